Context: an optimization exercise on an open-source flow, tuned for small area and a short achievable clock period. The choices shown serve that exercise and are no tape-out recipe. Where RTL was checked, it was by simulation tests only, not by an equivalence proof against the original. Runs are listed by start time; runs that overlapped did not see each other's results, and the first one shown may already differ from the original design. Not every run is shown, and edits may drop behaviour that the tests do not exercise. For runs 2 to 20, 23, 25, 29, 30, 33, 35, 38, 39, 42 and 43, only the layout was checked, not whether the RTL still works. No activity file was given, so power comes from the tool's default toggle rates.

==> flow/design.v <==
module alu_reg (
  input clk,
  input [7:0] a,
  input [7:0] b,
  input [3:0] mode,
  output reg [7:0] s,
  output reg cout
);
  reg [7:0] a_q, b_q;
  reg [3:0] mode_q;
  wire [7:0] s_w;
  wire cout_w;
  alu_8_bits alu (.s(s_w), .cout(cout_w), .mode(mode_q), .a(a_q), .b(b_q));
  always @(posedge clk) begin
    a_q <= a;
    b_q <= b;
    mode_q <= mode;
    s <= s_w;
    cout <= cout_w;
  end
endmodule

`timescale 1ns / 1ps
module alu_8_bits(s, cout, mode, a, b);
  input [7:0] a, b;
  input [3:0] mode;
  output [7:0] s;
  output cout;
  reg [8:0] alu_result;  
  assign s = alu_result[7:0];
  assign cout = alu_result[8];
  always @(*) begin
    case(mode)
      4'b0000: alu_result = a + b;
      4'b0001: alu_result = a - b;
      4'b0010: alu_result = a * b;
      4'b0011: alu_result = (b != 0) ? a / b : 9'd0;
      4'b0100: alu_result = a << 1;
      4'b0101: alu_result = a >> 1;
      4'b0110: alu_result = {a[6:0], a[7]};        
      4'b0111: alu_result = {a[0], a[7:1]};        
      4'b1000: alu_result = a & b;
      4'b1001: alu_result = a | b;
      4'b1010: alu_result = a ^ b;
      4'b1011: alu_result = ~(a | b);
      4'b1100: alu_result = ~(a & b);
      4'b1101: alu_result = ~(a ^ b);
      4'b1110: alu_result = (a > b) ? 9'd1 : 9'd0;   
      4'b1111: alu_result = (a == b) ? 9'd1 : 9'd0;  
      default: alu_result = a + b;
    endcase
  end
endmodule
==> flow/run.sh <==
#!/bin/bash
# synth_recipe.tcl (not shown) runs the flow's synth.tcl, then flattens the netlist and writes it again
# the make line also repeats each setting of config.mk as NAME=value (left out here)
make -C /OpenROAD-flow-scripts/flow DESIGN_CONFIG=/design/flow/config.mk WORK_HOME=/design/flow/orfs CLKGATE_MAP_FILE= SYNTH_SCRIPT=/design/flow/synth_recipe.tcl finish
==> flow/config.mk <==
export PLATFORM = sky130hd
export DESIGN_NAME = alu_reg
export DESIGN_NICKNAME = alu_reg
export VERILOG_FILES = /design/flow/design.v
export SDC_FILE = /design/flow/constraint.sdc
export NUM_CORES = 4
export LEC_CHECK = 0
export CAP_MARGIN = 20
export CORE_MARGIN = 2
export CORE_UTILIZATION = 40
export SLEW_MARGIN = 20
==> flow/constraint.sdc <==
create_clock -name core_clock -period 11.0 [get_ports {clk}]
set_input_delay 2.2000 -clock core_clock [delete_from_list [all_inputs] [get_ports {clk}]]
set_output_delay 2.2000 -clock core_clock [all_outputs]
set_load 0.01 [all_outputs]
==> reports/summary.txt, run 1 <==
Clock slew at reported path FFs = 0.05 ns
Reg-to-reg startpoint = b_q[6]
Hold Startpoint = a_q[7]
Worst setup SP type = flip-flop
Die H = 119 um
Int Pwr = 0.406 mW
Worst slew margin = 0.298
Finished Cell Area = 0.00639 mm^2
Commonest non-fill, non-tap cell in the layout = ha_1
Clock net sink count = 29
Syn_area_per_cell = 7.74 um^2
Worst slew pin tran = 1.04 ns
Total global-route track usage = 0.240
CTS max path bufs = 2
Crit-path slowest cell = or4b_2
Initial antenna violation count = 0
FF+latch count, synth = 29
Power per cell area = 107 mW/mm^2
Port Buffers = 29
Cells after Synth = 687
Highest Clock Rate = 93.9 MHz
Sequential-to-total area share from yosys stat = 0.109
GR Overflow Total = 0
Placed cell count = 882
DRC Markers = 0
Die area = 0.0142 mm^2
I/O Pins = 30
First-pass GRT wire length = 27.1 mm
Combinational power share = 0.573
Reg-to-Reg End = s[0]
Fin crit period = 10.64 ns
Crit end category = flip-flop
Number of CTS-inserted buffers = 5
CP max FO = 7
CTS tree = yes
Layout Skew = 0.00662 ns
Peak VDD IR = 0.0000724 V
Clock Latency Late Sink = 0.28 ns
Area after DPL = 0.00586 mm^2
1st-iter DRT viols = 472
Flop2flop setup slack = 0.36 ns
Setup ws final = 0.356 ns
Post-Place Setup Slack = -0.228 ns
FILL cells = 1,275
# diodes = 0
Vias/cell = 5.98
Arr. time, crit path = 10.79 ns
H-tree depth = 2
First-pass iteration count of the detailed router = 8
Most frequent CP cell = ha_1
GPL Wtd Cong = 0.897
Sw Pwr = 0.276 mW
Worst hold path cell count = 3
Number of global-route vias before repair = 5,246
Final slew viol count = 0
Switch share = 0.405
Antenna viol nets, final = 0
Starting Density = 0.406
Sequential fraction of design power = 0.184
Tot Pwr = 0.683 mW
CTS Root Cell = clkbuf_16
Row count = 42
Top_reg_cell synth = dfxtp_1
Final hold violation count = 0
Area Growth Syn to Fin = 20.2%
Synth Cell Area = 0.00532 mm^2
Final Core Density = 0.489
Commonest cells after routing, fill and taps aside = ha_1, nor2_1, inv_1
Worst EP required = 11.15 ns
Ratio of cells with drive above 1 in the final layout = 0.133
# nets final = 857
WL/cell = 19.3 um
LEAKAGE = 2.85 nW
Worst Hold End = cout
R2R cell count = 45
Fin crit share = 0.968
Final Setup Violations = 0
Worst Hold Class = reg2reg
EDFF count, synth = 0
Yosys cell types = 74
Max-cap viol count = 0
Dpl hpwl = 12.9 mm
Critical path class = reg2reg
Via Count = 5,421
DRT Wirelength = 17.5 mm
Clock power frac = 0.243
Largest net degree at the start of global routing = 44
Synth warnings = 2
Die width = 119 um
Placeable core area = 0.0131 mm^2
Status = finished clean
Slowest stage delay, CP = 0.66 ns
Non-Filler Instances = 907
Ys async rst share = 0
[power by group through the flow]
stage,Sequential [mW],Combinational (mW),Clock (mW)
finish,0.126,0.391,0.166
global route,0.126,0.430,0.176
CTS,0.125,0.362,0.169
floorplan,0.126,0.258,0
detailed placement,0.127,0.357,0
global placement,0.127,0.352,0
[state kept, by name, summed over array words and instances, names as in the netlist]
signal and flops:
a_q 8, b_q 8, cout 1, mode_q 4
s 8
[through the flow]
step | TNS, ns | hold slack (ns)
after floorplan | 0 | 0.612
after global placement | 0 | 0.794
after detailed placement | -0.228 | 0.785
after CTS | 0 | 0.790
after global routing | -0.0711 | 0.803
final | 0 | 0.790
[final cells by class]
| type | instances | area (um^2) | share of cell area |
|---|---|---|---|
| clock inverters | 2 | 37.5 | 0.00587 |
| well taps | 176 | 220 | 0.0344 |
| flip-flops and latches | 29 | 581 | 0.0908 |
| inverters | 60 | 225 | 0.0352 |
| multi-input cells | 569 | 4620 | 0.723 |
| clock buffers | 6 | 139 | 0.0217 |
| repair buffers | 65 | 568 | 0.0889 |
[synth_stat cells, types with 5 or more instances]
| master | n | area, um^2 |
|---|---|---|
| ha_1 | 86 | 1080 |
| nor2_1 | 78 | 293 |
| inv_1 | 59 | 221 |
| nand2_1 | 48 | 180 |
| a21oi_1 | 43 | 215 |
| o21ai_0 | 37 | 185 |
| dfxtp_1 | 29 | 581 |
| clkbuf_1 | 23 | 86.3 |
| fa_1 | 20 | 400 |
| nor3_1 | 17 | 85.1 |
| xnor2_1 | 17 | 149 |
| xor2_1 | 17 | 149 |
| a21o_1 | 15 | 113 |
| nand2b_1 | 14 | 87.6 |
| mux2_2 | 12 | 135 |
| mux2i_1 | 12 | 120 |
| o21a_1 | 10 | 75.1 |
| or3_1 | 10 | 62.6 |
| o211ai_1 | 9 | 67.6 |
| nand3_1 | 8 | 40.0 |
| o22ai_1 | 8 | 50.1 |
| a211oi_1 | 6 | 45.0 |
| a31oi_1 | 6 | 37.5 |
| o31ai_1 | 6 | 45.0 |
| a22o_1 | 5 | 43.8 |
[layer usage]
metal / share of wire / up-vias / global-route usage
met4: 0.036 / 0 / 0.0744
li1: - / 2548 / -
met1: 0.41 / 2568 / 0.314
met5: 0 / - / 0
met3: 0.086 / 62 / 0.0484
met2: 0.46 / 243 / 0.397
[worst max-delay path by stage]
| stage | start | to | slack (ns) | depth (start not counted) |
|---|---|---|---|---|
| 6_report | b_q[6] | s[0] | 0.36 | 45 |
| 5_1_grt | b_q[6] | s[0] | -0.07 | 49 |
| 4_1_cts | b_q[6] | s[0] | 0.01 | 45 |
| 3_5_place_dp | b_q[6] | s[0] | -0.23 | 45 |
| 3_3_place_gp | b_q[6] | s[0] | 0.22 | 45 |
| 2_1_floorplan | b_q[0] | s[0] | 0.02 | 46 |
[cell families after synthesis]
group           share of synthesized area
flops                               0.109
xor+xnor                           0.0645
mux                                0.0508
buf+inv                            0.0657
compound gates                      0.252
simple gates                        0.180
other cells                      0.000705
fa+ha+maj                           0.278
[critical path: cells and delay by family (launching register included)]
kind                       cells  cell delay, ns
AOI/OAI and AO/OA             21            3.64
adders and majority gates      7            1.97
buffers and inverters          3            0.47
DFF                            1            0.31
muxes                          3            0.99
and+or+nand+nor               11            3.10
[repair_timing]
item,4_1_cts,5_1_grt
setup buffers,1,16
hold buffers,0,0
setup endpoints to repair,1,1
resized for setup,4,40
pin swaps,1,19
==> inputs of run 2 (changes only) <==
==> flow/design.v (replaced) <==
module alu_reg (
  input clk,
  input [7:0] a,
  input [7:0] b,
  input [3:0] mode,
  output reg [7:0] s,
  output reg cout
);
  reg [7:0] a_q, b_q;
  reg [3:0] mode_q;
  wire [7:0] s_w;
  wire cout_w;
  alu_8_bits alu (.s(s_w), .cout(cout_w), .mode(mode_q), .a(a_q), .b(b_q));
  always @(posedge clk) begin
    a_q <= a;
    b_q <= b;
    mode_q <= mode;
    s <= s_w;
    cout <= cout_w;
  end
endmodule

`timescale 1ns / 1ps
module alu_div_step #(parameter W = 1) (t, d, hz, q, r);
  input  [W-1:0] t, d;
  input          hz;
  output         q;
  output [W-1:0] r;
  wire [W:0] diff = {1'b0, t} - {1'b0, d};
  assign q = hz & ~diff[W];
  assign r = q ? diff[W-1:0] : t;
endmodule
module alu_8_bits(s, cout, mode, a, b);
  input [7:0] a, b;
  input [3:0] mode;
  output [7:0] s;
  output cout;
  wire       sub = (mode == 4'd1) | (mode == 4'd14);
  wire [8:0] sum = {1'b0, a} + {sub, b ^ {8{sub}}} + {8'd0, sub};
  wire       eq  = (a == b);
  wire       gt  = ~sum[8] & ~eq;
  wire [8:0] prod = a * b;
  wire [6:0] r7; wire [6:0] r6w;
  wire q7, q6, q5, q4, q3, q2, q1, q0;
  wire [0:0] d7r; wire [1:0] d6r; wire [2:0] d5r; wire [3:0] d4r;
  wire [4:0] d3r; wire [5:0] d2r; wire [6:0] d1r; wire [7:0] d0r;
  alu_div_step #(1) s7 (.t(a[7]),              .d(b[0]),   .hz(b[7:1] == 0), .q(q7), .r(d7r));
  alu_div_step #(2) s6 (.t({d7r, a[6]}),       .d(b[1:0]), .hz(b[7:2] == 0), .q(q6), .r(d6r));
  alu_div_step #(3) s5 (.t({d6r, a[5]}),       .d(b[2:0]), .hz(b[7:3] == 0), .q(q5), .r(d5r));
  alu_div_step #(4) s4 (.t({d5r, a[4]}),       .d(b[3:0]), .hz(b[7:4] == 0), .q(q4), .r(d4r));
  alu_div_step #(5) s3 (.t({d4r, a[3]}),       .d(b[4:0]), .hz(b[7:5] == 0), .q(q3), .r(d3r));
  alu_div_step #(6) s2 (.t({d3r, a[2]}),       .d(b[5:0]), .hz(b[7:6] == 0), .q(q2), .r(d2r));
  alu_div_step #(7) s1 (.t({d2r, a[1]}),       .d(b[6:0]), .hz(b[7] == 0),   .q(q1), .r(d1r));
  alu_div_step #(8) s0 (.t({d1r, a[0]}),       .d(b[7:0]), .hz(1'b1),        .q(q0), .r(d0r));
  wire [7:0] quo = (b != 0) ? {q7, q6, q5, q4, q3, q2, q1, q0} : 8'd0;
  reg [8:0] r;
  assign s = r[7:0];
  assign cout = r[8];
  always @(*) begin
    case (mode)
      4'd0:  r = sum;
      4'd1:  r = sum;
      4'd2:  r = prod;
      4'd3:  r = {1'b0, quo};
      4'd4:  r = {a, 1'b0};
      4'd5:  r = {2'b0, a[7:1]};
      4'd6:  r = {1'b0, a[6:0], a[7]};
      4'd7:  r = {1'b0, a[0], a[7:1]};
      4'd8:  r = {1'b0, a & b};
      4'd9:  r = {1'b0, a | b};
      4'd10: r = {1'b0, a ^ b};
      4'd11: r = {1'b1, ~(a | b)};
      4'd12: r = {1'b1, ~(a & b)};
      4'd13: r = {1'b1, ~(a ^ b)};
      4'd14: r = {8'd0, gt};
      default: r = {8'd0, eq};
    endcase
  end
endmodule
--- a/flow/config.mk
+++ b/flow/config.mk
@@ -5,6 +5,7 @@
 export SDC_FILE = /design/flow/constraint.sdc
 export NUM_CORES = 4
 export LEC_CHECK = 0
+export ABC_AREA = 1
 export CAP_MARGIN = 20
 export CORE_MARGIN = 2
 export CORE_UTILIZATION = 40
==> reports/summary.txt, run 2 <==
Power per cell area = 111 mW/mm^2
Fin crit period = 9.37 ns
R2R cell count = 56
Final setup TNS = 0 ns
Setup ws final = 1.63 ns
Ratio of cells with drive above 1 in the final layout = 0.0695
CTS max path bufs = 2
Area Growth Syn to Fin = 13.1%
# diodes = 0
Crit-path slowest cell = dfxtp_1
Synth top area share = 0.219
RSZ-0062 raised after global routing = no
Critical path class = reg2reg
Finished Cell Area = 0.00529 mm^2
Via Count = 4,332
Crit end category = flip-flop
DRT Wirelength = 13.3 mm
Max-cap viol count = 0
Number of global-route vias before repair = 4,350
Reg-to-Reg End = s[0]
Fin crit share = 0.851
Layout Skew = 0.00254 ns
Port Buffers = 29
Die H = 112 um
Final slew viol count = 0
Commonest cells after routing, fill and taps aside = inv_1, nand2_1, ha_1
Post-cts sizing count = 0
H-tree depth = 2
Worst slew pin tran = 0.767 ns
Worst Setup SP = b_q[0]
Highest Clock Rate = 107 MHz
Clock net sink count = 29
Die width = 112 um
Initial antenna violation count = 0
Synth warnings = 2
Top_reg_cell synth = dfxtp_1
Antenna viol nets, final = 0
WL/cell = 16.2 um
Final hold violation count = 0
LEAKAGE = 2.82 nW
Clock Latency Late Sink = 0.29 ns
Hold-fix buffers, CTS = 0
I/O Pins = 30
Worst Hold End = s[0]
Area after DPL = 0.00511 mm^2
Flop2flop setup slack = 1.63 ns
Cells after Synth = 644
Die area = 0.0126 mm^2
Crit path max-delay family = adder cells
Post-CTS setup buffer count = 0
Synth Cell Area = 0.00468 mm^2
1st-iter DRT viols = 362
Peak VDD IR = 0.0000607 V
First-pass GRT wire length = 22.4 mm
Dpl hpwl = 10.4 mm
Worst hold path cell count = 4
GPL Wtd Cong = 0.963
Vias/cell = 5.29
Largest net degree at the start of global routing = 18
First-pass iteration count of the detailed router = 5
DRC Markers = 0
Worst slew margin = 0.488
Clock slew at reported path FFs = 0.06 ns
Count leader, synth = inv_1
FF+latch count, synth = 29
Row count = 39
Commonest non-fill, non-tap cell in the layout = inv_1
Hold Startpoint = mode_q[3]
Starting Density = 0.410
EDFF count, synth = 0
CTS Root Cell = clkbuf_16
Number of CTS-inserted buffers = 5
Yosys cell types = 53
CTS tree = yes
Sequential-to-total area share from yosys stat = 0.124
# nets final = 803
Ys async rst share = 0
Top post-synthesis cells by count = inv_1, nand2_1, ha_1, a21oi_1, nor2_1
Worst EP required = 11.14 ns
Worst Hold Class = reg2reg
Status = finished clean
Most frequent CP cell = nand2_1
Worst setup SP type = flip-flop
Top cells by area, synth = ha_1, dfxtp_1, fa_1, inv_1, nand2_1
GR Overflow Total = 0
Total global-route track usage = 0.222
Final Setup Violations = 0
Registers with the most flip-flops = a_q (8), b_q (8), s (8)
CP max FO = 17
Post-Place Setup Slack = 1.76 ns
Arr. time, crit path = 9.51 ns
Post-synth top area cell = ha_1
Placeable core area = 0.0114 mm^2
Buf/Inv on CP = 8
FILL cells = 1,187
Reg-to-reg startpoint = b_q[0]
Syn_area_per_cell = 7.26 um^2
Slowest stage delay, CP = 0.56 ns
run 2: worst max-delay path by stage:
stage / to / slack [ns] / cells after the start
after detailed placement: s[0] / 1.76 / 55
after global routing: s[0] / 0.71 / 56
after CTS: s[0] / 1.73 / 56
after global placement: s[0] / 2.18 / 55
after floorplan: s[0] / 3.01 / 57
final: s[0] / 1.63 / 56
run 2: report_power, final:
part	switching (mW)	leakage, nW	internal (mW)
Combinational	0.166	2.50	0.124
Sequential	0.0136	0.244	0.115
Clock	0.0567	0.0831	0.113
run 2: area by class of cell:
type,count,area [um^2],area share
repair buffers,30,298,0.0563
clock inverters,2,37.5,0.00709
well taps,143,179,0.0338
multi-input cells,479,3570,0.675
clock buffers,6,139,0.0262
inverters,130,488,0.0922
flip-flops and latches,29,581,0.110
run 2: per-stage QoR:
stage          instances  total power [mW]  utilization  hold WS (ns)
2_1_floorplan        644             0.343            -         0.633
3_3_place_gp         811             0.416        0.448         0.721
3_5_place_dp         811             0.419        0.448         0.729
4_1_cts              819             0.591        0.463         0.747
5_1_grt              819             0.644        0.463         0.801
6_report             819             0.588        0.463         0.740
run 2: cells by family after synthesis:
family,after synthesis,synth area share
AND/OR/NAND/NOR,216,0.207
buffers and inverters,136,0.113
AO/OA/AOI/OAI,121,0.164
adder cells (fa/ha/maj),107,0.326
XOR/XNOR,34,0.0637
flip-flops,29,0.124
multiplexers,1,0.00214
run 2: worst register-to-register path, delay by kind of cell (launching register included):
| kind | cells | cell delay [ns] |
|---|---|---|
| adder cells (fa/ha/maj) | 8 | 2.77 |
| AND/OR/NAND/NOR | 22 | 2.69 |
| AO/OA/AOI/OAI | 18 | 2.38 |
| buffers and inverters | 8 | 0.81 |
| flip-flops | 1 | 0.56 |
run 2: metal layers:
metal	vias up	share of wire	global-route usage
met5	-	0	0
met4	0	0.018	0.0577
met3	23	0.075	0.0313
met2	153	0.46	0.365
met1	2001	0.45	0.308
li1	2155	-	-
==> inputs of run 3 (changes only) <==
--- a/flow/config.mk
+++ b/flow/config.mk
@@ -9,4 +9,5 @@
 export CAP_MARGIN = 20
 export CORE_MARGIN = 2
 export CORE_UTILIZATION = 40
+export SETUP_SLACK_MARGIN = 4
 export SLEW_MARGIN = 20
==> reports/summary.txt, run 3 <==
Status = finished clean
Port Buffers = 29
Buf/Inv on CP = 3
Via Count = 4,580
Number of CTS-inserted buffers = 5
Peak VDD IR = 0.0000782 V
Final hold violation count = 0
Die area = 0.0126 mm^2
# nets final = 851
Final Setup Violations = 0
Top cells by area, synth = ha_1, dfxtp_1, fa_1, inv_1, nand2_1
DRT Wirelength = 14.7 mm
Worst Hold Class = reg2reg
Ys async rst share = 0
Hold Startpoint = mode_q[3]
Placeable core area = 0.0114 mm^2
CTS Root Cell = clkbuf_16
Commonest non-fill, non-tap cell in the layout = inv_1
Top post-synthesis cells by count = inv_1, nand2_1, ha_1, a21oi_1, nor2_1
Starting Density = 0.410
Crit end category = flip-flop
Final setup TNS = 0 ns
FF+latch count, synth = 29
Synth Cell Area = 0.00468 mm^2
Final Core Density = 0.533
Switch share = 0.407
RSZ-0062 raised after global routing = yes
Critical path class = reg2reg
H-tree depth = 2
Int Pwr = 0.387 mW
Dpl hpwl = 10.5 mm
Layout Skew = 0.0114 ns
I/O Pins = 30
Antenna viol nets, final = 0
LEAKAGE = 3.09 nW
Registers with the most flip-flops = a_q (8), b_q (8), s (8)
Post-synth top area cell = ha_1
Vias/cell = 5.28
Syn_area_per_cell = 7.26 um^2
CTS tree = yes
Reg-to-reg startpoint = a_q[7]
Row count = 39
Synth warnings = 2
Worst EP required = 11.15 ns
Worst slew pin tran = 0.677 ns
Final slew viol count = 0
1st-iter DRT viols = 320
Highest Clock Rate = 125 MHz
Clock net sink count = 29
First-pass GRT wire length = 23.0 mm
Clock Latency Late Sink = 0.29 ns
Arr. time, crit path = 8.15 ns
Sequential-to-total area share from yosys stat = 0.124
GR Overflow Total = 0
Largest net degree at the start of global routing = 17
Worst setup SP type = flip-flop
WL/cell = 16.9 um
Combinational power share = 0.540
Initial antenna violation count = 0
Cells after Synth = 644
First-pass iteration count of the detailed router = 5
Sequential fraction of design power = 0.197
Die width = 112 um
Count leader, synth = inv_1
Most frequent CP cell = nand2_2
Clock power frac = 0.263
Hold-fix buffers, CTS = 0
CTS max path bufs = 2
Fin crit share = 0.727
Max-cap viol count = 0
CP max FO = 8
DRC Markers = 0
GPL Wtd Cong = 0.918
Power per cell area = 107 mW/mm^2
EDFF count, synth = 0
Synth top area share = 0.219
Die H = 112 um
Area Growth Syn to Fin = 30.1%
Crit path max-delay family = simple AND/OR/NAND/NOR gates
Worst Setup SP = a_q[7]
Commonest cells after routing, fill and taps aside = inv_1, nand2_1, ha_1
Yosys cell types = 53
# diodes = 0
Number of global-route vias before repair = 4,603
Top_reg_cell synth = dfxtp_1
Clock slew at reported path FFs = 0.06 ns
Ratio of cells with drive above 1 in the final layout = 0.240
Slowest stage delay, CP = 0.52 ns
Total global-route track usage = 0.230
Crit-path slowest cell = fa_2
Fin crit period = 7.99 ns
Sw Pwr = 0.266 mW
Worst slew margin = 0.548
## run 3: cell type report
| class | instances | area (um^2) |
|---|---|---|
| multi-input combinational | 481 | 3990 |
| tap | 143 | 179 |
| inverter | 130 | 490 |
| sequential | 29 | 601 |
| clock inverter | 2 | 37.5 |
| clock buffer | 6 | 139 |
| fill | 1070 | 5330 |
| timing repair buffer | 76 | 654 |
## run 3: kinds of logic after synthesis
logic type / share of synthesized area
simple gates: 0.207
buf+inv: 0.113
compound gates: 0.164
fa+ha+maj: 0.326
xor+xnor: 0.0637
flops: 0.124
mux: 0.00214
## run 3: through the flow
stage | worst slack, ns | hold WS (ns) | instance area [um^2] | total power [mW] | instances
finish | 3.01 | 0.742 | 6090 | 0.653 | 867
global route | 2.47 | 0.794 | 6090 | 0.703 | 867
detailed placement | 2.44 | 0.657 | 5210 | 0.431 | 810
global placement | 2.82 | 0.649 | 5210 | 0.424 | 810
floorplan | 3.47 | 0.579 | 4790 | 0.350 | 644
CTS | 3.09 | 0.744 | 5810 | 0.626 | 858
## run 3: routing by layer
metal | vias to the layer above | GRT usage | routed length (um)
met5 | - | 0 | 0
met4 | 0 | 0.0829 | 496
met3 | 32 | 0.0297 | 675
met2 | 129 | 0.392 | 6960
met1 | 2166 | 0.298 | 6540
li1 | 2253 | - | -
## run 3: path summary, 6_finish.rpt
path	slack, ns	cells past startpoint	end
min	0.74	4	s[0]
max	3.01	54	s[0]
max reg2reg	3.01	54	s[0]
min reg2reg	0.74	4	s[0]
## run 3: power by group through the flow
stage	logic, mW	registers [mW]	clock network (mW)
floorplan	0.223	0.128	0
global placement	0.291	0.133	0
detailed placement	0.298	0.133	0
CTS	0.326	0.128	0.172
global route	0.396	0.129	0.177
finish	0.353	0.128	0.172
## run 3: worst reg2reg max path: cells and delay by family, from the launching register on
| family | cells | cell delay (ns) |
|---|---|---|
| xor+xnor | 1 | 0.14 |
| buf+inv | 3 | 0.23 |
| simple gates | 24 | 2.51 |
| compound gates | 18 | 2.32 |
| flops | 1 | 0.37 |
| fa+ha+maj | 8 | 2.32 |
## run 3: repair_timing
action,CTS,global route
endpoints found under the setup margin,2,2
pin swaps,43,43
cloned,2,0
endpoints found under the hold margin,0,0
setup buffers,38,9
resized for setup,40,48
==> inputs of run 4 (changes only) <==
==> flow/design.v (replaced) <==
module alu_reg (
  input clk,
  input [7:0] a,
  input [7:0] b,
  input [3:0] mode,
  output reg [7:0] s,
  output reg cout
);
  reg [7:0] a_q, b_q;
  reg [3:0] mode_q;
  wire [7:0] s_w;
  wire cout_w;
  alu_8_bits alu (.s(s_w), .cout(cout_w), .mode(mode_q), .a(a_q), .b(b_q));
  always @(posedge clk) begin
    a_q <= a;
    b_q <= b;
    mode_q <= mode;
    s <= s_w;
    cout <= cout_w;
  end
endmodule

`timescale 1ns / 1ps
module alu_md_step #(parameter W = 1) (dv, x, m, d, hz, q, r);
  input          dv;
  input  [W-1:0] x, m, d;
  input          hz;
  output         q;
  output [W-1:0] r;
  wire [W-1:0] op = dv ? ~d : m;
  wire [W:0]   y  = {1'b0, x} + {1'b0, op} + {{W{1'b0}}, dv};
  assign q = hz & y[W];
  assign r = (dv & ~q) ? x : y[W-1:0];
endmodule
module alu_8_bits(s, cout, mode, a, b);
  input [7:0] a, b;
  input [3:0] mode;
  output [7:0] s;
  output cout;
  wire       sub = (mode == 4'd1) | (mode == 4'd14);
  wire [8:0] sum = {1'b0, a} + {sub, b ^ {8{sub}}} + {8'd0, sub};
  wire       eq  = (a == b);
  wire       gt  = ~sum[8] & ~eq;
  wire dv = mode[0];
  wire q7, q6, q5, q4, q3, q2, q1, q0;
  wire [0:0] r7; wire [1:0] r6; wire [2:0] r5; wire [3:0] r4;
  wire [4:0] r3; wire [5:0] r2; wire [6:0] r1; wire [7:0] r0;
  assign q7 = (b[7:1] == 7'd0) & (a[7] | ~b[0]);
  assign r7 = dv ? (a[7] & ~(q7 & b[0])) : (a[1] & b[7]);
  alu_md_step #(2) s6 (.dv(dv), .x({r7, dv ? a[6] : a[0] & b[7]}), .m(a[2:1] & {2{b[6]}}),
                       .d(b[1:0]), .hz(b[7:2] == 6'd0), .q(q6), .r(r6));
  alu_md_step #(3) s5 (.dv(dv), .x({r6, dv ? a[5] : a[0] & b[6]}), .m(a[3:1] & {3{b[5]}}),
                       .d(b[2:0]), .hz(b[7:3] == 5'd0), .q(q5), .r(r5));
  alu_md_step #(4) s4 (.dv(dv), .x({r5, dv ? a[4] : a[0] & b[5]}), .m(a[4:1] & {4{b[4]}}),
                       .d(b[3:0]), .hz(b[7:4] == 4'd0), .q(q4), .r(r4));
  alu_md_step #(5) s3 (.dv(dv), .x({r4, dv ? a[3] : a[0] & b[4]}), .m(a[5:1] & {5{b[3]}}),
                       .d(b[4:0]), .hz(b[7:5] == 3'd0), .q(q3), .r(r3));
  alu_md_step #(6) s2 (.dv(dv), .x({r3, dv ? a[2] : a[0] & b[3]}), .m(a[6:1] & {6{b[2]}}),
                       .d(b[5:0]), .hz(b[7:6] == 2'd0), .q(q2), .r(r2));
  alu_md_step #(7) s1 (.dv(dv), .x({r2, dv ? a[1] : a[0] & b[2]}), .m(a[7:1] & {7{b[1]}}),
                       .d(b[6:0]), .hz(~b[7]), .q(q1), .r(r1));
  alu_md_step #(8) s0 (.dv(dv), .x({r1, dv ? a[0] : a[0] & b[1]}), .m({1'b0, a[7:1]} & {8{b[0]}}),
                       .d(b[7:0]), .hz(1'b1), .q(q0), .r(r0));
  wire [8:0] prod = {r0, a[0] & b[0]};
  wire [7:0] quo  = (b != 8'd0) ? {q7, q6, q5, q4, q3, q2, q1, q0} : 8'd0;
  reg [8:0] r;
  assign s = r[7:0];
  assign cout = r[8];
  always @(*) begin
    case (mode)
      4'd0:  r = sum;
      4'd1:  r = sum;
      4'd2:  r = prod;
      4'd3:  r = {1'b0, quo};
      4'd4:  r = {a, 1'b0};
      4'd5:  r = {2'b0, a[7:1]};
      4'd6:  r = {1'b0, a[6:0], a[7]};
      4'd7:  r = {1'b0, a[0], a[7:1]};
      4'd8:  r = {1'b0, a & b};
      4'd9:  r = {1'b0, a | b};
      4'd10: r = {1'b0, a ^ b};
      4'd11: r = {1'b1, ~(a | b)};
      4'd12: r = {1'b1, ~(a & b)};
      4'd13: r = {1'b1, ~(a ^ b)};
      4'd14: r = {8'd0, gt};
      default: r = {8'd0, eq};
    endcase
  end
endmodule
--- a/flow/config.mk
+++ b/flow/config.mk
@@ -9,5 +9,4 @@
 export CAP_MARGIN = 20
 export CORE_MARGIN = 2
 export CORE_UTILIZATION = 40
-export SETUP_SLACK_MARGIN = 4
 export SLEW_MARGIN = 20
==> reports/summary.txt, run 4 <==
Worst setup SP type = flip-flop
Placeable core area = 0.0104 mm^2
Status = finished clean
First-pass GRT wire length = 22.0 mm
CTS tree = yes
Top_reg_cell synth = dfxtp_1
Layout Skew = 0.0137 ns
Clock net sink count = 29
Area Growth Syn to Fin = 18.8%
Worst EP required = 11.22 ns
Slowest stage delay, CP = 0.46 ns
CTS Root Cell = clkbuf_8
I/O Pins = 30
FF+latch count, synth = 29
Arr. time, crit path = 10.46 ns
Syn_area_per_cell = 6.63 um^2
Cells after Synth = 645
Critical path class = reg2reg
Row count = 37
CP max FO = 21
Total global-route track usage = 0.245
Synth Cell Area = 0.00428 mm^2
Fin crit period = 10.24 ns
Clock Latency Late Sink = 0.29 ns
# nets final = 774
Synth top area share = 0.143
Top post-synthesis cells by count = nand2_1, inv_1, nor2_1, ha_1, o21ai_0
Crit end category = flip-flop
Final Core Density = 0.490
Die area = 0.0115 mm^2
Die H = 107 um
Worst slew pin tran = 0.883 ns
Final slew viol count = 0
Via Count = 4,492
First-pass iteration count of the detailed router = 5
Number of CTS-inserted buffers = 5
Worst slew margin = 0.405
DRC Markers = 0
Top cells by area, synth = ha_1, dfxtp_1, nand2_1, inv_1, fa_1
Sequential-to-total area share from yosys stat = 0.136
Worst Hold Class = reg2reg
1st-iter DRT viols = 394
LEAKAGE = 2.55 nW
Number of global-route vias before repair = 4,367
Buf/Inv on CP = 9
Yosys cell types = 53
Ys async rst share = 0
Initial antenna violation count = 0
Highest Clock Rate = 97.7 MHz
Crit path max-delay family = simple AND/OR/NAND/NOR gates
Final Setup Violations = 0
Commonest cells after routing, fill and taps aside = nand2_1, inv_1, nor2_1
Hold-fix buffers, CTS = 0
Fin crit share = 0.931
Final setup TNS = 0 ns
Registers with the most flip-flops = a_q (8), b_q (8), s (8)
GPL Wtd Cong = 0.973
Antenna viol nets, final = 0
EDFF count, synth = 0
DRT Wirelength = 13.9 mm
Post-synth top area cell = ha_1
Dpl hpwl = 11.0 mm
WL/cell = 16.8 um
Largest net degree at the start of global routing = 43
Power per cell area = 138 mW/mm^2
GR Overflow Total = 0
Clock slew at reported path FFs = 0.08 ns
CTS max path bufs = 2
Synth warnings = 2
H-tree depth = 2
Final hold violation count = 0
Starting Density = 0.413
Commonest non-fill, non-tap cell in the layout = nand2_1
Die width = 107 um
Max-cap viol count = 0
Peak VDD IR = 0.0000725 V
# diodes = 0
Crit-path slowest cell = fa_1
Port Buffers = 29
Vias/cell = 5.43
Most frequent CP cell = nand2_1
Count leader, synth = nand2_1
Ratio of cells with drive above 1 in the final layout = 0.145
## run 4: cell count changes in the layout (fill, tap and decap cells not counted), moves of 8 or more
cell	change
nor2_1	+19
inv_1	-17
ha_4	-8
nand2_2	-8
buf_4	-31
ha_1	-24
nand3_1	+18
o21ai_0	+11
nand2_1	+39
## run 4: worst register-to-register path: cells and delay by family (launching register included)
| kind | cells | cell delay, ns |
|---|---|---|
| AO/OA/AOI/OAI | 20 | 2.65 |
| multiplexers | 1 | 0.27 |
| adder cells (fa/ha/maj) | 8 | 2.74 |
| AND/OR/NAND/NOR | 32 | 3.29 |
| flip-flops | 1 | 0.40 |
| buffers and inverters | 9 | 0.81 |
## run 4: per-layer routing
metal,wire (um),vias to the layer above,GRT usage
met5,0,-,0
met4,197,0,0.0531
met3,858,21,0.0339
met2,6660,166,0.421
met1,6190,2093,0.328
li1,-,2212,-
## run 4: final cells by class
class / count / area, um^2
fill: 1060 / 5290
sequential: 29 / 587
multi-input combinational: 501 / 3370
timing repair buffer: 44 / 433
inverter: 109 / 417
clock inverter: 1 / 5.00
tap: 136 / 170
clock buffer: 7 / 96.3
## run 4: per-stage QoR
stage / setup WS [ns] / instances / power [mW] / cell area (um^2) / hold WS (ns)
floorplan: 0.555 / 645 / 0.452 / 4280 / 0.625
global placement: 0.241 / 815 / 0.561 / 4800 / 0.694
detailed placement: -0.0463 / 815 / 0.562 / 4800 / 0.692
CTS: 0.0143 / 823 / 0.668 / 4900 / 0.701
global route: -0.0580 / 827 / 0.772 / 5080 / 0.751
finish: 0.762 / 827 / 0.702 / 5080 / 0.699
## run 4: final timing paths
check / startpoint / end / slack [ns] / depth (start not counted)
max: mode_q[0] / s[2] / 0.76 / 70
min: b_q[7] / s[2] / 0.70 / 3
max reg2reg: mode_q[0] / s[2] / 0.76 / 70
min reg2reg: b_q[7] / s[2] / 0.70 / 3
## run 4: logic make-up after synthesis
| kind of cell | after synthesis | synth area share |
|---|---|---|
| compound gates | 119 | 0.179 |
| xor+xnor | 20 | 0.0409 |
| fa+ha+maj | 63 | 0.209 |
| buf+inv | 115 | 0.103 |
| flops | 29 | 0.136 |
| mux | 1 | 0.00234 |
| simple gates | 298 | 0.330 |
## run 4: repair_timing
action	CTS	global route
buffers inserted	0	3
pin swaps	0	4
endpoints found under the hold margin	0	0
endpoints found under the setup margin	3	9
cloned	0	1
resized for setup	2	43
## run 4: where the power goes
part	internal (mW)	switching (mW)
combinational	0.194	0.280
clock	0.0566	0.0469
sequential	0.115	0.00963
total	0.366	0.336
==> inputs of run 5 (changes only) <==
==> flow/design.v (replaced) <==
module alu_reg (
  input clk,
  input [7:0] a,
  input [7:0] b,
  input [3:0] mode,
  output reg [7:0] s,
  output reg cout
);
  reg [7:0] a_q, b_q;
  reg [3:0] mode_q;
  wire [7:0] s_w;
  wire cout_w;
  alu_8_bits alu (.s(s_w), .cout(cout_w), .mode(mode_q), .a(a_q), .b(b_q));
  always @(posedge clk) begin
    a_q <= a;
    b_q <= b;
    mode_q <= mode;
    s <= s_w;
    cout <= cout_w;
  end
endmodule

`timescale 1ns / 1ps
module alu_div4_step #(parameter W = 2) (t, d1, d2, d3, hz1, hz2, hz3, q, r);
  input  [W-1:0] t, d1, d2, d3;
  input          hz1, hz2, hz3;
  output [1:0]   q;
  output [W-1:0] r;
  wire [W:0] y1 = {1'b0, t} - {1'b0, d1};
  wire [W:0] y2 = {1'b0, t} - {1'b0, d2};
  wire [W:0] y3 = {1'b0, t} - {1'b0, d3};
  wire ge1 = hz1 & ~y1[W];
  wire ge2 = hz2 & ~y2[W];
  wire ge3 = hz3 & ~y3[W];
  assign q = {ge2, ge3 | (ge1 & ~ge2)};
  assign r = ge3 ? y3[W-1:0] : ge2 ? y2[W-1:0] : ge1 ? y1[W-1:0] : t;
endmodule
module alu_8_bits(s, cout, mode, a, b);
  input [7:0] a, b;
  input [3:0] mode;
  output [7:0] s;
  output cout;
  wire [15:0] m = 16'd1 << mode;
  wire sub = m[1] | m[14];
  wire [7:0] bb = b ^ {8{sub}};
  wire [7:0] p = a ^ bb;
  wire [8:0] sum0 = {1'b0, a} + {1'b0, bb} + {8'd0, sub};
  wire [8:0] sum = {sum0[8] ^ sub, sum0[7:0]};
  wire eq = ~|p;
  wire gt = sum0[8] & ~&p;
  wire [7:0] g = a & b;
  wire G = m[8] | m[9] | m[11] | m[12];
  wire P = m[9] | m[10] | m[11] | m[13];
  wire inv = m[11] | m[12] | m[13];
  wire lg = m[8] | m[9] | m[10] | inv;
  wire [7:0] f = ((g & {8{G}}) | (p & {8{P}})) ^ {8{inv}};
  wire [8:0] prod = a * b;
  wire [9:0] b3 = {2'b0, b} + {1'b0, b, 1'b0};
  wire [1:0] qa, qb, qc, qd;
  wire [1:0] ra; wire [3:0] rb; wire [5:0] rc; wire [7:0] rd;
  alu_div4_step #(2) d3s (.t(a[7:6]), .d1(b[1:0]), .d2({b[0], 1'b0}), .d3(b3[1:0]),
    .hz1(b[7:2] == 0), .hz2(b[7:1] == 0), .hz3(b3[9:2] == 0), .q(qa), .r(ra));
  alu_div4_step #(4) d2s (.t({ra, a[5:4]}), .d1(b[3:0]), .d2({b[2:0], 1'b0}), .d3(b3[3:0]),
    .hz1(b[7:4] == 0), .hz2(b[7:3] == 0), .hz3(b3[9:4] == 0), .q(qb), .r(rb));
  alu_div4_step #(6) d1s (.t({rb, a[3:2]}), .d1(b[5:0]), .d2({b[4:0], 1'b0}), .d3(b3[5:0]),
    .hz1(b[7:6] == 0), .hz2(b[7:5] == 0), .hz3(b3[9:6] == 0), .q(qc), .r(rc));
  alu_div4_step #(8) d0s (.t({rc, a[1:0]}), .d1(b[7:0]), .d2({b[6:0], 1'b0}), .d3(b3[7:0]),
    .hz1(1'b1), .hz2(~b[7]), .hz3(b3[9:8] == 0), .q(qd), .r(rd));
  wire [7:0] quo = {qa, qb, qc, qd} & {8{|b}};
  wire ar  = m[0] | m[1];
  wire shl = m[4] | m[6];
  wire shr = m[5] | m[7];
  assign s = (sum[7:0] & {8{ar}}) | (prod[7:0] & {8{m[2]}}) | (quo & {8{m[3]}})
           | (f & {8{lg}}) | ({a[6:0], 1'b0} & {8{shl}}) | ({1'b0, a[7:1]} & {8{shr}})
           | {7'd0, (m[6] & a[7]) | (m[14] & gt) | (m[15] & eq)} | {m[7] & a[0], 7'd0};
  assign cout = (ar & sum[8]) | (m[2] & prod[8]) | (m[4] & a[7]) | inv;
endmodule
==> reports/summary.txt, run 5 <==
Fin crit period = 7.37 ns
Largest net degree at the start of global routing = 16
Synth Cell Area = 0.00529 mm^2
Arr. time, crit path = 7.55 ns
Die area = 0.0142 mm^2
Antenna viol nets, final = 0
CTS Root Cell = clkbuf_16
Die width = 119 um
Most frequent CP cell = nand2_1
Highest Clock Rate = 136 MHz
Placeable core area = 0.0131 mm^2
CP max FO = 13
H-tree depth = 2
Crit end category = flip-flop
Slowest stage delay, CP = 0.66 ns
Area Growth Syn to Fin = 12.2%
Crit path max-delay family = simple AND/OR/NAND/NOR gates
Syn_area_per_cell = 7.19 um^2
Power per cell area = 110 mW/mm^2
LEAKAGE = 3.22 nW
Hold-fix buffers, CTS = 0
DRT Wirelength = 15.3 mm
Starting Density = 0.404
Final setup TNS = 0 ns
CTS tree = yes
Commonest cells after routing, fill and taps aside = nand2_1, inv_1, ha_1
Registers with the most flip-flops = a_q (8), b_q (8), s (8)
Worst EP required = 11.18 ns
# diodes = 0
Post-synthesis simple-gate area fraction = 0.224
# nets final = 916
Layout Skew = 0.0136 ns
Fin crit share = 0.670
Final slew viol count = 0
Final hold violation count = 0
Die H = 119 um
GR Overflow Total = 0
Final Setup Violations = 0
Total global-route track usage = 0.220
Synth top area share = 0.237
Row count = 42
Worst slew pin tran = 0.786 ns
Sequential-to-total area share from yosys stat = 0.110
DRC Markers = 0
Max-cap viol count = 0
WL/cell = 16.2 um
Setup ws final = 3.63 ns
Clock slew at reported path FFs = 0.06 ns
Ratio of cells with drive above 1 in the final layout = 0.0638
Buf/Inv on CP = 4
Top post-synthesis cells by count = nand2_1, inv_1, ha_1, a21oi_1, nor2_1
Commonest non-fill, non-tap cell in the layout = nand2_1
Crit-path slowest cell = dfxtp_1
Number of CTS-inserted buffers = 5
RSZ-0062 raised after global routing = no
Via Count = 4,906
Synth warnings = 1
First-pass iteration count of the detailed router = 7
Yosys cell types = 47
FF+latch count, synth = 29
Vias/cell = 5.20
Peak VDD IR = 0.0000733 V
Cells after Synth = 736
Post-cts sizing count = 0
GPL Wtd Cong = 0.930
Mux contribution to synthesized area = 0
Dpl hpwl = 12.3 mm
Top_reg_cell synth = dfxtp_1
1st-iter DRT viols = 317
Post-synth top area cell = ha_1
Clock net sink count = 29
Post-Place Setup Slack = 3.78 ns
I/O Pins = 30
Critical path class = reg2reg
Number of global-route vias before repair = 4,805
Post-Synth Adder-Cell Area = 0.343
EDFF count, synth = 0
Initial antenna violation count = 0
Post-CTS setup buffer count = 0
Compound-gate portion of the synthesized area = 0.134
Worst setup SP type = flip-flop
CTS max path bufs = 2
Flop2flop setup slack = 3.63 ns
Top cells by area, synth = ha_1, dfxtp_1, fa_1, nand2_1, inv_1
First-pass GRT wire length = 24.6 mm
Worst slew margin = 0.475
Ys async rst share = 0
Status = finished clean
Port Buffers = 29
Worst Hold Class = reg2reg
Largest family of logic cells by synthesized area = adder cells
Post-Synth XOR/XNOR Area = 0.0743
Clock Latency Late Sink = 0.29 ns
Count leader, synth = nand2_1
run 5: cell count changes after synthesis, moves of 14 or more:
cell,delta
a21oi_1,+16
fa_1,+14
ha_1,+51
inv_1,+41
nor2_1,-20
o21ai_0,-19
run 5: logic make-up (layout without fill, tap and decap cells):
| family | Yosys count | count (layout) |
|---|---|---|
| AO/OA/AOI/OAI | 119 | 119 |
| XOR/XNOR | 44 | 44 |
| adder cells (fa/ha/maj) | 128 | 128 |
| buffers and inverters | 159 | 191 |
| flip-flops | 29 | 29 |
| AND/OR/NAND/NOR | 257 | 257 |
run 5: worst reg2reg max path, delay by kind of cell (launching register included):
family | cells | cell delay (ns)
and+or+nand+nor | 21 | 2.38
AOI/OAI and AO/OA | 12 | 1.72
adders and majority gates | 4 | 1.51
buffers and inverters | 4 | 0.81
DFF | 1 | 0.66
xor gates and xnor gates | 1 | 0.20
run 5: final timing paths:
check	startpoint	to	cells after the start
max	b_q[1]	s[0]	42
min	mode_q[0]	cout	3
max reg2reg	b_q[1]	s[0]	42
min reg2reg	mode_q[0]	cout	3
run 5: area by class of cell:
cell class                 instances  area [um^2]
clock buffer                       7          153
clock inverter                     1         5.00
fill                            1344         7150
inverter                         152          573
multi-input combinational        548         4100
sequential                        29          581
tap                              176          220
timing repair buffer              31          305
run 5: power breakdown:
| part | total [mW] | switching (mW) | leakage, nW | internal [mW] |
|---|---|---|---|---|
| clock network | 0.151 | 0.0550 | 0.0799 | 0.0958 |
| logic | 0.367 | 0.217 | 2.89 | 0.150 |
| registers | 0.132 | 0.0157 | 0.245 | 0.117 |
| total | 0.650 | 0.288 | 3.22 | 0.363 |
run 5: routing by layer:
layer | global-route usage | share of wire | vias up
li1 | - | - | 2451
met1 | 0.289 | 0.46 | 2246
met2 | 0.365 | 0.46 | 162
met3 | 0.0254 | 0.046 | 47
met4 | 0.0923 | 0.040 | 0
met5 | 0 | 0 | -
run 5: per-stage QoR:
step                      cells  total power [mW]   util  instance area (um^2)  hold slack (ns)
after global placement      936             0.490  0.441                  5780            0.763
after floorplan             736             0.392      -                  5290            0.631
after CTS                   944             0.651  0.454                  5930            0.779
final                       944             0.650  0.454                  5930            0.785
after global routing        944             0.705  0.454                  5930            0.838
after detailed placement    936             0.497  0.441                  5780            0.745
==> inputs of run 6 (changes only) <==
==> flow/design.v (replaced) <==
module alu_reg (
  input clk,
  input [7:0] a,
  input [7:0] b,
  input [3:0] mode,
  output reg [7:0] s,
  output reg cout
);
  reg [7:0] a_q, b_q;
  reg [3:0] mode_q;
  wire [7:0] s_w;
  wire cout_w;
  alu_8_bits alu (.s(s_w), .cout(cout_w), .mode(mode_q), .a(a_q), .b(b_q));
  always @(posedge clk) begin
    a_q <= a;
    b_q <= b;
    mode_q <= mode;
    s <= s_w;
    cout <= cout_w;
  end
endmodule

`timescale 1ns / 1ps
module alu_rca #(parameter W = 2) (x, y, sum, co);
  input  [W-1:0] x, y;
  output [W-1:0] sum;
  output         co;
  wire [W:0] c;
  assign c[0] = 1'b0;
  genvar i;
  generate for (i = 0; i < W; i = i + 1) begin : bit_
    assign c[i+1] = (x[i] & y[i]) | ((x[i] | y[i]) & c[i]);
  end endgenerate
  assign sum = x ^ y ^ c[W-1:0];
  assign co = c[W];
endmodule
module alu_div4_step #(parameter W = 2) (t, n1, n2, n3, hz1, hz2, hz3, q, r);
  input  [W-1:0] t, n1, n2, n3;
  input          hz1, hz2, hz3;
  output [1:0]   q;
  output [W-1:0] r;
  wire [W-1:0] y1, y2, y3;
  wire c1, c2, c3;
  alu_rca #(W) u1 (.x(t), .y(n1), .sum(y1), .co(c1));
  alu_rca #(W) u2 (.x(t), .y(n2), .sum(y2), .co(c2));
  alu_rca #(W) u3 (.x(t), .y(n3), .sum(y3), .co(c3));
  wire ge1 = hz1 & c1;
  wire ge2 = hz2 & c2;
  wire ge3 = hz3 & c3;
  assign q = {ge2, ge3 | (ge1 & ~ge2)};
  assign r = ge3 ? y3 : ge2 ? y2 : ge1 ? y1 : t;
endmodule
module alu_8_bits(s, cout, mode, a, b);
  input [7:0] a, b;
  input [3:0] mode;
  output [7:0] s;
  output cout;
  wire [15:0] m = 16'd1 << mode;
  wire sub = m[1] | m[14];
  wire [7:0] bb = b ^ {8{sub}};
  wire [7:0] p = a ^ bb;
  wire [8:0] c;
  assign c[0] = sub;
  genvar j;
  generate for (j = 0; j < 8; j = j + 1) begin : add_
    assign c[j+1] = (a[j] & bb[j]) | (p[j] & c[j]);
  end endgenerate
  wire [8:0] sum = {c[8] ^ sub, p ^ c[7:0]};
  wire eq = ~|p;
  wire gt = c[8] & ~&p;
  wire [7:0] g = a & b;
  wire G = m[8] | m[9] | m[11] | m[12];
  wire P = m[9] | m[10] | m[11] | m[13];
  wire inv = m[11] | m[12] | m[13];
  wire lg = m[8] | m[9] | m[10] | inv;
  wire [7:0] f = ((g & {8{G}}) | (p & {8{P}})) ^ {8{inv}};
  wire [8:0] prod = a * b;
  wire [9:0] b3 = {2'b0, b} + {1'b0, b, 1'b0};
  wire [7:0] n1 = ~b + 8'd1;
  wire [7:0] n2 = {n1[6:0], 1'b0};
  wire [7:0] n3 = ~b3[7:0] + 8'd1;
  wire [1:0] qa, qb, qc, qd;
  wire [1:0] ra; wire [3:0] rb; wire [5:0] rc; wire [7:0] rd;
  alu_div4_step #(2) d3s (.t(a[7:6]), .n1(n1[1:0]), .n2(n2[1:0]), .n3(n3[1:0]),
    .hz1(b[7:2] == 0), .hz2(b[7:1] == 0), .hz3(b3[9:2] == 0), .q(qa), .r(ra));
  alu_div4_step #(4) d2s (.t({ra, a[5:4]}), .n1(n1[3:0]), .n2(n2[3:0]), .n3(n3[3:0]),
    .hz1(b[7:4] == 0), .hz2(b[7:3] == 0), .hz3(b3[9:4] == 0), .q(qb), .r(rb));
  alu_div4_step #(6) d1s (.t({rb, a[3:2]}), .n1(n1[5:0]), .n2(n2[5:0]), .n3(n3[5:0]),
    .hz1(b[7:6] == 0), .hz2(b[7:5] == 0), .hz3(b3[9:6] == 0), .q(qc), .r(rc));
  alu_div4_step #(8) d0s (.t({rc, a[1:0]}), .n1(n1[7:0]), .n2(n2[7:0]), .n3(n3[7:0]),
    .hz1(1'b1), .hz2(~b[7]), .hz3(b3[9:8] == 0), .q(qd), .r(rd));
  wire [7:0] quo = {qa, qb, qc, qd} & {8{|b}};
  wire ar  = m[0] | m[1];
  wire shl = m[4] | m[6];
  wire shr = m[5] | m[7];
  assign s = (sum[7:0] & {8{ar}}) | (prod[7:0] & {8{m[2]}}) | (quo & {8{m[3]}})
           | (f & {8{lg}}) | ({a[6:0], 1'b0} & {8{shl}}) | ({1'b0, a[7:1]} & {8{shr}})
           | {7'd0, (m[6] & a[7]) | (m[14] & gt) | (m[15] & eq)} | {m[7] & a[0], 7'd0};
  assign cout = (ar & sum[8]) | (m[2] & prod[8]) | (m[4] & a[7]) | inv;
endmodule
==> reports/summary.txt, run 6 <==
Clock net sink count = 29
# nets final = 871
Synth top area share = 0.172
Post-Place Setup Slack = 3.72 ns
Die width = 117 um
Final hold violation count = 0
Port Buffers = 29
Worst setup SP type = flip-flop
Via Count = 4,651
Fin crit share = 0.669
Most frequent CP cell = nand2_1
# diodes = 0
CTS max path bufs = 2
EDFF count, synth = 0
Syn_area_per_cell = 7.05 um^2
Initial antenna violation count = 0
Worst slew pin tran = 1.07 ns
CP max FO = 13
Worst Hold Class = reg2reg
1st-iter DRT viols = 401
I/O Pins = 30
Final slew viol count = 0
Area Growth Syn to Fin = 12.6%
Yosys cell types = 48
Count leader, synth = nand2_1
GPL Wtd Cong = 0.922
Final Setup Violations = 0
Dpl hpwl = 12.2 mm
Number of CTS-inserted buffers = 5
Synth Cell Area = 0.00512 mm^2
DRC Markers = 0
Post-CTS setup buffer count = 0
GR Overflow Total = 0
Final setup TNS = 0 ns
Hold Slack = 0.738 ns
Critical path class = reg2reg
CTS tree = yes
Top cells by area, synth = fa_1, ha_1, nand2_1, dfxtp_1, inv_1
Row count = 41
Die H = 117 um
Die area = 0.0137 mm^2
Crit-path slowest cell = dfxtp_1
Hold-fix buffers, CTS = 0
Total global-route track usage = 0.227
Top_reg_cell synth = dfxtp_1
Setup ws final = 3.64 ns
Number of global-route vias before repair = 4,539
Ys async rst share = 0
Layout Skew = 0.0161 ns
Crit end category = flip-flop
Top post-synthesis cells by count = nand2_1, inv_1, ha_1, nand3_1, fa_1
First-pass iteration count of the detailed router = 5
Peak VDD IR = 0.0000713 V
LEAKAGE = 3.07 nW
CTS Root Cell = clkbuf_16
Fin crit period = 7.36 ns
Starting Density = 0.407
Synth warnings = 1
Antenna viol nets, final = 0
Power per cell area = 114 mW/mm^2
Sequential-to-total area share from yosys stat = 0.113
Post-cts sizing count = 0
Commonest non-fill, non-tap cell in the layout = nand2_1
DRT Wirelength = 14.8 mm
Worst EP required = 11.17 ns
First-pass GRT wire length = 23.5 mm
WL/cell = 16.0 um
Tot Pwr = 0.660 mW
Registers with the most flip-flops = a_q (8), b_q (8), s (8)
Arr. time, crit path = 7.53 ns
Max-cap viol count = 0
Placeable core area = 0.0126 mm^2
Cells after Synth = 726
Largest net degree at the start of global routing = 15
Vias/cell = 5.02
FF+latch count, synth = 29
Commonest cells after routing, fill and taps aside = nand2_1, inv_1, ha_1
H-tree depth = 2
Post-synth top area cell = fa_1
Ratio of cells with drive above 1 in the final layout = 0.0836
Slowest stage delay, CP = 0.73 ns
Highest Clock Rate = 136 MHz
Clock slew at reported path FFs = 0.07 ns
Worst slew margin = 0.283
Clock Latency Late Sink = 0.30 ns
Status = finished clean
RSZ-0062 raised after global routing = no
-- run 6: critical path, delay by kind of cell, from the launching register on --
kind                       cells  cell delay [ns]
buffers and inverters         10             1.15
AOI/OAI and AO/OA              5             0.67
xor gates and xnor gates       1             0.26
adders and majority gates      6             2.10
and+or+nand+nor               26             2.32
DFF                            1             0.73
-- run 6: routing by layer --
layer  part of all wire  global-route usage  vias up
li1                   -                   -     2313
met1               0.48               0.321     2179
met2               0.44               0.367      139
met3              0.052              0.0350       20
met4              0.021              0.0471        0
met5                  0                   0        -
-- run 6: worst paths after layout --
path	cells after the start	end	slack, ns	from
hold reg to reg	2	s[3]	0.74	a_q[4]
hold / removal	2	s[3]	0.74	a_q[4]
setup reg to reg	48	s[0]	3.64	b_q[0]
setup / recovery	48	s[0]	3.64	b_q[0]
-- run 6: kinds of logic after synthesis --
family / Yosys count / synth area share
AOI/OAI and AO/OA: 73 / 0.0919
xor gates and xnor gates: 48 / 0.0821
adders and majority gates: 97 / 0.301
buffers and inverters: 166 / 0.124
DFF: 29 / 0.113
muxes: 1 / 0.00195
and+or+nand+nor: 312 / 0.286
-- run 6: power by group --
part / internal (mW) / switching [mW]
Clock: 0.113 / 0.0610
Combinational: 0.143 / 0.210
Sequential: 0.116 / 0.0169
Total: 0.372 / 0.288
-- run 6: area by class of cell --
type	count	area, um^2
clock buffer	6	139
clock inverter	2	37.5
fill	1277	6800
inverter	155	582
multi-input combinational	531	3910
sequential	29	581
tap	172	215
timing repair buffer	31	305
-- run 6: stage by stage --
step	utilization	cell area, um^2	std cells
finish	0.459	5770	926
global route	0.459	5770	926
CTS	0.459	5770	926
detailed placement	0.445	5590	918
global placement	0.445	5590	918
floorplan	-	5120	726
==> inputs of run 7 (changes only) <==
==> flow/design.v (replaced) <==
module alu_reg (
  input clk,
  input [7:0] a,
  input [7:0] b,
  input [3:0] mode,
  output reg [7:0] s,
  output reg cout
);
  reg [7:0] a_q, b_q;
  reg [3:0] mode_q;
  wire [7:0] s_w;
  wire cout_w;
  alu_8_bits alu (.s(s_w), .cout(cout_w), .mode(mode_q), .a(a_q), .b(b_q));
  always @(posedge clk) begin
    a_q <= a;
    b_q <= b;
    mode_q <= mode;
    s <= s_w;
    cout <= cout_w;
  end
endmodule

`timescale 1ns / 1ps
module alu_rcs #(parameter W = 2) (x, y, dif, nb);
  input  [W-1:0] x, y;
  output [W-1:0] dif;
  output         nb;
  wire [W:0] c;
  wire [W-1:0] yn = ~y;
  assign c[0] = 1'b1;
  genvar i;
  generate for (i = 0; i < W; i = i + 1) begin : bit_
    assign c[i+1] = (x[i] & yn[i]) | ((x[i] | yn[i]) & c[i]);
  end endgenerate
  assign dif = x ^ yn ^ c[W-1:0];
  assign nb = c[W];
endmodule
module alu_div4_step #(parameter W = 2) (t, d1, d2, d3, hz1, hz2, hz3, q, r);
  input  [W-1:0] t, d1, d2, d3;
  input          hz1, hz2, hz3;
  output [1:0]   q;
  output [W-1:0] r;
  wire [W-1:0] y1, y2, y3;
  wire c1, c2, c3;
  alu_rcs #(W) u1 (.x(t), .y(d1), .dif(y1), .nb(c1));
  alu_rcs #(W) u2 (.x(t), .y(d2), .dif(y2), .nb(c2));
  alu_rcs #(W) u3 (.x(t), .y(d3), .dif(y3), .nb(c3));
  wire ge1 = hz1 & c1;
  wire ge2 = hz2 & c2;
  wire ge3 = hz3 & c3;
  assign q = {ge2, ge3 | (ge1 & ~ge2)};
  assign r = ge3 ? y3 : ge2 ? y2 : ge1 ? y1 : t;
endmodule
module alu_mul9(a, b, p);
  input [7:0] a, b;
  output [8:0] p;
  wire mw1 = (a[0] & b[6]) ^ (a[1] & b[5]);
  wire mw2 = (a[0] & b[6]) & (a[1] & b[5]);
  wire mw3 = (a[0] & b[7]) ^ (a[1] & b[6]) ^ (a[2] & b[5]);
  wire mw4 = ((a[0] & b[7]) & (a[1] & b[6])) | ((a[0] & b[7]) & (a[2] & b[5])) | ((a[1] & b[6]) & (a[2] & b[5]));
  wire mw5 = (a[3] & b[4]) ^ (a[4] & b[3]);
  wire mw6 = (a[3] & b[4]) & (a[4] & b[3]);
  wire mw7 = (a[0] & b[4]) ^ (a[1] & b[3]);
  wire mw8 = (a[0] & b[4]) & (a[1] & b[3]);
  wire mw9 = (a[0] & b[5]) ^ (a[1] & b[4]) ^ (a[2] & b[3]);
  wire mw10 = ((a[0] & b[5]) & (a[1] & b[4])) | ((a[0] & b[5]) & (a[2] & b[3])) | ((a[1] & b[4]) & (a[2] & b[3]));
  wire mw11 = (a[3] & b[2]) ^ (a[4] & b[1]);
  wire mw12 = (a[3] & b[2]) & (a[4] & b[1]);
  wire mw13 = (a[2] & b[4]) ^ (a[3] & b[3]) ^ (a[4] & b[2]);
  wire mw14 = ((a[2] & b[4]) & (a[3] & b[3])) | ((a[2] & b[4]) & (a[4] & b[2])) | ((a[3] & b[3]) & (a[4] & b[2]));
  wire mw15 = (a[5] & b[1]) ^ (a[6] & b[0]) ^ mw1;
  wire mw16 = ((a[5] & b[1]) & (a[6] & b[0])) | ((a[5] & b[1]) & mw1) | ((a[6] & b[0]) & mw1);
  wire mw17 = (a[5] & b[2]) ^ (a[6] & b[1]) ^ (a[7] & b[0]);
  wire mw18 = ((a[5] & b[2]) & (a[6] & b[1])) | ((a[5] & b[2]) & (a[7] & b[0])) | ((a[6] & b[1]) & (a[7] & b[0]));
  wire mw19 = mw3 ^ mw5 ^ mw2;
  wire mw20 = (mw3 & mw5) | (mw3 & mw2) | (mw5 & mw2);
  wire mw21 = (a[0] & b[3]) ^ (a[1] & b[2]);
  wire mw22 = (a[0] & b[3]) & (a[1] & b[2]);
  wire mw23 = (a[2] & b[2]) ^ (a[3] & b[1]) ^ (a[4] & b[0]);
  wire mw24 = ((a[2] & b[2]) & (a[3] & b[1])) | ((a[2] & b[2]) & (a[4] & b[0])) | ((a[3] & b[1]) & (a[4] & b[0]));
  wire mw25 = (a[5] & b[0]) ^ mw9 ^ mw11;
  wire mw26 = ((a[5] & b[0]) & mw9) | ((a[5] & b[0]) & mw11) | (mw9 & mw11);
  wire mw27 = mw13 ^ mw15 ^ mw10;
  wire mw28 = (mw13 & mw15) | (mw13 & mw10) | (mw15 & mw10);
  wire mw29 = mw17 ^ mw19 ^ mw14;
  wire mw30 = (mw17 & mw19) | (mw17 & mw14) | (mw19 & mw14);
  wire mw31 = (a[0] & b[2]) ^ (a[1] & b[1]);
  wire mw32 = (a[0] & b[2]) & (a[1] & b[1]);
  wire mw33 = (a[2] & b[1]) ^ (a[3] & b[0]) ^ mw21;
  wire mw34 = ((a[2] & b[1]) & (a[3] & b[0])) | ((a[2] & b[1]) & mw21) | ((a[3] & b[0]) & mw21);
  wire mw35 = mw7 ^ mw23 ^ mw22;
  wire mw36 = (mw7 & mw23) | (mw7 & mw22) | (mw23 & mw22);
  wire mw37 = mw8 ^ mw25 ^ mw24;
  wire mw38 = (mw8 & mw25) | (mw8 & mw24) | (mw25 & mw24);
  wire mw39 = mw12 ^ mw27 ^ mw26;
  wire mw40 = (mw12 & mw27) | (mw12 & mw26) | (mw27 & mw26);
  wire mw41 = mw16 ^ mw29 ^ mw28;
  wire mw42 = (mw16 & mw29) | (mw16 & mw28) | (mw29 & mw28);
  wire mw43 = (a[0] & b[1]) ^ (a[1] & b[0]);
  wire mw44 = (a[0] & b[1]) & (a[1] & b[0]);
  wire mw45 = (a[2] & b[0]) ^ mw31 ^ mw44;
  wire mw46 = ((a[2] & b[0]) & mw31) | ((a[2] & b[0]) & mw44) | (mw31 & mw44);
  wire mw47 = mw33 ^ mw32 ^ mw46;
  wire mw48 = (mw33 & mw32) | (mw33 & mw46) | (mw32 & mw46);
  wire mw49 = mw35 ^ mw34 ^ mw48;
  wire mw50 = (mw35 & mw34) | (mw35 & mw48) | (mw34 & mw48);
  wire mw51 = mw37 ^ mw36 ^ mw50;
  wire mw52 = (mw37 & mw36) | (mw37 & mw50) | (mw36 & mw50);
  wire mw53 = mw39 ^ mw38 ^ mw52;
  wire mw54 = (mw39 & mw38) | (mw39 & mw52) | (mw38 & mw52);
  wire mw55 = mw41 ^ mw40 ^ mw54;
  wire mw56 = (mw41 & mw40) | (mw41 & mw54) | (mw40 & mw54);
  wire mw57 = (a[1] & b[7]) ^ (a[2] & b[6]) ^ (a[3] & b[5]) ^ (a[4] & b[4]) ^ (a[5] & b[3]) ^ (a[6] & b[2]) ^ (a[7] & b[1]) ^ mw4 ^ mw6 ^ mw18 ^ mw20 ^ mw30 ^ mw42 ^ mw56;
  assign p = {mw57, mw55, mw53, mw51, mw49, mw47, mw45, mw43, (a[0] & b[0])};
endmodule
module alu_8_bits(s, cout, mode, a, b);
  input [7:0] a, b;
  input [3:0] mode;
  output [7:0] s;
  output cout;
  wire [15:0] m = 16'd1 << mode;
  wire sub = m[1] | m[14];
  wire [7:0] bb = b ^ {8{sub}};
  wire [7:0] p = a ^ bb;
  wire [8:0] c;
  assign c[0] = sub;
  genvar j;
  generate for (j = 0; j < 8; j = j + 1) begin : add_
    assign c[j+1] = (a[j] & bb[j]) | (p[j] & c[j]);
  end endgenerate
  wire [8:0] sum = {c[8] ^ sub, p ^ c[7:0]};
  wire eq = ~|p;
  wire gt = c[8] & ~&p;
  wire [7:0] g = a & b;
  wire G = m[8] | m[9] | m[11] | m[12];
  wire P = m[9] | m[10] | m[11] | m[13];
  wire inv = m[11] | m[12] | m[13];
  wire lg = m[8] | m[9] | m[10] | inv;
  wire [7:0] f = ((g & {8{G}}) | (p & {8{P}})) ^ {8{inv}};
  wire [8:0] prod;
  alu_mul9 mul (.a(a), .b(b), .p(prod));
  wire [9:0] b3 = {2'b0, b} + {1'b0, b, 1'b0};
  wire [1:0] qa, qb, qc, qd;
  wire [1:0] ra; wire [3:0] rb; wire [5:0] rc; wire [7:0] rd;
  alu_div4_step #(2) d3s (.t(a[7:6]), .d1(b[1:0]), .d2({b[0], 1'b0}), .d3(b3[1:0]),
    .hz1(b[7:2] == 0), .hz2(b[7:1] == 0), .hz3(b <= 8'd1), .q(qa), .r(ra));
  alu_div4_step #(4) d2s (.t({ra, a[5:4]}), .d1(b[3:0]), .d2({b[2:0], 1'b0}), .d3(b3[3:0]),
    .hz1(b[7:4] == 0), .hz2(b[7:3] == 0), .hz3(b <= 8'd5), .q(qb), .r(rb));
  alu_div4_step #(6) d1s (.t({rb, a[3:2]}), .d1(b[5:0]), .d2({b[4:0], 1'b0}), .d3(b3[5:0]),
    .hz1(b[7:6] == 0), .hz2(b[7:5] == 0), .hz3(b <= 8'd21), .q(qc), .r(rc));
  alu_div4_step #(8) d0s (.t({rc, a[1:0]}), .d1(b[7:0]), .d2({b[6:0], 1'b0}), .d3(b3[7:0]),
    .hz1(1'b1), .hz2(~b[7]), .hz3(b <= 8'd85), .q(qd), .r(rd));
  wire [7:0] quo = {qa, qb, qc, qd} & {8{|b}};
  wire ar  = m[0] | m[1];
  wire shl = m[4] | m[6];
  wire shr = m[5] | m[7];
  assign s = (sum[7:0] & {8{ar}}) | (prod[7:0] & {8{m[2]}}) | (quo & {8{m[3]}})
           | (f & {8{lg}}) | ({a[6:0], 1'b0} & {8{shl}}) | ({1'b0, a[7:1]} & {8{shr}})
           | {7'd0, (m[6] & a[7]) | (m[14] & gt) | (m[15] & eq)} | {m[7] & a[0], 7'd0};
  assign cout = (ar & sum[8]) | (m[2] & prod[8]) | (m[4] & a[7]) | inv;
endmodule
==> reports/summary.txt, run 7 <==
Multi-input gate area = 0.00358 mm^2
Hold-fix buffers, CTS = 0
Fin crit share = 0.619
GR Overflow Total = 0
# nets final = 795
Fin crit period = 6.81 ns
Worst slew margin = 0.467
Synth Cell Area = 0.00474 mm^2
Hold Slack = 0.785 ns
Largest family of logic cells by synthesized area = adder cells
Count leader, synth = nand2_1
Die width = 113 um
Critical path class = reg2reg
Antenna viol nets, final = 0
Tot Pwr = 0.597 mW
LEAKAGE = 2.84 nW
Final Setup Violations = 0
Top post-synthesis cells by count = nand2_1, inv_1, fa_1, ha_1, nand3_1
Slowest stage delay, CP = 0.72 ns
Initial antenna violation count = 0
DRT Wirelength = 14.0 mm
Placeable core area = 0.0115 mm^2
Most frequent CP cell = nand2_1
CP max FO = 15
Number of CTS-inserted buffers = 5
Crit-path slowest cell = dfxtp_1
CTS Root Cell = clkbuf_16
Dpl hpwl = 11.2 mm
EDFF count, synth = 0
Post-synth top area cell = fa_1
Sequential cell area = 581 um^2
DRC Markers = 0
Final slew viol count = 0
Max-cap viol count = 0
Clock net sink count = 29
Largest net degree at the start of global routing = 22
Setup ws final = 4.19 ns
Finished Cell Area = 0.00535 mm^2
Post-Place Setup Slack = 4.22 ns
# diodes = 0
Top_reg_cell synth = dfxtp_1
Commonest cells after routing, fill and taps aside = nand2_1, inv_1, fa_1
Via Count = 4,241
Port Buffers = 29
CTS max path bufs = 2
Post-synthesis simple-gate area fraction = 0.241
Die area = 0.0127 mm^2
Yosys cell types = 44
Ratio of cells with drive above 1 in the final layout = 0.0627
CTS tree = yes
Arr. time, crit path = 7.00 ns
Synth warnings = 1
Area Growth Syn to Fin = 12.7%
Compound-gate portion of the synthesized area = 0.0912
Vias/cell = 5.22
Row count = 39
Post-Synth Adder-Cell Area = 0.361
Non-Filler Instances = 813
First-pass GRT wire length = 22.8 mm
Ys async rst share = 0
Placed cell count = 805
WL/cell = 17.2 um
Crit end category = flip-flop
Post-cts sizing count = 0
First-pass iteration count of the detailed router = 26
Worst EP required = 11.19 ns
Synth top area share = 0.224
Final hold violation count = 0
Die H = 113 um
GPL Wtd Cong = 0.988
Area after DPL = 0.00519 mm^2
Post-CTS setup buffer count = 0
RSZ-0062 raised after global routing = no
Final Core Density = 0.464
Number of global-route vias before repair = 4,356
Power per cell area = 112 mW/mm^2
Clock Latency Late Sink = 0.29 ns
Cells after Synth = 640
Mux contribution to synthesized area = 0
Status = finished clean
1st-iter DRT viols = 405
Syn_area_per_cell = 7.41 um^2
Peak VDD IR = 0.0000556 V
Commonest non-fill, non-tap cell in the layout = nand2_1
Registers with the most flip-flops = a_q (8), b_q (8), s (8)
Sequential-to-total area share from yosys stat = 0.122
Highest Clock Rate = 147 MHz
Worst setup SP type = flip-flop
Worst Hold Class = reg2reg
Starting Density = 0.412
Final setup TNS = 0 ns
H-tree depth = 2
Post-Synth XOR/XNOR Area = 0.0628
Total global-route track usage = 0.232
FILL cells = 1,161
I/O Pins = 30
Layout Skew = 0.00775 ns
FF+latch count, synth = 29
Clock slew at reported path FFs = 0.05 ns
Top cells by area, synth = fa_1, ha_1, dfxtp_1, nand2_1, inv_1
Worst slew pin tran = 0.798 ns
run 7: worst paths after layout:
path                                start    to  slack (ns)  cells after the start
worst max-delay path               b_q[1]  s[1]        4.19                     37
worst min-delay path            mode_q[0]  cout        0.79                      3
worst max register to register     b_q[1]  s[1]        4.19                     37
worst min register to register  mode_q[0]  cout        0.79                      3
run 7: logic make-up after synthesis:
group,Yosys count
and+or+nand+nor,252
buffers and inverters,153
adders and majority gates,105
AOI/OAI and AO/OA,67
xor gates and xnor gates,34
DFF,29
run 7: per-layer routing:
metal / part of all wire / GRT usage / routed length (um) / up-vias
met5: 0 / 0 / 0 / -
met4: 0.029 / 0.0764 / 403 / 0
met3: 0.074 / 0.0375 / 1040 / 24
met2: 0.46 / 0.382 / 6440 / 170
met1: 0.44 / 0.314 / 6120 / 2021
li1: - / - / - / 2026
run 7: layout make-up:
type | instances | area share
Inverter | 144 | 0.101
Clock buffer | 7 | 0.0285
Clock inverter | 1 | 0.000936
Sequential cell | 29 | 0.109
Timing Repair Buffer | 31 | 0.0571
Multi-Input combinational cell | 458 | 0.670
Tap cell | 143 | 0.0335
run 7: critical path, delay by kind of cell, from the launching register on:
kind	cells	cell delay, ns
buffers and inverters	7	0.81
AOI/OAI and AO/OA	3	0.49
DFF	1	0.72
adders and majority gates	8	2.65
and+or+nand+nor	19	2.04
run 7: power breakdown:
group | total (mW) | switching (mW) | internal, mW
clock | 0.147 | 0.0516 | 0.0957
combinational | 0.316 | 0.188 | 0.129
sequential | 0.133 | 0.0166 | 0.116
==> inputs of run 8 (changes only) <==
--- a/flow/design.v
+++ b/flow/design.v
@@ -25,15 +25,27 @@
   input  [W-1:0] x, y;
   output [W-1:0] dif;
   output         nb;
-  wire [W:0] c;
+  localparam L = (W <= 1) ? 1 : $clog2(W);
   wire [W-1:0] yn = ~y;
-  assign c[0] = 1'b1;
-  genvar i;
-  generate for (i = 0; i < W; i = i + 1) begin : bit_
-    assign c[i+1] = (x[i] & yn[i]) | ((x[i] | yn[i]) & c[i]);
+  wire [W-1:0] g [0:L];
+  wire [W-1:0] p [0:L];
+  assign g[0] = (x & yn) | {{(W-1){1'b0}}, x[0] | yn[0]};
+  assign p[0] = x | yn;
+  genvar l, i;
+  generate for (l = 0; l < L; l = l + 1) begin : lvl
+    for (i = 0; i < W; i = i + 1) begin : bit_
+      if ((i >> l) & 1) begin : join_
+        localparam integer J = ((i >> l) << l) - 1;
+        assign g[l+1][i] = g[l][i] | (p[l][i] & g[l][J]);
+        assign p[l+1][i] = p[l][i] & p[l][J];
+      end else begin : pass_
+        assign g[l+1][i] = g[l][i];
+        assign p[l+1][i] = p[l][i];
+      end
+    end
   end endgenerate
-  assign dif = x ^ yn ^ c[W-1:0];
-  assign nb = c[W];
+  assign dif = x ^ yn ^ {g[L][W-2:0], 1'b1};
+  assign nb = g[L][W-1];
 endmodule
 module alu_div4_step #(parameter W = 2) (t, d1, d2, d3, hz1, hz2, hz3, q, r);
   input  [W-1:0] t, d1, d2, d3;
==> reports/summary.txt, run 8 <==
Cells after Synth = 703
Grt met1 use = 0.280
Crit path max-delay family = adder cells
Fin crit period = 6.27 ns
FILL cells = 1,305
Die area = 0.0139 mm^2
Power per cell area = 116 mW/mm^2
Top_reg_cell synth = dfxtp_1
Port Buffers = 29
Die width = 118 um
LEAKAGE = 3.06 nW
EDFF count, synth = 0
Worst EP required = 11.19 ns
Antenna viol nets, final = 0
Worst setup SP type = flip-flop
# nets final = 874
Number of CTS-inserted buffers = 5
DRC Markers = 0
Arr. time, crit path = 6.46 ns
WL/cell = 16.8 um
Synth warnings = 5
Synth top area share = 0.190
Total global-route track usage = 0.226
Final hold violation count = 0
DRT Wirelength = 15.3 mm
1st-iter DRT viols = 392
Largest net degree at the start of global routing = 22
Peak VDD IR = 0.0000608 V
CP max FO = 16
Count leader, synth = nand2_1
Most frequent CP cell = nand2_1
Ratio of cells with drive above 1 in the final layout = 0.0870
First-pass iteration count of the detailed router = 5
Status = finished clean
Starting Density = 0.410
Hold-fix buffers, CTS = 0
RSZ-0062 raised after global routing = no
FF+latch count, synth = 29
Commonest non-fill, non-tap cell in the layout = nand2_1
Post-synth top area cell = ha_1
Top cells by area, synth = ha_1, fa_1, dfxtp_1, nand2_1, inv_1
Critical path class = reg2reg
Sequential-to-total area share from yosys stat = 0.112
GR Overflow Total = 0
Vias/cell = 5.18
Via Count = 4,705
Sequential cell area = 581 um^2
H-tree depth = 2
GPL Wtd Cong = 0.975
Row count = 41
Clock Latency Late Sink = 0.30 ns
Final slew viol count = 0
Synth Cell Area = 0.00519 mm^2
Number of global-route vias before repair = 4,814
Clock net sink count = 29
Final Setup Violations = 0
GR Util met2 = 0.375
Placeable core area = 0.0127 mm^2
Post-cts sizing count = 0
Ys async rst share = 0
Fin crit share = 0.570
CTS max path bufs = 2
CTS tree = yes
CTS Root Cell = clkbuf_16
Worst Hold Class = reg2reg
Post-CTS setup buffer count = 0
Crit-path slowest cell = o21ai_0
Registers with the most flip-flops = a_q (8), b_q (8), s (8)
Max-cap viol count = 0
Multi-input gate area = 0.00405 mm^2
Dpl hpwl = 12.2 mm
Post-Place Setup Slack = 4.74 ns
Final setup TNS = 0 ns
First-pass GRT wire length = 24.7 mm
Highest Clock Rate = 159 MHz
Syn_area_per_cell = 7.38 um^2
Die H = 118 um
Top Usage Layer GRT = met2
Area Growth Syn to Fin = 13.0%
# diodes = 0
Crit end category = flip-flop
Initial antenna violation count = 0
Clock slew at reported path FFs = 0.06 ns
Worst slew margin = 0.317
Worst slew pin tran = 1.01 ns
Commonest cells after routing, fill and taps aside = nand2_1, inv_1, ha_1
Setup ws final = 4.73 ns
I/O Pins = 30
Layout Skew = 0.00958 ns
Slowest stage delay, CP = 0.84 ns
GR Util met3 = 0.0441
Buf/Inv on CP = 4
Yosys cell types = 40
Top post-synthesis cells by count = nand2_1, inv_1, ha_1, nand3_1, fa_1
## run 8: kinds of logic after synthesis
family / Yosys count / share of synthesized area
AO/OA/AOI/OAI: 87 / 0.106
adder cells (fa/ha/maj): 118 / 0.341
buffers and inverters: 147 / 0.108
AND/OR/NAND/NOR: 277 / 0.258
flip-flops: 29 / 0.112
XOR/XNOR: 45 / 0.0759
## run 8: power breakdown
part / internal, mW / leakage, nW / switching, mW
clock: 0.113 / 0.0831 / 0.0602
sequential: 0.116 / 0.245 / 0.0134
combinational: 0.152 / 2.73 / 0.227
total: 0.381 / 3.06 / 0.301
## run 8: worst register-to-register path: cells and delay by family (launching register included)
kind	cells	cell delay [ns]
adder cells (fa/ha/maj)	4	1.62
AND/OR/NAND/NOR	18	1.60
buffers and inverters	4	1.01
AO/OA/AOI/OAI	2	0.93
flip-flops	1	0.81
XOR/XNOR	1	0.18
## run 8: final cells by class
| cell class | count | area share |
|---|---|---|
| Clock buffer | 6 | 0.0237 |
| Sequential cell | 29 | 0.0989 |
| Tap cell | 172 | 0.0367 |
| Inverter | 138 | 0.0883 |
| Multi-Input combinational cell | 527 | 0.690 |
| Clock inverter | 2 | 0.00640 |
| Timing Repair Buffer | 34 | 0.0559 |
## run 8: layer usage
layer	vias up	wire length, um
met5	-	0
met4	0	645
met3	40	997
met2	186	7090
met1	2196	6520
li1	2283	-
## run 8: final timing paths
check | startpoint | to | slack, ns | depth (start not counted)
hold / removal | mode_q[2] | cout | 0.62 | 2
setup reg to reg | b_q[1] | s[0] | 4.73 | 29
setup / recovery | b_q[1] | s[0] | 4.73 | 29
hold reg to reg | mode_q[2] | cout | 0.62 | 2
## run 8: stage by stage
stage	utilization	instance area, um^2	hold slack, ns	instances	total power [mW]
finish	0.463	5870	0.618	908	0.682
global route	0.463	5870	0.660	908	0.741
CTS	0.463	5870	0.636	908	0.688
detailed placement	0.449	5690	0.628	900	0.509
global placement	0.449	5690	0.611	900	0.504
floorplan	-	5190	0.559	703	0.395
==> inputs of run 9 (changes only) <==
--- a/flow/config.mk
+++ b/flow/config.mk
@@ -5,7 +5,6 @@
 export SDC_FILE = /design/flow/constraint.sdc
 export NUM_CORES = 4
 export LEC_CHECK = 0
-export ABC_AREA = 1
 export CAP_MARGIN = 20
 export CORE_MARGIN = 2
 export CORE_UTILIZATION = 40
==> reports/summary.txt, run 9 <==
1st-iter DRT viols = 445
Ratio of cells with drive above 1 in the final layout = 0.0728
Largest net degree at the start of global routing = 37
Starting Density = 0.407
Arr. time, crit path = 7.62 ns
Ys async rst share = 0
Fin crit period = 7.44 ns
Die H = 123 um
DRT Wirelength = 17.8 mm
Setup ws final = 3.56 ns
Final Setup Violations = 0
Commonest cells after routing, fill and taps aside = ha_1, nor2_1, inv_1
Final Core Density = 0.454
Final slew viol count = 0
Worst EP required = 11.18 ns
CTS tree = yes
Power per cell area = 117 mW/mm^2
First-pass iteration count of the detailed router = 5
Number of CTS-inserted buffers = 5
Clock net sink count = 29
Hold-fix buffers, CTS = 0
Worst setup SP type = flip-flop
Worst Hold Class = reg2reg
Synth warnings = 5
Max-cap viol count = 0
Worst slew pin tran = 0.887 ns
Largest family of logic cells by synthesized area = adder cells
EDFF count, synth = 0
Placeable core area = 0.0138 mm^2
Critical path class = reg2reg
Post-Synth Adder-Cell Area = 0.316
Port Buffers = 29
Clock slew at reported path FFs = 0.06 ns
Peak VDD IR = 0.0000808 V
LEAKAGE = 2.72 nW
Post-CTS setup buffer count = 0
Post-synth top area cell = ha_1
Dpl hpwl = 13.6 mm
FILL cells = 1,365
Top cells by area, synth = ha_1, fa_1, dfxtp_1, nor2_1, inv_1
Clock Latency Late Sink = 0.29 ns
Vias/cell = 5.92
Fin crit share = 0.677
# nets final = 852
Synth Cell Area = 0.00563 mm^2
Sequential-to-total area share from yosys stat = 0.103
Final setup TNS = 0 ns
Row count = 43
Registers with the most flip-flops = a_q (8), b_q (8), s (8)
Top post-synthesis cells by count = ha_1, nor2_1, inv_1, a21oi_1, nand2_1
GR Overflow Total = 0
Cells after Synth = 693
CTS max path bufs = 2
Compound-gate portion of the synthesized area = 0.256
I/O Pins = 30
Sequential cell area = 581 um^2
Via Count = 5,301
Initial antenna violation count = 1
CP max FO = 20
Highest Clock Rate = 134 MHz
Worst slew margin = 0.408
Number of global-route vias before repair = 5,315
GPL Wtd Cong = 0.953
Buf/Inv on CP = 5
Crit end category = flip-flop
Post-cts sizing count = 0
Layout Skew = 0.0150 ns
Crit path max-delay family = compound AO/OA/AOI/OAI gates
Post-Place Setup Slack = 3.65 ns
Mux contribution to synthesized area = 0.0325
Die area = 0.0150 mm^2
Yosys cell types = 83
Tot Pwr = 0.735 mW
Final hold violation count = 0
H-tree depth = 2
CTS Root Cell = clkbuf_16
Most frequent CP cell = o21ai_0
Count leader, synth = ha_1
Top_reg_cell synth = dfxtp_1
Area Growth Syn to Fin = 11.5%
Die width = 123 um
Post-synthesis simple-gate area fraction = 0.157
FF+latch count, synth = 29
Status = finished clean
WL/cell = 19.9 um
Slowest stage delay, CP = 0.52 ns
Commonest non-fill, non-tap cell in the layout = ha_1
Hold Slack = 0.800 ns
Synth top area share = 0.176
Antenna viol nets, final = 0
Syn_area_per_cell = 8.12 um^2
First-pass GRT wire length = 28.5 mm
Multi-input gate area = 0.00463 mm^2
Crit-path slowest cell = or4_1
Post-Synth XOR/XNOR Area = 0.0620
RSZ-0062 raised after global routing = no
Total global-route track usage = 0.248
DRC Markers = 0
==> run 9: cell families after synthesis <==
group,Yosys count
flops,29
simple gates,189
mux,17
compound gates,197
buf+inv,103
xor+xnor,39
fa+ha+maj,119
==> run 9: per-stage QoR <==
| stage | area, um^2 | std cells |
|---|---|---|
| floorplan | 5630 | 693 |
| global placement | 6090 | 886 |
| detailed placement | 6090 | 886 |
| CTS | 6270 | 894 |
| global route | 6270 | 894 |
| finish | 6270 | 895 |
==> run 9: worst paths after layout <==
| kind | endpoint | start | cells past startpoint | slack (ns) |
|---|---|---|---|---|
| setup / recovery | s[1] | b_q[1] | 28 | 3.56 |
| hold / removal | cout | mode_q[2] | 2 | 0.80 |
| setup reg to reg | s[1] | b_q[1] | 28 | 3.56 |
| hold reg to reg | cout | mode_q[2] | 2 | 0.80 |
==> run 9: layout make-up <==
type                            count  share of cell area
Antenna cell                        1            0.000399
Clock buffer                        6              0.0221
Clock inverter                      2             0.00599
Inverter                           78              0.0471
Multi-Input combinational cell    561               0.739
Sequential cell                    29              0.0926
Tap cell                          180              0.0359
Timing Repair Buffer               38              0.0571
==> run 9: worst min-delay path, cell delays in order (launching register included) <==
cell	delay, ns
dfxtp_1	0.30
buf_4	0.23
o22ai_1	0.21
==> run 9: where the power goes <==
group	leakage, nW	switching [mW]	internal (mW)	total (mW)
sequential	0.244	0.0135	0.115	0.129
combinational	2.39	0.254	0.182	0.436
clock	0.0831	0.0573	0.113	0.170
==> run 9: per-layer routing <==
metal,track usage,share of wire,up-vias
met4,0.0761,0.029,0
met5,0,0,-
met1,0.331,0.44,2544
met2,0.404,0.46,233
li1,-,-,2477
met3,0.0511,0.073,47
==> inputs of run 10 (changes only) <==
--- a/flow/config.mk
+++ b/flow/config.mk
@@ -5,7 +5,10 @@
 export SDC_FILE = /design/flow/constraint.sdc
 export NUM_CORES = 4
 export LEC_CHECK = 0
+export ABC_AREA = 1
 export CAP_MARGIN = 20
 export CORE_MARGIN = 2
 export CORE_UTILIZATION = 40
+export SETUP_SLACK_MARGIN = 5
 export SLEW_MARGIN = 20
+export TNS_END_PERCENT = 0
==> reports/summary.txt, run 10 <==
Layout Skew = 0.00875 ns
FILL cells = 1,299
I/O Pins = 30
Final Setup Violations = 0
Critical path class = reg2reg
EDFF count, synth = 0
Number of CTS-inserted buffers = 5
Die area = 0.0139 mm^2
# diodes = 0
Synth warnings = 5
Final hold violation count = 0
Clock Latency Late Sink = 0.30 ns
Fin crit period = 5.39 ns
Peak VDD IR = 0.0000605 V
Combinational power share = 0.557
Sequential-to-total area share from yosys stat = 0.112
Commonest cells after routing, fill and taps aside = nand2_1, inv_1, ha_1
Area Growth Syn to Fin = 14.3%
Placeable core area = 0.0127 mm^2
Mux contribution to synthesized area = 0
Die H = 118 um
First-pass iteration count of the detailed router = 5
WL/cell = 16.8 um
GR Overflow Total = 0
Switch share = 0.440
Area after DPL = 0.00569 mm^2
Synth top area share = 0.190
Hold-fix buffers, CTS = 0
CTS Root Cell = clkbuf_16
Finished Cell Area = 0.00593 mm^2
FF+latch count, synth = 29
DRT Wirelength = 15.4 mm
Largest net degree at the start of global routing = 22
Clock net sink count = 29
LEAKAGE = 3.07 nW
Syn_area_per_cell = 7.38 um^2
Count leader, synth = nand2_1
Registers with the most flip-flops = a_q (8), b_q (8), s (8)
Starting Density = 0.410
Arr. time, crit path = 5.58 ns
Max-cap viol count = 0
Int Pwr = 0.383 mW
Multi-input gate area = 0.00406 mm^2
Status = finished clean
# nets final = 879
Ys async rst share = 0
Total global-route track usage = 0.226
Post-synth top area cell = ha_1
Top_reg_cell synth = dfxtp_1
DRC Markers = 0
CP max FO = 16
Worst setup SP type = flip-flop
Final setup TNS = 0 ns
1st-iter DRT viols = 370
Worst EP required = 11.19 ns
First-pass GRT wire length = 24.7 mm
Antenna viol nets, final = 0
Port Buffers = 29
Final slew viol count = 0
Sequential cell area = 587 um^2
Synth Cell Area = 0.00519 mm^2
CTS tree = yes
Row count = 41
Power per cell area = 115 mW/mm^2
Most frequent CP cell = nand2_1
Post-Synth Adder-Cell Area = 0.341
Number of global-route vias before repair = 4,814
Die width = 118 um
Via Count = 4,768
Highest Clock Rate = 186 MHz
Ratio of cells with drive above 1 in the final layout = 0.101
Sequential fraction of design power = 0.190
Worst Hold Class = reg2reg
Initial antenna violation count = 0
Crit end category = flip-flop
Cells after Synth = 703
RSZ-0062 raised after global routing = no
Clock slew at reported path FFs = 0.06 ns
Sw Pwr = 0.301 mW
Dpl hpwl = 12.2 mm
Post-synthesis simple-gate area fraction = 0.258
Crit-path slowest cell = fa_1
Yosys cell types = 40
Worst slew pin tran = 0.865 ns
Slowest stage delay, CP = 0.41 ns
Fin crit share = 0.490
Vias/cell = 5.22
Largest family of logic cells by synthesized area = adder cells
Compound-gate portion of the synthesized area = 0.106
H-tree depth = 2
Commonest non-fill, non-tap cell in the layout = nand2_1
Post-Synth XOR/XNOR Area = 0.0759
GPL Wtd Cong = 0.975
Worst slew margin = 0.419
CTS max path bufs = 2
Top post-synthesis cells by count = nand2_1, inv_1, ha_1, nand3_1, fa_1
Top cells by area, synth = ha_1, fa_1, dfxtp_1, nand2_1, inv_1
Clock power frac = 0.253
-- run 10: changes by cell type in the layout (fill, tap and decap cells not counted), sizes merged, moves of 10 or more --
cell,before,now
a21oi,48,24
xnor2,30,12
nor2,78,30
mux2i,10,0
nand3,15,60
inv,76,136
xor2,9,33
o21ai,42,28
nand2,44,171
-- run 10: power by group through the flow --
stage                     logic [mW]  registers (mW)  clock network [mW]
after floorplan                0.264           0.131                   0
after global placement         0.373           0.132                   0
after detailed placement       0.377           0.132                   0
after CTS                      0.380           0.130               0.179
after global routing           0.429           0.131               0.184
final                          0.381           0.130               0.173
-- run 10: stage by stage --
step	instances	worst slack (ns)	power, mW	util	hold WS, ns
2_1_floorplan	703	5.92	0.395	-	0.559
3_3_place_gp	900	5.04	0.504	0.449	0.611
3_5_place_dp	900	4.74	0.509	0.449	0.628
4_1_cts	908	5.34	0.688	0.463	0.636
5_1_grt	913	5.02	0.744	0.468	0.660
6_report	913	5.61	0.684	0.468	0.616
-- run 10: final timing paths --
kind	start	endpoint	slack (ns)	cells past startpoint
max	b_q[3]	s[0]	5.61	39
min	mode_q[2]	cout	0.62	2
max reg2reg	b_q[3]	s[0]	5.61	39
min reg2reg	mode_q[2]	cout	0.62	2
-- run 10: per-layer routing --
metal / vias up / track usage / share of wire
met5: - / 0 / 0
met4: 0 / 0.110 / 0.040
met3: 44 / 0.0441 / 0.069
met2: 197 / 0.375 / 0.46
met1: 2230 / 0.280 / 0.43
li1: 2297 / - / -
-- run 10: layout make-up --
type	instances	area share
tap	172	0.0363
clock buffer	6	0.0234
multi-input combinational	527	0.685
sequential	29	0.0989
timing repair buffer	39	0.0616
inverter	138	0.0886
clock inverter	2	0.00633
-- run 10: worst max-delay path, delay by kind of cell, from the launching register on --
| family | cells | cell delay [ns] |
|---|---|---|
| DFF | 1 | 0.31 |
| AOI/OAI and AO/OA | 5 | 0.73 |
| buffers and inverters | 6 | 0.97 |
| and+or+nand+nor | 23 | 1.92 |
| xor gates and xnor gates | 1 | 0.18 |
| adders and majority gates | 4 | 1.16 |
-- run 10: cell families after synthesis --
kind of cell    after synthesis
flops                        29
compound gates               87
xor+xnor                     45
buf+inv                     147
fa+ha+maj                   118
simple gates                277
-- run 10: timing repair --
item / 4_1_cts / 5_1_grt
hold endpoints to repair: 0 / 0
resized for setup: 2 / 7
cloned: 0 / 0
setup buffers: 0 / 5
endpoints found under the setup margin: 2 / 2
==> inputs of run 11 (changes only) <==
--- a/flow/config.mk
+++ b/flow/config.mk
@@ -9,6 +9,6 @@
 export CAP_MARGIN = 20
 export CORE_MARGIN = 2
 export CORE_UTILIZATION = 40
-export SETUP_SLACK_MARGIN = 5
+export SETUP_SLACK_MARGIN = 3
 export SLEW_MARGIN = 20
 export TNS_END_PERCENT = 0
==> reports/summary.txt, run 11 <==
Commonest cells after routing, fill and taps aside = nand2_1, inv_1, ha_1
CTS Root Cell = clkbuf_16
Hold-fix buffers, CTS = 0
1st-iter DRT viols = 392
CTS max path bufs = 2
Die H = 118 um
Top_reg_cell synth = dfxtp_1
Initial antenna violation count = 0
Fin crit period = 6.27 ns
DRC Markers = 0
Peak VDD IR = 0.0000608 V
CTS tree = yes
Final setup TNS = 0 ns
Sequential-to-total area share from yosys stat = 0.112
Final Setup Violations = 0
Switch share = 0.441
Synth Cell Area = 0.00519 mm^2
Row count = 41
Clock net sink count = 29
Count leader, synth = nand2_1
Sequential fraction of design power = 0.190
Placeable core area = 0.0127 mm^2
Clock slew at reported path FFs = 0.06 ns
Critical path class = reg2reg
Ys async rst share = 0
GPL Wtd Cong = 0.975
Cells after Synth = 703
Ratio of cells with drive above 1 in the final layout = 0.0870
Combinational power share = 0.556
Worst EP required = 11.19 ns
Via Count = 4,705
Clock power frac = 0.254
Crit end category = flip-flop
Status = finished clean
Worst slew pin tran = 1.01 ns
RSZ-0062 raised after global routing = no
First-pass GRT wire length = 24.7 mm
Area Growth Syn to Fin = 13.0%
Largest net degree at the start of global routing = 22
Slowest stage delay, CP = 0.84 ns
Yosys cell types = 40
Arr. time, crit path = 6.46 ns
Antenna viol nets, final = 0
Most frequent CP cell = nand2_1
Post-CTS setup buffer count = 0
Synth top area share = 0.190
# diodes = 0
Commonest non-fill, non-tap cell in the layout = nand2_1
FF+latch count, synth = 29
Die width = 118 um
Int Pwr = 0.381 mW
Setup ws final = 4.73 ns
First-pass iteration count of the detailed router = 5
WL/cell = 16.8 um
Worst setup SP type = flip-flop
Layout Skew = 0.00958 ns
Post-Place Setup Slack = 4.74 ns
DRT Wirelength = 15.3 mm
GR Overflow Total = 0
Crit-path slowest cell = o21ai_0
Highest Clock Rate = 159 MHz
Final hold violation count = 0
Worst Hold Class = reg2reg
Fin crit share = 0.570
Final slew viol count = 0
I/O Pins = 30
Sw Pwr = 0.301 mW
Port Buffers = 29
Die area = 0.0139 mm^2
LEAKAGE = 3.06 nW
Dpl hpwl = 12.2 mm
CP max FO = 16
Total global-route track usage = 0.226
Registers with the most flip-flops = a_q (8), b_q (8), s (8)
Clock Latency Late Sink = 0.30 ns
Syn_area_per_cell = 7.38 um^2
Max-cap viol count = 0
Post-cts sizing count = 0
Post-synth top area cell = ha_1
Top cells by area, synth = ha_1, fa_1, dfxtp_1, nand2_1, inv_1
Synth warnings = 5
Number of CTS-inserted buffers = 5
Starting Density = 0.410
Vias/cell = 5.18
Top Usage Layer GRT = met2
Power per cell area = 116 mW/mm^2
Number of global-route vias before repair = 4,814
Top post-synthesis cells by count = nand2_1, inv_1, ha_1, nand3_1, fa_1
GR Util met3 = 0.0441
EDFF count, synth = 0
Worst slew margin = 0.317
# nets final = 874
H-tree depth = 2
GR Util met2 = 0.375
Grt met1 use = 0.280
run 11: stage by stage:
step	cell area, um^2	util	total power [mW]	cells	hold slack, ns
2_1_floorplan	5190	-	0.395	703	0.559
3_3_place_gp	5690	0.449	0.504	900	0.611
3_5_place_dp	5690	0.449	0.509	900	0.628
4_1_cts	5870	0.463	0.688	908	0.636
5_1_grt	5870	0.463	0.741	908	0.660
6_report	5870	0.463	0.682	908	0.618
run 11: routing by layer:
layer / wire length, um / vias up / part of all wire
met1: 6520 / 2196 / 0.43
met3: 997 / 40 / 0.065
met4: 645 / 0 / 0.042
li1: - / 2283 / -
met2: 7090 / 186 / 0.46
met5: 0 / - / 0
run 11: cell type report:
| cell class | instances | area (um^2) |
|---|---|---|
| timing repair buffer | 34 | 328 |
| tap | 172 | 215 |
| multi-input combinational | 527 | 4050 |
| sequential | 29 | 581 |
| inverter | 138 | 518 |
| fill | 1305 | 6800 |
| clock inverter | 2 | 37.5 |
| clock buffer | 6 | 139 |
run 11: cells by family (layout without fill, tap and decap cells):
logic type               after synthesis  after routing  synth area share
adder cells (fa/ha/maj)              118            118             0.341
XOR/XNOR                              45             45            0.0759
buffers and inverters                147            180             0.108
AO/OA/AOI/OAI                         87             87             0.106
AND/OR/NAND/NOR                      277            277             0.258
flip-flops                            29             29             0.112
run 11: worst paths after layout:
path / to / start / cells after the start / slack (ns)
max: s[0] / b_q[1] / 29 / 4.73
max reg2reg: s[0] / b_q[1] / 29 / 4.73
min: cout / mode_q[2] / 2 / 0.62
min reg2reg: cout / mode_q[2] / 2 / 0.62
run 11: power groups by stage:
stage | clock network [mW] | logic [mW] | registers (mW)
final | 0.173 | 0.379 | 0.130
after global routing | 0.184 | 0.426 | 0.131
after CTS | 0.179 | 0.379 | 0.130
after detailed placement | 0 | 0.377 | 0.132
after global placement | 0 | 0.373 | 0.132
after floorplan | 0 | 0.264 | 0.131
run 11: worst max-delay path, delay by kind of cell (launching register included):
kind,cells,cell delay (ns)
DFF,1,0.81
adders and majority gates,4,1.62
xor gates and xnor gates,1,0.18
and+or+nand+nor,18,1.60
AOI/OAI and AO/OA,2,0.93
buffers and inverters,4,1.01
==> inputs of run 12 (changes only) <==
--- a/flow/design.v
+++ b/flow/design.v
@@ -46,6 +46,31 @@
   end endgenerate
   assign dif = x ^ yn ^ {g[L][W-2:0], 1'b1};
   assign nb = g[L][W-1];
+endmodule
+module alu_pfa #(parameter W = 2) (x, y, sum, co);
+  input  [W-1:0] x, y;
+  output [W-1:0] sum;
+  output         co;
+  localparam L = (W <= 1) ? 1 : $clog2(W);
+  wire [W-1:0] g [0:L];
+  wire [W-1:0] p [0:L];
+  assign g[0] = x & y;
+  assign p[0] = x | y;
+  genvar l, i;
+  generate for (l = 0; l < L; l = l + 1) begin : lvl
+    for (i = 0; i < W; i = i + 1) begin : bit_
+      if ((i >> l) & 1) begin : join_
+        localparam integer J = ((i >> l) << l) - 1;
+        assign g[l+1][i] = g[l][i] | (p[l][i] & g[l][J]);
+        assign p[l+1][i] = p[l][i] & p[l][J];
+      end else begin : pass_
+        assign g[l+1][i] = g[l][i];
+        assign p[l+1][i] = p[l][i];
+      end
+    end
+  end endgenerate
+  assign sum = x ^ y ^ {g[L][W-2:0], 1'b0};
+  assign co = g[L][W-1];
 endmodule
 module alu_div4_step #(parameter W = 2) (t, d1, d2, d3, hz1, hz2, hz3, q, r);
   input  [W-1:0] t, d1, d2, d3;
@@ -151,7 +176,9 @@
   wire [7:0] f = ((g & {8{G}}) | (p & {8{P}})) ^ {8{inv}};
   wire [8:0] prod;
   alu_mul9 mul (.a(a), .b(b), .p(prod));
-  wire [9:0] b3 = {2'b0, b} + {1'b0, b, 1'b0};
+  wire [7:0] b3s; wire b3c;
+  alu_pfa #(8) b3a (.x({1'b0, b[7:1]}), .y(b), .sum(b3s), .co(b3c));
+  wire [9:0] b3 = {b3c, b3s, b[0]};
   wire [1:0] qa, qb, qc, qd;
   wire [1:0] ra; wire [3:0] rb; wire [5:0] rc; wire [7:0] rd;
   alu_div4_step #(2) d3s (.t(a[7:6]), .d1(b[1:0]), .d2({b[0], 1'b0}), .d3(b3[1:0]),
--- a/flow/config.mk
+++ b/flow/config.mk
@@ -9,6 +9,4 @@
 export CAP_MARGIN = 20
 export CORE_MARGIN = 2
 export CORE_UTILIZATION = 40
-export SETUP_SLACK_MARGIN = 3
 export SLEW_MARGIN = 20
-export TNS_END_PERCENT = 0
==> reports/summary.txt, run 12 <==
WL/cell = 17.0 um
Int Pwr = 0.347 mW
Arr. time, crit path = 6.20 ns
LEAKAGE = 3.01 nW
Die width = 117 um
# nets final = 872
Total global-route track usage = 0.242
Status = finished clean
Peak VDD IR = 0.0000615 V
Area after DPL = 0.00563 mm^2
GR Overflow Total = 0
Clock Latency Late Sink = 0.30 ns
Clock power frac = 0.219
Largest net degree at the start of global routing = 21
EDFF count, synth = 0
CTS Root Cell = clkbuf_16
1st-iter DRT viols = 481
Crit-path slowest cell = dfxtp_1
Highest Clock Rate = 165 MHz
Row count = 41
Number of global-route vias before repair = 4,849
Sequential-to-total area share from yosys stat = 0.113
Max-cap viol count = 0
Most frequent CP cell = nand2_1
Worst Hold Class = reg2reg
Slowest stage delay, CP = 0.78 ns
Antenna viol nets, final = 0
Starting Density = 0.408
Combinational power share = 0.577
Final slew viol count = 0
Post-cts sizing count = 0
Vias/cell = 5.20
Critical path class = reg2reg
Top post-synthesis cells by count = inv_1, nand2_1, ha_1, nand3_1, fa_1
Sequential fraction of design power = 0.204
Top_reg_cell synth = dfxtp_1
Fin crit period = 6.07 ns
Commonest non-fill, non-tap cell in the layout = inv_1
Ys async rst share = 0
Initial antenna violation count = 0
Worst slew pin tran = 0.718 ns
Registers with the most flip-flops = a_q (8), b_q (8), s (8)
Placeable core area = 0.0126 mm^2
Final setup TNS = 0 ns
Sw Pwr = 0.289 mW
Hold Slack = 0.670 ns
Setup ws final = 4.93 ns
H-tree depth = 2
Post-synth top area cell = ha_1
DRT Wirelength = 15.4 mm
FF+latch count, synth = 29
I/O Pins = 30
Die area = 0.0137 mm^2
FILL cells = 1,248
Cells after Synth = 700
Syn_area_per_cell = 7.32 um^2
Clock slew at reported path FFs = 0.06 ns
Via Count = 4,704
Final hold violation count = 0
GPL Wtd Cong = 0.974
Synth Cell Area = 0.00513 mm^2
First-pass iteration count of the detailed router = 5
Top cells by area, synth = ha_1, fa_1, dfxtp_1, inv_1, nand2_1
RSZ-0062 raised after global routing = no
Worst setup SP type = flip-flop
First-pass GRT wire length = 25.0 mm
Synth warnings = 6
Port Buffers = 29
Commonest cells after routing, fill and taps aside = inv_1, nand2_1, ha_1
Count leader, synth = inv_1
Synth top area share = 0.190
CTS tree = yes
# diodes = 0
Post-CTS setup buffer count = 0
Layout Skew = 0.0114 ns
Ratio of cells with drive above 1 in the final layout = 0.0655
Clock net sink count = 29
Worst slew margin = 0.521
CTS max path bufs = 2
CP max FO = 15
Crit end category = flip-flop
Hold-fix buffers, CTS = 0
Worst EP required = 11.13 ns
Area Growth Syn to Fin = 12.5%
Power per cell area = 110 mW/mm^2
Yosys cell types = 37
Dpl hpwl = 12.2 mm
Number of CTS-inserted buffers = 5
Fin crit share = 0.552
Finished Cell Area = 0.00577 mm^2
Final Setup Violations = 0
DRC Markers = 0
Post-Place Setup Slack = 5.00 ns
Die H = 117 um
Switch share = 0.454
==> run 12: final cells by class <==
| type | instances | area (um^2) | share of cell area |
|---|---|---|---|
| multi-input combinational | 517 | 3960 | 0.687 |
| tap | 172 | 215 | 0.0373 |
| sequential | 29 | 581 | 0.101 |
| timing repair buffer | 34 | 328 | 0.0568 |
| clock buffer | 6 | 129 | 0.0223 |
| inverter | 145 | 544 | 0.0944 |
| clock inverter | 2 | 10.0 | 0.00174 |
==> run 12: routing by layer <==
layer / track usage / wire length (um) / share of wire / vias up
met4: 0.115 / 665 / 0.043 / 0
met2: 0.401 / 7200 / 0.47 / 203
met1: 0.304 / 6430 / 0.42 / 2179
met5: 0 / 0 / 0 / -
met3: 0.0469 / 1090 / 0.071 / 49
li1: - / - / - / 2273
==> run 12: worst paths after layout <==
kind,start,end,slack [ns],cells after the start
setup / recovery,b_q[1],s[1],4.93,30
hold / removal,mode_q[1],cout,0.67,3
setup reg to reg,b_q[1],s[1],4.93,30
hold reg to reg,mode_q[1],cout,0.67,3
==> run 12: power by group through the flow <==
| stage | logic, mW | clock network [mW] | registers, mW |
|---|---|---|---|
| finish | 0.367 | 0.139 | 0.130 |
| detailed placement | 0.365 | 0 | 0.132 |
| floorplan | 0.258 | 0 | 0.131 |
| global placement | 0.361 | 0 | 0.131 |
| CTS | 0.367 | 0.144 | 0.130 |
| global route | 0.417 | 0.147 | 0.131 |
==> run 12: worst max-delay path: cells and delay by family, from the launching register on <==
kind            cells  cell delay, ns
flops               1            0.78
compound gates      7            1.20
fa+ha+maj           5            1.89
buf+inv             6            0.91
simple gates       12            1.12
==> run 12: kinds of logic (layout without fill, tap and decap cells) <==
kind of cell             Yosys count  after routing  share of synthesized area
AND/OR/NAND/NOR                  273            273                      0.247
buffers and inverters            154            187                      0.114
adder cells (fa/ha/maj)          119            119                      0.350
AO/OA/AOI/OAI                     82             82                      0.102
XOR/XNOR                          43             43                     0.0735
flip-flops                        29             29                      0.113
==> run 12: metrics by stage <==
stage	power (mW)	utilization	instances
3_5_place_dp	0.496	0.448	897
2_1_floorplan	0.388	-	700
5_1_grt	0.696	0.459	905
3_3_place_gp	0.492	0.448	897
4_1_cts	0.641	0.459	905
6_report	0.636	0.459	905
==> inputs of run 13 (changes only) <==
--- a/flow/design.v
+++ b/flow/design.v
@@ -46,31 +46,6 @@
   end endgenerate
   assign dif = x ^ yn ^ {g[L][W-2:0], 1'b1};
   assign nb = g[L][W-1];
-endmodule
-module alu_pfa #(parameter W = 2) (x, y, sum, co);
-  input  [W-1:0] x, y;
-  output [W-1:0] sum;
-  output         co;
-  localparam L = (W <= 1) ? 1 : $clog2(W);
-  wire [W-1:0] g [0:L];
-  wire [W-1:0] p [0:L];
-  assign g[0] = x & y;
-  assign p[0] = x | y;
-  genvar l, i;
-  generate for (l = 0; l < L; l = l + 1) begin : lvl
-    for (i = 0; i < W; i = i + 1) begin : bit_
-      if ((i >> l) & 1) begin : join_
-        localparam integer J = ((i >> l) << l) - 1;
-        assign g[l+1][i] = g[l][i] | (p[l][i] & g[l][J]);
-        assign p[l+1][i] = p[l][i] & p[l][J];
-      end else begin : pass_
-        assign g[l+1][i] = g[l][i];
-        assign p[l+1][i] = p[l][i];
-      end
-    end
-  end endgenerate
-  assign sum = x ^ y ^ {g[L][W-2:0], 1'b0};
-  assign co = g[L][W-1];
 endmodule
 module alu_div4_step #(parameter W = 2) (t, d1, d2, d3, hz1, hz2, hz3, q, r);
   input  [W-1:0] t, d1, d2, d3;
@@ -176,9 +151,7 @@
   wire [7:0] f = ((g & {8{G}}) | (p & {8{P}})) ^ {8{inv}};
   wire [8:0] prod;
   alu_mul9 mul (.a(a), .b(b), .p(prod));
-  wire [7:0] b3s; wire b3c;
-  alu_pfa #(8) b3a (.x({1'b0, b[7:1]}), .y(b), .sum(b3s), .co(b3c));
-  wire [9:0] b3 = {b3c, b3s, b[0]};
+  wire [9:0] b3 = {2'b0, b} + {1'b0, b, 1'b0};
   wire [1:0] qa, qb, qc, qd;
   wire [1:0] ra; wire [3:0] rb; wire [5:0] rc; wire [7:0] rd;
   alu_div4_step #(2) d3s (.t(a[7:6]), .d1(b[1:0]), .d2({b[0], 1'b0}), .d3(b3[1:0]),
--- a/flow/config.mk
+++ b/flow/config.mk
@@ -8,5 +8,5 @@
 export ABC_AREA = 1
 export CAP_MARGIN = 20
 export CORE_MARGIN = 2
-export CORE_UTILIZATION = 40
+export CORE_UTILIZATION = 65
 export SLEW_MARGIN = 20
==> reports/summary.txt, run 13 <==
Sequential fraction of design power = 0.211
Top cells by area, synth = ha_1, fa_1, dfxtp_1, nand2_1, inv_1
Status = finished clean
Max-cap viol count = 0
First-pass GRT wire length = 24.0 mm
Syn_area_per_cell = 7.38 um^2
Layout Skew = 0.00421 ns
Fin crit period = 6.28 ns
Die H = 93.4 um
Number of global-route vias before repair = 4,892
# nets final = 873
Sequential cell area = 581 um^2
Non-Filler Instances = 837
DRT Wirelength = 15.0 mm
Largest net degree at the start of global routing = 22
CTS Root Cell = clkbuf_8
Registers with the most flip-flops = a_q (8), b_q (8), s (8)
WL/cell = 17.9 um
Via Count = 4,886
Final Setup Violations = 0
Slowest stage delay, CP = 0.83 ns
Crit-path slowest cell = o21ai_0
Crit end category = flip-flop
Most frequent CP cell = nand2_1
Count leader, synth = nand2_1
Power per cell area = 108 mW/mm^2
RSZ-0062 raised after global routing = no
Top_reg_cell synth = dfxtp_1
GPL Wtd Cong = 0.974
Top post-synthesis cells by count = nand2_1, inv_1, ha_1, nand3_1, fa_1
I/O Pins = 30
Ys async rst share = 0
Combinational power share = 0.598
Synth Cell Area = 0.00519 mm^2
Placeable core area = 0.00773 mm^2
Die area = 0.00872 mm^2
Vias/cell = 5.84
Hold-fix buffers, CTS = 0
Cells after Synth = 703
Worst Hold Class = reg2reg
Dpl hpwl = 12.0 mm
Post-synth top area cell = ha_1
Sw Pwr = 0.281 mW
Clock power frac = 0.190
H-tree depth = 2
Peak VDD IR = 0.0000827 V
Row count = 32
Clock Latency Late Sink = 0.29 ns
Synth warnings = 5
CTS max path bufs = 2
CP max FO = 16
GR Overflow Total = 0
Worst EP required = 11.18 ns
Critical path class = reg2reg
Starting Density = 0.672
Worst slew pin tran = 1.01 ns
EDFF count, synth = 0
Post-CTS setup buffer count = 0
1st-iter DRT viols = 350
Hold Startpoint = mode_q[2]
Fin crit share = 0.571
Worst setup SP type = flip-flop
# diodes = 0
Initial antenna violation count = 0
FF+latch count, synth = 29
Ratio of cells with drive above 1 in the final layout = 0.0844
FILL cells = 628
Clock slew at reported path FFs = 0.07 ns
Clock net sink count = 29
Commonest non-fill, non-tap cell in the layout = nand2_1
Final Core Density = 0.739
Final setup TNS = 0 ns
Yosys cell types = 40
Int Pwr = 0.339 mW
Worst slew margin = 0.322
Multi-input gate area = 0.00405 mm^2
Hold Slack = 0.656 ns
Total global-route track usage = 0.361
First-pass iteration count of the detailed router = 10
Arr. time, crit path = 6.47 ns
Synth top area share = 0.190
Die width = 93.4 um
Post-cts sizing count = 0
Worst Setup SP = b_q[1]
Area Growth Syn to Fin = 10.1%
Reg-to-reg startpoint = b_q[1]
Port Buffers = 29
Antenna viol nets, final = 0
Final hold violation count = 0
Final slew viol count = 0
CTS tree = yes
Highest Clock Rate = 159 MHz
LEAKAGE = 3.03 nW
Sequential-to-total area share from yosys stat = 0.112
Placed cell count = 829
Switch share = 0.453
Commonest cells after routing, fill and taps aside = nand2_1, inv_1, ha_1
Number of CTS-inserted buffers = 5
DRC Markers = 0
==> run 13: area by class of cell <==
| class | instances | area share |
|---|---|---|
| inverters | 138 | 0.0907 |
| well taps | 102 | 0.0223 |
| clock buffers | 7 | 0.0151 |
| flip-flops and latches | 29 | 0.102 |
| clock inverters | 1 | 0.00526 |
| multi-input cells | 527 | 0.709 |
| repair buffers | 33 | 0.0561 |
==> run 13: critical path, delay by kind of cell (launching register included) <==
family	cells	cell delay (ns)
AO/OA/AOI/OAI	1	0.83
adder cells (fa/ha/maj)	4	1.37
buffers and inverters	4	1.00
flip-flops	1	0.80
AND/OR/NAND/NOR	24	2.15
==> run 13: cells by family (layout without fill, tap and decap cells) <==
family,Yosys count,in the layout,synth area share
adders and majority gates,118,118,0.341
AOI/OAI and AO/OA,87,87,0.106
and+or+nand+nor,277,277,0.258
buffers and inverters,147,179,0.108
DFF,29,29,0.112
xor gates and xnor gates,45,45,0.0759
==> run 13: worst paths after layout <==
check              end  slack (ns)  cells after the start
hold reg to reg   cout        0.66                      2
hold / removal    cout        0.66                      2
setup reg to reg  s[0]        4.72                     33
setup / recovery  s[0]        4.72                     33
==> run 13: power by group through the flow <==
stage | Sequential (mW) | Clock, mW | Combinational, mW
2_1_floorplan | 0.131 | 0 | 0.264
6_report | 0.131 | 0.118 | 0.371
5_1_grt | 0.132 | 0.123 | 0.411
4_1_cts | 0.131 | 0.118 | 0.368
3_3_place_gp | 0.133 | 0 | 0.356
3_5_place_dp | 0.133 | 0 | 0.365
==> run 13: metal layers <==
metal | global-route usage | part of all wire | up-vias | routed length (um)
li1 | - | - | 2288 | -
met1 | 0.427 | 0.38 | 2283 | 5720
met2 | 0.632 | 0.50 | 252 | 7460
met3 | 0.0379 | 0.069 | 63 | 1040
met4 | 0.208 | 0.053 | 0 | 802
met5 | 0 | 0 | - | 0
==> run 13: per-stage QoR <==
step	total power [mW]	setup slack [ns]	instance area [um^2]
after floorplan	0.395	5.92	5190
after global placement	0.489	5.16	5600
after detailed placement	0.498	4.83	5600
after CTS	0.617	4.79	5710
after global routing	0.667	4.10	5710
final	0.620	4.72	5710
==> inputs of run 14 (changes only) <==
--- a/flow/config.mk
+++ b/flow/config.mk
@@ -8,5 +8,6 @@
 export ABC_AREA = 1
 export CAP_MARGIN = 20
 export CORE_MARGIN = 2
-export CORE_UTILIZATION = 65
+export CORE_UTILIZATION = 40
+export SETUP_SLACK_MARGIN = 3
 export SLEW_MARGIN = 20
==> reports/summary.txt, run 14 <==
Status = finished clean
Number of global-route vias before repair = 4,814
# nets final = 874
Clock Latency Late Sink = 0.30 ns
Top post-synthesis cells by count = nand2_1, inv_1, ha_1, nand3_1, fa_1
Arr. time, crit path = 6.46 ns
Synth warnings = 5
GPL Wtd Cong = 0.975
CTS Root Cell = clkbuf_16
Ratio of cells with drive above 1 in the final layout = 0.0870
Registers with the most flip-flops = a_q (8), b_q (8), s (8)
Total global-route track usage = 0.226
Most frequent CP cell = nand2_1
Crit end category = flip-flop
Post-synth top area cell = ha_1
Worst EP required = 11.19 ns
Dpl hpwl = 12.2 mm
H-tree depth = 2
Worst setup SP type = flip-flop
Fin crit period = 6.27 ns
Multi-input gate area = 0.00405 mm^2
Sequential cell area = 581 um^2
LEAKAGE = 3.06 nW
Buf/Inv on CP = 4
Non-Filler Instances = 908
Syn_area_per_cell = 7.38 um^2
Initial antenna violation count = 0
First-pass iteration count of the detailed router = 5
Post-cts sizing count = 0
Largest net degree at the start of global routing = 22
Crit-path slowest cell = o21ai_0
Worst slew margin = 0.317
Highest Clock Rate = 159 MHz
Final setup TNS = 0 ns
Sequential-to-total area share from yosys stat = 0.112
Yosys cell types = 40
Peak VDD IR = 0.0000608 V
Slowest stage delay, CP = 0.84 ns
Synth Cell Area = 0.00519 mm^2
DRC Markers = 0
Placeable core area = 0.0127 mm^2
Critical path class = reg2reg
Die H = 118 um
GR Overflow Total = 0
Area Growth Syn to Fin = 13.0%
FILL cells = 1,305
CP max FO = 16
Max-cap viol count = 0
CTS tree = yes
Post-CTS setup buffer count = 0
Die area = 0.0139 mm^2
Crit path max-delay family = adder cells
FF+latch count, synth = 29
Synth top area share = 0.190
DRT Wirelength = 15.3 mm
Die width = 118 um
Top_reg_cell synth = dfxtp_1
Final hold violation count = 0
Commonest cells after routing, fill and taps aside = nand2_1, inv_1, ha_1
Vias/cell = 5.18
First-pass GRT wire length = 24.7 mm
Starting Density = 0.410
WL/cell = 16.8 um
CTS max path bufs = 2
RSZ-0062 raised after global routing = no
Final Setup Violations = 0
Port Buffers = 29
Row count = 41
Commonest non-fill, non-tap cell in the layout = nand2_1
Hold-fix buffers, CTS = 0
Via Count = 4,705
Worst slew pin tran = 1.01 ns
Clock net sink count = 29
Count leader, synth = nand2_1
Clock slew at reported path FFs = 0.06 ns
EDFF count, synth = 0
Ys async rst share = 0
Fin crit share = 0.570
Final slew viol count = 0
Number of CTS-inserted buffers = 5
Worst Hold Class = reg2reg
Placed cell count = 900
I/O Pins = 30
# diodes = 0
Cells after Synth = 703
1st-iter DRT viols = 392
Layout Skew = 0.00958 ns
Power per cell area = 116 mW/mm^2
Top cells by area, synth = ha_1, fa_1, dfxtp_1, nand2_1, inv_1
Antenna viol nets, final = 0
==> run 14: cell count changes in the layout (fill, tap and decap cells not counted), sizes merged <==
| cell | delta |
|---|---|
| clkinvlp | +1 |
| buf | +1 |
| clkbuf | -1 |
==> run 14: metal layers <==
| metal | vias to the layer above | track usage | routed length [um] |
|---|---|---|---|
| met5 | - | 0 | 0 |
| met1 | 2196 | 0.280 | 6520 |
| li1 | 2283 | - | - |
| met3 | 40 | 0.0441 | 997 |
| met2 | 186 | 0.375 | 7090 |
| met4 | 0 | 0.110 | 645 |
==> run 14: area by class of cell <==
class                           instances  share of cell area
Clock buffer                            6              0.0237
Clock inverter                          2             0.00640
Inverter                              138              0.0883
Multi-Input combinational cell        527               0.690
Sequential cell                        29              0.0989
Tap cell                              172              0.0367
Timing Repair Buffer                   34              0.0559
==> run 14: cell families after synthesis <==
| group | after synthesis | share of synthesized area |
|---|---|---|
| AND/OR/NAND/NOR | 277 | 0.258 |
| buffers and inverters | 147 | 0.108 |
| adder cells (fa/ha/maj) | 118 | 0.341 |
| AO/OA/AOI/OAI | 87 | 0.106 |
| XOR/XNOR | 45 | 0.0759 |
| flip-flops | 29 | 0.112 |
==> run 14: metrics by stage <==
| stage | setup slack [ns] | utilization | power, mW | cell area (um^2) | hold WS, ns |
|---|---|---|---|---|---|
| 2_1_floorplan | 5.92 | - | 0.395 | 5190 | 0.559 |
| 3_3_place_gp | 5.04 | 0.449 | 0.504 | 5690 | 0.611 |
| 3_5_place_dp | 4.74 | 0.449 | 0.509 | 5690 | 0.628 |
| 4_1_cts | 4.72 | 0.463 | 0.688 | 5870 | 0.636 |
| 5_1_grt | 4.12 | 0.463 | 0.741 | 5870 | 0.660 |
| 6_report | 4.73 | 0.463 | 0.682 | 5870 | 0.618 |
==> run 14: worst paths after layout <==
check	from	endpoint	slack [ns]	depth (start not counted)
setup reg to reg	b_q[1]	s[0]	4.73	29
hold / removal	mode_q[2]	cout	0.62	2
setup / recovery	b_q[1]	s[0]	4.73	29
hold reg to reg	mode_q[2]	cout	0.62	2
==> run 14: power breakdown <==
part	switching, mW	total (mW)	internal, mW
sequential	0.0134	0.130	0.116
clock	0.0602	0.173	0.113
combinational	0.227	0.379	0.152
total	0.301	0.682	0.381
==> run 14: worst register-to-register path, delay by kind of cell (launching register included) <==
kind,cells,cell delay (ns)
adders and majority gates,4,1.62
and+or+nand+nor,18,1.60
buffers and inverters,4,1.01
AOI/OAI and AO/OA,2,0.93
DFF,1,0.81
xor gates and xnor gates,1,0.18
==> inputs of run 15 (changes only) <==
--- a/flow/design.v
+++ b/flow/design.v
@@ -46,6 +46,31 @@
   end endgenerate
   assign dif = x ^ yn ^ {g[L][W-2:0], 1'b1};
   assign nb = g[L][W-1];
+endmodule
+module alu_pfa #(parameter W = 2) (x, y, sum, co);
+  input  [W-1:0] x, y;
+  output [W-1:0] sum;
+  output         co;
+  localparam L = (W <= 1) ? 1 : $clog2(W);
+  wire [W-1:0] g [0:L];
+  wire [W-1:0] p [0:L];
+  assign g[0] = x & y;
+  assign p[0] = x | y;
+  genvar l, i;
+  generate for (l = 0; l < L; l = l + 1) begin : lvl
+    for (i = 0; i < W; i = i + 1) begin : bit_
+      if ((i >> l) & 1) begin : join_
+        localparam integer J = ((i >> l) << l) - 1;
+        assign g[l+1][i] = g[l][i] | (p[l][i] & g[l][J]);
+        assign p[l+1][i] = p[l][i] & p[l][J];
+      end else begin : pass_
+        assign g[l+1][i] = g[l][i];
+        assign p[l+1][i] = p[l][i];
+      end
+    end
+  end endgenerate
+  assign sum = x ^ y ^ {g[L][W-2:0], 1'b0};
+  assign co = g[L][W-1];
 endmodule
 module alu_div4_step #(parameter W = 2) (t, d1, d2, d3, hz1, hz2, hz3, q, r);
   input  [W-1:0] t, d1, d2, d3;
@@ -151,7 +176,9 @@
   wire [7:0] f = ((g & {8{G}}) | (p & {8{P}})) ^ {8{inv}};
   wire [8:0] prod;
   alu_mul9 mul (.a(a), .b(b), .p(prod));
-  wire [9:0] b3 = {2'b0, b} + {1'b0, b, 1'b0};
+  wire [7:0] b3s; wire b3c;
+  alu_pfa #(8) b3a (.x({1'b0, b[7:1]}), .y(b), .sum(b3s), .co(b3c));
+  wire [9:0] b3 = {b3c, b3s, b[0]};
   wire [1:0] qa, qb, qc, qd;
   wire [1:0] ra; wire [3:0] rb; wire [5:0] rc; wire [7:0] rd;
   alu_div4_step #(2) d3s (.t(a[7:6]), .d1(b[1:0]), .d2({b[0], 1'b0}), .d3(b3[1:0]),
--- a/flow/config.mk
+++ b/flow/config.mk
@@ -9,5 +9,6 @@
 export CAP_MARGIN = 20
 export CORE_MARGIN = 2
 export CORE_UTILIZATION = 40
-export SETUP_SLACK_MARGIN = 3
+export SETUP_SLACK_MARGIN = 5
 export SLEW_MARGIN = 20
+export TNS_END_PERCENT = 0
==> reports/summary.txt, run 15 <==
Hold Startpoint = mode_q[1]
Hold-fix buffers, CTS = 0
Row count = 41
Final slew viol count = 0
Most frequent CP cell = nand2_1
Max-cap viol count = 0
Critical path class = reg2reg
Slowest stage delay, CP = 0.50 ns
Count leader, synth = inv_1
Clock net sink count = 29
Final Setup Violations = 0
Commonest non-fill, non-tap cell in the layout = inv_1
Antenna viol nets, final = 0
Placeable core area = 0.0126 mm^2
Die area = 0.0137 mm^2
Peak VDD IR = 0.0000613 V
Top post-synthesis cells by count = inv_1, nand2_1, ha_1, nand3_1, fa_1
Synth top area share = 0.190
Area Growth Syn to Fin = 13.2%
I/O Pins = 30
Crit end category = flip-flop
1st-iter DRT viols = 374
Worst hold path cell count = 3
R2R cell count = 34
Registers with the most flip-flops = a_q (8), b_q (8), s (8)
RSZ-0062 raised after global routing = no
Worst EP required = 11.13 ns
Status = finished clean
Port Buffers = 29
Fin crit share = 0.501
Number of global-route vias before repair = 4,849
Reg-to-Reg End = s[1]
Via Count = 4,730
Top cells by area, synth = ha_1, fa_1, dfxtp_1, inv_1, nand2_1
Commonest cells after routing, fill and taps aside = inv_1, nand2_1, ha_1
First-pass GRT wire length = 25.0 mm
Sequential-to-total area share from yosys stat = 0.113
Synth warnings = 6
GR Overflow Total = 0
Crit-path slowest cell = fa_1
Area after DPL = 0.00563 mm^2
Dpl hpwl = 12.2 mm
Die H = 117 um
Largest net degree at the start of global routing = 21
DRT Wirelength = 15.4 mm
Arr. time, crit path = 5.64 ns
# nets final = 875
Layout Skew = 0.0115 ns
Starting Density = 0.408
Flop2flop setup slack = 5.49 ns
Worst slew margin = 0.544
First-pass iteration count of the detailed router = 5
Highest Clock Rate = 182 MHz
Total global-route track usage = 0.242
Clock slew at reported path FFs = 0.06 ns
Finished Cell Area = 0.00581 mm^2
Yosys cell types = 37
FF+latch count, synth = 29
Reg-to-reg startpoint = b_q[3]
Final hold violation count = 0
Worst Hold Class = reg2reg
Ratio of cells with drive above 1 in the final layout = 0.0788
CTS Root Cell = clkbuf_16
CTS tree = yes
Placed cell count = 897
EDFF count, synth = 0
Die width = 117 um
# diodes = 0
CTS max path bufs = 2
GPL Wtd Cong = 0.974
Top_reg_cell synth = dfxtp_1
CP max FO = 16
DRC Markers = 0
Ys async rst share = 0
Worst Hold End = cout
Number of CTS-inserted buffers = 5
Syn_area_per_cell = 7.32 um^2
LEAKAGE = 3.02 nW
Vias/cell = 5.21
WL/cell = 17.0 um
Initial antenna violation count = 0
Final setup TNS = 0 ns
Fin crit period = 5.51 ns
Post-synth top area cell = ha_1
Power per cell area = 110 mW/mm^2
Worst setup SP type = flip-flop
Cells after Synth = 700
H-tree depth = 2
Worst slew pin tran = 0.681 ns
Non-Filler Instances = 908
Clock Latency Late Sink = 0.30 ns
Synth Cell Area = 0.00513 mm^2
[run 15: changes by cell type after synthesis, moves of 4 or more]
cell     previous run  this run
o21ai_0            23        19
xnor2_1            12        19
inv_1             134       141
nand4_1             3         7
nor2_1             28        33
xor2_1             33        24
nand2_2            25        14
[run 15: how the worst max path moves through the flow]
stage                 from  endpoint  slack, ns
CTS                 b_q[5]      s[1]       5.19
finish              b_q[3]      s[1]       5.49
global placement    b_q[1]      s[0]       5.21
global route        b_q[7]      s[0]       5.00
floorplan           b_q[1]      s[0]       5.85
detailed placement  b_q[1]      s[1]       5.00
[run 15: routing by layer]
layer,GRT usage,routed length [um],up-vias,share of wire
li1,-,-,2278,-
met1,0.304,6500,2198,0.42
met2,0.401,7190,205,0.47
met3,0.0469,1040,49,0.067
met4,0.115,667,0,0.043
met5,0,0,-,0
[run 15: layout make-up]
type	count	area, um^2
Fill cell	1248	6760
Multi-Input combinational cell	517	3970
Sequential cell	29	586
Inverter	145	548
Timing Repair Buffer	37	350
Tap cell	172	215
Clock buffer	6	129
Clock inverter	2	10.0
[run 15: worst max-delay path, delay by kind of cell (launching register included)]
family                   cells  cell delay, ns
AO/OA/AOI/OAI                7            1.12
adder cells (fa/ha/maj)      4            1.17
buffers and inverters        7            1.09
flip-flops                   1            0.30
AND/OR/NAND/NOR             16            1.63
[run 15: cells by family after synthesis]
group	count (synthesis)	synth area share
simple gates	273	0.247
buf+inv	154	0.114
fa+ha+maj	119	0.350
compound gates	82	0.102
xor+xnor	43	0.0735
flops	29	0.113
[run 15: per-stage QoR]
stage,util,hold WS [ns],total power [mW],setup slack (ns)
after global routing,0.462,0.723,0.698,5.00
after global placement,0.448,0.670,0.492,5.21
final,0.462,0.670,0.639,5.49
after detailed placement,0.448,0.657,0.496,5.00
after floorplan,-,0.545,0.388,5.85
after CTS,0.459,0.674,0.641,5.19
[run 15: what timing repair did]
item / CTS / global route
endpoints found under the setup margin: 1 / 2
resized for setup: 1 / 6
buffers inserted: 0 / 3
[run 15: where the power goes]
group | internal [mW] | switching [mW] | total [mW]
Combinational | 0.149 | 0.220 | 0.369
Clock | 0.0831 | 0.0563 | 0.139
Sequential | 0.117 | 0.0135 | 0.130
==> inputs of run 16 (changes only) <==
--- a/flow/design.v
+++ b/flow/design.v
@@ -46,31 +46,6 @@
   end endgenerate
   assign dif = x ^ yn ^ {g[L][W-2:0], 1'b1};
   assign nb = g[L][W-1];
-endmodule
-module alu_pfa #(parameter W = 2) (x, y, sum, co);
-  input  [W-1:0] x, y;
-  output [W-1:0] sum;
-  output         co;
-  localparam L = (W <= 1) ? 1 : $clog2(W);
-  wire [W-1:0] g [0:L];
-  wire [W-1:0] p [0:L];
-  assign g[0] = x & y;
-  assign p[0] = x | y;
-  genvar l, i;
-  generate for (l = 0; l < L; l = l + 1) begin : lvl
-    for (i = 0; i < W; i = i + 1) begin : bit_
-      if ((i >> l) & 1) begin : join_
-        localparam integer J = ((i >> l) << l) - 1;
-        assign g[l+1][i] = g[l][i] | (p[l][i] & g[l][J]);
-        assign p[l+1][i] = p[l][i] & p[l][J];
-      end else begin : pass_
-        assign g[l+1][i] = g[l][i];
-        assign p[l+1][i] = p[l][i];
-      end
-    end
-  end endgenerate
-  assign sum = x ^ y ^ {g[L][W-2:0], 1'b0};
-  assign co = g[L][W-1];
 endmodule
 module alu_div4_step #(parameter W = 2) (t, d1, d2, d3, hz1, hz2, hz3, q, r);
   input  [W-1:0] t, d1, d2, d3;
@@ -176,9 +151,7 @@
   wire [7:0] f = ((g & {8{G}}) | (p & {8{P}})) ^ {8{inv}};
   wire [8:0] prod;
   alu_mul9 mul (.a(a), .b(b), .p(prod));
-  wire [7:0] b3s; wire b3c;
-  alu_pfa #(8) b3a (.x({1'b0, b[7:1]}), .y(b), .sum(b3s), .co(b3c));
-  wire [9:0] b3 = {b3c, b3s, b[0]};
+  wire [9:0] b3 = {2'b0, b} + {1'b0, b, 1'b0};
   wire [1:0] qa, qb, qc, qd;
   wire [1:0] ra; wire [3:0] rb; wire [5:0] rc; wire [7:0] rd;
   alu_div4_step #(2) d3s (.t(a[7:6]), .d1(b[1:0]), .d2({b[0], 1'b0}), .d3(b3[1:0]),
==> flow/flow/run.sh (new file) <==
#!/bin/bash
set -euo pipefail
sed -e 's/SETUP_SLACK_MARGIN=[-0-9.]*/SETUP_SLACK_MARGIN=$MARGIN/' standard.sh > margin.sh
bash standard.sh synth > make_synth.log 2>&1
MARGIN=8 bash margin.sh > make_finish.log 2>&1
==> flow/standard.sh (new file) <==
#!/bin/bash
# synth_recipe.tcl (not shown) runs the flow's synth.tcl, then flattens the netlist and writes it again
# the make line also repeats each setting of config.mk as NAME=value (left out here)
make -C /OpenROAD-flow-scripts/flow DESIGN_CONFIG=/design/flow/config.mk WORK_HOME=/design/flow/orfs CLKGATE_MAP_FILE= SYNTH_SCRIPT=/design/flow/synth_recipe.tcl "${@:-finish}"
removed: flow/run.sh
==> reports/summary.txt, run 16 <==
Status = finished clean
Dpl hpwl = 12.5 mm
Max-cap viol count = 0
Combinational power share = 0.593
Arr. time, crit path = 4.86 ns
Number of global-route vias before repair = 5,211
Critical path class = reg2reg
Non-Filler Instances = 957
DRC Markers = 0
# diodes = 0
Int Pwr = 0.410 mW
Post-synth top area cell = ha_1
Total global-route track usage = 0.247
EDFF count, synth = 0
Top post-synthesis cells by count = nand2_1, inv_1, ha_1, nand3_1, fa_1
H-tree depth = 2
FILL cells = 1,220
R2R cell count = 23
Multi-input gate area = 0.00432 mm^2
Flop2flop setup slack = 6.32 ns
I/O Pins = 30
RSZ-0062 raised after global routing = yes
Fin crit period = 4.68 ns
Die area = 0.0139 mm^2
Commonest non-fill, non-tap cell in the layout = nand2_1
1st-iter DRT viols = 347
Highest Clock Rate = 214 MHz
Ys async rst share = 0
Cells after Synth = 703
Yosys cell types = 40
Ratio of cells with drive above 1 in the final layout = 0.231
Largest net degree at the start of global routing = 19
Die H = 118 um
Syn_area_per_cell = 7.38 um^2
FF+latch count, synth = 29
GPL Wtd Cong = 0.961
Sequential fraction of design power = 0.174
Final slew viol count = 0
Sequential cell area = 616 um^2
CTS tree = yes
Final Setup Violations = 0
Reg-to-reg startpoint = mode_q[1]
Power per cell area = 111 mW/mm^2
Port Buffers = 29
CTS max path bufs = 2
Clock net sink count = 29
DRT Wirelength = 16.9 mm
GR Overflow Total = 0
Clock Latency Late Sink = 0.29 ns
Worst hold path cell count = 2
Worst slew margin = 0.404
Crit-path slowest cell = fa_1
Worst setup SP type = flip-flop
Reg-to-Reg End = s[0]
Synth top area share = 0.190
Synth warnings = 5
Vias/cell = 5.23
Top_reg_cell synth = dfxtp_1
Synth Cell Area = 0.00519 mm^2
Initial antenna violation count = 0
Worst slew pin tran = 0.887 ns
LEAKAGE = 3.31 nW
Sequential-to-total area share from yosys stat = 0.112
Registers with the most flip-flops = a_q (8), b_q (8), s (8)
Worst Hold End = cout
Via Count = 5,006
CP max FO = 9
Clock power frac = 0.233
Worst Hold Class = reg2reg
WL/cell = 17.7 um
Fin crit share = 0.426
Slowest stage delay, CP = 0.42 ns
Sw Pwr = 0.325 mW
First-pass GRT wire length = 26.9 mm
Top cells by area, synth = ha_1, fa_1, dfxtp_1, nand2_1, inv_1
Antenna viol nets, final = 0
Hold Startpoint = mode_q[2]
Area Growth Syn to Fin = 27.1%
Commonest cells after routing, fill and taps aside = nand2_1, inv_1, ha_1
Switch share = 0.442
Area after DPL = 0.00575 mm^2
Placed cell count = 897
Finished Cell Area = 0.00660 mm^2
# nets final = 923
Worst EP required = 11.18 ns
Peak VDD IR = 0.0000601 V
Starting Density = 0.410
Hold-fix buffers, CTS = 0
CP Cell Sequence = inv_1 -> nor2_1 -> inv_1 -> nor3_2 -> nor2_1 -> buf_6 -> inv_1 -> o21ai_0 -> inv_1 -> fa_1 -> fa_1 -> fa_1 -> fa_1 -> inv_1 -> fa_1 -> inv_1 -> fa_1 -> fa_1 -> nand2_1 -> o41ai_1 -> nand2_1 -> o2111a_1 -> nand2_1
Most frequent CP cell = fa_1
CTS Root Cell = clkbuf_16
First-pass iteration count of the detailed router = 5
Placeable core area = 0.0127 mm^2
Row count = 41
Final setup TNS = 0 ns
Final hold violation count = 0
Layout Skew = 0.00500 ns
Clock slew at reported path FFs = 0.06 ns
Number of CTS-inserted buffers = 5
Die width = 118 um
Crit end category = flip-flop
Count leader, synth = nand2_1
==> run 16: changes by cell type in the layout (fill, tap and decap cells not counted), moves of 8 or more <==
cell     previous run  this run
buf_4               8        51
inv_1             140       116
nand2_2            14        26
nand2_1           139       129
nand2_4             6        16
nand3_1            54        45
dfxtp_1            25        17
dfxtp_4             0         8
inv_2               4        12
nand3_2             6        14
==> run 16: stage by stage <==
stage | hold WS, ns | setup slack [ns] | util | power (mW)
floorplan | 0.559 | 6.47 | - | 0.402
global placement | 0.619 | 5.15 | 0.454 | 0.513
detailed placement | 0.614 | 5.17 | 0.454 | 0.517
CTS | 0.624 | 6.39 | 0.508 | 0.714
global route | 0.678 | 6.09 | 0.521 | 0.791
finish | 0.613 | 6.32 | 0.521 | 0.735
==> run 16: metal layers <==
metal	up-vias	track usage	part of all wire
met2	190	0.419	0.48
met1	2370	0.304	0.41
met4	0	0.123	0.042
met3	58	0.0363	0.061
met5	-	0	0
li1	2388	-	-
==> run 16: worst max-delay path by stage <==
stage	startpoint	to	slack (ns)	cells after the start
floorplan	b_q[1]	s[0]	6.47	33
global placement	b_q[3]	s[0]	5.15	38
detailed placement	b_q[3]	s[0]	5.17	32
CTS	a_q[6]	s[0]	6.39	38
global route	a_q[6]	s[0]	6.09	39
finish	mode_q[1]	s[0]	6.32	23
==> run 16: area by class of cell <==
class / count / share of cell area
clock buffers: 6 / 0.0211
repair buffers: 83 / 0.108
flip-flops and latches: 29 / 0.0933
inverters: 138 / 0.0836
clock inverters: 2 / 0.00569
multi-input cells: 527 / 0.655
well taps: 172 / 0.0326
==> run 16: repair_timing <==
item,4_1_cts,5_1_grt
setup endpoints to repair,18,18
pin swaps,26,18
gates resized for setup,53,25
setup buffers,43,9
==> run 16: cells by family after synthesis <==
family | Yosys count | synth area share
xor+xnor | 45 | 0.0759
fa+ha+maj | 118 | 0.341
simple gates | 277 | 0.258
flops | 29 | 0.112
buf+inv | 147 | 0.108
compound gates | 87 | 0.106
==> run 16: power groups by stage <==
stage | clock network (mW) | registers [mW] | logic, mW
floorplan | 0 | 0.131 | 0.271
global placement | 0 | 0.137 | 0.376
detailed placement | 0 | 0.136 | 0.380
CTS | 0.173 | 0.128 | 0.413
global route | 0.179 | 0.129 | 0.483
finish | 0.171 | 0.128 | 0.436
==> run 16: worst max-delay path, delay by kind of cell, from the launching register on <==
family | cells | cell delay, ns
AO/OA/AOI/OAI | 3 | 0.50
adder cells (fa/ha/maj) | 7 | 2.56
buffers and inverters | 7 | 0.69
flip-flops | 1 | 0.33
AND/OR/NAND/NOR | 6 | 0.48
==> inputs of run 17 (changes only) <==
--- a/flow/design.v
+++ b/flow/design.v
@@ -25,27 +25,15 @@
   input  [W-1:0] x, y;
   output [W-1:0] dif;
   output         nb;
-  localparam L = (W <= 1) ? 1 : $clog2(W);
+  wire [W:0] c;
   wire [W-1:0] yn = ~y;
-  wire [W-1:0] g [0:L];
-  wire [W-1:0] p [0:L];
-  assign g[0] = (x & yn) | {{(W-1){1'b0}}, x[0] | yn[0]};
-  assign p[0] = x | yn;
-  genvar l, i;
-  generate for (l = 0; l < L; l = l + 1) begin : lvl
-    for (i = 0; i < W; i = i + 1) begin : bit_
-      if ((i >> l) & 1) begin : join_
-        localparam integer J = ((i >> l) << l) - 1;
-        assign g[l+1][i] = g[l][i] | (p[l][i] & g[l][J]);
-        assign p[l+1][i] = p[l][i] & p[l][J];
-      end else begin : pass_
-        assign g[l+1][i] = g[l][i];
-        assign p[l+1][i] = p[l][i];
-      end
-    end
+  assign c[0] = 1'b1;
+  genvar i;
+  generate for (i = 0; i < W; i = i + 1) begin : bit_
+    assign c[i+1] = (x[i] & yn[i]) | ((x[i] | yn[i]) & c[i]);
   end endgenerate
-  assign dif = x ^ yn ^ {g[L][W-2:0], 1'b1};
-  assign nb = g[L][W-1];
+  assign dif = x ^ yn ^ c[W-1:0];
+  assign nb = c[W];
 endmodule
 module alu_div4_step #(parameter W = 2) (t, d1, d2, d3, hz1, hz2, hz3, q, r);
   input  [W-1:0] t, d1, d2, d3;
==> flow/run.sh (new file) <==
#!/bin/bash
# synth_recipe.tcl (not shown) runs the flow's synth.tcl, then flattens the netlist and writes it again
# the make line also repeats each setting of config.mk as NAME=value (left out here)
make -C /OpenROAD-flow-scripts/flow DESIGN_CONFIG=/design/flow/config.mk WORK_HOME=/design/flow/orfs CLKGATE_MAP_FILE= SYNTH_SCRIPT=/design/flow/synth_recipe.tcl finish
removed: flow/flow/run.sh
removed: flow/standard.sh
==> reports/summary.txt, run 17 <==
Clock slew at reported path FFs = 0.05 ns
Highest Clock Rate = 176 MHz
# nets final = 829
Top_reg_cell synth = dfxtp_1
Commonest non-fill, non-tap cell in the layout = nand2_1
RSZ-0062 raised after global routing = no
Hold Startpoint = a_q[6]
Layout Skew = 0.00979 ns
Top post-synthesis cells by count = nand2_1, inv_1, fa_1, ha_1, nand3_1
Die area = 0.0127 mm^2
Post-Synth XOR/XNOR Area = 0.0628
Crit-path slowest cell = fa_2
Registers with the most flip-flops = a_q (8), b_q (8), s (8)
First-pass GRT wire length = 22.6 mm
Clock net sink count = 29
Final Core Density = 0.509
Fin crit period = 5.68 ns
LEAKAGE = 2.99 nW
H-tree depth = 2
Arr. time, crit path = 5.86 ns
Synth warnings = 1
Reg-to-Reg End = s[0]
Vias/cell = 5.20
Largest net degree at the start of global routing = 22
Initial antenna violation count = 0
Mux contribution to synthesized area = 0
DRC Markers = 0
Clock Latency Late Sink = 0.30 ns
Non-Filler Instances = 847
Port Buffers = 29
Area after DPL = 0.00520 mm^2
First-pass iteration count of the detailed router = 16
WL/cell = 17.0 um
Flop2flop setup slack = 5.32 ns
Worst setup SP type = flip-flop
Post-Synth Adder-Cell Area = 0.361
Hold-fix buffers, CTS = 0
FILL cells = 1,148
Post-Place Setup Slack = 4.25 ns
Slowest stage delay, CP = 0.41 ns
CTS max path bufs = 2
Compound-gate portion of the synthesized area = 0.0912
1st-iter DRT viols = 260
Commonest cells after routing, fill and taps aside = nand2_1, inv_1, ha_1
Placed cell count = 806
Hold Slack = 0.675 ns
Critical path class = reg2reg
Final Setup Violations = 0
Synth Cell Area = 0.00474 mm^2
Largest family of logic cells by synthesized area = adder cells
Antenna viol nets, final = 0
Via Count = 4,408
Worst Hold Class = reg2reg
Number of global-route vias before repair = 4,320
Worst slew pin tran = 0.816 ns
Dpl hpwl = 11.0 mm
Most frequent CP cell = nand2_1
Placeable core area = 0.0115 mm^2
Yosys cell types = 44
Cells after Synth = 640
CTS Root Cell = clkbuf_16
FF+latch count, synth = 29
Max-cap viol count = 0
Fin crit share = 0.516
R2R cell count = 48
I/O Pins = 30
CP max FO = 9
Number of CTS-inserted buffers = 5
# diodes = 0
Synth top area share = 0.224
Worst hold path cell count = 2
Ratio of cells with drive above 1 in the final layout = 0.180
Post-synth top area cell = fa_1
Finished Cell Area = 0.00586 mm^2
Final slew viol count = 0
Final setup TNS = 0 ns
Crit end category = flip-flop
Final hold violation count = 0
Top cells by area, synth = fa_1, ha_1, dfxtp_1, nand2_1, inv_1
Row count = 39
Area Growth Syn to Fin = 23.5%
Total global-route track usage = 0.233
Peak VDD IR = 0.0000705 V
DRT Wirelength = 14.4 mm
Worst Hold End = s[5]
Sequential-to-total area share from yosys stat = 0.122
Syn_area_per_cell = 7.41 um^2
CTS tree = yes
GR Overflow Total = 0
EDFF count, synth = 0
Ys async rst share = 0
Worst EP required = 11.18 ns
Post-synthesis simple-gate area fraction = 0.241
Setup ws final = 5.32 ns
Power per cell area = 110 mW/mm^2
Starting Density = 0.412
Count leader, synth = nand2_1
Tot Pwr = 0.644 mW
Status = finished clean
GPL Wtd Cong = 1.01
Die width = 113 um
Reg-to-reg startpoint = b_q[1]
Die H = 113 um
Worst slew margin = 0.453
run 17: timing repair:
item | in CTS | in global routing
buffers inserted | 6 | 26
resized for setup | 20 | 58
gates cloned | 0 | 1
endpoints found under the setup margin | 3 | 3
pin swaps | 0 | 21
run 17: worst max-delay path by stage:
stage | startpoint | endpoint | depth (start not counted) | slack (ns)
3_5_place_dp | b_q[1] | s[0] | 40 | 4.25
2_1_floorplan | b_q[1] | s[0] | 41 | 5.10
6_report | b_q[1] | s[0] | 48 | 5.32
5_1_grt | b_q[1] | s[0] | 48 | 4.88
4_1_cts | a_q[6] | s[0] | 46 | 5.01
3_3_place_gp | b_q[1] | s[0] | 40 | 4.57
run 17: logic make-up (layout without fill, tap and decap cells):
family,count (synthesis),in the layout
AOI/OAI and AO/OA,67,67
xor gates and xnor gates,34,34
adders and majority gates,105,105
buffers and inverters,153,217
DFF,29,29
and+or+nand+nor,252,252
run 17: critical path, delay by kind of cell (launching register included):
family,cells,cell delay [ns]
flip-flops,1,0.36
AND/OR/NAND/NOR,28,2.26
AO/OA/AOI/OAI,3,0.21
adder cells (fa/ha/maj),7,1.93
buffers and inverters,10,0.81
run 17: where the power goes:
| part | switching (mW) | internal [mW] |
|---|---|---|
| clock network | 0.0539 | 0.113 |
| logic | 0.201 | 0.147 |
| registers | 0.0140 | 0.116 |
| total | 0.269 | 0.376 |
run 17: layout make-up:
type	count	area [um^2]	area share
Multi-Input combinational cell	458	3720	0.635
Sequential cell	29	608	0.104
Timing Repair Buffer	65	598	0.102
Inverter	144	579	0.0988
Tap cell	143	179	0.0305
Clock buffer	7	143	0.0243
Clock inverter	1	30.0	0.00512
run 17: layer usage:
metal / global-route usage / vias to the layer above / part of all wire / wire [um]
met2: 0.366 / 204 / 0.45 / 6490
met1: 0.308 / 2062 / 0.43 / 6180
li1: - / 2103 / - / -
met5: 0 / - / 0 / 0
met4: 0.100 / 0 / 0.043 / 622
met3: 0.0562 / 39 / 0.079 / 1130
==> inputs of run 18 (changes only) <==
==> flow/flow/run.sh (new file) <==
#!/bin/bash
set -euo pipefail
sed -e 's/SETUP_SLACK_MARGIN=[-0-9.]*/SETUP_SLACK_MARGIN=$MARGIN/' standard.sh > margin.sh
bash standard.sh synth > make_synth.log 2>&1
MARGIN=8 bash margin.sh > make_finish.log 2>&1
==> flow/standard.sh (new file) <==
#!/bin/bash
# synth_recipe.tcl (not shown) runs the flow's synth.tcl, then flattens the netlist and writes it again
# the make line also repeats each setting of config.mk as NAME=value (left out here)
make -C /OpenROAD-flow-scripts/flow DESIGN_CONFIG=/design/flow/config.mk WORK_HOME=/design/flow/orfs CLKGATE_MAP_FILE= SYNTH_SCRIPT=/design/flow/synth_recipe.tcl "${@:-finish}"
removed: flow/run.sh
==> reports/summary.txt, run 18 <==
Crit path max-delay family = simple AND/OR/NAND/NOR gates
Worst slew margin = 0.397
Setup ws final = 5.44 ns
CTS Root Cell = clkbuf_16
Crit-path slowest cell = fa_2
1st-iter DRT viols = 451
Antenna viol nets, final = 0
Sequential-to-total area share from yosys stat = 0.122
# diodes = 0
Row count = 39
Top_reg_cell synth = dfxtp_1
Layout Skew = 0.00398 ns
CTS tree = yes
Fin crit share = 0.505
Synth warnings = 1
# nets final = 846
Hold Slack = 0.728 ns
Die width = 113 um
Worst setup SP type = flip-flop
FILL cells = 1,080
Top cells by area, synth = fa_1, ha_1, dfxtp_1, nand2_1, inv_1
Initial antenna violation count = 0
Registers with the most flip-flops = a_q (8), b_q (8), s (8)
Largest net degree at the start of global routing = 18
Worst hold path cell count = 3
Sequential fraction of design power = 0.194
Buf/Inv on CP = 7
Ys async rst share = 0
Max-cap viol count = 0
Clock net sink count = 29
Most frequent CP cell = nand2_1
EDFF count, synth = 0
Synth Cell Area = 0.00474 mm^2
Arr. time, crit path = 5.73 ns
Top post-synthesis cells by count = nand2_1, inv_1, fa_1, ha_1, nand3_1
Switch share = 0.420
RSZ-0062 raised after global routing = yes
Slowest stage delay, CP = 0.40 ns
Clock Latency Late Sink = 0.28 ns
Count leader, synth = nand2_1
LEAKAGE = 3.06 nW
Sw Pwr = 0.277 mW
Worst Hold Class = reg2reg
Port Buffers = 29
Worst slew pin tran = 0.901 ns
Yosys cell types = 44
Dpl hpwl = 11.2 mm
Ratio of cells with drive above 1 in the final layout = 0.223
First-pass iteration count of the detailed router = 18
Crit end category = flip-flop
Number of CTS-inserted buffers = 5
Die H = 113 um
Critical path class = reg2reg
Via Count = 4,563
Placeable core area = 0.0115 mm^2
GPL Wtd Cong = 1.00
Commonest cells after routing, fill and taps aside = nand2_1, inv_1, buf_4
Fin crit period = 5.56 ns
Synth top area share = 0.224
Final slew viol count = 0
First-pass GRT wire length = 24.1 mm
Clock slew at reported path FFs = 0.05 ns
Clock power frac = 0.252
Placed cell count = 806
Non-Filler Instances = 864
Worst EP required = 11.17 ns
Post-synth top area cell = fa_1
Final setup TNS = 0 ns
Post-Place Setup Slack = 4.82 ns
Vias/cell = 5.28
I/O Pins = 30
Syn_area_per_cell = 7.41 um^2
Commonest non-fill, non-tap cell in the layout = nand2_1
Area Growth Syn to Fin = 26.3%
Peak VDD IR = 0.0000512 V
WL/cell = 17.7 um
Number of global-route vias before repair = 4,597
Status = finished clean
Power per cell area = 110 mW/mm^2
Int Pwr = 0.382 mW
Total global-route track usage = 0.245
CTS max path bufs = 2
Combinational power share = 0.554
R2R cell count = 42
Crit path depth = 42
Starting Density = 0.412
Die area = 0.0127 mm^2
DRC Markers = 0
CP max FO = 7
H-tree depth = 2
GR Overflow Total = 0
FF+latch count, synth = 29
Final Setup Violations = 0
Final hold violation count = 0
DRT Wirelength = 15.3 mm
Tot Pwr = 0.659 mW
Highest Clock Rate = 180 MHz
Cells after Synth = 640
## run 18: cell counts after synthesis
No cell type changed its count.
## run 18: through the flow
step	cell area [um^2]	util
global route	5990	0.521
detailed placement	5270	0.458
global placement	5270	0.458
CTS	5960	0.517
finish	5990	0.521
floorplan	4830	-
## run 18: metal layers
metal	GRT usage	routed length [um]	vias to the layer above	part of all wire
met3	0.0487	1300	39	0.085
met1	0.326	6550	2154	0.43
li1	-	-	2138	-
met2	0.406	7040	232	0.46
met4	0.0756	397	0	0.026
met5	0	0	-	0
## run 18: final timing paths
path	start	to	slack, ns
worst max-delay path	a_q[7]	s[0]	5.44
worst min register to register	mode_q[0]	cout	0.73
worst max register to register	a_q[7]	s[0]	5.44
worst min-delay path	mode_q[0]	cout	0.73
## run 18: logic make-up after synthesis
family / count (synthesis) / share of synthesized area
compound gates: 67 / 0.0913
xor+xnor: 34 / 0.0628
fa+ha+maj: 105 / 0.361
buf+inv: 153 / 0.122
flops: 29 / 0.122
simple gates: 252 / 0.241
## run 18: final cells by class
| cell class | count | area [um^2] | area share |
|---|---|---|---|
| Multi-Input combinational cell | 458 | 3740 | 0.625 |
| Tap cell | 143 | 179 | 0.0298 |
| Clock inverter | 2 | 37.5 | 0.00626 |
| Timing Repair Buffer | 82 | 704 | 0.118 |
| Inverter | 144 | 578 | 0.0964 |
| Sequential cell | 29 | 612 | 0.102 |
| Clock buffer | 6 | 139 | 0.0232 |
## run 18: worst min-delay path, stage by stage (launching register included)
cell and delay [ns]:
dfxtp_1 0.37, nor2_1 0.15, a21oi_1 0.09, o211ai_1 0.08
## run 18: power by group through the flow
stage	registers, mW	clock network (mW)	logic [mW]
floorplan	0.131	0	0.223
global placement	0.135	0	0.317
detailed placement	0.135	0	0.321
CTS	0.128	0.170	0.359
global route	0.130	0.176	0.406
finish	0.128	0.166	0.365
## run 18: repair_timing
item	in CTS	in global routing
gates resized for setup	61	7
setup endpoints to repair	18	18
hold buffers	0	0
pin swaps	30	3
setup buffers	46	4
==> inputs of run 19 (changes only) <==
==> flow/design.v: back to that of run 12 <==
==> flow/flow/run.sh (replaced) <==
#!/bin/bash
set -euo pipefail
MARGIN=6
BUFCELL=sky130_fd_sc_hd__buf_1
sed -e "s/SETUP_SLACK_MARGIN=[-0-9.]*/SETUP_SLACK_MARGIN=${MARGIN}/" \
    -e "s/\"\\\${@:-finish}\"/BUFFER_PORTS_ARGS=\"-buffer_cell ${BUFCELL}\" \"\${@:-finish}\"/" \
    standard.sh > layout.sh
bash standard.sh synth > make_synth.log 2>&1
bash layout.sh > make_layout.log 2>&1
==> reports/summary.txt, run 19 <==
Ratio of cells with drive above 1 in the final layout = 0.217
Cells after Synth = 700
Antenna viol nets, final = 0
Fin crit period = 4.87 ns
Worst slew margin = 0.523
Power per cell area = 104 mW/mm^2
Commonest non-fill, non-tap cell in the layout = nand2_1
Vias/cell = 5.29
Final Setup Violations = 0
Status = finished clean
H-tree depth = 2
GPL Wtd Cong = 0.976
Die area = 0.0137 mm^2
Fin crit share = 0.443
Registers with the most flip-flops = a_q (8), b_q (8), s (8)
First-pass iteration count of the detailed router = 5
Worst EP required = 11.18 ns
Top post-synthesis cells by count = inv_1, nand2_1, ha_1, nand3_1, fa_1
First-pass GRT wire length = 25.4 mm
Initial antenna violation count = 0
Post-synth top area cell = ha_1
Clock net sink count = 29
Synth warnings = 6
Sequential-to-total area share from yosys stat = 0.113
Worst Hold Class = reg2reg
Largest net degree at the start of global routing = 21
Final setup TNS = 0 ns
CTS max path bufs = 2
Placeable core area = 0.0126 mm^2
CP max FO = 9
Max-cap viol count = 0
Port Buffers = 29
Die H = 117 um
Commonest cells after routing, fill and taps aside = nand2_1, inv_1, ha_1
Area Growth Syn to Fin = 25.7%
FF+latch count, synth = 29
# diodes = 0
Final Core Density = 0.513
LEAKAGE = 3.22 nW
EDFF count, synth = 0
Crit-path slowest cell = fa_2
Starting Density = 0.408
Worst slew pin tran = 0.712 ns
Most frequent CP cell = nand2_1
GR Overflow Total = 0
WL/cell = 17.5 um
Top cells by area, synth = ha_1, fa_1, dfxtp_1, inv_1, nand2_1
I/O Pins = 30
Final hold violation count = 0
Dpl hpwl = 12.0 mm
DRT Wirelength = 17.0 mm
Critical path class = reg2reg
Clock Latency Late Sink = 0.29 ns
Clock slew at reported path FFs = 0.06 ns
Row count = 41
Count leader, synth = inv_1
Slowest stage delay, CP = 0.38 ns
Final slew viol count = 0
Ys async rst share = 0
Crit end category = flip-flop
DR top layer = met4
Hold Slack = 0.660 ns
Total global-route track usage = 0.245
Yosys cell types = 37
Worst setup SP type = flip-flop
Via Count = 5,124
Number of CTS-inserted buffers = 5
RSZ-0062 raised after global routing = yes
CTS Root Cell = clkbuf_16
DRC Markers = 0
Syn_area_per_cell = 7.32 um^2
Number of global-route vias before repair = 4,898
Layout Skew = 0.00713 ns
Met1 WL = 6.99 mm
Arr. time, crit path = 5.05 ns
Synth top area share = 0.190
Die width = 117 um
Highest Clock Rate = 205 MHz
Met2 Wirelength = 7.96 mm
1st-iter DRT viols = 622
Met3 routed WL = 1.17 mm
CTS tree = yes
Peak VDD IR = 0.0000639 V
# nets final = 936
Top_reg_cell synth = dfxtp_1
Synth Cell Area = 0.00513 mm^2
==> run 19: path summary, 6_finish.rpt <==
path                              from   end  slack, ns  depth (start not counted)
worst min register to register  a_q[7]  cout       0.66                          2
worst max register to register  a_q[6]  s[0]       6.13                         37
worst max-delay path            a_q[6]  s[0]       6.13                         37
worst min-delay path            a_q[7]  cout       0.66                          2
==> run 19: worst max-delay path: cells and delay by family, from the launching register on <==
family	cells	cell delay [ns]
adders and majority gates	4	0.95
DFF	1	0.37
and+or+nand+nor	22	2.04
AOI/OAI and AO/OA	4	0.54
buffers and inverters	7	0.86
==> run 19: routing by layer <==
layer	vias to the layer above	global-route usage
li1	2410	-
met1	2416	0.308
met2	237	0.402
met3	61	0.0448
met4	0	0.122
met5	-	0
==> run 19: metrics by stage <==
step           setup slack (ns)  cell area, um^2  total power [mW]  cells
2_1_floorplan              6.07             5130             0.389    700
3_3_place_gp               5.34             5450             0.479    897
3_5_place_dp               5.10             5450             0.482    897
4_1_cts                    6.02             5810             0.635    921
5_1_grt                    5.79             6440             0.731    969
6_report                   6.13             6440             0.672    969
==> run 19: report_power, final <==
group	switching [mW]	leakage [nW]	total [mW]	internal (mW)
clock	0.0563	0.0706	0.140	0.0832
sequential	0.0123	0.247	0.128	0.116
combinational	0.239	2.90	0.405	0.166
==> run 19: cell type report <==
type	count	area (um^2)
Clock inverter	2	10.0
Inverter	145	593
Timing Repair Buffer	98	719
Tap cell	172	215
Multi-Input combinational cell	517	4170
Sequential cell	29	607
Fill cell	1227	6120
Clock buffer	6	129
==> run 19: logic make-up (layout without fill, tap and decap cells) <==
logic type,count (synthesis),after routing,synth area share
AO/OA/AOI/OAI,82,82,0.102
flip-flops,29,29,0.113
AND/OR/NAND/NOR,273,273,0.247
buffers and inverters,154,251,0.114
adder cells (fa/ha/maj),119,119,0.350
XOR/XNOR,43,43,0.0735
==> run 19: timing repair <==
action                                  in CTS  in global routing
gates cloned                                 0                  2
endpoints found under the setup margin       3                  2
hold buffers                                 0                  0
pin swaps                                    2                 33
setup buffers                               16                 46
gates resized for setup                     32                 67
==> inputs of run 20 (changes only) <==
--- a/flow/flow/run.sh
+++ b/flow/flow/run.sh
@@ -1,6 +1,6 @@
 #!/bin/bash
 set -euo pipefail
-MARGIN=6
+MARGIN=7
 BUFCELL=sky130_fd_sc_hd__buf_1
 sed -e "s/SETUP_SLACK_MARGIN=[-0-9.]*/SETUP_SLACK_MARGIN=${MARGIN}/" \
     -e "s/\"\\\${@:-finish}\"/BUFFER_PORTS_ARGS=\"-buffer_cell ${BUFCELL}\" \"\${@:-finish}\"/" \
--- a/flow/config.mk
+++ b/flow/config.mk
@@ -9,6 +9,7 @@
 export CAP_MARGIN = 20
 export CORE_MARGIN = 2
 export CORE_UTILIZATION = 40
+export CTS_BUF_LIST = sky130_fd_sc_hd__clkbuf_4
 export SETUP_SLACK_MARGIN = 5
 export SLEW_MARGIN = 20
 export TNS_END_PERCENT = 0
==> reports/summary.txt, run 20 <==
Area after DPL = 0.00546 mm^2
CP max FO = 5
Final hold violation count = 0
First-pass iteration count of the detailed router = 8
Die width = 117 um
WL/cell = 17.9 um
Non-Filler Instances = 950
Crit path depth = 31
Int Pwr = 0.302 mW
Hold Slack = 0.690 ns
Top cells by area, synth = ha_1, fa_1, dfxtp_1, inv_1, nand2_1
Worst setup SP type = flip-flop
Commonest cells after routing, fill and taps aside = nand2_1, inv_1, ha_1
GR Util met3 = 0.0412
DRT Wirelength = 17.0 mm
Number of CTS-inserted buffers = 5
Ratio of cells with drive above 1 in the final layout = 0.201
Largest net degree at the start of global routing = 18
I/O Pins = 30
Grt met1 use = 0.336
Antenna viol nets, final = 0
Arr. time, crit path = 5.02 ns
CTS tree = yes
Power per cell area = 97.8 mW/mm^2
Syn_area_per_cell = 7.32 um^2
Highest Clock Rate = 210 MHz
Row count = 41
Mux contribution to synthesized area = 0
Reg-to-Reg End = s[0]
Die H = 117 um
Yosys cell types = 37
Worst slew pin tran = 0.739 ns
Clock net sink count = 29
Fin crit period = 4.75 ns
EDFF count, synth = 0
DRC Markers = 0
Synth top area share = 0.190
Cells after Synth = 700
RSZ-0062 raised after global routing = yes
Tot Pwr = 0.596 mW
Hold Startpoint = mode_q[1]
Worst Setup SP = b_q[1]
Top Usage Layer GRT = met2
Post-Synth Adder-Cell Area = 0.350
Crit end category = flip-flop
Initial antenna violation count = 0
FF+latch count, synth = 29
Placed cell count = 894
Vias/cell = 5.25
Largest family of logic cells by synthesized area = adder cells
Sequential-to-total area share from yosys stat = 0.113
Switch share = 0.493
Total global-route track usage = 0.260
Post-Synth XOR/XNOR Area = 0.0735
Sequential fraction of design power = 0.214
Final setup TNS = 0 ns
Port Buffers = 29
Max-cap viol count = 0
Worst Hold Class = reg2reg
Top post-synthesis cells by count = inv_1, nand2_1, ha_1, nand3_1, fa_1
Clock slew at reported path FFs = 0.11 ns
Synth warnings = 6
1st-iter DRT viols = 532
Number of global-route vias before repair = 4,996
H-tree depth = 2
Slowest stage delay, CP = 0.53 ns
Die area = 0.0137 mm^2
Area Growth Syn to Fin = 18.9%
Flop2flop setup slack = 6.25 ns
Worst EP required = 11.27 ns
Starting Density = 0.408
Crit-path slowest cell = fa_2
Compound-gate portion of the synthesized area = 0.102
Clock Latency Late Sink = 0.36 ns
Reg-to-reg startpoint = b_q[1]
Combinational power share = 0.669
Status = finished clean
Buf/Inv on CP = 5
CTS max path bufs = 2
Top_reg_cell synth = dfxtp_1
GPL Wtd Cong = 0.945
Crit path max-delay family = adder cells
Fin crit share = 0.432
Critical path class = reg2reg
Dpl hpwl = 12.3 mm
R2R cell count = 31
Worst slew margin = 0.505
Ys async rst share = 0
Placeable core area = 0.0126 mm^2
Crit path capture = s[0]
Final slew viol count = 0
Final Setup Violations = 0
Layout Skew = 0.0177 ns
Peak VDD IR = 0.0000733 V
# nets final = 918
Clock power frac = 0.117
Commonest non-fill, non-tap cell in the layout = nand2_1
Finished Cell Area = 0.00609 mm^2
Post-synth top area cell = ha_1
Synth Cell Area = 0.00513 mm^2
Registers with the most flip-flops = a_q (8), b_q (8), s (8)
GR Overflow Total = 0
Post-synthesis simple-gate area fraction = 0.247
Sw Pwr = 0.294 mW
First-pass GRT wire length = 26.4 mm
GR Util met2 = 0.423
# diodes = 0
LEAKAGE = 3.08 nW
Via Count = 4,988
CTS Root Cell = clkbuf_4
Count leader, synth = inv_1
run 20: kinds of logic (layout without fill, tap and decap cells):
group,Yosys count,after routing
and+or+nand+nor,273,273
adders and majority gates,119,119
DFF,29,29
xor gates and xnor gates,43,43
buffers and inverters,154,232
AOI/OAI and AO/OA,82,82
run 20: how the worst min path moves through the flow:
stage	cells past startpoint	slack (ns)	to
floorplan	2	0.55	s[1]
global placement	3	0.66	cout
detailed placement	3	0.65	cout
CTS	3	0.68	cout
global route	3	0.71	cout
finish	3	0.69	cout
run 20: metrics by stage:
step	worst slack (ns)	utilization
final	6.25	0.485
after floorplan	6.36	-
after global placement	5.19	0.435
after global routing	5.95	0.485
after CTS	6.31	0.475
after detailed placement	5.06	0.435
run 20: power groups by stage:
stage / Combinational, mW / Clock [mW] / Sequential [mW]
finish: 0.399 / 0.0699 / 0.128
global route: 0.447 / 0.0745 / 0.129
CTS: 0.381 / 0.0721 / 0.128
detailed placement: 0.349 / 0 / 0.136
global placement: 0.347 / 0 / 0.135
floorplan: 0.261 / 0 / 0.131
run 20: final cells by class:
type                    instances  area [um^2]
clock buffers                   6         45.0
clock inverters                 1         3.75
fillers                      1277         6470
inverters                     145          576
multi-input cells             517         4140
flip-flops and latches         29          612
well taps                     172          215
repair buffers                 80          507
run 20: per-layer routing:
metal,routed length (um),part of all wire
met3,1170,0.069
met5,0,0
met2,7750,0.46
met4,1010,0.059
met1,7090,0.42
run 20: worst register-to-register path, delay by kind of cell, from the launching register on:
family	cells	cell delay, ns
and+or+nand+nor	15	1.16
DFF	1	0.38
AOI/OAI and AO/OA	6	0.91
buffers and inverters	5	0.54
adders and majority gates	5	1.64
run 20: timing repair:
action | CTS | global route
setup endpoints to repair | 8 | 8
cloned | 0 | 0
pin swaps | 20 | 22
gates resized for setup | 53 | 18
endpoints found under the hold margin | 0 | 0
setup buffers | 41 | 8
hold buffers | 0 | 0
==> inputs of run 21 (changes only) <==
==> flow/design.v (replaced) <==
module alu_reg (
  input clk,
  input [7:0] a,
  input [7:0] b,
  input [3:0] mode,
  output reg [7:0] s,
  output reg cout
);
  reg [7:0] a_q, b_q;
  reg [3:0] mode_q;
  wire [7:0] s_w;
  wire cout_w;
  alu_8_bits alu (.s(s_w), .cout(cout_w), .mode(mode_q), .a(a_q), .b(b_q));
  always @(posedge clk) begin
    a_q <= a;
    b_q <= b;
    mode_q <= mode;
    s <= s_w;
    cout <= cout_w;
  end
endmodule

`timescale 1ns / 1ps
module alu_rcs #(parameter W = 2) (x, y, dif, nb);
  input  [W-1:0] x, y;
  output [W-1:0] dif;
  output         nb;
  localparam L = (W > 8) ? 4 : (W > 4) ? 3 : (W > 2) ? 2 : 1;
  wire [W-1:0] yn = ~y;
  wire [W-1:0] g [0:L];
  wire [W-1:0] p [0:L];
  assign g[0] = (x & yn) | {{(W-1){1'b0}}, x[0] | yn[0]};
  assign p[0] = x | yn;
  genvar l, i;
  generate for (l = 0; l < L; l = l + 1) begin : lvl
    for (i = 0; i < W; i = i + 1) begin : bit_
      if ((i >> l) & 1) begin : join_
        localparam integer J = ((i >> l) << l) - 1;
        assign g[l+1][i] = g[l][i] | (p[l][i] & g[l][J]);
        assign p[l+1][i] = p[l][i] & p[l][J];
      end else begin : pass_
        assign g[l+1][i] = g[l][i];
        assign p[l+1][i] = p[l][i];
      end
    end
  end endgenerate
  assign dif = x ^ yn ^ {g[L][W-2:0], 1'b1};
  assign nb = g[L][W-1];
endmodule
module alu_pfa #(parameter W = 2) (x, y, sum, co);
  input  [W-1:0] x, y;
  output [W-1:0] sum;
  output         co;
  localparam L = (W > 8) ? 4 : (W > 4) ? 3 : (W > 2) ? 2 : 1;
  wire [W-1:0] g [0:L];
  wire [W-1:0] p [0:L];
  assign g[0] = x & y;
  assign p[0] = x | y;
  genvar l, i;
  generate for (l = 0; l < L; l = l + 1) begin : lvl
    for (i = 0; i < W; i = i + 1) begin : bit_
      if ((i >> l) & 1) begin : join_
        localparam integer J = ((i >> l) << l) - 1;
        assign g[l+1][i] = g[l][i] | (p[l][i] & g[l][J]);
        assign p[l+1][i] = p[l][i] & p[l][J];
      end else begin : pass_
        assign g[l+1][i] = g[l][i];
        assign p[l+1][i] = p[l][i];
      end
    end
  end endgenerate
  assign sum = x ^ y ^ {g[L][W-2:0], 1'b0};
  assign co = g[L][W-1];
endmodule
module alu_div4_step #(parameter W = 2) (t, d1, d2, d3, hz1, hz2, hz3, q, r);
  input  [W-1:0] t, d1, d2, d3;
  input          hz1, hz2, hz3;
  output [1:0]   q;
  output [W-1:0] r;
  wire [W-1:0] y1, y2, y3;
  wire c1, c2, c3;
  alu_rcs #(W) u1 (.x(t), .y(d1), .dif(y1), .nb(c1));
  alu_rcs #(W) u2 (.x(t), .y(d2), .dif(y2), .nb(c2));
  alu_rcs #(W) u3 (.x(t), .y(d3), .dif(y3), .nb(c3));
  wire ge1 = hz1 & c1;
  wire ge2 = hz2 & c2;
  wire ge3 = hz3 & c3;
  assign q = {ge2, ge3 | (ge1 & ~ge2)};
  assign r = ge3 ? y3 : ge2 ? y2 : ge1 ? y1 : t;
endmodule
module alu_mul9(m0, m1, m2, m3, p);
  input [8:0] m0;
  input [6:0] m1;
  input [4:0] m2;
  input [2:0] m3;
  output [8:0] p;
  wire mw1 = m0[6] ^ m1[4];
  wire mw2 = m0[6] & m1[4];
  wire mw3 = m0[7] ^ m1[5] ^ m2[3];
  wire mw4 = (m0[7] & m1[5]) | (m0[7] & m2[3]) | (m1[5] & m2[3]);
  wire mw5 = m0[4] ^ m1[2];
  wire mw6 = m0[4] & m1[2];
  wire mw7 = m0[5] ^ m1[3] ^ m2[1];
  wire mw8 = (m0[5] & m1[3]) | (m0[5] & m2[1]) | (m1[3] & m2[1]);
  wire mw9 = m2[2] ^ m3[0] ^ mw1;
  wire mw10 = (m2[2] & m3[0]) | (m2[2] & mw1) | (m3[0] & mw1);
  wire mw11 = m3[1] ^ mw3 ^ mw2;
  wire mw12 = (m3[1] & mw3) | (m3[1] & mw2) | (mw3 & mw2);
  wire mw13 = m0[2] ^ m1[0];
  wire mw14 = m0[2] & m1[0];
  wire mw15 = m0[3] ^ m1[1] ^ mw14;
  wire mw16 = (m0[3] & m1[1]) | (m0[3] & mw14) | (m1[1] & mw14);
  wire mw17 = m2[0] ^ mw5 ^ mw16;
  wire mw18 = (m2[0] & mw5) | (m2[0] & mw16) | (mw5 & mw16);
  wire mw19 = mw7 ^ mw6 ^ mw18;
  wire mw20 = (mw7 & mw6) | (mw7 & mw18) | (mw6 & mw18);
  wire mw21 = mw9 ^ mw8 ^ mw20;
  wire mw22 = (mw9 & mw8) | (mw9 & mw20) | (mw8 & mw20);
  wire mw23 = mw11 ^ mw10 ^ mw22;
  wire mw24 = (mw11 & mw10) | (mw11 & mw22) | (mw10 & mw22);
  wire mw25 = m0[8] ^ m1[6] ^ m2[4] ^ m3[2] ^ mw4 ^ mw12 ^ mw24;
  assign p = {mw25, mw23, mw21, mw19, mw17, mw15, mw13, m0[1], m0[0]};
endmodule
module alu_8_bits(s, cout, mode, a, b);
  input [7:0] a, b;
  input [3:0] mode;
  output [7:0] s;
  output cout;
  wire [15:0] m = 16'd1 << mode;
  wire sub = m[1] | m[14];
  wire [7:0] bb = b ^ {8{sub}};
  wire [7:0] p = a ^ bb;
  wire [8:0] c;
  assign c[0] = sub;
  genvar j;
  generate for (j = 0; j < 8; j = j + 1) begin : add_
    assign c[j+1] = (a[j] & bb[j]) | (p[j] & c[j]);
  end endgenerate
  wire [8:0] sum = {c[8] ^ sub, p ^ c[7:0]};
  wire eq = ~|p;
  wire gt = c[8] & ~&p;
  wire [7:0] g = a & b;
  wire G = m[8] | m[9] | m[11] | m[12];
  wire P = m[9] | m[10] | m[11] | m[13];
  wire inv = m[11] | m[12] | m[13];
  wire lg = m[8] | m[9] | m[10] | inv;
  wire [7:0] f = ((g & {8{G}}) | (p & {8{P}})) ^ {8{inv}};
  wire [7:0] b3s; wire b3c;
  alu_pfa #(8) b3a (.x({1'b0, b[7:1]}), .y(b), .sum(b3s), .co(b3c));
  wire [9:0] b3 = {b3c, b3s, b[0]};
  function [8:0] pick(input [1:0] d, input [8:0] b1, input [8:0] b3x);
    case (d)
      2'd0: pick = 9'd0;
      2'd1: pick = b1;
      2'd2: pick = {b1[7:0], 1'b0};
      default: pick = b3x;
    endcase
  endfunction
  wire [8:0] m0 = pick(a[1:0], {1'b0, b}, b3[8:0]);
  wire [8:0] m1 = pick(a[3:2], {1'b0, b}, b3[8:0]);
  wire [8:0] m2 = pick(a[5:4], {1'b0, b}, b3[8:0]);
  wire [8:0] m3 = pick(a[7:6], {1'b0, b}, b3[8:0]);
  wire [8:0] prod;
  alu_mul9 mul (.m0(m0), .m1(m1[6:0]), .m2(m2[4:0]), .m3(m3[2:0]), .p(prod));
  wire [1:0] qa, qb, qc, qd;
  wire [1:0] ra; wire [3:0] rb; wire [5:0] rc; wire [7:0] rd;
  alu_div4_step #(2) d3s (.t(a[7:6]), .d1(b[1:0]), .d2({b[0], 1'b0}), .d3(b3[1:0]),
    .hz1(b[7:2] == 0), .hz2(b[7:1] == 0), .hz3(b <= 8'd1), .q(qa), .r(ra));
  alu_div4_step #(4) d2s (.t({ra, a[5:4]}), .d1(b[3:0]), .d2({b[2:0], 1'b0}), .d3(b3[3:0]),
    .hz1(b[7:4] == 0), .hz2(b[7:3] == 0), .hz3(b <= 8'd5), .q(qb), .r(rb));
  alu_div4_step #(6) d1s (.t({rb, a[3:2]}), .d1(b[5:0]), .d2({b[4:0], 1'b0}), .d3(b3[5:0]),
    .hz1(b[7:6] == 0), .hz2(b[7:5] == 0), .hz3(b <= 8'd21), .q(qc), .r(rc));
  alu_div4_step #(8) d0s (.t({rc, a[1:0]}), .d1(b[7:0]), .d2({b[6:0], 1'b0}), .d3(b3[7:0]),
    .hz1(1'b1), .hz2(~b[7]), .hz3(b <= 8'd85), .q(qd), .r(rd));
  wire [7:0] quo = {qa, qb, qc, qd} & {8{|b}};
  wire ar  = m[0] | m[1];
  wire shl = m[4] | m[6];
  wire shr = m[5] | m[7];
  assign s = (sum[7:0] & {8{ar}}) | (prod[7:0] & {8{m[2]}}) | (quo & {8{m[3]}})
           | (f & {8{lg}}) | ({a[6:0], 1'b0} & {8{shl}}) | ({1'b0, a[7:1]} & {8{shr}})
           | {7'd0, (m[6] & a[7]) | (m[14] & gt) | (m[15] & eq)} | {m[7] & a[0], 7'd0};
  assign cout = (ar & sum[8]) | (m[2] & prod[8]) | (m[4] & a[7]) | inv;
endmodule
--- a/flow/flow/run.sh
+++ b/flow/flow/run.sh
@@ -1,6 +1,6 @@
 #!/bin/bash
 set -euo pipefail
-MARGIN=7
+MARGIN=8
 BUFCELL=sky130_fd_sc_hd__buf_1
 sed -e "s/SETUP_SLACK_MARGIN=[-0-9.]*/SETUP_SLACK_MARGIN=${MARGIN}/" \
     -e "s/\"\\\${@:-finish}\"/BUFFER_PORTS_ARGS=\"-buffer_cell ${BUFCELL}\" \"\${@:-finish}\"/" \
--- a/flow/config.mk
+++ b/flow/config.mk
@@ -9,7 +9,7 @@
 export CAP_MARGIN = 20
 export CORE_MARGIN = 2
 export CORE_UTILIZATION = 40
-export CTS_BUF_LIST = sky130_fd_sc_hd__clkbuf_4
+export CTS_BUF_LIST = sky130_fd_sc_hd__clkbuf_8
 export SETUP_SLACK_MARGIN = 5
 export SLEW_MARGIN = 20
 export TNS_END_PERCENT = 0
==> reports/summary.txt, run 21 <==
Status = finished clean
Yosys cell types = 41
Flop2flop setup slack = 6.50 ns
H-tree depth = 2
Ratio of cells with drive above 1 in the final layout = 0.297
FILL cells = 1,075
Crit path depth = 35
First-pass GRT wire length = 26.6 mm
Number of CTS-inserted buffers = 5
Worst slew margin = 0.562
Sequential fraction of design power = 0.209
Registers with the most flip-flops = a_q (8), b_q (8), s (8)
Worst EP required = 11.18 ns
Fin crit period = 4.50 ns
Crit-path slowest cell = dfxtp_4
CP max FO = 10
Top post-synthesis cells by count = nand2_1, inv_1, ha_1, nand3_1, nor2_1
DRT Wirelength = 16.9 mm
Port Buffers = 29
# diodes = 0
Die width = 113 um
Largest net degree at the start of global routing = 15
Worst setup SP type = flip-flop
FF+latch count, synth = 29
Max-cap viol count = 0
Power per cell area = 96.7 mW/mm^2
Number of global-route vias before repair = 5,021
Synth warnings = 7
Antenna viol nets, final = 0
LEAKAGE = 2.99 nW
Commonest cells after routing, fill and taps aside = nand2_1, inv_1, buf_4
Syn_area_per_cell = 7.15 um^2
CTS Root Cell = clkbuf_8
Arr. time, crit path = 4.68 ns
Clock power frac = 0.182
Via Count = 5,095
Dpl hpwl = 11.9 mm
Final Core Density = 0.541
Final slew viol count = 0
Worst Hold Class = reg2reg
Cells after Synth = 671
Worst hold path cell count = 3
Worst slew pin tran = 0.655 ns
WL/cell = 18.5 um
Placeable core area = 0.0116 mm^2
Final setup TNS = 0 ns
Die area = 0.0129 mm^2
Combinational power share = 0.609
Top Usage Layer GRT = met2
Fin crit share = 0.410
Slowest stage delay, CP = 0.41 ns
Sw Pwr = 0.286 mW
Final Setup Violations = 0
Post-Place Setup Slack = 5.65 ns
Most frequent CP cell = nand2_1
Buf/Inv on CP = 4
Switch share = 0.473
Final hold violation count = 0
Clock net sink count = 29
Initial antenna violation count = 0
Grt met1 use = 0.349
Int Pwr = 0.319 mW
# nets final = 885
Starting Density = 0.415
Sequential-to-total area share from yosys stat = 0.121
Top_reg_cell synth = dfxtp_1
Post-synth top area cell = ha_1
Total global-route track usage = 0.265
R2R cell count = 35
Crit end category = flip-flop
Layout Skew = 0.0144 ns
I/O Pins = 30
GR Util met3 = 0.0574
RSZ-0062 raised after global routing = yes
Synth top area share = 0.172
CTS tree = yes
Synth Cell Area = 0.00479 mm^2
Clock Latency Late Sink = 0.30 ns
EDFF count, synth = 0
Area Growth Syn to Fin = 30.5%
GR Util met2 = 0.431
Count leader, synth = nand2_1
GPL Wtd Cong = 0.929
Setup ws final = 6.50 ns
Highest Clock Rate = 222 MHz
First-pass iteration count of the detailed router = 6
CTS max path bufs = 2
Top cells by area, synth = ha_1, dfxtp_1, fa_1, nand2_1, inv_1
Crit path max-delay family = simple AND/OR/NAND/NOR gates
Critical path class = reg2reg
Peak VDD IR = 0.0000525 V
Clock slew at reported path FFs = 0.07 ns
1st-iter DRT viols = 506
Commonest non-fill, non-tap cell in the layout = nand2_1
Vias/cell = 5.57
DRC Markers = 0
Ys async rst share = 0
GR Overflow Total = 0
Die H = 113 um
Row count = 39
==> run 21: cell types whose count changed in the layout (fill, tap and decap cells not counted), sizes merged, moves of 7 or more <==
| cell | previous run | this run |
|---|---|---|
| nand2 | 159 | 151 |
| buf | 80 | 102 |
| inv | 138 | 111 |
| o21ai | 21 | 38 |
| nor3 | 2 | 9 |
| o221ai | 0 | 8 |
| xnor2 | 19 | 7 |
| fa | 41 | 28 |
| ha | 78 | 66 |
==> run 21: worst min-delay path, stage by stage, from the launching register on <==
cell       delay [ns]
dfxtp_2          0.39
nor2_1           0.08
nand3_1          0.09
o2111ai_1        0.09
==> run 21: repair_timing <==
item                       CTS  global route
cloned                       0             0
setup buffers               48            25
pin swaps                   37            43
gates resized for setup     64            44
setup endpoints to repair    9            16
hold buffers                 0             0
==> run 21: per-stage QoR <==
stage          cells  cell area, um^2  power, mW  hold WS (ns)
6_report         914             6250      0.605         0.712
5_1_grt          914             6250      0.656         0.743
4_1_cts          889             5890      0.576         0.710
3_5_place_dp     833             5180      0.434         0.646
3_3_place_gp     833             5180      0.431         0.650
2_1_floorplan    671             4970      0.355         0.571
==> run 21: worst paths after layout <==
path,startpoint,end
setup / recovery,b_q[0],s[0]
hold / removal,mode_q[1],cout
setup reg to reg,b_q[0],s[0]
hold reg to reg,mode_q[1],cout
==> run 21: cell type report <==
class | count | area [um^2] | share of cell area
clock buffer | 7 | 96.3 | 0.0154
clock inverter | 1 | 5.00 | 0.000800
inverter | 119 | 498 | 0.0796
multi-input combinational | 513 | 4190 | 0.669
sequential | 29 | 621 | 0.0992
tap | 143 | 179 | 0.0286
timing repair buffer | 102 | 669 | 0.107
==> run 21: cells by family (layout without fill, tap and decap cells) <==
group                      Yosys count  count (layout)  share of synthesized area
and+or+nand+nor                    269             269                      0.269
adders and majority gates           94              94                      0.289
xor gates and xnor gates            35              35                     0.0639
buffers and inverters              129             229                      0.102
DFF                                 29              29                      0.121
AOI/OAI and AO/OA                  115             115                      0.154
==> run 21: power by group through the flow <==
stage	clock network (mW)	logic [mW]	registers, mW
2_1_floorplan	0	0.225	0.130
3_3_place_gp	0	0.296	0.135
3_5_place_dp	0	0.299	0.135
4_1_cts	0.114	0.337	0.126
5_1_grt	0.120	0.409	0.128
6_report	0.110	0.368	0.126
==> run 21: metal layers <==
layer / routed length (um) / up-vias
met1: 7210 / 2430
met3: 1340 / 39
met2: 7850 / 225
met5: 0 / -
li1: - / 2401
met4: 478 / 0
==> inputs of run 22 (changes only) <==
--- a/flow/flow/run.sh
+++ b/flow/flow/run.sh
@@ -1,6 +1,6 @@
 #!/bin/bash
 set -euo pipefail
-MARGIN=8
+MARGIN=7
 BUFCELL=sky130_fd_sc_hd__buf_1
 sed -e "s/SETUP_SLACK_MARGIN=[-0-9.]*/SETUP_SLACK_MARGIN=${MARGIN}/" \
     -e "s/\"\\\${@:-finish}\"/BUFFER_PORTS_ARGS=\"-buffer_cell ${BUFCELL}\" \"\${@:-finish}\"/" \
==> reports/summary.txt, run 22 <==
Status = finished clean
I/O Pins = 30
CTS max path bufs = 2
Non-Filler Instances = 914
H-tree depth = 2
1st-iter DRT viols = 506
Layout Skew = 0.0144 ns
Syn_area_per_cell = 7.15 um^2
Sequential fraction of design power = 0.209
Vias/cell = 5.57
Sw Pwr = 0.286 mW
Arr. time, crit path = 4.68 ns
Worst Hold Class = reg2reg
FF+latch count, synth = 29
DRC Markers = 0
CTS Root Cell = clkbuf_8
Worst hold path cell count = 3
Placeable core area = 0.0116 mm^2
Worst Setup SP = b_q[0]
Top cells by area, synth = ha_1, dfxtp_1, fa_1, nand2_1, inv_1
Largest net degree at the start of global routing = 15
Antenna viol nets, final = 0
Die H = 113 um
Synth Cell Area = 0.00479 mm^2
Count leader, synth = nand2_1
Slowest stage delay, CP = 0.41 ns
Hold-fix buffers, CTS = 0
FILL cells = 1,075
Die area = 0.0129 mm^2
Worst Hold End = cout
Top post-synthesis cells by count = nand2_1, inv_1, ha_1, nand3_1, nor2_1
Flop2flop setup slack = 6.50 ns
Final hold violation count = 0
Critical path class = reg2reg
Total global-route track usage = 0.265
Final setup TNS = 0 ns
Dpl hpwl = 11.9 mm
EDFF count, synth = 0
Combinational power share = 0.609
Final Setup Violations = 0
Clock net sink count = 29
Clock Latency Late Sink = 0.30 ns
LEAKAGE = 2.99 nW
GPL Wtd Cong = 0.929
First-pass GRT wire length = 26.6 mm
Int Pwr = 0.319 mW
Sequential-to-total area share from yosys stat = 0.121
Reg-to-Reg End = s[0]
Worst slew margin = 0.562
Number of global-route vias before repair = 5,021
RSZ-0062 raised after global routing = yes
# nets final = 885
Worst setup SP type = flip-flop
Commonest cells after routing, fill and taps aside = nand2_1, inv_1, buf_4
Top_reg_cell synth = dfxtp_1
Power per cell area = 96.7 mW/mm^2
Most frequent CP cell = nand2_1
GR Overflow Total = 0
Worst slew pin tran = 0.655 ns
Port Buffers = 29
Hold Startpoint = mode_q[1]
Registers with the most flip-flops = a_q (8), b_q (8), s (8)
Reg-to-reg startpoint = b_q[0]
Initial antenna violation count = 0
Highest Clock Rate = 222 MHz
First-pass iteration count of the detailed router = 6
Placed cell count = 833
Ratio of cells with drive above 1 in the final layout = 0.297
Clock slew at reported path FFs = 0.07 ns
Clock power frac = 0.182
Die width = 113 um
Sequential cell area = 621 um^2
Worst EP required = 11.18 ns
Fin crit period = 4.50 ns
Hold Slack = 0.712 ns
CP max FO = 10
Multi-input gate area = 0.00419 mm^2
Crit-path slowest cell = dfxtp_4
WL/cell = 18.5 um
Fin crit share = 0.410
DRT Wirelength = 16.9 mm
Final Core Density = 0.541
R2R cell count = 35
Peak VDD IR = 0.0000525 V
Yosys cell types = 41
Synth top area share = 0.172
Number of CTS-inserted buffers = 5
Cells after Synth = 671
Crit end category = flip-flop
CTS tree = yes
Post-synth top area cell = ha_1
Area Growth Syn to Fin = 30.5%
Max-cap viol count = 0
Row count = 39
Switch share = 0.473
Starting Density = 0.415
# diodes = 0
Tot Pwr = 0.605 mW
Final slew viol count = 0
Commonest non-fill, non-tap cell in the layout = nand2_1
Via Count = 5,095
Ys async rst share = 0
Synth warnings = 7
run 22: worst max-delay path by stage:
stage / end
floorplan: s[0]
detailed placement: s[0]
global placement: s[0]
finish: s[0]
CTS: s[0]
global route: s[0]
run 22: metrics by stage:
step	setup WS, ns	area (um^2)
floorplan	6.77	4970
global placement	5.67	5180
detailed placement	5.65	5180
CTS	6.54	5890
global route	6.15	6250
finish	6.50	6250
run 22: logic make-up after synthesis:
group,after synthesis,share of synthesized area
xor gates and xnor gates,35,0.0639
AOI/OAI and AO/OA,115,0.154
DFF,29,0.121
buffers and inverters,129,0.102
and+or+nand+nor,269,0.269
adders and majority gates,94,0.289
run 22: critical path: cells and delay by family, from the launching register on:
| kind | cells | cell delay [ns] |
|---|---|---|
| flops | 1 | 0.41 |
| compound gates | 4 | 0.69 |
| buf+inv | 4 | 0.48 |
| fa+ha+maj | 4 | 0.91 |
| simple gates | 23 | 1.90 |
run 22: cell type report:
| type | count | area share |
|---|---|---|
| Inverter | 119 | 0.0796 |
| Sequential cell | 29 | 0.0992 |
| Multi-Input combinational cell | 513 | 0.669 |
| Timing Repair Buffer | 102 | 0.107 |
| Tap cell | 143 | 0.0286 |
| Clock buffer | 7 | 0.0154 |
| Clock inverter | 1 | 0.000800 |
run 22: repair_timing:
action / in CTS / in global routing
endpoints found under the setup margin: 8 / 7
pin swaps: 37 / 43
buffers inserted: 48 / 25
resized for setup: 64 / 44
run 22: power by group through the flow:
stage	Combinational, mW	Clock (mW)	Sequential (mW)
2_1_floorplan	0.225	0	0.130
3_3_place_gp	0.296	0	0.135
4_1_cts	0.337	0.114	0.126
3_5_place_dp	0.299	0	0.135
6_report	0.368	0.110	0.126
5_1_grt	0.409	0.120	0.128
run 22: per-layer routing:
layer | global-route usage | routed length, um | part of all wire
met1 | 0.349 | 7210 | 0.43
met2 | 0.431 | 7850 | 0.47
met3 | 0.0574 | 1340 | 0.079
met4 | 0.0911 | 478 | 0.028
met5 | 0 | 0 | 0
==> inputs of run 23 (changes only) <==
--- a/flow/design.v
+++ b/flow/design.v
@@ -21,32 +21,6 @@
 endmodule
 
 `timescale 1ns / 1ps
-module alu_rcs #(parameter W = 2) (x, y, dif, nb);
-  input  [W-1:0] x, y;
-  output [W-1:0] dif;
-  output         nb;
-  localparam L = (W > 8) ? 4 : (W > 4) ? 3 : (W > 2) ? 2 : 1;
-  wire [W-1:0] yn = ~y;
-  wire [W-1:0] g [0:L];
-  wire [W-1:0] p [0:L];
-  assign g[0] = (x & yn) | {{(W-1){1'b0}}, x[0] | yn[0]};
-  assign p[0] = x | yn;
-  genvar l, i;
-  generate for (l = 0; l < L; l = l + 1) begin : lvl
-    for (i = 0; i < W; i = i + 1) begin : bit_
-      if ((i >> l) & 1) begin : join_
-        localparam integer J = ((i >> l) << l) - 1;
-        assign g[l+1][i] = g[l][i] | (p[l][i] & g[l][J]);
-        assign p[l+1][i] = p[l][i] & p[l][J];
-      end else begin : pass_
-        assign g[l+1][i] = g[l][i];
-        assign p[l+1][i] = p[l][i];
-      end
-    end
-  end endgenerate
-  assign dif = x ^ yn ^ {g[L][W-2:0], 1'b1};
-  assign nb = g[L][W-1];
-endmodule
 module alu_pfa #(parameter W = 2) (x, y, sum, co);
   input  [W-1:0] x, y;
   output [W-1:0] sum;
@@ -72,21 +46,21 @@
   assign sum = x ^ y ^ {g[L][W-2:0], 1'b0};
   assign co = g[L][W-1];
 endmodule
-module alu_div4_step #(parameter W = 2) (t, d1, d2, d3, hz1, hz2, hz3, q, r);
-  input  [W-1:0] t, d1, d2, d3;
+module alu_div4_step #(parameter W = 2) (tn, d1, d2, d3, hz1, hz2, hz3, q, rn);
+  input  [W-1:0] tn, d1, d2, d3;
   input          hz1, hz2, hz3;
   output [1:0]   q;
-  output [W-1:0] r;
+  output [W-1:0] rn;
   wire [W-1:0] y1, y2, y3;
   wire c1, c2, c3;
-  alu_rcs #(W) u1 (.x(t), .y(d1), .dif(y1), .nb(c1));
-  alu_rcs #(W) u2 (.x(t), .y(d2), .dif(y2), .nb(c2));
-  alu_rcs #(W) u3 (.x(t), .y(d3), .dif(y3), .nb(c3));
-  wire ge1 = hz1 & c1;
-  wire ge2 = hz2 & c2;
-  wire ge3 = hz3 & c3;
+  alu_pfa #(W) u1 (.x(tn), .y(d1), .sum(y1), .co(c1));
+  alu_pfa #(W) u2 (.x(tn), .y(d2), .sum(y2), .co(c2));
+  alu_pfa #(W) u3 (.x(tn), .y(d3), .sum(y3), .co(c3));
+  wire ge1 = hz1 & ~c1;
+  wire ge2 = hz2 & ~c2;
+  wire ge3 = hz3 & ~c3;
   assign q = {ge2, ge3 | (ge1 & ~ge2)};
-  assign r = ge3 ? y3 : ge2 ? y2 : ge1 ? y1 : t;
+  assign rn = ge3 ? y3 : ge2 ? y2 : ge1 ? y1 : tn;
 endmodule
 module alu_mul9(m0, m1, m2, m3, p);
   input [8:0] m0;
@@ -164,14 +138,14 @@
   alu_mul9 mul (.m0(m0), .m1(m1[6:0]), .m2(m2[4:0]), .m3(m3[2:0]), .p(prod));
   wire [1:0] qa, qb, qc, qd;
   wire [1:0] ra; wire [3:0] rb; wire [5:0] rc; wire [7:0] rd;
-  alu_div4_step #(2) d3s (.t(a[7:6]), .d1(b[1:0]), .d2({b[0], 1'b0}), .d3(b3[1:0]),
-    .hz1(b[7:2] == 0), .hz2(b[7:1] == 0), .hz3(b <= 8'd1), .q(qa), .r(ra));
-  alu_div4_step #(4) d2s (.t({ra, a[5:4]}), .d1(b[3:0]), .d2({b[2:0], 1'b0}), .d3(b3[3:0]),
-    .hz1(b[7:4] == 0), .hz2(b[7:3] == 0), .hz3(b <= 8'd5), .q(qb), .r(rb));
-  alu_div4_step #(6) d1s (.t({rb, a[3:2]}), .d1(b[5:0]), .d2({b[4:0], 1'b0}), .d3(b3[5:0]),
-    .hz1(b[7:6] == 0), .hz2(b[7:5] == 0), .hz3(b <= 8'd21), .q(qc), .r(rc));
-  alu_div4_step #(8) d0s (.t({rc, a[1:0]}), .d1(b[7:0]), .d2({b[6:0], 1'b0}), .d3(b3[7:0]),
-    .hz1(1'b1), .hz2(~b[7]), .hz3(b <= 8'd85), .q(qd), .r(rd));
+  alu_div4_step #(2) d3s (.tn(~a[7:6]), .d1(b[1:0]), .d2({b[0], 1'b0}), .d3(b3[1:0]),
+    .hz1(b[7:2] == 0), .hz2(b[7:1] == 0), .hz3(b <= 8'd1), .q(qa), .rn(ra));
+  alu_div4_step #(4) d2s (.tn({ra, ~a[5:4]}), .d1(b[3:0]), .d2({b[2:0], 1'b0}), .d3(b3[3:0]),
+    .hz1(b[7:4] == 0), .hz2(b[7:3] == 0), .hz3(b <= 8'd5), .q(qb), .rn(rb));
+  alu_div4_step #(6) d1s (.tn({rb, ~a[3:2]}), .d1(b[5:0]), .d2({b[4:0], 1'b0}), .d3(b3[5:0]),
+    .hz1(b[7:6] == 0), .hz2(b[7:5] == 0), .hz3(b <= 8'd21), .q(qc), .rn(rc));
+  alu_div4_step #(8) d0s (.tn({rc, ~a[1:0]}), .d1(b[7:0]), .d2({b[6:0], 1'b0}), .d3(b3[7:0]),
+    .hz1(1'b1), .hz2(~b[7]), .hz3(b <= 8'd85), .q(qd), .rn(rd));
   wire [7:0] quo = {qa, qb, qc, qd} & {8{|b}};
   wire ar  = m[0] | m[1];
   wire shl = m[4] | m[6];
==> reports/summary.txt, run 23 <==
Final slew viol count = 0
Commonest cells after routing, fill and taps aside = nand2_1, inv_1, ha_1, buf_4, nand3_1
CP max FO = 7
First-pass GRT wire length = 25.6 mm
Tot Pwr = 0.605 mW
Clock Latency Late Sink = 0.31 ns
Worst slew pin tran = 0.791 ns
Die area = 0.0126 mm^2
Clock power frac = 0.210
Post-synthesis simple-gate area fraction = 0.245
Top_reg_cell synth = dfxtp_1
Worst slew margin = 0.470
Layout Skew = 0.0243 ns
LEAKAGE = 2.80 nW
Total global-route track usage = 0.256
Initial antenna violation count = 0
Multi-input gate area = 0.00400 mm^2
Antenna viol nets, final = 0
I/O Pins = 30
Dpl hpwl = 11.8 mm
Worst setup SP type = flip-flop
Clock slew at reported path FFs = 0.07 ns
Post-synth top area cell = ha_1
Ratio of cells with drive above 1 in the final layout = 0.271
Most frequent CP cell = nand2_1
GR Overflow Total = 0
Count leader, synth = nand2_1
# diodes = 0
Registers with the most flip-flops = a_q (8), b_q (8), s (8)
Worst EP required = 11.24 ns
Ys async rst share = 0
Via Count = 4,956
Critical path class = reg2reg
Clock net sink count = 29
FILL cells = 1,098
# nets final = 856
Number of global-route vias before repair = 4,814
Starting Density = 0.410
Sequential-to-total area share from yosys stat = 0.123
Power per cell area = 102 mW/mm^2
Hold Slack = 0.651 ns
CTS tree = yes
RSZ-0062 raised after global routing = yes
Sequential cell area = 618 um^2
Final Setup Violations = 0
Yosys cell types = 41
Synth warnings = 6
Compound-gate portion of the synthesized area = 0.169
Fin crit period = 4.81 ns
Syn_area_per_cell = 7.18 um^2
Die H = 112 um
Number of CTS-inserted buffers = 5
Sw Pwr = 0.275 mW
Largest net degree at the start of global routing = 16
Placed cell count = 818
1st-iter DRT viols = 649
Post-Synth Adder-Cell Area = 0.297
Slowest stage delay, CP = 0.47 ns
Post-Synth XOR/XNOR Area = 0.0670
Synth Cell Area = 0.00470 mm^2
Synth top area share = 0.178
Setup ws final = 6.19 ns
Post-Place Setup Slack = 5.26 ns
Top cells by area, synth = ha_1, dfxtp_1, fa_1, nand2_1, inv_1
Int Pwr = 0.330 mW
WL/cell = 18.2 um
Die width = 112 um
Switch share = 0.454
CTS Root Cell = clkbuf_8
First-pass iteration count of the detailed router = 5
Mux contribution to synthesized area = 0
GPL Wtd Cong = 0.975
Top post-synthesis cells by count = nand2_1, inv_1, ha_1, nand3_1, o21ai_0
DRC Markers = 0
Hold-fix buffers, CTS = 0
Worst Hold Class = reg2reg
Row count = 39
CTS max path bufs = 2
Placeable core area = 0.0115 mm^2
Final setup TNS = 0 ns
Port Buffers = 29
Peak VDD IR = 0.0000700 V
Area Growth Syn to Fin = 26.5%
Status = finished clean
Commonest non-fill, non-tap cell in the layout = nand2_1
Largest family of logic cells by synthesized area = adder cells
H-tree depth = 2
Crit end category = flip-flop
DRT Wirelength = 16.1 mm
Combinational power share = 0.581
Non-Filler Instances = 884
Crit-path slowest cell = fa_2
Cells after Synth = 655
Area after DPL = 0.00505 mm^2
Final hold violation count = 0
Highest Clock Rate = 208 MHz
Final Core Density = 0.519
Sequential fraction of design power = 0.209
FF+latch count, synth = 29
Arr. time, crit path = 5.05 ns
Vias/cell = 5.61
Max-cap viol count = 0
Fin crit share = 0.438
EDFF count, synth = 0
Finished Cell Area = 0.00595 mm^2
[run 23: cell count changes after synthesis, moves of 3 or more]
cell,previous run,this run
a21oi_1,25,30
or2_2,0,5
nand4_1,3,6
nand2_1,121,111
clkinv_1,4,7
inv_2,1,4
o22ai_1,11,16
nor3_1,8,4
inv_1,113,102
nand3b_1,3,0
nor2_1,37,32
[run 23: routing by layer]
metal / track usage / routed length [um]
met1: 0.367 / 7250
met2: 0.406 / 7210
met3: 0.0346 / 1240
met4: 0.0707 / 418
met5: 0 / 0
[run 23: what timing repair did]
action                                  4_1_cts  5_1_grt
endpoints found under the setup margin        8        8
cloned                                        0        0
resized for setup                            90       13
endpoints found under the hold margin         0        0
setup buffers                                46       12
pin swaps                                    42       21
[run 23: final timing paths]
| path | startpoint | endpoint | slack (ns) | cells past startpoint |
|---|---|---|---|---|
| max | b_q[0] | s[0] | 6.19 | 30 |
| min | mode_q[0] | s[6] | 0.65 | 2 |
| max reg2reg | b_q[0] | s[0] | 6.19 | 30 |
| min reg2reg | mode_q[0] | s[6] | 0.65 | 2 |
[run 23: power by group through the flow]
| stage | Sequential (mW) | Combinational (mW) | Clock (mW) |
|---|---|---|---|
| after floorplan | 0.130 | 0.215 | 0 |
| after global routing | 0.127 | 0.391 | 0.133 |
| after detailed placement | 0.134 | 0.290 | 0 |
| after CTS | 0.126 | 0.334 | 0.129 |
| final | 0.126 | 0.352 | 0.127 |
| after global placement | 0.134 | 0.290 | 0 |
[run 23: cell type report]
type                       instances  share of cell area
inverter                         113              0.0795
multi-input combinational        504               0.673
tap                              143              0.0301
sequential                        29               0.104
clock buffer                       6              0.0139
clock inverter                     2             0.00631
timing repair buffer              87              0.0934
[run 23: worst max-delay path, delay by kind of cell (launching register included)]
family	cells	cell delay, ns
fa+ha+maj	5	1.59
buf+inv	8	1.00
xor+xnor	1	0.18
simple gates	13	0.96
flops	1	0.40
compound gates	3	0.63
[run 23: cells by family (layout without fill, tap and decap cells)]
group                      count (synthesis)  in the layout
AOI/OAI and AO/OA                        128            128
xor gates and xnor gates                  36             36
adders and majority gates                 95             95
buffers and inverters                    122            208
DFF                                       29             29
and+or+nand+nor                          245            245
==> inputs of run 24 (changes only) <==
==> flow/design.v: back to that of run 21 <==
==> flow/flow/run.sh (replaced) <==
#!/bin/bash
set -euo pipefail
MARGIN=7
BUFCELL=sky130_fd_sc_hd__buf_1
sed -e "s/SETUP_SLACK_MARGIN=[-0-9.]*/SETUP_SLACK_MARGIN=${MARGIN}/" \
    -e "s/\"\\\${@:-finish}\"/BUFFER_PORTS_ARGS=\"-buffer_cell ${BUFCELL}\" RECOVER_POWER=100 \"\${@:-finish}\"/" \
    standard.sh > layout.sh
bash standard.sh synth > make_synth.log 2>&1
bash layout.sh > make_layout.log 2>&1
==> reports/summary.txt, run 24 <==
Fin crit share = 0.482
Sequential cell area = 617 um^2
Ratio of cells with drive above 1 in the final layout = 0.285
Power per cell area = 96.9 mW/mm^2
Tot Pwr = 0.600 mW
DRC Markers = 0
Clock Latency Late Sink = 0.30 ns
Final setup TNS = 0 ns
Final Setup Violations = 0
Non-Filler Instances = 914
Final hold violation count = 0
1st-iter DRT viols = 467
Synth warnings = 7
Worst Hold Class = reg2reg
Count leader, synth = nand2_1
Commonest non-fill, non-tap cell in the layout = nand2_1
Total global-route track usage = 0.265
Die width = 113 um
Clock slew at reported path FFs = 0.07 ns
Worst EP required = 11.18 ns
GPL Wtd Cong = 0.929
Area Growth Syn to Fin = 29.2%
Peak VDD IR = 0.0000521 V
Yosys cell types = 41
Antenna viol nets, final = 0
Final slew viol count = 0
EDFF count, synth = 0
Dpl hpwl = 11.9 mm
Placeable core area = 0.0116 mm^2
Clock net sink count = 29
Highest Clock Rate = 189 MHz
Synth top area share = 0.172
Crit-path slowest cell = dfxtp_1
Max-cap viol count = 0
Buf/Inv on CP = 6
Placed cell count = 833
Commonest cells after routing, fill and taps aside = nand2_1, inv_1, buf_4
Cells after Synth = 671
Registers with the most flip-flops = a_q (8), b_q (8), s (8)
Critical path class = reg2reg
FILL cells = 1,086
Top cells by area, synth = ha_1, dfxtp_1, fa_1, nand2_1, inv_1
Sequential-to-total area share from yosys stat = 0.121
CTS tree = yes
Top_reg_cell synth = dfxtp_1
Multi-input gate area = 0.00413 mm^2
Worst slew margin = 0.421
# diodes = 0
Final Core Density = 0.536
Number of CTS-inserted buffers = 5
CTS Root Cell = clkbuf_8
Arr. time, crit path = 5.48 ns
WL/cell = 18.4 um
Die area = 0.0129 mm^2
GR Overflow Total = 0
Fin crit period = 5.30 ns
Post-synth top area cell = ha_1
Largest net degree at the start of global routing = 15
# nets final = 885
Row count = 39
First-pass GRT wire length = 26.6 mm
Die H = 113 um
Area after DPL = 0.00518 mm^2
Finished Cell Area = 0.00620 mm^2
Most frequent CP cell = nand2_1
Vias/cell = 5.58
H-tree depth = 2
Starting Density = 0.415
RSZ-0062 raised after global routing = yes
Syn_area_per_cell = 7.15 um^2
I/O Pins = 30
Slowest stage delay, CP = 0.66 ns
Worst setup SP type = flip-flop
Worst slew pin tran = 0.860 ns
FF+latch count, synth = 29
Layout Skew = 0.0134 ns
CTS max path bufs = 2
Ys async rst share = 0
Port Buffers = 29
Number of global-route vias before repair = 5,021
Crit path max-delay family = adder cells
Synth Cell Area = 0.00479 mm^2
Via Count = 5,099
Status = finished clean
First-pass iteration count of the detailed router = 5
Top post-synthesis cells by count = nand2_1, inv_1, ha_1, nand3_1, nor2_1
LEAKAGE = 2.99 nW
DRT Wirelength = 16.8 mm
Crit end category = flip-flop
Initial antenna violation count = 0
CP max FO = 7
Flop2flop setup slack = 5.70 ns
[run 24: power breakdown]
group | total [mW] | internal [mW] | switching (mW)
combinational | 0.364 | 0.145 | 0.219
clock | 0.110 | 0.0567 | 0.0532
sequential | 0.126 | 0.115 | 0.0111
[run 24: final cells by class]
cell class | count | area share
repair buffers | 102 | 0.108
clock inverters | 1 | 0.000808
multi-input cells | 513 | 0.667
inverters | 119 | 0.0804
well taps | 143 | 0.0289
flip-flops and latches | 29 | 0.0996
clock buffers | 7 | 0.0155
[run 24: logic make-up (layout without fill, tap and decap cells)]
group / count (synthesis) / count (layout) / synth area share
simple gates: 269 / 269 / 0.269
flops: 29 / 29 / 0.121
xor+xnor: 35 / 35 / 0.0639
buf+inv: 129 / 229 / 0.102
fa+ha+maj: 94 / 94 / 0.289
compound gates: 115 / 115 / 0.154
[run 24: final timing paths]
path | from | endpoint | cells after the start
max | b_q[0] | s[0] | 30
min | mode_q[0] | cout | 3
max reg2reg | b_q[0] | s[0] | 30
min reg2reg | mode_q[0] | cout | 3
[run 24: timing repair]
action	in CTS	in global routing
endpoints found under the setup margin	8	7
buffers inserted	48	25
hold endpoints to repair	0	0
gates resized for setup	64	44
hold buffers	0	0
pin swaps	37	43
[run 24: worst min-delay path, cell delays in order, from the launching register on]
cell	delay (ns)
dfxtp_1	0.35
nor2_1	0.15
nand3_1	0.10
o2111ai_1	0.08
[run 24: per-stage QoR]
stage	hold slack, ns	setup slack [ns]
2_1_floorplan	0.571	6.77
3_3_place_gp	0.650	5.67
3_5_place_dp	0.646	5.65
4_1_cts	0.710	6.54
5_1_grt	0.743	5.26
6_report	0.710	5.70
[run 24: metal layers]
layer	global-route usage	wire length, um	share of wire	up-vias
met5	0	0	0	-
met4	0.0911	493	0.029	0
met3	0.0574	1290	0.077	44
met2	0.431	7840	0.47	234
met1	0.349	7210	0.43	2417
li1	-	-	-	2404
==> inputs of run 25 (changes only) <==
--- a/flow/design.v
+++ b/flow/design.v
@@ -162,21 +162,29 @@
   wire [8:0] m3 = pick(a[7:6], {1'b0, b}, b3[8:0]);
   wire [8:0] prod;
   alu_mul9 mul (.m0(m0), .m1(m1[6:0]), .m2(m2[4:0]), .m3(m3[2:0]), .p(prod));
-  wire [1:0] qa, qb, qc, qd;
-  wire [1:0] ra; wire [3:0] rb; wire [5:0] rc; wire [7:0] rd;
+  wire [1:0] qa, qb, qc;
+  wire [1:0] ra; wire [3:0] rb; wire [5:0] rc;
   alu_div4_step #(2) d3s (.t(a[7:6]), .d1(b[1:0]), .d2({b[0], 1'b0}), .d3(b3[1:0]),
     .hz1(b[7:2] == 0), .hz2(b[7:1] == 0), .hz3(b <= 8'd1), .q(qa), .r(ra));
   alu_div4_step #(4) d2s (.t({ra, a[5:4]}), .d1(b[3:0]), .d2({b[2:0], 1'b0}), .d3(b3[3:0]),
     .hz1(b[7:4] == 0), .hz2(b[7:3] == 0), .hz3(b <= 8'd5), .q(qb), .r(rb));
   alu_div4_step #(6) d1s (.t({rb, a[3:2]}), .d1(b[5:0]), .d2({b[4:0], 1'b0}), .d3(b3[5:0]),
     .hz1(b[7:6] == 0), .hz2(b[7:5] == 0), .hz3(b <= 8'd21), .q(qc), .r(rc));
-  alu_div4_step #(8) d0s (.t({rc, a[1:0]}), .d1(b[7:0]), .d2({b[6:0], 1'b0}), .d3(b3[7:0]),
-    .hz1(1'b1), .hz2(~b[7]), .hz3(b <= 8'd85), .q(qd), .r(rd));
-  wire [7:0] quo = {qa, qb, qc, qd} & {8{|b}};
+  wire dq = m[3] & (|b);
+  wire n1, n2, n3;
+  wire [7:0] u1, u2, u3;
+  alu_rcs #(8) c1s (.x({rc, a[1:0]}), .y(b[7:0]), .dif(u1), .nb(n1));
+  alu_rcs #(8) c2s (.x({rc, a[1:0]}), .y({b[6:0], 1'b0}), .dif(u2), .nb(n2));
+  alu_rcs #(8) c3s (.x({rc, a[1:0]}), .y(b3[7:0]), .dif(u3), .nb(n3));
+  wire e1 = dq;
+  wire e2 = dq & ~b[7];
+  wire e3 = dq & (b <= 8'd85);
+  wire [1:0] qd = {e2 & n2, (e3 & n3) | (e1 & n1 & ~(e2 & n2))};
+  wire [7:0] quo = {{qa, qb, qc} & {6{dq}}, qd};
   wire ar  = m[0] | m[1];
   wire shl = m[4] | m[6];
   wire shr = m[5] | m[7];
-  assign s = (sum[7:0] & {8{ar}}) | (prod[7:0] & {8{m[2]}}) | (quo & {8{m[3]}})
+  assign s = (sum[7:0] & {8{ar}}) | (prod[7:0] & {8{m[2]}}) | quo
            | (f & {8{lg}}) | ({a[6:0], 1'b0} & {8{shl}}) | ({1'b0, a[7:1]} & {8{shr}})
            | {7'd0, (m[6] & a[7]) | (m[14] & gt) | (m[15] & eq)} | {m[7] & a[0], 7'd0};
   assign cout = (ar & sum[8]) | (m[2] & prod[8]) | (m[4] & a[7]) | inv;
==> flow/flow/run.sh (replaced) <==
#!/bin/bash
set -euo pipefail
MARGIN=7
BUFCELL=sky130_fd_sc_hd__buf_1
sed -e "s/SETUP_SLACK_MARGIN=[-0-9.]*/SETUP_SLACK_MARGIN=${MARGIN}/" \
    -e "s/\"\\\${@:-finish}\"/BUFFER_PORTS_ARGS=\"-buffer_cell ${BUFCELL}\" \"\${@:-finish}\"/" \
    standard.sh > layout.sh
bash standard.sh synth > make_synth.log 2>&1
bash layout.sh > make_layout.log 2>&1
==> reports/summary.txt, run 25 <==
DRC Markers = 0
Ratio of cells with drive above 1 in the final layout = 0.334
Yosys cell types = 41
I/O Pins = 30
Total global-route track usage = 0.275
Commonest cells after routing, fill and taps aside = nand2_1, inv_1, buf_4
First-pass iteration count of the detailed router = 6
CP max FO = 5
DR top layer = met4
1st-iter DRT viols = 578
RSZ-0062 raised after global routing = yes
FF+latch count, synth = 29
Layout Skew = 0.0210 ns
Placeable core area = 0.0119 mm^2
Largest net degree at the start of global routing = 15
Worst slew margin = 0.489
Final slew viol count = 0
# nets final = 884
Synth warnings = 7
Status = finished clean
Vias/cell = 5.72
Sequential cell area = 617 um^2
Synth top area share = 0.170
Via Count = 5,242
Synth Cell Area = 0.00485 mm^2
Critical path class = reg2reg
Ys async rst share = 0
Cells after Synth = 677
Multi-input gate area = 0.00435 mm^2
Hold-fix buffers, CTS = 0
Die H = 114 um
Fin crit period = 4.56 ns
DRT Wirelength = 17.8 mm
Clock slew at reported path FFs = 0.07 ns
Number of CTS-inserted buffers = 5
Registers with the most flip-flops = a_q (8), b_q (8), s (8)
Crit end category = flip-flop
Starting Density = 0.407
Most frequent CP cell = nand2_2
Met2 Wirelength = 8.38 mm
# diodes = 0
WL/cell = 19.4 um
Final setup TNS = 0 ns
CTS tree = yes
Power per cell area = 96.3 mW/mm^2
Dpl hpwl = 12.3 mm
Antenna viol nets, final = 0
Worst EP required = 11.24 ns
Worst slew pin tran = 0.763 ns
Worst Hold Class = reg2reg
Sequential-to-total area share from yosys stat = 0.120
FILL cells = 1,164
Count leader, synth = nand2_1
Final Setup Violations = 0
Die width = 114 um
Final hold violation count = 0
LEAKAGE = 2.97 nW
First-pass GRT wire length = 27.6 mm
EDFF count, synth = 0
Met1 WL = 7.23 mm
Row count = 40
Fin crit share = 0.415
Top cells by area, synth = ha_1, dfxtp_1, fa_1, nand2_1, inv_1
Arr. time, crit path = 4.80 ns
Peak VDD IR = 0.0000668 V
Clock net sink count = 29
Area Growth Syn to Fin = 31.6%
Flop2flop setup slack = 6.44 ns
Initial antenna violation count = 0
Worst setup SP type = flip-flop
Max-cap viol count = 0
Highest Clock Rate = 219 MHz
Top_reg_cell synth = dfxtp_1
H-tree depth = 2
GPL Wtd Cong = 0.984
Commonest non-fill, non-tap cell in the layout = nand2_1
Slowest stage delay, CP = 0.54 ns
Clock Latency Late Sink = 0.31 ns
Post-synth top area cell = ha_1
Met3 routed WL = 1.52 mm
Top post-synthesis cells by count = nand2_1, inv_1, ha_1, nand3_1
Number of global-route vias before repair = 5,144
Tot Pwr = 0.614 mW
Syn_area_per_cell = 7.16 um^2
Crit-path slowest cell = fa_2
GR Overflow Total = 0
Port Buffers = 29
CTS max path bufs = 2
Die area = 0.0130 mm^2
CTS Root Cell = clkbuf_8
run 25: worst max-delay path: cells and delay by family (launching register included):
kind	cells	cell delay [ns]
xor gates and xnor gates	1	0.16
and+or+nand+nor	19	1.82
adders and majority gates	5	1.41
AOI/OAI and AO/OA	3	0.41
buffers and inverters	5	0.31
DFF	1	0.38
run 25: cells by family (layout without fill, tap and decap cells):
logic type | after synthesis | after routing | synth area share
XOR/XNOR | 34 | 34 | 0.0615
buffers and inverters | 127 | 220 | 0.100
flip-flops | 29 | 29 | 0.120
AO/OA/AOI/OAI | 121 | 121 | 0.156
AND/OR/NAND/NOR | 272 | 272 | 0.276
adder cells (fa/ha/maj) | 94 | 94 | 0.286
run 25: per-layer routing:
metal,global-route usage,vias up
met5,0,-
met4,0.107,0
met3,0.0641,57
met2,0.450,279
met1,0.352,2496
li1,-,2410
run 25: repair_timing:
| action | 4_1_cts | 5_1_grt |
|---|---|---|
| endpoints found under the hold margin | 0 | 0 |
| resized for setup | 91 | 44 |
| pin swaps | 63 | 40 |
| buffers inserted | 56 | 10 |
| endpoints found under the setup margin | 8 | 8 |
run 25: path summary, 6_finish.rpt:
| path | end | startpoint | depth (start not counted) |
|---|---|---|---|
| setup / recovery | s[0] | a_q[6] | 33 |
| hold / removal | s[7] | mode_q[1] | 2 |
| setup reg to reg | s[0] | a_q[6] | 33 |
| hold reg to reg | s[7] | mode_q[1] | 2 |
run 25: cell type report:
type / instances / share of cell area
Clock buffer: 5 / 0.0108
Clock inverter: 3 / 0.00216
Sequential cell: 29 / 0.0968
Timing Repair Buffer: 95 / 0.100
Multi-Input combinational cell: 521 / 0.682
Inverter: 117 / 0.0787
Tap cell: 147 / 0.0289
run 25: report_power, final:
part / leakage, nW / internal [mW] / switching (mW) / total (mW)
combinational: 2.67 / 0.158 / 0.239 / 0.396
clock: 0.0491 / 0.0429 / 0.0480 / 0.0910
sequential: 0.248 / 0.115 / 0.0116 / 0.127
run 25: per-stage QoR:
step / std cells / instance area [um^2] / hold WS (ns) / worst slack, ns / util
after global placement: 843 / 5260 / 0.697 / 5.58 / 0.441
after CTS: 907 / 6140 / 0.626 / 6.50 / 0.515
final: 917 / 6370 / 0.692 / 6.44 / 0.535
after detailed placement: 843 / 5260 / 0.701 / 5.58 / 0.441
after global routing: 917 / 6370 / 0.708 / 6.20 / 0.535
after floorplan: 677 / 5040 / 0.587 / 6.74 / -
==> inputs of run 26 (changes only) <==
--- a/flow/design.v
+++ b/flow/design.v
@@ -162,29 +162,21 @@
   wire [8:0] m3 = pick(a[7:6], {1'b0, b}, b3[8:0]);
   wire [8:0] prod;
   alu_mul9 mul (.m0(m0), .m1(m1[6:0]), .m2(m2[4:0]), .m3(m3[2:0]), .p(prod));
-  wire [1:0] qa, qb, qc;
-  wire [1:0] ra; wire [3:0] rb; wire [5:0] rc;
+  wire [1:0] qa, qb, qc, qd;
+  wire [1:0] ra; wire [3:0] rb; wire [5:0] rc; wire [7:0] rd;
   alu_div4_step #(2) d3s (.t(a[7:6]), .d1(b[1:0]), .d2({b[0], 1'b0}), .d3(b3[1:0]),
     .hz1(b[7:2] == 0), .hz2(b[7:1] == 0), .hz3(b <= 8'd1), .q(qa), .r(ra));
   alu_div4_step #(4) d2s (.t({ra, a[5:4]}), .d1(b[3:0]), .d2({b[2:0], 1'b0}), .d3(b3[3:0]),
     .hz1(b[7:4] == 0), .hz2(b[7:3] == 0), .hz3(b <= 8'd5), .q(qb), .r(rb));
   alu_div4_step #(6) d1s (.t({rb, a[3:2]}), .d1(b[5:0]), .d2({b[4:0], 1'b0}), .d3(b3[5:0]),
     .hz1(b[7:6] == 0), .hz2(b[7:5] == 0), .hz3(b <= 8'd21), .q(qc), .r(rc));
-  wire dq = m[3] & (|b);
-  wire n1, n2, n3;
-  wire [7:0] u1, u2, u3;
-  alu_rcs #(8) c1s (.x({rc, a[1:0]}), .y(b[7:0]), .dif(u1), .nb(n1));
-  alu_rcs #(8) c2s (.x({rc, a[1:0]}), .y({b[6:0], 1'b0}), .dif(u2), .nb(n2));
-  alu_rcs #(8) c3s (.x({rc, a[1:0]}), .y(b3[7:0]), .dif(u3), .nb(n3));
-  wire e1 = dq;
-  wire e2 = dq & ~b[7];
-  wire e3 = dq & (b <= 8'd85);
-  wire [1:0] qd = {e2 & n2, (e3 & n3) | (e1 & n1 & ~(e2 & n2))};
-  wire [7:0] quo = {{qa, qb, qc} & {6{dq}}, qd};
+  alu_div4_step #(8) d0s (.t({rc, a[1:0]}), .d1(b[7:0]), .d2({b[6:0], 1'b0}), .d3(b3[7:0]),
+    .hz1(1'b1), .hz2(~b[7]), .hz3(b <= 8'd85), .q(qd), .r(rd));
+  wire [7:0] quo = {qa, qb, qc, qd} & {8{|b}};
   wire ar  = m[0] | m[1];
   wire shl = m[4] | m[6];
   wire shr = m[5] | m[7];
-  assign s = (sum[7:0] & {8{ar}}) | (prod[7:0] & {8{m[2]}}) | quo
+  assign s = (sum[7:0] & {8{ar}}) | (prod[7:0] & {8{m[2]}}) | (quo & {8{m[3]}})
            | (f & {8{lg}}) | ({a[6:0], 1'b0} & {8{shl}}) | ({1'b0, a[7:1]} & {8{shr}})
            | {7'd0, (m[6] & a[7]) | (m[14] & gt) | (m[15] & eq)} | {m[7] & a[0], 7'd0};
   assign cout = (ar & sum[8]) | (m[2] & prod[8]) | (m[4] & a[7]) | inv;
--- a/flow/config.mk
+++ b/flow/config.mk
@@ -8,7 +8,7 @@
 export ABC_AREA = 1
 export CAP_MARGIN = 20
 export CORE_MARGIN = 2
-export CORE_UTILIZATION = 40
+export CORE_UTILIZATION = 50
 export CTS_BUF_LIST = sky130_fd_sc_hd__clkbuf_8
 export SETUP_SLACK_MARGIN = 5
 export SLEW_MARGIN = 20
==> reports/summary.txt, run 26 <==
Status = finished clean
Crit-path slowest cell = fa_1
Worst Hold Class = reg2reg
DRC Markers = 0
Number of global-route vias before repair = 5,031
Peak VDD IR = 0.0000752 V
Synth warnings = 7
Dpl hpwl = 11.8 mm
Placeable core area = 0.00928 mm^2
Buf/Inv on CP = 4
Worst setup SP type = flip-flop
Post-synth top area cell = ha_1
Top post-synthesis cells by count = nand2_1, inv_1, ha_1, nand3_1, nor2_1
Clock Latency Late Sink = 0.29 ns
Post-Synth Adder-Cell Area = 0.289
Highest Clock Rate = 216 MHz
Die area = 0.0104 mm^2
CTS max path bufs = 2
DRT Wirelength = 17.2 mm
Area Growth Syn to Fin = 29.1%
Most frequent CP cell = nand2_2
GR Overflow Total = 0
Worst slew pin tran = 0.724 ns
Ratio of cells with drive above 1 in the final layout = 0.288
Compound-gate portion of the synthesized area = 0.154
Largest net degree at the start of global routing = 16
Crit path depth = 37
Worst slew margin = 0.515
Slowest stage delay, CP = 0.42 ns
Power per cell area = 98.9 mW/mm^2
Row count = 35
First-pass iteration count of the detailed router = 7
Clock slew at reported path FFs = 0.07 ns
Cells after Synth = 671
Initial antenna violation count = 0
Fin crit share = 0.422
Die width = 102 um
Crit path max-delay family = simple AND/OR/NAND/NOR gates
Max-cap viol count = 0
Commonest non-fill, non-tap cell in the layout = nand2_1
Worst EP required = 11.23 ns
CTS tree = yes
Final slew viol count = 0
Registers with the most flip-flops = a_q (8), b_q (8), s (8)
Final hold violation count = 0
Arr. time, crit path = 4.87 ns
EDFF count, synth = 0
Yosys cell types = 41
Largest family of logic cells by synthesized area = adder cells
Starting Density = 0.516
GPL Wtd Cong = 0.948
Count leader, synth = nand2_1
Top_reg_cell synth = dfxtp_1
Synth Cell Area = 0.00479 mm^2
1st-iter DRT viols = 386
Number of CTS-inserted buffers = 5
Post-synthesis simple-gate area fraction = 0.269
Synth top area share = 0.172
Sequential-to-total area share from yosys stat = 0.121
Post-Synth XOR/XNOR Area = 0.0639
RSZ-0062 raised after global routing = yes
Antenna viol nets, final = 0
Top cells by area, synth = ha_1, dfxtp_1, fa_1, nand2_1, inv_1
Critical path class = reg2reg
CTS Root Cell = clkbuf_8
Ys async rst share = 0
Syn_area_per_cell = 7.15 um^2
Layout Skew = 0.00998 ns
# nets final = 881
Via Count = 5,117
LEAKAGE = 2.95 nW
Vias/cell = 5.71
R2R cell count = 37
Crit end category = flip-flop
WL/cell = 19.1 um
Worst hold path cell count = 3
Commonest cells after routing, fill and taps aside = nand2_1, inv_1, buf_4
FF+latch count, synth = 29
Hold Slack = 0.698 ns
Fin crit period = 4.64 ns
Final Setup Violations = 0
Final Core Density = 0.667
Hold-fix buffers, CTS = 0
H-tree depth = 2
Mux contribution to synthesized area = 0
Die H = 102 um
Final setup TNS = 0 ns
I/O Pins = 30
First-pass GRT wire length = 26.4 mm
Total global-route track usage = 0.336
# diodes = 0
CP max FO = 10
Port Buffers = 29
Clock net sink count = 29
## run 26: cell types whose count changed in the layout (fill, tap and decap cells not counted), sizes merged, moves of 4 or more
cell	change
nand3	-12
a21oi	-8
nor3	+4
o2111ai	-4
o22ai	+4
## run 26: cell families (layout without fill, tap and decap cells)
logic type               count (synthesis)  in the layout
AND/OR/NAND/NOR                        269            269
AO/OA/AOI/OAI                          115            115
XOR/XNOR                                35             35
adder cells (fa/ha/maj)                 94             94
buffers and inverters                  129            225
flip-flops                              29             29
## run 26: metal layers
layer  vias up  share of wire  GRT usage
li1       2389              -          -
met4         0          0.040      0.129
met1      2427           0.42      0.449
met5         -              0          0
met3        60          0.077     0.0499
met2       241           0.46      0.549
## run 26: final cells by class
| class | instances | area (um^2) |
|---|---|---|
| Sequential cell | 29 | 617 |
| Clock inverter | 2 | 37.5 |
| Multi-Input combinational cell | 513 | 4150 |
| Fill cell | 822 | 3090 |
| Tap cell | 129 | 161 |
| Inverter | 119 | 502 |
| Clock buffer | 6 | 82.6 |
| Timing Repair Buffer | 98 | 638 |
## run 26: through the flow
stage	cells	setup WS, ns	power (mW)	instance area, um^2
detailed placement	819	5.60	0.432	5170
global route	896	6.10	0.658	6190
finish	896	6.36	0.612	6190
global placement	819	5.61	0.433	5170
floorplan	671	6.77	0.355	4970
CTS	878	6.53	0.587	5880
## run 26: repair_timing
item | in CTS | in global routing
resized for setup | 55 | 47
hold endpoints to repair | 0 | 0
setup buffers | 51 | 18
pin swaps | 27 | 41
endpoints found under the setup margin | 8 | 8
## run 26: power by group
group | total (mW) | internal [mW] | switching (mW)
logic | 0.361 | 0.142 | 0.219
clock network | 0.124 | 0.0737 | 0.0506
registers | 0.126 | 0.115 | 0.0113
total | 0.612 | 0.331 | 0.281
## run 26: worst paths after layout
kind	from	end	slack, ns
worst max-delay path	b_q[4]	s[0]	6.36
worst min-delay path	mode_q[1]	cout	0.70
worst max register to register	b_q[4]	s[0]	6.36
worst min register to register	mode_q[1]	cout	0.70
## run 26: worst reg2reg max path, delay by kind of cell, from the launching register on
| kind | cells | cell delay, ns |
|---|---|---|
| fa+ha+maj | 4 | 1.02 |
| flops | 1 | 0.38 |
| buf+inv | 4 | 0.49 |
| simple gates | 27 | 2.41 |
| compound gates | 2 | 0.28 |
==> inputs of run 27 (changes only) <==
==> flow/flow/run.sh (replaced) <==
#!/bin/bash
set -euo pipefail
MARGIN=7
BUFCELL=sky130_fd_sc_hd__buf_1
sed -e "s/SETUP_SLACK_MARGIN=[-0-9.]*/SETUP_SLACK_MARGIN=${MARGIN}/" \
    -e "s/\"\\\${@:-finish}\"/BUFFER_PORTS_ARGS=\"-buffer_cell ${BUFCELL}\" REMOVE_ABC_BUFFERS=1 \"\${@:-finish}\"/" \
    standard.sh > layout.sh
bash standard.sh synth > make_synth.log 2>&1
bash layout.sh > make_layout.log 2>&1
--- a/flow/config.mk
+++ b/flow/config.mk
@@ -8,7 +8,7 @@
 export ABC_AREA = 1
 export CAP_MARGIN = 20
 export CORE_MARGIN = 2
-export CORE_UTILIZATION = 50
+export CORE_UTILIZATION = 40
 export CTS_BUF_LIST = sky130_fd_sc_hd__clkbuf_8
 export SETUP_SLACK_MARGIN = 5
 export SLEW_MARGIN = 20
==> reports/summary.txt, run 27 <==
Final slew viol count = 0
Worst Hold Class = reg2reg
Yosys cell types = 41
Worst Hold End = cout
Row count = 39
Worst EP required = 11.18 ns
CP max FO = 5
CTS max path bufs = 2
H-tree depth = 2
Crit-path slowest cell = dfxtp_4
Port Buffers = 29
Clock Latency Late Sink = 0.31 ns
CTS tree = yes
Arr. time, crit path = 4.83 ns
Clock net sink count = 29
DRC Markers = 0
LEAKAGE = 2.92 nW
Post-synth top area cell = ha_1
Area after DPL = 0.00505 mm^2
EDFF count, synth = 0
Via Count = 5,150
Flop2flop setup slack = 6.35 ns
Total global-route track usage = 0.279
Worst setup SP type = flip-flop
Number of CTS-inserted buffers = 5
GR Overflow Total = 0
Ratio of cells with drive above 1 in the final layout = 0.278
RSZ-0062 raised after global routing = yes
Top cells by area, synth = ha_1, dfxtp_1, fa_1, nand2_1, inv_1
Placed cell count = 834
I/O Pins = 30
Placeable core area = 0.0116 mm^2
# nets final = 883
Top post-synthesis cells by count = nand2_1, inv_1, ha_1, nand3_1, nor2_1
Finished Cell Area = 0.00612 mm^2
Status = finished clean
Fin crit share = 0.423
Syn_area_per_cell = 7.15 um^2
Hold-fix buffers, CTS = 0
Critical path class = reg2reg
Peak VDD IR = 0.0000549 V
WL/cell = 19.2 um
Dpl hpwl = 12.5 mm
Commonest non-fill, non-tap cell in the layout = nand2_1
Largest net degree at the start of global routing = 15
Worst hold path cell count = 3
Initial antenna violation count = 0
Power per cell area = 96.7 mW/mm^2
Reg-to-reg startpoint = b_q[0]
Vias/cell = 5.65
DRT Wirelength = 17.5 mm
Antenna viol nets, final = 0
Synth warnings = 7
Synth Cell Area = 0.00479 mm^2
Setup ws final = 6.35 ns
Synth top area share = 0.172
Highest Clock Rate = 215 MHz
Post-Place Setup Slack = 4.82 ns
Reg-to-Reg End = s[0]
First-pass GRT wire length = 27.8 mm
Final hold violation count = 0
Cells after Synth = 671
Die area = 0.0129 mm^2
# diodes = 0
Worst slew pin tran = 0.710 ns
Layout Skew = 0.0151 ns
Final setup TNS = 0 ns
Tot Pwr = 0.592 mW
Number of global-route vias before repair = 5,205
Commonest cells after routing, fill and taps aside = nand2_1, inv_1, buf_4
Clock slew at reported path FFs = 0.08 ns
Sequential-to-total area share from yosys stat = 0.121
R2R cell count = 39
Ys async rst share = 0
Hold Startpoint = mode_q[1]
Final Setup Violations = 0
Non-Filler Instances = 912
1st-iter DRT viols = 435
Registers with the most flip-flops = a_q (8), b_q (8), s (8)
GPL Wtd Cong = 0.937
CTS Root Cell = clkbuf_8
Area Growth Syn to Fin = 27.6%
Count leader, synth = nand2_1
FF+latch count, synth = 29
Starting Density = 0.415
Max-cap viol count = 0
Die H = 113 um
First-pass iteration count of the detailed router = 5
Fin crit period = 4.65 ns
Die width = 113 um
Slowest stage delay, CP = 0.36 ns
Top_reg_cell synth = dfxtp_1
Crit end category = flip-flop
Worst slew margin = 0.525
==> run 27: final cells by class <==
cell class                 instances  area, um^2
tap                              143         179
multi-input combinational        513        4070
timing repair buffer             100         678
inverter                         119         487
clock inverter                     3        17.5
clock buffer                       5        68.8
fill                            1091        5450
sequential                        29         616
==> run 27: worst max path at each step <==
stage          slack [ns]  depth (start not counted)  startpoint  endpoint
6_report             6.35                         39      b_q[0]      s[0]
5_1_grt              6.08                         35      b_q[0]      s[0]
3_3_place_gp         4.92                         35      b_q[1]      s[0]
4_1_cts              6.45                         37      b_q[0]      s[0]
2_1_floorplan        6.19                         36      b_q[1]      s[0]
3_5_place_dp         4.82                         35      b_q[1]      s[0]
==> run 27: logic make-up (layout without fill, tap and decap cells) <==
family	after synthesis	in the layout	share of synthesized area
simple gates	269	269	0.269
buf+inv	129	227	0.102
compound gates	115	115	0.154
fa+ha+maj	94	94	0.289
xor+xnor	35	35	0.0639
flops	29	29	0.121
==> run 27: worst max-delay path, delay by kind of cell, from the launching register on <==
| family | cells | cell delay [ns] |
|---|---|---|
| AO/OA/AOI/OAI | 2 | 0.28 |
| XOR/XNOR | 1 | 0.14 |
| adder cells (fa/ha/maj) | 5 | 1.18 |
| buffers and inverters | 4 | 0.40 |
| flip-flops | 1 | 0.36 |
| AND/OR/NAND/NOR | 27 | 2.16 |
==> run 27: power breakdown <==
part	internal (mW)	switching, mW
Combinational	0.149	0.224
Sequential	0.115	0.0107
Clock	0.0436	0.0497
==> run 27: through the flow <==
| step | hold WS (ns) | utilization |
|---|---|---|
| after floorplan | 0.607 | - |
| final | 0.734 | 0.529 |
| after CTS | 0.723 | 0.521 |
| after global routing | 0.779 | 0.529 |
| after detailed placement | 0.712 | 0.437 |
| after global placement | 0.733 | 0.437 |
==> run 27: repair_timing <==
action	4_1_cts	5_1_grt
setup endpoints to repair	9	8
pin swaps	49	14
gates resized for setup	118	11
setup buffers	62	8
==> run 27: routing by layer <==
layer | global-route usage | vias to the layer above | share of wire
met1 | 0.363 | 2446 | 0.42
met3 | 0.0505 | 58 | 0.073
li1 | - | 2396 | -
met4 | 0.124 | 0 | 0.039
met5 | 0 | - | 0
met2 | 0.454 | 250 | 0.47
==> inputs of run 28 (changes only) <==
==> flow/flow/run.sh (replaced) <==
#!/bin/bash
set -euo pipefail
MARGIN=7
BUFCELL=sky130_fd_sc_hd__buf_1
sed -e "s/SETUP_SLACK_MARGIN=[-0-9.]*/SETUP_SLACK_MARGIN=${MARGIN}/" \
    -e "s/\"\\\${@:-finish}\"/BUFFER_PORTS_ARGS=\"-buffer_cell ${BUFCELL}\" SKIP_CTS_REPAIR_TIMING=1 \"\${@:-finish}\"/" \
    standard.sh > layout.sh
bash standard.sh synth > make_synth.log 2>&1
bash layout.sh > make_layout.log 2>&1
==> reports/summary.txt, run 28 <==
I/O Pins = 30
Sequential-to-total area share from yosys stat = 0.121
Port Buffers = 29
Commonest cells after routing, fill and taps aside = nand2_1, inv_1, buf_4
R2R cell count = 34
LEAKAGE = 2.95 nW
DRT Wirelength = 16.8 mm
FILL cells = 1,095
Most frequent CP cell = nand2_1
Vias/cell = 5.59
Highest Clock Rate = 219 MHz
# diodes = 0
Ys async rst share = 0
Reg-to-reg startpoint = b_q[0]
Worst EP required = 11.18 ns
Yosys cell types = 41
Crit-path slowest cell = fa_2
Placeable core area = 0.0116 mm^2
Count leader, synth = nand2_1
Top_reg_cell synth = dfxtp_1
Flop2flop setup slack = 6.43 ns
Non-Filler Instances = 908
Worst slew margin = 0.539
Row count = 39
DRC Markers = 0
Cells after Synth = 671
Max-cap viol count = 0
Largest net degree at the start of global routing = 19
Status = finished clean
CP max FO = 6
Syn_area_per_cell = 7.15 um^2
Synth Cell Area = 0.00479 mm^2
Final Setup Violations = 0
CTS Root Cell = clkbuf_8
Layout Skew = 0.0136 ns
GPL Wtd Cong = 0.929
Final setup TNS = 0 ns
Fin crit share = 0.416
EDFF count, synth = 0
WL/cell = 18.5 um
Worst slew pin tran = 0.688 ns
Critical path class = reg2reg
Final Core Density = 0.536
Arr. time, crit path = 4.75 ns
# nets final = 879
Worst hold path cell count = 2
Setup ws final = 6.43 ns
Die width = 113 um
Worst Hold End = s[6]
H-tree depth = 2
Clock slew at reported path FFs = 0.08 ns
Power per cell area = 96.3 mW/mm^2
Commonest non-fill, non-tap cell in the layout = nand2_1
Ratio of cells with drive above 1 in the final layout = 0.273
Worst Hold Class = reg2reg
1st-iter DRT viols = 502
GR Overflow Total = 0
First-pass iteration count of the detailed router = 5
Synth warnings = 7
Synth top area share = 0.172
Initial antenna violation count = 0
Clock Latency Late Sink = 0.30 ns
Placed cell count = 833
Final slew viol count = 0
Final hold violation count = 0
Area after DPL = 0.00518 mm^2
CTS tree = yes
Reg-to-Reg End = s[0]
Number of CTS-inserted buffers = 5
Starting Density = 0.415
Top cells by area, synth = ha_1, dfxtp_1, fa_1, nand2_1, inv_1
Fin crit period = 4.57 ns
Hold Startpoint = a_q[7]
Slowest stage delay, CP = 0.54 ns
Worst setup SP type = flip-flop
Clock net sink count = 29
Finished Cell Area = 0.00620 mm^2
Peak VDD IR = 0.0000519 V
CTS max path bufs = 2
Post-Place Setup Slack = 5.65 ns
Hold Slack = 0.613 ns
Number of global-route vias before repair = 4,742
FF+latch count, synth = 29
Total global-route track usage = 0.248
First-pass GRT wire length = 24.9 mm
Post-synth top area cell = ha_1
Tot Pwr = 0.597 mW
RSZ-0062 raised after global routing = yes
Die area = 0.0129 mm^2
Dpl hpwl = 11.9 mm
Crit end category = flip-flop
Registers with the most flip-flops = a_q (8), b_q (8), s (8)
Die H = 113 um
Antenna viol nets, final = 0
Top post-synthesis cells by count = nand2_1, inv_1, ha_1, nand3_1, nor2_1
Via Count = 5,072
Area Growth Syn to Fin = 29.3%
-- run 28: cell types whose count changed in the layout (fill, tap and decap cells not counted), sizes merged --
cell / delta
clkbuf: +3
inv: +2
clkinvlp: -4
buf: -5
-- run 28: worst max path at each step --
stage                       from    to  cells after the start
after global placement    b_q[6]  s[0]                     38
after CTS                 b_q[6]  s[0]                     38
final                     b_q[0]  s[0]                     34
after global routing      b_q[0]  s[0]                     29
after floorplan           b_q[1]  s[0]                     36
after detailed placement  b_q[6]  s[0]                     38
-- run 28: critical path: cells and delay by family, from the launching register on --
family                   cells  cell delay, ns
AND/OR/NAND/NOR             22            1.67
AO/OA/AOI/OAI                2            0.30
flip-flops                   1            0.45
buffers and inverters        4            0.29
adder cells (fa/ha/maj)      5            1.53
XOR/XNOR                     1            0.17
-- run 28: where the power goes --
part	switching, mW	leakage, nW	internal, mW
sequential	0.0119	0.248	0.115
combinational	0.218	2.64	0.142
clock	0.0531	0.0542	0.0567
-- run 28: cell type report --
cell class,instances,area [um^2],share of cell area
Multi-Input combinational cell,513,4170,0.673
Tap cell,143,179,0.0289
Clock inverter,1,5.00,0.000807
Timing Repair Buffer,96,623,0.101
Sequential cell,29,619,0.0999
Clock buffer,7,96.3,0.0155
Inverter,119,503,0.0811
-- run 28: layer usage --
layer	track usage	vias to the layer above	routed length, um	share of wire
li1	-	2390	-	-
met1	0.334	2399	7070	0.42
met2	0.402	249	7930	0.47
met3	0.0499	34	1420	0.085
met4	0.0740	0	362	0.022
met5	0	-	0	0
-- run 28: logic make-up after synthesis --
kind of cell    share of synthesized area
buf+inv                             0.102
xor+xnor                           0.0639
simple gates                        0.269
fa+ha+maj                           0.289
compound gates                      0.154
flops                               0.121
==> inputs of run 29 (changes only) <==
--- a/flow/design.v
+++ b/flow/design.v
@@ -164,11 +164,22 @@
   alu_mul9 mul (.m0(m0), .m1(m1[6:0]), .m2(m2[4:0]), .m3(m3[2:0]), .p(prod));
   wire [1:0] qa, qb, qc, qd;
   wire [1:0] ra; wire [3:0] rb; wire [5:0] rc; wire [7:0] rd;
+  reg [3:0] b3s4;
+  always @(*) begin
+    case (b[2:0])
+      3'd0: b3s4 = 4'd0;  3'd1: b3s4 = 4'd3;  3'd2: b3s4 = 4'd6;  3'd3: b3s4 = 4'd9;
+      3'd4: b3s4 = 4'd12; 3'd5: b3s4 = 4'd15; 3'd6: b3s4 = 4'd2;  default: b3s4 = 4'd5;
+    endcase
+  end
+  wire [5:0] b3s6;
+  wire b3s6c;
+  alu_pfa #(5) b3s6a (.x({1'b0, b[4:1]}), .y(b[4:0]), .sum(b3s6[5:1]), .co(b3s6c));
+  assign b3s6[0] = b[0];
   alu_div4_step #(2) d3s (.t(a[7:6]), .d1(b[1:0]), .d2({b[0], 1'b0}), .d3(b3[1:0]),
     .hz1(b[7:2] == 0), .hz2(b[7:1] == 0), .hz3(b <= 8'd1), .q(qa), .r(ra));
-  alu_div4_step #(4) d2s (.t({ra, a[5:4]}), .d1(b[3:0]), .d2({b[2:0], 1'b0}), .d3(b3[3:0]),
+  alu_div4_step #(4) d2s (.t({ra, a[5:4]}), .d1(b[3:0]), .d2({b[2:0], 1'b0}), .d3(b3s4),
     .hz1(b[7:4] == 0), .hz2(b[7:3] == 0), .hz3(b <= 8'd5), .q(qb), .r(rb));
-  alu_div4_step #(6) d1s (.t({rb, a[3:2]}), .d1(b[5:0]), .d2({b[4:0], 1'b0}), .d3(b3[5:0]),
+  alu_div4_step #(6) d1s (.t({rb, a[3:2]}), .d1(b[5:0]), .d2({b[4:0], 1'b0}), .d3(b3s6),
     .hz1(b[7:6] == 0), .hz2(b[7:5] == 0), .hz3(b <= 8'd21), .q(qc), .r(rc));
   alu_div4_step #(8) d0s (.t({rc, a[1:0]}), .d1(b[7:0]), .d2({b[6:0], 1'b0}), .d3(b3[7:0]),
     .hz1(1'b1), .hz2(~b[7]), .hz3(b <= 8'd85), .q(qd), .r(rd));
==> flow/flow/run.sh (replaced) <==
#!/bin/bash
set -euo pipefail
MARGIN=7
BUFCELL=sky130_fd_sc_hd__buf_1
sed -e "s/SETUP_SLACK_MARGIN=[-0-9.]*/SETUP_SLACK_MARGIN=${MARGIN}/" \
    -e "s/\"\\\${@:-finish}\"/BUFFER_PORTS_ARGS=\"-buffer_cell ${BUFCELL}\" \"\${@:-finish}\"/" \
    standard.sh > layout.sh
bash standard.sh synth > make_synth.log 2>&1
bash layout.sh > make_layout.log 2>&1
==> reports/summary.txt, run 29 <==
Status = finished clean
Sequential-to-total area share from yosys stat = 0.118
Final slew viol count = 0
Commonest non-fill, non-tap cell in the layout = nand2_1
Registers with the most flip-flops = a_q (8), b_q (8), s (8)
Ratio of cells with drive above 1 in the final layout = 0.251
Highest Clock Rate = 208 MHz
Clock Latency Late Sink = 0.32 ns
Cells after Synth = 685
Arr. time, crit path = 4.99 ns
CTS max path bufs = 2
Number of CTS-inserted buffers = 5
RSZ-0062 raised after global routing = yes
Ys async rst share = 0
Sequential fraction of design power = 0.215
I/O Pins = 30
Die H = 115 um
First-pass GRT wire length = 27.1 mm
Starting Density = 0.409
DRC Markers = 0
Buf/Inv on CP = 7
Die width = 115 um
Top_reg_cell synth = dfxtp_1
Largest family of logic cells by synthesized area = adder cells
Worst slew margin = 0.506
Number of global-route vias before repair = 4,976
Post-synthesis simple-gate area fraction = 0.239
Setup ws final = 6.20 ns
CTS Root Cell = clkbuf_8
Placeable core area = 0.0120 mm^2
Post-Synth Adder-Cell Area = 0.307
First-pass iteration count of the detailed router = 8
Multi-input gate area = 0.00420 mm^2
Final setup TNS = 0 ns
Post-Place Setup Slack = 5.22 ns
Combinational power share = 0.608
Post-synth top area cell = ha_1
Mux contribution to synthesized area = 0
Dpl hpwl = 12.5 mm
Synth top area share = 0.189
Worst slew pin tran = 0.734 ns
Slowest stage delay, CP = 0.51 ns
Top post-synthesis cells by count = nand2_1, inv_1, ha_1, nand3_1, o21ai_0
Final hold violation count = 0
Peak VDD IR = 0.0000712 V
Row count = 40
Synth Cell Area = 0.00491 mm^2
Fin crit share = 0.436
Fin crit period = 4.80 ns
FF+latch count, synth = 29
Critical path class = reg2reg
Commonest cells after routing, fill and taps aside = nand2_1, inv_1, ha_1
Largest net degree at the start of global routing = 18
Sw Pwr = 0.284 mW
H-tree depth = 2
Crit-path slowest cell = fa_2
Layout Skew = 0.0181 ns
Post-Synth XOR/XNOR Area = 0.0642
Final Setup Violations = 0
Hold-fix buffers, CTS = 0
Most frequent CP cell = nand2_2
CP max FO = 6
Area Growth Syn to Fin = 23.7%
Crit end category = flip-flop
Clock power frac = 0.177
Max-cap viol count = 0
Power per cell area = 97.6 mW/mm^2
Top cells by area, synth = ha_1, dfxtp_1, fa_1, nand2_1, inv_1
GPL Wtd Cong = 0.955
Total global-route track usage = 0.269
1st-iter DRT viols = 543
Yosys cell types = 41
Clock slew at reported path FFs = 0.06 ns
Count leader, synth = nand2_1
Synth warnings = 8
GR Overflow Total = 0
Int Pwr = 0.310 mW
WL/cell = 19.2 um
Sequential cell area = 616 um^2
Via Count = 5,067
Worst Hold Class = reg2reg
Crit path max-delay family = simple AND/OR/NAND/NOR gates
Antenna viol nets, final = 0
Die area = 0.0132 mm^2
Initial antenna violation count = 0
# diodes = 0
Syn_area_per_cell = 7.17 um^2
Port Buffers = 29
DRT Wirelength = 17.2 mm
# nets final = 872
FILL cells = 1,180
Switch share = 0.478
CTS tree = yes
Worst setup SP type = flip-flop
EDFF count, synth = 0
Clock net sink count = 29
Vias/cell = 5.66
LEAKAGE = 2.89 nW
Worst EP required = 11.19 ns
Compound-gate portion of the synthesized area = 0.164
run 29: cell count changes after synthesis, moves of 3 or more:
cell	previous run	this run
ha_1	66	74
nand2_2	22	14
a21oi_1	25	32
o21ai_0	33	40
inv_2	1	7
nor3_1	8	4
nand2_1	121	118
nor2_1	37	34
run 29: what timing repair did:
action,CTS,global route
pin swaps,42,21
resized for setup,89,12
setup buffers,35,5
endpoints found under the setup margin,9,9
run 29: logic make-up after synthesis:
family	Yosys count
xor gates and xnor gates	36
AOI/OAI and AO/OA	130
adders and majority gates	103
DFF	29
and+or+nand+nor	248
buffers and inverters	139
run 29: worst reg2reg max path: cells and delay by family, from the launching register on:
| family | cells | cell delay (ns) |
|---|---|---|
| flops | 1 | 0.44 |
| buf+inv | 7 | 0.60 |
| simple gates | 22 | 1.70 |
| fa+ha+maj | 5 | 1.45 |
| compound gates | 4 | 0.49 |
run 29: metrics by stage:
step                      std cells  instance area (um^2)  total power, mW  hold WS, ns  utilization
after floorplan                 685                  5110            0.355        0.585            -
after global placement          848                  5310            0.436        0.655        0.442
after detailed placement        848                  5310            0.439        0.682        0.442
after CTS                       891                  5980            0.583        0.709        0.498
after global routing            896                  6080            0.642        0.773        0.506
final                           896                  6080            0.593        0.717        0.506
run 29: layout make-up:
type                            instances  share of cell area
Sequential cell                        29               0.101
Clock buffer                            7              0.0159
Multi-Input combinational cell        517               0.691
Clock inverter                          1            0.000824
Inverter                              126              0.0883
Tap cell                              147              0.0303
Timing Repair Buffer                   69              0.0725
run 29: metal layers:
| metal | vias up | GRT usage | routed length (um) |
|---|---|---|---|
| met1 | 2404 | 0.369 | 7650 |
| met5 | - | 0 | 0 |
| met2 | 242 | 0.427 | 7740 |
| li1 | 2380 | - | - |
| met3 | 41 | 0.0527 | 1300 |
| met4 | 0 | 0.0900 | 481 |
run 29: power by group through the flow:
stage / Clock, mW / Combinational [mW] / Sequential [mW]
2_1_floorplan: 0 / 0.226 / 0.130
3_3_place_gp: 0 / 0.300 / 0.137
3_5_place_dp: 0 / 0.303 / 0.136
4_1_cts: 0.110 / 0.346 / 0.127
5_1_grt: 0.113 / 0.400 / 0.129
6_report: 0.105 / 0.360 / 0.128
run 29: path summary, 6_finish.rpt:
| check | start | end | slack (ns) | cells after the start |
|---|---|---|---|---|
| hold reg to reg | mode_q[1] | cout | 0.72 | 3 |
| hold / removal | mode_q[1] | cout | 0.72 | 3 |
| setup / recovery | b_q[0] | s[0] | 6.20 | 38 |
| setup reg to reg | b_q[0] | s[0] | 6.20 | 38 |
==> inputs of run 30 (changes only) <==
--- a/flow/design.v
+++ b/flow/design.v
@@ -71,6 +71,32 @@
   end endgenerate
   assign sum = x ^ y ^ {g[L][W-2:0], 1'b0};
   assign co = g[L][W-1];
+endmodule
+module alu_pfc #(parameter N = 8) (x, y, ci, sum, co);
+  input  [N-1:0] x, y;
+  input          ci;
+  output [N-1:0] sum;
+  output         co;
+  localparam L = (N > 8) ? 4 : (N > 4) ? 3 : (N > 2) ? 2 : 1;
+  wire [N-1:0] g [0:L];
+  wire [N-1:0] p [0:L];
+  assign g[0] = (x & y) | {{(N-1){1'b0}}, (x[0] | y[0]) & ci};
+  assign p[0] = x | y;
+  genvar l, i;
+  generate for (l = 0; l < L; l = l + 1) begin : lvl
+    for (i = 0; i < N; i = i + 1) begin : bit_
+      if ((i >> l) & 1) begin : join_
+        localparam integer J = ((i >> l) << l) - 1;
+        assign g[l+1][i] = g[l][i] | (p[l][i] & g[l][J]);
+        assign p[l+1][i] = p[l][i] & p[l][J];
+      end else begin : pass_
+        assign g[l+1][i] = g[l][i];
+        assign p[l+1][i] = p[l][i];
+      end
+    end
+  end endgenerate
+  assign sum = x ^ y ^ {g[L][N-2:0], ci};
+  assign co = g[L][N-1];
 endmodule
 module alu_div4_step #(parameter W = 2) (t, d1, d2, d3, hz1, hz2, hz3, q, r);
   input  [W-1:0] t, d1, d2, d3;
@@ -130,15 +156,11 @@
   wire sub = m[1] | m[14];
   wire [7:0] bb = b ^ {8{sub}};
   wire [7:0] p = a ^ bb;
-  wire [8:0] c;
-  assign c[0] = sub;
-  genvar j;
-  generate for (j = 0; j < 8; j = j + 1) begin : add_
-    assign c[j+1] = (a[j] & bb[j]) | (p[j] & c[j]);
-  end endgenerate
-  wire [8:0] sum = {c[8] ^ sub, p ^ c[7:0]};
+  wire [7:0] s8; wire c8;
+  alu_pfc #(8) addsub (.x(a), .y(bb), .ci(sub), .sum(s8), .co(c8));
+  wire [8:0] sum = {c8 ^ sub, s8};
   wire eq = ~|p;
-  wire gt = c[8] & ~&p;
+  wire gt = c8 & ~&p;
   wire [7:0] g = a & b;
   wire G = m[8] | m[9] | m[11] | m[12];
   wire P = m[9] | m[10] | m[11] | m[13];
@@ -164,22 +186,11 @@
   alu_mul9 mul (.m0(m0), .m1(m1[6:0]), .m2(m2[4:0]), .m3(m3[2:0]), .p(prod));
   wire [1:0] qa, qb, qc, qd;
   wire [1:0] ra; wire [3:0] rb; wire [5:0] rc; wire [7:0] rd;
-  reg [3:0] b3s4;
-  always @(*) begin
-    case (b[2:0])
-      3'd0: b3s4 = 4'd0;  3'd1: b3s4 = 4'd3;  3'd2: b3s4 = 4'd6;  3'd3: b3s4 = 4'd9;
-      3'd4: b3s4 = 4'd12; 3'd5: b3s4 = 4'd15; 3'd6: b3s4 = 4'd2;  default: b3s4 = 4'd5;
-    endcase
-  end
-  wire [5:0] b3s6;
-  wire b3s6c;
-  alu_pfa #(5) b3s6a (.x({1'b0, b[4:1]}), .y(b[4:0]), .sum(b3s6[5:1]), .co(b3s6c));
-  assign b3s6[0] = b[0];
   alu_div4_step #(2) d3s (.t(a[7:6]), .d1(b[1:0]), .d2({b[0], 1'b0}), .d3(b3[1:0]),
     .hz1(b[7:2] == 0), .hz2(b[7:1] == 0), .hz3(b <= 8'd1), .q(qa), .r(ra));
-  alu_div4_step #(4) d2s (.t({ra, a[5:4]}), .d1(b[3:0]), .d2({b[2:0], 1'b0}), .d3(b3s4),
+  alu_div4_step #(4) d2s (.t({ra, a[5:4]}), .d1(b[3:0]), .d2({b[2:0], 1'b0}), .d3(b3[3:0]),
     .hz1(b[7:4] == 0), .hz2(b[7:3] == 0), .hz3(b <= 8'd5), .q(qb), .r(rb));
-  alu_div4_step #(6) d1s (.t({rb, a[3:2]}), .d1(b[5:0]), .d2({b[4:0], 1'b0}), .d3(b3s6),
+  alu_div4_step #(6) d1s (.t({rb, a[3:2]}), .d1(b[5:0]), .d2({b[4:0], 1'b0}), .d3(b3[5:0]),
     .hz1(b[7:6] == 0), .hz2(b[7:5] == 0), .hz3(b <= 8'd21), .q(qc), .r(rc));
   alu_div4_step #(8) d0s (.t({rc, a[1:0]}), .d1(b[7:0]), .d2({b[6:0], 1'b0}), .d3(b3[7:0]),
     .hz1(1'b1), .hz2(~b[7]), .hz3(b <= 8'd85), .q(qd), .r(rd));
==> reports/summary.txt, run 30 <==
Synth top area share = 0.185
DRT Wirelength = 17.1 mm
Tot Pwr = 0.601 mW
GPL Wtd Cong = 0.947
Ratio of cells with drive above 1 in the final layout = 0.269
Final Setup Violations = 0
GR Overflow Total = 0
Number of global-route vias before repair = 4,864
Yosys cell types = 44
Final hold violation count = 0
DRC Markers = 0
Worst slew margin = 0.540
Arr. time, crit path = 4.88 ns
Worst Hold Class = reg2reg
FF+latch count, synth = 29
Area Growth Syn to Fin = 24.6%
Status = finished clean
Peak VDD IR = 0.0000706 V
Final slew viol count = 0
Fin crit share = 0.432
Vias/cell = 5.63
EDFF count, synth = 0
Clock slew at reported path FFs = 0.09 ns
1st-iter DRT viols = 474
Cells after Synth = 690
Worst setup SP type = flip-flop
H-tree depth = 2
Count leader, synth = nand2_1
Crit end category = flip-flop
First-pass iteration count of the detailed router = 5
Number of CTS-inserted buffers = 5
Crit path max-delay family = adder cells
Crit-path slowest cell = fa_1
FILL cells = 1,167
CTS max path bufs = 2
First-pass GRT wire length = 26.6 mm
Registers with the most flip-flops = a_q (8), b_q (8), s (8)
Die area = 0.0132 mm^2
Setup ws final = 6.25 ns
Critical path class = reg2reg
Sequential-to-total area share from yosys stat = 0.118
Multi-input gate area = 0.00417 mm^2
Initial antenna violation count = 1
Top_reg_cell synth = dfxtp_1
Starting Density = 0.411
Via Count = 5,188
Synth Cell Area = 0.00494 mm^2
Commonest non-fill, non-tap cell in the layout = nand2_1
CTS Root Cell = clkbuf_8
Total global-route track usage = 0.261
CP Cell Sequence = buf_12 -> ha_4 -> fa_2 -> a21oi_2 -> nor2_1 -> nor2_2 -> o31ai_1 -> xor2_1 -> o22ai_1 -> fa_1 -> inv_1 -> fa_1 -> inv_1 -> fa_2 -> xor2_1 -> xor2_1 -> xor2_1 -> or2_4 -> nand3_2 -> nand4_1
Largest net degree at the start of global routing = 16
Final Core Density = 0.512
Layout Skew = 0.0255 ns
Fin crit period = 4.75 ns
Clock Latency Late Sink = 0.31 ns
Max-cap viol count = 0
Commonest cells after routing, fill and taps aside = nand2_1, inv_1, ha_1
Top post-synthesis cells by count = nand2_1, inv_1, ha_1, nand3_1, nor2_1
Post-synth top area cell = ha_1
Worst slew pin tran = 0.691 ns
LEAKAGE = 2.93 nW
Slowest stage delay, CP = 0.55 ns
Worst EP required = 11.13 ns
Buf/Inv on CP = 3
Sequential cell area = 618 um^2
Antenna viol nets, final = 0
Dpl hpwl = 12.4 mm
Final setup TNS = 0 ns
Ys async rst share = 0
Post-Place Setup Slack = 5.42 ns
Port Buffers = 29
Row count = 40
CTS tree = yes
I/O Pins = 30
RSZ-0062 raised after global routing = yes
Die H = 115 um
CP max FO = 6
WL/cell = 18.6 um
Top cells by area, synth = ha_1, dfxtp_1, fa_1, nand2_1, inv_1
Die width = 115 um
Synth warnings = 8
Syn_area_per_cell = 7.15 um^2
Highest Clock Rate = 211 MHz
Placeable core area = 0.0120 mm^2
Most frequent CP cell = xor2_1
Clock net sink count = 29
# nets final = 892
Power per cell area = 97.7 mW/mm^2
run 30: cell types whose count changed in the layout (fill, tap and decap cells not counted), moves of 7 or more:
| cell | delta |
|---|---|
| buf_4 | +18 |
| nor2_1 | +13 |
| fa_1 | -13 |
| a21oi_1 | +7 |
| o21ai_0 | -15 |
| fa_2 | +8 |
run 30: worst register-to-register path, delay by kind of cell, from the launching register on:
family                     cells  cell delay [ns]
adders and majority gates      5             1.74
xor gates and xnor gates       4             0.88
AOI/OAI and AO/OA              3             0.65
and+or+nand+nor                5             0.59
DFF                            1             0.46
buffers and inverters          3             0.25
run 30: cells by family (layout without fill, tap and decap cells):
| kind of cell | Yosys count | after routing | synth area share |
|---|---|---|---|
| buf+inv | 130 | 214 | 0.101 |
| simple gates | 275 | 275 | 0.276 |
| compound gates | 121 | 121 | 0.156 |
| other cells | 0 | 1 | 0 |
| flops | 29 | 29 | 0.118 |
| xor+xnor | 38 | 38 | 0.0674 |
| fa+ha+maj | 97 | 97 | 0.282 |
run 30: worst paths after layout:
path,startpoint,to,slack (ns),cells past startpoint
setup / recovery,b_q[0],cout,6.25,20
setup reg to reg,b_q[0],cout,6.25,20
hold reg to reg,mode_q[1],cout,0.67,3
hold / removal,mode_q[1],cout,0.67,3
run 30: cell type report:
class / count / share of cell area
tap: 147 / 0.0299
clock buffer: 6 / 0.0134
timing repair buffer: 86 / 0.0926
clock inverter: 1 / 0.000610
multi-input combinational: 531 / 0.678
sequential: 29 / 0.101
inverter: 121 / 0.0850
antenna: 1 / 0.000407
run 30: metal layers:
metal	global-route usage	routed length, um
met5	0	0
met2	0.416	7800
met4	0.0819	472
met3	0.0438	1230
met1	0.360	7630
run 30: metrics by stage:
step | hold WS [ns] | area, um^2 | instances
finish | 0.669 | 6150 | 922
global route | 0.718 | 6150 | 921
CTS | 0.671 | 5780 | 897
detailed placement | 0.661 | 5330 | 857
global placement | 0.651 | 5330 | 857
floorplan | 0.572 | 5100 | 690
run 30: repair_timing:
item,4_1_cts,5_1_grt
pin swaps,16,27
buffers inserted,33,24
endpoints found under the setup margin,7,8
resized for setup,38,40
hold buffers,0,0
run 30: power by group:
group	total [mW]	internal (mW)	switching (mW)	leakage, nW
Combinational	0.378	0.152	0.226	2.63
Sequential	0.129	0.115	0.0135	0.248
Clock	0.0938	0.0487	0.0452	0.0485
==> inputs of run 31 (changes only) <==
--- a/flow/design.v
+++ b/flow/design.v
@@ -72,32 +72,6 @@
   assign sum = x ^ y ^ {g[L][W-2:0], 1'b0};
   assign co = g[L][W-1];
 endmodule
-module alu_pfc #(parameter N = 8) (x, y, ci, sum, co);
-  input  [N-1:0] x, y;
-  input          ci;
-  output [N-1:0] sum;
-  output         co;
-  localparam L = (N > 8) ? 4 : (N > 4) ? 3 : (N > 2) ? 2 : 1;
-  wire [N-1:0] g [0:L];
-  wire [N-1:0] p [0:L];
-  assign g[0] = (x & y) | {{(N-1){1'b0}}, (x[0] | y[0]) & ci};
-  assign p[0] = x | y;
-  genvar l, i;
-  generate for (l = 0; l < L; l = l + 1) begin : lvl
-    for (i = 0; i < N; i = i + 1) begin : bit_
-      if ((i >> l) & 1) begin : join_
-        localparam integer J = ((i >> l) << l) - 1;
-        assign g[l+1][i] = g[l][i] | (p[l][i] & g[l][J]);
-        assign p[l+1][i] = p[l][i] & p[l][J];
-      end else begin : pass_
-        assign g[l+1][i] = g[l][i];
-        assign p[l+1][i] = p[l][i];
-      end
-    end
-  end endgenerate
-  assign sum = x ^ y ^ {g[L][N-2:0], ci};
-  assign co = g[L][N-1];
-endmodule
 module alu_div4_step #(parameter W = 2) (t, d1, d2, d3, hz1, hz2, hz3, q, r);
   input  [W-1:0] t, d1, d2, d3;
   input          hz1, hz2, hz3;
@@ -156,11 +130,15 @@
   wire sub = m[1] | m[14];
   wire [7:0] bb = b ^ {8{sub}};
   wire [7:0] p = a ^ bb;
-  wire [7:0] s8; wire c8;
-  alu_pfc #(8) addsub (.x(a), .y(bb), .ci(sub), .sum(s8), .co(c8));
-  wire [8:0] sum = {c8 ^ sub, s8};
+  wire [8:0] c;
+  assign c[0] = sub;
+  genvar j;
+  generate for (j = 0; j < 8; j = j + 1) begin : add_
+    assign c[j+1] = (a[j] & bb[j]) | (p[j] & c[j]);
+  end endgenerate
+  wire [8:0] sum = {c[8] ^ sub, p ^ c[7:0]};
   wire eq = ~|p;
-  wire gt = c8 & ~&p;
+  wire gt = c[8] & ~&p;
   wire [7:0] g = a & b;
   wire G = m[8] | m[9] | m[11] | m[12];
   wire P = m[9] | m[10] | m[11] | m[13];
--- a/flow/config.mk
+++ b/flow/config.mk
@@ -10,6 +10,7 @@
 export CORE_MARGIN = 2
 export CORE_UTILIZATION = 40
 export CTS_BUF_LIST = sky130_fd_sc_hd__clkbuf_8
+export PLACE_DENSITY = 0.75
 export SETUP_SLACK_MARGIN = 5
 export SLEW_MARGIN = 20
 export TNS_END_PERCENT = 0
==> reports/summary.txt, run 31 <==
Peak VDD IR = 0.0000702 V
FF+latch count, synth = 29
Placeable core area = 0.0116 mm^2
Final hold violation count = 0
LEAKAGE = 2.99 nW
Die width = 113 um
Fin crit share = 0.421
DRT Wirelength = 16.9 mm
Starting Density = 0.415
Vias/cell = 5.76
Hold Startpoint = mode_q[0]
Count leader, synth = nand2_1
Fin crit period = 4.63 ns
Crit end category = flip-flop
Number of global-route vias before repair = 4,859
Cells after Synth = 671
Highest Clock Rate = 216 MHz
H-tree depth = 2
Clock slew at reported path FFs = 0.08 ns
# diodes = 0
Crit-path slowest cell = dfxtp_4
CP max FO = 10
Top post-synthesis cells by count = nand2_1, inv_1, ha_1, nand3_1, nor2_1
R2R cell count = 36
Antenna viol nets, final = 0
Worst hold path cell count = 3
Sequential-to-total area share from yosys stat = 0.121
Reg-to-reg startpoint = b_q[0]
Most frequent CP cell = nand2_1
Port Buffers = 29
Row count = 39
Largest net degree at the start of global routing = 16
Flop2flop setup slack = 6.37 ns
Die H = 113 um
Area after DPL = 0.00518 mm^2
Hold-fix buffers, CTS = 0
WL/cell = 18.5 um
Dpl hpwl = 11.0 mm
I/O Pins = 30
RSZ-0062 raised after global routing = yes
Post-synth top area cell = ha_1
Clock Latency Late Sink = 0.31 ns
Final Setup Violations = 0
Ratio of cells with drive above 1 in the final layout = 0.303
CTS max path bufs = 2
EDFF count, synth = 0
First-pass iteration count of the detailed router = 5
Die area = 0.0129 mm^2
DRC Markers = 0
Worst EP required = 11.17 ns
Clock net sink count = 29
Final setup TNS = 0 ns
CTS tree = yes
Worst slew margin = 0.581
Slowest stage delay, CP = 0.41 ns
Arr. time, crit path = 4.80 ns
Clock power frac = 0.165
Worst Hold End = cout
CTS Root Cell = clkbuf_8
Registers with the most flip-flops = a_q (8), b_q (8), s (8)
Synth Cell Area = 0.00479 mm^2
Synth warnings = 7
GPL Wtd Cong = 0.952
Layout Skew = 0.0254 ns
Critical path class = reg2reg
Commonest non-fill, non-tap cell in the layout = nand2_1
Worst slew pin tran = 0.626 ns
Max-cap viol count = 0
Top_reg_cell synth = dfxtp_1
Number of CTS-inserted buffers = 5
Via Count = 5,255
Area Growth Syn to Fin = 30.8%
1st-iter DRT viols = 602
Top cells by area, synth = ha_1, dfxtp_1, fa_1, nand2_1, inv_1
Synth top area share = 0.172
FILL cells = 1,025
Sequential fraction of design power = 0.211
Int Pwr = 0.307 mW
Tot Pwr = 0.599 mW
Sw Pwr = 0.292 mW
Worst Hold Class = reg2reg
Final slew viol count = 0
GR Overflow Total = 0
Final Core Density = 0.542
# nets final = 884
Ys async rst share = 0
Combinational power share = 0.624
Switch share = 0.488
Initial antenna violation count = 0
Syn_area_per_cell = 7.15 um^2
Worst setup SP type = flip-flop
Yosys cell types = 41
Total global-route track usage = 0.248
Reg-to-Reg End = s[0]
Status = finished clean
First-pass GRT wire length = 25.3 mm
Power per cell area = 95.4 mW/mm^2
Finished Cell Area = 0.00627 mm^2
Commonest cells after routing, fill and taps aside = nand2_1, inv_1, buf_4
## run 31: what timing repair did
action / in CTS / in global routing
setup endpoints to repair: 8 / 7
gates resized for setup: 70 / 44
pin swaps: 51 / 57
setup buffers: 54 / 18
## run 31: cell families after synthesis
logic type      share of synthesized area
xor+xnor                           0.0639
simple gates                        0.269
buf+inv                             0.102
flops                               0.121
compound gates                      0.154
fa+ha+maj                           0.289
## run 31: critical path: cells and delay by family, from the launching register on
kind,cells,cell delay [ns]
AND/OR/NAND/NOR,22,1.93
flip-flops,1,0.41
AO/OA/AOI/OAI,4,0.67
buffers and inverters,6,0.60
adder cells (fa/ha/maj),4,0.88
## run 31: per-stage QoR
step | cells | worst slack [ns] | hold WS, ns
floorplan | 671 | 6.77 | 0.571
global placement | 833 | 5.73 | 0.637
detailed placement | 833 | 5.69 | 0.630
CTS | 895 | 6.54 | 0.702
global route | 913 | 6.08 | 0.753
finish | 913 | 6.37 | 0.712
## run 31: how the worst max path moves through the flow
stage / slack [ns] / cells past startpoint / to / startpoint
after global routing: 6.08 / 36 / s[0] / b_q[0]
after detailed placement: 5.69 / 38 / s[0] / b_q[6]
after floorplan: 6.77 / 36 / s[0] / b_q[1]
after CTS: 6.54 / 39 / s[0] / b_q[0]
final: 6.37 / 36 / s[0] / b_q[0]
after global placement: 5.73 / 38 / s[0] / b_q[6]
## run 31: power by group through the flow
stage	registers, mW	clock network, mW	logic [mW]
floorplan	0.130	0	0.225
global placement	0.135	0	0.292
detailed placement	0.135	0	0.293
CTS	0.126	0.0987	0.336
global route	0.127	0.103	0.407
finish	0.126	0.0987	0.374
## run 31: area by class of cell
| class | count | area, um^2 | share of cell area |
|---|---|---|---|
| clock buffers | 5 | 68.8 | 0.0110 |
| clock inverters | 3 | 17.5 | 0.00279 |
| inverters | 119 | 489 | 0.0780 |
| multi-input cells | 513 | 4230 | 0.675 |
| flip-flops and latches | 29 | 619 | 0.0987 |
| well taps | 143 | 179 | 0.0285 |
| repair buffers | 101 | 666 | 0.106 |
## run 31: routing by layer
| layer | track usage | up-vias | wire length, um |
|---|---|---|---|
| li1 | - | 2394 | - |
| met1 | 0.326 | 2437 | 6660 |
| met2 | 0.402 | 333 | 7690 |
| met3 | 0.0489 | 91 | 1650 |
| met4 | 0.100 | 0 | 857 |
| met5 | 0 | - | 0 |
==> inputs of run 32 (changes only) <==
==> flow/flow/run.sh (replaced) <==
#!/bin/bash
set -euo pipefail
MARGIN=7
BUFCELL=sky130_fd_sc_hd__buf_1
sed -e "s/SETUP_SLACK_MARGIN=[-0-9.]*/SETUP_SLACK_MARGIN=${MARGIN}/" \
    -e "s/\"\\\${@:-finish}\"/BUFFER_PORTS_ARGS=\"-buffer_cell ${BUFCELL}\" SETUP_MOVE_SEQUENCE=unbuffer,sizeup,swap \"\${@:-finish}\"/" \
    standard.sh > layout.sh
bash standard.sh synth > make_synth.log 2>&1
bash layout.sh > make_layout.log 2>&1
--- a/flow/config.mk
+++ b/flow/config.mk
@@ -10,7 +10,6 @@
 export CORE_MARGIN = 2
 export CORE_UTILIZATION = 40
 export CTS_BUF_LIST = sky130_fd_sc_hd__clkbuf_8
-export PLACE_DENSITY = 0.75
 export SETUP_SLACK_MARGIN = 5
 export SLEW_MARGIN = 20
 export TNS_END_PERCENT = 0
==> reports/summary.txt, run 32 <==
Worst hold path cell count = 2
Synth Cell Area = 0.00479 mm^2
Sequential cell area = 611 um^2
Post-CTS setup buffer count = 0
First-pass iteration count of the detailed router = 5
Worst setup SP type = flip-flop
Switch share = 0.482
Hold Startpoint = a_q[7]
Clock power frac = 0.192
Clock slew at reported path FFs = 0.07 ns
Arr. time, crit path = 5.08 ns
Worst slew pin tran = 0.678 ns
Crit path max-delay family = adder cells
Sw Pwr = 0.276 mW
Worst Hold End = cout
Final slew viol count = 0
Most frequent CP cell = fa_1
Top cells by area, synth = ha_1, dfxtp_1, fa_1, nand2_1, inv_1
Initial antenna violation count = 0
Worst Hold Class = reg2reg
CTS max path bufs = 2
Ratio of cells with drive above 1 in the final layout = 0.203
FF+latch count, synth = 29
Largest net degree at the start of global routing = 19
Reg-to-Reg End = s[0]
Number of global-route vias before repair = 4,764
Commonest non-fill, non-tap cell in the layout = nand2_1
Top_reg_cell synth = dfxtp_1
Area Growth Syn to Fin = 16.3%
FILL cells = 1,156
Cells after Synth = 671
EDFF count, synth = 0
Status = finished clean
Slowest stage delay, CP = 0.58 ns
Synth top area share = 0.172
Combinational power share = 0.574
Sequential-to-total area share from yosys stat = 0.121
Starting Density = 0.415
Vias/cell = 5.64
Critical path class = reg2reg
First-pass GRT wire length = 25.2 mm
Final Core Density = 0.482
Peak VDD IR = 0.0000522 V
Reg-to-reg startpoint = mode_q[3]
Top post-synthesis cells by count = nand2_1, inv_1, ha_1, nand3_1, nor2_1
Layout Skew = 0.0142 ns
Hold-fix buffers, CTS = 0
GR Overflow Total = 0
RSZ-0062 raised after global routing = yes
Die width = 113 um
# diodes = 0
Row count = 39
CTS tree = yes
Sequential fraction of design power = 0.233
Non-Filler Instances = 841
Number of CTS-inserted buffers = 5
Crit-path slowest cell = a2111oi_1
Final Setup Violations = 0
Registers with the most flip-flops = a_q (8), b_q (8), s (8)
Antenna viol nets, final = 0
I/O Pins = 30
Clock Latency Late Sink = 0.30 ns
1st-iter DRT viols = 471
Int Pwr = 0.296 mW
Placed cell count = 833
DRT Wirelength = 15.6 mm
CP Cell Sequence = nor2_1 -> inv_1 -> nor2_4 -> nand2_1 -> nand2_4 -> xor2_1 -> fa_1 -> fa_1 -> fa_2 -> fa_1 -> inv_1 -> fa_1 -> inv_1 -> fa_1 -> fa_2 -> inv_1 -> o21ai_0 -> a2111oi_1 -> nand2_1
LEAKAGE = 2.61 nW
CTS Root Cell = clkbuf_8
Flop2flop setup slack = 6.09 ns
# nets final = 812
Fin crit period = 4.91 ns
Die H = 113 um
H-tree depth = 2
Hold Slack = 0.663 ns
Dpl hpwl = 11.9 mm
Highest Clock Rate = 204 MHz
R2R cell count = 19
CP max FO = 11
Commonest cells after routing, fill and taps aside = nand2_1, inv_1, nand3_1, ha_1, nor2_1
WL/cell = 18.5 um
Fin crit share = 0.447
Clock net sink count = 29
Via Count = 4,745
Total global-route track usage = 0.251
Synth warnings = 7
DRC Markers = 0
Placeable core area = 0.0116 mm^2
Power per cell area = 103 mW/mm^2
Final hold violation count = 0
Worst EP required = 11.17 ns
Max-cap viol count = 0
Ys async rst share = 0
Count leader, synth = nand2_1
Multi-input gate area = 0.00410 mm^2
Port Buffers = 29
Worst slew margin = 0.546
Buf/Inv on CP = 4
Crit end category = flip-flop
Yosys cell types = 41
Post-synth top area cell = ha_1
Final setup TNS = 0 ns
GPL Wtd Cong = 0.929
Syn_area_per_cell = 7.15 um^2
Die area = 0.0129 mm^2
## run 32: cell types whose count changed in the layout (fill, tap and decap cells not counted), sizes merged
cell,change
buf,-72
clkbuf,+2
clkinv,-1
clkinvlp,-1
## run 32: area by class of cell
type,count,area share
inverters,119,0.0860
multi-input cells,513,0.735
well taps,143,0.0321
clock inverters,1,0.000898
clock buffers,7,0.0173
repair buffers,29,0.0195
flip-flops and latches,29,0.110
## run 32: tightest hold or removal path, delay by kind of cell (launching register included)
kind	cells	cell delay, ns
flip-flops	1	0.39
AO/OA/AOI/OAI	1	0.09
AND/OR/NAND/NOR	1	0.12
## run 32: worst max-delay path by stage
stage,startpoint,end,slack [ns],cells past startpoint
after global placement,b_q[6],s[0],5.67,38
after CTS,b_q[3],s[0],6.10,39
final,mode_q[3],s[0],6.09,19
after detailed placement,b_q[6],s[0],5.65,38
after floorplan,b_q[1],s[0],6.77,36
after global routing,b_q[3],s[0],5.78,36
## run 32: cell families (layout without fill, tap and decap cells)
logic type                 count (synthesis)  in the layout  synth area share
adders and majority gates                 94             94             0.289
buffers and inverters                    129            156             0.102
DFF                                       29             29             0.121
xor gates and xnor gates                  35             35            0.0639
and+or+nand+nor                          269            269             0.269
AOI/OAI and AO/OA                        115            115             0.154
## run 32: routing by layer
layer  GRT usage  share of wire  up-vias  wire length, um
met5           0              0        -                0
met4      0.0724          0.024        0              367
met3      0.0515          0.076       34             1190
met2       0.410           0.46      214             7190
met1       0.337           0.44     2237             6850
li1            -              -     2260                -
## run 32: metrics by stage
step	instance area [um^2]	setup slack, ns	total power, mW
3_5_place_dp	5180	5.65	0.434
6_report	5570	6.09	0.572
2_1_floorplan	4970	6.77	0.355
3_3_place_gp	5180	5.67	0.431
5_1_grt	5570	5.78	0.622
4_1_cts	5420	6.10	0.556
## run 32: power by group through the flow
stage | sequential [mW] | clock [mW] | combinational (mW)
6_report | 0.134 | 0.110 | 0.328
5_1_grt | 0.135 | 0.120 | 0.367
4_1_cts | 0.133 | 0.114 | 0.310
3_5_place_dp | 0.135 | 0 | 0.299
3_3_place_gp | 0.135 | 0 | 0.296
2_1_floorplan | 0.130 | 0 | 0.225
## run 32: repair_timing
action / in CTS / in global routing
pin swaps: 22 / 34
gates resized for setup: 35 / 43
cloned: 0 / 0
setup endpoints to repair: 8 / 9
==> inputs of run 33 (changes only) <==
==> flow/design.v: back to that of run 23 <==
==> reports/summary.txt, run 33 <==
Status = finished clean
Fin crit period = 5.16 ns
Initial antenna violation count = 0
Die area = 0.0126 mm^2
Area Growth Syn to Fin = 12.4%
Sequential-to-total area share from yosys stat = 0.123
CTS Root Cell = clkbuf_8
Worst Hold Class = reg2reg
Most frequent CP cell = nand2_1
Final Setup Violations = 0
GPL Wtd Cong = 0.975
Synth top area share = 0.178
Synth Cell Area = 0.00470 mm^2
Clock power frac = 0.224
Commonest non-fill, non-tap cell in the layout = nand2_1
Worst slew margin = 0.488
Syn_area_per_cell = 7.18 um^2
Clock Latency Late Sink = 0.30 ns
Int Pwr = 0.302 mW
FILL cells = 1,157
Arr. time, crit path = 5.35 ns
Multi-input gate area = 0.00383 mm^2
Via Count = 4,624
Worst EP required = 11.19 ns
# nets final = 798
H-tree depth = 2
DR top layer = met4
Tot Pwr = 0.558 mW
WL/cell = 18.1 um
Placeable core area = 0.0115 mm^2
Cells after Synth = 655
First-pass GRT wire length = 24.4 mm
Top post-synthesis cells by count = nand2_1, inv_1, ha_1, nand3_1, o21ai_0
Met2 Wirelength = 6.65 mm
Dpl hpwl = 11.8 mm
DRT Wirelength = 15.0 mm
Peak VDD IR = 0.0000719 V
1st-iter DRT viols = 474
Worst slew pin tran = 0.764 ns
Ys async rst share = 0
EDFF count, synth = 0
Ratio of cells with drive above 1 in the final layout = 0.141
Worst setup SP type = flip-flop
Highest Clock Rate = 194 MHz
Number of CTS-inserted buffers = 5
Commonest cells after routing, fill and taps aside = nand2_1, inv_1, ha_1
Met3 routed WL = 1.02 mm
Sequential fraction of design power = 0.237
Hold-fix buffers, CTS = 0
Antenna viol nets, final = 0
# diodes = 0
CTS tree = yes
Sequential cell area = 603 um^2
Fin crit share = 0.469
Top_reg_cell synth = dfxtp_1
CP max FO = 15
Synth warnings = 6
Die width = 112 um
Post-CTS setup buffer count = 0
Setup ws final = 5.84 ns
Post-Place Setup Slack = 5.26 ns
Post-synth top area cell = ha_1
Port Buffers = 29
GR Overflow Total = 0
Worst hold path cell count = 2
Switch share = 0.458
Largest net degree at the start of global routing = 19
Die H = 112 um
Flop2flop setup slack = 5.84 ns
Top cells by area, synth = ha_1, dfxtp_1, fa_1, nand2_1, inv_1
Met1 WL = 7.01 mm
Combinational power share = 0.539
Total global-route track usage = 0.244
Slowest stage delay, CP = 0.52 ns
Hold Slack = 0.651 ns
Vias/cell = 5.60
First-pass iteration count of the detailed router = 5
Final setup TNS = 0 ns
Power per cell area = 105 mW/mm^2
Final hold violation count = 0
I/O Pins = 30
Final slew viol count = 0
DRC Markers = 0
Critical path class = reg2reg
FF+latch count, synth = 29
RSZ-0062 raised after global routing = yes
R2R cell count = 32
Max-cap viol count = 0
Crit-path slowest cell = dfxtp_4
Clock slew at reported path FFs = 0.07 ns
CTS max path bufs = 2
Count leader, synth = nand2_1
Sw Pwr = 0.255 mW
Crit end category = flip-flop
Registers with the most flip-flops = a_q (8), b_q (8), s (8)
LEAKAGE = 2.53 nW
Layout Skew = 0.0164 ns
Clock net sink count = 29
Row count = 39
Number of global-route vias before repair = 4,521
Starting Density = 0.410
Yosys cell types = 41
[run 33: power groups by stage]
stage | clock (mW) | combinational, mW | sequential [mW]
global route | 0.133 | 0.340 | 0.134
floorplan | 0 | 0.215 | 0.130
global placement | 0 | 0.290 | 0.134
detailed placement | 0 | 0.290 | 0.134
finish | 0.125 | 0.300 | 0.132
CTS | 0.129 | 0.296 | 0.132
[run 33: layout make-up]
| type | count | area share |
|---|---|---|
| well taps | 143 | 0.0339 |
| inverters | 113 | 0.0848 |
| repair buffers | 29 | 0.0206 |
| clock inverters | 2 | 0.00710 |
| flip-flops and latches | 29 | 0.114 |
| multi-input cells | 504 | 0.724 |
| clock buffers | 6 | 0.0156 |
[run 33: worst paths after layout]
check / from / to
worst max-delay path: b_q[1] / s[0]
worst min-delay path: mode_q[0] / s[6]
worst max register to register: b_q[1] / s[0]
worst min register to register: mode_q[0] / s[6]
[run 33: repair_timing]
action / 4_1_cts / 5_1_grt
gates resized for setup: 25 / 4
pin swaps: 12 / 8
endpoints found under the setup margin: 8 / 8
hold endpoints to repair: 0 / 0
[run 33: worst max-delay path, delay by kind of cell (launching register included)]
family / cells / cell delay, ns
xor gates and xnor gates: 1 / 0.15
buffers and inverters: 6 / 0.70
DFF: 1 / 0.52
and+or+nand+nor: 14 / 1.22
AOI/OAI and AO/OA: 6 / 0.89
adders and majority gates: 5 / 1.56
[run 33: routing by layer]
layer / up-vias / GRT usage
met3: 28 / 0.0367
li1: 2231 / -
met4: 0 / 0.0610
met2: 191 / 0.384
met1: 2174 / 0.353
met5: - / 0
[run 33: cells by family after synthesis]
family	after synthesis	synth area share
XOR/XNOR	36	0.0670
flip-flops	29	0.123
AO/OA/AOI/OAI	128	0.169
adder cells (fa/ha/maj)	95	0.297
buffers and inverters	122	0.0982
AND/OR/NAND/NOR	245	0.245
[run 33: per-stage QoR]
stage | util | area, um^2 | cells
after detailed placement | 0.440 | 5050 | 818
after CTS | 0.459 | 5260 | 826
after global routing | 0.461 | 5290 | 826
after floorplan | - | 4810 | 655
after global placement | 0.440 | 5050 | 818
final | 0.461 | 5290 | 826
==> inputs of run 34 (changes only) <==
==> flow/design.v: back to that of run 21 <==
==> flow/flow/run.sh (replaced) <==
#!/bin/bash
set -euo pipefail
MARGIN=7
BUFCELL=sky130_fd_sc_hd__buf_1
sed -e "s/SETUP_SLACK_MARGIN=[-0-9.]*/SETUP_SLACK_MARGIN=${MARGIN}/" \
    -e "s/\"\\\${@:-finish}\"/BUFFER_PORTS_ARGS=\"-buffer_cell ${BUFCELL}\" SETUP_MOVE_SEQUENCE=unbuffer,sizeup,swap,clone \"\${@:-finish}\"/" \
    standard.sh > layout.sh
bash standard.sh synth > make_synth.log 2>&1
bash layout.sh > make_layout.log 2>&1
==> reports/summary.txt, run 34 <==
Worst Hold Class = reg2reg
Highest Clock Rate = 208 MHz
Worst slew pin tran = 0.686 ns
Tot Pwr = 0.571 mW
Clock net sink count = 29
GR Overflow Total = 0
Slowest stage delay, CP = 0.53 ns
First-pass GRT wire length = 25.2 mm
Sequential-to-total area share from yosys stat = 0.121
Final setup TNS = 0 ns
Reg-to-reg startpoint = b_q[2]
I/O Pins = 30
FF+latch count, synth = 29
Worst setup SP type = flip-flop
Post-synth top area cell = ha_1
CTS Root Cell = clkbuf_8
Arr. time, crit path = 4.99 ns
Final Setup Violations = 0
DRC Markers = 0
Starting Density = 0.415
Reg-to-Reg End = s[0]
Die width = 113 um
WL/cell = 18.8 um
Ys async rst share = 0
LEAKAGE = 2.61 nW
Number of global-route vias before repair = 4,743
FILL cells = 1,153
Final slew viol count = 0
DRT Wirelength = 15.9 mm
Initial antenna violation count = 0
1st-iter DRT viols = 478
Commonest non-fill, non-tap cell in the layout = nand2_1
Crit-path slowest cell = dfxtp_4
Synth Cell Area = 0.00479 mm^2
Fin crit period = 4.82 ns
Area Growth Syn to Fin = 16.7%
Clock Latency Late Sink = 0.30 ns
Worst slew margin = 0.541
Dpl hpwl = 11.9 mm
Final hold violation count = 0
Total global-route track usage = 0.251
Port Buffers = 29
Status = finished clean
Yosys cell types = 41
# diodes = 0
Top post-synthesis cells by count = nand2_1, inv_1, ha_1, nand3_1, nor2_1
Antenna viol nets, final = 0
H-tree depth = 2
Critical path class = reg2reg
Fin crit share = 0.438
Hold-fix buffers, CTS = 0
Die H = 113 um
R2R cell count = 38
RSZ-0062 raised after global routing = yes
GPL Wtd Cong = 0.929
Top_reg_cell synth = dfxtp_1
Die area = 0.0129 mm^2
Placeable core area = 0.0116 mm^2
Worst Setup SP = b_q[2]
Registers with the most flip-flops = a_q (8), b_q (8), s (8)
Syn_area_per_cell = 7.15 um^2
Layout Skew = 0.0144 ns
Synth warnings = 7
Post-CTS setup buffer count = 0
Via Count = 4,838
Flop2flop setup slack = 6.18 ns
Commonest cells after routing, fill and taps aside = nand2_1, inv_1, ha_1
# nets final = 815
CP max FO = 16
Cells after Synth = 671
Row count = 39
Largest net degree at the start of global routing = 19
Ratio of cells with drive above 1 in the final layout = 0.198
Hold Startpoint = a_q[7]
Crit path capture = s[0]
Top cells by area, synth = ha_1, dfxtp_1, fa_1, nand2_1, inv_1
Worst EP required = 11.17 ns
Most frequent CP cell = nand2_1
CTS max path bufs = 2
Number of CTS-inserted buffers = 5
First-pass iteration count of the detailed router = 7
EDFF count, synth = 0
Max-cap viol count = 0
CTS tree = yes
Vias/cell = 5.73
Peak VDD IR = 0.0000512 V
Crit end category = flip-flop
Count leader, synth = nand2_1
Synth top area share = 0.172
Clock slew at reported path FFs = 0.08 ns
Power per cell area = 102 mW/mm^2
## run 34: what timing repair did
item | CTS | global route
pin swaps | 5 | 26
resized for setup | 39 | 35
endpoints found under the hold margin | 0 | 0
cloned | 3 | 0
endpoints found under the setup margin | 8 | 8
## run 34: through the flow
step                hold WS (ns)  instance area (um^2)  std cells  setup WS (ns)   util
global placement           0.650                  5180        833           5.67  0.448
finish                     0.655                  5590        844           6.18  0.484
global route               0.681                  5590        844           5.82  0.484
detailed placement         0.646                  5180        833           5.65  0.448
CTS                        0.666                  5460        844           6.27  0.472
floorplan                  0.571                  4970        671           6.77      -
## run 34: worst max-delay path, delay by kind of cell (launching register included)
kind | cells | cell delay, ns
xor+xnor | 1 | 0.16
compound gates | 3 | 0.43
flops | 1 | 0.53
simple gates | 27 | 2.14
buf+inv | 3 | 0.49
fa+ha+maj | 4 | 0.94
## run 34: where the power goes
group | internal, mW | switching (mW)
registers | 0.115 | 0.0184
logic | 0.124 | 0.204
clock network | 0.0567 | 0.0516
## run 34: worst min-delay path by stage
stage,cells past startpoint,endpoint
after floorplan,2,cout
after global placement,2,cout
after detailed placement,2,cout
after CTS,2,cout
after global routing,2,cout
final,2,cout
## run 34: cell type report
| cell class | instances | area (um^2) | area share |
|---|---|---|---|
| Tap cell | 143 | 179 | 0.0320 |
| Clock buffer | 7 | 96.3 | 0.0172 |
| Clock inverter | 1 | 5.00 | 0.000895 |
| Inverter | 119 | 487 | 0.0870 |
| Timing Repair inverter | 3 | 15.0 | 0.00268 |
| Sequential cell | 29 | 613 | 0.110 |
| Timing Repair Buffer | 29 | 109 | 0.0195 |
| Multi-Input combinational cell | 513 | 4090 | 0.731 |
## run 34: metal layers
metal  share of wire  up-vias  GRT usage
met5               0        -          0
met2            0.46      249      0.410
met1            0.43     2281      0.338
met3           0.087       45     0.0489
li1                -     2263          -
met4           0.027        0     0.0732
## run 34: kinds of logic (layout without fill, tap and decap cells)
group	Yosys count	count (layout)	share of synthesized area
AO/OA/AOI/OAI	115	115	0.154
XOR/XNOR	35	35	0.0639
adder cells (fa/ha/maj)	94	94	0.289
buffers and inverters	129	159	0.102
flip-flops	29	29	0.121
AND/OR/NAND/NOR	269	269	0.269
==> inputs of run 35 (changes only) <==
==> flow/design.v: back to that of run 23 <==
==> reports/summary.txt, run 35 <==
Cells after Synth = 655
Placed cell count = 818
CTS tree = yes
Layout Skew = 0.0191 ns
Post-CTS setup buffer count = 0
Setup ws final = 5.94 ns
Count leader, synth = nand2_1
Vias/cell = 5.67
Final setup TNS = 0 ns
Yosys cell types = 41
Final Core Density = 0.473
Hold-fix buffers, CTS = 0
Met3 routed WL = 1.28 mm
Power per cell area = 105 mW/mm^2
Reg-to-Reg End = cout
CP max FO = 18
DRC Markers = 0
Synth warnings = 6
Commonest non-fill, non-tap cell in the layout = nand2_1
Synth Cell Area = 0.00470 mm^2
# diodes = 0
EDFF count, synth = 0
Registers with the most flip-flops = a_q (8), b_q (8), s (8)
Final Setup Violations = 0
Worst slew pin tran = 0.770 ns
Met2 Wirelength = 6.86 mm
Final hold violation count = 0
Commonest cells after routing, fill and taps aside = nand2_1, inv_1, ha_1
Area Growth Syn to Fin = 15.3%
I/O Pins = 30
Placeable core area = 0.0115 mm^2
FF+latch count, synth = 29
Multi-input gate area = 0.00393 mm^2
CTS max path bufs = 2
CTS Root Cell = clkbuf_8
Most frequent CP cell = fa_1
Flop2flop setup slack = 5.94 ns
FILL cells = 1,145
Top cells by area, synth = ha_1, dfxtp_1, fa_1, nand2_1, inv_1
Sequential-to-total area share from yosys stat = 0.123
Clock slew at reported path FFs = 0.07 ns
Sequential cell area = 609 um^2
Highest Clock Rate = 198 MHz
Initial antenna violation count = 0
Crit-path slowest cell = fa_1
First-pass iteration count of the detailed router = 5
Port Buffers = 29
Max-cap viol count = 0
Top_reg_cell synth = dfxtp_1
Met1 WL = 6.84 mm
DR top layer = met4
Reg-to-reg startpoint = b_q[0]
Clock net sink count = 29
Worst slew margin = 0.484
GPL Wtd Cong = 0.975
H-tree depth = 2
Ys async rst share = 0
Number of global-route vias before repair = 4,568
Number of CTS-inserted buffers = 5
Worst Hold Class = reg2reg
Clock Latency Late Sink = 0.31 ns
Row count = 39
Antenna viol nets, final = 0
LEAKAGE = 2.54 nW
R2R cell count = 21
Crit end category = flip-flop
Hold Startpoint = mode_q[0]
1st-iter DRT viols = 494
Worst Hold End = s[6]
Starting Density = 0.410
Slowest stage delay, CP = 0.46 ns
Top post-synthesis cells by count = nand2_1, inv_1, ha_1, nand3_1, o21ai_0
Worst hold path cell count = 2
Status = finished clean
Worst setup SP type = flip-flop
Total global-route track usage = 0.248
Die width = 112 um
Largest net degree at the start of global routing = 19
Die H = 112 um
Via Count = 4,708
Fin crit period = 5.06 ns
DRT Wirelength = 15.3 mm
Synth top area share = 0.178
CP Cell Sequence = ha_1 -> fa_1 -> a21oi_1 -> nor2_1 -> nor2_2 -> fa_2 -> xor2_2 -> inv_1 -> o221ai_2 -> inv_1 -> ha_1 -> inv_1 -> fa_1 -> fa_1 -> fa_1 -> xor2_1 -> xnor2_1 -> xor2_1 -> a21oi_1 -> o21ai_0 -> nand3_1
# nets final = 802
WL/cell = 18.5 um
Peak VDD IR = 0.0000717 V
Worst EP required = 11.17 ns
Dpl hpwl = 11.8 mm
Syn_area_per_cell = 7.18 um^2
Fin crit share = 0.460
RSZ-0062 raised after global routing = yes
Die area = 0.0126 mm^2
Critical path class = reg2reg
Post-Place Setup Slack = 5.26 ns
Final slew viol count = 0
Tot Pwr = 0.568 mW
GR Overflow Total = 0
First-pass GRT wire length = 24.8 mm
Non-Filler Instances = 830
Arr. time, crit path = 5.23 ns
Post-synth top area cell = ha_1
Ratio of cells with drive above 1 in the final layout = 0.172
## run 35: worst max path at each step
stage,slack (ns),cells after the start,start,to
after detailed placement,5.26,32,b_q[4],s[0]
after global routing,5.59,35,b_q[1],s[0]
after CTS,6.02,28,b_q[1],s[0]
after global placement,5.32,32,b_q[4],s[0]
after floorplan,6.46,35,b_q[1],s[0]
final,5.94,21,b_q[0],cout
## run 35: kinds of logic after synthesis
kind of cell,count (synthesis),share of synthesized area
and+or+nand+nor,245,0.245
AOI/OAI and AO/OA,128,0.169
buffers and inverters,122,0.0982
DFF,29,0.123
adders and majority gates,95,0.297
xor gates and xnor gates,36,0.0670
## run 35: layer usage
layer	vias to the layer above	global-route usage
met5	-	0
met4	0	0.0642
met3	38	0.0405
met2	230	0.394
met1	2209	0.353
li1	2231	-
## run 35: cell type report
class,instances,share of cell area
multi-input cells,505,0.725
flip-flops and latches,29,0.112
inverters,113,0.0851
well taps,143,0.0330
repair buffers,29,0.0201
clock buffers,6,0.0152
clock inverters,2,0.00692
repair inverters,3,0.00277
## run 35: worst max-delay path, delay by kind of cell (launching register included)
family,cells,cell delay (ns)
flops,1,0.43
fa+ha+maj,7,2.53
simple gates,3,0.36
compound gates,4,0.57
xor+xnor,4,0.75
buf+inv,3,0.28
## run 35: power by group
| group | total [mW] | internal [mW] | switching, mW |
|---|---|---|---|
| combinational | 0.310 | 0.117 | 0.193 |
| sequential | 0.133 | 0.115 | 0.0173 |
| clock | 0.126 | 0.0737 | 0.0518 |
| total | 0.568 | 0.306 | 0.262 |
## run 35: what timing repair did
item,in CTS,in global routing
setup endpoints to repair,8,8
resized for setup,35,24
gates cloned,4,0
pin swaps,16,27
## run 35: through the flow
stage               area [um^2]  hold WS, ns
floorplan                  4810        0.578
global placement           5050        0.668
detailed placement         5050        0.627
CTS                        5330        0.648
global route               5420        0.693
finish                     5420        0.649
==> inputs of run 36 (changes only) <==
==> flow/design.v: back to that of run 21 <==
--- a/flow/flow/run.sh
+++ b/flow/flow/run.sh
@@ -1,6 +1,6 @@
 #!/bin/bash
 set -euo pipefail
-MARGIN=7
+MARGIN=6
 BUFCELL=sky130_fd_sc_hd__buf_1
 sed -e "s/SETUP_SLACK_MARGIN=[-0-9.]*/SETUP_SLACK_MARGIN=${MARGIN}/" \
     -e "s/\"\\\${@:-finish}\"/BUFFER_PORTS_ARGS=\"-buffer_cell ${BUFCELL}\" SETUP_MOVE_SEQUENCE=unbuffer,sizeup,swap,clone \"\${@:-finish}\"/" \
==> reports/summary.txt, run 36 <==
Status = finished clean
Final slew viol count = 0
Ratio of cells with drive above 1 in the final layout = 0.214
Post-synth top area cell = ha_1
Tot Pwr = 0.587 mW
Most frequent CP cell = fa_1
Largest net degree at the start of global routing = 19
Syn_area_per_cell = 7.15 um^2
Placeable core area = 0.0116 mm^2
Cells after Synth = 671
Worst slew pin tran = 0.682 ns
EDFF count, synth = 0
Initial antenna violation count = 0
Commonest non-fill, non-tap cell in the layout = nand2_1
Hold Startpoint = a_q[7]
Final Core Density = 0.492
Yosys cell types = 41
CTS max path bufs = 2
DRT Wirelength = 16.6 mm
Area Growth Syn to Fin = 18.7%
Arr. time, crit path = 5.17 ns
Top post-synthesis cells by count = nand2_1, inv_1, ha_1, nand3_1, nor2_1
Ys async rst share = 0
Final hold violation count = 0
Number of global-route vias before repair = 4,767
Finished Cell Area = 0.00569 mm^2
Crit end category = flip-flop
Fin crit share = 0.455
CTS tree = yes
Worst setup SP type = flip-flop
Synth Cell Area = 0.00479 mm^2
First-pass GRT wire length = 25.4 mm
RSZ-0062 raised after global routing = yes
Crit path max-delay family = adder cells
I/O Pins = 30
GPL Wtd Cong = 0.983
Buf/Inv on CP = 3
Synth top area share = 0.172
Commonest cells after routing, fill and taps aside = nand2_1, inv_1, ha_1
CTS Root Cell = clkbuf_8
Vias/cell = 5.76
Total global-route track usage = 0.255
Hold Slack = 0.646 ns
Fin crit period = 5.00 ns
Synth warnings = 7
Power per cell area = 103 mW/mm^2
Worst slew margin = 0.534
Slowest stage delay, CP = 0.73 ns
Antenna viol nets, final = 0
Clock Latency Late Sink = 0.30 ns
Dpl hpwl = 12.3 mm
LEAKAGE = 2.64 nW
Count leader, synth = nand2_1
Registers with the most flip-flops = a_q (8), b_q (8), s (8)
Reg-to-reg startpoint = b_q[3]
Die area = 0.0129 mm^2
Post-Place Setup Slack = 4.89 ns
Via Count = 4,896
Top_reg_cell synth = dfxtp_1
Sequential-to-total area share from yosys stat = 0.121
H-tree depth = 2
CP max FO = 16
CP Cell Sequence = clkinvlp_4 -> ha_1 -> inv_1 -> a31oi_1 -> fa_2 -> o221ai_1 -> fa_1 -> inv_1 -> fa_1 -> fa_1 -> fa_1 -> o22ai_1 -> a211oi_1 -> o211ai_1
Die H = 113 um
GR Overflow Total = 0
Peak VDD IR = 0.0000540 V
Final setup TNS = 0 ns
Highest Clock Rate = 200 MHz
Port Buffers = 29
# diodes = 0
Top cells by area, synth = ha_1, dfxtp_1, fa_1, nand2_1, inv_1
Setup ws final = 6.00 ns
Area after DPL = 0.00506 mm^2
Worst EP required = 11.17 ns
FF+latch count, synth = 29
Crit-path slowest cell = fa_2
Hold-fix buffers, CTS = 0
Final Setup Violations = 0
First-pass iteration count of the detailed router = 6
Die width = 113 um
Number of CTS-inserted buffers = 5
Critical path class = reg2reg
WL/cell = 19.5 um
1st-iter DRT viols = 581
# nets final = 821
Max-cap viol count = 0
Starting Density = 0.415
Clock net sink count = 29
Placed cell count = 835
Clock slew at reported path FFs = 0.08 ns
Row count = 39
Layout Skew = 0.00584 ns
Non-Filler Instances = 850
Worst Setup SP = b_q[3]
DRC Markers = 0
Worst Hold Class = reg2reg
==> run 36: repair_timing <==
item                                    4_1_cts  5_1_grt
setup buffers                                 0        0
cloned                                        5        2
endpoints found under the setup margin        7        4
pin swaps                                     9       59
resized for setup                            46       89
==> run 36: cell families after synthesis <==
kind of cell               Yosys count  synth area share
AOI/OAI and AO/OA                  115             0.154
adders and majority gates           94             0.289
xor gates and xnor gates            35            0.0639
DFF                                 29             0.121
and+or+nand+nor                    269             0.269
buffers and inverters              129             0.102
==> run 36: layout make-up <==
class	count	area, um^2
Tap cell	143	179
Timing Repair Buffer	32	165
Clock buffer	7	96.3
Multi-Input combinational cell	514	4130
Clock inverter	1	5.00
Timing Repair inverter	5	25.0
Sequential cell	29	606
Fill cell	1164	5870
Inverter	119	487
==> run 36: worst paths after layout <==
check                            end  slack [ns]  depth (start not counted)
worst max-delay path            s[7]        6.00                         14
worst min-delay path            cout        0.65                          2
worst max register to register  s[7]        6.00                         14
worst min register to register  cout        0.65                          2
==> run 36: metal layers <==
| metal | vias up | part of all wire | track usage |
|---|---|---|---|
| li1 | 2270 | - | - |
| met1 | 2336 | 0.43 | 0.338 |
| met2 | 226 | 0.45 | 0.399 |
| met3 | 64 | 0.072 | 0.0473 |
| met4 | 0 | 0.049 | 0.126 |
| met5 | - | 0 | 0 |
==> run 36: worst min-delay path, delay by kind of cell (launching register included) <==
family	cells	cell delay, ns
and+or+nand+nor	1	0.10
AOI/OAI and AO/OA	1	0.10
DFF	1	0.39
==> run 36: where the power goes <==
| group | leakage, nW | switching, mW | internal, mW |
|---|---|---|---|
| Clock | 0.0542 | 0.0508 | 0.0566 |
| Sequential | 0.247 | 0.0161 | 0.116 |
| Combinational | 2.34 | 0.219 | 0.129 |
==> inputs of run 37 (changes only) <==
==> flow/flow/run.sh (replaced) <==
#!/bin/bash
set -euo pipefail
MARGIN=7
BUFCELL=sky130_fd_sc_hd__buf_1
sed -e "s/SETUP_SLACK_MARGIN=[-0-9.]*/SETUP_SLACK_MARGIN=${MARGIN}/" \
    -e "s/\"\\\${@:-finish}\"/BUFFER_PORTS_ARGS=\"-buffer_cell ${BUFCELL}\" SETUP_MOVE_SEQUENCE=unbuffer,sizeup,swap,clone,split \"\${@:-finish}\"/" \
    standard.sh > layout.sh
bash standard.sh synth > make_synth.log 2>&1
bash layout.sh > make_layout.log 2>&1
==> reports/summary.txt, run 37 <==
Peak VDD IR = 0.0000522 V
Clock slew at reported path FFs = 0.07 ns
Max-cap viol count = 0
Cells after Synth = 671
Post-Place Setup Slack = 5.65 ns
Port Buffers = 29
Worst EP required = 11.18 ns
Arr. time, crit path = 4.85 ns
H-tree depth = 2
Commonest non-fill, non-tap cell in the layout = nand2_1
Most frequent CP cell = nand2_1
FILL cells = 1,148
Clock net sink count = 29
RSZ-0062 raised after global routing = yes
Ys async rst share = 0
DRT Wirelength = 16.7 mm
Top cells by area, synth = ha_1, dfxtp_1, fa_1, nand2_1, inv_1
Synth top area share = 0.172
Count leader, synth = nand2_1
Top post-synthesis cells by count = nand2_1, inv_1, ha_1, nand3_1, nor2_1
Number of global-route vias before repair = 4,906
Final Core Density = 0.491
Antenna viol nets, final = 0
First-pass iteration count of the detailed router = 5
Critical path class = reg2reg
Highest Clock Rate = 214 MHz
Finished Cell Area = 0.00568 mm^2
Die area = 0.0129 mm^2
Number of CTS-inserted buffers = 5
Commonest cells after routing, fill and taps aside = nand2_1, inv_1, ha_1
Worst slew pin tran = 0.676 ns
Slowest stage delay, CP = 0.40 ns
Sequential-to-total area share from yosys stat = 0.121
EDFF count, synth = 0
Fin crit share = 0.425
Worst slew margin = 0.547
Row count = 39
Registers with the most flip-flops = a_q (8), b_q (8), s (8)
Top_reg_cell synth = dfxtp_1
CTS Root Cell = clkbuf_8
Worst setup SP type = flip-flop
Starting Density = 0.415
Post-Synth Adder-Cell Area = 0.289
Largest family of logic cells by synthesized area = adder cells
Worst Hold Class = reg2reg
Die width = 113 um
# diodes = 0
Initial antenna violation count = 0
Yosys cell types = 41
Synth Cell Area = 0.00479 mm^2
Synth warnings = 7
Area after DPL = 0.00518 mm^2
Die H = 113 um
WL/cell = 19.6 um
Largest net degree at the start of global routing = 13
Vias/cell = 5.74
GPL Wtd Cong = 0.929
DRC Markers = 0
Power per cell area = 101 mW/mm^2
Total global-route track usage = 0.266
FF+latch count, synth = 29
Final slew viol count = 0
Fin crit period = 4.67 ns
Hold-fix buffers, CTS = 0
1st-iter DRT viols = 564
Status = finished clean
Via Count = 4,916
Placeable core area = 0.0116 mm^2
Ratio of cells with drive above 1 in the final layout = 0.222
Area Growth Syn to Fin = 18.4%
First-pass GRT wire length = 26.3 mm
Crit end category = flip-flop
Final Setup Violations = 0
Final hold violation count = 0
Setup ws final = 6.33 ns
# nets final = 827
Post-synth top area cell = ha_1
GR Overflow Total = 0
Dpl hpwl = 11.9 mm
Compound-gate portion of the synthesized area = 0.154
LEAKAGE = 2.66 nW
Layout Skew = 0.0135 ns
I/O Pins = 30
CP max FO = 7
Crit-path slowest cell = dfxtp_4
Post-Synth XOR/XNOR Area = 0.0639
Mux contribution to synthesized area = 0
CTS max path bufs = 2
Final setup TNS = 0 ns
Clock Latency Late Sink = 0.30 ns
Post-synthesis simple-gate area fraction = 0.269
Syn_area_per_cell = 7.15 um^2
CTS tree = yes
[run 37: cell counts after synthesis]
Identical to the previous run, type by type.
[run 37: kinds of logic (layout without fill, tap and decap cells)]
group	Yosys count	count (layout)
AND/OR/NAND/NOR	269	270
buffers and inverters	129	170
AO/OA/AOI/OAI	115	115
adder cells (fa/ha/maj)	94	94
XOR/XNOR	35	35
flip-flops	29	29
[run 37: worst paths after layout]
path / start / endpoint / slack (ns) / cells past startpoint
max: b_q[6] / s[0] / 6.33 / 37
min: a_q[7] / cout / 0.66 / 2
max reg2reg: b_q[6] / s[0] / 6.33 / 37
min reg2reg: a_q[7] / cout / 0.66 / 2
[run 37: area by class of cell]
type | count | area [um^2] | area share
repair inverters | 4 | 21.3 | 0.00375
flip-flops and latches | 29 | 613 | 0.108
repair buffers | 39 | 175 | 0.0309
clock buffers | 7 | 96.3 | 0.0170
multi-input cells | 514 | 4100 | 0.722
inverters | 119 | 487 | 0.0857
well taps | 143 | 179 | 0.0315
clock inverters | 1 | 5.00 | 0.000881
[run 37: where the power goes]
part | switching (mW) | internal [mW]
Combinational | 0.210 | 0.124
Clock | 0.0533 | 0.0567
Sequential | 0.0150 | 0.115
[run 37: worst max-delay path: cells and delay by family, from the launching register on]
family | cells | cell delay [ns]
buffers and inverters | 4 | 0.39
AOI/OAI and AO/OA | 3 | 0.48
adders and majority gates | 4 | 0.99
DFF | 1 | 0.40
and+or+nand+nor | 25 | 2.11
xor gates and xnor gates | 1 | 0.17
[run 37: layer usage]
metal | vias to the layer above | global-route usage | part of all wire
met1 | 2297 | 0.349 | 0.41
met5 | - | 0 | 0
met4 | 0 | 0.0943 | 0.038
met3 | 53 | 0.0590 | 0.098
met2 | 271 | 0.434 | 0.46
li1 | 2295 | - | -
[run 37: metrics by stage]
| step | instances | total power [mW] | hold WS [ns] |
|---|---|---|---|
| 6_report | 856 | 0.574 | 0.659 |
| 5_1_grt | 856 | 0.623 | 0.681 |
| 4_1_cts | 855 | 0.567 | 0.666 |
| 3_5_place_dp | 833 | 0.434 | 0.646 |
| 3_3_place_gp | 833 | 0.431 | 0.650 |
| 2_1_floorplan | 671 | 0.355 | 0.571 |
[run 37: repair_timing]
item	in CTS	in global routing
setup endpoints to repair	8	8
resized for setup	61	22
cloned	5	0
setup buffers	9	1
pin swaps	34	28
==> inputs of run 38 (changes only) <==
==> flow/design.v: back to that of run 23 <==
==> reports/summary.txt, run 38 <==
Yosys cell types = 41
Commonest non-fill, non-tap cell in the layout = nand2_1
FF+latch count, synth = 29
Synth Cell Area = 0.00470 mm^2
Final slew viol count = 0
I/O Pins = 30
DRT Wirelength = 16.3 mm
Starting Density = 0.410
H-tree depth = 2
GR Overflow Total = 0
Final hold violation count = 0
Post-Place Setup Slack = 5.26 ns
Die width = 112 um
Ys async rst share = 0
Worst slew margin = 0.484
Clock net sink count = 29
Ratio of cells with drive above 1 in the final layout = 0.204
Combinational power share = 0.558
GR Util met2 = 0.412
Tot Pwr = 0.578 mW
Sequential-to-total area share from yosys stat = 0.123
CP max FO = 6
Synth warnings = 6
Total global-route track usage = 0.263
Final Setup Violations = 0
Int Pwr = 0.310 mW
Worst slew pin tran = 0.770 ns
Critical path class = reg2reg
Number of CTS-inserted buffers = 5
Via Count = 4,849
Initial antenna violation count = 0
Crit end category = flip-flop
Power per cell area = 104 mW/mm^2
Most frequent CP cell = nand2_1
Number of global-route vias before repair = 4,696
Layout Skew = 0.0200 ns
Sw Pwr = 0.268 mW
Highest Clock Rate = 203 MHz
Worst setup SP type = flip-flop
Clock Latency Late Sink = 0.31 ns
Clock slew at reported path FFs = 0.07 ns
Die area = 0.0126 mm^2
DRC Markers = 0
Arr. time, crit path = 5.12 ns
Cells after Synth = 655
Area after DPL = 0.00505 mm^2
CTS max path bufs = 2
Finished Cell Area = 0.00553 mm^2
Post-synth top area cell = ha_1
WL/cell = 19.4 um
1st-iter DRT viols = 628
CTS tree = yes
EDFF count, synth = 0
Setup ws final = 6.07 ns
# diodes = 0
LEAKAGE = 2.57 nW
Count leader, synth = nand2_1
Dpl hpwl = 11.8 mm
Die H = 112 um
RSZ-0062 raised after global routing = yes
Max-cap viol count = 0
Commonest cells after routing, fill and taps aside = nand2_1, inv_1, ha_1
CTS Root Cell = clkbuf_8
Antenna viol nets, final = 0
Port Buffers = 29
Area Growth Syn to Fin = 17.6%
First-pass GRT wire length = 26.0 mm
First-pass iteration count of the detailed router = 5
Fin crit period = 4.93 ns
Worst EP required = 11.19 ns
Switch share = 0.464
Placeable core area = 0.0115 mm^2
Row count = 39
Top post-synthesis cells by count = nand2_1, inv_1, ha_1, nand3_1, o21ai_0
Slowest stage delay, CP = 0.45 ns
# nets final = 812
Clock power frac = 0.219
GR Util met3 = 0.0351
Grt met1 use = 0.376
Vias/cell = 5.77
Synth top area share = 0.178
Syn_area_per_cell = 7.18 um^2
Sequential fraction of design power = 0.224
Final setup TNS = 0 ns
Top cells by area, synth = ha_1, dfxtp_1, fa_1, nand2_1, inv_1
Largest net degree at the start of global routing = 16
Status = finished clean
Worst Hold Class = reg2reg
Top_reg_cell synth = dfxtp_1
Flop2flop setup slack = 6.07 ns
Registers with the most flip-flops = a_q (8), b_q (8), s (8)
GPL Wtd Cong = 0.975
Crit-path slowest cell = dfxtp_4
Peak VDD IR = 0.0000691 V
Top Usage Layer GRT = met2
Fin crit share = 0.448
==> run 38: cell types whose count changed after synthesis, moves of 4 or more <==
cell | before | now
inv_1 | 113 | 102
o22ai_1 | 11 | 16
a21oi_1 | 25 | 30
nor3_1 | 8 | 4
or2_2 | 0 | 5
nand2_1 | 121 | 111
nor2_1 | 37 | 32
==> run 38: area by class of cell <==
cell class                 instances  area (um^2)
fill                            1135         5940
multi-input combinational        505         3960
sequential                        29          616
inverter                         113          470
tap                              143          179
timing repair buffer              39          171
clock buffer                       6         82.6
clock inverter                     2         37.5
timing repair inverter             3         15.0
==> run 38: final timing paths <==
check,startpoint,to,cells past startpoint
max,b_q[1],s[0],32
min,mode_q[0],s[6],2
max reg2reg,b_q[1],s[0],32
min reg2reg,mode_q[0],s[6],2
==> run 38: per-layer routing <==
metal	part of all wire	wire length, um
met1	0.44	7210
met2	0.44	7200
met3	0.084	1370
met4	0.031	504
met5	0	0
==> run 38: cells by family (layout without fill, tap and decap cells) <==
family,Yosys count,after routing,share of synthesized area
AOI/OAI and AO/OA,128,128,0.169
xor gates and xnor gates,36,36,0.0670
buffers and inverters,122,163,0.0982
adders and majority gates,95,95,0.297
DFF,29,29,0.123
and+or+nand+nor,245,246,0.245
==> run 38: power by group through the flow <==
| stage | clock [mW] | sequential [mW] | combinational, mW |
|---|---|---|---|
| final | 0.126 | 0.129 | 0.322 |
| after floorplan | 0 | 0.130 | 0.215 |
| after detailed placement | 0 | 0.134 | 0.290 |
| after global placement | 0 | 0.134 | 0.290 |
| after global routing | 0.133 | 0.130 | 0.360 |
| after CTS | 0.129 | 0.129 | 0.314 |
==> run 38: critical path, delay by kind of cell, from the launching register on <==
family,cells,cell delay [ns]
xor+xnor,1,0.18
fa+ha+maj,5,1.51
simple gates,14,1.21
compound gates,6,0.90
flops,1,0.45
buf+inv,6,0.56
==> run 38: what timing repair did <==
action | 4_1_cts | 5_1_grt
endpoints found under the hold margin | 0 | 0
resized for setup | 67 | 11
hold buffers | 0 | 0
buffers inserted | 10 | 0
pin swaps | 36 | 20
setup endpoints to repair | 8 | 8
cloned | 4 | 0
==> run 38: per-stage QoR <==
| stage | hold slack, ns | std cells | util |
|---|---|---|---|
| CTS | 0.648 | 840 | 0.478 |
| global route | 0.694 | 840 | 0.482 |
| global placement | 0.668 | 818 | 0.440 |
| floorplan | 0.578 | 655 | - |
| detailed placement | 0.627 | 818 | 0.440 |
| finish | 0.650 | 840 | 0.482 |
==> inputs of run 39 (changes only) <==
==> flow/design.v: back to that of run 30 <==
==> reports/summary.txt, run 39 <==
Reg-to-reg startpoint = b_q[1]
Hold Slack = 0.667 ns
Number of CTS-inserted buffers = 5
Layout Skew = 0.0233 ns
Fin crit share = 0.440
Antenna viol nets, final = 0
Top cells by area, synth = ha_1, dfxtp_1, fa_1, nand2_1, inv_1
Ys async rst share = 0
Post-Place Setup Slack = 5.42 ns
Placeable core area = 0.0120 mm^2
Number of global-route vias before repair = 4,841
Power per cell area = 100 mW/mm^2
Via Count = 4,967
First-pass iteration count of the detailed router = 5
Vias/cell = 5.71
LEAKAGE = 2.66 nW
Slowest stage delay, CP = 0.49 ns
Initial antenna violation count = 1
Syn_area_per_cell = 7.15 um^2
Post-synth top area cell = ha_1
Tot Pwr = 0.580 mW
1st-iter DRT viols = 429
DRT Wirelength = 16.5 mm
R2R cell count = 34
RSZ-0062 raised after global routing = yes
Worst slew pin tran = 0.729 ns
Worst Hold End = cout
Critical path class = reg2reg
Peak VDD IR = 0.0000703 V
Row count = 40
Cells after Synth = 690
Synth top area share = 0.185
Crit-path slowest cell = dfxtp_4
Die H = 115 um
Clock net sink count = 29
Port Buffers = 29
CTS Root Cell = clkbuf_8
Clock slew at reported path FFs = 0.06 ns
Commonest cells after routing, fill and taps aside = nand2_1, inv_1, ha_1
Crit end category = flip-flop
Final Setup Violations = 0
Dpl hpwl = 12.4 mm
Ratio of cells with drive above 1 in the final layout = 0.235
CTS tree = yes
Clock Latency Late Sink = 0.31 ns
Sequential-to-total area share from yosys stat = 0.118
Hold-fix buffers, CTS = 0
Worst hold path cell count = 3
Hold Startpoint = mode_q[1]
# nets final = 841
Final slew viol count = 0
Max-cap viol count = 0
CTS max path bufs = 2
I/O Pins = 30
Final setup TNS = 0 ns
First-pass GRT wire length = 26.2 mm
Largest net degree at the start of global routing = 16
WL/cell = 19.0 um
Worst Hold Class = reg2reg
EDFF count, synth = 0
DRC Markers = 0
Die area = 0.0132 mm^2
Registers with the most flip-flops = a_q (8), b_q (8), s (8)
Total global-route track usage = 0.257
Count leader, synth = nand2_1
Arr. time, crit path = 5.00 ns
GPL Wtd Cong = 0.947
Worst setup SP type = flip-flop
Highest Clock Rate = 207 MHz
CP max FO = 8
Die width = 115 um
Area Growth Syn to Fin = 17.2%
Non-Filler Instances = 870
FF+latch count, synth = 29
Placed cell count = 857
Worst EP required = 11.16 ns
Commonest non-fill, non-tap cell in the layout = nand2_1
Yosys cell types = 44
Flop2flop setup slack = 6.16 ns
Final hold violation count = 0
Worst slew margin = 0.514
Status = finished clean
Reg-to-Reg End = s[0]
Top_reg_cell synth = dfxtp_1
# diodes = 0
Synth Cell Area = 0.00494 mm^2
Fin crit period = 4.84 ns
Setup ws final = 6.16 ns
GR Overflow Total = 0
Synth warnings = 8
H-tree depth = 2
Starting Density = 0.411
Top post-synthesis cells by count = nand2_1, inv_1, ha_1, nand3_1, nor2_1
[run 39: changes by cell type after synthesis, sizes merged, moves of 6 or more]
cell	delta
ha	+6
a21oi	+6
o21ai	-11
inv	+6
nand2	+9
nor2	+19
[run 39: worst max path at each step]
| stage | depth (start not counted) | endpoint | slack (ns) | from |
|---|---|---|---|---|
| floorplan | 17 | cout | 6.59 | b_q[1] |
| global placement | 40 | s[0] | 5.42 | b_q[7] |
| detailed placement | 40 | s[0] | 5.42 | b_q[7] |
| CTS | 35 | s[0] | 6.20 | b_q[1] |
| global route | 34 | s[0] | 5.84 | b_q[1] |
| finish | 34 | s[0] | 6.16 | b_q[1] |
[run 39: metal layers]
metal | up-vias | GRT usage | part of all wire
li1 | 2344 | - | -
met1 | 2348 | 0.352 | 0.45
met2 | 224 | 0.396 | 0.45
met3 | 49 | 0.0543 | 0.076
met4 | 2 | 0.102 | 0.031
met5 | - | 0 | 0.00067
[run 39: through the flow]
step,utilization,area [um^2]
6_report,0.482,5790
5_1_grt,0.482,5790
4_1_cts,0.465,5580
3_5_place_dp,0.443,5330
3_3_place_gp,0.443,5330
2_1_floorplan,-,5100
[run 39: repair_timing]
item                                    4_1_cts  5_1_grt
resized for setup                            45       47
pin swaps                                     9       29
buffers inserted                              3        0
endpoints found under the setup margin        7        8
cloned                                        2        1
[run 39: logic make-up after synthesis]
group | after synthesis | share of synthesized area
and+or+nand+nor | 275 | 0.276
buffers and inverters | 130 | 0.101
AOI/OAI and AO/OA | 121 | 0.156
adders and majority gates | 97 | 0.282
xor gates and xnor gates | 38 | 0.0674
DFF | 29 | 0.118
[run 39: cell type report]
class                   instances  area (um^2)
repair inverters                2         13.8
well taps                     147          184
flip-flops and latches         29          616
clock buffers                   6         82.6
repair buffers                 32          126
inverters                     121          517
fillers                      1178         6230
clock inverters                 1         3.75
multi-input cells             532         4240
[run 39: worst max-delay path: cells and delay by family (launching register included)]
| kind | cells | cell delay (ns) |
|---|---|---|
| and+or+nand+nor | 23 | 2.16 |
| AOI/OAI and AO/OA | 3 | 0.56 |
| buffers and inverters | 4 | 0.38 |
| DFF | 1 | 0.49 |
| adders and majority gates | 4 | 1.12 |
[run 39: power by group]
part	total [mW]	internal, mW	switching, mW	leakage [nW]
Combinational	0.354	0.134	0.219	2.37
Sequential	0.133	0.115	0.0172	0.248
Clock	0.0937	0.0487	0.0450	0.0485
==> inputs of run 40 (changes only) <==
--- a/flow/design.v
+++ b/flow/design.v
@@ -72,32 +72,6 @@
   assign sum = x ^ y ^ {g[L][W-2:0], 1'b0};
   assign co = g[L][W-1];
 endmodule
-module alu_pfc #(parameter N = 8) (x, y, ci, sum, co);
-  input  [N-1:0] x, y;
-  input          ci;
-  output [N-1:0] sum;
-  output         co;
-  localparam L = (N > 8) ? 4 : (N > 4) ? 3 : (N > 2) ? 2 : 1;
-  wire [N-1:0] g [0:L];
-  wire [N-1:0] p [0:L];
-  assign g[0] = (x & y) | {{(N-1){1'b0}}, (x[0] | y[0]) & ci};
-  assign p[0] = x | y;
-  genvar l, i;
-  generate for (l = 0; l < L; l = l + 1) begin : lvl
-    for (i = 0; i < N; i = i + 1) begin : bit_
-      if ((i >> l) & 1) begin : join_
-        localparam integer J = ((i >> l) << l) - 1;
-        assign g[l+1][i] = g[l][i] | (p[l][i] & g[l][J]);
-        assign p[l+1][i] = p[l][i] & p[l][J];
-      end else begin : pass_
-        assign g[l+1][i] = g[l][i];
-        assign p[l+1][i] = p[l][i];
-      end
-    end
-  end endgenerate
-  assign sum = x ^ y ^ {g[L][N-2:0], ci};
-  assign co = g[L][N-1];
-endmodule
 module alu_div4_step #(parameter W = 2) (t, d1, d2, d3, hz1, hz2, hz3, q, r);
   input  [W-1:0] t, d1, d2, d3;
   input          hz1, hz2, hz3;
@@ -156,11 +130,15 @@
   wire sub = m[1] | m[14];
   wire [7:0] bb = b ^ {8{sub}};
   wire [7:0] p = a ^ bb;
-  wire [7:0] s8; wire c8;
-  alu_pfc #(8) addsub (.x(a), .y(bb), .ci(sub), .sum(s8), .co(c8));
-  wire [8:0] sum = {c8 ^ sub, s8};
+  wire [8:0] c;
+  assign c[0] = sub;
+  genvar j;
+  generate for (j = 0; j < 8; j = j + 1) begin : add_
+    assign c[j+1] = (a[j] & bb[j]) | (p[j] & c[j]);
+  end endgenerate
+  wire [8:0] sum = {c[8] ^ sub, p ^ c[7:0]};
   wire eq = ~|p;
-  wire gt = c8 & ~&p;
+  wire gt = c[8] & ~&p;
   wire [7:0] g = a & b;
   wire G = m[8] | m[9] | m[11] | m[12];
   wire P = m[9] | m[10] | m[11] | m[13];
==> reports/summary.txt, run 40 <==
Commonest cells after routing, fill and taps aside = nand2_1, inv_1, ha_1
Clock slew at reported path FFs = 0.07 ns
Fin crit period = 4.67 ns
CTS tree = yes
Largest net degree at the start of global routing = 13
Syn_area_per_cell = 7.15 um^2
Worst EP required = 11.18 ns
First-pass GRT wire length = 26.3 mm
Critical path class = reg2reg
Ratio of cells with drive above 1 in the final layout = 0.222
Layout Skew = 0.0135 ns
# nets final = 827
Number of CTS-inserted buffers = 5
DRT Wirelength = 16.7 mm
Final Setup Violations = 0
Top post-synthesis cells by count = nand2_1, inv_1, ha_1, nand3_1, nor2_1
Multi-input gate area = 0.00410 mm^2
FF+latch count, synth = 29
Fin crit share = 0.425
Number of global-route vias before repair = 4,906
Die H = 113 um
Starting Density = 0.415
Synth warnings = 7
Highest Clock Rate = 214 MHz
Ys async rst share = 0
Peak VDD IR = 0.0000522 V
Final setup TNS = 0 ns
Registers with the most flip-flops = a_q (8), b_q (8), s (8)
I/O Pins = 30
FILL cells = 1,148
# diodes = 0
Die width = 113 um
Clock net sink count = 29
Antenna viol nets, final = 0
Clock Latency Late Sink = 0.30 ns
Final Core Density = 0.491
Via Count = 4,916
Count leader, synth = nand2_1
Initial antenna violation count = 0
Hold-fix buffers, CTS = 0
LEAKAGE = 2.66 nW
WL/cell = 19.6 um
Final slew viol count = 0
Crit end category = flip-flop
Yosys cell types = 41
CTS Root Cell = clkbuf_8
Placeable core area = 0.0116 mm^2
CTS max path bufs = 2
Status = finished clean
Commonest non-fill, non-tap cell in the layout = nand2_1
Max-cap viol count = 0
Total global-route track usage = 0.266
Cells after Synth = 671
Synth Cell Area = 0.00479 mm^2
DRC Markers = 0
Row count = 39
Post-synth top area cell = ha_1
Worst slew margin = 0.547
Tot Pwr = 0.574 mW
First-pass iteration count of the detailed router = 5
H-tree depth = 2
RSZ-0062 raised after global routing = yes
Top_reg_cell synth = dfxtp_1
1st-iter DRT viols = 564
Port Buffers = 29
Final hold violation count = 0
Hold Slack = 0.659 ns
Dpl hpwl = 11.9 mm
Vias/cell = 5.74
Post-Place Setup Slack = 5.65 ns
Top cells by area, synth = ha_1, dfxtp_1, fa_1, nand2_1, inv_1
Most frequent CP cell = nand2_1
GPL Wtd Cong = 0.929
Crit-path slowest cell = dfxtp_4
Sequential cell area = 613 um^2
Area Growth Syn to Fin = 18.4%
GR Overflow Total = 0
Die area = 0.0129 mm^2
Slowest stage delay, CP = 0.40 ns
Worst slew pin tran = 0.676 ns
Worst Hold Class = reg2reg
Arr. time, crit path = 4.85 ns
Sequential-to-total area share from yosys stat = 0.121
CP max FO = 7
EDFF count, synth = 0
Power per cell area = 101 mW/mm^2
Worst setup SP type = flip-flop
Synth top area share = 0.172
Setup ws final = 6.33 ns
## run 40: changes by cell type after synthesis, moves of 5 or more
cell,previous run,this run
nand3_2,11,6
clkinv_1,9,4
nand2_1,112,121
nand3_1,46,53
inv_1,106,113
inv_2,6,1
a21oi_1,37,25
o21ai_0,22,33
ha_1,73,66
nor2_1,46,37
## run 40: worst paths after layout
kind	cells past startpoint	slack (ns)	start	to
min	2	0.66	a_q[7]	cout
min reg2reg	2	0.66	a_q[7]	cout
max	37	6.33	b_q[6]	s[0]
max reg2reg	37	6.33	b_q[6]	s[0]
## run 40: metal layers
| metal | up-vias | global-route usage | part of all wire | wire length [um] |
|---|---|---|---|---|
| li1 | 2295 | - | - | - |
| met5 | - | 0 | 0 | 0 |
| met4 | 0 | 0.0943 | 0.038 | 640 |
| met2 | 271 | 0.434 | 0.46 | 7670 |
| met3 | 53 | 0.0590 | 0.098 | 1640 |
| met1 | 2297 | 0.349 | 0.41 | 6800 |
## run 40: cell type report
type	instances	area share
clock buffer	7	0.0170
timing repair buffer	39	0.0309
multi-input combinational	514	0.722
tap	143	0.0315
clock inverter	1	0.000881
timing repair inverter	4	0.00375
sequential	29	0.108
inverter	119	0.0857
## run 40: what timing repair did
item | in CTS | in global routing
resized for setup | 61 | 22
cloned | 5 | 0
endpoints found under the setup margin | 8 | 8
pin swaps | 34 | 28
setup buffers | 9 | 1
## run 40: cells by family (layout without fill, tap and decap cells)
group,Yosys count,in the layout,synth area share
adders and majority gates,94,94,0.289
buffers and inverters,129,170,0.102
AOI/OAI and AO/OA,115,115,0.154
DFF,29,29,0.121
and+or+nand+nor,269,270,0.269
xor gates and xnor gates,35,35,0.0639
## run 40: critical path: cells and delay by family, from the launching register on
family / cells / cell delay, ns
xor gates and xnor gates: 1 / 0.17
AOI/OAI and AO/OA: 3 / 0.48
DFF: 1 / 0.40
buffers and inverters: 4 / 0.39
and+or+nand+nor: 25 / 2.11
adders and majority gates: 4 / 0.99
## run 40: per-stage QoR
| stage | std cells | area, um^2 |
|---|---|---|
| after floorplan | 671 | 4970 |
| after global placement | 833 | 5180 |
| after detailed placement | 833 | 5180 |
| after CTS | 855 | 5610 |
| after global routing | 856 | 5680 |
| final | 856 | 5680 |
## run 40: report_power, final
part | internal (mW) | switching [mW] | total [mW]
Combinational | 0.124 | 0.210 | 0.334
Sequential | 0.115 | 0.0150 | 0.130
Clock | 0.0567 | 0.0533 | 0.110
==> inputs of run 41 (changes only) <==
--- a/flow/config.mk
+++ b/flow/config.mk
@@ -12,4 +12,4 @@
 export CTS_BUF_LIST = sky130_fd_sc_hd__clkbuf_8
 export SETUP_SLACK_MARGIN = 5
 export SLEW_MARGIN = 20
-export TNS_END_PERCENT = 0
+export TNS_END_PERCENT = 20
==> reports/summary.txt, run 41 <==
DRC Markers = 0
Sw Pwr = 0.278 mW
Synth warnings = 7
Row count = 39
R2R cell count = 37
Hold Slack = 0.659 ns
Cells after Synth = 671
Int Pwr = 0.296 mW
DRT Wirelength = 16.7 mm
Peak VDD IR = 0.0000522 V
Worst setup SP type = flip-flop
Arr. time, crit path = 4.85 ns
Die width = 113 um
Worst slew pin tran = 0.676 ns
Hold-fix buffers, CTS = 0
Registers with the most flip-flops = a_q (8), b_q (8), s (8)
Top_reg_cell synth = dfxtp_1
Clock power frac = 0.192
Top cells by area, synth = ha_1, dfxtp_1, fa_1, nand2_1, inv_1
Placed cell count = 833
I/O Pins = 30
Switch share = 0.484
Synth Cell Area = 0.00479 mm^2
Yosys cell types = 41
Ys async rst share = 0
Final Setup Violations = 0
Port Buffers = 29
Clock net sink count = 29
Synth top area share = 0.172
GPL Wtd Cong = 0.929
CP max FO = 7
Crit end category = flip-flop
Via Count = 4,916
Final Core Density = 0.491
LEAKAGE = 2.66 nW
Syn_area_per_cell = 7.15 um^2
Largest net degree at the start of global routing = 13
Sequential-to-total area share from yosys stat = 0.121
FF+latch count, synth = 29
Commonest cells after routing, fill and taps aside = nand2_1, inv_1, ha_1
Number of CTS-inserted buffers = 5
Flop2flop setup slack = 6.33 ns
RSZ-0062 raised after global routing = yes
Worst Setup SP = b_q[6]
Worst EP required = 11.18 ns
H-tree depth = 2
Die area = 0.0129 mm^2
Final hold violation count = 0
Worst slew margin = 0.547
Max-cap viol count = 0
Combinational power share = 0.581
1st-iter DRT viols = 564
Non-Filler Instances = 856
Antenna viol nets, final = 0
Die H = 113 um
Commonest non-fill, non-tap cell in the layout = nand2_1
Clock slew at reported path FFs = 0.07 ns
Reg-to-reg startpoint = b_q[6]
Dpl hpwl = 11.9 mm
Sequential fraction of design power = 0.227
GR Overflow Total = 0
Worst Hold Class = reg2reg
WL/cell = 19.6 um
First-pass GRT wire length = 26.3 mm
Status = finished clean
Vias/cell = 5.74
Most frequent CP cell = nand2_1
CTS tree = yes
Highest Clock Rate = 214 MHz
Total global-route track usage = 0.266
Post-synth top area cell = ha_1
Slowest stage delay, CP = 0.40 ns
Buf/Inv on CP = 4
Critical path class = reg2reg
Fin crit period = 4.67 ns
Final setup TNS = 0 ns
Top post-synthesis cells by count = nand2_1, inv_1, ha_1, nand3_1, nor2_1
Final slew viol count = 0
Power per cell area = 101 mW/mm^2
EDFF count, synth = 0
Crit path depth = 37
# nets final = 827
Layout Skew = 0.0135 ns
Clock Latency Late Sink = 0.30 ns
Area Growth Syn to Fin = 18.4%
Crit path max-delay family = simple AND/OR/NAND/NOR gates
Placeable core area = 0.0116 mm^2
Initial antenna violation count = 0
Ratio of cells with drive above 1 in the final layout = 0.222
Starting Density = 0.415
First-pass iteration count of the detailed router = 5
CTS Root Cell = clkbuf_8
CTS max path bufs = 2
Number of global-route vias before repair = 4,906
Count leader, synth = nand2_1
Crit path capture = s[0]
Fin crit share = 0.425
# diodes = 0
Crit-path slowest cell = dfxtp_4
Reg-to-Reg End = s[0]
## run 41: logic make-up (layout without fill, tap and decap cells)
family	count (synthesis)	after routing	synth area share
flops	29	29	0.121
xor+xnor	35	35	0.0639
simple gates	269	270	0.269
buf+inv	129	170	0.102
fa+ha+maj	94	94	0.289
compound gates	115	115	0.154
## run 41: per-layer routing
metal | vias up | routed length, um | global-route usage
met3 | 53 | 1640 | 0.0590
met5 | - | 0 | 0
met2 | 271 | 7670 | 0.434
met4 | 0 | 640 | 0.0943
li1 | 2295 | - | -
met1 | 2297 | 6800 | 0.349
## run 41: what timing repair did
action | 4_1_cts | 5_1_grt
endpoints found under the hold margin | 0 | 0
buffers inserted | 9 | 1
setup endpoints to repair | 8 | 8
pin swaps | 34 | 28
cloned | 5 | 0
resized for setup | 61 | 22
## run 41: worst min-delay path by stage
stage / startpoint / endpoint / slack (ns) / depth (start not counted)
6_report: a_q[7] / cout / 0.66 / 2
4_1_cts: a_q[7] / cout / 0.67 / 2
3_5_place_dp: a_q[7] / cout / 0.65 / 2
5_1_grt: a_q[7] / cout / 0.68 / 2
2_1_floorplan: a_q[7] / cout / 0.57 / 2
3_3_place_gp: a_q[7] / cout / 0.65 / 2
## run 41: power by group through the flow
| stage | clock network [mW] | logic [mW] | registers, mW |
|---|---|---|---|
| 3_5_place_dp | 0 | 0.299 | 0.135 |
| 4_1_cts | 0.114 | 0.323 | 0.130 |
| 5_1_grt | 0.120 | 0.371 | 0.132 |
| 6_report | 0.110 | 0.334 | 0.130 |
| 3_3_place_gp | 0 | 0.296 | 0.135 |
| 2_1_floorplan | 0 | 0.225 | 0.130 |
## run 41: cell type report
class,count,area (um^2)
clock buffers,7,96.3
repair buffers,39,175
inverters,119,487
repair inverters,4,21.3
flip-flops and latches,29,613
fillers,1148,5890
multi-input cells,514,4100
well taps,143,179
clock inverters,1,5.00
## run 41: metrics by stage
step	total power [mW]	area (um^2)	setup slack, ns
after CTS	0.567	5610	6.38
after global placement	0.431	5180	5.67
final	0.574	5680	6.33
after detailed placement	0.434	5180	5.65
after floorplan	0.355	4970	6.77
after global routing	0.623	5680	5.98
## run 41: worst register-to-register path, delay by kind of cell, from the launching register on
kind	cells	cell delay, ns
AOI/OAI and AO/OA	3	0.48
buffers and inverters	4	0.39
xor gates and xnor gates	1	0.17
and+or+nand+nor	25	2.12
adders and majority gates	4	1.00
DFF	1	0.40
==> inputs of run 42 (changes only) <==
--- a/flow/design.v
+++ b/flow/design.v
@@ -162,21 +162,29 @@
   wire [8:0] m3 = pick(a[7:6], {1'b0, b}, b3[8:0]);
   wire [8:0] prod;
   alu_mul9 mul (.m0(m0), .m1(m1[6:0]), .m2(m2[4:0]), .m3(m3[2:0]), .p(prod));
-  wire [1:0] qa, qb, qc, qd;
-  wire [1:0] ra; wire [3:0] rb; wire [5:0] rc; wire [7:0] rd;
+  wire [1:0] qa, qb, qc;
+  wire [1:0] ra; wire [3:0] rb; wire [5:0] rc;
   alu_div4_step #(2) d3s (.t(a[7:6]), .d1(b[1:0]), .d2({b[0], 1'b0}), .d3(b3[1:0]),
     .hz1(b[7:2] == 0), .hz2(b[7:1] == 0), .hz3(b <= 8'd1), .q(qa), .r(ra));
   alu_div4_step #(4) d2s (.t({ra, a[5:4]}), .d1(b[3:0]), .d2({b[2:0], 1'b0}), .d3(b3[3:0]),
     .hz1(b[7:4] == 0), .hz2(b[7:3] == 0), .hz3(b <= 8'd5), .q(qb), .r(rb));
   alu_div4_step #(6) d1s (.t({rb, a[3:2]}), .d1(b[5:0]), .d2({b[4:0], 1'b0}), .d3(b3[5:0]),
     .hz1(b[7:6] == 0), .hz2(b[7:5] == 0), .hz3(b <= 8'd21), .q(qc), .r(rc));
-  alu_div4_step #(8) d0s (.t({rc, a[1:0]}), .d1(b[7:0]), .d2({b[6:0], 1'b0}), .d3(b3[7:0]),
-    .hz1(1'b1), .hz2(~b[7]), .hz3(b <= 8'd85), .q(qd), .r(rd));
-  wire [7:0] quo = {qa, qb, qc, qd} & {8{|b}};
+  wire dq = m[3] & (|b);
+  wire n1, n2, n3;
+  wire [7:0] u1, u2, u3;
+  alu_rcs #(8) c1s (.x({rc, a[1:0]}), .y(b[7:0]), .dif(u1), .nb(n1));
+  alu_rcs #(8) c2s (.x({rc, a[1:0]}), .y({b[6:0], 1'b0}), .dif(u2), .nb(n2));
+  alu_rcs #(8) c3s (.x({rc, a[1:0]}), .y(b3[7:0]), .dif(u3), .nb(n3));
+  wire e1 = dq;
+  wire e2 = dq & ~b[7];
+  wire e3 = dq & (b <= 8'd85);
+  wire [1:0] qd = {e2 & n2, (e3 & n3) | (e1 & n1 & ~(e2 & n2))};
+  wire [7:0] quo = {{qa, qb, qc} & {6{dq}}, qd};
   wire ar  = m[0] | m[1];
   wire shl = m[4] | m[6];
   wire shr = m[5] | m[7];
-  assign s = (sum[7:0] & {8{ar}}) | (prod[7:0] & {8{m[2]}}) | (quo & {8{m[3]}})
+  assign s = (sum[7:0] & {8{ar}}) | (prod[7:0] & {8{m[2]}}) | quo
            | (f & {8{lg}}) | ({a[6:0], 1'b0} & {8{shl}}) | ({1'b0, a[7:1]} & {8{shr}})
            | {7'd0, (m[6] & a[7]) | (m[14] & gt) | (m[15] & eq)} | {m[7] & a[0], 7'd0};
   assign cout = (ar & sum[8]) | (m[2] & prod[8]) | (m[4] & a[7]) | inv;
--- a/flow/config.mk
+++ b/flow/config.mk
@@ -12,4 +12,4 @@
 export CTS_BUF_LIST = sky130_fd_sc_hd__clkbuf_8
 export SETUP_SLACK_MARGIN = 5
 export SLEW_MARGIN = 20
-export TNS_END_PERCENT = 20
+export TNS_END_PERCENT = 0
==> reports/summary.txt, run 42 <==
Number of global-route vias before repair = 4,845
Final Setup Violations = 0
Row count = 40
Highest Clock Rate = 208 MHz
Final Core Density = 0.483
Dpl hpwl = 12.3 mm
# diodes = 0
Ys async rst share = 0
H-tree depth = 2
Vias/cell = 5.82
Synth Cell Area = 0.00485 mm^2
Int Pwr = 0.291 mW
Port Buffers = 29
Antenna viol nets, final = 0
Cells after Synth = 677
Placed cell count = 843
Critical path class = reg2reg
Peak VDD IR = 0.0000674 V
FF+latch count, synth = 29
Post-Place Setup Slack = 5.58 ns
Worst slew margin = 0.497
Initial antenna violation count = 0
Yosys cell types = 41
I/O Pins = 30
CTS Root Cell = clkbuf_8
WL/cell = 19.8 um
Tot Pwr = 0.577 mW
Synth top area share = 0.170
Ratio of cells with drive above 1 in the final layout = 0.245
Die H = 114 um
Fin crit period = 4.80 ns
Clock Latency Late Sink = 0.31 ns
Post-synth top area cell = ha_1
Worst EP required = 11.19 ns
Top post-synthesis cells by count = nand2_1, inv_1, ha_1, nand3_1
EDFF count, synth = 0
Combinational power share = 0.614
Finished Cell Area = 0.00575 mm^2
LEAKAGE = 2.66 nW
Power per cell area = 100 mW/mm^2
Layout Skew = 0.0201 ns
# nets final = 825
Max-cap viol count = 0
CP max FO = 11
Sequential-to-total area share from yosys stat = 0.120
FILL cells = 1,214
Via Count = 4,996
Clock power frac = 0.157
Die width = 114 um
RSZ-0062 raised after global routing = yes
Count leader, synth = nand2_1
Top cells by area, synth = ha_1, dfxtp_1, fa_1, nand2_1, inv_1
Arr. time, crit path = 5.00 ns
DRC Markers = 0
Multi-input gate area = 0.00424 mm^2
Starting Density = 0.407
DRT Wirelength = 16.9 mm
GPL Wtd Cong = 0.984
Largest net degree at the start of global routing = 18
Registers with the most flip-flops = a_q (8), b_q (8), s (8)
Final hold violation count = 0
Commonest non-fill, non-tap cell in the layout = nand2_1
Synth warnings = 7
Commonest cells after routing, fill and taps aside = nand2_1, inv_1, ha_1
Status = finished clean
Setup ws final = 6.20 ns
Area Growth Syn to Fin = 18.7%
First-pass iteration count of the detailed router = 6
Sequential cell area = 612 um^2
Hold Slack = 0.704 ns
Area after DPL = 0.00526 mm^2
Fin crit share = 0.437
Die area = 0.0130 mm^2
Final setup TNS = 0 ns
Switch share = 0.496
CTS max path bufs = 2
Placeable core area = 0.0119 mm^2
Final slew viol count = 0
1st-iter DRT viols = 521
First-pass GRT wire length = 26.5 mm
Sw Pwr = 0.286 mW
CTS tree = yes
Top_reg_cell synth = dfxtp_1
Total global-route track usage = 0.265
Worst slew pin tran = 0.752 ns
Non-Filler Instances = 858
Sequential fraction of design power = 0.228
Worst setup SP type = flip-flop
GR Overflow Total = 0
Clock net sink count = 29
Crit end category = flip-flop
Worst Hold Class = reg2reg
Syn_area_per_cell = 7.16 um^2
Clock slew at reported path FFs = 0.07 ns
Number of CTS-inserted buffers = 5
==> run 42: cell types whose count changed in the layout (fill, tap and decap cells not counted), moves of 3 or more <==
cell / previous run / this run
a21oi_1: 22 / 25
a21oi_2: 3 / 7
nand2_1: 106 / 96
nand2_2: 28 / 34
nand3_2: 6 / 17
nor3_1: 8 / 5
o2111ai_1: 1 / 5
o211ai_1: 10 / 13
o21ai_1: 4 / 0
o22ai_1: 11 / 7
o31ai_1: 0 / 3
==> run 42: cell type report <==
| cell class | instances | area share |
|---|---|---|
| sequential | 29 | 0.106 |
| clock inverter | 3 | 0.00239 |
| timing repair buffer | 34 | 0.0250 |
| timing repair inverter | 2 | 0.00174 |
| tap | 147 | 0.0320 |
| multi-input combinational | 521 | 0.736 |
| inverter | 117 | 0.0841 |
| clock buffer | 5 | 0.0120 |
==> run 42: worst max-delay path, stage by stage (launching register included) <==
cell,delay [ns]
dfxtp_1,0.37
nor2_1,0.14
inv_1,0.08
nor2_2,0.27
nand2_1,0.08
nand2_1,0.40
xor2_1,0.20
fa_1,0.47
fa_1,0.40
fa_1,0.40
fa_1,0.37
inv_1,0.07
fa_1,0.16
inv_1,0.05
fa_1,0.37
fa_1,0.41
o31ai_1,0.09
o2111ai_1,0.15
a21oi_2,0.14
nand2_2,0.06
==> run 42: timing repair <==
item                       4_1_cts  5_1_grt
setup buffers                    5        0
resized for setup               64       31
hold buffers                     0        0
gates cloned                     2        0
setup endpoints to repair        8        8
pin swaps                       33       33
==> run 42: cells by family after synthesis <==
kind of cell | count (synthesis) | share of synthesized area
and+or+nand+nor | 272 | 0.276
buffers and inverters | 127 | 0.100
AOI/OAI and AO/OA | 121 | 0.156
adders and majority gates | 94 | 0.286
xor gates and xnor gates | 34 | 0.0615
DFF | 29 | 0.120
==> run 42: worst paths after layout <==
check,end,start,depth (start not counted),slack (ns)
setup / recovery,s[0],mode_q[3],19,6.20
hold / removal,cout,a_q[7],2,0.70
setup reg to reg,s[0],mode_q[3],19,6.20
hold reg to reg,cout,a_q[7],2,0.70
==> run 42: layer usage <==
| layer | wire, um | global-route usage | up-vias | part of all wire |
|---|---|---|---|---|
| met5 | 0 | 0 | - | 0 |
| met4 | 665 | 0.0943 | 0 | 0.039 |
| met3 | 1370 | 0.0540 | 60 | 0.081 |
| met2 | 7800 | 0.428 | 276 | 0.46 |
| met1 | 7120 | 0.351 | 2364 | 0.42 |
| li1 | - | - | 2296 | - |
==> run 42: power groups by stage <==
stage	combinational, mW	clock, mW	sequential (mW)
after floorplan	0.234	0	0.130
after global placement	0.307	0	0.135
after detailed placement	0.310	0	0.135
after CTS	0.339	0.0947	0.131
after global routing	0.392	0.0991	0.133
final	0.355	0.0908	0.132
==> inputs of run 43 (changes only) <==
==> flow/design.v: back to that of run 29 <==
==> reports/summary.txt, run 43 <==
Status = finished clean
EDFF count, synth = 0
Count leader, synth = nand2_1
Crit-path slowest cell = a22oi_2
Area after DPL = 0.00531 mm^2
I/O Pins = 30
R2R cell count = 31
Layout Skew = 0.0170 ns
Hold Slack = 0.720 ns
Commonest non-fill, non-tap cell in the layout = inv_1
Sequential cell area = 613 um^2
GR Overflow Total = 0
Ys async rst share = 0
Clock Latency Late Sink = 0.32 ns
CP max FO = 8
Registers with the most flip-flops = a_q (8), b_q (8), s (8)
Fin crit share = 0.463
Tot Pwr = 0.582 mW
Top_reg_cell synth = dfxtp_1
Arr. time, crit path = 5.29 ns
Yosys cell types = 41
Final Setup Violations = 0
Area Growth Syn to Fin = 17.8%
Synth warnings = 8
Die area = 0.0132 mm^2
Reg-to-reg startpoint = b_q[1]
Placeable core area = 0.0120 mm^2
WL/cell = 19.6 um
Worst hold path cell count = 3
Final setup TNS = 0 ns
Initial antenna violation count = 0
Worst slew margin = 0.470
Antenna viol nets, final = 0
Slowest stage delay, CP = 0.52 ns
Flop2flop setup slack = 5.90 ns
Critical path class = reg2reg
Reg-to-Reg End = s[0]
Vias/cell = 5.67
Clock slew at reported path FFs = 0.08 ns
Worst Hold End = cout
Via Count = 4,901
Multi-input gate area = 0.00420 mm^2
Most frequent CP cell = nand2_2
DRC Markers = 0
Starting Density = 0.409
Die H = 115 um
Sequential-to-total area share from yosys stat = 0.118
RSZ-0062 raised after global routing = yes
CTS Root Cell = clkbuf_8
1st-iter DRT viols = 445
Hold Startpoint = mode_q[1]
FF+latch count, synth = 29
Post-Place Setup Slack = 5.22 ns
Setup ws final = 5.90 ns
Die width = 115 um
Max-cap viol count = 0
Commonest cells after routing, fill and taps aside = inv_1, nand2_1, ha_1
Total global-route track usage = 0.264
Worst slew pin tran = 0.787 ns
Row count = 40
GPL Wtd Cong = 0.955
Worst Hold Class = reg2reg
Top post-synthesis cells by count = nand2_1, inv_1, ha_1, nand3_1, o21ai_0
Dpl hpwl = 12.5 mm
Final hold violation count = 0
Fin crit period = 5.10 ns
H-tree depth = 2
Final slew viol count = 0
Cells after Synth = 685
Worst EP required = 11.20 ns
First-pass iteration count of the detailed router = 5
Ratio of cells with drive above 1 in the final layout = 0.205
Finished Cell Area = 0.00579 mm^2
# diodes = 0
LEAKAGE = 2.73 nW
# nets final = 841
DRT Wirelength = 16.9 mm
Crit end category = flip-flop
Worst setup SP type = flip-flop
Number of global-route vias before repair = 4,803
Synth Cell Area = 0.00491 mm^2
CTS max path bufs = 2
Syn_area_per_cell = 7.17 um^2
Top cells by area, synth = ha_1, dfxtp_1, fa_1, nand2_1, inv_1
Peak VDD IR = 0.0000747 V
Synth top area share = 0.189
Hold-fix buffers, CTS = 0
Clock net sink count = 29
First-pass GRT wire length = 26.4 mm
FILL cells = 1,213
Highest Clock Rate = 196 MHz
Post-synth top area cell = ha_1
Port Buffers = 29
CTS tree = yes
Number of CTS-inserted buffers = 5
Power per cell area = 101 mW/mm^2
Largest net degree at the start of global routing = 18
[run 43: cell types whose count changed in the layout (fill, tap and decap cells not counted), moves of 4 or more]
cell       before  now
a221oi_1        6   10
fa_1           16   26
fa_2           12    3
ha_1           54   62
inv_1          88   98
nand2_2        34   30
nand2_4        19   11
nand3_1        51   44
nand3_2        17   13
o2111ai_1       5    0
o21ai_1         0    7
o22ai_1         7   11
xor2_1         26   30
[run 43: routing by layer]
| metal | up-vias | part of all wire | wire length, um | GRT usage |
|---|---|---|---|---|
| met3 | 28 | 0.072 | 1220 | 0.0343 |
| met2 | 231 | 0.46 | 7770 | 0.420 |
| met4 | 0 | 0.022 | 371 | 0.0835 |
| li1 | 2320 | - | - | - |
| met5 | - | 0 | 0 | 0 |
| met1 | 2322 | 0.45 | 7570 | 0.373 |
[run 43: worst max-delay path, delay by kind of cell, from the launching register on]
family / cells / cell delay (ns)
buffers and inverters: 6 / 0.67
adders and majority gates: 4 / 1.23
and+or+nand+nor: 16 / 1.31
DFF: 1 / 0.49
AOI/OAI and AO/OA: 5 / 1.24
[run 43: metrics by stage]
step,utilization,instances
after floorplan,-,685
after global placement,0.442,848
after detailed placement,0.442,848
after CTS,0.473,864
after global routing,0.482,865
final,0.482,865
[run 43: area by class of cell]
class / count / share of cell area
timing repair inverter: 1 / 0.00151
timing repair buffer: 36 / 0.0266
sequential: 29 / 0.106
clock inverter: 1 / 0.000865
tap: 147 / 0.0318
clock buffer: 7 / 0.0166
multi-input combinational: 518 / 0.725
inverter: 126 / 0.0917
[run 43: where the power goes]
part	leakage (nW)	switching, mW	internal (mW)	total [mW]
clock	0.0542	0.0498	0.0565	0.106
combinational	2.43	0.217	0.126	0.343
sequential	0.247	0.0171	0.115	0.132
total	2.73	0.284	0.298	0.582
[run 43: cell families (layout without fill, tap and decap cells)]
logic type	Yosys count	count (layout)	share of synthesized area
simple gates	248	249	0.239
xor+xnor	36	36	0.0642
compound gates	130	130	0.164
buf+inv	139	171	0.107
flops	29	29	0.118
fa+ha+maj	103	103	0.307
[run 43: how the worst max path moves through the flow]
stage,start,to,slack [ns],cells after the start
global route,b_q[1],s[0],5.64,34
floorplan,b_q[0],s[0],6.59,35
detailed placement,b_q[6],s[0],5.22,35
CTS,b_q[1],s[0],5.98,31
finish,b_q[1],s[0],5.90,31
global placement,b_q[6],s[0],5.23,35
[run 43: timing repair]
action | 4_1_cts | 5_1_grt
setup endpoints to repair | 9 | 9
resized for setup | 60 | 28
pin swaps | 20 | 31
setup buffers | 6 | 1
cloned | 2 | 0
==> inputs of run 44 (changes only) <==
--- a/flow/design.v
+++ b/flow/design.v
@@ -164,22 +164,11 @@
   alu_mul9 mul (.m0(m0), .m1(m1[6:0]), .m2(m2[4:0]), .m3(m3[2:0]), .p(prod));
   wire [1:0] qa, qb, qc, qd;
   wire [1:0] ra; wire [3:0] rb; wire [5:0] rc; wire [7:0] rd;
-  reg [3:0] b3s4;
-  always @(*) begin
-    case (b[2:0])
-      3'd0: b3s4 = 4'd0;  3'd1: b3s4 = 4'd3;  3'd2: b3s4 = 4'd6;  3'd3: b3s4 = 4'd9;
-      3'd4: b3s4 = 4'd12; 3'd5: b3s4 = 4'd15; 3'd6: b3s4 = 4'd2;  default: b3s4 = 4'd5;
-    endcase
-  end
-  wire [5:0] b3s6;
-  wire b3s6c;
-  alu_pfa #(5) b3s6a (.x({1'b0, b[4:1]}), .y(b[4:0]), .sum(b3s6[5:1]), .co(b3s6c));
-  assign b3s6[0] = b[0];
   alu_div4_step #(2) d3s (.t(a[7:6]), .d1(b[1:0]), .d2({b[0], 1'b0}), .d3(b3[1:0]),
     .hz1(b[7:2] == 0), .hz2(b[7:1] == 0), .hz3(b <= 8'd1), .q(qa), .r(ra));
-  alu_div4_step #(4) d2s (.t({ra, a[5:4]}), .d1(b[3:0]), .d2({b[2:0], 1'b0}), .d3(b3s4),
+  alu_div4_step #(4) d2s (.t({ra, a[5:4]}), .d1(b[3:0]), .d2({b[2:0], 1'b0}), .d3(b3[3:0]),
     .hz1(b[7:4] == 0), .hz2(b[7:3] == 0), .hz3(b <= 8'd5), .q(qb), .r(rb));
-  alu_div4_step #(6) d1s (.t({rb, a[3:2]}), .d1(b[5:0]), .d2({b[4:0], 1'b0}), .d3(b3s6),
+  alu_div4_step #(6) d1s (.t({rb, a[3:2]}), .d1(b[5:0]), .d2({b[4:0], 1'b0}), .d3(b3[5:0]),
     .hz1(b[7:6] == 0), .hz2(b[7:5] == 0), .hz3(b <= 8'd21), .q(qc), .r(rc));
   alu_div4_step #(8) d0s (.t({rc, a[1:0]}), .d1(b[7:0]), .d2({b[6:0], 1'b0}), .d3(b3[7:0]),
     .hz1(1'b1), .hz2(~b[7]), .hz3(b <= 8'd85), .q(qd), .r(rd));
--- a/flow/config.mk
+++ b/flow/config.mk
@@ -8,7 +8,7 @@
 export ABC_AREA = 1
 export CAP_MARGIN = 20
 export CORE_MARGIN = 2
-export CORE_UTILIZATION = 40
+export CORE_UTILIZATION = 33
 export CTS_BUF_LIST = sky130_fd_sc_hd__clkbuf_8
 export SETUP_SLACK_MARGIN = 5
 export SLEW_MARGIN = 20
==> reports/summary.txt, run 44 <==
GR Overflow Total = 0
Switch share = 0.471
Placed cell count = 874
Worst hold path cell count = 2
Syn_area_per_cell = 7.15 um^2
DRC Markers = 0
Crit-path slowest cell = dfxtp_4
Largest net degree at the start of global routing = 13
RSZ-0062 raised after global routing = yes
1st-iter DRT viols = 527
Reg-to-reg startpoint = b_q[2]
Worst slew pin tran = 0.699 ns
Fin crit share = 0.429
GR Util met3 = 0.0417
Worst setup SP type = flip-flop
Ratio of cells with drive above 1 in the final layout = 0.227
Non-Filler Instances = 897
First-pass GRT wire length = 26.2 mm
CTS Root Cell = clkbuf_8
Area Growth Syn to Fin = 22.0%
Cells after Synth = 671
Top cells by area, synth = ha_1, dfxtp_1, fa_1, nand2_1, inv_1
Critical path class = reg2reg
Total global-route track usage = 0.216
DRT Wirelength = 16.8 mm
Sequential fraction of design power = 0.220
H-tree depth = 2
Number of global-route vias before repair = 4,684
First-pass iteration count of the detailed router = 7
Ys async rst share = 0
Port Buffers = 29
Grt met1 use = 0.286
Row count = 44
Synth warnings = 7
Post-synth top area cell = ha_1
Sequential cell area = 616 um^2
Die width = 125 um
Clock Latency Late Sink = 0.32 ns
# nets final = 827
GPL Wtd Cong = 0.923
Starting Density = 0.334
Top Usage Layer GRT = met2
I/O Pins = 30
Status = finished clean
GR Util met2 = 0.343
R2R cell count = 39
Antenna viol nets, final = 0
Multi-input gate area = 0.00420 mm^2
Final hold violation count = 0
Commonest non-fill, non-tap cell in the layout = nand2_1
Max-cap viol count = 0
Final Core Density = 0.407
Slowest stage delay, CP = 0.44 ns
CTS max path bufs = 2
Commonest cells after routing, fill and taps aside = nand2_1, inv_1, nand3_1, ha_1, nor2_1
Vias/cell = 5.42
Clock slew at reported path FFs = 0.09 ns
Synth Cell Area = 0.00479 mm^2
Hold-fix buffers, CTS = 0
Dpl hpwl = 11.7 mm
LEAKAGE = 2.70 nW
Int Pwr = 0.314 mW
Final slew viol count = 0
Synth top area share = 0.172
Flop2flop setup slack = 6.28 ns
Most frequent CP cell = nand2_4
Layout Skew = 0.0203 ns
Arr. time, crit path = 4.91 ns
Via Count = 4,863
Worst Hold Class = reg2reg
Registers with the most flip-flops = a_q (8), b_q (8), s (8)
Number of CTS-inserted buffers = 5
Die area = 0.0155 mm^2
Final Setup Violations = 0
FF+latch count, synth = 29
Top_reg_cell synth = dfxtp_1
Fin crit period = 4.72 ns
Yosys cell types = 41
Reg-to-Reg End = s[0]
Clock power frac = 0.213
Clock net sink count = 29
# diodes = 0
Initial antenna violation count = 0
Crit end category = flip-flop
FILL cells = 1,509
Worst EP required = 11.19 ns
Power per cell area = 101 mW/mm^2
Sw Pwr = 0.279 mW
Sequential-to-total area share from yosys stat = 0.121
Worst Hold End = cout
Worst slew margin = 0.532
Top post-synthesis cells by count = nand2_1, inv_1, ha_1, nand3_1, nor2_1
Die H = 125 um
WL/cell = 18.7 um
Highest Clock Rate = 212 MHz
Placeable core area = 0.0144 mm^2
CP max FO = 7
Final setup TNS = 0 ns
Combinational power share = 0.567
CTS tree = yes
Peak VDD IR = 0.0000757 V
Hold Startpoint = a_q[7]
EDFF count, synth = 0
Count leader, synth = nand2_1
==> run 44: changes by cell type after synthesis, moves of 4 or more <==
| cell | change |
|---|---|
| a21oi_1 | -7 |
| inv_2 | -6 |
| ha_1 | -8 |
| o21ai_0 | -7 |
| nand2_2 | +8 |
| nor3_1 | +4 |
==> run 44: what timing repair did <==
item	in CTS	in global routing
hold endpoints to repair	0	0
gates resized for setup	52	46
gates cloned	6	0
buffers inserted	9	0
pin swaps	22	44
setup endpoints to repair	8	8
==> run 44: kinds of logic (layout without fill, tap and decap cells) <==
| group | count (synthesis) | after routing | share of synthesized area |
|---|---|---|---|
| simple gates | 269 | 271 | 0.269 |
| buf+inv | 129 | 169 | 0.102 |
| compound gates | 115 | 115 | 0.154 |
| fa+ha+maj | 94 | 94 | 0.289 |
| xor+xnor | 35 | 35 | 0.0639 |
| flops | 29 | 29 | 0.121 |
==> run 44: how the worst max path moves through the flow <==
stage                 to  slack (ns)  startpoint
detailed placement  s[0]        5.71      b_q[6]
global route        s[0]        6.02      b_q[2]
floorplan           s[0]        6.77      b_q[1]
global placement    s[0]        5.68      b_q[6]
finish              s[0]        6.28      b_q[2]
CTS                 s[0]        6.35      b_q[1]
==> run 44: layer usage <==
metal,vias up,wire length [um]
li1,2293,-
met4,0,571
met1,2299,7150
met3,47,1330
met5,-,0
met2,224,7700
==> run 44: power groups by stage <==
stage	clock, mW	combinational (mW)	sequential [mW]
floorplan	0	0.225	0.130
finish	0.126	0.336	0.131
global placement	0	0.298	0.135
detailed placement	0	0.297	0.135
CTS	0.129	0.319	0.130
global route	0.133	0.376	0.132
==> run 44: cell type report <==
| cell class | instances | area share |
|---|---|---|
| Sequential cell | 29 | 0.105 |
| Multi-Input combinational cell | 515 | 0.718 |
| Clock inverter | 2 | 0.00578 |
| Clock buffer | 6 | 0.0141 |
| Timing Repair Buffer | 38 | 0.0308 |
| Inverter | 119 | 0.0832 |
| Tap cell | 184 | 0.0394 |
| Timing Repair inverter | 4 | 0.00364 |
==> run 44: stage by stage <==
stage / total power [mW] / setup slack (ns) / cell area [um^2] / hold slack, ns
5_1_grt: 0.641 / 6.02 / 5850 / 0.684
4_1_cts: 0.579 / 6.35 / 5670 / 0.660
3_3_place_gp: 0.433 / 5.68 / 5240 / 0.644
3_5_place_dp: 0.432 / 5.71 / 5240 / 0.649
2_1_floorplan: 0.355 / 6.77 / 4970 / 0.571
6_report: 0.593 / 6.28 / 5850 / 0.634
==> run 44: critical path: cells and delay by family, from the launching register on <==
kind                     cells  cell delay, ns
AO/OA/AOI/OAI                3            0.43
AND/OR/NAND/NOR             26            2.04
XOR/XNOR                     1            0.16
flip-flops                   1            0.44
buffers and inverters        5            0.51
adder cells (fa/ha/maj)      4            0.98
==> inputs of run 45 (changes only) <==
--- a/flow/config.mk
+++ b/flow/config.mk
@@ -8,7 +8,7 @@
 export ABC_AREA = 1
 export CAP_MARGIN = 20
 export CORE_MARGIN = 2
-export CORE_UTILIZATION = 33
+export CORE_UTILIZATION = 50
 export CTS_BUF_LIST = sky130_fd_sc_hd__clkbuf_8
 export SETUP_SLACK_MARGIN = 5
 export SLEW_MARGIN = 20
==> reports/summary.txt, run 45 <==
Initial antenna violation count = 0
Fin crit share = 0.427
Count leader, synth = nand2_1
Die H = 102 um
Status = finished clean
Dpl hpwl = 11.8 mm
Area after DPL = 0.00517 mm^2
Layout Skew = 0.00978 ns
Die area = 0.0104 mm^2
Post-Place Setup Slack = 5.60 ns
Yosys cell types = 41
Ratio of cells with drive above 1 in the final layout = 0.201
WL/cell = 20.1 um
RSZ-0062 raised after global routing = yes
First-pass iteration count of the detailed router = 5
EDFF count, synth = 0
FILL cells = 880
Synth warnings = 7
Via Count = 4,910
Port Buffers = 29
Slowest stage delay, CP = 0.45 ns
Combinational power share = 0.561
H-tree depth = 2
Critical path class = reg2reg
Synth Cell Area = 0.00479 mm^2
Placeable core area = 0.00928 mm^2
Row count = 35
Fin crit period = 4.70 ns
# diodes = 0
Top_reg_cell synth = dfxtp_1
Sequential-to-total area share from yosys stat = 0.121
Cells after Synth = 671
CTS max path bufs = 2
# nets final = 826
Highest Clock Rate = 213 MHz
Starting Density = 0.516
CTS Root Cell = clkbuf_8
Worst EP required = 11.18 ns
Tot Pwr = 0.588 mW
CP Cell Sequence = nor2_1 -> inv_1 -> nor2_4 -> nand2_1 -> nand2_4 -> xor2_1 -> fa_1 -> fa_1 -> fa_2 -> fa_1 -> inv_1 -> fa_1 -> inv_1 -> fa_1 -> fa_2 -> inv_1 -> o21ai_0 -> a2111oi_2 -> nand2_1
Worst slew margin = 0.522
First-pass GRT wire length = 26.7 mm
Number of global-route vias before repair = 4,881
Number of CTS-inserted buffers = 5
Worst Hold Class = reg2reg
Clock Latency Late Sink = 0.31 ns
Worst setup SP type = flip-flop
Antenna viol nets, final = 0
Most frequent CP cell = fa_1
Worst slew pin tran = 0.714 ns
GR Overflow Total = 0
LEAKAGE = 2.66 nW
Final setup TNS = 0 ns
Power per cell area = 103 mW/mm^2
Crit path max-delay family = adder cells
Peak VDD IR = 0.0000748 V
Finished Cell Area = 0.00569 mm^2
Flop2flop setup slack = 6.30 ns
Clock net sink count = 29
CP max FO = 8
I/O Pins = 30
Total global-route track usage = 0.344
Ys async rst share = 0
GPL Wtd Cong = 0.948
Commonest non-fill, non-tap cell in the layout = nand2_1
Max-cap viol count = 0
Sequential fraction of design power = 0.222
Clock slew at reported path FFs = 0.08 ns
Clock power frac = 0.217
Top post-synthesis cells by count = nand2_1, inv_1, ha_1, nand3_1, nor2_1
Registers with the most flip-flops = a_q (8), b_q (8), s (8)
DRT Wirelength = 16.9 mm
Post-synth top area cell = ha_1
DRC Markers = 0
1st-iter DRT viols = 494
Placed cell count = 819
FF+latch count, synth = 29
CTS tree = yes
Top cells by area, synth = ha_1, dfxtp_1, fa_1, nand2_1, inv_1
Final Core Density = 0.612
Synth top area share = 0.172
Non-Filler Instances = 841
Crit-path slowest cell = a2111oi_2
Syn_area_per_cell = 7.15 um^2
Die width = 102 um
Hold Slack = 0.654 ns
Final slew viol count = 0
Crit end category = flip-flop
Area Growth Syn to Fin = 18.6%
Largest net degree at the start of global routing = 13
Commonest cells after routing, fill and taps aside = nand2_1, inv_1, nand3_1, ha_1, nor2_1
Buf/Inv on CP = 4
Setup ws final = 6.30 ns
Sw Pwr = 0.276 mW
Arr. time, crit path = 4.88 ns
Switch share = 0.470
Final Setup Violations = 0
Final hold violation count = 0
Vias/cell = 5.84
Int Pwr = 0.312 mW
run 45: cell counts after synthesis:
Identical to the previous run, type by type.
run 45: power groups by stage:
| stage | Sequential [mW] | Combinational [mW] | Clock, mW |
|---|---|---|---|
| CTS | 0.130 | 0.324 | 0.126 |
| global route | 0.132 | 0.368 | 0.130 |
| finish | 0.131 | 0.330 | 0.127 |
| detailed placement | 0.135 | 0.297 | 0 |
| floorplan | 0.130 | 0.225 | 0 |
| global placement | 0.135 | 0.298 | 0 |
run 45: cell families after synthesis:
family | count (synthesis) | share of synthesized area
AOI/OAI and AO/OA | 115 | 0.154
DFF | 29 | 0.121
xor gates and xnor gates | 35 | 0.0639
adders and majority gates | 94 | 0.289
buffers and inverters | 129 | 0.102
and+or+nand+nor | 269 | 0.269
run 45: worst min-delay path: cells and delay by family (launching register included):
kind	cells	cell delay [ns]
AO/OA/AOI/OAI	1	0.10
AND/OR/NAND/NOR	1	0.10
flip-flops	1	0.39
run 45: timing repair:
item                                   in CTS  in global routing
gates cloned                                5                  0
gates resized for setup                    67                  4
pin swaps                                  42                  5
endpoints found under the hold margin       0                  0
buffers inserted                            9                  0
hold buffers                                0                  0
setup endpoints to repair                   8                  8
run 45: final cells by class:
type | instances | area, um^2 | area share
clock buffers | 6 | 82.6 | 0.0145
clock inverters | 2 | 37.5 | 0.00660
inverters | 119 | 484 | 0.0852
multi-input cells | 514 | 4120 | 0.724
flip-flops and latches | 29 | 613 | 0.108
well taps | 129 | 161 | 0.0284
repair buffers | 38 | 166 | 0.0293
repair inverters | 4 | 21.3 | 0.00374
run 45: worst paths after layout:
path                             end  cells after the start       from
worst max-delay path            s[0]                     19  mode_q[3]
worst min-delay path            cout                      2     a_q[7]
worst max register to register  s[0]                     19  mode_q[3]
worst min register to register  cout                      2     a_q[7]
run 45: routing by layer:
layer  GRT usage  up-vias  part of all wire
li1            -     2291                 -
met1       0.458     2331              0.43
met2       0.563      237              0.46
met3      0.0609       51             0.082
met4       0.122        0             0.032
met5           0        -                 0

-- separate check: timing with driven ports --
The results above use ideal ports. As a check the final layouts listed here were re-extracted and re-timed, cells and wires unchanged. Step 1: set_driving_cell puts a clkbuf_16 on clk and a buf_2 on each other input, an assumption about the parent block. Step 2 moves the port delays by t, midway between the first and last clock arrival at a register: inputs arrive t later, outputs are due t later. That takes back most of the time a late clock gives input paths. Three values: ideal ports, drivers, drivers and shift; two values: the first two.
run | t (ns) | setup slack, ns | worst hold slack (ns) | pins driven straight from the clock port
run 1 | 0.320 | 0.356 / 0.356 / 0.356 | 0.790 / 0.790 / 0.790 | 1
run 2 | 0.318 | 1.634 / 1.634 / 1.634 | 0.740 / 0.740 / 0.740 | 1
run 3 | 0.317 | 3.007 / 3.007 / 3.007 | 0.742 / 0.742 / 0.742 | 1
run 4 | 0.317 | 0.762 / 0.762 / 0.762 | 0.699 / 0.699 / 0.699 | 1
run 5 | 0.326 | 3.631 / 3.631 / 3.631 | 0.785 / 0.785 / 0.785 | 1
run 6 | 0.327 | 3.637 / 3.637 / 3.637 | 0.738 / 0.738 / 0.738 | 1
run 7 | 0.322 | 4.186 / 4.186 / 4.186 | 0.785 / 0.785 / 0.785 | 1
run 8 | 0.331 | 4.730 / 4.730 / 4.730 | 0.618 / 0.618 / 0.618 | 1
run 9 | 0.327 | 3.555 / 3.555 / 3.555 | 0.800 / 0.800 / 0.800 | 1
run 10 | 0.331 | 5.609 / 5.609 / 5.609 | 0.616 / 0.616 / 0.616 | 1
run 11 | 0.331 | 4.730 / 4.730 / 4.730 | 0.618 / 0.618 / 0.618 | 1
run 12 | 0.334 | 4.929 / 4.929 / 4.929 | 0.670 / 0.670 / 0.670 | 1
run 13 | 0.319 | 4.717 / 4.717 / 4.717 | 0.656 / 0.656 / 0.656 | 1
run 14 | 0.331 | 4.730 / 4.730 / 4.730 | 0.618 / 0.618 / 0.618 | 1
run 15 | 0.336 | 5.491 / 5.491 / 5.491 | 0.670 / 0.670 / 0.670 | 1
run 16 | 0.325 | 6.319 / 6.319 / 6.319 | 0.613 / 0.613 / 0.613 | 1
run 17 | 0.333 | 5.323 / 5.323 / 5.323 | 0.675 / 0.675 / 0.675 | 1
run 18 | 0.319 | 5.441 / 5.441 / 5.441 | 0.728 / 0.728 / 0.728 | 1
run 19 | 0.324 | 6.127 / 6.127 / 6.127 | 0.660 / 0.660 / 0.660 | 1
run 20 | 0.384 | 6.249 / 6.249 / 6.249 | 0.690 / 0.690 / 0.690 | 1
run 21 | 0.333 | 6.495 / 6.495 / 6.495 | 0.712 / 0.712 / 0.712 | 1
run 22 | 0.333 | 6.495 / 6.495 / 6.495 | 0.712 / 0.712 / 0.712 | 1
run 23 | 0.337 | 6.186 / 6.186 / 6.186 | 0.651 / 0.651 / 0.651 | 1
run 24 | 0.335 | 5.697 / 5.697 / 5.697 | 0.710 / 0.710 / 0.710 | 1
run 25 | 0.331 | 6.438 / 6.438 / 6.438 | 0.692 / 0.692 / 0.692 | 1
run 26 | 0.326 | 6.362 / 6.362 / 6.362 | 0.698 / 0.698 / 0.698 | 1
run 27 | 0.332 | 6.349 / 6.349 / 6.349 | 0.734 / 0.734 / 0.734 | 1
run 28 | 0.334 | 6.428 / 6.428 / 6.428 | 0.613 / 0.613 / 0.613 | 1
run 29 | 0.347 | 6.202 / 6.202 / 6.202 | 0.717 / 0.717 / 0.717 | 1
run 30 | 0.330 | 6.250 / 6.250 / 6.250 | 0.669 / 0.669 / 0.669 | 1
run 31 | 0.331 | 6.374 / 6.374 / 6.374 | 0.712 / 0.712 / 0.712 | 1
run 32 | 0.334 | 6.086 / 6.086 / 6.086 | 0.663 / 0.663 / 0.663 | 1
run 33 | 0.330 | 5.836 / 5.836 / 5.836 | 0.651 / 0.651 / 0.651 | 1
run 34 | 0.331 | 6.184 / 6.184 / 6.184 | 0.655 / 0.655 / 0.655 | 1
run 35 | 0.331 | 5.945 / 5.945 / 5.945 | 0.649 / 0.649 / 0.649 | 1
run 36 | 0.336 | 5.996 / 5.996 / 5.996 | 0.646 / 0.646 / 0.646 | 1
run 37 | 0.331 | 6.328 / 6.328 / 6.328 | 0.659 / 0.659 / 0.659 | 1
run 38 | 0.339 | 6.072 / 6.072 / 6.072 | 0.650 / 0.650 / 0.650 | 1
run 39 | 0.331 | 6.163 / 6.163 / 6.163 | 0.667 / 0.667 / 0.667 | 1
run 40 | 0.331 | 6.328 / 6.328 / 6.328 | 0.659 / 0.659 / 0.659 | 1
run 41 | 0.331 | 6.328 / 6.328 / 6.328 | 0.659 / 0.659 / 0.659 | 1
run 42 | 0.331 | 6.198 / 6.198 / 6.198 | 0.704 / 0.704 / 0.704 | 1
run 43 | 0.352 | 5.902 / 5.902 / 5.902 | 0.720 / 0.720 / 0.720 | 1
run 44 | 0.347 | 6.280 / 6.280 / 6.280 | 0.634 / 0.634 / 0.634 | 1
run 45 | 0.336 | 6.303 / 6.303 / 6.303 | 0.654 / 0.654 / 0.654 | 1
After both steps setup and hold are still met in every run listed.
